Source: an optimization exercise on an open RTL-to-GDS flow (aim: small area). Production flows keep margins and buffers that such runs may drop. At most, simulation tests tie the RTL to the original design; equivalence was not proved. Order is by start time. A run may have started before the one above it ended, and the first run may already hold edits. Not every run is shown, and edits may drop behaviour that the tests do not exercise. Only the layout flow was run in runs 6 and 7; the RTL was not checked for function there. Power is estimated from default activity; no workload was simulated.

### flow/design.v
module LedMatrix (
  output reg [34:0]   io_col,
  output     [5:0]    io_row,
  input               bus_write,
  input      [6:0]    bus_address,
  input      [31:0]   bus_writeData,
  input               clk,
  input               reset
);
  wire       [0:0]    _zz_112;
  wire       [7:0]    _zz_113;
  wire       [0:0]    _zz_114;
  wire       [2:0]    _zz_115;
  wire       [5:0]    _zz_116;
  wire                _zz_117;
  wire       [0:0]    _zz_118;
  wire       [64:0]   _zz_119;
  wire                _zz_120;
  wire       [0:0]    _zz_121;
  wire       [56:0]   _zz_122;
  wire                _zz_123;
  wire       [0:0]    _zz_124;
  wire       [48:0]   _zz_125;
  wire                _zz_126;
  wire       [0:0]    _zz_127;
  wire       [40:0]   _zz_128;
  wire                _zz_129;
  wire       [0:0]    _zz_130;
  wire       [32:0]   _zz_131;
  wire                _zz_132;
  wire       [0:0]    _zz_133;
  wire       [24:0]   _zz_134;
  wire                _zz_135;
  wire       [0:0]    _zz_136;
  wire       [16:0]   _zz_137;
  wire                _zz_138;
  wire       [0:0]    _zz_139;
  wire       [8:0]    _zz_140;
  wire                _zz_141;
  wire       [0:0]    _zz_142;
  wire       [0:0]    _zz_143;
  wire       [7:0]    regs_ice_0;
  wire       [7:0]    regs_ice_1;
  wire       [7:0]    regs_ice_2;
  wire       [7:0]    regs_ice_3;
  wire       [7:0]    regs_ice_4;
  wire       [7:0]    regs_ice_5;
  wire       [7:0]    regs_ice_6;
  wire       [7:0]    regs_ice_7;
  wire       [7:0]    regs_ice_8;
  wire       [7:0]    regs_ice_9;
  wire       [7:0]    regs_ice_10;
  wire       [7:0]    regs_ice_11;
  wire       [7:0]    regs_ice_12;
  wire       [7:0]    regs_ice_13;
  wire       [7:0]    regs_ice_14;
  wire       [7:0]    regs_ice_15;
  wire       [7:0]    regs_ice_16;
  wire       [7:0]    regs_ice_17;
  wire       [7:0]    regs_ice_18;
  wire       [7:0]    regs_ice_19;
  wire       [7:0]    regs_ice_20;
  wire       [7:0]    regs_ice_21;
  wire       [7:0]    regs_ice_22;
  wire       [7:0]    regs_ice_23;
  wire       [7:0]    regs_ice_24;
  wire       [7:0]    regs_ice_25;
  wire       [7:0]    regs_ice_26;
  wire       [7:0]    regs_ice_27;
  wire       [7:0]    regs_ice_28;
  wire       [7:0]    regs_ice_29;
  wire       [7:0]    regs_ice_30;
  wire       [7:0]    regs_ice_31;
  wire       [7:0]    regs_ice_32;
  wire       [7:0]    regs_ice_33;
  wire       [7:0]    regs_ice_34;
  wire       [7:0]    regs_ice_35;
  wire       [7:0]    regs_ice_36;
  wire       [7:0]    regs_ice_37;
  wire       [7:0]    regs_ice_38;
  wire       [7:0]    regs_ice_39;
  wire       [7:0]    regs_ice_40;
  wire       [7:0]    regs_ice_41;
  wire       [7:0]    regs_ice_42;
  wire       [7:0]    regs_ice_43;
  wire       [7:0]    regs_ice_44;
  wire       [7:0]    regs_ice_45;
  wire       [7:0]    regs_ice_46;
  wire       [7:0]    regs_ice_47;
  wire       [7:0]    regs_ice_48;
  wire       [7:0]    regs_ice_49;
  wire       [7:0]    regs_ice_50;
  wire       [7:0]    regs_ice_51;
  wire       [7:0]    regs_ice_52;
  wire       [7:0]    regs_ice_53;
  wire       [7:0]    regs_ice_54;
  wire       [7:0]    regs_ice_55;
  wire       [7:0]    regs_ice_56;
  wire       [7:0]    regs_ice_57;
  wire       [7:0]    regs_ice_58;
  wire       [7:0]    regs_ice_59;
  wire       [7:0]    regs_ice_60;
  wire       [7:0]    regs_ice_61;
  wire       [7:0]    regs_ice_62;
  wire       [7:0]    regs_ice_63;
  wire       [7:0]    regs_ice_64;
  wire       [7:0]    regs_ice_65;
  wire       [7:0]    regs_ice_66;
  wire       [7:0]    regs_ice_67;
  wire       [7:0]    regs_ice_68;
  wire       [7:0]    regs_ice_69;
  wire       [7:0]    regs_ice_70;
  wire       [7:0]    regs_ice_71;
  wire       [7:0]    regs_ice_72;
  wire       [15:0]   regs_fn;
  wire       [7:0]    regs_locks_0;
  wire       [7:0]    regs_locks_1;
  wire       [7:0]    regs_locks_2;
  wire       [23:0]   regs_rgb_0;
  wire       [23:0]   regs_rgb_1;
  wire       [23:0]   regs_rgb_2;
  wire       [23:0]   regs_rgb_3;
  wire       [23:0]   regs_rgb_4;
  wire       [23:0]   regs_rgb_5;
  wire       [23:0]   regs_rgb_6;
  wire       [23:0]   regs_rgb_7;
  wire       [23:0]   regs_rgb_8;
  wire       [23:0]   regs_rgb_9;
  wire       [23:0]   regs_rgb_10;
  wire       [23:0]   regs_rgb_11;
  wire       [23:0]   regs_rgb_12;
  wire       [23:0]   regs_rgb_13;
  wire       [23:0]   regs_rgb_14;
  wire       [23:0]   regs_rgb_15;
  wire       [23:0]   regs_rgb_16;
  wire       [23:0]   regs_rgb_17;
  wire       [23:0]   regs_rgb_18;
  wire       [23:0]   regs_rgb_19;
  wire       [23:0]   regs_rgb_20;
  wire       [23:0]   regs_rgb_21;
  wire       [23:0]   regs_rgb_22;
  wire       [23:0]   regs_rgb_23;
  wire       [23:0]   regs_rgb_24;
  wire       [23:0]   regs_rgb_25;
  wire       [23:0]   regs_rgb_26;
  wire       [23:0]   regs_rgb_27;
  wire       [23:0]   regs_rgb_28;
  wire       [23:0]   regs_rgb_29;
  reg        [7:0]    _zz_1;
  reg        [7:0]    _zz_2;
  reg        [7:0]    _zz_3;
  reg        [7:0]    _zz_4;
  reg        [7:0]    _zz_5;
  reg        [7:0]    _zz_6;
  reg        [7:0]    _zz_7;
  reg        [7:0]    _zz_8;
  reg        [7:0]    _zz_9;
  reg        [7:0]    _zz_10;
  reg        [7:0]    _zz_11;
  reg        [7:0]    _zz_12;
  reg        [7:0]    _zz_13;
  reg        [7:0]    _zz_14;
  reg        [7:0]    _zz_15;
  reg        [7:0]    _zz_16;
  reg        [7:0]    _zz_17;
  reg        [7:0]    _zz_18;
  reg        [7:0]    _zz_19;
  reg        [7:0]    _zz_20;
  reg        [7:0]    _zz_21;
  reg        [7:0]    _zz_22;
  reg        [7:0]    _zz_23;
  reg        [7:0]    _zz_24;
  reg        [7:0]    _zz_25;
  reg        [7:0]    _zz_26;
  reg        [7:0]    _zz_27;
  reg        [7:0]    _zz_28;
  reg        [7:0]    _zz_29;
  reg        [7:0]    _zz_30;
  reg        [7:0]    _zz_31;
  reg        [7:0]    _zz_32;
  reg        [7:0]    _zz_33;
  reg        [7:0]    _zz_34;
  reg        [7:0]    _zz_35;
  reg        [7:0]    _zz_36;
  reg        [7:0]    _zz_37;
  reg        [7:0]    _zz_38;
  reg        [7:0]    _zz_39;
  reg        [7:0]    _zz_40;
  reg        [7:0]    _zz_41;
  reg        [7:0]    _zz_42;
  reg        [7:0]    _zz_43;
  reg        [7:0]    _zz_44;
  reg        [7:0]    _zz_45;
  reg        [7:0]    _zz_46;
  reg        [7:0]    _zz_47;
  reg        [7:0]    _zz_48;
  reg        [7:0]    _zz_49;
  reg        [7:0]    _zz_50;
  reg        [7:0]    _zz_51;
  reg        [7:0]    _zz_52;
  reg        [7:0]    _zz_53;
  reg        [7:0]    _zz_54;
  reg        [7:0]    _zz_55;
  reg        [7:0]    _zz_56;
  reg        [7:0]    _zz_57;
  reg        [7:0]    _zz_58;
  reg        [7:0]    _zz_59;
  reg        [7:0]    _zz_60;
  reg        [7:0]    _zz_61;
  reg        [7:0]    _zz_62;
  reg        [7:0]    _zz_63;
  reg        [7:0]    _zz_64;
  reg        [7:0]    _zz_65;
  reg        [7:0]    _zz_66;
  reg        [7:0]    _zz_67;
  reg        [7:0]    _zz_68;
  reg        [7:0]    _zz_69;
  reg        [7:0]    _zz_70;
  reg        [7:0]    _zz_71;
  reg        [7:0]    _zz_72;
  reg        [7:0]    _zz_73;
  reg        [15:0]   _zz_74;
  reg        [23:0]   _zz_75;
  reg        [23:0]   _zz_76;
  reg        [23:0]   _zz_77;
  reg        [23:0]   _zz_78;
  reg        [23:0]   _zz_79;
  reg        [23:0]   _zz_80;
  reg        [23:0]   _zz_81;
  reg        [23:0]   _zz_82;
  reg        [23:0]   _zz_83;
  reg        [23:0]   _zz_84;
  reg        [23:0]   _zz_85;
  reg        [23:0]   _zz_86;
  reg        [23:0]   _zz_87;
  reg        [23:0]   _zz_88;
  reg        [23:0]   _zz_89;
  reg        [23:0]   _zz_90;
  reg        [23:0]   _zz_91;
  reg        [23:0]   _zz_92;
  reg        [23:0]   _zz_93;
  reg        [23:0]   _zz_94;
  reg        [23:0]   _zz_95;
  reg        [23:0]   _zz_96;
  reg        [23:0]   _zz_97;
  reg        [23:0]   _zz_98;
  reg        [23:0]   _zz_99;
  reg        [23:0]   _zz_100;
  reg        [23:0]   _zz_101;
  reg        [23:0]   _zz_102;
  reg        [23:0]   _zz_103;
  reg        [23:0]   _zz_104;
  reg        [7:0]    _zz_105;
  reg        [7:0]    _zz_106;
  reg        [7:0]    _zz_107;
  reg        [167:0]  ledSta;
  reg        [12:0]   _zz_108;
  wire                _zz_109;
  reg                 _zz_109_regNext;
  wire                pwm_pwmCnt_willIncrement;
  wire                pwm_pwmCnt_willClear;
  reg        [7:0]    pwm_pwmCnt_valueNext;
  reg        [7:0]    pwm_pwmCnt_value;
  wire                pwm_pwmCnt_willOverflowIfInc;
  wire                pwm_pwmCnt_willOverflow;
  reg        [9:0]    _zz_110;
  wire                _zz_111;
  reg                 _zz_111_regNext;
  wire                scanner_rowCnt_willIncrement;
  wire                scanner_rowCnt_willClear;
  reg        [2:0]    scanner_rowCnt_valueNext;
  reg        [2:0]    scanner_rowCnt_value;
  wire                scanner_rowCnt_willOverflowIfInc;
  wire                scanner_rowCnt_willOverflow;
  assign _zz_112 = pwm_pwmCnt_willIncrement;
  assign _zz_113 = {7'd0, _zz_112};
  assign _zz_114 = scanner_rowCnt_willIncrement;
  assign _zz_115 = {2'd0, _zz_114};
  assign _zz_116 = (6'h01 <<< scanner_rowCnt_value);
  assign _zz_117 = (regs_ice_66 < pwm_pwmCnt_value);
  assign _zz_118 = (regs_ice_65 < pwm_pwmCnt_value);
  assign _zz_119 = {(regs_ice_64 < pwm_pwmCnt_value),{(regs_ice_63 < pwm_pwmCnt_value),{(regs_ice_62 < pwm_pwmCnt_value),{(regs_ice_61 < pwm_pwmCnt_value),{(regs_ice_60 < pwm_pwmCnt_value),{(regs_ice_59 < pwm_pwmCnt_value),{_zz_120,{_zz_121,_zz_122}}}}}}}};
  assign _zz_120 = (regs_ice_58 < pwm_pwmCnt_value);
  assign _zz_121 = (regs_ice_57 < pwm_pwmCnt_value);
  assign _zz_122 = {(regs_ice_56 < pwm_pwmCnt_value),{(regs_ice_55 < pwm_pwmCnt_value),{(regs_ice_54 < pwm_pwmCnt_value),{(regs_ice_53 < pwm_pwmCnt_value),{(regs_ice_52 < pwm_pwmCnt_value),{(regs_ice_51 < pwm_pwmCnt_value),{_zz_123,{_zz_124,_zz_125}}}}}}}};
  assign _zz_123 = (regs_ice_50 < pwm_pwmCnt_value);
  assign _zz_124 = (regs_ice_49 < pwm_pwmCnt_value);
  assign _zz_125 = {(regs_ice_48 < pwm_pwmCnt_value),{(regs_ice_47 < pwm_pwmCnt_value),{(regs_ice_46 < pwm_pwmCnt_value),{(regs_ice_45 < pwm_pwmCnt_value),{(regs_ice_44 < pwm_pwmCnt_value),{(regs_ice_43 < pwm_pwmCnt_value),{_zz_126,{_zz_127,_zz_128}}}}}}}};
  assign _zz_126 = (regs_ice_42 < pwm_pwmCnt_value);
  assign _zz_127 = (regs_ice_41 < pwm_pwmCnt_value);
  assign _zz_128 = {(regs_ice_40 < pwm_pwmCnt_value),{(regs_ice_39 < pwm_pwmCnt_value),{(regs_ice_38 < pwm_pwmCnt_value),{(regs_ice_37 < pwm_pwmCnt_value),{(regs_ice_36 < pwm_pwmCnt_value),{(regs_ice_35 < pwm_pwmCnt_value),{_zz_129,{_zz_130,_zz_131}}}}}}}};
  assign _zz_129 = (regs_ice_34 < pwm_pwmCnt_value);
  assign _zz_130 = (regs_ice_33 < pwm_pwmCnt_value);
  assign _zz_131 = {(regs_ice_32 < pwm_pwmCnt_value),{(regs_ice_31 < pwm_pwmCnt_value),{(regs_ice_30 < pwm_pwmCnt_value),{(regs_ice_29 < pwm_pwmCnt_value),{(regs_ice_28 < pwm_pwmCnt_value),{(regs_ice_27 < pwm_pwmCnt_value),{_zz_132,{_zz_133,_zz_134}}}}}}}};
  assign _zz_132 = (regs_ice_26 < pwm_pwmCnt_value);
  assign _zz_133 = (regs_ice_25 < pwm_pwmCnt_value);
  assign _zz_134 = {(regs_ice_24 < pwm_pwmCnt_value),{(regs_ice_23 < pwm_pwmCnt_value),{(regs_ice_22 < pwm_pwmCnt_value),{(regs_ice_21 < pwm_pwmCnt_value),{(regs_ice_20 < pwm_pwmCnt_value),{(regs_ice_19 < pwm_pwmCnt_value),{_zz_135,{_zz_136,_zz_137}}}}}}}};
  assign _zz_135 = (regs_ice_18 < pwm_pwmCnt_value);
  assign _zz_136 = (regs_ice_17 < pwm_pwmCnt_value);
  assign _zz_137 = {(regs_ice_16 < pwm_pwmCnt_value),{(regs_ice_15 < pwm_pwmCnt_value),{(regs_ice_14 < pwm_pwmCnt_value),{(regs_ice_13 < pwm_pwmCnt_value),{(regs_ice_12 < pwm_pwmCnt_value),{(regs_ice_11 < pwm_pwmCnt_value),{_zz_138,{_zz_139,_zz_140}}}}}}}};
  assign _zz_138 = (regs_ice_10 < pwm_pwmCnt_value);
  assign _zz_139 = (regs_ice_9 < pwm_pwmCnt_value);
  assign _zz_140 = {(regs_ice_8 < pwm_pwmCnt_value),{(regs_ice_7 < pwm_pwmCnt_value),{(regs_ice_6 < pwm_pwmCnt_value),{(regs_ice_5 < pwm_pwmCnt_value),{(regs_ice_4 < pwm_pwmCnt_value),{(regs_ice_3 < pwm_pwmCnt_value),{_zz_141,{_zz_142,_zz_143}}}}}}}};
  assign _zz_141 = (regs_ice_2 < pwm_pwmCnt_value);
  assign _zz_142 = (regs_ice_1 < pwm_pwmCnt_value);
  assign _zz_143 = (regs_ice_0 < pwm_pwmCnt_value);
  assign regs_ice_0 = _zz_1;
  assign regs_ice_1 = _zz_2;
  assign regs_ice_2 = _zz_3;
  assign regs_ice_3 = _zz_4;
  assign regs_ice_4 = _zz_5;
  assign regs_ice_5 = _zz_6;
  assign regs_ice_6 = _zz_7;
  assign regs_ice_7 = _zz_8;
  assign regs_ice_8 = _zz_9;
  assign regs_ice_9 = _zz_10;
  assign regs_ice_10 = _zz_11;
  assign regs_ice_11 = _zz_12;
  assign regs_ice_12 = _zz_13;
  assign regs_ice_13 = _zz_14;
  assign regs_ice_14 = _zz_15;
  assign regs_ice_15 = _zz_16;
  assign regs_ice_16 = _zz_17;
  assign regs_ice_17 = _zz_18;
  assign regs_ice_18 = _zz_19;
  assign regs_ice_19 = _zz_20;
  assign regs_ice_20 = _zz_21;
  assign regs_ice_21 = _zz_22;
  assign regs_ice_22 = _zz_23;
  assign regs_ice_23 = _zz_24;
  assign regs_ice_24 = _zz_25;
  assign regs_ice_25 = _zz_26;
  assign regs_ice_26 = _zz_27;
  assign regs_ice_27 = _zz_28;
  assign regs_ice_28 = _zz_29;
  assign regs_ice_29 = _zz_30;
  assign regs_ice_30 = _zz_31;
  assign regs_ice_31 = _zz_32;
  assign regs_ice_32 = _zz_33;
  assign regs_ice_33 = _zz_34;
  assign regs_ice_34 = _zz_35;
  assign regs_ice_35 = _zz_36;
  assign regs_ice_36 = _zz_37;
  assign regs_ice_37 = _zz_38;
  assign regs_ice_38 = _zz_39;
  assign regs_ice_39 = _zz_40;
  assign regs_ice_40 = _zz_41;
  assign regs_ice_41 = _zz_42;
  assign regs_ice_42 = _zz_43;
  assign regs_ice_43 = _zz_44;
  assign regs_ice_44 = _zz_45;
  assign regs_ice_45 = _zz_46;
  assign regs_ice_46 = _zz_47;
  assign regs_ice_47 = _zz_48;
  assign regs_ice_48 = _zz_49;
  assign regs_ice_49 = _zz_50;
  assign regs_ice_50 = _zz_51;
  assign regs_ice_51 = _zz_52;
  assign regs_ice_52 = _zz_53;
  assign regs_ice_53 = _zz_54;
  assign regs_ice_54 = _zz_55;
  assign regs_ice_55 = _zz_56;
  assign regs_ice_56 = _zz_57;
  assign regs_ice_57 = _zz_58;
  assign regs_ice_58 = _zz_59;
  assign regs_ice_59 = _zz_60;
  assign regs_ice_60 = _zz_61;
  assign regs_ice_61 = _zz_62;
  assign regs_ice_62 = _zz_63;
  assign regs_ice_63 = _zz_64;
  assign regs_ice_64 = _zz_65;
  assign regs_ice_65 = _zz_66;
  assign regs_ice_66 = _zz_67;
  assign regs_ice_67 = _zz_68;
  assign regs_ice_68 = _zz_69;
  assign regs_ice_69 = _zz_70;
  assign regs_ice_70 = _zz_71;
  assign regs_ice_71 = _zz_72;
  assign regs_ice_72 = _zz_73;
  assign regs_fn = _zz_74;
  assign regs_rgb_0 = _zz_75;
  assign regs_rgb_1 = _zz_76;
  assign regs_rgb_2 = _zz_77;
  assign regs_rgb_3 = _zz_78;
  assign regs_rgb_4 = _zz_79;
  assign regs_rgb_5 = _zz_80;
  assign regs_rgb_6 = _zz_81;
  assign regs_rgb_7 = _zz_82;
  assign regs_rgb_8 = _zz_83;
  assign regs_rgb_9 = _zz_84;
  assign regs_rgb_10 = _zz_85;
  assign regs_rgb_11 = _zz_86;
  assign regs_rgb_12 = _zz_87;
  assign regs_rgb_13 = _zz_88;
  assign regs_rgb_14 = _zz_89;
  assign regs_rgb_15 = _zz_90;
  assign regs_rgb_16 = _zz_91;
  assign regs_rgb_17 = _zz_92;
  assign regs_rgb_18 = _zz_93;
  assign regs_rgb_19 = _zz_94;
  assign regs_rgb_20 = _zz_95;
  assign regs_rgb_21 = _zz_96;
  assign regs_rgb_22 = _zz_97;
  assign regs_rgb_23 = _zz_98;
  assign regs_rgb_24 = _zz_99;
  assign regs_rgb_25 = _zz_100;
  assign regs_rgb_26 = _zz_101;
  assign regs_rgb_27 = _zz_102;
  assign regs_rgb_28 = _zz_103;
  assign regs_rgb_29 = _zz_104;
  assign regs_locks_0 = _zz_105;
  assign regs_locks_1 = _zz_106;
  assign regs_locks_2 = _zz_107;
  assign _zz_109 = (_zz_108 == 13'h1387);
  assign pwm_pwmCnt_willClear = 1'b0;
  assign pwm_pwmCnt_willOverflowIfInc = (pwm_pwmCnt_value == 8'hff);
  assign pwm_pwmCnt_willOverflow = (pwm_pwmCnt_willOverflowIfInc && pwm_pwmCnt_willIncrement);
  always @ (*) begin
    pwm_pwmCnt_valueNext = (pwm_pwmCnt_value + _zz_113);
    if(pwm_pwmCnt_willClear)begin
      pwm_pwmCnt_valueNext = 8'h0;
    end
  end
  assign pwm_pwmCnt_willIncrement = 1'b1;
  always @ (*) begin
    ledSta[72 : 0] = {(regs_ice_72 < pwm_pwmCnt_value),{(regs_ice_71 < pwm_pwmCnt_value),{(regs_ice_70 < pwm_pwmCnt_value),{(regs_ice_69 < pwm_pwmCnt_value),{(regs_ice_68 < pwm_pwmCnt_value),{(regs_ice_67 < pwm_pwmCnt_value),{_zz_117,{_zz_118,_zz_119}}}}}}}};
    ledSta[74 : 73] = {(regs_fn[7 : 0] < pwm_pwmCnt_value),(regs_fn[15 : 8] < pwm_pwmCnt_value)};
    ledSta[77 : 75] = {(regs_rgb_0[7 : 0] < pwm_pwmCnt_value),{(regs_rgb_0[15 : 8] < pwm_pwmCnt_value),(regs_rgb_0[23 : 16] < pwm_pwmCnt_value)}};
    ledSta[80 : 78] = {(regs_rgb_1[7 : 0] < pwm_pwmCnt_value),{(regs_rgb_1[15 : 8] < pwm_pwmCnt_value),(regs_rgb_1[23 : 16] < pwm_pwmCnt_value)}};
    ledSta[83 : 81] = {(regs_rgb_2[7 : 0] < pwm_pwmCnt_value),{(regs_rgb_2[15 : 8] < pwm_pwmCnt_value),(regs_rgb_2[23 : 16] < pwm_pwmCnt_value)}};
    ledSta[86 : 84] = {(regs_rgb_3[7 : 0] < pwm_pwmCnt_value),{(regs_rgb_3[15 : 8] < pwm_pwmCnt_value),(regs_rgb_3[23 : 16] < pwm_pwmCnt_value)}};
    ledSta[89 : 87] = {(regs_rgb_4[7 : 0] < pwm_pwmCnt_value),{(regs_rgb_4[15 : 8] < pwm_pwmCnt_value),(regs_rgb_4[23 : 16] < pwm_pwmCnt_value)}};
    ledSta[92 : 90] = {(regs_rgb_5[7 : 0] < pwm_pwmCnt_value),{(regs_rgb_5[15 : 8] < pwm_pwmCnt_value),(regs_rgb_5[23 : 16] < pwm_pwmCnt_value)}};
    ledSta[95 : 93] = {(regs_rgb_6[7 : 0] < pwm_pwmCnt_value),{(regs_rgb_6[15 : 8] < pwm_pwmCnt_value),(regs_rgb_6[23 : 16] < pwm_pwmCnt_value)}};
    ledSta[98 : 96] = {(regs_rgb_7[7 : 0] < pwm_pwmCnt_value),{(regs_rgb_7[15 : 8] < pwm_pwmCnt_value),(regs_rgb_7[23 : 16] < pwm_pwmCnt_value)}};
    ledSta[101 : 99] = {(regs_rgb_8[7 : 0] < pwm_pwmCnt_value),{(regs_rgb_8[15 : 8] < pwm_pwmCnt_value),(regs_rgb_8[23 : 16] < pwm_pwmCnt_value)}};
    ledSta[104 : 102] = {(regs_rgb_9[7 : 0] < pwm_pwmCnt_value),{(regs_rgb_9[15 : 8] < pwm_pwmCnt_value),(regs_rgb_9[23 : 16] < pwm_pwmCnt_value)}};
    ledSta[107 : 105] = {(regs_rgb_10[7 : 0] < pwm_pwmCnt_value),{(regs_rgb_10[15 : 8] < pwm_pwmCnt_value),(regs_rgb_10[23 : 16] < pwm_pwmCnt_value)}};
    ledSta[110 : 108] = {(regs_rgb_11[7 : 0] < pwm_pwmCnt_value),{(regs_rgb_11[15 : 8] < pwm_pwmCnt_value),(regs_rgb_11[23 : 16] < pwm_pwmCnt_value)}};
    ledSta[113 : 111] = {(regs_rgb_12[7 : 0] < pwm_pwmCnt_value),{(regs_rgb_12[15 : 8] < pwm_pwmCnt_value),(regs_rgb_12[23 : 16] < pwm_pwmCnt_value)}};
    ledSta[116 : 114] = {(regs_rgb_13[7 : 0] < pwm_pwmCnt_value),{(regs_rgb_13[15 : 8] < pwm_pwmCnt_value),(regs_rgb_13[23 : 16] < pwm_pwmCnt_value)}};
    ledSta[119 : 117] = {(regs_rgb_14[7 : 0] < pwm_pwmCnt_value),{(regs_rgb_14[15 : 8] < pwm_pwmCnt_value),(regs_rgb_14[23 : 16] < pwm_pwmCnt_value)}};
    ledSta[122 : 120] = {(regs_rgb_15[7 : 0] < pwm_pwmCnt_value),{(regs_rgb_15[15 : 8] < pwm_pwmCnt_value),(regs_rgb_15[23 : 16] < pwm_pwmCnt_value)}};
    ledSta[125 : 123] = {(regs_rgb_16[7 : 0] < pwm_pwmCnt_value),{(regs_rgb_16[15 : 8] < pwm_pwmCnt_value),(regs_rgb_16[23 : 16] < pwm_pwmCnt_value)}};
    ledSta[128 : 126] = {(regs_rgb_17[7 : 0] < pwm_pwmCnt_value),{(regs_rgb_17[15 : 8] < pwm_pwmCnt_value),(regs_rgb_17[23 : 16] < pwm_pwmCnt_value)}};
    ledSta[131 : 129] = {(regs_rgb_18[7 : 0] < pwm_pwmCnt_value),{(regs_rgb_18[15 : 8] < pwm_pwmCnt_value),(regs_rgb_18[23 : 16] < pwm_pwmCnt_value)}};
    ledSta[134 : 132] = {(regs_rgb_19[7 : 0] < pwm_pwmCnt_value),{(regs_rgb_19[15 : 8] < pwm_pwmCnt_value),(regs_rgb_19[23 : 16] < pwm_pwmCnt_value)}};
    ledSta[137 : 135] = {(regs_rgb_20[7 : 0] < pwm_pwmCnt_value),{(regs_rgb_20[15 : 8] < pwm_pwmCnt_value),(regs_rgb_20[23 : 16] < pwm_pwmCnt_value)}};
    ledSta[140 : 138] = {(regs_rgb_21[7 : 0] < pwm_pwmCnt_value),{(regs_rgb_21[15 : 8] < pwm_pwmCnt_value),(regs_rgb_21[23 : 16] < pwm_pwmCnt_value)}};
    ledSta[143 : 141] = {(regs_rgb_22[7 : 0] < pwm_pwmCnt_value),{(regs_rgb_22[15 : 8] < pwm_pwmCnt_value),(regs_rgb_22[23 : 16] < pwm_pwmCnt_value)}};
    ledSta[146 : 144] = {(regs_rgb_23[7 : 0] < pwm_pwmCnt_value),{(regs_rgb_23[15 : 8] < pwm_pwmCnt_value),(regs_rgb_23[23 : 16] < pwm_pwmCnt_value)}};
    ledSta[149 : 147] = {(regs_rgb_24[7 : 0] < pwm_pwmCnt_value),{(regs_rgb_24[15 : 8] < pwm_pwmCnt_value),(regs_rgb_24[23 : 16] < pwm_pwmCnt_value)}};
    ledSta[152 : 150] = {(regs_rgb_25[7 : 0] < pwm_pwmCnt_value),{(regs_rgb_25[15 : 8] < pwm_pwmCnt_value),(regs_rgb_25[23 : 16] < pwm_pwmCnt_value)}};
    ledSta[155 : 153] = {(regs_rgb_26[7 : 0] < pwm_pwmCnt_value),{(regs_rgb_26[15 : 8] < pwm_pwmCnt_value),(regs_rgb_26[23 : 16] < pwm_pwmCnt_value)}};
    ledSta[158 : 156] = {(regs_rgb_27[7 : 0] < pwm_pwmCnt_value),{(regs_rgb_27[15 : 8] < pwm_pwmCnt_value),(regs_rgb_27[23 : 16] < pwm_pwmCnt_value)}};
    ledSta[161 : 159] = {(regs_rgb_28[7 : 0] < pwm_pwmCnt_value),{(regs_rgb_28[15 : 8] < pwm_pwmCnt_value),(regs_rgb_28[23 : 16] < pwm_pwmCnt_value)}};
    ledSta[164 : 162] = {(regs_rgb_29[7 : 0] < pwm_pwmCnt_value),{(regs_rgb_29[15 : 8] < pwm_pwmCnt_value),(regs_rgb_29[23 : 16] < pwm_pwmCnt_value)}};
    ledSta[167 : 165] = {(regs_locks_2 < pwm_pwmCnt_value),{(regs_locks_1 < pwm_pwmCnt_value),(regs_locks_0 < pwm_pwmCnt_value)}};
  end
  assign _zz_111 = (_zz_110 == 10'h340);
  assign scanner_rowCnt_willClear = 1'b0;
  assign scanner_rowCnt_willOverflowIfInc = (scanner_rowCnt_value == 3'b101);
  assign scanner_rowCnt_willOverflow = (scanner_rowCnt_willOverflowIfInc && scanner_rowCnt_willIncrement);
  always @ (*) begin
    if(scanner_rowCnt_willOverflow)begin
      scanner_rowCnt_valueNext = 3'b000;
    end else begin
      scanner_rowCnt_valueNext = (scanner_rowCnt_value + _zz_115);
    end
    if(scanner_rowCnt_willClear)begin
      scanner_rowCnt_valueNext = 3'b000;
    end
  end
  assign scanner_rowCnt_willIncrement = 1'b1;
  assign io_row = (~ _zz_116);
  always @ (*) begin
    io_col = (~ 35'h0);
    case(scanner_rowCnt_value)
      3'b000 : begin
        io_col[0] = ledSta[0];
        io_col[13 : 2] = ledSta[12 : 1];
        io_col[22 : 14] = ledSta[83 : 75];
        io_col[28] = ledSta[165];
        io_col[31] = ledSta[166];
        io_col[34] = ledSta[167];
      end
      3'b001 : begin
        io_col[13 : 0] = ledSta[26 : 13];
        io_col[34 : 14] = ledSta[104 : 84];
      end
      3'b010 : begin
        io_col[13 : 0] = ledSta[40 : 27];
        io_col[34 : 14] = ledSta[125 : 105];
      end
      3'b011 : begin
        io_col[11 : 0] = ledSta[52 : 41];
        io_col[13] = ledSta[53];
        io_col[31 : 23] = ledSta[134 : 126];
      end
      3'b100 : begin
        io_col[10 : 0] = ledSta[64 : 54];
        io_col[13] = ledSta[65];
        io_col[19 : 17] = ledSta[137 : 135];
        io_col[31 : 23] = ledSta[146 : 138];
      end
      3'b101 : begin
        io_col[2 : 0] = ledSta[68 : 66];
        io_col[5] = ledSta[69];
        io_col[10 : 9] = ledSta[71 : 70];
        io_col[12 : 11] = ledSta[74 : 73];
        io_col[25 : 13] = {ledSta[158 : 147],ledSta[72]};
        io_col[34 : 29] = ledSta[164 : 159];
      end
      default : begin
      end
    endcase
  end
  always @ (posedge clk or posedge reset) begin
    if (reset) begin
      _zz_1 <= 8'h0;
      _zz_2 <= 8'h0;
      _zz_3 <= 8'h0;
      _zz_4 <= 8'h0;
      _zz_5 <= 8'h0;
      _zz_6 <= 8'h0;
      _zz_7 <= 8'h0;
      _zz_8 <= 8'h0;
      _zz_9 <= 8'h0;
      _zz_10 <= 8'h0;
      _zz_11 <= 8'h0;
      _zz_12 <= 8'h0;
      _zz_13 <= 8'h0;
      _zz_14 <= 8'h0;
      _zz_15 <= 8'h0;
      _zz_16 <= 8'h0;
      _zz_17 <= 8'h0;
      _zz_18 <= 8'h0;
      _zz_19 <= 8'h0;
      _zz_20 <= 8'h0;
      _zz_21 <= 8'h0;
      _zz_22 <= 8'h0;
      _zz_23 <= 8'h0;
      _zz_24 <= 8'h0;
      _zz_25 <= 8'h0;
      _zz_26 <= 8'h0;
      _zz_27 <= 8'h0;
      _zz_28 <= 8'h0;
      _zz_29 <= 8'h0;
      _zz_30 <= 8'h0;
      _zz_31 <= 8'h0;
      _zz_32 <= 8'h0;
      _zz_33 <= 8'h0;
      _zz_34 <= 8'h0;
      _zz_35 <= 8'h0;
      _zz_36 <= 8'h0;
      _zz_37 <= 8'h0;
      _zz_38 <= 8'h0;
      _zz_39 <= 8'h0;
      _zz_40 <= 8'h0;
      _zz_41 <= 8'h0;
      _zz_42 <= 8'h0;
      _zz_43 <= 8'h0;
      _zz_44 <= 8'h0;
      _zz_45 <= 8'h0;
      _zz_46 <= 8'h0;
      _zz_47 <= 8'h0;
      _zz_48 <= 8'h0;
      _zz_49 <= 8'h0;
      _zz_50 <= 8'h0;
      _zz_51 <= 8'h0;
      _zz_52 <= 8'h0;
      _zz_53 <= 8'h0;
      _zz_54 <= 8'h0;
      _zz_55 <= 8'h0;
      _zz_56 <= 8'h0;
      _zz_57 <= 8'h0;
      _zz_58 <= 8'h0;
      _zz_59 <= 8'h0;
      _zz_60 <= 8'h0;
      _zz_61 <= 8'h0;
      _zz_62 <= 8'h0;
      _zz_63 <= 8'h0;
      _zz_64 <= 8'h0;
      _zz_65 <= 8'h0;
      _zz_66 <= 8'h0;
      _zz_67 <= 8'h0;
      _zz_68 <= 8'h0;
      _zz_69 <= 8'h0;
      _zz_70 <= 8'h0;
      _zz_71 <= 8'h0;
      _zz_72 <= 8'h0;
      _zz_73 <= 8'h0;
      _zz_74 <= 16'h0;
      _zz_75 <= 24'h0;
      _zz_76 <= 24'h0;
      _zz_77 <= 24'h0;
      _zz_78 <= 24'h0;
      _zz_79 <= 24'h0;
      _zz_80 <= 24'h0;
      _zz_81 <= 24'h0;
      _zz_82 <= 24'h0;
      _zz_83 <= 24'h0;
      _zz_84 <= 24'h0;
      _zz_85 <= 24'h0;
      _zz_86 <= 24'h0;
      _zz_87 <= 24'h0;
      _zz_88 <= 24'h0;
      _zz_89 <= 24'h0;
      _zz_90 <= 24'h0;
      _zz_91 <= 24'h0;
      _zz_92 <= 24'h0;
      _zz_93 <= 24'h0;
      _zz_94 <= 24'h0;
      _zz_95 <= 24'h0;
      _zz_96 <= 24'h0;
      _zz_97 <= 24'h0;
      _zz_98 <= 24'h0;
      _zz_99 <= 24'h0;
      _zz_100 <= 24'h0;
      _zz_101 <= 24'h0;
      _zz_102 <= 24'h0;
      _zz_103 <= 24'h0;
      _zz_104 <= 24'h0;
      _zz_105 <= 8'h0;
      _zz_106 <= 8'h0;
      _zz_107 <= 8'h0;
      _zz_108 <= 13'h0;
      _zz_109_regNext <= 1'b0;
      _zz_110 <= 10'h0;
      _zz_111_regNext <= 1'b0;
    end else begin
      if((bus_write && (bus_address == 7'h0)))begin
        _zz_1 <= bus_writeData[7:0];
      end
      if((bus_write && (bus_address == 7'h01)))begin
        _zz_2 <= bus_writeData[7:0];
      end
      if((bus_write && (bus_address == 7'h02)))begin
        _zz_3 <= bus_writeData[7:0];
      end
      if((bus_write && (bus_address == 7'h03)))begin
        _zz_4 <= bus_writeData[7:0];
      end
      if((bus_write && (bus_address == 7'h04)))begin
        _zz_5 <= bus_writeData[7:0];
      end
      if((bus_write && (bus_address == 7'h05)))begin
        _zz_6 <= bus_writeData[7:0];
      end
      if((bus_write && (bus_address == 7'h06)))begin
        _zz_7 <= bus_writeData[7:0];
      end
      if((bus_write && (bus_address == 7'h07)))begin
        _zz_8 <= bus_writeData[7:0];
      end
      if((bus_write && (bus_address == 7'h08)))begin
        _zz_9 <= bus_writeData[7:0];
      end
      if((bus_write && (bus_address == 7'h09)))begin
        _zz_10 <= bus_writeData[7:0];
      end
      if((bus_write && (bus_address == 7'h0a)))begin
        _zz_11 <= bus_writeData[7:0];
      end
      if((bus_write && (bus_address == 7'h0b)))begin
        _zz_12 <= bus_writeData[7:0];
      end
      if((bus_write && (bus_address == 7'h0c)))begin
        _zz_13 <= bus_writeData[7:0];
      end
      if((bus_write && (bus_address == 7'h0d)))begin
        _zz_14 <= bus_writeData[7:0];
      end
      if((bus_write && (bus_address == 7'h0e)))begin
        _zz_15 <= bus_writeData[7:0];
      end
      if((bus_write && (bus_address == 7'h0f)))begin
        _zz_16 <= bus_writeData[7:0];
      end
      if((bus_write && (bus_address == 7'h10)))begin
        _zz_17 <= bus_writeData[7:0];
      end
      if((bus_write && (bus_address == 7'h11)))begin
        _zz_18 <= bus_writeData[7:0];
      end
      if((bus_write && (bus_address == 7'h12)))begin
        _zz_19 <= bus_writeData[7:0];
      end
      if((bus_write && (bus_address == 7'h13)))begin
        _zz_20 <= bus_writeData[7:0];
      end
      if((bus_write && (bus_address == 7'h14)))begin
        _zz_21 <= bus_writeData[7:0];
      end
      if((bus_write && (bus_address == 7'h15)))begin
        _zz_22 <= bus_writeData[7:0];
      end
      if((bus_write && (bus_address == 7'h16)))begin
        _zz_23 <= bus_writeData[7:0];
      end
      if((bus_write && (bus_address == 7'h17)))begin
        _zz_24 <= bus_writeData[7:0];
      end
      if((bus_write && (bus_address == 7'h18)))begin
        _zz_25 <= bus_writeData[7:0];
      end
      if((bus_write && (bus_address == 7'h19)))begin
        _zz_26 <= bus_writeData[7:0];
      end
      if((bus_write && (bus_address == 7'h1a)))begin
        _zz_27 <= bus_writeData[7:0];
      end
      if((bus_write && (bus_address == 7'h1b)))begin
        _zz_28 <= bus_writeData[7:0];
      end
      if((bus_write && (bus_address == 7'h1c)))begin
        _zz_29 <= bus_writeData[7:0];
      end
      if((bus_write && (bus_address == 7'h1d)))begin
        _zz_30 <= bus_writeData[7:0];
      end
      if((bus_write && (bus_address == 7'h1e)))begin
        _zz_31 <= bus_writeData[7:0];
      end
      if((bus_write && (bus_address == 7'h1f)))begin
        _zz_32 <= bus_writeData[7:0];
      end
      if((bus_write && (bus_address == 7'h20)))begin
        _zz_33 <= bus_writeData[7:0];
      end
      if((bus_write && (bus_address == 7'h21)))begin
        _zz_34 <= bus_writeData[7:0];
      end
      if((bus_write && (bus_address == 7'h22)))begin
        _zz_35 <= bus_writeData[7:0];
      end
      if((bus_write && (bus_address == 7'h23)))begin
        _zz_36 <= bus_writeData[7:0];
      end
      if((bus_write && (bus_address == 7'h24)))begin
        _zz_37 <= bus_writeData[7:0];
      end
      if((bus_write && (bus_address == 7'h25)))begin
        _zz_38 <= bus_writeData[7:0];
      end
      if((bus_write && (bus_address == 7'h26)))begin
        _zz_39 <= bus_writeData[7:0];
      end
      if((bus_write && (bus_address == 7'h27)))begin
        _zz_40 <= bus_writeData[7:0];
      end
      if((bus_write && (bus_address == 7'h28)))begin
        _zz_41 <= bus_writeData[7:0];
      end
      if((bus_write && (bus_address == 7'h29)))begin
        _zz_42 <= bus_writeData[7:0];
      end
      if((bus_write && (bus_address == 7'h2a)))begin
        _zz_43 <= bus_writeData[7:0];
      end
      if((bus_write && (bus_address == 7'h2b)))begin
        _zz_44 <= bus_writeData[7:0];
      end
      if((bus_write && (bus_address == 7'h2c)))begin
        _zz_45 <= bus_writeData[7:0];
      end
      if((bus_write && (bus_address == 7'h2d)))begin
        _zz_46 <= bus_writeData[7:0];
      end
      if((bus_write && (bus_address == 7'h2e)))begin
        _zz_47 <= bus_writeData[7:0];
      end
      if((bus_write && (bus_address == 7'h2f)))begin
        _zz_48 <= bus_writeData[7:0];
      end
      if((bus_write && (bus_address == 7'h30)))begin
        _zz_49 <= bus_writeData[7:0];
      end
      if((bus_write && (bus_address == 7'h31)))begin
        _zz_50 <= bus_writeData[7:0];
      end
      if((bus_write && (bus_address == 7'h32)))begin
        _zz_51 <= bus_writeData[7:0];
      end
      if((bus_write && (bus_address == 7'h33)))begin
        _zz_52 <= bus_writeData[7:0];
      end
      if((bus_write && (bus_address == 7'h34)))begin
        _zz_53 <= bus_writeData[7:0];
      end
      if((bus_write && (bus_address == 7'h35)))begin
        _zz_54 <= bus_writeData[7:0];
      end
      if((bus_write && (bus_address == 7'h36)))begin
        _zz_55 <= bus_writeData[7:0];
      end
      if((bus_write && (bus_address == 7'h37)))begin
        _zz_56 <= bus_writeData[7:0];
      end
      if((bus_write && (bus_address == 7'h38)))begin
        _zz_57 <= bus_writeData[7:0];
      end
      if((bus_write && (bus_address == 7'h39)))begin
        _zz_58 <= bus_writeData[7:0];
      end
      if((bus_write && (bus_address == 7'h3a)))begin
        _zz_59 <= bus_writeData[7:0];
      end
      if((bus_write && (bus_address == 7'h3b)))begin
        _zz_60 <= bus_writeData[7:0];
      end
      if((bus_write && (bus_address == 7'h3c)))begin
        _zz_61 <= bus_writeData[7:0];
      end
      if((bus_write && (bus_address == 7'h3d)))begin
        _zz_62 <= bus_writeData[7:0];
      end
      if((bus_write && (bus_address == 7'h3e)))begin
        _zz_63 <= bus_writeData[7:0];
      end
      if((bus_write && (bus_address == 7'h3f)))begin
        _zz_64 <= bus_writeData[7:0];
      end
      if((bus_write && (bus_address == 7'h40)))begin
        _zz_65 <= bus_writeData[7:0];
      end
      if((bus_write && (bus_address == 7'h41)))begin
        _zz_66 <= bus_writeData[7:0];
      end
      if((bus_write && (bus_address == 7'h42)))begin
        _zz_67 <= bus_writeData[7:0];
      end
      if((bus_write && (bus_address == 7'h43)))begin
        _zz_68 <= bus_writeData[7:0];
      end
      if((bus_write && (bus_address == 7'h44)))begin
        _zz_69 <= bus_writeData[7:0];
      end
      if((bus_write && (bus_address == 7'h45)))begin
        _zz_70 <= bus_writeData[7:0];
      end
      if((bus_write && (bus_address == 7'h46)))begin
        _zz_71 <= bus_writeData[7:0];
      end
      if((bus_write && (bus_address == 7'h47)))begin
        _zz_72 <= bus_writeData[7:0];
      end
      if((bus_write && (bus_address == 7'h48)))begin
        _zz_73 <= bus_writeData[7:0];
      end
      if((bus_write && (bus_address == 7'h49)))begin
        _zz_74 <= bus_writeData[15:0];
      end
      if((bus_write && (bus_address == 7'h4a)))begin
        _zz_75 <= bus_writeData[23:0];
      end
      if((bus_write && (bus_address == 7'h4b)))begin
        _zz_76 <= bus_writeData[23:0];
      end
      if((bus_write && (bus_address == 7'h4c)))begin
        _zz_77 <= bus_writeData[23:0];
      end
      if((bus_write && (bus_address == 7'h4d)))begin
        _zz_78 <= bus_writeData[23:0];
      end
      if((bus_write && (bus_address == 7'h4e)))begin
        _zz_79 <= bus_writeData[23:0];
      end
      if((bus_write && (bus_address == 7'h4f)))begin
        _zz_80 <= bus_writeData[23:0];
      end
      if((bus_write && (bus_address == 7'h50)))begin
        _zz_81 <= bus_writeData[23:0];
      end
      if((bus_write && (bus_address == 7'h51)))begin
        _zz_82 <= bus_writeData[23:0];
      end
      if((bus_write && (bus_address == 7'h52)))begin
        _zz_83 <= bus_writeData[23:0];
      end
      if((bus_write && (bus_address == 7'h53)))begin
        _zz_84 <= bus_writeData[23:0];
      end
      if((bus_write && (bus_address == 7'h54)))begin
        _zz_85 <= bus_writeData[23:0];
      end
      if((bus_write && (bus_address == 7'h55)))begin
        _zz_86 <= bus_writeData[23:0];
      end
      if((bus_write && (bus_address == 7'h56)))begin
        _zz_87 <= bus_writeData[23:0];
      end
      if((bus_write && (bus_address == 7'h57)))begin
        _zz_88 <= bus_writeData[23:0];
      end
      if((bus_write && (bus_address == 7'h58)))begin
        _zz_89 <= bus_writeData[23:0];
      end
      if((bus_write && (bus_address == 7'h59)))begin
        _zz_90 <= bus_writeData[23:0];
      end
      if((bus_write && (bus_address == 7'h5a)))begin
        _zz_91 <= bus_writeData[23:0];
      end
      if((bus_write && (bus_address == 7'h5b)))begin
        _zz_92 <= bus_writeData[23:0];
      end
      if((bus_write && (bus_address == 7'h5c)))begin
        _zz_93 <= bus_writeData[23:0];
      end
      if((bus_write && (bus_address == 7'h5d)))begin
        _zz_94 <= bus_writeData[23:0];
      end
      if((bus_write && (bus_address == 7'h5e)))begin
        _zz_95 <= bus_writeData[23:0];
      end
      if((bus_write && (bus_address == 7'h5f)))begin
        _zz_96 <= bus_writeData[23:0];
      end
      if((bus_write && (bus_address == 7'h60)))begin
        _zz_97 <= bus_writeData[23:0];
      end
      if((bus_write && (bus_address == 7'h61)))begin
        _zz_98 <= bus_writeData[23:0];
      end
      if((bus_write && (bus_address == 7'h62)))begin
        _zz_99 <= bus_writeData[23:0];
      end
      if((bus_write && (bus_address == 7'h63)))begin
        _zz_100 <= bus_writeData[23:0];
      end
      if((bus_write && (bus_address == 7'h64)))begin
        _zz_101 <= bus_writeData[23:0];
      end
      if((bus_write && (bus_address == 7'h65)))begin
        _zz_102 <= bus_writeData[23:0];
      end
      if((bus_write && (bus_address == 7'h66)))begin
        _zz_103 <= bus_writeData[23:0];
      end
      if((bus_write && (bus_address == 7'h67)))begin
        _zz_104 <= bus_writeData[23:0];
      end
      if((bus_write && (bus_address == 7'h68)))begin
        _zz_105 <= bus_writeData[7:0];
      end
      if((bus_write && (bus_address == 7'h69)))begin
        _zz_106 <= bus_writeData[7:0];
      end
      if((bus_write && (bus_address == 7'h6a)))begin
        _zz_107 <= bus_writeData[7:0];
      end
      _zz_108 <= (_zz_108 + 13'h0001);
      if(_zz_109)begin
        _zz_108 <= 13'h0;
      end
      _zz_109_regNext <= _zz_109;
      _zz_110 <= (_zz_110 + 10'h001);
      if(_zz_111)begin
        _zz_110 <= 10'h0;
      end
      _zz_111_regNext <= _zz_111;
    end
  end
  always @ (posedge clk or posedge reset) begin
    if (reset) begin
      pwm_pwmCnt_value <= 8'h0;
    end else begin
      if(_zz_109_regNext) begin
        pwm_pwmCnt_value <= pwm_pwmCnt_valueNext;
      end
    end
  end
  always @ (posedge clk or posedge reset) begin
    if (reset) begin
      scanner_rowCnt_value <= 3'b000;
    end else begin
      if(_zz_111_regNext) begin
        scanner_rowCnt_value <= scanner_rowCnt_valueNext;
      end
    end
  end
endmodule
### flow/run.sh
#!/bin/bash
# synth_recipe.tcl (not shown) runs the flow's synth.tcl, then flattens the netlist and writes it again
# the make line also repeats each setting of config.mk as NAME=value (left out here)
make -C /OpenROAD-flow-scripts/flow DESIGN_CONFIG=/design/flow/config.mk WORK_HOME=/design/flow/orfs CLKGATE_MAP_FILE= SYNTH_SCRIPT=/design/flow/synth_recipe.tcl finish
### flow/config.mk
export PLATFORM = sky130hd
export DESIGN_NAME = LedMatrix
export DESIGN_NICKNAME = LedMatrix
export VERILOG_FILES = /design/flow/design.v
export SDC_FILE = /design/flow/constraint.sdc
export NUM_CORES = 4
export LEC_CHECK = 0
export CAP_MARGIN = 20
export CORE_MARGIN = 2
export CORE_UTILIZATION = 40
export SLEW_MARGIN = 20
### flow/constraint.sdc
create_clock -name core_clock -period 10.0 [get_ports {clk}]
set_input_delay 2.0000 -clock core_clock [delete_from_list [all_inputs] [get_ports {clk}]]
set_output_delay 2.0000 -clock core_clock [all_outputs]
set_load 0.01 [all_outputs]
==> summary.txt, run 1 <==
Clocking
  • CTS sink count: 1,380
  • CTS tree: built
  • Htree depth: 4
  • Worst-Skew Late Latency: 0.80 ns
  • Setup Fix Bufs, Post-CTS: 0
  • Post-CTS Resized: 0
  • CTS Buffer Depth: 3
  • Worst-path clk slew: 0.06 ns
  • CTS root buffer: clkbuf_16
  • Post-CTS Hold Buffers: 0
  • CTS Buf Count: 155

Pwr
  • Switching share of power: 0.2618
  • Int Pwr: 10.37 mW
  • Peak supply drop: 0.1316 mV
  • Part of the power in the clock network: 0.412
  • PwrDens: 162.6 nW/µm²
  • Net Sw Power: 3.679 mW
  • Combinational share of power: 0.142
  • Flop pwr share: 0.446
  • Lkg Pwr: 42.61 nW

STA
  • Final Max Tran Viols: 0
  • Final setup fails: 0
  • Final hold vios: 0
  • Final Critical Period: 7.124 ns
  • Worst slew margin: 0.2004
  • Worst Tran Pin Value: 1.190 ns
  • Setup TNS: 0 ns
  • Fmax: 140.4 MHz
  • RSZ-0062 raised after global routing: no
  • Layout Skew: 0.03100 ns
  • Fin crit share: 0.7124

Hold path
  • Worst hold path stage count: 1
  • Min-delay worst type: register to register
  • Hold Crit Endpoint: _zz_108[0]
  • Hold path start: _zz_108[0]

Yosys
  • EDFF count, synth: 0
  • Synth area leaders: dfrtp_1, mux2_2, ha_1
  • Mapped Cells: 6,118
  • Synth cell count leaders: dfrtp_1, mux2_2, ha_1
  • Area leader, netlist: dfrtp_1
  • Synthesis-stage register bit count: 1,380
  • Yosys warning count: 1
  • Post-synth top area share: 0.4434
  • Post-Syn Area: 77,880 µm²
  • Async SR Flop Fraction: 1.000
  • Synth unique cells: 83
  • Sequential-to-total area share from yosys stat: 0.4434
  • Primary FF master, synth: dfrtp_1
  • Net count after synthesis: 7,343
  • Syn Area/Cell: 12.73 µm²
  • Count leader, synth: dfrtp_1

Route
  • Post-DR vias/cell: 5.770
  • Initial drt markers: 2,931
  • Residual DRC count: 0
  • Metal1 wirelength: 99.87 mm
  • Post-route ant nets: 0
  • First-pass DRT Iterations: 5
  • Avg WL per Cell: 24.48 µm
  • Metal2 WL: 99.21 mm
  • Via count: 50,900
  • Top Layer Used: met5
  • Post-Route WL: 216.0 mm
  • Metal3 WL: 9.801 mm

Worst setup path
  • Crit path max-delay cell type: clkdlybuf4s50_1
  • Reg2Reg Capture Point: pwm_pwmCnt_value[6]
  • Worst reg2reg path depth: 4
  • Crit path top cell by count: buf_4
  • CP peak stage delay: 0.69 ns
  • Req. time, crit path: 8.00 ns
  • Worst-path maximum fanout: 67
  • Crit-path cells: inv_8 -> buf_4 -> ha_1 -> and3_1 -> a2111o_1 -> a31oi_1 -> a2111oi_1 -> buf_4 -> o311ai_0 -> clkdlybuf4s50_1
  • CP startpoint: pwm_pwmCnt_value[5]
  • CP Capture Type: output port
  • Worst reg2reg startpoint: pwm_pwmCnt_value[6]
  • Worst setup SP type: register
  • Crit path DAT: 5.12 ns
  • Critical setup path kind: register to output port
  • Flop2flop setup slack: 7.80 ns

Layout
  • Nets: 7,395
  • Multi-input logic area: 41,970 µm²
  • Layout area overhead: 10.99%
  • Number of fill cells: 17,540
  • Non-filler cells, final: 8,821
  • Layout cells sized above 1: 0.2797
  • Register Area: 34,540 µm²

Placed design
  • Placer congestion estimate: 0.7884
  • DP Cell Count: 8,538
  • Hpwl dp: 123.9 mm
  • Port Buffers: 74

Floorplanning
  • Starting Density: 0.4036
  • Site row count: 161
  • Die X: 445.2 µm
  • Die span in y: 445.2 µm
  • Io pins: 83
  • Die Area: 198,200 µm²
  • Placeable core region: 193,000 µm²

Status
  • Outcome: finished clean

Global route
  • Total grt overflow: 0
  • First-pass GRT wire length: 329.8 mm
  • Pin count of the biggest net entering global routing: 152
  • GRT Overall Usage: 0.2187
  • Vias in the first global route: 52,630
  • Initial antenna violation count: 18

Run
  • Max Cap Viol: 0
cells in the final DEF (no fill, tap or decap), types with 10 or more instances in the layout:
master           count
xor2_1              12
mux2_2            1315
nand2b_1            93
o21ai_1             15
o21ai_0            272
nand3_1             59
o211ai_1            54
a2111oi_0           55
a21o_1             143
a211oi_1           121
buf_2               16
clkdlybuf4s50_1     50
clkbuf_16          157
clkbuf_1            41
a211o_1             36
nor3_1              26
o21a_1              27
xnor2_1             13
and3_1              22
clkbuf_8            37
o2111ai_1           28
a31oi_1             18
nor2_4              14
ha_1              1183
and4_1              35
dfrtp_1           1379
nand2_1            187
nor2b_1             62
nand4_1             86
nand2_2             10
buf_12              11
a21oi_1            255
a21boi_0            14
buf_4               72
clkinv_2            20
nor2_1              98
inv_1               19
mux2_4              20
cell type report:
| cell class | count | share of cell area |
|---|---|---|
| inverters | 33 | 0.002099 |
| multi-input cells | 4441 | 0.4855 |
| clock buffers | 235 | 0.05312 |
| diodes | 5 | 0.0001448 |
| clock inverters | 42 | 0.005949 |
| repair buffers | 159 | 0.01705 |
| flip-flops and latches | 1380 | 0.3996 |
| well taps | 2526 | 0.03656 |
power by group through the flow:
stage,registers [mW],logic [mW],clock network (mW)
6_report,6.27,1.99,5.79
5_1_grt,6.32,2.28,6.16
4_1_cts,6.27,2.02,5.93
3_5_place_dp,6.37,2.01,0
3_3_place_gp,6.34,1.94,0
2_1_floorplan,6.33,1.45,0
worst max-delay path by stage:
stage | to | slack (ns) | cells past startpoint
2_1_floorplan | _zz_100[0] | -11.09 | 1
3_3_place_gp | io_col[11] | 3.69 | 10
3_5_place_dp | io_col[11] | 3.67 | 10
4_1_cts | io_col[11] | 2.78 | 10
5_1_grt | io_col[31] | 2.71 | 8
6_report | io_col[11] | 2.88 | 10
critical path, delay by kind of cell (launching register included):
kind	cells	cell delay [ns]
buffers and inverters	4	2.03
AOI/OAI and AO/OA	4	1.20
DFF	1	0.44
adders and majority gates	1	0.33
and+or+nand+nor	1	0.18
stage by stage:
| step | hold slack (ns) | setup WS (ns) | total power [mW] | area, µm² | util |
|---|---|---|---|---|---|
| 6_report | 0.4620 | 2.876 | 14.05 | 86440 | 0.4479 |
| 5_1_grt | 0.4832 | 2.710 | 14.77 | 86440 | 0.4479 |
| 4_1_cts | 0.4637 | 2.775 | 14.21 | 86400 | 0.4477 |
| 3_5_place_dp | 0.4570 | 3.669 | 8.371 | 81290 | 0.4212 |
| 3_3_place_gp | 0.4488 | 3.686 | 8.282 | 81270 | 0.4211 |
| 2_1_floorplan | 0.4329 | -11.09 | 7.786 | 77880 | - |
cells by family (layout without fill, tap and decap cells):
logic type	Yosys count	after routing	synth area share
buffers and inverters	297	469	0.01811
xor gates and xnor gates	25	25	0.002812
and+or+nand+nor	771	771	0.05646
AOI/OAI and AO/OA	1118	1118	0.09386
adders and majority gates	1183	1183	0.1901
muxes	1344	1344	0.1953
other	0	5	0
DFF	1380	1380	0.4434
routing by layer:
| metal | global-route usage | vias up |
|---|---|---|
| met2 | 0.3533 | 902 |
| met3 | 0.03516 | 348 |
| met4 | 0.07086 | 4 |
| met5 | 0 | - |
| met1 | 0.2993 | 26340 |
| li1 | - | 23300 |
==> run 2, diff against run 1 <==
==> flow/design.v (replaced) <==
module LedMatrix (
  output     [34:0]   io_col,
  output     [5:0]    io_row,
  input               bus_write,
  input      [6:0]    bus_address,
  input      [31:0]   bus_writeData,
  input               clk,
  input               reset
);
  reg [12:0] pwmPre;
  reg        pwmTick;
  reg [7:0]  pwm;
  reg [9:0]  rowPre;
  reg        rowTick;
  reg [2:0]  row;
  always @(posedge clk or posedge reset) begin
    if (reset) begin
      pwmPre <= 13'd0; pwmTick <= 1'b0; pwm <= 8'd0;
      rowPre <= 10'd0; rowTick <= 1'b0; row <= 3'd0;
    end else begin
      pwmPre  <= (pwmPre == 13'd4999) ? 13'd0 : pwmPre + 13'd1;
      pwmTick <= (pwmPre == 13'd4999);
      if (pwmTick) pwm <= pwm + 8'd1;
      rowPre  <= (rowPre == 10'd832) ? 10'd0 : rowPre + 10'd1;
      rowTick <= (rowPre == 10'd832);
      if (rowTick) row <= (row == 3'd5) ? 3'd0 : row + 3'd1;
    end
  end
  wire [5:0] rowHot = 6'b000001 << row;
  assign io_row = ~rowHot;
  reg [7:0] r0;
  reg       v0;
  reg [7:0] r1;
  reg       v1;
  reg [7:0] r2;
  reg       v2;
  reg [7:0] r3;
  reg       v3;
  reg [7:0] r4;
  reg       v4;
  reg [7:0] r5;
  reg       v5;
  reg [7:0] r6;
  reg       v6;
  reg [7:0] r7;
  reg       v7;
  reg [7:0] r8;
  reg       v8;
  reg [7:0] r9;
  reg       v9;
  reg [7:0] r10;
  reg       v10;
  reg [7:0] r11;
  reg       v11;
  reg [7:0] r12;
  reg       v12;
  reg [7:0] r13;
  reg       v13;
  reg [7:0] r14;
  reg       v14;
  reg [7:0] r15;
  reg       v15;
  reg [7:0] r16;
  reg       v16;
  reg [7:0] r17;
  reg       v17;
  reg [7:0] r18;
  reg       v18;
  reg [7:0] r19;
  reg       v19;
  reg [7:0] r20;
  reg       v20;
  reg [7:0] r21;
  reg       v21;
  reg [7:0] r22;
  reg       v22;
  reg [7:0] r23;
  reg       v23;
  reg [7:0] r24;
  reg       v24;
  reg [7:0] r25;
  reg       v25;
  reg [7:0] r26;
  reg       v26;
  reg [7:0] r27;
  reg       v27;
  reg [7:0] r28;
  reg       v28;
  reg [7:0] r29;
  reg       v29;
  reg [7:0] r30;
  reg       v30;
  reg [7:0] r31;
  reg       v31;
  reg [7:0] r32;
  reg       v32;
  reg [7:0] r33;
  reg       v33;
  reg [7:0] r34;
  reg       v34;
  reg [7:0] r35;
  reg       v35;
  reg [7:0] r36;
  reg       v36;
  reg [7:0] r37;
  reg       v37;
  reg [7:0] r38;
  reg       v38;
  reg [7:0] r39;
  reg       v39;
  reg [7:0] r40;
  reg       v40;
  reg [7:0] r41;
  reg       v41;
  reg [7:0] r42;
  reg       v42;
  reg [7:0] r43;
  reg       v43;
  reg [7:0] r44;
  reg       v44;
  reg [7:0] r45;
  reg       v45;
  reg [7:0] r46;
  reg       v46;
  reg [7:0] r47;
  reg       v47;
  reg [7:0] r48;
  reg       v48;
  reg [7:0] r49;
  reg       v49;
  reg [7:0] r50;
  reg       v50;
  reg [7:0] r51;
  reg       v51;
  reg [7:0] r52;
  reg       v52;
  reg [7:0] r53;
  reg       v53;
  reg [7:0] r54;
  reg       v54;
  reg [7:0] r55;
  reg       v55;
  reg [7:0] r56;
  reg       v56;
  reg [7:0] r57;
  reg       v57;
  reg [7:0] r58;
  reg       v58;
  reg [7:0] r59;
  reg       v59;
  reg [7:0] r60;
  reg       v60;
  reg [7:0] r61;
  reg       v61;
  reg [7:0] r62;
  reg       v62;
  reg [7:0] r63;
  reg       v63;
  reg [7:0] r64;
  reg       v64;
  reg [7:0] r65;
  reg       v65;
  reg [7:0] r66;
  reg       v66;
  reg [7:0] r67;
  reg       v67;
  reg [7:0] r68;
  reg       v68;
  reg [7:0] r69;
  reg       v69;
  reg [7:0] r70;
  reg       v70;
  reg [7:0] r71;
  reg       v71;
  reg [7:0] r72;
  reg       v72;
  reg [15:0] r73;
  reg       v73;
  reg [23:0] r74;
  reg       v74;
  reg [23:0] r75;
  reg       v75;
  reg [23:0] r76;
  reg       v76;
  reg [23:0] r77;
  reg       v77;
  reg [23:0] r78;
  reg       v78;
  reg [23:0] r79;
  reg       v79;
  reg [23:0] r80;
  reg       v80;
  reg [23:0] r81;
  reg       v81;
  reg [23:0] r82;
  reg       v82;
  reg [23:0] r83;
  reg       v83;
  reg [23:0] r84;
  reg       v84;
  reg [23:0] r85;
  reg       v85;
  reg [23:0] r86;
  reg       v86;
  reg [23:0] r87;
  reg       v87;
  reg [23:0] r88;
  reg       v88;
  reg [23:0] r89;
  reg       v89;
  reg [23:0] r90;
  reg       v90;
  reg [23:0] r91;
  reg       v91;
  reg [23:0] r92;
  reg       v92;
  reg [23:0] r93;
  reg       v93;
  reg [23:0] r94;
  reg       v94;
  reg [23:0] r95;
  reg       v95;
  reg [23:0] r96;
  reg       v96;
  reg [23:0] r97;
  reg       v97;
  reg [23:0] r98;
  reg       v98;
  reg [23:0] r99;
  reg       v99;
  reg [23:0] r100;
  reg       v100;
  reg [23:0] r101;
  reg       v101;
  reg [23:0] r102;
  reg       v102;
  reg [23:0] r103;
  reg       v103;
  reg [7:0] r104;
  reg       v104;
  reg [7:0] r105;
  reg       v105;
  reg [7:0] r106;
  reg       v106;
  always @(posedge clk) begin
    if (bus_write && bus_address == 7'd0) r0 <= bus_writeData[7:0];
    if (bus_write && bus_address == 7'd1) r1 <= bus_writeData[7:0];
    if (bus_write && bus_address == 7'd2) r2 <= bus_writeData[7:0];
    if (bus_write && bus_address == 7'd3) r3 <= bus_writeData[7:0];
    if (bus_write && bus_address == 7'd4) r4 <= bus_writeData[7:0];
    if (bus_write && bus_address == 7'd5) r5 <= bus_writeData[7:0];
    if (bus_write && bus_address == 7'd6) r6 <= bus_writeData[7:0];
    if (bus_write && bus_address == 7'd7) r7 <= bus_writeData[7:0];
    if (bus_write && bus_address == 7'd8) r8 <= bus_writeData[7:0];
    if (bus_write && bus_address == 7'd9) r9 <= bus_writeData[7:0];
    if (bus_write && bus_address == 7'd10) r10 <= bus_writeData[7:0];
    if (bus_write && bus_address == 7'd11) r11 <= bus_writeData[7:0];
    if (bus_write && bus_address == 7'd12) r12 <= bus_writeData[7:0];
    if (bus_write && bus_address == 7'd13) r13 <= bus_writeData[7:0];
    if (bus_write && bus_address == 7'd14) r14 <= bus_writeData[7:0];
    if (bus_write && bus_address == 7'd15) r15 <= bus_writeData[7:0];
    if (bus_write && bus_address == 7'd16) r16 <= bus_writeData[7:0];
    if (bus_write && bus_address == 7'd17) r17 <= bus_writeData[7:0];
    if (bus_write && bus_address == 7'd18) r18 <= bus_writeData[7:0];
    if (bus_write && bus_address == 7'd19) r19 <= bus_writeData[7:0];
    if (bus_write && bus_address == 7'd20) r20 <= bus_writeData[7:0];
    if (bus_write && bus_address == 7'd21) r21 <= bus_writeData[7:0];
    if (bus_write && bus_address == 7'd22) r22 <= bus_writeData[7:0];
    if (bus_write && bus_address == 7'd23) r23 <= bus_writeData[7:0];
    if (bus_write && bus_address == 7'd24) r24 <= bus_writeData[7:0];
    if (bus_write && bus_address == 7'd25) r25 <= bus_writeData[7:0];
    if (bus_write && bus_address == 7'd26) r26 <= bus_writeData[7:0];
    if (bus_write && bus_address == 7'd27) r27 <= bus_writeData[7:0];
    if (bus_write && bus_address == 7'd28) r28 <= bus_writeData[7:0];
    if (bus_write && bus_address == 7'd29) r29 <= bus_writeData[7:0];
    if (bus_write && bus_address == 7'd30) r30 <= bus_writeData[7:0];
    if (bus_write && bus_address == 7'd31) r31 <= bus_writeData[7:0];
    if (bus_write && bus_address == 7'd32) r32 <= bus_writeData[7:0];
    if (bus_write && bus_address == 7'd33) r33 <= bus_writeData[7:0];
    if (bus_write && bus_address == 7'd34) r34 <= bus_writeData[7:0];
    if (bus_write && bus_address == 7'd35) r35 <= bus_writeData[7:0];
    if (bus_write && bus_address == 7'd36) r36 <= bus_writeData[7:0];
    if (bus_write && bus_address == 7'd37) r37 <= bus_writeData[7:0];
    if (bus_write && bus_address == 7'd38) r38 <= bus_writeData[7:0];
    if (bus_write && bus_address == 7'd39) r39 <= bus_writeData[7:0];
    if (bus_write && bus_address == 7'd40) r40 <= bus_writeData[7:0];
    if (bus_write && bus_address == 7'd41) r41 <= bus_writeData[7:0];
    if (bus_write && bus_address == 7'd42) r42 <= bus_writeData[7:0];
    if (bus_write && bus_address == 7'd43) r43 <= bus_writeData[7:0];
    if (bus_write && bus_address == 7'd44) r44 <= bus_writeData[7:0];
    if (bus_write && bus_address == 7'd45) r45 <= bus_writeData[7:0];
    if (bus_write && bus_address == 7'd46) r46 <= bus_writeData[7:0];
    if (bus_write && bus_address == 7'd47) r47 <= bus_writeData[7:0];
    if (bus_write && bus_address == 7'd48) r48 <= bus_writeData[7:0];
    if (bus_write && bus_address == 7'd49) r49 <= bus_writeData[7:0];
    if (bus_write && bus_address == 7'd50) r50 <= bus_writeData[7:0];
    if (bus_write && bus_address == 7'd51) r51 <= bus_writeData[7:0];
    if (bus_write && bus_address == 7'd52) r52 <= bus_writeData[7:0];
    if (bus_write && bus_address == 7'd53) r53 <= bus_writeData[7:0];
    if (bus_write && bus_address == 7'd54) r54 <= bus_writeData[7:0];
    if (bus_write && bus_address == 7'd55) r55 <= bus_writeData[7:0];
    if (bus_write && bus_address == 7'd56) r56 <= bus_writeData[7:0];
    if (bus_write && bus_address == 7'd57) r57 <= bus_writeData[7:0];
    if (bus_write && bus_address == 7'd58) r58 <= bus_writeData[7:0];
    if (bus_write && bus_address == 7'd59) r59 <= bus_writeData[7:0];
    if (bus_write && bus_address == 7'd60) r60 <= bus_writeData[7:0];
    if (bus_write && bus_address == 7'd61) r61 <= bus_writeData[7:0];
    if (bus_write && bus_address == 7'd62) r62 <= bus_writeData[7:0];
    if (bus_write && bus_address == 7'd63) r63 <= bus_writeData[7:0];
    if (bus_write && bus_address == 7'd64) r64 <= bus_writeData[7:0];
    if (bus_write && bus_address == 7'd65) r65 <= bus_writeData[7:0];
    if (bus_write && bus_address == 7'd66) r66 <= bus_writeData[7:0];
    if (bus_write && bus_address == 7'd67) r67 <= bus_writeData[7:0];
    if (bus_write && bus_address == 7'd68) r68 <= bus_writeData[7:0];
    if (bus_write && bus_address == 7'd69) r69 <= bus_writeData[7:0];
    if (bus_write && bus_address == 7'd70) r70 <= bus_writeData[7:0];
    if (bus_write && bus_address == 7'd71) r71 <= bus_writeData[7:0];
    if (bus_write && bus_address == 7'd72) r72 <= bus_writeData[7:0];
    if (bus_write && bus_address == 7'd73) r73 <= bus_writeData[15:0];
    if (bus_write && bus_address == 7'd74) r74 <= bus_writeData[23:0];
    if (bus_write && bus_address == 7'd75) r75 <= bus_writeData[23:0];
    if (bus_write && bus_address == 7'd76) r76 <= bus_writeData[23:0];
    if (bus_write && bus_address == 7'd77) r77 <= bus_writeData[23:0];
    if (bus_write && bus_address == 7'd78) r78 <= bus_writeData[23:0];
    if (bus_write && bus_address == 7'd79) r79 <= bus_writeData[23:0];
    if (bus_write && bus_address == 7'd80) r80 <= bus_writeData[23:0];
    if (bus_write && bus_address == 7'd81) r81 <= bus_writeData[23:0];
    if (bus_write && bus_address == 7'd82) r82 <= bus_writeData[23:0];
    if (bus_write && bus_address == 7'd83) r83 <= bus_writeData[23:0];
    if (bus_write && bus_address == 7'd84) r84 <= bus_writeData[23:0];
    if (bus_write && bus_address == 7'd85) r85 <= bus_writeData[23:0];
    if (bus_write && bus_address == 7'd86) r86 <= bus_writeData[23:0];
    if (bus_write && bus_address == 7'd87) r87 <= bus_writeData[23:0];
    if (bus_write && bus_address == 7'd88) r88 <= bus_writeData[23:0];
    if (bus_write && bus_address == 7'd89) r89 <= bus_writeData[23:0];
    if (bus_write && bus_address == 7'd90) r90 <= bus_writeData[23:0];
    if (bus_write && bus_address == 7'd91) r91 <= bus_writeData[23:0];
    if (bus_write && bus_address == 7'd92) r92 <= bus_writeData[23:0];
    if (bus_write && bus_address == 7'd93) r93 <= bus_writeData[23:0];
    if (bus_write && bus_address == 7'd94) r94 <= bus_writeData[23:0];
    if (bus_write && bus_address == 7'd95) r95 <= bus_writeData[23:0];
    if (bus_write && bus_address == 7'd96) r96 <= bus_writeData[23:0];
    if (bus_write && bus_address == 7'd97) r97 <= bus_writeData[23:0];
    if (bus_write && bus_address == 7'd98) r98 <= bus_writeData[23:0];
    if (bus_write && bus_address == 7'd99) r99 <= bus_writeData[23:0];
    if (bus_write && bus_address == 7'd100) r100 <= bus_writeData[23:0];
    if (bus_write && bus_address == 7'd101) r101 <= bus_writeData[23:0];
    if (bus_write && bus_address == 7'd102) r102 <= bus_writeData[23:0];
    if (bus_write && bus_address == 7'd103) r103 <= bus_writeData[23:0];
    if (bus_write && bus_address == 7'd104) r104 <= bus_writeData[7:0];
    if (bus_write && bus_address == 7'd105) r105 <= bus_writeData[7:0];
    if (bus_write && bus_address == 7'd106) r106 <= bus_writeData[7:0];
  end
  always @(posedge clk or posedge reset) begin
    if (reset) begin
      v0 <= 1'b0;
      v1 <= 1'b0;
      v2 <= 1'b0;
      v3 <= 1'b0;
      v4 <= 1'b0;
      v5 <= 1'b0;
      v6 <= 1'b0;
      v7 <= 1'b0;
      v8 <= 1'b0;
      v9 <= 1'b0;
      v10 <= 1'b0;
      v11 <= 1'b0;
      v12 <= 1'b0;
      v13 <= 1'b0;
      v14 <= 1'b0;
      v15 <= 1'b0;
      v16 <= 1'b0;
      v17 <= 1'b0;
      v18 <= 1'b0;
      v19 <= 1'b0;
      v20 <= 1'b0;
      v21 <= 1'b0;
      v22 <= 1'b0;
      v23 <= 1'b0;
      v24 <= 1'b0;
      v25 <= 1'b0;
      v26 <= 1'b0;
      v27 <= 1'b0;
      v28 <= 1'b0;
      v29 <= 1'b0;
      v30 <= 1'b0;
      v31 <= 1'b0;
      v32 <= 1'b0;
      v33 <= 1'b0;
      v34 <= 1'b0;
      v35 <= 1'b0;
      v36 <= 1'b0;
      v37 <= 1'b0;
      v38 <= 1'b0;
      v39 <= 1'b0;
      v40 <= 1'b0;
      v41 <= 1'b0;
      v42 <= 1'b0;
      v43 <= 1'b0;
      v44 <= 1'b0;
      v45 <= 1'b0;
      v46 <= 1'b0;
      v47 <= 1'b0;
      v48 <= 1'b0;
      v49 <= 1'b0;
      v50 <= 1'b0;
      v51 <= 1'b0;
      v52 <= 1'b0;
      v53 <= 1'b0;
      v54 <= 1'b0;
      v55 <= 1'b0;
      v56 <= 1'b0;
      v57 <= 1'b0;
      v58 <= 1'b0;
      v59 <= 1'b0;
      v60 <= 1'b0;
      v61 <= 1'b0;
      v62 <= 1'b0;
      v63 <= 1'b0;
      v64 <= 1'b0;
      v65 <= 1'b0;
      v66 <= 1'b0;
      v67 <= 1'b0;
      v68 <= 1'b0;
      v69 <= 1'b0;
      v70 <= 1'b0;
      v71 <= 1'b0;
      v72 <= 1'b0;
      v73 <= 1'b0;
      v74 <= 1'b0;
      v75 <= 1'b0;
      v76 <= 1'b0;
      v77 <= 1'b0;
      v78 <= 1'b0;
      v79 <= 1'b0;
      v80 <= 1'b0;
      v81 <= 1'b0;
      v82 <= 1'b0;
      v83 <= 1'b0;
      v84 <= 1'b0;
      v85 <= 1'b0;
      v86 <= 1'b0;
      v87 <= 1'b0;
      v88 <= 1'b0;
      v89 <= 1'b0;
      v90 <= 1'b0;
      v91 <= 1'b0;
      v92 <= 1'b0;
      v93 <= 1'b0;
      v94 <= 1'b0;
      v95 <= 1'b0;
      v96 <= 1'b0;
      v97 <= 1'b0;
      v98 <= 1'b0;
      v99 <= 1'b0;
      v100 <= 1'b0;
      v101 <= 1'b0;
      v102 <= 1'b0;
      v103 <= 1'b0;
      v104 <= 1'b0;
      v105 <= 1'b0;
      v106 <= 1'b0;
    end else begin
      if (bus_write && bus_address == 7'd0) v0 <= 1'b1;
      if (bus_write && bus_address == 7'd1) v1 <= 1'b1;
      if (bus_write && bus_address == 7'd2) v2 <= 1'b1;
      if (bus_write && bus_address == 7'd3) v3 <= 1'b1;
      if (bus_write && bus_address == 7'd4) v4 <= 1'b1;
      if (bus_write && bus_address == 7'd5) v5 <= 1'b1;
      if (bus_write && bus_address == 7'd6) v6 <= 1'b1;
      if (bus_write && bus_address == 7'd7) v7 <= 1'b1;
      if (bus_write && bus_address == 7'd8) v8 <= 1'b1;
      if (bus_write && bus_address == 7'd9) v9 <= 1'b1;
      if (bus_write && bus_address == 7'd10) v10 <= 1'b1;
      if (bus_write && bus_address == 7'd11) v11 <= 1'b1;
      if (bus_write && bus_address == 7'd12) v12 <= 1'b1;
      if (bus_write && bus_address == 7'd13) v13 <= 1'b1;
      if (bus_write && bus_address == 7'd14) v14 <= 1'b1;
      if (bus_write && bus_address == 7'd15) v15 <= 1'b1;
      if (bus_write && bus_address == 7'd16) v16 <= 1'b1;
      if (bus_write && bus_address == 7'd17) v17 <= 1'b1;
      if (bus_write && bus_address == 7'd18) v18 <= 1'b1;
      if (bus_write && bus_address == 7'd19) v19 <= 1'b1;
      if (bus_write && bus_address == 7'd20) v20 <= 1'b1;
      if (bus_write && bus_address == 7'd21) v21 <= 1'b1;
      if (bus_write && bus_address == 7'd22) v22 <= 1'b1;
      if (bus_write && bus_address == 7'd23) v23 <= 1'b1;
      if (bus_write && bus_address == 7'd24) v24 <= 1'b1;
      if (bus_write && bus_address == 7'd25) v25 <= 1'b1;
      if (bus_write && bus_address == 7'd26) v26 <= 1'b1;
      if (bus_write && bus_address == 7'd27) v27 <= 1'b1;
      if (bus_write && bus_address == 7'd28) v28 <= 1'b1;
      if (bus_write && bus_address == 7'd29) v29 <= 1'b1;
      if (bus_write && bus_address == 7'd30) v30 <= 1'b1;
      if (bus_write && bus_address == 7'd31) v31 <= 1'b1;
      if (bus_write && bus_address == 7'd32) v32 <= 1'b1;
      if (bus_write && bus_address == 7'd33) v33 <= 1'b1;
      if (bus_write && bus_address == 7'd34) v34 <= 1'b1;
      if (bus_write && bus_address == 7'd35) v35 <= 1'b1;
      if (bus_write && bus_address == 7'd36) v36 <= 1'b1;
      if (bus_write && bus_address == 7'd37) v37 <= 1'b1;
      if (bus_write && bus_address == 7'd38) v38 <= 1'b1;
      if (bus_write && bus_address == 7'd39) v39 <= 1'b1;
      if (bus_write && bus_address == 7'd40) v40 <= 1'b1;
      if (bus_write && bus_address == 7'd41) v41 <= 1'b1;
      if (bus_write && bus_address == 7'd42) v42 <= 1'b1;
      if (bus_write && bus_address == 7'd43) v43 <= 1'b1;
      if (bus_write && bus_address == 7'd44) v44 <= 1'b1;
      if (bus_write && bus_address == 7'd45) v45 <= 1'b1;
      if (bus_write && bus_address == 7'd46) v46 <= 1'b1;
      if (bus_write && bus_address == 7'd47) v47 <= 1'b1;
      if (bus_write && bus_address == 7'd48) v48 <= 1'b1;
      if (bus_write && bus_address == 7'd49) v49 <= 1'b1;
      if (bus_write && bus_address == 7'd50) v50 <= 1'b1;
      if (bus_write && bus_address == 7'd51) v51 <= 1'b1;
      if (bus_write && bus_address == 7'd52) v52 <= 1'b1;
      if (bus_write && bus_address == 7'd53) v53 <= 1'b1;
      if (bus_write && bus_address == 7'd54) v54 <= 1'b1;
      if (bus_write && bus_address == 7'd55) v55 <= 1'b1;
      if (bus_write && bus_address == 7'd56) v56 <= 1'b1;
      if (bus_write && bus_address == 7'd57) v57 <= 1'b1;
      if (bus_write && bus_address == 7'd58) v58 <= 1'b1;
      if (bus_write && bus_address == 7'd59) v59 <= 1'b1;
      if (bus_write && bus_address == 7'd60) v60 <= 1'b1;
      if (bus_write && bus_address == 7'd61) v61 <= 1'b1;
      if (bus_write && bus_address == 7'd62) v62 <= 1'b1;
      if (bus_write && bus_address == 7'd63) v63 <= 1'b1;
      if (bus_write && bus_address == 7'd64) v64 <= 1'b1;
      if (bus_write && bus_address == 7'd65) v65 <= 1'b1;
      if (bus_write && bus_address == 7'd66) v66 <= 1'b1;
      if (bus_write && bus_address == 7'd67) v67 <= 1'b1;
      if (bus_write && bus_address == 7'd68) v68 <= 1'b1;
      if (bus_write && bus_address == 7'd69) v69 <= 1'b1;
      if (bus_write && bus_address == 7'd70) v70 <= 1'b1;
      if (bus_write && bus_address == 7'd71) v71 <= 1'b1;
      if (bus_write && bus_address == 7'd72) v72 <= 1'b1;
      if (bus_write && bus_address == 7'd73) v73 <= 1'b1;
      if (bus_write && bus_address == 7'd74) v74 <= 1'b1;
      if (bus_write && bus_address == 7'd75) v75 <= 1'b1;
      if (bus_write && bus_address == 7'd76) v76 <= 1'b1;
      if (bus_write && bus_address == 7'd77) v77 <= 1'b1;
      if (bus_write && bus_address == 7'd78) v78 <= 1'b1;
      if (bus_write && bus_address == 7'd79) v79 <= 1'b1;
      if (bus_write && bus_address == 7'd80) v80 <= 1'b1;
      if (bus_write && bus_address == 7'd81) v81 <= 1'b1;
      if (bus_write && bus_address == 7'd82) v82 <= 1'b1;
      if (bus_write && bus_address == 7'd83) v83 <= 1'b1;
      if (bus_write && bus_address == 7'd84) v84 <= 1'b1;
      if (bus_write && bus_address == 7'd85) v85 <= 1'b1;
      if (bus_write && bus_address == 7'd86) v86 <= 1'b1;
      if (bus_write && bus_address == 7'd87) v87 <= 1'b1;
      if (bus_write && bus_address == 7'd88) v88 <= 1'b1;
      if (bus_write && bus_address == 7'd89) v89 <= 1'b1;
      if (bus_write && bus_address == 7'd90) v90 <= 1'b1;
      if (bus_write && bus_address == 7'd91) v91 <= 1'b1;
      if (bus_write && bus_address == 7'd92) v92 <= 1'b1;
      if (bus_write && bus_address == 7'd93) v93 <= 1'b1;
      if (bus_write && bus_address == 7'd94) v94 <= 1'b1;
      if (bus_write && bus_address == 7'd95) v95 <= 1'b1;
      if (bus_write && bus_address == 7'd96) v96 <= 1'b1;
      if (bus_write && bus_address == 7'd97) v97 <= 1'b1;
      if (bus_write && bus_address == 7'd98) v98 <= 1'b1;
      if (bus_write && bus_address == 7'd99) v99 <= 1'b1;
      if (bus_write && bus_address == 7'd100) v100 <= 1'b1;
      if (bus_write && bus_address == 7'd101) v101 <= 1'b1;
      if (bus_write && bus_address == 7'd102) v102 <= 1'b1;
      if (bus_write && bus_address == 7'd103) v103 <= 1'b1;
      if (bus_write && bus_address == 7'd104) v104 <= 1'b1;
      if (bus_write && bus_address == 7'd105) v105 <= 1'b1;
      if (bus_write && bus_address == 7'd106) v106 <= 1'b1;
    end
  end
  wire s0_0 = rowHot[0] & v0;
  wire s0_1 = rowHot[0] & v1;
  wire s0_2 = rowHot[0] & v2;
  wire s0_3 = rowHot[0] & v3;
  wire s0_4 = rowHot[0] & v4;
  wire s0_5 = rowHot[0] & v5;
  wire s0_6 = rowHot[0] & v6;
  wire s0_7 = rowHot[0] & v7;
  wire s0_8 = rowHot[0] & v8;
  wire s0_9 = rowHot[0] & v9;
  wire s0_10 = rowHot[0] & v10;
  wire s0_11 = rowHot[0] & v11;
  wire s0_12 = rowHot[0] & v12;
  wire s0_74 = rowHot[0] & v74;
  wire s0_75 = rowHot[0] & v75;
  wire s0_76 = rowHot[0] & v76;
  wire s0_104 = rowHot[0] & v104;
  wire s0_105 = rowHot[0] & v105;
  wire s0_106 = rowHot[0] & v106;
  wire s1_13 = rowHot[1] & v13;
  wire s1_14 = rowHot[1] & v14;
  wire s1_15 = rowHot[1] & v15;
  wire s1_16 = rowHot[1] & v16;
  wire s1_17 = rowHot[1] & v17;
  wire s1_18 = rowHot[1] & v18;
  wire s1_19 = rowHot[1] & v19;
  wire s1_20 = rowHot[1] & v20;
  wire s1_21 = rowHot[1] & v21;
  wire s1_22 = rowHot[1] & v22;
  wire s1_23 = rowHot[1] & v23;
  wire s1_24 = rowHot[1] & v24;
  wire s1_25 = rowHot[1] & v25;
  wire s1_26 = rowHot[1] & v26;
  wire s1_77 = rowHot[1] & v77;
  wire s1_78 = rowHot[1] & v78;
  wire s1_79 = rowHot[1] & v79;
  wire s1_80 = rowHot[1] & v80;
  wire s1_81 = rowHot[1] & v81;
  wire s1_82 = rowHot[1] & v82;
  wire s1_83 = rowHot[1] & v83;
  wire s2_27 = rowHot[2] & v27;
  wire s2_28 = rowHot[2] & v28;
  wire s2_29 = rowHot[2] & v29;
  wire s2_30 = rowHot[2] & v30;
  wire s2_31 = rowHot[2] & v31;
  wire s2_32 = rowHot[2] & v32;
  wire s2_33 = rowHot[2] & v33;
  wire s2_34 = rowHot[2] & v34;
  wire s2_35 = rowHot[2] & v35;
  wire s2_36 = rowHot[2] & v36;
  wire s2_37 = rowHot[2] & v37;
  wire s2_38 = rowHot[2] & v38;
  wire s2_39 = rowHot[2] & v39;
  wire s2_40 = rowHot[2] & v40;
  wire s2_84 = rowHot[2] & v84;
  wire s2_85 = rowHot[2] & v85;
  wire s2_86 = rowHot[2] & v86;
  wire s2_87 = rowHot[2] & v87;
  wire s2_88 = rowHot[2] & v88;
  wire s2_89 = rowHot[2] & v89;
  wire s2_90 = rowHot[2] & v90;
  wire s3_41 = rowHot[3] & v41;
  wire s3_42 = rowHot[3] & v42;
  wire s3_43 = rowHot[3] & v43;
  wire s3_44 = rowHot[3] & v44;
  wire s3_45 = rowHot[3] & v45;
  wire s3_46 = rowHot[3] & v46;
  wire s3_47 = rowHot[3] & v47;
  wire s3_48 = rowHot[3] & v48;
  wire s3_49 = rowHot[3] & v49;
  wire s3_50 = rowHot[3] & v50;
  wire s3_51 = rowHot[3] & v51;
  wire s3_52 = rowHot[3] & v52;
  wire s3_53 = rowHot[3] & v53;
  wire s3_91 = rowHot[3] & v91;
  wire s3_92 = rowHot[3] & v92;
  wire s3_93 = rowHot[3] & v93;
  wire s4_54 = rowHot[4] & v54;
  wire s4_55 = rowHot[4] & v55;
  wire s4_56 = rowHot[4] & v56;
  wire s4_57 = rowHot[4] & v57;
  wire s4_58 = rowHot[4] & v58;
  wire s4_59 = rowHot[4] & v59;
  wire s4_60 = rowHot[4] & v60;
  wire s4_61 = rowHot[4] & v61;
  wire s4_62 = rowHot[4] & v62;
  wire s4_63 = rowHot[4] & v63;
  wire s4_64 = rowHot[4] & v64;
  wire s4_65 = rowHot[4] & v65;
  wire s4_94 = rowHot[4] & v94;
  wire s4_95 = rowHot[4] & v95;
  wire s4_96 = rowHot[4] & v96;
  wire s4_97 = rowHot[4] & v97;
  wire s5_66 = rowHot[5] & v66;
  wire s5_67 = rowHot[5] & v67;
  wire s5_68 = rowHot[5] & v68;
  wire s5_69 = rowHot[5] & v69;
  wire s5_70 = rowHot[5] & v70;
  wire s5_71 = rowHot[5] & v71;
  wire s5_72 = rowHot[5] & v72;
  wire s5_73 = rowHot[5] & v73;
  wire s5_98 = rowHot[5] & v98;
  wire s5_99 = rowHot[5] & v99;
  wire s5_100 = rowHot[5] & v100;
  wire s5_101 = rowHot[5] & v101;
  wire s5_102 = rowHot[5] & v102;
  wire s5_103 = rowHot[5] & v103;
  wire [34:0] lt;
  wire [7:0] val0 = ({8{s0_0}} & r0[7:0]) | ({8{s1_13}} & r13[7:0]) | ({8{s2_27}} & r27[7:0]) | ({8{s3_41}} & r41[7:0]) | ({8{s4_54}} & r54[7:0]) | ({8{s5_66}} & r66[7:0]);
  assign lt[0] = val0 < pwm;
  assign io_col[0] = lt[0] | ~(rowHot[0] | rowHot[1] | rowHot[2] | rowHot[3] | rowHot[4] | rowHot[5]);
  wire [7:0] val1 = ({8{s1_14}} & r14[7:0]) | ({8{s2_28}} & r28[7:0]) | ({8{s3_42}} & r42[7:0]) | ({8{s4_55}} & r55[7:0]) | ({8{s5_67}} & r67[7:0]);
  assign lt[1] = val1 < pwm;
  assign io_col[1] = lt[1] | ~(rowHot[1] | rowHot[2] | rowHot[3] | rowHot[4] | rowHot[5]);
  wire [7:0] val2 = ({8{s0_1}} & r1[7:0]) | ({8{s1_15}} & r15[7:0]) | ({8{s2_29}} & r29[7:0]) | ({8{s3_43}} & r43[7:0]) | ({8{s4_56}} & r56[7:0]) | ({8{s5_68}} & r68[7:0]);
  assign lt[2] = val2 < pwm;
  assign io_col[2] = lt[2] | ~(rowHot[0] | rowHot[1] | rowHot[2] | rowHot[3] | rowHot[4] | rowHot[5]);
  wire [7:0] val3 = ({8{s0_2}} & r2[7:0]) | ({8{s1_16}} & r16[7:0]) | ({8{s2_30}} & r30[7:0]) | ({8{s3_44}} & r44[7:0]) | ({8{s4_57}} & r57[7:0]);
  assign lt[3] = val3 < pwm;
  assign io_col[3] = lt[3] | ~(rowHot[0] | rowHot[1] | rowHot[2] | rowHot[3] | rowHot[4]);
  wire [7:0] val4 = ({8{s0_3}} & r3[7:0]) | ({8{s1_17}} & r17[7:0]) | ({8{s2_31}} & r31[7:0]) | ({8{s3_45}} & r45[7:0]) | ({8{s4_58}} & r58[7:0]);
  assign lt[4] = val4 < pwm;
  assign io_col[4] = lt[4] | ~(rowHot[0] | rowHot[1] | rowHot[2] | rowHot[3] | rowHot[4]);
  wire [7:0] val5 = ({8{s0_4}} & r4[7:0]) | ({8{s1_18}} & r18[7:0]) | ({8{s2_32}} & r32[7:0]) | ({8{s3_46}} & r46[7:0]) | ({8{s4_59}} & r59[7:0]) | ({8{s5_69}} & r69[7:0]);
  assign lt[5] = val5 < pwm;
  assign io_col[5] = lt[5] | ~(rowHot[0] | rowHot[1] | rowHot[2] | rowHot[3] | rowHot[4] | rowHot[5]);
  wire [7:0] val6 = ({8{s0_5}} & r5[7:0]) | ({8{s1_19}} & r19[7:0]) | ({8{s2_33}} & r33[7:0]) | ({8{s3_47}} & r47[7:0]) | ({8{s4_60}} & r60[7:0]);
  assign lt[6] = val6 < pwm;
  assign io_col[6] = lt[6] | ~(rowHot[0] | rowHot[1] | rowHot[2] | rowHot[3] | rowHot[4]);
  wire [7:0] val7 = ({8{s0_6}} & r6[7:0]) | ({8{s1_20}} & r20[7:0]) | ({8{s2_34}} & r34[7:0]) | ({8{s3_48}} & r48[7:0]) | ({8{s4_61}} & r61[7:0]);
  assign lt[7] = val7 < pwm;
  assign io_col[7] = lt[7] | ~(rowHot[0] | rowHot[1] | rowHot[2] | rowHot[3] | rowHot[4]);
  wire [7:0] val8 = ({8{s0_7}} & r7[7:0]) | ({8{s1_21}} & r21[7:0]) | ({8{s2_35}} & r35[7:0]) | ({8{s3_49}} & r49[7:0]) | ({8{s4_62}} & r62[7:0]);
  assign lt[8] = val8 < pwm;
  assign io_col[8] = lt[8] | ~(rowHot[0] | rowHot[1] | rowHot[2] | rowHot[3] | rowHot[4]);
  wire [7:0] val9 = ({8{s0_8}} & r8[7:0]) | ({8{s1_22}} & r22[7:0]) | ({8{s2_36}} & r36[7:0]) | ({8{s3_50}} & r50[7:0]) | ({8{s4_63}} & r63[7:0]) | ({8{s5_70}} & r70[7:0]);
  assign lt[9] = val9 < pwm;
  assign io_col[9] = lt[9] | ~(rowHot[0] | rowHot[1] | rowHot[2] | rowHot[3] | rowHot[4] | rowHot[5]);
  wire [7:0] val10 = ({8{s0_9}} & r9[7:0]) | ({8{s1_23}} & r23[7:0]) | ({8{s2_37}} & r37[7:0]) | ({8{s3_51}} & r51[7:0]) | ({8{s4_64}} & r64[7:0]) | ({8{s5_71}} & r71[7:0]);
  assign lt[10] = val10 < pwm;
  assign io_col[10] = lt[10] | ~(rowHot[0] | rowHot[1] | rowHot[2] | rowHot[3] | rowHot[4] | rowHot[5]);
  wire [7:0] val11 = ({8{s0_10}} & r10[7:0]) | ({8{s1_24}} & r24[7:0]) | ({8{s2_38}} & r38[7:0]) | ({8{s3_52}} & r52[7:0]) | ({8{s5_73}} & r73[15:8]);
  assign lt[11] = val11 < pwm;
  assign io_col[11] = lt[11] | ~(rowHot[0] | rowHot[1] | rowHot[2] | rowHot[3] | rowHot[5]);
  wire [7:0] val12 = ({8{s0_11}} & r11[7:0]) | ({8{s1_25}} & r25[7:0]) | ({8{s2_39}} & r39[7:0]) | ({8{s5_73}} & r73[7:0]);
  assign lt[12] = val12 < pwm;
  assign io_col[12] = lt[12] | ~(rowHot[0] | rowHot[1] | rowHot[2] | rowHot[5]);
  wire [7:0] val13 = ({8{s0_12}} & r12[7:0]) | ({8{s1_26}} & r26[7:0]) | ({8{s2_40}} & r40[7:0]) | ({8{s3_53}} & r53[7:0]) | ({8{s4_65}} & r65[7:0]) | ({8{s5_72}} & r72[7:0]);
  assign lt[13] = val13 < pwm;
  assign io_col[13] = lt[13] | ~(rowHot[0] | rowHot[1] | rowHot[2] | rowHot[3] | rowHot[4] | rowHot[5]);
  wire [7:0] val14 = ({8{s0_74}} & r74[23:16]) | ({8{s1_77}} & r77[23:16]) | ({8{s2_84}} & r84[23:16]) | ({8{s5_98}} & r98[23:16]);
  assign lt[14] = val14 < pwm;
  assign io_col[14] = lt[14] | ~(rowHot[0] | rowHot[1] | rowHot[2] | rowHot[5]);
  wire [7:0] val15 = ({8{s0_74}} & r74[15:8]) | ({8{s1_77}} & r77[15:8]) | ({8{s2_84}} & r84[15:8]) | ({8{s5_98}} & r98[15:8]);
  assign lt[15] = val15 < pwm;
  assign io_col[15] = lt[15] | ~(rowHot[0] | rowHot[1] | rowHot[2] | rowHot[5]);
  wire [7:0] val16 = ({8{s0_74}} & r74[7:0]) | ({8{s1_77}} & r77[7:0]) | ({8{s2_84}} & r84[7:0]) | ({8{s5_98}} & r98[7:0]);
  assign lt[16] = val16 < pwm;
  assign io_col[16] = lt[16] | ~(rowHot[0] | rowHot[1] | rowHot[2] | rowHot[5]);
  wire [7:0] val17 = ({8{s0_75}} & r75[23:16]) | ({8{s1_78}} & r78[23:16]) | ({8{s2_85}} & r85[23:16]) | ({8{s4_94}} & r94[23:16]) | ({8{s5_99}} & r99[23:16]);
  assign lt[17] = val17 < pwm;
  assign io_col[17] = lt[17] | ~(rowHot[0] | rowHot[1] | rowHot[2] | rowHot[4] | rowHot[5]);
  wire [7:0] val18 = ({8{s0_75}} & r75[15:8]) | ({8{s1_78}} & r78[15:8]) | ({8{s2_85}} & r85[15:8]) | ({8{s4_94}} & r94[15:8]) | ({8{s5_99}} & r99[15:8]);
  assign lt[18] = val18 < pwm;
  assign io_col[18] = lt[18] | ~(rowHot[0] | rowHot[1] | rowHot[2] | rowHot[4] | rowHot[5]);
  wire [7:0] val19 = ({8{s0_75}} & r75[7:0]) | ({8{s1_78}} & r78[7:0]) | ({8{s2_85}} & r85[7:0]) | ({8{s4_94}} & r94[7:0]) | ({8{s5_99}} & r99[7:0]);
  assign lt[19] = val19 < pwm;
  assign io_col[19] = lt[19] | ~(rowHot[0] | rowHot[1] | rowHot[2] | rowHot[4] | rowHot[5]);
  wire [7:0] val20 = ({8{s0_76}} & r76[23:16]) | ({8{s1_79}} & r79[23:16]) | ({8{s2_86}} & r86[23:16]) | ({8{s5_100}} & r100[23:16]);
  assign lt[20] = val20 < pwm;
  assign io_col[20] = lt[20] | ~(rowHot[0] | rowHot[1] | rowHot[2] | rowHot[5]);
  wire [7:0] val21 = ({8{s0_76}} & r76[15:8]) | ({8{s1_79}} & r79[15:8]) | ({8{s2_86}} & r86[15:8]) | ({8{s5_100}} & r100[15:8]);
  assign lt[21] = val21 < pwm;
  assign io_col[21] = lt[21] | ~(rowHot[0] | rowHot[1] | rowHot[2] | rowHot[5]);
  wire [7:0] val22 = ({8{s0_76}} & r76[7:0]) | ({8{s1_79}} & r79[7:0]) | ({8{s2_86}} & r86[7:0]) | ({8{s5_100}} & r100[7:0]);
  assign lt[22] = val22 < pwm;
  assign io_col[22] = lt[22] | ~(rowHot[0] | rowHot[1] | rowHot[2] | rowHot[5]);
  wire [7:0] val23 = ({8{s1_80}} & r80[23:16]) | ({8{s2_87}} & r87[23:16]) | ({8{s3_91}} & r91[23:16]) | ({8{s4_95}} & r95[23:16]) | ({8{s5_101}} & r101[23:16]);
  assign lt[23] = val23 < pwm;
  assign io_col[23] = lt[23] | ~(rowHot[1] | rowHot[2] | rowHot[3] | rowHot[4] | rowHot[5]);
  wire [7:0] val24 = ({8{s1_80}} & r80[15:8]) | ({8{s2_87}} & r87[15:8]) | ({8{s3_91}} & r91[15:8]) | ({8{s4_95}} & r95[15:8]) | ({8{s5_101}} & r101[15:8]);
  assign lt[24] = val24 < pwm;
  assign io_col[24] = lt[24] | ~(rowHot[1] | rowHot[2] | rowHot[3] | rowHot[4] | rowHot[5]);
  wire [7:0] val25 = ({8{s1_80}} & r80[7:0]) | ({8{s2_87}} & r87[7:0]) | ({8{s3_91}} & r91[7:0]) | ({8{s4_95}} & r95[7:0]) | ({8{s5_101}} & r101[7:0]);
  assign lt[25] = val25 < pwm;
  assign io_col[25] = lt[25] | ~(rowHot[1] | rowHot[2] | rowHot[3] | rowHot[4] | rowHot[5]);
  wire [7:0] val26 = ({8{s1_81}} & r81[23:16]) | ({8{s2_88}} & r88[23:16]) | ({8{s3_92}} & r92[23:16]) | ({8{s4_96}} & r96[23:16]);
  assign lt[26] = val26 < pwm;
  assign io_col[26] = lt[26] | ~(rowHot[1] | rowHot[2] | rowHot[3] | rowHot[4]);
  wire [7:0] val27 = ({8{s1_81}} & r81[15:8]) | ({8{s2_88}} & r88[15:8]) | ({8{s3_92}} & r92[15:8]) | ({8{s4_96}} & r96[15:8]);
  assign lt[27] = val27 < pwm;
  assign io_col[27] = lt[27] | ~(rowHot[1] | rowHot[2] | rowHot[3] | rowHot[4]);
  wire [7:0] val28 = ({8{s0_104}} & r104[7:0]) | ({8{s1_81}} & r81[7:0]) | ({8{s2_88}} & r88[7:0]) | ({8{s3_92}} & r92[7:0]) | ({8{s4_96}} & r96[7:0]);
  assign lt[28] = val28 < pwm;
  assign io_col[28] = lt[28] | ~(rowHot[0] | rowHot[1] | rowHot[2] | rowHot[3] | rowHot[4]);
  wire [7:0] val29 = ({8{s1_82}} & r82[23:16]) | ({8{s2_89}} & r89[23:16]) | ({8{s3_93}} & r93[23:16]) | ({8{s4_97}} & r97[23:16]) | ({8{s5_102}} & r102[23:16]);
  assign lt[29] = val29 < pwm;
  assign io_col[29] = lt[29] | ~(rowHot[1] | rowHot[2] | rowHot[3] | rowHot[4] | rowHot[5]);
  wire [7:0] val30 = ({8{s1_82}} & r82[15:8]) | ({8{s2_89}} & r89[15:8]) | ({8{s3_93}} & r93[15:8]) | ({8{s4_97}} & r97[15:8]) | ({8{s5_102}} & r102[15:8]);
  assign lt[30] = val30 < pwm;
  assign io_col[30] = lt[30] | ~(rowHot[1] | rowHot[2] | rowHot[3] | rowHot[4] | rowHot[5]);
  wire [7:0] val31 = ({8{s0_105}} & r105[7:0]) | ({8{s1_82}} & r82[7:0]) | ({8{s2_89}} & r89[7:0]) | ({8{s3_93}} & r93[7:0]) | ({8{s4_97}} & r97[7:0]) | ({8{s5_102}} & r102[7:0]);
  assign lt[31] = val31 < pwm;
  assign io_col[31] = lt[31] | ~(rowHot[0] | rowHot[1] | rowHot[2] | rowHot[3] | rowHot[4] | rowHot[5]);
  wire [7:0] val32 = ({8{s1_83}} & r83[23:16]) | ({8{s2_90}} & r90[23:16]) | ({8{s5_103}} & r103[23:16]);
  assign lt[32] = val32 < pwm;
  assign io_col[32] = lt[32] | ~(rowHot[1] | rowHot[2] | rowHot[5]);
  wire [7:0] val33 = ({8{s1_83}} & r83[15:8]) | ({8{s2_90}} & r90[15:8]) | ({8{s5_103}} & r103[15:8]);
  assign lt[33] = val33 < pwm;
  assign io_col[33] = lt[33] | ~(rowHot[1] | rowHot[2] | rowHot[5]);
  wire [7:0] val34 = ({8{s0_106}} & r106[7:0]) | ({8{s1_83}} & r83[7:0]) | ({8{s2_90}} & r90[7:0]) | ({8{s5_103}} & r103[7:0]);
  assign lt[34] = val34 < pwm;
  assign io_col[34] = lt[34] | ~(rowHot[0] | rowHot[1] | rowHot[2] | rowHot[5]);
endmodule
==> run 2 against run 1 <==
Compared with the run above:
- still clean on timing, DRC and antenna
- wire length decreased by 28%
- first-iteration DRC count rose by 40%
- die area fell by 24%
- synthesized area is 24% lower
- maximum frequency fell by 9.0%
- synthesized cell count down 40%
- clock power is 4.1% lower
- via count fell by 34%
- sequential power is about 10% higher
- critical path depth increased by 3
- final cell count is 34% lower
- sequential share of layout area increased by 26 points
- critical endpoint is now io_col[10]
==> summary.txt, run 2 <==
Yosys
  • Synth cell count leaders: edfxtp_1, nand2_1, ha_1 (was dfrtp_1, mux2_2, ha_1)
  • Sequential-to-total area share from yosys stat: 0.7453 (was 0.4434)
  • Synthesis-stage register bit count: 1,487 (was 1,380)
  • Compound-Gate Fraction of Synth Area: 0.1103 (was 0.09386)
  • Primary FF master, synth: edfxtp_1 (was dfrtp_1)
  • Synth area leaders: edfxtp_1, dfrtp_1, ha_1 (was dfrtp_1, mux2_2, ha_1)
  • Syn Area/Cell: 16.17 µm² (was 12.73 µm²)
  • Post-Syn Area: 58,960 µm² (was 77,880 µm²)
  • Synth Area in Simple Gates: 0.07080 (was 0.05646)
  • Area leader, netlist: edfxtp_1 (was dfrtp_1)
  • Post-Synth XOR/XNOR Area: 0.004160 (was 0.002812)
  • Async SR Flop Fraction: 0.09617 (was 1.000)
  • Mapped Cells: 3,646 (was 6,118)
  • Post-synth top area share: 0.6846 (was 0.4434)
  • Count leader, synth: edfxtp_1 (was dfrtp_1)
  • EDFF count, synth: 1,344 (was 0)
  • Yosys warning count: 1 (unchanged)
  • Net count after synthesis: 3,938 (was 7,343)
  • Post-synthesis adder-cell area fraction: 0.05306 (was 0.1901)
  • Largest family of logic cells by synthesized area: compound AO/OA/AOI/OAI gates (was multiplexers)
  • Mux cell area share after synthesis: 0.0001910 (was 0.1953)
  • Synth unique cells: 68 (was 83)

Worst setup path
  • CP Capture Type: output port (unchanged)
  • CP peak stage delay: 0.81 ns (was 0.69 ns)
  • Worst setup SP type: register (unchanged)
  • Crit-path cells: buf_4 -> nor3b_2 -> buf_4 -> and2_1 -> a222oi_1 -> nand2_1 -> ha_1 -> a211oi_1 -> nand2_1 -> a221oi_1 -> a31oi_1 -> o21ai_0 -> clkdlybuf4s50_1 (was inv_8 -> buf_4 -> ha_1 -> and3_1 -> a2111o_1 -> a31oi_1 -> a2111oi_1 -> buf_4 -> o311ai_0 -> clkdlybuf4s50_1)
  • Worst-path maximum fanout: 32 (was 67)
  • Crit path DAT: 5.83 ns (was 5.12 ns)
  • Crit path max-delay cell type: nor3b_2 (was clkdlybuf4s50_1)
  • Critical setup path kind: register to output port (unchanged)
  • Req. time, crit path: 8.00 ns (about the same)

STA
  • Final Max Tran Viols: 0 (unchanged)
  • Setup TNS: 0 ns (unchanged)
  • Final Critical Period: 7.826 ns (was 7.124 ns)
  • Final setup fails: 0 (unchanged)
  • Final hold vios: 0 (unchanged)
  • RSZ-0062 raised after global routing: no (unchanged)
  • Worst slew margin: 0.1846 (was 0.2004)
  • Fmax: 127.8 MHz (was 140.4 MHz)
  • Layout Skew: 0.01176 ns (was 0.03100 ns)
  • Worst hold margin: 0.4576 ns (was 0.4620 ns)
  • Worst Tran Pin Value: 1.223 ns (was 1.190 ns)
  • Fin crit share: 0.7826 (was 0.7124)

Placed design
  • DP Cell Count: 5,543 (was 8,538)
  • Port Buffers: 74 (unchanged)
  • Placer congestion estimate: 0.8143 (was 0.7884)
  • Hpwl dp: 84.96 mm (was 123.9 mm)

Pwr
  • PwrDens: 195.2 nW/µm² (was 162.6 nW/µm²)
  • Peak supply drop: 0.1714 mV (was 0.1316 mV)
  • Lkg Pwr: 23.84 nW (was 42.61 nW)

Layout
  • Number of fill cells: 12,430 (was 17,540)
  • Layout area overhead: 13.74% (was 10.99%)
  • Nets: 4,071 (was 7,395)
  • Commonest non-fill, non-tap cell in the layout: edfxtp_1 (was dfrtp_1)
  • Commonest non-fill, non-tap cells in the layout: edfxtp_1, nand2_1, ha_1 (was dfrtp_1, mux2_2, ha_1)
  • Layout cells sized above 1: 0.1276 (was 0.2797)
  • Non-filler cells, final: 5,821 (was 8,821)

Clocking
  • CTS tree: built (unchanged)
  • CTS Buffer Depth: 3 (unchanged)
  • Post-CTS Hold Buffers: 0 (unchanged)
  • CTS sink count: 1,487 (was 1,380)
  • CTS root buffer: clkbuf_16 (unchanged)
  • Setup Fix Bufs, Post-CTS: 0 (unchanged)
  • Post-CTS Resized: 0 (unchanged)
  • Worst-path clk slew: 0.06 ns (about the same)
  • Worst-Skew Late Latency: 0.77 ns (was 0.80 ns)
  • Htree depth: 4 (unchanged)
  • CTS Buf Count: 151 (was 155)

Route
  • Via count: 33,820 (was 50,900)
  • Metal1 wirelength: 65.85 mm (was 99.87 mm)
  • Top Layer Used: met5 (unchanged)
  • Metal2 WL: 74.72 mm (was 99.21 mm)
  • Avg WL per Cell: 26.55 µm (was 24.48 µm)
  • Metal3 WL: 9.697 mm (was 9.801 mm)
  • Post-Route WL: 154.6 mm (was 216.0 mm)
  • Residual DRC count: 0 (unchanged)
  • First-pass DRT Iterations: 9 (was 5)
  • Post-DR vias/cell: 5.811 (was 5.770)
  • Post-route ant nets: 0 (unchanged)
  • Initial drt markers: 4,108 (was 2,931)

Floorplanning
  • Die Area: 150,500 µm² (was 198,200 µm²)
  • Die X: 387.9 µm (was 445.2 µm)
  • Placeable core region: 145,900 µm² (was 193,000 µm²)
  • Site row count: 140 (was 161)
  • Io pins: 83 (unchanged)
  • Die span in y: 387.9 µm (was 445.2 µm)
  • Starting Density: 0.4040 (was 0.4036)

Global route
  • GRT Overall Usage: 0.2031 (was 0.2187)
  • Pin count of the biggest net entering global routing: 90 (was 152)
  • Initial antenna violation count: 9 (was 18)
  • Vias in the first global route: 33,660 (was 52,630)
  • First-pass GRT wire length: 225.5 mm (was 329.8 mm)
  • Total grt overflow: 0 (unchanged)

Hold path
  • Min-delay worst type: register to register (unchanged)

Status
  • Outcome: finished clean (unchanged)

Run
  • Max Cap Viol: 0 (unchanged)
-- run 2: changes by cell type after synthesis, sizes merged, moves of 104 or more --
| cell | delta |
|---|---|
| a22oi | +214 |
| nand2 | +122 |
| mux2 | -1343 |
| a222oi | +206 |
| edfxtp | +1344 |
| o21ai | -247 |
| or2 | +104 |
| ha | -933 |
| a21oi | -166 |
| dfrtp | -1237 |
-- run 2: cells by family (layout without fill, tap and decap cells) --
logic type               Yosys count  count (layout)
adder cells (fa/ha/maj)          250             250
other                              0               1
multiplexers                       1               1
AND/OR/NAND/NOR                  841             841
XOR/XNOR                          28              28
buffers and inverters            227             484
AO/OA/AOI/OAI                    812             812
flip-flops                      1487            1487
-- run 2: routing by layer --
| metal | GRT usage | up-vias |
|---|---|---|
| met4 | 0.06534 | 6 |
| met5 | 0 | - |
| met1 | 0.2752 | 17420 |
| met3 | 0.03047 | 212 |
| li1 | - | 15000 |
| met2 | 0.3364 | 1185 |
-- run 2: layout make-up --
type                            count  area, µm²  area share
Tap cell                         1917       2399     0.03577
Clock buffer                      220       4263     0.06357
Clock inverter                     57      574.3    0.008565
Timing Repair Buffer              183       1524     0.02273
Sequential cell                  1487      43940      0.6553
Multi-Input combinational cell   1932      14250      0.2125
Inverter                           24      106.4    0.001586
Antenna cell                        1      2.502  0.00003732
-- run 2: worst max-delay path: cells and delay by family, from the launching register on --
kind	cells	cell delay (ns)
buffers and inverters	3	1.57
adders and majority gates	1	0.23
AOI/OAI and AO/OA	5	1.19
DFF	1	0.60
and+or+nand+nor	4	1.43
-- run 2: per-stage QoR --
stage,power (mW),worst slack [ns],utilization,area [µm²]
after CTS,13.18,2.037,0.4595,67050
after detailed placement,7.673,2.901,0.4264,62220
after global routing,13.49,1.948,0.4595,67050
final,13.09,2.174,0.4596,67060
after floorplan,7.350,4.162,-,58960
after global placement,7.661,2.921,0.4264,62210
-- run 2: path summary, 6_finish.rpt --
check	startpoint	endpoint	slack (ns)	cells past startpoint
min	v19	v19	0.46	1
min in group asynchronous	reset	pwmPre[2]	1.80	2
max reg2reg	pwm[0]	pwm[7]	7.78	4
min reg2reg	v19	v19	0.46	1
max in group asynchronous	reset	row[2]	6.67	3
max	row[2]	io_col[10]	2.17	13
-- run 2: where the power goes --
group / switching [mW] / internal [mW]
sequential: 0.0401 / 6.86
combinational: 0.390 / 0.257
clock: 2.33 / 3.22
total: 2.76 / 10.3
==> run 3: too many edits to list; what changed since run 2 <==
flow/design.v: 786 -> 904 lines; modules unchanged: 0
  LedMatrix: edited, 786 -> 904 lines, shown in part
==> module LedMatrix, changes in run 3, first 69 of 1483 lines <==
@@ -8,779 +8,897 @@
   input               reset
 );
   reg [12:0] pwmPre;
-  reg        pwmTick;
   reg [7:0]  pwm;
   reg [9:0]  rowPre;
-  reg        rowTick;
-  reg [2:0]  row;
+  reg [5:0]  rowHot;  
+  wire pwmStep = (pwmPre == 13'd5000);
+  wire rowStep = (rowPre == 10'd833);
   always @(posedge clk or posedge reset) begin
     if (reset) begin
-      pwmPre <= 13'd0; pwmTick <= 1'b0; pwm <= 8'd0;
-      rowPre <= 10'd0; rowTick <= 1'b0; row <= 3'd0;
+      pwmPre <= 13'd0; pwm <= 8'd0;
+      rowPre <= 10'd0; rowHot <= 6'b000001;
     end else begin
-      pwmPre  <= (pwmPre == 13'd4999) ? 13'd0 : pwmPre + 13'd1;
-      pwmTick <= (pwmPre == 13'd4999);
-      if (pwmTick) pwm <= pwm + 8'd1;
-      rowPre  <= (rowPre == 10'd832) ? 10'd0 : rowPre + 10'd1;
-      rowTick <= (rowPre == 10'd832);
-      if (rowTick) row <= (row == 3'd5) ? 3'd0 : row + 3'd1;
+      pwmPre <= pwmStep ? 13'd1 : pwmPre + 13'd1;
+      if (pwmStep) pwm <= pwm + 8'd1;
+      rowPre <= rowStep ? 10'd1 : rowPre + 10'd1;
+      if (rowStep) rowHot <= {rowHot[4:0], rowHot[5]};
     end
   end
-  wire [5:0] rowHot = 6'b000001 << row;
   assign io_row = ~rowHot;
   reg [7:0] r0;
-  reg       v0;
   reg [7:0] r1;
-  reg       v1;
   reg [7:0] r2;
-  reg       v2;
   reg [7:0] r3;
-  reg       v3;
   reg [7:0] r4;
-  reg       v4;
   reg [7:0] r5;
-  reg       v5;
   reg [7:0] r6;
-  reg       v6;
   reg [7:0] r7;
-  reg       v7;
   reg [7:0] r8;
-  reg       v8;
   reg [7:0] r9;
-  reg       v9;
   reg [7:0] r10;
-  reg       v10;
   reg [7:0] r11;
-  reg       v11;
   reg [7:0] r12;
-  reg       v12;
   reg [7:0] r13;
-  reg       v13;
   reg [7:0] r14;
-  reg       v14;
   reg [7:0] r15;
-  reg       v15;
   reg [7:0] r16;
-  reg       v16;
   reg [7:0] r17;
-  reg       v17;
==> run 3 against run 2 <==
Compared with the run above:
- worst setup slack gained 0.57 ns
- sequential power grew 4.6%
- die area shrank 8.0%
- via count shrank 5.5%
- total power shrank 0.92%
- core utilization grew 0.36 points
- synthesized cell count shrank 7.0%
- clock skew grew 0.0075 ns
- critical path type unchanged
- largest cell class unchanged
==> summary.txt, run 3 <==
Status
  • Outcome: finished clean (unchanged)

Route
  • First-pass DRT Iterations: 8 (was 9)
  • Post-route ant nets: 0 (unchanged)
  • Initial drt markers: 3,595 (was 4,108)
  • Post-DR vias/cell: 5.868 (was 5.811)
  • Avg WL per Cell: 25.98 µm (was 26.55 µm)
  • Post-Route WL: 141.5 mm (was 154.6 mm)
  • Residual DRC count: 0 (unchanged)
  • Via count: 31,950 (was 33,820)

Yosys
  • Net count after synthesis: 3,437 (was 3,938)
  • Synth cell count leaders: edfxtp_1, nand2_1, a22oi_1 (was edfxtp_1, nand2_1, ha_1)
  • Synthesis-stage register bit count: 1,415 (was 1,487)
  • Synth area leaders: edfxtp_1, a22oi_1, nand2_1 (was edfxtp_1, dfrtp_1, ha_1)
  • Count leader, synth: edfxtp_1 (unchanged)
  • Syn Area/Cell: 15.98 µm² (was 16.17 µm²)
  • EDFF count, synth: 1,344 (unchanged)
  • Yosys warning count: 1 (unchanged)
  • Mapped Cells: 3,390 (was 3,646)
  • Post-Syn Area: 54,160 µm² (was 58,960 µm²)
  • Post-synth top area share: 0.7451 (was 0.6846)
  • Primary FF master, synth: edfxtp_1 (unchanged)
  • Area leader, netlist: edfxtp_1 (unchanged)
  • Synth unique cells: 67 (was 68)
  • Sequential-to-total area share from yosys stat: 0.7750 (was 0.7453)
  • Async SR Flop Fraction: 0.02756 (was 0.09617)

Clocking
  • CTS Buffer Depth: 3 (unchanged)
  • CTS tree: built (unchanged)
  • Post-CTS Hold Buffers: 0 (unchanged)
  • Post-CTS Resized: 0 (unchanged)
  • Worst-path clk slew: 0.06 ns (about the same)
  • CTS sink count: 1,415 (was 1,487)
  • Setup Fix Bufs, Post-CTS: 0 (unchanged)
  • Htree depth: 4 (unchanged)
  • Worst-Skew Late Latency: 0.76 ns (was 0.77 ns)
  • CTS root buffer: clkbuf_16 (unchanged)
  • CTS Buf Count: 146 (was 151)

Global route
  • Initial antenna violation count: 2 (was 9)
  • Grt peak-use layer: met2 (unchanged)
  • First-pass GRT wire length: 208.5 mm (was 225.5 mm)
  • Fraction of met2 tracks used by global routing: 0.3448 (was 0.3364)
  • Met1 Use GR: 0.2666 (was 0.2752)
  • Met3 usage: 0.03696 (was 0.03047)
  • Pin count of the biggest net entering global routing: 113 (was 90)
  • Vias in the first global route: 31,940 (was 33,660)
  • Total grt overflow: 0 (unchanged)
  • GRT Overall Usage: 0.2046 (was 0.2031)

STA
  • Final Critical Period: 7.261 ns (was 7.826 ns)
  • Worst slew margin: 0.2827 (was 0.1846)
  • Fin crit share: 0.7261 (was 0.7826)
  • Final Max Tran Viols: 0 (unchanged)
  • RSZ-0062 raised after global routing: no (unchanged)
  • Final WS setup: 2.739 ns (was 2.174 ns)
  • Worst Tran Pin Value: 1.068 ns (was 1.223 ns)
  • Worst hold margin: 0.4937 ns (was 0.4576 ns)
  • Fmax: 137.7 MHz (was 127.8 MHz)
  • Final hold vios: 0 (unchanged)
  • Final setup fails: 0 (unchanged)
  • Layout Skew: 0.01924 ns (was 0.01176 ns)
  • Setup TNS: 0 ns (unchanged)

Layout
  • Commonest non-fill, non-tap cells in the layout: edfxtp_1, nand2_1, a22oi_1 (was edfxtp_1, nand2_1, ha_1)
  • Nets: 3,600 (was 4,071)
  • Number of fill cells: 11,420 (was 12,430)
  • Layout area overhead: 15.41% (was 13.74%)
  • Post-Layout Inst Area: 62,510 µm² (was 67,060 µm²)
  • Commonest non-fill, non-tap cell in the layout: edfxtp_1 (unchanged)
  • Final core occ: 0.4632 (was 0.4596)
  • Layout cells sized above 1: 0.1308 (was 0.1276)

Worst setup path
  • Flop2flop setup slack: 5.09 ns (was 7.78 ns)
  • Worst setup SP type: register (unchanged)
  • Worst reg2reg startpoint: addrQ[1] (was pwm[0])
  • Reg2Reg Capture Point: r98[18] (was pwm[7])
  • Req. time, crit path: 8.00 ns (about the same)
  • Crit path DAT: 5.26 ns (was 5.83 ns)
  • Critical setup path kind: register to output port (unchanged)
  • Worst-path maximum fanout: 62 (was 32)
  • CP Capture Type: output port (unchanged)
  • Worst reg2reg path depth: 9 (was 4)

Placed design
  • Dpl cell area: 57,770 µm² (was 62,220 µm²)
  • Placer congestion estimate: 0.7762 (was 0.8143)
  • Post-place setup slack: 2.865 ns (was 2.901 ns)
  • Port Buffers: 74 (unchanged)
  • Hpwl dp: 75.92 mm (was 84.96 mm)

Floorplanning
  • Starting Density: 0.4013 (was 0.4040)
  • Die X: 372.0 µm (was 387.9 µm)
  • Placeable core region: 135,000 µm² (was 145,900 µm²)
  • Io pins: 83 (unchanged)
  • Site row count: 135 (was 140)
  • Die Area: 138,400 µm² (was 150,500 µm²)
  • Die span in y: 372.0 µm (was 387.9 µm)

Pwr
  • Lkg Pwr: 21.75 nW (was 23.84 nW)
  • PwrDens: 207.5 nW/µm² (was 195.2 nW/µm²)
  • Peak supply drop: 0.2014 mV (was 0.1714 mV)

Hold path
  • Worst hold path stage count: 1 (unchanged)
  • Min-delay worst type: register to register (unchanged)
  • Hold path start: pwmPre[10] (was v19)
  • Hold Crit Endpoint: pwmPre[10] (was v19)

Run
  • Max Cap Viol: 0 (unchanged)
## run 3: changes by cell type in the layout (fill, tap and decap cells not counted), sizes merged, moves of 70 or more
cell,before,now
o21ai,40,159
nor2,139,69
maj3,0,94
nand2,320,420
or2,109,1
ha,250,5
a22oi,216,344
dfrtp,143,37
## run 3: area by class of cell
class,instances,area (µm²),area share
clock inverters,71,641.9,0.01027
clock buffers,185,3970,0.06351
flip-flops and latches,1415,42010,0.6720
diodes,2,5.005,0.00008007
repair buffers,240,2113,0.03381
multi-input cells,1702,11360,0.1818
well taps,1781,2228,0.03565
inverters,48,181.4,0.002902
## run 3: kinds of logic (layout without fill, tap and decap cells)
family,Yosys count,after routing,share of synthesized area
flops,1415,1415,0.7750
compound gates,891,891,0.1244
simple gates,676,676,0.05362
buf+inv,273,544,0.02185
fa+ha+maj,99,99,0.01934
xor+xnor,33,33,0.005336
mux,2,2,0.0003927
other cells,1,3,0.00006924
## run 3: worst max path at each step
| stage | depth (start not counted) | slack [ns] | endpoint | from |
|---|---|---|---|---|
| global route | 11 | 2.47 | io_col[33] | rowHot[1] |
| global placement | 10 | 2.79 | r64[5] | bus_address[0] |
| finish | 11 | 2.74 | io_col[33] | rowHot[1] |
| floorplan | 8 | 2.83 | r0[4] | bus_address[0] |
| CTS | 10 | 2.64 | io_col[12] | rowHot[0] |
| detailed placement | 10 | 2.86 | r34[7] | bus_address[1] |
## run 3: stage by stage
step / total power [mW] / std cells
2_1_floorplan: 7.526 / 3390
3_3_place_gp: 7.780 / 5180
3_5_place_dp: 7.813 / 5182
4_1_cts: 13.05 / 5438
5_1_grt: 13.36 / 5442
6_report: 12.97 / 5444
## run 3: where the power goes
part	internal, mW	switching, mW	leakage (nW)
Sequential	7.09	0.129	15.0
Combinational	0.0870	0.389	4.48
Clock	3.08	2.19	2.26
Total	10.3	2.71	21.7
## run 3: worst max-delay path: stages, from the launching register on
cell and delay (ns):
dfrtp_4 0.84, buf_4 0.77, buf_4 0.60, a222oi_1 0.25, a41oi_1 0.27, a2bb2oi_1 0.19, o21ai_0 0.14, maj3_1 0.37
a21oi_1 0.13, a211o_1 0.11, nand4_1 0.11, clkdlybuf4s50_1 0.54
## run 3: layer usage
layer / part of all wire / vias up
li1: - / 14080
met1: 0.41 / 16520
met2: 0.49 / 1132
met3: 0.065 / 219
met4: 0.029 / 0
met5: 0 / -
==> run 4, diff against run 3 <==
--- a/flow/config.mk
+++ b/flow/config.mk
@@ -8,4 +8,7 @@
 export CAP_MARGIN = 20
 export CORE_MARGIN = 2
 export CORE_UTILIZATION = 40
+export CTS_BUF_LIST = sky130_fd_sc_hd__clkbuf_16
+export CTS_CLUSTER_DIAMETER = 100
+export CTS_CLUSTER_SIZE = 20
 export SLEW_MARGIN = 20
==> run 4 against run 3 <==
Compared with the run above:
- final area fell by 3.7%
- non-clock buffer count stayed put
- still clean
- sequential power about the same
- highest routed layer unchanged
- clock-buffer cell count fell by 101
- worst hold slack better by 0.0035 ns
- sequential cell count did not move
- final cell count is 2.5% lower
- total power shrank 15%
- via count fell by 1.5%
- clock skew rose by 0.015 ns
- core utilization shrank 1.7 points
==> summary.txt, run 4 <==
Status
  • Outcome: finished clean (unchanged)

Route
  • Initial drt markers: 3,770 (was 3,595)
  • First-pass DRT Iterations: 6 (was 8)
  • Post-DR vias/cell: 5.927 (was 5.868)
  • Post-route ant nets: 0 (unchanged)
  • Avg WL per Cell: 26.43 µm (was 25.98 µm)
  • Post-Route WL: 140.3 mm (was 141.5 mm)
  • Via count: 31,460 (was 31,950)
  • Residual DRC count: 0 (unchanged)

Pwr
  • Combinational share of power: 0.043 (was 0.037)
  • Flop pwr share: 0.651 (was 0.557)
  • Net Sw Power: 2.350 mW (was 2.710 mW)
  • Part of the power in the clock network: 0.305 (was 0.407)
  • Switching share of power: 0.2126 (was 0.2090)
  • Lkg Pwr: 20.73 nW (was 21.75 nW)
  • Int Pwr: 8.707 mW (was 10.26 mW)
  • Peak supply drop: 0.1185 mV (was 0.2014 mV)
  • PwrDens: 183.7 nW/µm² (was 207.5 nW/µm²)

Global route
  • Initial antenna violation count: 1 (was 2)
  • First-pass GRT wire length: 205.8 mm (was 208.5 mm)
  • GRT Overall Usage: 0.2009 (was 0.2046)
  • Vias in the first global route: 31,200 (was 31,940)
  • Total grt overflow: 0 (unchanged)
  • Pin count of the biggest net entering global routing: 113 (unchanged)

Yosys
  • Synthesis-stage register bit count: 1,415 (unchanged)
  • Primary FF master, synth: edfxtp_1 (unchanged)
  • Yosys warning count: 1 (unchanged)
  • Count leader, synth: edfxtp_1 (unchanged)
  • Area leader, netlist: edfxtp_1 (unchanged)
  • EDFF count, synth: 1,344 (unchanged)
  • Synth area leaders: edfxtp_1, a22oi_1, nand2_1 (unchanged)
  • Net count after synthesis: 3,437 (unchanged)
  • Mapped Cells: 3,390 (unchanged)
  • Async SR Flop Fraction: 0.02756 (unchanged)
  • Post-synth top area share: 0.7451 (unchanged)
  • Post-Syn Area: 54,160 µm² (unchanged)
  • Sequential-to-total area share from yosys stat: 0.7750 (unchanged)
  • Syn Area/Cell: 15.98 µm² (unchanged)
  • Synth unique cells: 67 (unchanged)
  • Synth cell count leaders: edfxtp_1, nand2_1, a22oi_1 (unchanged)

Layout
  • Commonest non-fill, non-tap cells in the layout: edfxtp_1, nand2_1, a22oi_1 (unchanged)
  • Layout area overhead: 11.14% (was 15.41%)
  • Non-filler cells, final: 5,308 (was 5,444)
  • Commonest non-fill, non-tap cell in the layout: edfxtp_1 (unchanged)
  • Nets: 3,535 (was 3,600)
  • Layout cells sized above 1: 0.1041 (was 0.1308)

Worst setup path
  • Req. time, crit path: 8.00 ns (about the same)
  • Flop2flop setup slack: 5.07 ns (was 5.09 ns)
  • CP peak stage delay: 0.85 ns (was 0.84 ns)
  • Worst reg2reg path depth: 9 (unchanged)
  • Worst setup SP type: register (unchanged)
  • Worst reg2reg startpoint: addrQ[1] (unchanged)
  • CP Capture Type: output port (unchanged)
  • Cell family with most CP delay: buffers and inverters (unchanged)
  • Crit path DAT: 5.17 ns (was 5.26 ns)
  • Crit-path cells: buf_4 -> buf_4 -> a222oi_1 -> a41oi_1 -> a2bb2oi_1 -> o21ai_0 -> maj3_1 -> a21oi_1 -> a211o_1 -> nand4_1 -> clkdlybuf4s50_1 (unchanged)
  • Worst-path maximum fanout: 62 (unchanged)
  • Crit path top cell by count: buf_4 (unchanged)
  • Reg2Reg Capture Point: r98[18] (unchanged)
  • CP bufs+invs: 3 (unchanged)
  • Crit path max-delay cell type: dfrtp_4 (unchanged)
  • Critical setup path kind: register to output port (unchanged)

Floorplanning
  • Io pins: 83 (unchanged)
  • Die span in y: 372.0 µm (unchanged)
  • Site row count: 135 (unchanged)
  • Starting Density: 0.4013 (unchanged)
  • Placeable core region: 135,000 µm² (unchanged)
  • Die X: 372.0 µm (unchanged)
  • Die Area: 138,400 µm² (unchanged)

STA
  • Final Critical Period: 7.170 ns (was 7.261 ns)
  • Worst Tran Pin Value: 1.083 ns (was 1.068 ns)
  • Fin crit share: 0.7170 (was 0.7261)
  • Worst slew margin: 0.2773 (was 0.2827)
  • Final hold vios: 0 (unchanged)
  • Layout Skew: 0.03415 ns (was 0.01924 ns)
  • Fmax: 139.5 MHz (was 137.7 MHz)
  • RSZ-0062 raised after global routing: no (unchanged)
  • Final Max Tran Viols: 0 (unchanged)
  • Setup TNS: 0 ns (unchanged)
  • Final setup fails: 0 (unchanged)

Run
  • Max Cap Viol: 0 (unchanged)

Clocking
  • Setup Fix Bufs, Post-CTS: 0 (unchanged)
  • CTS root buffer: clkbuf_16 (unchanged)
  • Worst-path clk slew: 0.08 ns (was 0.06 ns)
  • CTS Buf Count: 81 (was 146)
  • CTS tree: built (unchanged)
  • Post-CTS Resized: 0 (unchanged)
  • Worst-Skew Late Latency: 0.68 ns (was 0.76 ns)
  • CTS sink count: 1,415 (unchanged)
  • CTS Buffer Depth: 3 (unchanged)
  • Htree depth: 3 (was 4)
  • Post-CTS Hold Buffers: 0 (unchanged)

Placed design
  • Hpwl dp: 75.92 mm (unchanged)
  • Port Buffers: 74 (unchanged)
  • DP Cell Count: 5,182 (unchanged)
  • Placer congestion estimate: 0.7762 (unchanged)

Hold path
  • Min-delay worst type: register to register (unchanged)
  • Hold path start: pwmPre[10] (unchanged)
  • Hold Crit Endpoint: pwmPre[10] (unchanged)
  • Worst hold path stage count: 1 (unchanged)
## run 4: cell counts after synthesis
No cell type changed its count.
## run 4: logic make-up after synthesis
kind of cell | Yosys count | synth area share
simple gates | 676 | 0.05362
buf+inv | 273 | 0.02185
mux | 2 | 0.0003927
fa+ha+maj | 99 | 0.01934
flops | 1415 | 0.7750
compound gates | 891 | 0.1244
xor+xnor | 33 | 0.005336
other cells | 1 | 0.00006924
## run 4: worst max path at each step
stage                   startpoint    endpoint  slack, ns  cells past startpoint
global placement    bus_address[0]      r64[5]       2.79                     10
global route             rowHot[1]  io_col[33]       2.56                     11
CTS                      rowHot[0]  io_col[12]       2.72                     10
detailed placement  bus_address[1]      r34[7]       2.86                     10
floorplan           bus_address[0]       r0[4]       2.83                      8
finish                   rowHot[1]  io_col[33]       2.83                     11
## run 4: layout make-up
class / count / area [µm²]
inverter: 48 / 181.4
multi-input combinational: 1702 / 11360
sequential: 1415 / 42010
timing repair buffer: 240 / 2113
tap: 1781 / 2228
antenna: 1 / 2.502
fill: 11630 / 74770
clock buffer: 84 / 2102
clock inverter: 37 / 200.2
## run 4: power groups by stage
stage / clock [mW] / sequential, mW / combinational, mW
after floorplan: 0 / 7.32 / 0.202
after global placement: 0 / 7.32 / 0.465
after detailed placement: 0 / 7.34 / 0.475
after CTS: 3.45 / 7.20 / 0.475
after global routing: 3.66 / 7.25 / 0.511
final: 3.38 / 7.20 / 0.477
## run 4: per-layer routing
metal,vias to the layer above,share of wire,wire [µm],track usage
met5,-,0,0,0
met4,0,0.022,3155,0.05366
met3,152,0.066,9322,0.02632
met2,1107,0.50,69920,0.3469
met1,16330,0.41,57890,0.2674
li1,13870,-,-,-
## run 4: per-stage QoR
| stage | util | area, µm² | setup WS, ns | hold WS [ns] | total power [mW] |
|---|---|---|---|---|---|
| after detailed placement | 0.4280 | 57770 | 2.865 | 0.4903 | 7.813 |
| after global placement | 0.4279 | 57760 | 2.795 | 0.4836 | 7.780 |
| final | 0.4460 | 60200 | 2.830 | 0.4973 | 11.06 |
| after global routing | 0.4460 | 60190 | 2.559 | 0.5299 | 11.42 |
| after CTS | 0.4451 | 60070 | 2.719 | 0.5069 | 11.12 |
| after floorplan | - | 54160 | 2.832 | 0.4604 | 7.526 |
==> run 5, diff against run 4 <==
--- a/flow/config.mk
+++ b/flow/config.mk
@@ -10,5 +10,5 @@
 export CORE_UTILIZATION = 40
 export CTS_BUF_LIST = sky130_fd_sc_hd__clkbuf_16
 export CTS_CLUSTER_DIAMETER = 100
-export CTS_CLUSTER_SIZE = 20
+export CTS_CLUSTER_SIZE = 28
 export SLEW_MARGIN = 20
==> run 5 against run 4 <==
Compared with the run above:
- still clean on timing, DRC and antenna
- clock skew is 0.015 ns lower
- sequential share of layout area rose by 0.70 points
- synthesized cell count did not move
- final area fell by 1.0%
- die area did not move
- critical path type unchanged
- critical endpoint unchanged
- largest cell class unchanged
==> summary.txt, run 5 <==
STA
  • Fmax: 138.8 MHz (was 139.5 MHz)
  • Setup TNS: 0 ns (unchanged)
  • Final hold vios: 0 (unchanged)
  • Final Critical Period: 7.205 ns (was 7.170 ns)
  • Final setup fails: 0 (unchanged)
  • Worst Tran Pin Value: 1.089 ns (was 1.083 ns)
  • Final Max Tran Viols: 0 (unchanged)
  • Fin crit share: 0.7205 (was 0.7170)
  • Layout Skew: 0.01939 ns (was 0.03415 ns)
  • Final WS setup: 2.795 ns (was 2.830 ns)
  • RSZ-0062 raised after global routing: no (unchanged)
  • Worst slew margin: 0.2735 (was 0.2773)

Placed design
  • Hpwl dp: 75.92 mm (unchanged)
  • Placer congestion estimate: 0.7762 (unchanged)
  • Port Buffers: 74 (unchanged)
  • Post-place setup slack: 2.865 ns (unchanged)

Run
  • Max Cap Viol: 0 (unchanged)

Pwr
  • Flop pwr share: 0.685 (was 0.651)
  • Peak supply drop: 0.1817 mV (was 0.1185 mV)
  • Lkg Pwr: 20.48 nW (was 20.73 nW)
  • Net Sw Power: 2.265 mW (was 2.350 mW)
  • PwrDens: 176.5 nW/µm² (was 183.7 nW/µm²)
  • Part of the power in the clock network: 0.270 (was 0.305)
  • Combinational share of power: 0.045 (was 0.043)
  • Int Pwr: 8.254 mW (was 8.707 mW)
  • Switching share of power: 0.2153 (was 0.2126)

Layout
  • Nets: 3,511 (was 3,535)
  • Commonest non-fill, non-tap cells in the layout: edfxtp_1, nand2_1, a22oi_1 (unchanged)
  • Commonest non-fill, non-tap cell in the layout: edfxtp_1 (unchanged)
  • Layout area overhead: 10.03% (was 11.14%)
  • Final core occ: 0.4416 (was 0.4460)
  • Layout cells sized above 1: 0.09735 (was 0.1041)

Floorplanning
  • Die X: 372.0 µm (unchanged)
  • Placeable core region: 135,000 µm² (unchanged)
  • Starting Density: 0.4013 (unchanged)
  • Io pins: 83 (unchanged)
  • Die span in y: 372.0 µm (unchanged)
  • Site row count: 135 (unchanged)
  • Die Area: 138,400 µm² (unchanged)

Yosys
  • Area leader, netlist: edfxtp_1 (unchanged)
  • Mapped Cells: 3,390 (unchanged)
  • Yosys warning count: 1 (unchanged)
  • Net count after synthesis: 3,437 (unchanged)
  • Async SR Flop Fraction: 0.02756 (unchanged)
  • Synthesis-stage register bit count: 1,415 (unchanged)
  • Synth area leaders: edfxtp_1, a22oi_1, nand2_1 (unchanged)
  • EDFF count, synth: 1,344 (unchanged)
  • Post-synth top area share: 0.7451 (unchanged)
  • Synth cell count leaders: edfxtp_1, nand2_1, a22oi_1 (unchanged)
  • Primary FF master, synth: edfxtp_1 (unchanged)
  • Synth unique cells: 67 (unchanged)
  • Sequential-to-total area share from yosys stat: 0.7750 (unchanged)
  • Post-Syn Area: 54,160 µm² (unchanged)
  • Syn Area/Cell: 15.98 µm² (unchanged)
  • Count leader, synth: edfxtp_1 (unchanged)

Global route
  • First-pass GRT wire length: 204.5 mm (was 205.8 mm)
  • Initial antenna violation count: 1 (unchanged)
  • Pin count of the biggest net entering global routing: 113 (unchanged)
  • GRT Overall Usage: 0.1994 (was 0.2009)
  • Total grt overflow: 0 (unchanged)
  • Vias in the first global route: 30,930 (was 31,200)

Status
  • Outcome: finished clean (unchanged)

Clocking
  • CTS sink count: 1,415 (unchanged)
  • CTS tree: built (unchanged)
  • CTS Buffer Depth: 3 (unchanged)
  • Worst-path clk slew: 0.10 ns (was 0.08 ns)
  • CTS Buf Count: 57 (was 81)
  • Post-CTS Resized: 0 (unchanged)
  • CTS root buffer: clkbuf_16 (unchanged)
  • Worst-Skew Late Latency: 0.71 ns (was 0.68 ns)
  • Post-CTS Hold Buffers: 0 (unchanged)
  • Setup Fix Bufs, Post-CTS: 0 (unchanged)
  • Htree depth: 2 (was 3)

Hold path
  • Worst hold path stage count: 1 (unchanged)
  • Min-delay worst type: register to register (unchanged)

Route
  • Post-route ant nets: 0 (unchanged)
  • Avg WL per Cell: 26.28 µm (was 26.43 µm)
  • Post-Route WL: 139.2 mm (was 140.3 mm)
  • Via count: 31,160 (was 31,460)
  • Initial drt markers: 3,760 (was 3,770)
  • First-pass DRT Iterations: 6 (unchanged)
  • Residual DRC count: 0 (unchanged)
  • Post-DR vias/cell: 5.884 (was 5.927)

Worst setup path
  • Crit path DAT: 5.21 ns (was 5.17 ns)
  • Worst reg2reg path depth: 9 (unchanged)
  • Req. time, crit path: 8.00 ns (about the same)
  • Worst setup SP type: register (unchanged)
  • Critical setup path kind: register to output port (unchanged)
  • CP Capture Type: output port (unchanged)
  • Worst-path maximum fanout: 62 (unchanged)
  • Flop2flop setup slack: 5.04 ns (was 5.07 ns)
==> run 5: layout make-up <==
type                       count  area, µm²
fill                       11680      75370
sequential                  1415      42010
multi-input combinational   1702      11360
tap                         1781       2228
timing repair buffer         240       2113
clock buffer                  59       1476
clock inverter                49      222.7
inverter                      48      181.4
antenna                        2      5.005
==> run 5: routing by layer <==
layer | track usage | part of all wire | vias up | wire, µm
met3 | 0.02749 | 0.063 | 145 | 8804
met4 | 0.05009 | 0.024 | 0 | 3281
met5 | 0 | 0 | - | 0
li1 | - | - | 13820 | -
met1 | 0.2660 | 0.42 | 16130 | 58150
met2 | 0.3439 | 0.50 | 1064 | 68960
==> run 5: cell families (layout without fill, tap and decap cells) <==
| group | count (synthesis) | in the layout | synth area share |
|---|---|---|---|
| AND/OR/NAND/NOR | 676 | 676 | 0.05362 |
| buffers and inverters | 273 | 396 | 0.02185 |
| adder cells (fa/ha/maj) | 99 | 99 | 0.01934 |
| multiplexers | 2 | 2 | 0.0003927 |
| AO/OA/AOI/OAI | 891 | 891 | 0.1244 |
| other | 1 | 3 | 0.00006924 |
| flip-flops | 1415 | 1415 | 0.7750 |
| XOR/XNOR | 33 | 33 | 0.005336 |
==> run 5: worst max-delay path: stages (launching register included) <==
cell and delay (ns):
dfrtp_4 0.86, buf_4 0.78, buf_4 0.60, a222oi_1 0.24
a41oi_1 0.27, a2bb2oi_1 0.19, o21ai_0 0.14, maj3_1 0.37
a21oi_1 0.13, a211o_1 0.11, nand4_1 0.11, clkdlybuf4s50_1 0.54
==> run 5: stage by stage <==
| stage | std cells | cell area [µm²] | hold slack, ns | total power [mW] |
|---|---|---|---|---|
| floorplan | 3390 | 54160 | 0.4604 | 7.526 |
| global placement | 5180 | 57760 | 0.4836 | 7.780 |
| detailed placement | 5182 | 57770 | 0.4903 | 7.813 |
| CTS | 5290 | 59470 | 0.5095 | 10.59 |
| global route | 5294 | 59590 | 0.5336 | 10.86 |
| finish | 5296 | 59590 | 0.5032 | 10.52 |
==> run 5: power by group through the flow <==
stage / sequential (mW) / clock, mW / combinational (mW)
floorplan: 7.32 / 0 / 0.202
global placement: 7.32 / 0 / 0.465
detailed placement: 7.34 / 0 / 0.475
CTS: 7.20 / 2.91 / 0.475
global route: 7.24 / 3.10 / 0.511
finish: 7.20 / 2.84 / 0.476
==> run 5: final timing paths <==
kind | start | end
min in group asynchronous | reset | held
worst max register to register | addrQ[0] | r98[20]
worst min-delay path | pwmPre[6] | pwmPre[6]
max in group asynchronous | reset | rowHot[2]
worst min register to register | pwmPre[6] | pwmPre[6]
worst max-delay path | rowHot[1] | io_col[33]
==> run 6, diff against run 5 <==
--- a/flow/design.v
+++ b/flow/design.v
@@ -133,13 +133,11 @@
   reg [7:0] r105;
   reg [7:0] r106;
   reg resetSeen;    
-  reg resetAtEdge;  
   always @(posedge clk or posedge reset) begin
     if (reset) resetSeen <= 1'b1;
     else resetSeen <= 1'b0;
   end
-  always @(posedge clk) resetAtEdge <= reset;
-  wire clr = reset | (resetSeen & ~resetAtEdge);
+  wire clr = reset | resetSeen;
   wire addrValid = (bus_address < 7'd107);
   reg        held;
   reg [6:0]  addrQ;
==> flow/flow/run.sh (new file) <==
#!/bin/bash
# The standard layout (standard.sh), with one change to synthesis: Yosys's abc call maps the
# combinational logic with flow/area.abc, an area-oriented script, in place of ORFS's speed
# script. Everything else in synth_recipe.tcl (and so every register) is as the standard
# synthesis makes it.
# Port buffers are buf_1 cells.
set -euo pipefail
W=$(pwd)
cat > "$W/own_synth.tcl" <<TCL
# synth_recipe.tcl, with the -script of every abc call pointing at flow/area.abc
proc abc {args} {
  set i [lsearch -exact \$args -script]
  if {\$i >= 0} { lset args [expr {\$i + 1}] $W/flow/area.abc }
  yosys abc {*}\$args
}
source $W/synth_recipe.tcl
TCL
sed "s|SYNTH_SCRIPT=[^ ]*|SYNTH_SCRIPT=$W/own_synth.tcl|" standard.sh > own_standard.sh
grep -q "SYNTH_SCRIPT=$W/own_synth.tcl" own_standard.sh
# port buffers: the smallest buffer (ORFS otherwise picks clkdlybuf4s50_1)
bash own_standard.sh "BUFFER_PORTS_ARGS=-buffer_cell sky130_fd_sc_hd__buf_1" finish > "$W/flow_make.log" 2>&1
==> flow/flow/area.abc (new file) <==
strash
&get -n
&dch
&nf -R 1000
&put
strash
&get -n
&dch
&nf -R 1000
&put
==> flow/standard.sh (new file) <==
#!/bin/bash
# synth_recipe.tcl (not shown) runs the flow's synth.tcl, then flattens the netlist and writes it again
# the make line also repeats each setting of config.mk as NAME=value (left out here)
make -C /OpenROAD-flow-scripts/flow DESIGN_CONFIG=/design/flow/config.mk WORK_HOME=/design/flow/orfs CLKGATE_MAP_FILE= SYNTH_SCRIPT=/design/flow/synth_recipe.tcl "${@:-finish}"
removed: flow/run.sh
==> run 6 against run 5 <==
Compared with the run above:
- still clean on timing, DRC and antenna
- synthesized area fell by 3.1%
- core utilization up 0.66 points
- maximum frequency increased by 1.1%
- sequential power down 1%
- combinational power shrank 19%
- critical endpoint is now io_col[22]
==> summary.txt, run 6 <==
Status
  • Outcome: finished clean (unchanged)

Floorplanning
  • Starting Density: 0.4042 (was 0.4013)
  • Die span in y: 366.2 µm (was 372.0 µm)
  • Die Area: 134,100 µm² (was 138,400 µm²)
  • Site row count: 132 (was 135)
  • Die X: 366.2 µm (was 372.0 µm)
  • Placeable core region: 129,800 µm² (was 135,000 µm²)
  • Io pins: 83 (unchanged)

Worst setup path
  • Crit path top cell by count: maj3_1 (was buf_4)
  • Crit path DAT: 5.13 ns (was 5.21 ns)
  • Req. time, crit path: 8.00 ns (about the same)
  • Critical setup path kind: register to output port (unchanged)
  • Worst-path maximum fanout: 72 (was 62)
  • Crit path max-delay cell type: dfstp_4 (was dfrtp_4)
  • Worst reg2reg path depth: 9 (unchanged)
  • Worst setup SP type: register (unchanged)
  • CP peak stage delay: 1.07 ns (was 0.86 ns)
  • Crit-path cells: buf_12 -> a222oi_1 -> a21oi_1 -> o21ai_0 -> maj3_1 -> maj3_1 -> maj3_1 -> maj3_1 -> maj3_1 -> o21ai_0 -> nand3_1 -> buf_1 (was buf_4 -> buf_4 -> a222oi_1 -> a41oi_1 -> a2bb2oi_1 -> o21ai_0 -> maj3_1 -> a21oi_1 -> a211o_1 -> nand4_1 -> clkdlybuf4s50_1)
  • CP Capture Type: output port (unchanged)

STA
  • Layout Skew: 0.02418 ns (was 0.01939 ns)
  • Final Critical Period: 7.126 ns (was 7.205 ns)
  • Worst hold margin: 0.5214 ns (was 0.5032 ns)
  • Final Max Tran Viols: 0 (unchanged)
  • Final setup fails: 0 (unchanged)
  • RSZ-0062 raised after global routing: no (unchanged)
  • Worst slew margin: 0.2567 (was 0.2735)
  • Final hold vios: 0 (unchanged)
  • Setup TNS: 0 ns (unchanged)
  • Fmax: 140.3 MHz (was 138.8 MHz)
  • Fin crit share: 0.7126 (was 0.7205)
  • Worst Tran Pin Value: 1.115 ns (was 1.089 ns)

Layout
  • Layout cells sized above 1: 0.08914 (was 0.09735)
  • Nets: 3,389 (was 3,511)
  • Commonest non-fill, non-tap cell in the layout: edfxtp_1 (unchanged)
  • Layout area overhead: 10.89% (was 10.03%)
  • Commonest non-fill, non-tap cells in the layout: edfxtp_1, a222oi_1, nand2_1 (was edfxtp_1, nand2_1, a22oi_1)
  • Post-Layout Inst Area: 58,180 µm² (was 59,590 µm²)

Pwr
  • Lkg Pwr: 19.84 nW (was 20.48 nW)
  • PwrDens: 177.0 nW/µm² (was 176.5 nW/µm²)
  • Peak supply drop: 0.1371 mV (was 0.1817 mV)

Yosys
  • Synth cell count leaders: edfxtp_1, a222oi_1, nand2_1 (was edfxtp_1, nand2_1, a22oi_1)
  • Post-synth top area share: 0.7692 (was 0.7451)
  • Synth area leaders: edfxtp_1, a222oi_1, o21ai_0 (was edfxtp_1, a22oi_1, nand2_1)
  • Mapped Cells: 3,040 (was 3,390)
  • Count leader, synth: edfxtp_1 (unchanged)
  • EDFF count, synth: 1,344 (unchanged)
  • Synth unique cells: 47 (was 67)
  • Net count after synthesis: 3,087 (was 3,437)
  • Post-Syn Area: 52,470 µm² (was 54,160 µm²)
  • Yosys warning count: 1 (unchanged)
  • Async SR Flop Fraction: 0.02758 (was 0.02756)
  • Syn Area/Cell: 17.26 µm² (was 15.98 µm²)
  • Area leader, netlist: edfxtp_1 (unchanged)
  • Primary FF master, synth: edfxtp_1 (unchanged)
  • Synthesis-stage register bit count: 1,414 (was 1,415)
  • Sequential-to-total area share from yosys stat: 0.7997 (was 0.7750)

Global route
  • Met1 Use GR: 0.2884 (was 0.2660)
  • First-pass GRT wire length: 204.8 mm (was 204.5 mm)
  • Fraction of met2 tracks used by global routing: 0.3302 (was 0.3439)
  • Grt peak-use layer: met2 (unchanged)
  • Vias in the first global route: 30,830 (was 30,930)
  • Met3 usage: 0.02974 (was 0.02749)
  • GRT Overall Usage: 0.2030 (was 0.1994)
  • Pin count of the biggest net entering global routing: 108 (was 113)
  • Total grt overflow: 0 (unchanged)
  • Initial antenna violation count: 6 (was 1)

Run
  • Max Cap Viol: 0 (unchanged)

Clocking
  • CTS sink count: 1,414 (was 1,415)
  • Setup Fix Bufs, Post-CTS: 0 (unchanged)
  • Htree depth: 2 (unchanged)
  • Worst-Skew Late Latency: 0.69 ns (was 0.71 ns)
  • Post-CTS Hold Buffers: 0 (unchanged)
  • CTS Buf Count: 56 (was 57)
  • CTS root buffer: clkbuf_16 (unchanged)
  • CTS tree: built (unchanged)
  • Post-CTS Resized: 0 (unchanged)
  • Worst-path clk slew: 0.10 ns (about the same)
  • CTS Buffer Depth: 3 (unchanged)

Placed design
  • Hpwl dp: 73.72 mm (was 75.92 mm)
  • Port Buffers: 74 (unchanged)
  • Placer congestion estimate: 0.7673 (was 0.7762)
  • Dpl cell area: 56,510 µm² (was 57,770 µm²)

Hold path
  • Worst hold path stage count: 1 (unchanged)
  • Min-delay worst type: register to register (unchanged)

Route
  • First-pass DRT Iterations: 10 (was 6)
  • Initial drt markers: 5,046 (was 3,760)
  • Avg WL per Cell: 27.41 µm (was 26.28 µm)
  • Post-DR vias/cell: 6.123 (was 5.884)
  • Via count: 31,420 (was 31,160)
  • Post-Route WL: 140.6 mm (was 139.2 mm)
  • Residual DRC count: 0 (unchanged)
  • Post-route ant nets: 0 (unchanged)
run 6: cell count changes after synthesis, sizes merged, moves of 44 or more:
cell    change
a21boi     +57
buf       -139
a21oi     +102
clkbuf     -86
nand2     -155
a222oi    +185
o21ai      +49
inv        -46
a22oi     -287
clkinv     +44
run 6: cell families after synthesis:
family                   synth area share
flip-flops                         0.7997
AO/OA/AOI/OAI                      0.1309
AND/OR/NAND/NOR                   0.04820
adder cells (fa/ha/maj)           0.01283
buffers and inverters            0.003291
XOR/XNOR                         0.003672
multiplexers                     0.001359
other                          0.00007147
run 6: path summary, 6_finish.rpt:
kind / endpoint / startpoint / slack, ns
max in group asynchronous: pwm[3] / reset / 7.88
setup reg to reg: r73[6] / addrQ[3] / 5.76
setup / recovery: io_col[22] / rowHot[0] / 2.87
hold / removal: pwmPre[2] / pwmPre[2] / 0.52
min in group asynchronous: rowHot[4] / reset / 1.63
hold reg to reg: pwmPre[2] / pwmPre[2] / 0.52
run 6: area by class of cell:
type	count	area [µm²]
fillers	11380	71640
flip-flops and latches	1414	42010
multi-input cells	1580	10580
well taps	1742	2180
repair buffers	244	1624
clock buffers	57	1426
clock inverters	47	188.9
inverters	46	172.7
diodes	2	5.005
run 6: where the power goes:
part	internal, mW	leakage (nW)	switching [mW]	total (mW)
clock	1.05	0.955	1.74	2.80
combinational	0.0593	3.42	0.325	0.384
sequential	7.00	15.5	0.121	7.12
total	8.11	19.8	2.19	10.3
run 6: critical path: cells and delay by family (launching register included):
family | cells | cell delay, ns
adders and majority gates | 5 | 1.92
DFF | 1 | 1.07
AOI/OAI and AO/OA | 4 | 0.64
buffers and inverters | 2 | 0.60
and+or+nand+nor | 1 | 0.16
run 6: per-layer routing:
layer  vias up  wire length [µm]
met2      1428             65400
met4         4              3237
li1      13560                 -
met3       165             12360
met1     16270             59620
met5         -                25
run 6: per-stage QoR:
step,cells,setup WS (ns),power [mW],utilization
2_1_floorplan,3040,0.5354,7.398,-
3_3_place_gp,5024,3.567,7.609,0.4353
3_5_place_dp,5024,3.569,7.638,0.4353
4_1_cts,5128,2.808,10.34,0.4477
5_1_grt,5130,2.658,10.60,0.4481
6_report,5132,2.874,10.30,0.4482
==> run 7, diff against run 6 <==
--- a/flow/config.mk
+++ b/flow/config.mk
@@ -7,8 +7,9 @@
 export LEC_CHECK = 0
 export CAP_MARGIN = 20
 export CORE_MARGIN = 2
-export CORE_UTILIZATION = 40
+export CORE_UTILIZATION = 55
 export CTS_BUF_LIST = sky130_fd_sc_hd__clkbuf_16
-export CTS_CLUSTER_DIAMETER = 100
-export CTS_CLUSTER_SIZE = 28
+export CTS_CLUSTER_DIAMETER = 60
+export CTS_CLUSTER_SIZE = 30
+export PLACE_DENSITY = 0.7
 export SLEW_MARGIN = 20
==> run 7 against run 6 <==
Compared with the run above:
- sequential cell count is the same
- clock power grew 47%
- worst hold slack lost 0.018 ns
==> summary.txt, run 7 <==
Status
  • Outcome: finished clean (unchanged)

STA
  • Final Max Tran Viols: 0 (unchanged)
  • Fin crit share: 0.7355 (was 0.7126)
  • Worst slew margin: 0.2304 (was 0.2567)
  • Worst Tran Pin Value: 1.152 ns (was 1.115 ns)
  • Setup TNS: 0 ns (unchanged)
  • RSZ-0062 raised after global routing: no (unchanged)
  • Final Critical Period: 7.355 ns (was 7.126 ns)
  • Layout Skew: 0.03744 ns (was 0.02418 ns)
  • Final hold vios: 0 (unchanged)
  • Worst hold margin: 0.5033 ns (was 0.5214 ns)
  • Final setup fails: 0 (unchanged)
  • Fmax: 136.0 MHz (was 140.3 MHz)

Clocking
  • CTS sink count: 1,414 (unchanged)
  • Worst-Skew Late Latency: 0.70 ns (was 0.69 ns)
  • CTS tree: built (unchanged)
  • Htree depth: 3 (was 2)
  • Post-CTS Resized: 0 (unchanged)
  • Setup Fix Bufs, Post-CTS: 0 (unchanged)
  • CTS Buffer Depth: 3 (unchanged)
  • Worst-path clk slew: 0.09 ns (was 0.10 ns)
  • CTS Buf Count: 85 (was 56)
  • Post-CTS Hold Buffers: 0 (unchanged)
  • CTS root buffer: clkbuf_16 (unchanged)

Worst setup path
  • CP peak stage delay: 0.98 ns (was 1.07 ns)
  • Cell family with most CP delay: adder cells (unchanged)
  • Req. time, crit path: 8.00 ns (about the same)
  • Crit path max-delay cell type: dfrtp_4 (was dfstp_4)
  • Crit path top cell by count: maj3_1 (unchanged)
  • Critical setup path kind: register to output port (unchanged)
  • Crit-path cells: buf_4 -> a222oi_1 -> a21oi_1 -> o21ai_0 -> maj3_1 -> maj3_1 -> maj3_1 -> maj3_1 -> maj3_1 -> o21ai_0 -> nand3_1 -> buf_1 (was buf_12 -> a222oi_1 -> a21oi_1 -> o21ai_0 -> maj3_1 -> maj3_1 -> maj3_1 -> maj3_1 -> maj3_1 -> o21ai_0 -> nand3_1 -> buf_1)
  • Worst setup SP type: register (unchanged)
  • CP bufs+invs: 2 (unchanged)
  • CP Capture Type: output port (unchanged)
  • CP startpoint: rowHot[2] (was rowHot[0])
  • Crit path DAT: 5.36 ns (was 5.13 ns)
  • Worst-path maximum fanout: 67 (was 72)
  • Worst reg2reg startpoint: addrQ[3] (unchanged)

Route
  • Avg WL per Cell: 28.64 µm (was 27.41 µm)
  • Via count: 31,830 (was 31,420)
  • Post-route ant nets: 0 (unchanged)
  • Post-Route WL: 133.6 mm (was 140.6 mm)
  • First-pass DRT Iterations: 11 (was 10)
  • Post-DR vias/cell: 6.822 (was 6.123)
  • Residual DRC count: 0 (unchanged)
  • Initial drt markers: 5,079 (was 5,046)

Placed design
  • Dpl cell area: 55,570 µm² (was 56,510 µm²)
  • Hpwl dp: 69.70 mm (was 73.72 mm)
  • DP Cell Count: 4,502 (was 5,024)
  • Placer congestion estimate: 0.7970 (was 0.7673)
  • Port Buffers: 74 (unchanged)

Yosys
  • Syn Area/Cell: 17.26 µm² (unchanged)
  • Area leader, netlist: edfxtp_1 (unchanged)
  • Post-Syn Area: 52,470 µm² (unchanged)
  • Mapped Cells: 3,040 (unchanged)
  • Compound-Gate Fraction of Synth Area: 0.1309 (unchanged)
  • Synthesis-stage register bit count: 1,414 (unchanged)
  • Post-synth top area share: 0.7692 (unchanged)
  • Mux cell area share after synthesis: 0.001359 (unchanged)
  • Sequential-to-total area share from yosys stat: 0.7997 (unchanged)
  • Synth Area in Simple Gates: 0.04820 (unchanged)
  • EDFF count, synth: 1,344 (unchanged)
  • Yosys warning count: 1 (unchanged)
  • Async SR Flop Fraction: 0.02758 (unchanged)
  • Primary FF master, synth: edfxtp_1 (unchanged)
  • Net count after synthesis: 3,087 (unchanged)
  • Largest family of logic cells by synthesized area: compound AO/OA/AOI/OAI gates (unchanged)
  • Post-Synth XOR/XNOR Area: 0.003673 (unchanged)
  • Synth area leaders: edfxtp_1, a222oi_1, o21ai_0 (unchanged)
  • Synth cell count leaders: edfxtp_1, a222oi_1, nand2_1 (unchanged)
  • Synth unique cells: 47 (unchanged)
  • Post-synthesis adder-cell area fraction: 0.01283 (unchanged)
  • Count leader, synth: edfxtp_1 (unchanged)

Pwr
  • Lkg Pwr: 20.23 nW (was 19.84 nW)
  • PwrDens: 197.3 nW/µm² (was 177.0 nW/µm²)
  • Peak supply drop: 0.1611 mV (was 0.1371 mV)

Floorplanning
  • Io pins: 83 (unchanged)
  • Die Area: 97,880 µm² (was 134,100 µm²)
  • Site row count: 113 (was 132)
  • Die X: 312.9 µm (was 366.2 µm)
  • Placeable core region: 94,730 µm² (was 129,800 µm²)
  • Die span in y: 312.9 µm (was 366.2 µm)
  • Starting Density: 0.5539 (was 0.4042)

Layout
  • Commonest non-fill, non-tap cell in the layout: edfxtp_1 (unchanged)
  • Non-filler cells, final: 4,665 (was 5,132)
  • Post-Layout Inst Area: 58,860 µm² (was 58,180 µm²)
  • Number of fill cells: 6,571 (was 11,380)
  • Commonest non-fill, non-tap cells in the layout: edfxtp_1, a222oi_1, nand2_1 (unchanged)
  • Layout cells sized above 1: 0.1047 (was 0.08914)
  • Layout area overhead: 12.18% (was 10.89%)
  • Antenna Cells: 0 (was 2)
  • Nets: 3,374 (was 3,389)

Global route
  • Total grt overflow: 0 (unchanged)
  • GRT Overall Usage: 0.2694 (was 0.2030)
  • Vias in the first global route: 31,520 (was 30,830)
  • Initial antenna violation count: 3 (was 6)
  • First-pass GRT wire length: 196.4 mm (was 204.8 mm)
  • Pin count of the biggest net entering global routing: 170 (was 108)

Hold path
  • Min-delay worst type: register to register (unchanged)
  • Hold path start: pwmPre[11] (was pwmPre[2])

Run
  • Max Cap Viol: 0 (unchanged)
==> run 7: final timing paths <==
check                             end  cells past startpoint  slack (ns)
setup / recovery           io_col[14]                     12        2.64
hold / removal             pwmPre[11]                      1        0.50
setup reg to reg               r70[0]                      9        5.50
hold reg to reg            pwmPre[11]                      1        0.50
max in group asynchronous      pwm[6]                      3        7.87
min in group asynchronous   rowPre[6]                      3        1.66
==> run 7: cell families after synthesis <==
family                     count (synthesis)
AOI/OAI and AO/OA                        923
xor gates and xnor gates                  22
adders and majority gates                 66
buffers and inverters                     46
DFF                                     1414
muxes                                      7
other                                      1
and+or+nand+nor                          561
==> run 7: power by group <==
group | internal, mW | switching, mW | total, mW | leakage, nW
Clock | 1.92 | 2.19 | 4.11 | 1.56
Sequential | 7.00 | 0.134 | 7.14 | 15.5
Combinational | 0.0505 | 0.313 | 0.364 | 3.20
Total | 8.98 | 2.64 | 11.6 | 20.2
==> run 7: layer usage <==
layer | part of all wire | track usage | wire (µm)
met3 | 0.094 | 0.03374 | 12490
met5 | 0 | 0 | 0
met1 | 0.37 | 0.3553 | 49380
met2 | 0.50 | 0.4661 | 67080
met4 | 0.035 | 0.09374 | 4629
==> run 7: per-stage QoR <==
step / total power [mW] / setup slack [ns] / utilization
after floorplan: 7.398 / 0.5354 / -
after global placement: 7.575 / 3.495 / 0.5864
after detailed placement: 7.628 / 3.484 / 0.5867
after CTS: 11.64 / 2.734 / 0.6208
after global routing: 11.92 / 2.472 / 0.6213
final: 11.61 / 2.645 / 0.6213
==> run 7: final cells by class <==
type	count	area (µm²)	area share
Timing Repair Buffer	200	1295	0.02200
Multi-Input combinational cell	1580	10570	0.1796
Inverter	46	172.7	0.002934
Sequential cell	1414	42000	0.7137
Tap cell	1265	1583	0.02689
Clock inverter	71	1006	0.01709
Clock buffer	89	2227	0.03784
==> run 7: worst reg2reg max path, stage by stage, from the launching register on <==
cell and delay, ns:
dfxtp_1 0.33, xor2_1 0.16, nor4_1 0.34, nand3_1 0.14, nand2_1 0.32, mux2i_1 0.47, nor2b_1 0.36, nand2_1 0.74
o21ai_0 1.08, buf_4 0.28
==> run 8, diff against run 7 <==
--- a/flow/design.v
+++ b/flow/design.v
@@ -11,16 +11,16 @@
   reg [7:0]  pwm;
   reg [9:0]  rowPre;
   reg [5:0]  rowHot;  
-  wire pwmStep = (pwmPre == 13'd5000);
-  wire rowStep = (rowPre == 10'd833);
+  wire pwmStep = (pwmPre == 13'd622);
+  wire rowStep = (rowPre == 10'd247);
   always @(posedge clk or posedge reset) begin
     if (reset) begin
       pwmPre <= 13'd0; pwm <= 8'd0;
       rowPre <= 10'd0; rowHot <= 6'b000001;
     end else begin
-      pwmPre <= pwmStep ? 13'd1 : pwmPre + 13'd1;
+      pwmPre <= pwmStep ? 13'd1 : {pwmPre[11:0], ~(pwmPre[12] ^ pwmPre[0])};
       if (pwmStep) pwm <= pwm + 8'd1;
-      rowPre <= rowStep ? 10'd1 : rowPre + 10'd1;
+      rowPre <= rowStep ? 10'd1 : {rowPre[8:0], ~(rowPre[9] ^ rowPre[0])};
       if (rowStep) rowHot <= {rowHot[4:0], rowHot[5]};
     end
   end
@@ -490,7 +490,7 @@
   assign cc0[6] = (pwm[6] & ~val0[6]) | (cc0[5] & (pwm[6] | ~val0[6]));
   assign cc0[7] = (pwm[7] & ~val0[7]) | (cc0[6] & (pwm[7] | ~val0[7]));
   assign lt[0] = cc0[7];
-  assign io_col[0] = lt[0] | ~(rowHot[0] | rowHot[1] | rowHot[2] | rowHot[3] | rowHot[4] | rowHot[5]);
+  assign io_col[0] = lt[0];
   wire [7:0] val1 = ({8{s1_14}} & r14[7:0]) | ({8{s2_28}} & r28[7:0]) | ({8{s3_42}} & r42[7:0]) | ({8{s4_55}} & r55[7:0]) | ({8{s5_67}} & r67[7:0]);
   wire [7:0] cc1;
   assign cc1[0] = pwm[0] & ~val1[0];
@@ -502,7 +502,7 @@
   assign cc1[6] = (pwm[6] & ~val1[6]) | (cc1[5] & (pwm[6] | ~val1[6]));
   assign cc1[7] = (pwm[7] & ~val1[7]) | (cc1[6] & (pwm[7] | ~val1[7]));
   assign lt[1] = cc1[7];
-  assign io_col[1] = lt[1] | ~(rowHot[1] | rowHot[2] | rowHot[3] | rowHot[4] | rowHot[5]);
+  assign io_col[1] = lt[1] | rowHot[0];
   wire [7:0] val2 = ({8{s0_1}} & r1[7:0]) | ({8{s1_15}} & r15[7:0]) | ({8{s2_29}} & r29[7:0]) | ({8{s3_43}} & r43[7:0]) | ({8{s4_56}} & r56[7:0]) | ({8{s5_68}} & r68[7:0]);
   wire [7:0] cc2;
   assign cc2[0] = pwm[0] & ~val2[0];
@@ -514,7 +514,7 @@
   assign cc2[6] = (pwm[6] & ~val2[6]) | (cc2[5] & (pwm[6] | ~val2[6]));
   assign cc2[7] = (pwm[7] & ~val2[7]) | (cc2[6] & (pwm[7] | ~val2[7]));
   assign lt[2] = cc2[7];
-  assign io_col[2] = lt[2] | ~(rowHot[0] | rowHot[1] | rowHot[2] | rowHot[3] | rowHot[4] | rowHot[5]);
+  assign io_col[2] = lt[2];
   wire [7:0] val3 = ({8{s0_2}} & r2[7:0]) | ({8{s1_16}} & r16[7:0]) | ({8{s2_30}} & r30[7:0]) | ({8{s3_44}} & r44[7:0]) | ({8{s4_57}} & r57[7:0]);
   wire [7:0] cc3;
   assign cc3[0] = pwm[0] & ~val3[0];
@@ -526,7 +526,7 @@
   assign cc3[6] = (pwm[6] & ~val3[6]) | (cc3[5] & (pwm[6] | ~val3[6]));
   assign cc3[7] = (pwm[7] & ~val3[7]) | (cc3[6] & (pwm[7] | ~val3[7]));
   assign lt[3] = cc3[7];
-  assign io_col[3] = lt[3] | ~(rowHot[0] | rowHot[1] | rowHot[2] | rowHot[3] | rowHot[4]);
+  assign io_col[3] = lt[3] | rowHot[5];
   wire [7:0] val4 = ({8{s0_3}} & r3[7:0]) | ({8{s1_17}} & r17[7:0]) | ({8{s2_31}} & r31[7:0]) | ({8{s3_45}} & r45[7:0]) | ({8{s4_58}} & r58[7:0]);
   wire [7:0] cc4;
   assign cc4[0] = pwm[0] & ~val4[0];
@@ -538,7 +538,7 @@
   assign cc4[6] = (pwm[6] & ~val4[6]) | (cc4[5] & (pwm[6] | ~val4[6]));
   assign cc4[7] = (pwm[7] & ~val4[7]) | (cc4[6] & (pwm[7] | ~val4[7]));
   assign lt[4] = cc4[7];
-  assign io_col[4] = lt[4] | ~(rowHot[0] | rowHot[1] | rowHot[2] | rowHot[3] | rowHot[4]);
+  assign io_col[4] = lt[4] | rowHot[5];
   wire [7:0] val5 = ({8{s0_4}} & r4[7:0]) | ({8{s1_18}} & r18[7:0]) | ({8{s2_32}} & r32[7:0]) | ({8{s3_46}} & r46[7:0]) | ({8{s4_59}} & r59[7:0]) | ({8{s5_69}} & r69[7:0]);
   wire [7:0] cc5;
   assign cc5[0] = pwm[0] & ~val5[0];
@@ -550,7 +550,7 @@
   assign cc5[6] = (pwm[6] & ~val5[6]) | (cc5[5] & (pwm[6] | ~val5[6]));
   assign cc5[7] = (pwm[7] & ~val5[7]) | (cc5[6] & (pwm[7] | ~val5[7]));
   assign lt[5] = cc5[7];
-  assign io_col[5] = lt[5] | ~(rowHot[0] | rowHot[1] | rowHot[2] | rowHot[3] | rowHot[4] | rowHot[5]);
+  assign io_col[5] = lt[5];
   wire [7:0] val6 = ({8{s0_5}} & r5[7:0]) | ({8{s1_19}} & r19[7:0]) | ({8{s2_33}} & r33[7:0]) | ({8{s3_47}} & r47[7:0]) | ({8{s4_60}} & r60[7:0]);
   wire [7:0] cc6;
   assign cc6[0] = pwm[0] & ~val6[0];
@@ -562,7 +562,7 @@
   assign cc6[6] = (pwm[6] & ~val6[6]) | (cc6[5] & (pwm[6] | ~val6[6]));
   assign cc6[7] = (pwm[7] & ~val6[7]) | (cc6[6] & (pwm[7] | ~val6[7]));
   assign lt[6] = cc6[7];
-  assign io_col[6] = lt[6] | ~(rowHot[0] | rowHot[1] | rowHot[2] | rowHot[3] | rowHot[4]);
+  assign io_col[6] = lt[6] | rowHot[5];
   wire [7:0] val7 = ({8{s0_6}} & r6[7:0]) | ({8{s1_20}} & r20[7:0]) | ({8{s2_34}} & r34[7:0]) | ({8{s3_48}} & r48[7:0]) | ({8{s4_61}} & r61[7:0]);
   wire [7:0] cc7;
   assign cc7[0] = pwm[0] & ~val7[0];
@@ -574,7 +574,7 @@
   assign cc7[6] = (pwm[6] & ~val7[6]) | (cc7[5] & (pwm[6] | ~val7[6]));
   assign cc7[7] = (pwm[7] & ~val7[7]) | (cc7[6] & (pwm[7] | ~val7[7]));
   assign lt[7] = cc7[7];
-  assign io_col[7] = lt[7] | ~(rowHot[0] | rowHot[1] | rowHot[2] | rowHot[3] | rowHot[4]);
+  assign io_col[7] = lt[7] | rowHot[5];
   wire [7:0] val8 = ({8{s0_7}} & r7[7:0]) | ({8{s1_21}} & r21[7:0]) | ({8{s2_35}} & r35[7:0]) | ({8{s3_49}} & r49[7:0]) | ({8{s4_62}} & r62[7:0]);
   wire [7:0] cc8;
   assign cc8[0] = pwm[0] & ~val8[0];
@@ -586,7 +586,7 @@
   assign cc8[6] = (pwm[6] & ~val8[6]) | (cc8[5] & (pwm[6] | ~val8[6]));
   assign cc8[7] = (pwm[7] & ~val8[7]) | (cc8[6] & (pwm[7] | ~val8[7]));
   assign lt[8] = cc8[7];
-  assign io_col[8] = lt[8] | ~(rowHot[0] | rowHot[1] | rowHot[2] | rowHot[3] | rowHot[4]);
+  assign io_col[8] = lt[8] | rowHot[5];
   wire [7:0] val9 = ({8{s0_8}} & r8[7:0]) | ({8{s1_22}} & r22[7:0]) | ({8{s2_36}} & r36[7:0]) | ({8{s3_50}} & r50[7:0]) | ({8{s4_63}} & r63[7:0]) | ({8{s5_70}} & r70[7:0]);
   wire [7:0] cc9;
   assign cc9[0] = pwm[0] & ~val9[0];
@@ -598,7 +598,7 @@
   assign cc9[6] = (pwm[6] & ~val9[6]) | (cc9[5] & (pwm[6] | ~val9[6]));
   assign cc9[7] = (pwm[7] & ~val9[7]) | (cc9[6] & (pwm[7] | ~val9[7]));
   assign lt[9] = cc9[7];
-  assign io_col[9] = lt[9] | ~(rowHot[0] | rowHot[1] | rowHot[2] | rowHot[3] | rowHot[4] | rowHot[5]);
+  assign io_col[9] = lt[9];
   wire [7:0] val10 = ({8{s0_9}} & r9[7:0]) | ({8{s1_23}} & r23[7:0]) | ({8{s2_37}} & r37[7:0]) | ({8{s3_51}} & r51[7:0]) | ({8{s4_64}} & r64[7:0]) | ({8{s5_71}} & r71[7:0]);
   wire [7:0] cc10;
   assign cc10[0] = pwm[0] & ~val10[0];
@@ -610,7 +610,7 @@
   assign cc10[6] = (pwm[6] & ~val10[6]) | (cc10[5] & (pwm[6] | ~val10[6]));
   assign cc10[7] = (pwm[7] & ~val10[7]) | (cc10[6] & (pwm[7] | ~val10[7]));
   assign lt[10] = cc10[7];
-  assign io_col[10] = lt[10] | ~(rowHot[0] | rowHot[1] | rowHot[2] | rowHot[3] | rowHot[4] | rowHot[5]);
+  assign io_col[10] = lt[10];
   wire [7:0] val11 = ({8{s0_10}} & r10[7:0]) | ({8{s1_24}} & r24[7:0]) | ({8{s2_38}} & r38[7:0]) | ({8{s3_52}} & r52[7:0]) | ({8{s5_73}} & r73[15:8]);
   wire [7:0] cc11;
   assign cc11[0] = pwm[0] & ~val11[0];
@@ -622,7 +622,7 @@
   assign cc11[6] = (pwm[6] & ~val11[6]) | (cc11[5] & (pwm[6] | ~val11[6]));
   assign cc11[7] = (pwm[7] & ~val11[7]) | (cc11[6] & (pwm[7] | ~val11[7]));
   assign lt[11] = cc11[7];
-  assign io_col[11] = lt[11] | ~(rowHot[0] | rowHot[1] | rowHot[2] | rowHot[3] | rowHot[5]);
+  assign io_col[11] = lt[11] | rowHot[4];
   wire [7:0] val12 = ({8{s0_11}} & r11[7:0]) | ({8{s1_25}} & r25[7:0]) | ({8{s2_39}} & r39[7:0]) | ({8{s5_73}} & r73[7:0]);
   wire [7:0] cc12;
   assign cc12[0] = pwm[0] & ~val12[0];
@@ -634,7 +634,7 @@
   assign cc12[6] = (pwm[6] & ~val12[6]) | (cc12[5] & (pwm[6] | ~val12[6]));
   assign cc12[7] = (pwm[7] & ~val12[7]) | (cc12[6] & (pwm[7] | ~val12[7]));
   assign lt[12] = cc12[7];
-  assign io_col[12] = lt[12] | ~(rowHot[0] | rowHot[1] | rowHot[2] | rowHot[5]);
+  assign io_col[12] = lt[12] | rowHot[3] | rowHot[4];
   wire [7:0] val13 = ({8{s0_12}} & r12[7:0]) | ({8{s1_26}} & r26[7:0]) | ({8{s2_40}} & r40[7:0]) | ({8{s3_53}} & r53[7:0]) | ({8{s4_65}} & r65[7:0]) | ({8{s5_72}} & r72[7:0]);
   wire [7:0] cc13;
   assign cc13[0] = pwm[0] & ~val13[0];
@@ -646,7 +646,7 @@
   assign cc13[6] = (pwm[6] & ~val13[6]) | (cc13[5] & (pwm[6] | ~val13[6]));
   assign cc13[7] = (pwm[7] & ~val13[7]) | (cc13[6] & (pwm[7] | ~val13[7]));
   assign lt[13] = cc13[7];
-  assign io_col[13] = lt[13] | ~(rowHot[0] | rowHot[1] | rowHot[2] | rowHot[3] | rowHot[4] | rowHot[5]);
+  assign io_col[13] = lt[13];
   wire [7:0] val14 = ({8{s0_74}} & r74[23:16]) | ({8{s1_77}} & r77[23:16]) | ({8{s2_84}} & r84[23:16]) | ({8{s5_98}} & r98[23:16]);
   wire [7:0] cc14;
   assign cc14[0] = pwm[0] & ~val14[0];
@@ -658,7 +658,7 @@
   assign cc14[6] = (pwm[6] & ~val14[6]) | (cc14[5] & (pwm[6] | ~val14[6]));
   assign cc14[7] = (pwm[7] & ~val14[7]) | (cc14[6] & (pwm[7] | ~val14[7]));
   assign lt[14] = cc14[7];
-  assign io_col[14] = lt[14] | ~(rowHot[0] | rowHot[1] | rowHot[2] | rowHot[5]);
+  assign io_col[14] = lt[14] | rowHot[3] | rowHot[4];
   wire [7:0] val15 = ({8{s0_74}} & r74[15:8]) | ({8{s1_77}} & r77[15:8]) | ({8{s2_84}} & r84[15:8]) | ({8{s5_98}} & r98[15:8]);
   wire [7:0] cc15;
   assign cc15[0] = pwm[0] & ~val15[0];
@@ -670,7 +670,7 @@
   assign cc15[6] = (pwm[6] & ~val15[6]) | (cc15[5] & (pwm[6] | ~val15[6]));
   assign cc15[7] = (pwm[7] & ~val15[7]) | (cc15[6] & (pwm[7] | ~val15[7]));
   assign lt[15] = cc15[7];
-  assign io_col[15] = lt[15] | ~(rowHot[0] | rowHot[1] | rowHot[2] | rowHot[5]);
+  assign io_col[15] = lt[15] | rowHot[3] | rowHot[4];
   wire [7:0] val16 = ({8{s0_74}} & r74[7:0]) | ({8{s1_77}} & r77[7:0]) | ({8{s2_84}} & r84[7:0]) | ({8{s5_98}} & r98[7:0]);
   wire [7:0] cc16;
   assign cc16[0] = pwm[0] & ~val16[0];
@@ -682,7 +682,7 @@
   assign cc16[6] = (pwm[6] & ~val16[6]) | (cc16[5] & (pwm[6] | ~val16[6]));
   assign cc16[7] = (pwm[7] & ~val16[7]) | (cc16[6] & (pwm[7] | ~val16[7]));
   assign lt[16] = cc16[7];
-  assign io_col[16] = lt[16] | ~(rowHot[0] | rowHot[1] | rowHot[2] | rowHot[5]);
+  assign io_col[16] = lt[16] | rowHot[3] | rowHot[4];
   wire [7:0] val17 = ({8{s0_75}} & r75[23:16]) | ({8{s1_78}} & r78[23:16]) | ({8{s2_85}} & r85[23:16]) | ({8{s4_94}} & r94[23:16]) | ({8{s5_99}} & r99[23:16]);
   wire [7:0] cc17;
   assign cc17[0] = pwm[0] & ~val17[0];
@@ -694,7 +694,7 @@
   assign cc17[6] = (pwm[6] & ~val17[6]) | (cc17[5] & (pwm[6] | ~val17[6]));
   assign cc17[7] = (pwm[7] & ~val17[7]) | (cc17[6] & (pwm[7] | ~val17[7]));
   assign lt[17] = cc17[7];
-  assign io_col[17] = lt[17] | ~(rowHot[0] | rowHot[1] | rowHot[2] | rowHot[4] | rowHot[5]);
+  assign io_col[17] = lt[17] | rowHot[3];
   wire [7:0] val18 = ({8{s0_75}} & r75[15:8]) | ({8{s1_78}} & r78[15:8]) | ({8{s2_85}} & r85[15:8]) | ({8{s4_94}} & r94[15:8]) | ({8{s5_99}} & r99[15:8]);
   wire [7:0] cc18;
   assign cc18[0] = pwm[0] & ~val18[0];
@@ -706,7 +706,7 @@
   assign cc18[6] = (pwm[6] & ~val18[6]) | (cc18[5] & (pwm[6] | ~val18[6]));
   assign cc18[7] = (pwm[7] & ~val18[7]) | (cc18[6] & (pwm[7] | ~val18[7]));
   assign lt[18] = cc18[7];
-  assign io_col[18] = lt[18] | ~(rowHot[0] | rowHot[1] | rowHot[2] | rowHot[4] | rowHot[5]);
+  assign io_col[18] = lt[18] | rowHot[3];
   wire [7:0] val19 = ({8{s0_75}} & r75[7:0]) | ({8{s1_78}} & r78[7:0]) | ({8{s2_85}} & r85[7:0]) | ({8{s4_94}} & r94[7:0]) | ({8{s5_99}} & r99[7:0]);
   wire [7:0] cc19;
   assign cc19[0] = pwm[0] & ~val19[0];
@@ -718,7 +718,7 @@
   assign cc19[6] = (pwm[6] & ~val19[6]) | (cc19[5] & (pwm[6] | ~val19[6]));
   assign cc19[7] = (pwm[7] & ~val19[7]) | (cc19[6] & (pwm[7] | ~val19[7]));
   assign lt[19] = cc19[7];
-  assign io_col[19] = lt[19] | ~(rowHot[0] | rowHot[1] | rowHot[2] | rowHot[4] | rowHot[5]);
+  assign io_col[19] = lt[19] | rowHot[3];
   wire [7:0] val20 = ({8{s0_76}} & r76[23:16]) | ({8{s1_79}} & r79[23:16]) | ({8{s2_86}} & r86[23:16]) | ({8{s5_100}} & r100[23:16]);
   wire [7:0] cc20;
   assign cc20[0] = pwm[0] & ~val20[0];
@@ -730,7 +730,7 @@
   assign cc20[6] = (pwm[6] & ~val20[6]) | (cc20[5] & (pwm[6] | ~val20[6]));
   assign cc20[7] = (pwm[7] & ~val20[7]) | (cc20[6] & (pwm[7] | ~val20[7]));
   assign lt[20] = cc20[7];
-  assign io_col[20] = lt[20] | ~(rowHot[0] | rowHot[1] | rowHot[2] | rowHot[5]);
+  assign io_col[20] = lt[20] | rowHot[3] | rowHot[4];
   wire [7:0] val21 = ({8{s0_76}} & r76[15:8]) | ({8{s1_79}} & r79[15:8]) | ({8{s2_86}} & r86[15:8]) | ({8{s5_100}} & r100[15:8]);
   wire [7:0] cc21;
   assign cc21[0] = pwm[0] & ~val21[0];
@@ -742,7 +742,7 @@
   assign cc21[6] = (pwm[6] & ~val21[6]) | (cc21[5] & (pwm[6] | ~val21[6]));
   assign cc21[7] = (pwm[7] & ~val21[7]) | (cc21[6] & (pwm[7] | ~val21[7]));
   assign lt[21] = cc21[7];
-  assign io_col[21] = lt[21] | ~(rowHot[0] | rowHot[1] | rowHot[2] | rowHot[5]);
+  assign io_col[21] = lt[21] | rowHot[3] | rowHot[4];
   wire [7:0] val22 = ({8{s0_76}} & r76[7:0]) | ({8{s1_79}} & r79[7:0]) | ({8{s2_86}} & r86[7:0]) | ({8{s5_100}} & r100[7:0]);
   wire [7:0] cc22;
   assign cc22[0] = pwm[0] & ~val22[0];
@@ -754,7 +754,7 @@
   assign cc22[6] = (pwm[6] & ~val22[6]) | (cc22[5] & (pwm[6] | ~val22[6]));
   assign cc22[7] = (pwm[7] & ~val22[7]) | (cc22[6] & (pwm[7] | ~val22[7]));
   assign lt[22] = cc22[7];
-  assign io_col[22] = lt[22] | ~(rowHot[0] | rowHot[1] | rowHot[2] | rowHot[5]);
+  assign io_col[22] = lt[22] | rowHot[3] | rowHot[4];
   wire [7:0] val23 = ({8{s1_80}} & r80[23:16]) | ({8{s2_87}} & r87[23:16]) | ({8{s3_91}} & r91[23:16]) | ({8{s4_95}} & r95[23:16]) | ({8{s5_101}} & r101[23:16]);
   wire [7:0] cc23;
   assign cc23[0] = pwm[0] & ~val23[0];
@@ -766,7 +766,7 @@
   assign cc23[6] = (pwm[6] & ~val23[6]) | (cc23[5] & (pwm[6] | ~val23[6]));
   assign cc23[7] = (pwm[7] & ~val23[7]) | (cc23[6] & (pwm[7] | ~val23[7]));
   assign lt[23] = cc23[7];
-  assign io_col[23] = lt[23] | ~(rowHot[1] | rowHot[2] | rowHot[3] | rowHot[4] | rowHot[5]);
+  assign io_col[23] = lt[23] | rowHot[0];
   wire [7:0] val24 = ({8{s1_80}} & r80[15:8]) | ({8{s2_87}} & r87[15:8]) | ({8{s3_91}} & r91[15:8]) | ({8{s4_95}} & r95[15:8]) | ({8{s5_101}} & r101[15:8]);
   wire [7:0] cc24;
   assign cc24[0] = pwm[0] & ~val24[0];
@@ -778,7 +778,7 @@
   assign cc24[6] = (pwm[6] & ~val24[6]) | (cc24[5] & (pwm[6] | ~val24[6]));
   assign cc24[7] = (pwm[7] & ~val24[7]) | (cc24[6] & (pwm[7] | ~val24[7]));
   assign lt[24] = cc24[7];
-  assign io_col[24] = lt[24] | ~(rowHot[1] | rowHot[2] | rowHot[3] | rowHot[4] | rowHot[5]);
+  assign io_col[24] = lt[24] | rowHot[0];
   wire [7:0] val25 = ({8{s1_80}} & r80[7:0]) | ({8{s2_87}} & r87[7:0]) | ({8{s3_91}} & r91[7:0]) | ({8{s4_95}} & r95[7:0]) | ({8{s5_101}} & r101[7:0]);
   wire [7:0] cc25;
   assign cc25[0] = pwm[0] & ~val25[0];
@@ -790,7 +790,7 @@
   assign cc25[6] = (pwm[6] & ~val25[6]) | (cc25[5] & (pwm[6] | ~val25[6]));
   assign cc25[7] = (pwm[7] & ~val25[7]) | (cc25[6] & (pwm[7] | ~val25[7]));
   assign lt[25] = cc25[7];
-  assign io_col[25] = lt[25] | ~(rowHot[1] | rowHot[2] | rowHot[3] | rowHot[4] | rowHot[5]);
+  assign io_col[25] = lt[25] | rowHot[0];
   wire [7:0] val26 = ({8{s1_81}} & r81[23:16]) | ({8{s2_88}} & r88[23:16]) | ({8{s3_92}} & r92[23:16]) | ({8{s4_96}} & r96[23:16]);
   wire [7:0] cc26;
   assign cc26[0] = pwm[0] & ~val26[0];
@@ -802,7 +802,7 @@
   assign cc26[6] = (pwm[6] & ~val26[6]) | (cc26[5] & (pwm[6] | ~val26[6]));
   assign cc26[7] = (pwm[7] & ~val26[7]) | (cc26[6] & (pwm[7] | ~val26[7]));
   assign lt[26] = cc26[7];
-  assign io_col[26] = lt[26] | ~(rowHot[1] | rowHot[2] | rowHot[3] | rowHot[4]);
+  assign io_col[26] = lt[26] | rowHot[0] | rowHot[5];
   wire [7:0] val27 = ({8{s1_81}} & r81[15:8]) | ({8{s2_88}} & r88[15:8]) | ({8{s3_92}} & r92[15:8]) | ({8{s4_96}} & r96[15:8]);
   wire [7:0] cc27;
   assign cc27[0] = pwm[0] & ~val27[0];
@@ -814,7 +814,7 @@
   assign cc27[6] = (pwm[6] & ~val27[6]) | (cc27[5] & (pwm[6] | ~val27[6]));
   assign cc27[7] = (pwm[7] & ~val27[7]) | (cc27[6] & (pwm[7] | ~val27[7]));
   assign lt[27] = cc27[7];
-  assign io_col[27] = lt[27] | ~(rowHot[1] | rowHot[2] | rowHot[3] | rowHot[4]);
+  assign io_col[27] = lt[27] | rowHot[0] | rowHot[5];
   wire [7:0] val28 = ({8{s0_104}} & r104[7:0]) | ({8{s1_81}} & r81[7:0]) | ({8{s2_88}} & r88[7:0]) | ({8{s3_92}} & r92[7:0]) | ({8{s4_96}} & r96[7:0]);
   wire [7:0] cc28;
   assign cc28[0] = pwm[0] & ~val28[0];
@@ -826,7 +826,7 @@
   assign cc28[6] = (pwm[6] & ~val28[6]) | (cc28[5] & (pwm[6] | ~val28[6]));
   assign cc28[7] = (pwm[7] & ~val28[7]) | (cc28[6] & (pwm[7] | ~val28[7]));
   assign lt[28] = cc28[7];
-  assign io_col[28] = lt[28] | ~(rowHot[0] | rowHot[1] | rowHot[2] | rowHot[3] | rowHot[4]);
+  assign io_col[28] = lt[28] | rowHot[5];
   wire [7:0] val29 = ({8{s1_82}} & r82[23:16]) | ({8{s2_89}} & r89[23:16]) | ({8{s3_93}} & r93[23:16]) | ({8{s4_97}} & r97[23:16]) | ({8{s5_102}} & r102[23:16]);
   wire [7:0] cc29;
   assign cc29[0] = pwm[0] & ~val29[0];
@@ -838,7 +838,7 @@
   assign cc29[6] = (pwm[6] & ~val29[6]) | (cc29[5] & (pwm[6] | ~val29[6]));
   assign cc29[7] = (pwm[7] & ~val29[7]) | (cc29[6] & (pwm[7] | ~val29[7]));
   assign lt[29] = cc29[7];
-  assign io_col[29] = lt[29] | ~(rowHot[1] | rowHot[2] | rowHot[3] | rowHot[4] | rowHot[5]);
+  assign io_col[29] = lt[29] | rowHot[0];
   wire [7:0] val30 = ({8{s1_82}} & r82[15:8]) | ({8{s2_89}} & r89[15:8]) | ({8{s3_93}} & r93[15:8]) | ({8{s4_97}} & r97[15:8]) | ({8{s5_102}} & r102[15:8]);
   wire [7:0] cc30;
   assign cc30[0] = pwm[0] & ~val30[0];
@@ -850,7 +850,7 @@
   assign cc30[6] = (pwm[6] & ~val30[6]) | (cc30[5] & (pwm[6] | ~val30[6]));
   assign cc30[7] = (pwm[7] & ~val30[7]) | (cc30[6] & (pwm[7] | ~val30[7]));
   assign lt[30] = cc30[7];
-  assign io_col[30] = lt[30] | ~(rowHot[1] | rowHot[2] | rowHot[3] | rowHot[4] | rowHot[5]);
+  assign io_col[30] = lt[30] | rowHot[0];
   wire [7:0] val31 = ({8{s0_105}} & r105[7:0]) | ({8{s1_82}} & r82[7:0]) | ({8{s2_89}} & r89[7:0]) | ({8{s3_93}} & r93[7:0]) | ({8{s4_97}} & r97[7:0]) | ({8{s5_102}} & r102[7:0]);
   wire [7:0] cc31;
   assign cc31[0] = pwm[0] & ~val31[0];
@@ -862,7 +862,7 @@
   assign cc31[6] = (pwm[6] & ~val31[6]) | (cc31[5] & (pwm[6] | ~val31[6]));
   assign cc31[7] = (pwm[7] & ~val31[7]) | (cc31[6] & (pwm[7] | ~val31[7]));
   assign lt[31] = cc31[7];
-  assign io_col[31] = lt[31] | ~(rowHot[0] | rowHot[1] | rowHot[2] | rowHot[3] | rowHot[4] | rowHot[5]);
+  assign io_col[31] = lt[31];
   wire [7:0] val32 = ({8{s1_83}} & r83[23:16]) | ({8{s2_90}} & r90[23:16]) | ({8{s5_103}} & r103[23:16]);
   wire [7:0] cc32;
   assign cc32[0] = pwm[0] & ~val32[0];
@@ -874,7 +874,7 @@
   assign cc32[6] = (pwm[6] & ~val32[6]) | (cc32[5] & (pwm[6] | ~val32[6]));
   assign cc32[7] = (pwm[7] & ~val32[7]) | (cc32[6] & (pwm[7] | ~val32[7]));
   assign lt[32] = cc32[7];
-  assign io_col[32] = lt[32] | ~(rowHot[1] | rowHot[2] | rowHot[5]);
+  assign io_col[32] = lt[32] | rowHot[0] | rowHot[3] | rowHot[4];
   wire [7:0] val33 = ({8{s1_83}} & r83[15:8]) | ({8{s2_90}} & r90[15:8]) | ({8{s5_103}} & r103[15:8]);
   wire [7:0] cc33;
   assign cc33[0] = pwm[0] & ~val33[0];
@@ -886,7 +886,7 @@
   assign cc33[6] = (pwm[6] & ~val33[6]) | (cc33[5] & (pwm[6] | ~val33[6]));
   assign cc33[7] = (pwm[7] & ~val33[7]) | (cc33[6] & (pwm[7] | ~val33[7]));
   assign lt[33] = cc33[7];
-  assign io_col[33] = lt[33] | ~(rowHot[1] | rowHot[2] | rowHot[5]);
+  assign io_col[33] = lt[33] | rowHot[0] | rowHot[3] | rowHot[4];
   wire [7:0] val34 = ({8{s0_106}} & r106[7:0]) | ({8{s1_83}} & r83[7:0]) | ({8{s2_90}} & r90[7:0]) | ({8{s5_103}} & r103[7:0]);
   wire [7:0] cc34;
   assign cc34[0] = pwm[0] & ~val34[0];
@@ -898,5 +898,5 @@
   assign cc34[6] = (pwm[6] & ~val34[6]) | (cc34[5] & (pwm[6] | ~val34[6]));
   assign cc34[7] = (pwm[7] & ~val34[7]) | (cc34[6] & (pwm[7] | ~val34[7]));
   assign lt[34] = cc34[7];
-  assign io_col[34] = lt[34] | ~(rowHot[0] | rowHot[1] | rowHot[2] | rowHot[5]);
+  assign io_col[34] = lt[34] | rowHot[3] | rowHot[4];
 endmodule
--- a/flow/config.mk
+++ b/flow/config.mk
@@ -7,9 +7,8 @@
 export LEC_CHECK = 0
 export CAP_MARGIN = 20
 export CORE_MARGIN = 2
-export CORE_UTILIZATION = 55
+export CORE_UTILIZATION = 40
 export CTS_BUF_LIST = sky130_fd_sc_hd__clkbuf_16
-export CTS_CLUSTER_DIAMETER = 60
-export CTS_CLUSTER_SIZE = 30
-export PLACE_DENSITY = 0.7
+export CTS_CLUSTER_DIAMETER = 100
+export CTS_CLUSTER_SIZE = 28
 export SLEW_MARGIN = 20
==> run 8 against run 7 <==
Compared with the run above:
- critical path type unchanged
- core utilization down 18 points
- largest cell class unchanged
- final area decreased by 2.0%
- clock-buffer cell count fell by 32
- largest power group unchanged
- global-route usage decreased by 7.2 points
- maximum frequency is 3.9% higher
- worst setup slack improved by 0.27 ns
==> summary.txt, run 8 <==
Status
  • Outcome: finished clean (unchanged)

Route
  • Post-route ant nets: 0 (unchanged)
  • Post-Route WL: 134.3 mm (was 133.6 mm)
  • Initial drt markers: 5,087 (was 5,079)
  • Via count: 30,540 (was 31,830)
  • Avg WL per Cell: 26.71 µm (was 28.64 µm)
  • Residual DRC count: 0 (unchanged)
  • Post-DR vias/cell: 6.075 (was 6.822)
  • First-pass DRT Iterations: 7 (was 11)

Floorplanning
  • Io pins: 83 (unchanged)
  • Starting Density: 0.4027 (was 0.5539)
  • Site row count: 132 (was 113)
  • Die Area: 133,100 µm² (was 97,880 µm²)
  • Die X: 364.8 µm (was 312.9 µm)
  • Placeable core region: 129,300 µm² (was 94,730 µm²)
  • Die span in y: 364.8 µm (was 312.9 µm)

Worst setup path
  • Worst setup SP type: register (unchanged)
  • Req. time, crit path: 8.00 ns (about the same)
  • Worst-path maximum fanout: 123 (was 67)
  • Crit path DAT: 5.08 ns (was 5.36 ns)
  • Critical setup path kind: register to output port (unchanged)
  • CP Capture Type: output port (unchanged)

STA
  • Final Critical Period: 7.081 ns (was 7.355 ns)
  • Worst Tran Pin Value: 1.120 ns (was 1.152 ns)
  • Final setup fails: 0 (unchanged)
  • Fmax: 141.2 MHz (was 136.0 MHz)
  • Setup TNS: 0 ns (unchanged)
  • Final hold vios: 0 (unchanged)
  • Layout Skew: 0.02709 ns (was 0.03744 ns)
  • Final Max Tran Viols: 0 (unchanged)
  • Final WS setup: 2.919 ns (was 2.645 ns)
  • RSZ-0062 raised after global routing: no (unchanged)
  • Fin crit share: 0.7081 (was 0.7355)
  • Worst hold margin: 0.3759 ns (was 0.5033 ns)
  • Worst slew margin: 0.2466 (was 0.2304)

Global route
  • First-pass GRT wire length: 195.4 mm (was 196.4 mm)
  • Vias in the first global route: 29,340 (was 31,520)
  • Pin count of the biggest net entering global routing: 124 (was 170)
  • Initial antenna violation count: 2 (was 3)
  • GRT Overall Usage: 0.1970 (was 0.2694)
  • Total grt overflow: 0 (unchanged)

Clocking
  • CTS root buffer: clkbuf_16 (unchanged)
  • Post-CTS Hold Buffers: 0 (unchanged)
  • Post-CTS Resized: 0 (unchanged)
  • Htree depth: 2 (was 3)
  • CTS Buffer Depth: 3 (unchanged)
  • CTS Buf Count: 56 (was 85)
  • Worst-Skew Late Latency: 0.69 ns (was 0.70 ns)
  • CTS tree: built (unchanged)
  • Setup Fix Bufs, Post-CTS: 0 (unchanged)
  • Worst-path clk slew: 0.11 ns (was 0.09 ns)
  • CTS sink count: 1,414 (unchanged)

Layout
  • Layout area overhead: 10.76% (was 12.18%)
  • Nets: 3,282 (was 3,374)
  • Layout cells sized above 1: 0.08858 (was 0.1047)
  • Commonest non-fill, non-tap cells in the layout: edfxtp_1, a222oi_1, nand2_1 (unchanged)
  • Post-Layout Inst Area: 57,670 µm² (was 58,860 µm²)
  • Commonest non-fill, non-tap cell in the layout: edfxtp_1 (unchanged)
  • Antenna Cells: 0 (unchanged)
  • Non-filler cells, final: 5,027 (was 4,665)

Yosys
  • Post-Syn Area: 52,070 µm² (was 52,470 µm²)
  • Synth cell count leaders: edfxtp_1, a222oi_1, nand2_1 (unchanged)
  • Post-synth top area share: 0.7751 (was 0.7692)
  • Net count after synthesis: 2,996 (was 3,087)
  • EDFF count, synth: 1,344 (unchanged)
  • Async SR Flop Fraction: 0.02758 (unchanged)
  • Count leader, synth: edfxtp_1 (unchanged)
  • Area leader, netlist: edfxtp_1 (unchanged)
  • Syn Area/Cell: 17.63 µm² (was 17.26 µm²)
  • Primary FF master, synth: edfxtp_1 (unchanged)
  • Synth area leaders: edfxtp_1, a222oi_1, o21ai_0 (unchanged)
  • Sequential-to-total area share from yosys stat: 0.8058 (was 0.7997)
  • Yosys warning count: 1 (unchanged)
  • Synthesis-stage register bit count: 1,414 (unchanged)
  • Mapped Cells: 2,953 (was 3,040)
  • Synth unique cells: 45 (was 47)

Run
  • Max Cap Viol: 0 (unchanged)

Pwr
  • PwrDens: 178.1 nW/µm² (was 197.3 nW/µm²)
  • Peak supply drop: 0.1418 mV (was 0.1611 mV)
  • Lkg Pwr: 19.50 nW (was 20.23 nW)

Placed design
  • Post-place setup slack: 3.665 ns (was 3.484 ns)
  • Placer congestion estimate: 0.7477 (was 0.7970)
  • Port Buffers: 74 (unchanged)
  • Dpl cell area: 56,050 µm² (was 55,570 µm²)
  • Hpwl dp: 69.65 mm (was 69.70 mm)
  • DP Cell Count: 4,923 (was 4,502)

Hold path
  • Min-delay worst type: register to register (unchanged)
-- run 8: path summary, 6_finish.rpt --
path                            from    endpoint  slack [ns]  cells past startpoint
setup / recovery           rowHot[0]  io_col[12]        2.92                     12
hold / removal             pwmPre[4]   pwmPre[5]        0.38                      0
setup reg to reg            addrQ[0]      r32[0]        5.96                      9
hold reg to reg            pwmPre[4]   pwmPre[5]        0.38                      0
max in group asynchronous      reset      pwm[4]        7.83                      3
min in group asynchronous      reset   rowPre[3]        1.37                      2
-- run 8: cells by family after synthesis --
family / Yosys count / share of synthesized area
xor+xnor: 16 / 0.002691
fa+ha+maj: 61 / 0.01177
buf+inv: 30 / 0.002163
simple gates: 496 / 0.04347
other cells: 1 / 0.00007202
compound gates: 929 / 0.1329
flops: 1414 / 0.8058
mux: 6 / 0.001153
-- run 8: stage by stage --
stage | utilization | total power [mW]
after floorplan | - | 7.399
after global placement | 0.4334 | 7.608
after detailed placement | 0.4334 | 7.634
after CTS | 0.4459 | 10.33
after global routing | 0.4460 | 10.58
final | 0.4460 | 10.27
-- run 8: cell type report --
cell class                 instances  area (µm²)
clock buffer                      57        1426
clock inverter                    47       188.9
fill                           11280       71650
inverter                          22       82.58
multi-input combinational       1509       10240
sequential                      1414       42010
tap                             1742        2180
timing repair buffer             236        1549
-- run 8: layer usage --
| layer | track usage | up-vias | share of wire |
|---|---|---|---|
| li1 | - | 13280 | - |
| met1 | 0.2820 | 15780 | 0.43 |
| met2 | 0.3269 | 1360 | 0.47 |
| met3 | 0.02553 | 121 | 0.086 |
| met4 | 0.03273 | 0 | 0.013 |
| met5 | 0 | - | 0 |
-- run 8: critical path: stages, from the launching register on --
cell	delay, ns
dfstp_4	1.07
buf_12	0.56
a222oi_1	0.23
nand3_1	0.14
maj3_1	0.18
a21oi_1	0.07
maj3_1	0.37
maj3_1	0.36
maj3_1	0.37
maj3_1	0.35
o21ai_0	0.07
nand3_1	0.27
buf_1	0.22
-- run 8: power breakdown --
part / total, mW / switching, mW / leakage [nW] / internal [mW]
Combinational: 0.378 / 0.320 / 3.10 / 0.0585
Clock: 2.78 / 1.73 / 0.954 / 1.05
Sequential: 7.12 / 0.119 / 15.4 / 7.00
Total: 10.3 / 2.16 / 19.5 / 8.11
==> run 9, diff against run 8 <==
==> flow/config.mk (replaced) <==
export PLATFORM = sky130hd
export DESIGN_NAME = LedMatrix
export DESIGN_NICKNAME = LedMatrix
export VERILOG_FILES = /design/flow/design.v
export SDC_FILE = /design/flow/constraint.sdc
export NUM_CORES = 4
export LEC_CHECK = 0
export CAP_MARGIN = 5
export CORE_MARGIN = 2
export CORE_UTILIZATION = 55
export CTS_BUF_LIST = sky130_fd_sc_hd__clkbuf_16
export CTS_CLUSTER_DIAMETER = 100
export CTS_CLUSTER_SIZE = 28
export PLACE_DENSITY = 0.7
export SLEW_MARGIN = 5
==> run 9 against run 8 <==
Compared with the run above:
- worst hold slack gained 0.0055 ns
- final cell count is 10% lower
- total power is 0.54% lower
- largest power group unchanged
==> summary.txt, run 9 <==
Yosys
  • Post-Syn Area: 52,070 µm² (unchanged)
  • Synth cell count leaders: edfxtp_1, a222oi_1, nand2_1 (unchanged)
  • Net count after synthesis: 2,996 (unchanged)
  • Mapped Cells: 2,953 (unchanged)
  • Area leader, netlist: edfxtp_1 (unchanged)
  • Count leader, synth: edfxtp_1 (unchanged)
  • Syn Area/Cell: 17.63 µm² (unchanged)
  • Synth area leaders: edfxtp_1, a222oi_1, o21ai_0 (unchanged)
  • EDFF count, synth: 1,344 (unchanged)
  • Synthesis-stage register bit count: 1,414 (unchanged)
  • Sequential-to-total area share from yosys stat: 0.8058 (unchanged)
  • Primary FF master, synth: edfxtp_1 (unchanged)
  • Synth unique cells: 45 (unchanged)
  • Post-synth top area share: 0.7751 (unchanged)
  • Async SR Flop Fraction: 0.02758 (unchanged)
  • Yosys warning count: 1 (unchanged)

Layout
  • Commonest non-fill, non-tap cell in the layout: edfxtp_1 (unchanged)
  • Layout cells sized above 1: 0.07882 (was 0.08858)
  • Layout area overhead: 9.025% (was 10.76%)
  • Nets: 3,245 (was 3,282)
  • Commonest non-fill, non-tap cells in the layout: edfxtp_1, a222oi_1, nand2_1 (unchanged)

Floorplanning
  • Die Area: 97,150 µm² (was 133,100 µm²)
  • Die X: 311.7 µm (was 364.8 µm)
  • Io pins: 83 (unchanged)
  • Placeable core region: 93,610 µm² (was 129,300 µm²)
  • Starting Density: 0.5563 (was 0.4027)
  • Die span in y: 311.7 µm (was 364.8 µm)
  • Site row count: 112 (was 132)

Route
  • Post-route ant nets: 0 (unchanged)
  • Initial drt markers: 5,085 (was 5,087)
  • Via count: 30,920 (was 30,540)
  • Avg WL per Cell: 28.96 µm (was 26.71 µm)
  • First-pass DRT Iterations: 12 (was 7)
  • Residual DRC count: 0 (unchanged)
  • Post-Route WL: 130.4 mm (was 134.3 mm)
  • Post-DR vias/cell: 6.867 (was 6.075)

Worst setup path
  • Req. time, crit path: 8.00 ns (about the same)
  • CP Capture Type: output port (unchanged)
  • Crit-path cells: buf_4 -> a222oi_1 -> nand3_1 -> maj3_1 -> a21oi_1 -> maj3_1 -> maj3_1 -> maj3_1 -> maj3_1 -> o21ai_0 -> nand3_1 -> buf_1 (was buf_12 -> a222oi_1 -> nand3_1 -> maj3_1 -> a21oi_1 -> maj3_1 -> maj3_1 -> maj3_1 -> maj3_1 -> o21ai_0 -> nand3_1 -> buf_1)
  • Cell family with most CP delay: adder cells (unchanged)
  • Flop2flop setup slack: 5.32 ns (was 5.96 ns)
  • Worst setup SP type: register (unchanged)
  • Reg2Reg Capture Point: r18[7] (was r32[0])
  • Worst-path maximum fanout: 65 (was 123)
  • CP peak stage delay: 0.97 ns (was 1.07 ns)
  • Crit path DAT: 5.04 ns (was 5.08 ns)
  • CP bufs+invs: 2 (unchanged)
  • Crit path max-delay cell type: dfrtp_4 (was dfstp_4)
  • Worst reg2reg path depth: 9 (unchanged)
  • Critical setup path kind: register to output port (unchanged)
  • Worst reg2reg startpoint: addrQ[0] (unchanged)
  • Crit path top cell by count: maj3_1 (unchanged)

STA
  • Setup TNS: 0 ns (unchanged)
  • Final Critical Period: 7.039 ns (was 7.081 ns)
  • Fin crit share: 0.7039 (was 0.7081)
  • RSZ-0062 raised after global routing: no (unchanged)
  • Final Max Tran Viols: 0 (unchanged)
  • Worst slew margin: 0.1067 (was 0.2466)
  • Final setup fails: 0 (unchanged)
  • Worst Tran Pin Value: 1.326 ns (was 1.120 ns)
  • Fmax: 142.1 MHz (was 141.2 MHz)
  • Final hold vios: 0 (unchanged)
  • Worst hold margin: 0.3815 ns (was 0.3759 ns)
  • Layout Skew: 0.02930 ns (was 0.02709 ns)

Placed design
  • Hpwl dp: 68.15 mm (was 69.65 mm)
  • Placer congestion estimate: 0.8451 (was 0.7477)
  • Port Buffers: 74 (unchanged)

Clocking
  • Post-CTS Resized: 0 (unchanged)
  • CTS tree: built (unchanged)
  • Worst-Skew Late Latency: 0.67 ns (was 0.69 ns)
  • Post-CTS Hold Buffers: 0 (unchanged)
  • CTS root buffer: clkbuf_16 (unchanged)
  • CTS Buf Count: 56 (unchanged)
  • Worst-path clk slew: 0.10 ns (was 0.11 ns)
  • Htree depth: 2 (unchanged)
  • CTS sink count: 1,414 (unchanged)
  • CTS Buffer Depth: 3 (unchanged)
  • Setup Fix Bufs, Post-CTS: 0 (unchanged)

Hold path
  • Hold Crit Endpoint: rowPre[4] (was pwmPre[5])
  • Hold path start: rowPre[3] (was pwmPre[4])
  • Worst hold path stage count: 0 (unchanged)
  • Min-delay worst type: register to register (unchanged)

Global route
  • Total grt overflow: 0 (unchanged)
  • Pin count of the biggest net entering global routing: 121 (was 124)
  • First-pass GRT wire length: 190.8 mm (was 195.4 mm)
  • GRT Overall Usage: 0.2618 (was 0.1970)
  • Initial antenna violation count: 7 (was 2)
  • Vias in the first global route: 30,220 (was 29,340)

Pwr
  • Peak supply drop: 0.1365 mV (was 0.1418 mV)
  • Lkg Pwr: 19.33 nW (was 19.50 nW)
  • PwrDens: 180.0 nW/µm² (was 178.1 nW/µm²)

Status
  • Outcome: finished clean (unchanged)

Run
  • Max Cap Viol: 0 (unchanged)
[run 9: logic make-up after synthesis]
logic type      synth area share
compound gates            0.1329
buf+inv                 0.002163
simple gates             0.04347
other cells           0.00007202
fa+ha+maj                0.01177
mux                     0.001153
xor+xnor                0.002691
flops                     0.8058
[run 9: through the flow]
step	total power, mW	instances	cell area, µm²	utilization	setup slack, ns
2_1_floorplan	7.399	2953	52070	-	0.8199
3_3_place_gp	7.572	4393	55100	0.5886	3.714
3_5_place_dp	7.625	4393	55100	0.5886	3.729
4_1_cts	10.23	4497	56710	0.6058	3.005
5_1_grt	10.50	4502	56770	0.6064	2.826
6_report	10.22	4503	56770	0.6065	2.961
[run 9: power by group]
group          total [mW]  switching [mW]  internal [mW]
combinational       0.365           0.316         0.0489
sequential           7.14           0.132           7.00
clock                2.72            1.67           1.05
[run 9: routing by layer]
layer | track usage | wire length (µm) | vias to the layer above
li1 | - | - | 13200
met1 | 0.3553 | 49080 | 15740
met2 | 0.4446 | 64020 | 1801
met3 | 0.04732 | 14270 | 183
met4 | 0.06086 | 2998 | 4
met5 | 0 | 21 | -
[run 9: area by class of cell]
type,count,area [µm²]
diodes,1,2.502
clock buffers,57,1426
clock inverters,47,183.9
fillers,6760,36840
inverters,22,82.58
multi-input cells,1509,10240
flip-flops and latches,1414,42010
well taps,1254,1569
repair buffers,199,1259
[run 9: how the worst max path moves through the flow]
stage,start,cells past startpoint,end
after floorplan,rowHot[1],9,io_col[21]
after global placement,rowHot[1],12,io_col[12]
after detailed placement,rowHot[0],12,io_col[21]
after CTS,rowHot[0],12,io_col[21]
after global routing,rowHot[1],12,io_col[12]
final,rowHot[1],12,io_col[12]
==> run 10, diff against run 9 <==
==> flow/config.mk (replaced) <==
export PLATFORM = sky130hd
export DESIGN_NAME = LedMatrix
export DESIGN_NICKNAME = LedMatrix
export VERILOG_FILES = /design/flow/design.v
export SDC_FILE = /design/flow/constraint.sdc
export NUM_CORES = 4
export LEC_CHECK = 0
export CAP_MARGIN = 0
export CORE_MARGIN = 2
export CORE_UTILIZATION = 70
export CTS_BUF_LIST = sky130_fd_sc_hd__clkbuf_16
export CTS_CLUSTER_DIAMETER = 100
export CTS_CLUSTER_SIZE = 30
export PLACE_DENSITY = 0.8
export SLEW_MARGIN = 0
==> run 10 against run 9 <==
Compared with the run above:
- the layout now fails its checks (max-capacitance violations, max-slew violations)
- final cell count shrank 6.8%
- sequential share of layout area grew 0.67 points
- final area shrank 0.91%
- first-iteration DRC count grew 6.7%
- highest routed layer unchanged
- critical path depth shrank 1
==> summary.txt, run 10 <==
Floorplanning
  • Die X: 276.7 µm (was 311.7 µm)
  • Io pins: 83 (unchanged)
  • Placeable core region: 74,070 µm² (was 93,610 µm²)
  • Die Area: 76,590 µm² (was 97,150 µm²)
  • Starting Density: 0.7030 (was 0.5563)
  • Die span in y: 276.7 µm (was 311.7 µm)
  • Site row count: 100 (was 112)

Layout
  • Layout area overhead: 8.028% (was 9.025%)
  • Commonest non-fill, non-tap cell in the layout: edfxtp_1 (unchanged)
  • Number of fill cells: 4,070 (was 6,760)
  • Layout cells sized above 1: 0.07289 (was 0.07882)
  • Final core occ: 0.7594 (was 0.6065)
  • Nets: 3,222 (was 3,245)
  • Commonest non-fill, non-tap cells in the layout: edfxtp_1, a222oi_1, nand2_1 (unchanged)
  • Post-Layout Inst Area: 56,250 µm² (was 56,770 µm²)
  • Non-filler cells, final: 4,195 (was 4,503)

Yosys
  • Area leader, netlist: edfxtp_1 (unchanged)
  • EDFF count, synth: 1,344 (unchanged)
  • Primary FF master, synth: edfxtp_1 (unchanged)
  • Yosys warning count: 1 (unchanged)
  • Post-synth top area share: 0.7751 (unchanged)
  • Mapped Cells: 2,953 (unchanged)
  • Syn Area/Cell: 17.63 µm² (unchanged)
  • Synth area leaders: edfxtp_1, a222oi_1, o21ai_0 (unchanged)
  • Count leader, synth: edfxtp_1 (unchanged)
  • Sequential-to-total area share from yosys stat: 0.8058 (unchanged)
  • Async SR Flop Fraction: 0.02758 (unchanged)
  • Synth unique cells: 45 (unchanged)
  • Net count after synthesis: 2,996 (unchanged)
  • Post-Syn Area: 52,070 µm² (unchanged)
  • Synthesis-stage register bit count: 1,414 (unchanged)
  • Synth cell count leaders: edfxtp_1, a222oi_1, nand2_1 (unchanged)

Route
  • Post-DR vias/cell: 7.455 (was 6.867)
  • Post-Route WL: 125.5 mm (was 130.4 mm)
  • Initial drt markers: 5,424 (was 5,085)
  • Avg WL per Cell: 29.91 µm (was 28.96 µm)
  • Via count: 31,270 (was 30,920)
  • First-pass DRT Iterations: 10 (was 12)
  • Residual DRC count: 0 (unchanged)
  • Post-route ant nets: 0 (unchanged)

STA
  • Final setup fails: 0 (unchanged)
  • Final Critical Period: 7.090 ns (was 7.039 ns)
  • Final hold vios: 0 (unchanged)
  • Final WS setup: 2.910 ns (was 2.961 ns)
  • Worst Tran Pin Value: 1.497 ns (was 1.326 ns)
  • Layout Skew: 0.02486 ns (was 0.02930 ns)
  • Final Max Tran Viols: 1 (was 0)
  • Setup TNS: 0 ns (unchanged)
  • Fmax: 141.0 MHz (was 142.1 MHz)
  • Worst hold margin: 0.3859 ns (was 0.3815 ns)
  • Fin crit share: 0.7090 (was 0.7039)
  • RSZ-0062 raised after global routing: no (unchanged)
  • Worst slew margin: -0.008398 (was 0.1067)

Placed design
  • Dpl cell area: 54,670 µm² (was 55,100 µm²)
  • Hpwl dp: 64.47 mm (was 68.15 mm)
  • DP Cell Count: 4,092 (was 4,393)
  • Post-place setup slack: 3.700 ns (was 3.729 ns)
  • Port Buffers: 74 (unchanged)
  • Placer congestion estimate: 0.8436 (was 0.8451)

Pwr
  • Combinational share of power: 0.034 (was 0.036)
  • PwrDens: 180.4 nW/µm² (was 180.0 nW/µm²)
  • Total power: 10.15 mW (was 10.22 mW)
  • Flop pwr share: 0.704 (was 0.698)
  • Lkg Pwr: 19.20 nW (was 19.33 nW)
  • Net Sw Power: 2.079 mW (was 2.116 mW)
  • Part of the power in the clock network: 0.262 (was 0.266)
  • Switching share of power: 0.2049 (was 0.2071)
  • Peak supply drop: 0.1927 mV (was 0.1365 mV)
  • Int Pwr: 8.070 mW (was 8.100 mW)

Clocking
  • CTS tree: built (unchanged)
  • Worst-path clk slew: 0.10 ns (about the same)
  • Worst-Skew Late Latency: 0.68 ns (was 0.67 ns)
  • Setup Fix Bufs, Post-CTS: 0 (unchanged)
  • Htree depth: 2 (unchanged)
  • Post-CTS Resized: 0 (unchanged)
  • CTS root buffer: clkbuf_16 (unchanged)
  • Post-CTS Hold Buffers: 0 (unchanged)
  • CTS sink count: 1,414 (unchanged)
  • CTS Buf Count: 53 (was 56)
  • CTS Buffer Depth: 3 (unchanged)

Hold path
  • Min-delay worst type: register to register (unchanged)
  • Worst hold path stage count: 0 (unchanged)

Worst setup path
  • Crit path DAT: 5.09 ns (was 5.04 ns)
  • CP Capture Type: output port (unchanged)
  • Critical setup path kind: register to output port (unchanged)
  • Worst setup SP type: register (unchanged)
  • Worst-path maximum fanout: 114 (was 65)
  • Flop2flop setup slack: 5.60 ns (was 5.32 ns)
  • Worst reg2reg path depth: 9 (unchanged)
  • Req. time, crit path: 8.00 ns (about the same)

Global route
  • Pin count of the biggest net entering global routing: 136 (was 121)
  • First-pass GRT wire length: 186.0 mm (was 190.8 mm)
  • Total grt overflow: 0 (unchanged)
  • Initial antenna violation count: 1 (was 7)
  • Vias in the first global route: 31,210 (was 30,220)
  • GRT Overall Usage: 0.3245 (was 0.2618)

Status
  • Layout Check Fails: max-capacitance violations, max-slew violations
  • Outcome: finished with violations (was finished clean)

Run
  • Max Cap Viol: 1 (was 0)
-- run 10: power groups by stage --
stage | clock network (mW) | logic (mW) | registers, mW
4_1_cts | 2.67 | 0.343 | 7.14
3_3_place_gp | 0 | 0.326 | 7.23
3_5_place_dp | 0 | 0.343 | 7.27
5_1_grt | 2.87 | 0.368 | 7.18
2_1_floorplan | 0 | 0.162 | 7.24
6_report | 2.66 | 0.346 | 7.15
-- run 10: kinds of logic after synthesis --
family,synth area share
AND/OR/NAND/NOR,0.04347
XOR/XNOR,0.002691
flip-flops,0.8058
other,0.00007202
buffers and inverters,0.002163
multiplexers,0.001153
adder cells (fa/ha/maj),0.01177
AO/OA/AOI/OAI,0.1329
-- run 10: layout make-up --
type | count | area, µm² | share of cell area
diodes | 2 | 5.005 | 0.00008897
clock buffers | 55 | 1376 | 0.02447
well taps | 969 | 1212 | 0.02155
multi-input cells | 1509 | 10240 | 0.1821
inverters | 22 | 82.58 | 0.001468
clock inverters | 45 | 193.9 | 0.003448
flip-flops and latches | 1414 | 42000 | 0.7467
repair buffers | 179 | 1139 | 0.02024
-- run 10: worst max-delay path, cell delays in order (launching register included) --
cell	delay, ns
dfstp_4	1.07
buf_12	0.45
a222oi_1	0.23
a21boi_0	0.18
maj3_1	0.37
maj3_1	0.36
maj3_1	0.36
maj3_1	0.34
maj3_1	0.36
a21oi_1	0.15
o211ai_1	0.12
buf_1	0.15
-- run 10: final timing paths --
path,end,from
setup reg to reg,r12[5],addrQ[0]
hold / removal,rowPre[4],rowPre[3]
max in group asynchronous,rowHot[4],reset
setup / recovery,io_col[21],rowHot[0]
min in group asynchronous,held,reset
hold reg to reg,rowPre[4],rowPre[3]
-- run 10: routing by layer --
layer,share of wire,up-vias,GRT usage
met1,0.35,15430,0.4413
met5,0.00013,-,0
li1,-,13150,-
met4,0.038,2,0.1162
met3,0.12,318,0.05307
met2,0.49,2373,0.5429
==> run 11, diff against run 10 <==
==> flow/config.mk (replaced) <==
export PLATFORM = sky130hd
export DESIGN_NAME = LedMatrix
export DESIGN_NICKNAME = LedMatrix
export VERILOG_FILES = /design/flow/design.v
export SDC_FILE = /design/flow/constraint.sdc
export NUM_CORES = 4
export LEC_CHECK = 0
export CAP_MARGIN = 5
export CORE_MARGIN = 2
export CORE_UTILIZATION = 55
export CTS_BUF_LIST = sky130_fd_sc_hd__clkbuf_8
export CTS_CLUSTER_DIAMETER = 100
export CTS_CLUSTER_SIZE = 18
export PLACE_DENSITY = 0.7
export SLEW_MARGIN = 5
==> run 11 against run 10 <==
Compared with the run above:
- now clean on timing, DRC and antenna
- global-route usage is 6.0 points lower
- worst setup slack lost 0.025 ns
- register-to-register slack lost 0.17 ns
- critical path depth grew 1
- sequential power is essentially flat
- combinational power grew 5%
- final area rose by 0.61%
- critical path type unchanged
- largest cell class unchanged
- largest power group unchanged
- highest routed layer unchanged
==> summary.txt, run 11 <==
Clocking
  • Setup Fix Bufs, Post-CTS: 0 (unchanged)
  • CTS tree: built (unchanged)
  • Worst-path clk slew: 0.11 ns (was 0.10 ns)
  • CTS root buffer: clkbuf_8 (was clkbuf_16)
  • Post-CTS Hold Buffers: 0 (unchanged)
  • Worst-Skew Late Latency: 0.78 ns (was 0.68 ns)
  • Htree depth: 3 (was 2)
  • CTS sink count: 1,414 (unchanged)
  • Post-CTS Resized: 0 (unchanged)
  • CTS Buffer Depth: 3 (unchanged)
  • CTS Buf Count: 88 (was 53)

Worst setup path
  • Crit-path cells: buf_4 -> a222oi_1 -> nand3_1 -> maj3_1 -> a21oi_1 -> maj3_1 -> maj3_1 -> maj3_1 -> maj3_1 -> o21ai_0 -> nand3_1 -> buf_1 (was buf_12 -> a222oi_1 -> a21boi_0 -> maj3_1 -> maj3_1 -> maj3_1 -> maj3_1 -> maj3_1 -> a21oi_1 -> o211ai_1 -> buf_1)
  • Crit path top cell by count: maj3_1 (unchanged)
  • Req. time, crit path: 8.00 ns (about the same)
  • Crit path max-delay cell type: dfrtp_4 (was dfstp_4)
  • CP Capture Type: output port (unchanged)
  • Worst setup SP type: register (unchanged)
  • Crit path DAT: 5.11 ns (was 5.09 ns)
  • Critical setup path kind: register to output port (unchanged)
  • CP peak stage delay: 0.98 ns (was 1.07 ns)
  • Worst-path maximum fanout: 65 (was 114)
  • Worst reg2reg path depth: 9 (unchanged)

Yosys
  • Yosys warning count: 1 (unchanged)
  • Synth area leaders: edfxtp_1, a222oi_1, o21ai_0 (unchanged)
  • Synth unique cells: 45 (unchanged)
  • Mapped Cells: 2,953 (unchanged)
  • Synth cell count leaders: edfxtp_1, a222oi_1, nand2_1 (unchanged)
  • Syn Area/Cell: 17.63 µm² (unchanged)
  • Sequential-to-total area share from yosys stat: 0.8058 (unchanged)
  • Primary FF master, synth: edfxtp_1 (unchanged)
  • Synthesis-stage register bit count: 1,414 (unchanged)
  • Async SR Flop Fraction: 0.02758 (unchanged)
  • Net count after synthesis: 2,996 (unchanged)
  • Post-synth top area share: 0.7751 (unchanged)
  • Post-Syn Area: 52,070 µm² (unchanged)
  • Area leader, netlist: edfxtp_1 (unchanged)
  • Count leader, synth: edfxtp_1 (unchanged)
  • EDFF count, synth: 1,344 (unchanged)

Route
  • Initial drt markers: 5,204 (was 5,424)
  • Post-DR vias/cell: 6.859 (was 7.455)
  • Avg WL per Cell: 28.87 µm (was 29.91 µm)
  • Post-route ant nets: 0 (unchanged)
  • First-pass DRT Iterations: 9 (was 10)
  • Post-Route WL: 131.0 mm (was 125.5 mm)
  • Via count: 31,120 (was 31,270)
  • Residual DRC count: 0 (unchanged)

Layout
  • Commonest non-fill, non-tap cell in the layout: edfxtp_1 (unchanged)
  • Layout cells sized above 1: 0.08927 (was 0.07289)
  • Commonest non-fill, non-tap cells in the layout: edfxtp_1, a222oi_1, nand2_1 (unchanged)
  • Layout area overhead: 8.691% (was 8.028%)
  • Post-Layout Inst Area: 56,600 µm² (was 56,250 µm²)
  • Nets: 3,278 (was 3,222)

STA
  • Final Max Tran Viols: 0 (was 1)
  • Final Critical Period: 7.115 ns (was 7.090 ns)
  • Layout Skew: 0.05015 ns (was 0.02486 ns)
  • Worst Tran Pin Value: 1.328 ns (was 1.497 ns)
  • Worst slew margin: 0.1055 (was -0.008398)
  • Setup TNS: 0 ns (unchanged)
  • Fin crit share: 0.7115 (was 0.7090)
  • Final hold vios: 0 (unchanged)
  • Final setup fails: 0 (unchanged)
  • RSZ-0062 raised after global routing: no (unchanged)
  • Fmax: 140.6 MHz (was 141.0 MHz)

Pwr
  • PwrDens: 177.2 nW/µm² (was 180.4 nW/µm²)
  • Peak supply drop: 0.1710 mV (was 0.1927 mV)
  • Lkg Pwr: 19.26 nW (was 19.20 nW)

Global route
  • GRT Overall Usage: 0.2646 (was 0.3245)
  • Pin count of the biggest net entering global routing: 121 (was 136)
  • Initial antenna violation count: 9 (was 1)
  • Total grt overflow: 0 (unchanged)
  • Vias in the first global route: 30,590 (was 31,210)
  • First-pass GRT wire length: 192.1 mm (was 186.0 mm)

Floorplanning
  • Die Area: 97,150 µm² (was 76,590 µm²)
  • Starting Density: 0.5563 (was 0.7030)
  • Placeable core region: 93,610 µm² (was 74,070 µm²)
  • Die span in y: 311.7 µm (was 276.7 µm)
  • Site row count: 112 (was 100)
  • Io pins: 83 (unchanged)
  • Die X: 311.7 µm (was 276.7 µm)

Placed design
  • Dpl cell area: 55,100 µm² (was 54,670 µm²)
  • Placer congestion estimate: 0.8451 (was 0.8436)
  • Hpwl dp: 68.15 mm (was 64.47 mm)
  • Port Buffers: 74 (unchanged)

Run
  • Max Cap Viol: 0 (was 1)

Status
  • Outcome: finished clean (was finished with violations)

Hold path
  • Min-delay worst type: register to register (unchanged)
  • Worst hold path stage count: 0 (unchanged)
-- run 11: cell type report --
cell class              count  area [µm²]
multi-input cells        1509       10240
inverters                  22       82.58
well taps                1254        1569
fillers                  6759       37010
repair buffers            200        1254
flip-flops and latches   1414       42010
clock inverters            46       188.9
diodes                      1       2.502
clock buffers              91        1252
-- run 11: through the flow --
| stage | power (mW) | utilization | worst slack [ns] | hold slack (ns) | std cells |
|---|---|---|---|---|---|
| floorplan | 7.399 | - | 0.8199 | 0.4206 | 2953 |
| global placement | 7.572 | 0.5886 | 3.714 | 0.3521 | 4393 |
| detailed placement | 7.625 | 0.5886 | 3.729 | 0.3594 | 4393 |
| CTS | 10.07 | 0.6040 | 2.869 | 0.3896 | 4530 |
| global route | 10.34 | 0.6046 | 2.699 | 0.4003 | 4537 |
| finish | 10.03 | 0.6046 | 2.885 | 0.3895 | 4537 |
-- run 11: final timing paths --
kind                       startpoint         end  slack, ns
max in group asynchronous       reset   rowHot[2]       7.60
min                        pwmPre[10]  pwmPre[11]       0.39
max reg2reg                  addrQ[0]      r18[2]       5.43
max                         rowHot[1]  io_col[12]       2.89
min reg2reg                pwmPre[10]  pwmPre[11]       0.39
min in group asynchronous       reset      pwm[0]       1.64
-- run 11: kinds of logic after synthesis --
group | Yosys count | synth area share
buffers and inverters | 30 | 0.002163
adders and majority gates | 61 | 0.01177
xor gates and xnor gates | 16 | 0.002691
AOI/OAI and AO/OA | 929 | 0.1329
muxes | 6 | 0.001153
DFF | 1414 | 0.8058
and+or+nand+nor | 496 | 0.04347
other | 1 | 0.00007202
-- run 11: worst max-delay path, delay by kind of cell, from the launching register on --
family          cells  cell delay, ns
flops               1            0.98
simple gates        2            0.40
fa+ha+maj           5            1.61
buf+inv             2            0.98
compound gates      3            0.35
-- run 11: where the power goes --
group | switching (mW) | internal [mW] | total, mW
registers | 0.131 | 7.00 | 7.13
clock network | 1.69 | 0.845 | 2.53
logic | 0.315 | 0.0487 | 0.364
total | 2.13 | 7.90 | 10.0
-- run 11: layer usage --
layer	GRT usage	vias up	part of all wire
met5	0	-	0.00016
met3	0.05104	225	0.11
met1	0.3576	15730	0.37
met2	0.4429	1915	0.49
li1	-	13250	-
met4	0.07397	4	0.027
==> run 12, diff against run 11 <==
--- a/flow/design.v
+++ b/flow/design.v
@@ -132,352 +132,548 @@
   reg [7:0] r104;
   reg [7:0] r105;
   reg [7:0] r106;
-  reg resetSeen;    
-  always @(posedge clk or posedge reset) begin
-    if (reset) resetSeen <= 1'b1;
-    else resetSeen <= 1'b0;
-  end
-  wire clr = reset | resetSeen;
-  wire addrValid = (bus_address < 7'd107);
-  reg        held;
-  reg [6:0]  addrQ;
-  reg [23:0] dataQ;
+  reg       v0;
+  reg       v1;
+  reg       v2;
+  reg       v3;
+  reg       v4;
+  reg       v5;
+  reg       v6;
+  reg       v7;
+  reg       v8;
+  reg       v9;
+  reg       v10;
+  reg       v11;
+  reg       v12;
+  reg       v13;
+  reg       v14;
+  reg       v15;
+  reg       v16;
+  reg       v17;
+  reg       v18;
+  reg       v19;
+  reg       v20;
+  reg       v21;
+  reg       v22;
+  reg       v23;
+  reg       v24;
+  reg       v25;
+  reg       v26;
+  reg       v27;
+  reg       v28;
+  reg       v29;
+  reg       v30;
+  reg       v31;
+  reg       v32;
+  reg       v33;
+  reg       v34;
+  reg       v35;
+  reg       v36;
+  reg       v37;
+  reg       v38;
+  reg       v39;
+  reg       v40;
+  reg       v41;
+  reg       v42;
+  reg       v43;
+  reg       v44;
+  reg       v45;
+  reg       v46;
+  reg       v47;
+  reg       v48;
+  reg       v49;
+  reg       v50;
+  reg       v51;
+  reg       v52;
+  reg       v53;
+  reg       v54;
+  reg       v55;
+  reg       v56;
+  reg       v57;
+  reg       v58;
+  reg       v59;
+  reg       v60;
+  reg       v61;
+  reg       v62;
+  reg       v63;
+  reg       v64;
+  reg       v65;
+  reg       v66;
+  reg       v67;
+  reg       v68;
+  reg       v69;
+  reg       v70;
+  reg       v71;
+  reg       v72;
+  reg       v73;
+  reg       v74;
+  reg       v75;
+  reg       v76;
+  reg       v77;
+  reg       v78;
+  reg       v79;
+  reg       v80;
+  reg       v81;
+  reg       v82;
+  reg       v83;
+  reg       v84;
+  reg       v85;
+  reg       v86;
+  reg       v87;
+  reg       v88;
+  reg       v89;
+  reg       v90;
+  reg       v91;
+  reg       v92;
+  reg       v93;
+  reg       v94;
+  reg       v95;
+  reg       v96;
+  reg       v97;
+  reg       v98;
+  reg       v99;
+  reg       v100;
+  reg       v101;
+  reg       v102;
+  reg       v103;
+  reg       v104;
+  reg       v105;
+  reg       v106;
   always @(posedge clk) begin
-    addrQ <= bus_address;
-    dataQ <= bus_writeData[23:0];
+    if (bus_write && bus_address == 7'd0) r0 <= bus_writeData[7:0];
+    if (bus_write && bus_address == 7'd1) r1 <= bus_writeData[7:0];
+    if (bus_write && bus_address == 7'd2) r2 <= bus_writeData[7:0];
+    if (bus_write && bus_address == 7'd3) r3 <= bus_writeData[7:0];
+    if (bus_write && bus_address == 7'd4) r4 <= bus_writeData[7:0];
+    if (bus_write && bus_address == 7'd5) r5 <= bus_writeData[7:0];
+    if (bus_write && bus_address == 7'd6) r6 <= bus_writeData[7:0];
+    if (bus_write && bus_address == 7'd7) r7 <= bus_writeData[7:0];
+    if (bus_write && bus_address == 7'd8) r8 <= bus_writeData[7:0];
+    if (bus_write && bus_address == 7'd9) r9 <= bus_writeData[7:0];
+    if (bus_write && bus_address == 7'd10) r10 <= bus_writeData[7:0];
+    if (bus_write && bus_address == 7'd11) r11 <= bus_writeData[7:0];
+    if (bus_write && bus_address == 7'd12) r12 <= bus_writeData[7:0];
+    if (bus_write && bus_address == 7'd13) r13 <= bus_writeData[7:0];
+    if (bus_write && bus_address == 7'd14) r14 <= bus_writeData[7:0];
+    if (bus_write && bus_address == 7'd15) r15 <= bus_writeData[7:0];
+    if (bus_write && bus_address == 7'd16) r16 <= bus_writeData[7:0];
+    if (bus_write && bus_address == 7'd17) r17 <= bus_writeData[7:0];
+    if (bus_write && bus_address == 7'd18) r18 <= bus_writeData[7:0];
+    if (bus_write && bus_address == 7'd19) r19 <= bus_writeData[7:0];
+    if (bus_write && bus_address == 7'd20) r20 <= bus_writeData[7:0];
+    if (bus_write && bus_address == 7'd21) r21 <= bus_writeData[7:0];
+    if (bus_write && bus_address == 7'd22) r22 <= bus_writeData[7:0];
+    if (bus_write && bus_address == 7'd23) r23 <= bus_writeData[7:0];
+    if (bus_write && bus_address == 7'd24) r24 <= bus_writeData[7:0];
+    if (bus_write && bus_address == 7'd25) r25 <= bus_writeData[7:0];
+    if (bus_write && bus_address == 7'd26) r26 <= bus_writeData[7:0];
+    if (bus_write && bus_address == 7'd27) r27 <= bus_writeData[7:0];
+    if (bus_write && bus_address == 7'd28) r28 <= bus_writeData[7:0];
+    if (bus_write && bus_address == 7'd29) r29 <= bus_writeData[7:0];
+    if (bus_write && bus_address == 7'd30) r30 <= bus_writeData[7:0];
+    if (bus_write && bus_address == 7'd31) r31 <= bus_writeData[7:0];
+    if (bus_write && bus_address == 7'd32) r32 <= bus_writeData[7:0];
+    if (bus_write && bus_address == 7'd33) r33 <= bus_writeData[7:0];
+    if (bus_write && bus_address == 7'd34) r34 <= bus_writeData[7:0];
+    if (bus_write && bus_address == 7'd35) r35 <= bus_writeData[7:0];
+    if (bus_write && bus_address == 7'd36) r36 <= bus_writeData[7:0];
+    if (bus_write && bus_address == 7'd37) r37 <= bus_writeData[7:0];
+    if (bus_write && bus_address == 7'd38) r38 <= bus_writeData[7:0];
+    if (bus_write && bus_address == 7'd39) r39 <= bus_writeData[7:0];
+    if (bus_write && bus_address == 7'd40) r40 <= bus_writeData[7:0];
+    if (bus_write && bus_address == 7'd41) r41 <= bus_writeData[7:0];
+    if (bus_write && bus_address == 7'd42) r42 <= bus_writeData[7:0];
+    if (bus_write && bus_address == 7'd43) r43 <= bus_writeData[7:0];
+    if (bus_write && bus_address == 7'd44) r44 <= bus_writeData[7:0];
+    if (bus_write && bus_address == 7'd45) r45 <= bus_writeData[7:0];
+    if (bus_write && bus_address == 7'd46) r46 <= bus_writeData[7:0];
+    if (bus_write && bus_address == 7'd47) r47 <= bus_writeData[7:0];
+    if (bus_write && bus_address == 7'd48) r48 <= bus_writeData[7:0];
+    if (bus_write && bus_address == 7'd49) r49 <= bus_writeData[7:0];
+    if (bus_write && bus_address == 7'd50) r50 <= bus_writeData[7:0];
+    if (bus_write && bus_address == 7'd51) r51 <= bus_writeData[7:0];
+    if (bus_write && bus_address == 7'd52) r52 <= bus_writeData[7:0];
+    if (bus_write && bus_address == 7'd53) r53 <= bus_writeData[7:0];
+    if (bus_write && bus_address == 7'd54) r54 <= bus_writeData[7:0];
+    if (bus_write && bus_address == 7'd55) r55 <= bus_writeData[7:0];
+    if (bus_write && bus_address == 7'd56) r56 <= bus_writeData[7:0];
+    if (bus_write && bus_address == 7'd57) r57 <= bus_writeData[7:0];
+    if (bus_write && bus_address == 7'd58) r58 <= bus_writeData[7:0];
+    if (bus_write && bus_address == 7'd59) r59 <= bus_writeData[7:0];
+    if (bus_write && bus_address == 7'd60) r60 <= bus_writeData[7:0];
+    if (bus_write && bus_address == 7'd61) r61 <= bus_writeData[7:0];
+    if (bus_write && bus_address == 7'd62) r62 <= bus_writeData[7:0];
+    if (bus_write && bus_address == 7'd63) r63 <= bus_writeData[7:0];
+    if (bus_write && bus_address == 7'd64) r64 <= bus_writeData[7:0];
+    if (bus_write && bus_address == 7'd65) r65 <= bus_writeData[7:0];
+    if (bus_write && bus_address == 7'd66) r66 <= bus_writeData[7:0];
+    if (bus_write && bus_address == 7'd67) r67 <= bus_writeData[7:0];
+    if (bus_write && bus_address == 7'd68) r68 <= bus_writeData[7:0];
+    if (bus_write && bus_address == 7'd69) r69 <= bus_writeData[7:0];
+    if (bus_write && bus_address == 7'd70) r70 <= bus_writeData[7:0];
+    if (bus_write && bus_address == 7'd71) r71 <= bus_writeData[7:0];
+    if (bus_write && bus_address == 7'd72) r72 <= bus_writeData[7:0];
+    if (bus_write && bus_address == 7'd73) r73 <= bus_writeData[15:0];
+    if (bus_write && bus_address == 7'd74) r74 <= bus_writeData[23:0];
+    if (bus_write && bus_address == 7'd75) r75 <= bus_writeData[23:0];
+    if (bus_write && bus_address == 7'd76) r76 <= bus_writeData[23:0];
+    if (bus_write && bus_address == 7'd77) r77 <= bus_writeData[23:0];
+    if (bus_write && bus_address == 7'd78) r78 <= bus_writeData[23:0];
+    if (bus_write && bus_address == 7'd79) r79 <= bus_writeData[23:0];
+    if (bus_write && bus_address == 7'd80) r80 <= bus_writeData[23:0];
+    if (bus_write && bus_address == 7'd81) r81 <= bus_writeData[23:0];
+    if (bus_write && bus_address == 7'd82) r82 <= bus_writeData[23:0];
+    if (bus_write && bus_address == 7'd83) r83 <= bus_writeData[23:0];
+    if (bus_write && bus_address == 7'd84) r84 <= bus_writeData[23:0];
+    if (bus_write && bus_address == 7'd85) r85 <= bus_writeData[23:0];
+    if (bus_write && bus_address == 7'd86) r86 <= bus_writeData[23:0];
+    if (bus_write && bus_address == 7'd87) r87 <= bus_writeData[23:0];
+    if (bus_write && bus_address == 7'd88) r88 <= bus_writeData[23:0];
+    if (bus_write && bus_address == 7'd89) r89 <= bus_writeData[23:0];
+    if (bus_write && bus_address == 7'd90) r90 <= bus_writeData[23:0];
+    if (bus_write && bus_address == 7'd91) r91 <= bus_writeData[23:0];
+    if (bus_write && bus_address == 7'd92) r92 <= bus_writeData[23:0];
+    if (bus_write && bus_address == 7'd93) r93 <= bus_writeData[23:0];
+    if (bus_write && bus_address == 7'd94) r94 <= bus_writeData[23:0];
+    if (bus_write && bus_address == 7'd95) r95 <= bus_writeData[23:0];
+    if (bus_write && bus_address == 7'd96) r96 <= bus_writeData[23:0];
+    if (bus_write && bus_address == 7'd97) r97 <= bus_writeData[23:0];
+    if (bus_write && bus_address == 7'd98) r98 <= bus_writeData[23:0];
+    if (bus_write && bus_address == 7'd99) r99 <= bus_writeData[23:0];
+    if (bus_write && bus_address == 7'd100) r100 <= bus_writeData[23:0];
+    if (bus_write && bus_address == 7'd101) r101 <= bus_writeData[23:0];
+    if (bus_write && bus_address == 7'd102) r102 <= bus_writeData[23:0];
+    if (bus_write && bus_address == 7'd103) r103 <= bus_writeData[23:0];
+    if (bus_write && bus_address == 7'd104) r104 <= bus_writeData[7:0];
+    if (bus_write && bus_address == 7'd105) r105 <= bus_writeData[7:0];
+    if (bus_write && bus_address == 7'd106) r106 <= bus_writeData[7:0];
   end
-  wire sameAddr = (bus_address == addrQ);
-  wire useHeld = held & ~(bus_write & sameAddr);
   always @(posedge clk or posedge reset) begin
-    if (reset) held <= 1'b0;
-    else held <= bus_write & addrValid & (clr | useHeld);
-  end
-  wire [6:0]  wa  = useHeld ? addrQ : bus_address;
-  wire        wen = useHeld | bus_write;
-  wire [23:0] wd  = clr ? 24'd0 : (useHeld ? dataQ : bus_writeData[23:0]);
-  always @(posedge clk) begin
-    if (clr || (wen && wa == 7'd0)) r0 <= wd[7:0];
-    if (clr || (wen && wa == 7'd1)) r1 <= wd[7:0];
-    if (clr || (wen && wa == 7'd2)) r2 <= wd[7:0];
-    if (clr || (wen && wa == 7'd3)) r3 <= wd[7:0];
-    if (clr || (wen && wa == 7'd4)) r4 <= wd[7:0];
-    if (clr || (wen && wa == 7'd5)) r5 <= wd[7:0];
-    if (clr || (wen && wa == 7'd6)) r6 <= wd[7:0];
-    if (clr || (wen && wa == 7'd7)) r7 <= wd[7:0];
-    if (clr || (wen && wa == 7'd8)) r8 <= wd[7:0];
-    if (clr || (wen && wa == 7'd9)) r9 <= wd[7:0];
-    if (clr || (wen && wa == 7'd10)) r10 <= wd[7:0];
-    if (clr || (wen && wa == 7'd11)) r11 <= wd[7:0];
-    if (clr || (wen && wa == 7'd12)) r12 <= wd[7:0];
-    if (clr || (wen && wa == 7'd13)) r13 <= wd[7:0];
-    if (clr || (wen && wa == 7'd14)) r14 <= wd[7:0];
-    if (clr || (wen && wa == 7'd15)) r15 <= wd[7:0];
-    if (clr || (wen && wa == 7'd16)) r16 <= wd[7:0];
-    if (clr || (wen && wa == 7'd17)) r17 <= wd[7:0];
-    if (clr || (wen && wa == 7'd18)) r18 <= wd[7:0];
-    if (clr || (wen && wa == 7'd19)) r19 <= wd[7:0];
-    if (clr || (wen && wa == 7'd20)) r20 <= wd[7:0];
-    if (clr || (wen && wa == 7'd21)) r21 <= wd[7:0];
-    if (clr || (wen && wa == 7'd22)) r22 <= wd[7:0];
-    if (clr || (wen && wa == 7'd23)) r23 <= wd[7:0];
-    if (clr || (wen && wa == 7'd24)) r24 <= wd[7:0];
-    if (clr || (wen && wa == 7'd25)) r25 <= wd[7:0];
-    if (clr || (wen && wa == 7'd26)) r26 <= wd[7:0];
-    if (clr || (wen && wa == 7'd27)) r27 <= wd[7:0];
-    if (clr || (wen && wa == 7'd28)) r28 <= wd[7:0];
-    if (clr || (wen && wa == 7'd29)) r29 <= wd[7:0];
-    if (clr || (wen && wa == 7'd30)) r30 <= wd[7:0];
-    if (clr || (wen && wa == 7'd31)) r31 <= wd[7:0];
-    if (clr || (wen && wa == 7'd32)) r32 <= wd[7:0];
-    if (clr || (wen && wa == 7'd33)) r33 <= wd[7:0];
-    if (clr || (wen && wa == 7'd34)) r34 <= wd[7:0];
-    if (clr || (wen && wa == 7'd35)) r35 <= wd[7:0];
-    if (clr || (wen && wa == 7'd36)) r36 <= wd[7:0];
-    if (clr || (wen && wa == 7'd37)) r37 <= wd[7:0];
-    if (clr || (wen && wa == 7'd38)) r38 <= wd[7:0];
-    if (clr || (wen && wa == 7'd39)) r39 <= wd[7:0];
-    if (clr || (wen && wa == 7'd40)) r40 <= wd[7:0];
-    if (clr || (wen && wa == 7'd41)) r41 <= wd[7:0];
-    if (clr || (wen && wa == 7'd42)) r42 <= wd[7:0];
-    if (clr || (wen && wa == 7'd43)) r43 <= wd[7:0];
-    if (clr || (wen && wa == 7'd44)) r44 <= wd[7:0];
-    if (clr || (wen && wa == 7'd45)) r45 <= wd[7:0];
-    if (clr || (wen && wa == 7'd46)) r46 <= wd[7:0];
-    if (clr || (wen && wa == 7'd47)) r47 <= wd[7:0];
-    if (clr || (wen && wa == 7'd48)) r48 <= wd[7:0];
-    if (clr || (wen && wa == 7'd49)) r49 <= wd[7:0];
-    if (clr || (wen && wa == 7'd50)) r50 <= wd[7:0];
-    if (clr || (wen && wa == 7'd51)) r51 <= wd[7:0];
-    if (clr || (wen && wa == 7'd52)) r52 <= wd[7:0];
-    if (clr || (wen && wa == 7'd53)) r53 <= wd[7:0];
-    if (clr || (wen && wa == 7'd54)) r54 <= wd[7:0];
-    if (clr || (wen && wa == 7'd55)) r55 <= wd[7:0];
-    if (clr || (wen && wa == 7'd56)) r56 <= wd[7:0];
-    if (clr || (wen && wa == 7'd57)) r57 <= wd[7:0];
-    if (clr || (wen && wa == 7'd58)) r58 <= wd[7:0];
-    if (clr || (wen && wa == 7'd59)) r59 <= wd[7:0];
-    if (clr || (wen && wa == 7'd60)) r60 <= wd[7:0];
-    if (clr || (wen && wa == 7'd61)) r61 <= wd[7:0];
-    if (clr || (wen && wa == 7'd62)) r62 <= wd[7:0];
-    if (clr || (wen && wa == 7'd63)) r63 <= wd[7:0];
-    if (clr || (wen && wa == 7'd64)) r64 <= wd[7:0];
-    if (clr || (wen && wa == 7'd65)) r65 <= wd[7:0];
-    if (clr || (wen && wa == 7'd66)) r66 <= wd[7:0];
-    if (clr || (wen && wa == 7'd67)) r67 <= wd[7:0];
-    if (clr || (wen && wa == 7'd68)) r68 <= wd[7:0];
-    if (clr || (wen && wa == 7'd69)) r69 <= wd[7:0];
-    if (clr || (wen && wa == 7'd70)) r70 <= wd[7:0];
-    if (clr || (wen && wa == 7'd71)) r71 <= wd[7:0];
-    if (clr || (wen && wa == 7'd72)) r72 <= wd[7:0];
-    if (clr || (wen && wa == 7'd73)) r73 <= wd[15:0];
-    if (clr || (wen && wa == 7'd74)) r74 <= wd[23:0];
-    if (clr || (wen && wa == 7'd75)) r75 <= wd[23:0];
-    if (clr || (wen && wa == 7'd76)) r76 <= wd[23:0];
-    if (clr || (wen && wa == 7'd77)) r77 <= wd[23:0];
-    if (clr || (wen && wa == 7'd78)) r78 <= wd[23:0];
-    if (clr || (wen && wa == 7'd79)) r79 <= wd[23:0];
-    if (clr || (wen && wa == 7'd80)) r80 <= wd[23:0];
-    if (clr || (wen && wa == 7'd81)) r81 <= wd[23:0];
-    if (clr || (wen && wa == 7'd82)) r82 <= wd[23:0];
-    if (clr || (wen && wa == 7'd83)) r83 <= wd[23:0];
-    if (clr || (wen && wa == 7'd84)) r84 <= wd[23:0];
-    if (clr || (wen && wa == 7'd85)) r85 <= wd[23:0];
-    if (clr || (wen && wa == 7'd86)) r86 <= wd[23:0];
-    if (clr || (wen && wa == 7'd87)) r87 <= wd[23:0];
-    if (clr || (wen && wa == 7'd88)) r88 <= wd[23:0];
-    if (clr || (wen && wa == 7'd89)) r89 <= wd[23:0];
-    if (clr || (wen && wa == 7'd90)) r90 <= wd[23:0];
-    if (clr || (wen && wa == 7'd91)) r91 <= wd[23:0];
-    if (clr || (wen && wa == 7'd92)) r92 <= wd[23:0];
-    if (clr || (wen && wa == 7'd93)) r93 <= wd[23:0];
-    if (clr || (wen && wa == 7'd94)) r94 <= wd[23:0];
-    if (clr || (wen && wa == 7'd95)) r95 <= wd[23:0];
-    if (clr || (wen && wa == 7'd96)) r96 <= wd[23:0];
-    if (clr || (wen && wa == 7'd97)) r97 <= wd[23:0];
-    if (clr || (wen && wa == 7'd98)) r98 <= wd[23:0];
-    if (clr || (wen && wa == 7'd99)) r99 <= wd[23:0];
-    if (clr || (wen && wa == 7'd100)) r100 <= wd[23:0];
-    if (clr || (wen && wa == 7'd101)) r101 <= wd[23:0];
-    if (clr || (wen && wa == 7'd102)) r102 <= wd[23:0];
-    if (clr || (wen && wa == 7'd103)) r103 <= wd[23:0];
-    if (clr || (wen && wa == 7'd104)) r104 <= wd[7:0];
-    if (clr || (wen && wa == 7'd105)) r105 <= wd[7:0];
-    if (clr || (wen && wa == 7'd106)) r106 <= wd[7:0];
+    if (reset) begin
+      v0 <= 1'b0;
+      v1 <= 1'b0;
+      v2 <= 1'b0;
+      v3 <= 1'b0;
+      v4 <= 1'b0;
+      v5 <= 1'b0;
+      v6 <= 1'b0;
+      v7 <= 1'b0;
+      v8 <= 1'b0;
+      v9 <= 1'b0;
+      v10 <= 1'b0;
+      v11 <= 1'b0;
+      v12 <= 1'b0;
+      v13 <= 1'b0;
+      v14 <= 1'b0;
+      v15 <= 1'b0;
+      v16 <= 1'b0;
+      v17 <= 1'b0;
+      v18 <= 1'b0;
+      v19 <= 1'b0;
+      v20 <= 1'b0;
+      v21 <= 1'b0;
+      v22 <= 1'b0;
+      v23 <= 1'b0;
+      v24 <= 1'b0;
+      v25 <= 1'b0;
+      v26 <= 1'b0;
+      v27 <= 1'b0;
+      v28 <= 1'b0;
+      v29 <= 1'b0;
+      v30 <= 1'b0;
+      v31 <= 1'b0;
+      v32 <= 1'b0;
+      v33 <= 1'b0;
+      v34 <= 1'b0;
+      v35 <= 1'b0;
+      v36 <= 1'b0;
+      v37 <= 1'b0;
+      v38 <= 1'b0;
+      v39 <= 1'b0;
+      v40 <= 1'b0;
+      v41 <= 1'b0;
+      v42 <= 1'b0;
+      v43 <= 1'b0;
+      v44 <= 1'b0;
+      v45 <= 1'b0;
+      v46 <= 1'b0;
+      v47 <= 1'b0;
+      v48 <= 1'b0;
+      v49 <= 1'b0;
+      v50 <= 1'b0;
+      v51 <= 1'b0;
+      v52 <= 1'b0;
+      v53 <= 1'b0;
+      v54 <= 1'b0;
+      v55 <= 1'b0;
+      v56 <= 1'b0;
+      v57 <= 1'b0;
+      v58 <= 1'b0;
+      v59 <= 1'b0;
+      v60 <= 1'b0;
+      v61 <= 1'b0;
+      v62 <= 1'b0;
+      v63 <= 1'b0;
+      v64 <= 1'b0;
+      v65 <= 1'b0;
+      v66 <= 1'b0;
+      v67 <= 1'b0;
+      v68 <= 1'b0;
+      v69 <= 1'b0;
+      v70 <= 1'b0;
+      v71 <= 1'b0;
+      v72 <= 1'b0;
+      v73 <= 1'b0;
+      v74 <= 1'b0;
+      v75 <= 1'b0;
+      v76 <= 1'b0;
+      v77 <= 1'b0;
+      v78 <= 1'b0;
+      v79 <= 1'b0;
+      v80 <= 1'b0;
+      v81 <= 1'b0;
+      v82 <= 1'b0;
+      v83 <= 1'b0;
+      v84 <= 1'b0;
+      v85 <= 1'b0;
+      v86 <= 1'b0;
+      v87 <= 1'b0;
+      v88 <= 1'b0;
+      v89 <= 1'b0;
+      v90 <= 1'b0;
+      v91 <= 1'b0;
+      v92 <= 1'b0;
+      v93 <= 1'b0;
+      v94 <= 1'b0;
+      v95 <= 1'b0;
+      v96 <= 1'b0;
+      v97 <= 1'b0;
+      v98 <= 1'b0;
+      v99 <= 1'b0;
+      v100 <= 1'b0;
+      v101 <= 1'b0;
+      v102 <= 1'b0;
+      v103 <= 1'b0;
+      v104 <= 1'b0;
+      v105 <= 1'b0;
+      v106 <= 1'b0;
+    end else begin
+      if (bus_write && bus_address == 7'd0) v0 <= 1'b1;
+      if (bus_write && bus_address == 7'd1) v1 <= 1'b1;
+      if (bus_write && bus_address == 7'd2) v2 <= 1'b1;
+      if (bus_write && bus_address == 7'd3) v3 <= 1'b1;
+      if (bus_write && bus_address == 7'd4) v4 <= 1'b1;
+      if (bus_write && bus_address == 7'd5) v5 <= 1'b1;
+      if (bus_write && bus_address == 7'd6) v6 <= 1'b1;
+      if (bus_write && bus_address == 7'd7) v7 <= 1'b1;
+      if (bus_write && bus_address == 7'd8) v8 <= 1'b1;
+      if (bus_write && bus_address == 7'd9) v9 <= 1'b1;
+      if (bus_write && bus_address == 7'd10) v10 <= 1'b1;
+      if (bus_write && bus_address == 7'd11) v11 <= 1'b1;
+      if (bus_write && bus_address == 7'd12) v12 <= 1'b1;
+      if (bus_write && bus_address == 7'd13) v13 <= 1'b1;
+      if (bus_write && bus_address == 7'd14) v14 <= 1'b1;
+      if (bus_write && bus_address == 7'd15) v15 <= 1'b1;
+      if (bus_write && bus_address == 7'd16) v16 <= 1'b1;
+      if (bus_write && bus_address == 7'd17) v17 <= 1'b1;
+      if (bus_write && bus_address == 7'd18) v18 <= 1'b1;
+      if (bus_write && bus_address == 7'd19) v19 <= 1'b1;
+      if (bus_write && bus_address == 7'd20) v20 <= 1'b1;
+      if (bus_write && bus_address == 7'd21) v21 <= 1'b1;
+      if (bus_write && bus_address == 7'd22) v22 <= 1'b1;
+      if (bus_write && bus_address == 7'd23) v23 <= 1'b1;
+      if (bus_write && bus_address == 7'd24) v24 <= 1'b1;
+      if (bus_write && bus_address == 7'd25) v25 <= 1'b1;
+      if (bus_write && bus_address == 7'd26) v26 <= 1'b1;
+      if (bus_write && bus_address == 7'd27) v27 <= 1'b1;
+      if (bus_write && bus_address == 7'd28) v28 <= 1'b1;
+      if (bus_write && bus_address == 7'd29) v29 <= 1'b1;
+      if (bus_write && bus_address == 7'd30) v30 <= 1'b1;
+      if (bus_write && bus_address == 7'd31) v31 <= 1'b1;
+      if (bus_write && bus_address == 7'd32) v32 <= 1'b1;
+      if (bus_write && bus_address == 7'd33) v33 <= 1'b1;
+      if (bus_write && bus_address == 7'd34) v34 <= 1'b1;
+      if (bus_write && bus_address == 7'd35) v35 <= 1'b1;
+      if (bus_write && bus_address == 7'd36) v36 <= 1'b1;
+      if (bus_write && bus_address == 7'd37) v37 <= 1'b1;
+      if (bus_write && bus_address == 7'd38) v38 <= 1'b1;
+      if (bus_write && bus_address == 7'd39) v39 <= 1'b1;
+      if (bus_write && bus_address == 7'd40) v40 <= 1'b1;
+      if (bus_write && bus_address == 7'd41) v41 <= 1'b1;
+      if (bus_write && bus_address == 7'd42) v42 <= 1'b1;
+      if (bus_write && bus_address == 7'd43) v43 <= 1'b1;
+      if (bus_write && bus_address == 7'd44) v44 <= 1'b1;
+      if (bus_write && bus_address == 7'd45) v45 <= 1'b1;
+      if (bus_write && bus_address == 7'd46) v46 <= 1'b1;
+      if (bus_write && bus_address == 7'd47) v47 <= 1'b1;
+      if (bus_write && bus_address == 7'd48) v48 <= 1'b1;
+      if (bus_write && bus_address == 7'd49) v49 <= 1'b1;
+      if (bus_write && bus_address == 7'd50) v50 <= 1'b1;
+      if (bus_write && bus_address == 7'd51) v51 <= 1'b1;
+      if (bus_write && bus_address == 7'd52) v52 <= 1'b1;
+      if (bus_write && bus_address == 7'd53) v53 <= 1'b1;
+      if (bus_write && bus_address == 7'd54) v54 <= 1'b1;
+      if (bus_write && bus_address == 7'd55) v55 <= 1'b1;
+      if (bus_write && bus_address == 7'd56) v56 <= 1'b1;
+      if (bus_write && bus_address == 7'd57) v57 <= 1'b1;
+      if (bus_write && bus_address == 7'd58) v58 <= 1'b1;
+      if (bus_write && bus_address == 7'd59) v59 <= 1'b1;
+      if (bus_write && bus_address == 7'd60) v60 <= 1'b1;
+      if (bus_write && bus_address == 7'd61) v61 <= 1'b1;
+      if (bus_write && bus_address == 7'd62) v62 <= 1'b1;
+      if (bus_write && bus_address == 7'd63) v63 <= 1'b1;
+      if (bus_write && bus_address == 7'd64) v64 <= 1'b1;
+      if (bus_write && bus_address == 7'd65) v65 <= 1'b1;
+      if (bus_write && bus_address == 7'd66) v66 <= 1'b1;
+      if (bus_write && bus_address == 7'd67) v67 <= 1'b1;
+      if (bus_write && bus_address == 7'd68) v68 <= 1'b1;
+      if (bus_write && bus_address == 7'd69) v69 <= 1'b1;
+      if (bus_write && bus_address == 7'd70) v70 <= 1'b1;
+      if (bus_write && bus_address == 7'd71) v71 <= 1'b1;
+      if (bus_write && bus_address == 7'd72) v72 <= 1'b1;
+      if (bus_write && bus_address == 7'd73) v73 <= 1'b1;
+      if (bus_write && bus_address == 7'd74) v74 <= 1'b1;
+      if (bus_write && bus_address == 7'd75) v75 <= 1'b1;
+      if (bus_write && bus_address == 7'd76) v76 <= 1'b1;
+      if (bus_write && bus_address == 7'd77) v77 <= 1'b1;
+      if (bus_write && bus_address == 7'd78) v78 <= 1'b1;
+      if (bus_write && bus_address == 7'd79) v79 <= 1'b1;
+      if (bus_write && bus_address == 7'd80) v80 <= 1'b1;
+      if (bus_write && bus_address == 7'd81) v81 <= 1'b1;
+      if (bus_write && bus_address == 7'd82) v82 <= 1'b1;
+      if (bus_write && bus_address == 7'd83) v83 <= 1'b1;
+      if (bus_write && bus_address == 7'd84) v84 <= 1'b1;
+      if (bus_write && bus_address == 7'd85) v85 <= 1'b1;
+      if (bus_write && bus_address == 7'd86) v86 <= 1'b1;
+      if (bus_write && bus_address == 7'd87) v87 <= 1'b1;
+      if (bus_write && bus_address == 7'd88) v88 <= 1'b1;
+      if (bus_write && bus_address == 7'd89) v89 <= 1'b1;
+      if (bus_write && bus_address == 7'd90) v90 <= 1'b1;
+      if (bus_write && bus_address == 7'd91) v91 <= 1'b1;
+      if (bus_write && bus_address == 7'd92) v92 <= 1'b1;
+      if (bus_write && bus_address == 7'd93) v93 <= 1'b1;
+      if (bus_write && bus_address == 7'd94) v94 <= 1'b1;
+      if (bus_write && bus_address == 7'd95) v95 <= 1'b1;
+      if (bus_write && bus_address == 7'd96) v96 <= 1'b1;
+      if (bus_write && bus_address == 7'd97) v97 <= 1'b1;
+      if (bus_write && bus_address == 7'd98) v98 <= 1'b1;
+      if (bus_write && bus_address == 7'd99) v99 <= 1'b1;
+      if (bus_write && bus_address == 7'd100) v100 <= 1'b1;
+      if (bus_write && bus_address == 7'd101) v101 <= 1'b1;
+      if (bus_write && bus_address == 7'd102) v102 <= 1'b1;
+      if (bus_write && bus_address == 7'd103) v103 <= 1'b1;
+      if (bus_write && bus_address == 7'd104) v104 <= 1'b1;
+      if (bus_write && bus_address == 7'd105) v105 <= 1'b1;
+      if (bus_write && bus_address == 7'd106) v106 <= 1'b1;
+    end
   end
-  wire v0 = 1'b1;
-  wire v1 = 1'b1;
-  wire v2 = 1'b1;
-  wire v3 = 1'b1;
-  wire v4 = 1'b1;
-  wire v5 = 1'b1;
-  wire v6 = 1'b1;
-  wire v7 = 1'b1;
-  wire v8 = 1'b1;
-  wire v9 = 1'b1;
-  wire v10 = 1'b1;
-  wire v11 = 1'b1;
-  wire v12 = 1'b1;
-  wire v13 = 1'b1;
-  wire v14 = 1'b1;
-  wire v15 = 1'b1;
-  wire v16 = 1'b1;
-  wire v17 = 1'b1;
-  wire v18 = 1'b1;
-  wire v19 = 1'b1;
-  wire v20 = 1'b1;
-  wire v21 = 1'b1;
-  wire v22 = 1'b1;
-  wire v23 = 1'b1;
-  wire v24 = 1'b1;
-  wire v25 = 1'b1;
-  wire v26 = 1'b1;
-  wire v27 = 1'b1;
-  wire v28 = 1'b1;
-  wire v29 = 1'b1;
-  wire v30 = 1'b1;
-  wire v31 = 1'b1;
-  wire v32 = 1'b1;
-  wire v33 = 1'b1;
-  wire v34 = 1'b1;
-  wire v35 = 1'b1;
-  wire v36 = 1'b1;
-  wire v37 = 1'b1;
-  wire v38 = 1'b1;
-  wire v39 = 1'b1;
-  wire v40 = 1'b1;
-  wire v41 = 1'b1;
-  wire v42 = 1'b1;
-  wire v43 = 1'b1;
-  wire v44 = 1'b1;
-  wire v45 = 1'b1;
-  wire v46 = 1'b1;
-  wire v47 = 1'b1;
-  wire v48 = 1'b1;
-  wire v49 = 1'b1;
-  wire v50 = 1'b1;
-  wire v51 = 1'b1;
-  wire v52 = 1'b1;
-  wire v53 = 1'b1;
-  wire v54 = 1'b1;
-  wire v55 = 1'b1;
-  wire v56 = 1'b1;
-  wire v57 = 1'b1;
-  wire v58 = 1'b1;
-  wire v59 = 1'b1;
-  wire v60 = 1'b1;
-  wire v61 = 1'b1;
-  wire v62 = 1'b1;
-  wire v63 = 1'b1;
-  wire v64 = 1'b1;
-  wire v65 = 1'b1;
-  wire v66 = 1'b1;
-  wire v67 = 1'b1;
-  wire v68 = 1'b1;
-  wire v69 = 1'b1;
-  wire v70 = 1'b1;
-  wire v71 = 1'b1;
-  wire v72 = 1'b1;
-  wire v73 = 1'b1;
-  wire v74 = 1'b1;
-  wire v75 = 1'b1;
-  wire v76 = 1'b1;
-  wire v77 = 1'b1;
-  wire v78 = 1'b1;
-  wire v79 = 1'b1;
-  wire v80 = 1'b1;
-  wire v81 = 1'b1;
-  wire v82 = 1'b1;
-  wire v83 = 1'b1;
-  wire v84 = 1'b1;
-  wire v85 = 1'b1;
-  wire v86 = 1'b1;
-  wire v87 = 1'b1;
-  wire v88 = 1'b1;
-  wire v89 = 1'b1;
-  wire v90 = 1'b1;
-  wire v91 = 1'b1;
-  wire v92 = 1'b1;
-  wire v93 = 1'b1;
-  wire v94 = 1'b1;
-  wire v95 = 1'b1;
-  wire v96 = 1'b1;
-  wire v97 = 1'b1;
-  wire v98 = 1'b1;
-  wire v99 = 1'b1;
-  wire v100 = 1'b1;
-  wire v101 = 1'b1;
-  wire v102 = 1'b1;
-  wire v103 = 1'b1;
-  wire v104 = 1'b1;
-  wire v105 = 1'b1;
-  wire v106 = 1'b1;
-  wire s0_0 = rowHot[0];
-  wire s0_1 = rowHot[0];
-  wire s0_2 = rowHot[0];
-  wire s0_3 = rowHot[0];
-  wire s0_4 = rowHot[0];
-  wire s0_5 = rowHot[0];
-  wire s0_6 = rowHot[0];
-  wire s0_7 = rowHot[0];
-  wire s0_8 = rowHot[0];
-  wire s0_9 = rowHot[0];
-  wire s0_10 = rowHot[0];
-  wire s0_11 = rowHot[0];
-  wire s0_12 = rowHot[0];
-  wire s0_74 = rowHot[0];
-  wire s0_75 = rowHot[0];
-  wire s0_76 = rowHot[0];
-  wire s0_104 = rowHot[0];
-  wire s0_105 = rowHot[0];
-  wire s0_106 = rowHot[0];
-  wire s1_13 = rowHot[1];
-  wire s1_14 = rowHot[1];
-  wire s1_15 = rowHot[1];
-  wire s1_16 = rowHot[1];
-  wire s1_17 = rowHot[1];
-  wire s1_18 = rowHot[1];
-  wire s1_19 = rowHot[1];
-  wire s1_20 = rowHot[1];
-  wire s1_21 = rowHot[1];
-  wire s1_22 = rowHot[1];
-  wire s1_23 = rowHot[1];
-  wire s1_24 = rowHot[1];
-  wire s1_25 = rowHot[1];
-  wire s1_26 = rowHot[1];
-  wire s1_77 = rowHot[1];
-  wire s1_78 = rowHot[1];
-  wire s1_79 = rowHot[1];
-  wire s1_80 = rowHot[1];
-  wire s1_81 = rowHot[1];
-  wire s1_82 = rowHot[1];
-  wire s1_83 = rowHot[1];
-  wire s2_27 = rowHot[2];
-  wire s2_28 = rowHot[2];
-  wire s2_29 = rowHot[2];
-  wire s2_30 = rowHot[2];
-  wire s2_31 = rowHot[2];
-  wire s2_32 = rowHot[2];
-  wire s2_33 = rowHot[2];
-  wire s2_34 = rowHot[2];
-  wire s2_35 = rowHot[2];
-  wire s2_36 = rowHot[2];
-  wire s2_37 = rowHot[2];
-  wire s2_38 = rowHot[2];
-  wire s2_39 = rowHot[2];
-  wire s2_40 = rowHot[2];
-  wire s2_84 = rowHot[2];
-  wire s2_85 = rowHot[2];
-  wire s2_86 = rowHot[2];
-  wire s2_87 = rowHot[2];
-  wire s2_88 = rowHot[2];
-  wire s2_89 = rowHot[2];
-  wire s2_90 = rowHot[2];
-  wire s3_41 = rowHot[3];
-  wire s3_42 = rowHot[3];
-  wire s3_43 = rowHot[3];
-  wire s3_44 = rowHot[3];
-  wire s3_45 = rowHot[3];
-  wire s3_46 = rowHot[3];
-  wire s3_47 = rowHot[3];
-  wire s3_48 = rowHot[3];
-  wire s3_49 = rowHot[3];
-  wire s3_50 = rowHot[3];
-  wire s3_51 = rowHot[3];
-  wire s3_52 = rowHot[3];
-  wire s3_53 = rowHot[3];
-  wire s3_91 = rowHot[3];
-  wire s3_92 = rowHot[3];
-  wire s3_93 = rowHot[3];
-  wire s4_54 = rowHot[4];
-  wire s4_55 = rowHot[4];
-  wire s4_56 = rowHot[4];
-  wire s4_57 = rowHot[4];
-  wire s4_58 = rowHot[4];
-  wire s4_59 = rowHot[4];
-  wire s4_60 = rowHot[4];
-  wire s4_61 = rowHot[4];
-  wire s4_62 = rowHot[4];
-  wire s4_63 = rowHot[4];
-  wire s4_64 = rowHot[4];
-  wire s4_65 = rowHot[4];
-  wire s4_94 = rowHot[4];
-  wire s4_95 = rowHot[4];
-  wire s4_96 = rowHot[4];
-  wire s4_97 = rowHot[4];
-  wire s5_66 = rowHot[5];
-  wire s5_67 = rowHot[5];
-  wire s5_68 = rowHot[5];
-  wire s5_69 = rowHot[5];
-  wire s5_70 = rowHot[5];
-  wire s5_71 = rowHot[5];
-  wire s5_72 = rowHot[5];
-  wire s5_73 = rowHot[5];
-  wire s5_98 = rowHot[5];
-  wire s5_99 = rowHot[5];
-  wire s5_100 = rowHot[5];
-  wire s5_101 = rowHot[5];
-  wire s5_102 = rowHot[5];
-  wire s5_103 = rowHot[5];
+  wire s0_0 = rowHot[0] & v0;
+  wire s0_1 = rowHot[0] & v1;
+  wire s0_2 = rowHot[0] & v2;
+  wire s0_3 = rowHot[0] & v3;
+  wire s0_4 = rowHot[0] & v4;
+  wire s0_5 = rowHot[0] & v5;
+  wire s0_6 = rowHot[0] & v6;
+  wire s0_7 = rowHot[0] & v7;
+  wire s0_8 = rowHot[0] & v8;
+  wire s0_9 = rowHot[0] & v9;
+  wire s0_10 = rowHot[0] & v10;
+  wire s0_11 = rowHot[0] & v11;
+  wire s0_12 = rowHot[0] & v12;
+  wire s0_74 = rowHot[0] & v74;
+  wire s0_75 = rowHot[0] & v75;
+  wire s0_76 = rowHot[0] & v76;
+  wire s0_104 = rowHot[0] & v104;
+  wire s0_105 = rowHot[0] & v105;
+  wire s0_106 = rowHot[0] & v106;
+  wire s1_13 = rowHot[1] & v13;
+  wire s1_14 = rowHot[1] & v14;
+  wire s1_15 = rowHot[1] & v15;
+  wire s1_16 = rowHot[1] & v16;
+  wire s1_17 = rowHot[1] & v17;
+  wire s1_18 = rowHot[1] & v18;
+  wire s1_19 = rowHot[1] & v19;
+  wire s1_20 = rowHot[1] & v20;
+  wire s1_21 = rowHot[1] & v21;
+  wire s1_22 = rowHot[1] & v22;
+  wire s1_23 = rowHot[1] & v23;
+  wire s1_24 = rowHot[1] & v24;
+  wire s1_25 = rowHot[1] & v25;
+  wire s1_26 = rowHot[1] & v26;
+  wire s1_77 = rowHot[1] & v77;
+  wire s1_78 = rowHot[1] & v78;
+  wire s1_79 = rowHot[1] & v79;
+  wire s1_80 = rowHot[1] & v80;
+  wire s1_81 = rowHot[1] & v81;
+  wire s1_82 = rowHot[1] & v82;
+  wire s1_83 = rowHot[1] & v83;
+  wire s2_27 = rowHot[2] & v27;
+  wire s2_28 = rowHot[2] & v28;
+  wire s2_29 = rowHot[2] & v29;
+  wire s2_30 = rowHot[2] & v30;
+  wire s2_31 = rowHot[2] & v31;
+  wire s2_32 = rowHot[2] & v32;
+  wire s2_33 = rowHot[2] & v33;
+  wire s2_34 = rowHot[2] & v34;
+  wire s2_35 = rowHot[2] & v35;
+  wire s2_36 = rowHot[2] & v36;
+  wire s2_37 = rowHot[2] & v37;
+  wire s2_38 = rowHot[2] & v38;
+  wire s2_39 = rowHot[2] & v39;
+  wire s2_40 = rowHot[2] & v40;
+  wire s2_84 = rowHot[2] & v84;
+  wire s2_85 = rowHot[2] & v85;
+  wire s2_86 = rowHot[2] & v86;
+  wire s2_87 = rowHot[2] & v87;
+  wire s2_88 = rowHot[2] & v88;
+  wire s2_89 = rowHot[2] & v89;
+  wire s2_90 = rowHot[2] & v90;
+  wire s3_41 = rowHot[3] & v41;
+  wire s3_42 = rowHot[3] & v42;
+  wire s3_43 = rowHot[3] & v43;
+  wire s3_44 = rowHot[3] & v44;
+  wire s3_45 = rowHot[3] & v45;
+  wire s3_46 = rowHot[3] & v46;
+  wire s3_47 = rowHot[3] & v47;
+  wire s3_48 = rowHot[3] & v48;
+  wire s3_49 = rowHot[3] & v49;
+  wire s3_50 = rowHot[3] & v50;
+  wire s3_51 = rowHot[3] & v51;
+  wire s3_52 = rowHot[3] & v52;
+  wire s3_53 = rowHot[3] & v53;
+  wire s3_91 = rowHot[3] & v91;
+  wire s3_92 = rowHot[3] & v92;
+  wire s3_93 = rowHot[3] & v93;
+  wire s4_54 = rowHot[4] & v54;
+  wire s4_55 = rowHot[4] & v55;
+  wire s4_56 = rowHot[4] & v56;
+  wire s4_57 = rowHot[4] & v57;
+  wire s4_58 = rowHot[4] & v58;
+  wire s4_59 = rowHot[4] & v59;
+  wire s4_60 = rowHot[4] & v60;
+  wire s4_61 = rowHot[4] & v61;
+  wire s4_62 = rowHot[4] & v62;
+  wire s4_63 = rowHot[4] & v63;
+  wire s4_64 = rowHot[4] & v64;
+  wire s4_65 = rowHot[4] & v65;
+  wire s4_94 = rowHot[4] & v94;
+  wire s4_95 = rowHot[4] & v95;
+  wire s4_96 = rowHot[4] & v96;
+  wire s4_97 = rowHot[4] & v97;
+  wire s5_66 = rowHot[5] & v66;
+  wire s5_67 = rowHot[5] & v67;
+  wire s5_68 = rowHot[5] & v68;
+  wire s5_69 = rowHot[5] & v69;
+  wire s5_70 = rowHot[5] & v70;
+  wire s5_71 = rowHot[5] & v71;
+  wire s5_72 = rowHot[5] & v72;
+  wire s5_73 = rowHot[5] & v73;
+  wire s5_98 = rowHot[5] & v98;
+  wire s5_99 = rowHot[5] & v99;
+  wire s5_100 = rowHot[5] & v100;
+  wire s5_101 = rowHot[5] & v101;
+  wire s5_102 = rowHot[5] & v102;
+  wire s5_103 = rowHot[5] & v103;
   wire [34:0] lt;
   wire [7:0] val0 = ({8{s0_0}} & r0[7:0]) | ({8{s1_13}} & r13[7:0]) | ({8{s2_27}} & r27[7:0]) | ({8{s3_41}} & r41[7:0]) | ({8{s4_54}} & r54[7:0]) | ({8{s5_66}} & r66[7:0]);
   wire [7:0] cc0;
--- a/flow/config.mk
+++ b/flow/config.mk
@@ -8,8 +8,8 @@
 export CAP_MARGIN = 5
 export CORE_MARGIN = 2
 export CORE_UTILIZATION = 55
-export CTS_BUF_LIST = sky130_fd_sc_hd__clkbuf_8
+export CTS_BUF_LIST = sky130_fd_sc_hd__clkbuf_16
 export CTS_CLUSTER_DIAMETER = 100
-export CTS_CLUSTER_SIZE = 18
+export CTS_CLUSTER_SIZE = 28
 export PLACE_DENSITY = 0.7
 export SLEW_MARGIN = 5
==> run 12 against run 11 <==
Compared with the run above:
- worst setup slack worse by 0.24 ns
- largest cell class unchanged
- critical endpoint unchanged
- wire length grew 2.6%
- synthesized cell count up 7.1%
- clock skew is 0.043 ns lower
- final area is 5.0% higher
- still clean on timing, DRC and antenna
- maximum frequency is 3.2% lower
- synthesized area grew 5.5%
- largest power group unchanged
- non-clock buffer count decreased by 30
- critical path type unchanged
==> summary.txt, run 12 <==
STA
  • Worst Tran Pin Value: 1.236 ns (was 1.328 ns)
  • Worst slew margin: 0.1760 (was 0.1055)
  • Fin crit share: 0.7350 (was 0.7115)
  • Final setup fails: 0 (unchanged)
  • Final Max Tran Viols: 0 (unchanged)
  • Final hold vios: 0 (unchanged)
  • RSZ-0062 raised after global routing: no (unchanged)
  • Layout Skew: 0.006720 ns (was 0.05015 ns)
  • Fmax: 136.1 MHz (was 140.6 MHz)
  • Setup TNS: 0 ns (unchanged)
  • Final Critical Period: 7.350 ns (was 7.115 ns)

Clocking
  • CTS sink count: 1,488 (was 1,414)
  • CTS Buf Count: 59 (was 88)
  • Worst-path clk slew: 0.10 ns (was 0.11 ns)
  • CTS root buffer: clkbuf_16 (was clkbuf_8)
  • CTS tree: built (unchanged)
  • Worst-Skew Late Latency: 0.69 ns (was 0.78 ns)
  • Post-CTS Hold Buffers: 0 (unchanged)
  • CTS Buffer Depth: 3 (unchanged)
  • Post-CTS Resized: 0 (unchanged)
  • Setup Fix Bufs, Post-CTS: 0 (unchanged)
  • Htree depth: 2 (was 3)

Route
  • Initial drt markers: 5,329 (was 5,204)
  • Avg WL per Cell: 28.43 µm (was 28.87 µm)
  • First-pass DRT Iterations: 10 (was 9)
  • Via count: 31,530 (was 31,120)
  • Post-route ant nets: 0 (unchanged)
  • Post-Route WL: 134.4 mm (was 131.0 mm)
  • Post-DR vias/cell: 6.672 (was 6.859)
  • Residual DRC count: 0 (unchanged)

Yosys
  • Area leader, netlist: edfxtp_1 (unchanged)
  • Primary FF master, synth: edfxtp_1 (unchanged)
  • Sequential-to-total area share from yosys stat: 0.8004 (was 0.8058)
  • Net count after synthesis: 3,205 (was 2,996)
  • Mapped Cells: 3,162 (was 2,953)
  • Async SR Flop Fraction: 0.09677 (was 0.02758)
  • EDFF count, synth: 1,344 (unchanged)
  • Count leader, synth: edfxtp_1 (unchanged)
  • Post-synth top area share: 0.7348 (was 0.7751)
  • Post-Syn Area: 54,930 µm² (was 52,070 µm²)
  • Syn Area/Cell: 17.37 µm² (was 17.63 µm²)
  • Synth area leaders: edfxtp_1, dfrtp_1, a222oi_1 (was edfxtp_1, a222oi_1, o21ai_0)
  • Synth cell count leaders: edfxtp_1, a222oi_1, nand2_1 (unchanged)
  • Yosys warning count: 1 (unchanged)
  • Synthesis-stage register bit count: 1,488 (was 1,414)
  • Synth unique cells: 46 (was 45)

Layout
  • Commonest non-fill, non-tap cells in the layout: edfxtp_1, a222oi_1, nand2_1 (unchanged)
  • Number of fill cells: 7,118 (was 6,759)
  • Layout area overhead: 8.194% (was 8.691%)
  • Final core occ: 0.6021 (was 0.6046)
  • Multi-input logic area: 10,970 µm² (was 10,240 µm²)
  • Register Area: 43,990 µm² (was 42,010 µm²)
  • Commonest non-fill, non-tap cell in the layout: edfxtp_1 (unchanged)
  • Layout cells sized above 1: 0.06405 (was 0.08927)
  • Nets: 3,428 (was 3,278)

Worst setup path
  • Req. time, crit path: 8.00 ns (about the same)
  • Flop2flop setup slack: 7.64 ns (was 5.43 ns)
  • CP Capture Type: output port (unchanged)
  • End point of the critical path: io_col[12] (unchanged)
  • Reg2Reg Capture Point: pwm[7] (was r18[2])
  • Worst-path maximum fanout: 16 (was 65)
  • Worst setup SP type: register (unchanged)
  • Worst reg2reg path depth: 7 (was 9)
  • Crit path DAT: 5.35 ns (was 5.11 ns)
  • Worst reg2reg startpoint: pwmPre[7] (was addrQ[0])
  • Critical setup path kind: register to output port (unchanged)
  • CP startpoint: rowHot[5] (was rowHot[1])

Run
  • Max Cap Viol: 0 (unchanged)

Global route
  • Pin count of the biggest net entering global routing: 108 (was 121)
  • Vias in the first global route: 30,670 (was 30,590)
  • GRT Overall Usage: 0.2575 (was 0.2646)
  • Initial antenna violation count: 9 (unchanged)
  • First-pass GRT wire length: 196.0 mm (was 192.1 mm)
  • Total grt overflow: 0 (unchanged)

Placed design
  • Hpwl dp: 72.57 mm (was 68.15 mm)
  • Placer congestion estimate: 0.8479 (was 0.8451)
  • Port Buffers: 74 (unchanged)

Pwr
  • Lkg Pwr: 18.54 nW (was 19.26 nW)
  • Peak supply drop: 0.1441 mV (was 0.1710 mV)
  • PwrDens: 167.8 nW/µm² (was 177.2 nW/µm²)
  • Total power: 9.974 mW (was 10.03 mW)

Floorplanning
  • Die X: 320.0 µm (was 311.7 µm)
  • Placeable core region: 98,710 µm² (was 93,610 µm²)
  • Io pins: 83 (unchanged)
  • Die span in y: 320.0 µm (was 311.7 µm)
  • Starting Density: 0.5565 (was 0.5563)
  • Site row count: 115 (was 112)
  • Die Area: 102,400 µm² (was 97,150 µm²)

Status
  • Outcome: finished clean (unchanged)

Hold path
  • Min-delay worst type: register to register (unchanged)
run 12: metal layers:
| layer | vias to the layer above | wire (µm) | track usage |
|---|---|---|---|
| met3 | 213 | 12670 | 0.03875 |
| met5 | - | 85 | 0 |
| met4 | 12 | 3516 | 0.07032 |
| li1 | 13570 | - | - |
| met1 | 16120 | 53650 | 0.3656 |
| met2 | 1619 | 64440 | 0.4211 |
run 12: worst min path at each step:
stage,from,end,cells past startpoint
global placement,rowPre[3],rowPre[4],0
CTS,rowPre[3],rowPre[4],0
detailed placement,rowPre[3],rowPre[4],0
finish,pwmPre[11],pwmPre[12],0
global route,pwmPre[11],pwmPre[12],0
floorplan,pwmPre[4],pwmPre[5],1
run 12: layout make-up:
class                   count  area share
diodes                      4   0.0001684
clock buffers              61     0.02569
clock inverters            50    0.003600
inverters                  17    0.001158
multi-input cells        1649      0.1846
flip-flops and latches   1488      0.7402
well taps                1287     0.02710
repair buffers            170     0.01748
run 12: kinds of logic after synthesis:
family	count (synthesis)	synth area share
compound gates	769	0.1089
xor+xnor	9	0.001435
fa+ha+maj	89	0.01626
buf+inv	25	0.001708
flops	1488	0.8004
mux	1	0.0002050
simple gates	781	0.07105
run 12: power by group:
part / internal, mW / total [mW] / switching, mW
Sequential: 6.85 / 6.88 / 0.0330
Clock: 1.12 / 2.89 / 1.77
Combinational: 0.0357 / 0.199 / 0.163
run 12: critical path: stages (launching register included):
cell and delay [ns]:
dfrtp_1 0.92, and2_0 0.79, nand2_1 0.16, a21oi_1 0.15, o21ai_0 0.10, maj3_1 0.39, maj3_1 0.37, maj3_1 0.36
maj3_1 0.35, maj3_1 0.36, o21ai_0 0.11, nand3_1 0.32, buf_1 0.25
run 12: through the flow:
step | hold slack [ns] | setup WS (ns) | cell area [µm²] | cells
after global placement | 0.3510 | 3.509 | 57670 | 4611
after global routing | 0.3853 | 2.555 | 59420 | 4723
after CTS | 0.3816 | 2.690 | 59410 | 4722
after floorplan | 0.4206 | 3.833 | 54930 | 3162
after detailed placement | 0.3571 | 3.473 | 57670 | 4611
final | 0.3798 | 2.650 | 59430 | 4726
==> run 13, diff against run 12 <==
==> flow/design.v (replaced) <==
module LedMatrix (
  output     [34:0]   io_col,
  output     [5:0]    io_row,
  input               bus_write,
  input      [6:0]    bus_address,
  input      [31:0]   bus_writeData,
  input               clk,
  input               reset
);
  reg [12:0] pwmPre;
  reg [7:0]  npwm;  
  wire [7:0] pwm = ~npwm;
  reg [9:0]  rowPre;
  reg [5:0]  rowHot;  
  wire pwmStep = (pwmPre == 13'd622);
  wire rowStep = (rowPre == 10'd247);
  always @(posedge clk or posedge reset) begin
    if (reset) begin
      pwmPre <= 13'd0; npwm <= 8'hff;
      rowPre <= 10'd0; rowHot <= 6'b000001;
    end else begin
      pwmPre <= pwmStep ? 13'd1 : {pwmPre[11:0], ~(pwmPre[12] ^ pwmPre[0])};
      if (pwmStep) npwm <= npwm - 8'd1;
      rowPre <= rowStep ? 10'd1 : {rowPre[8:0], ~(rowPre[9] ^ rowPre[0])};
      if (rowStep) rowHot <= {rowHot[4:0], rowHot[5]};
    end
  end
  assign io_row = ~rowHot;
  reg [7:0] r0;
  reg [7:0] r1;
  reg [7:0] r2;
  reg [7:0] r3;
  reg [7:0] r4;
  reg [7:0] r5;
  reg [7:0] r6;
  reg [7:0] r7;
  reg [7:0] r8;
  reg [7:0] r9;
  reg [7:0] r10;
  reg [7:0] r11;
  reg [7:0] r12;
  reg [7:0] r13;
  reg [7:0] r14;
  reg [7:0] r15;
  reg [7:0] r16;
  reg [7:0] r17;
  reg [7:0] r18;
  reg [7:0] r19;
  reg [7:0] r20;
  reg [7:0] r21;
  reg [7:0] r22;
  reg [7:0] r23;
  reg [7:0] r24;
  reg [7:0] r25;
  reg [7:0] r26;
  reg [7:0] r27;
  reg [7:0] r28;
  reg [7:0] r29;
  reg [7:0] r30;
  reg [7:0] r31;
  reg [7:0] r32;
  reg [7:0] r33;
  reg [7:0] r34;
  reg [7:0] r35;
  reg [7:0] r36;
  reg [7:0] r37;
  reg [7:0] r38;
  reg [7:0] r39;
  reg [7:0] r40;
  reg [7:0] r41;
  reg [7:0] r42;
  reg [7:0] r43;
  reg [7:0] r44;
  reg [7:0] r45;
  reg [7:0] r46;
  reg [7:0] r47;
  reg [7:0] r48;
  reg [7:0] r49;
  reg [7:0] r50;
  reg [7:0] r51;
  reg [7:0] r52;
  reg [7:0] r53;
  reg [7:0] r54;
  reg [7:0] r55;
  reg [7:0] r56;
  reg [7:0] r57;
  reg [7:0] r58;
  reg [7:0] r59;
  reg [7:0] r60;
  reg [7:0] r61;
  reg [7:0] r62;
  reg [7:0] r63;
  reg [7:0] r64;
  reg [7:0] r65;
  reg [7:0] r66;
  reg [7:0] r67;
  reg [7:0] r68;
  reg [7:0] r69;
  reg [7:0] r70;
  reg [7:0] r71;
  reg [7:0] r72;
  reg [15:0] r73;
  reg [23:0] r74;
  reg [23:0] r75;
  reg [23:0] r76;
  reg [23:0] r77;
  reg [23:0] r78;
  reg [23:0] r79;
  reg [23:0] r80;
  reg [23:0] r81;
  reg [23:0] r82;
  reg [23:0] r83;
  reg [23:0] r84;
  reg [23:0] r85;
  reg [23:0] r86;
  reg [23:0] r87;
  reg [23:0] r88;
  reg [23:0] r89;
  reg [23:0] r90;
  reg [23:0] r91;
  reg [23:0] r92;
  reg [23:0] r93;
  reg [23:0] r94;
  reg [23:0] r95;
  reg [23:0] r96;
  reg [23:0] r97;
  reg [23:0] r98;
  reg [23:0] r99;
  reg [23:0] r100;
  reg [23:0] r101;
  reg [23:0] r102;
  reg [23:0] r103;
  reg [7:0] r104;
  reg [7:0] r105;
  reg [7:0] r106;
  reg resetSeen;    
  always @(posedge clk or posedge reset) begin
    if (reset) resetSeen <= 1'b1;
    else resetSeen <= 1'b0;
  end
  wire clr = reset | resetSeen;
  wire addrValid = (bus_address < 7'd107);
  reg        held;
  reg [6:0]  addrQ;
  reg [23:0] dataQ;
  always @(posedge clk) begin
    addrQ <= bus_address;
    dataQ <= bus_writeData[23:0];
  end
  wire sameAddr = (bus_address == addrQ);
  wire useHeld = held & ~(bus_write & sameAddr);
  always @(posedge clk or posedge reset) begin
    if (reset) held <= 1'b0;
    else held <= bus_write & addrValid & (clr | useHeld);
  end
  wire [6:0]  wa  = useHeld ? addrQ : bus_address;
  wire        wen = useHeld | bus_write;
  wire [23:0] wd  = clr ? 24'd0 : (useHeld ? dataQ : bus_writeData[23:0]);
  always @(posedge clk) begin
    if (clr || (wen && wa == 7'd0)) r0 <= wd[7:0];
    if (clr || (wen && wa == 7'd1)) r1 <= wd[7:0];
    if (clr || (wen && wa == 7'd2)) r2 <= wd[7:0];
    if (clr || (wen && wa == 7'd3)) r3 <= wd[7:0];
    if (clr || (wen && wa == 7'd4)) r4 <= wd[7:0];
    if (clr || (wen && wa == 7'd5)) r5 <= wd[7:0];
    if (clr || (wen && wa == 7'd6)) r6 <= wd[7:0];
    if (clr || (wen && wa == 7'd7)) r7 <= wd[7:0];
    if (clr || (wen && wa == 7'd8)) r8 <= wd[7:0];
    if (clr || (wen && wa == 7'd9)) r9 <= wd[7:0];
    if (clr || (wen && wa == 7'd10)) r10 <= wd[7:0];
    if (clr || (wen && wa == 7'd11)) r11 <= wd[7:0];
    if (clr || (wen && wa == 7'd12)) r12 <= wd[7:0];
    if (clr || (wen && wa == 7'd13)) r13 <= wd[7:0];
    if (clr || (wen && wa == 7'd14)) r14 <= wd[7:0];
    if (clr || (wen && wa == 7'd15)) r15 <= wd[7:0];
    if (clr || (wen && wa == 7'd16)) r16 <= wd[7:0];
    if (clr || (wen && wa == 7'd17)) r17 <= wd[7:0];
    if (clr || (wen && wa == 7'd18)) r18 <= wd[7:0];
    if (clr || (wen && wa == 7'd19)) r19 <= wd[7:0];
    if (clr || (wen && wa == 7'd20)) r20 <= wd[7:0];
    if (clr || (wen && wa == 7'd21)) r21 <= wd[7:0];
    if (clr || (wen && wa == 7'd22)) r22 <= wd[7:0];
    if (clr || (wen && wa == 7'd23)) r23 <= wd[7:0];
    if (clr || (wen && wa == 7'd24)) r24 <= wd[7:0];
    if (clr || (wen && wa == 7'd25)) r25 <= wd[7:0];
    if (clr || (wen && wa == 7'd26)) r26 <= wd[7:0];
    if (clr || (wen && wa == 7'd27)) r27 <= wd[7:0];
    if (clr || (wen && wa == 7'd28)) r28 <= wd[7:0];
    if (clr || (wen && wa == 7'd29)) r29 <= wd[7:0];
    if (clr || (wen && wa == 7'd30)) r30 <= wd[7:0];
    if (clr || (wen && wa == 7'd31)) r31 <= wd[7:0];
    if (clr || (wen && wa == 7'd32)) r32 <= wd[7:0];
    if (clr || (wen && wa == 7'd33)) r33 <= wd[7:0];
    if (clr || (wen && wa == 7'd34)) r34 <= wd[7:0];
    if (clr || (wen && wa == 7'd35)) r35 <= wd[7:0];
    if (clr || (wen && wa == 7'd36)) r36 <= wd[7:0];
    if (clr || (wen && wa == 7'd37)) r37 <= wd[7:0];
    if (clr || (wen && wa == 7'd38)) r38 <= wd[7:0];
    if (clr || (wen && wa == 7'd39)) r39 <= wd[7:0];
    if (clr || (wen && wa == 7'd40)) r40 <= wd[7:0];
    if (clr || (wen && wa == 7'd41)) r41 <= wd[7:0];
    if (clr || (wen && wa == 7'd42)) r42 <= wd[7:0];
    if (clr || (wen && wa == 7'd43)) r43 <= wd[7:0];
    if (clr || (wen && wa == 7'd44)) r44 <= wd[7:0];
    if (clr || (wen && wa == 7'd45)) r45 <= wd[7:0];
    if (clr || (wen && wa == 7'd46)) r46 <= wd[7:0];
    if (clr || (wen && wa == 7'd47)) r47 <= wd[7:0];
    if (clr || (wen && wa == 7'd48)) r48 <= wd[7:0];
    if (clr || (wen && wa == 7'd49)) r49 <= wd[7:0];
    if (clr || (wen && wa == 7'd50)) r50 <= wd[7:0];
    if (clr || (wen && wa == 7'd51)) r51 <= wd[7:0];
    if (clr || (wen && wa == 7'd52)) r52 <= wd[7:0];
    if (clr || (wen && wa == 7'd53)) r53 <= wd[7:0];
    if (clr || (wen && wa == 7'd54)) r54 <= wd[7:0];
    if (clr || (wen && wa == 7'd55)) r55 <= wd[7:0];
    if (clr || (wen && wa == 7'd56)) r56 <= wd[7:0];
    if (clr || (wen && wa == 7'd57)) r57 <= wd[7:0];
    if (clr || (wen && wa == 7'd58)) r58 <= wd[7:0];
    if (clr || (wen && wa == 7'd59)) r59 <= wd[7:0];
    if (clr || (wen && wa == 7'd60)) r60 <= wd[7:0];
    if (clr || (wen && wa == 7'd61)) r61 <= wd[7:0];
    if (clr || (wen && wa == 7'd62)) r62 <= wd[7:0];
    if (clr || (wen && wa == 7'd63)) r63 <= wd[7:0];
    if (clr || (wen && wa == 7'd64)) r64 <= wd[7:0];
    if (clr || (wen && wa == 7'd65)) r65 <= wd[7:0];
    if (clr || (wen && wa == 7'd66)) r66 <= wd[7:0];
    if (clr || (wen && wa == 7'd67)) r67 <= wd[7:0];
    if (clr || (wen && wa == 7'd68)) r68 <= wd[7:0];
    if (clr || (wen && wa == 7'd69)) r69 <= wd[7:0];
    if (clr || (wen && wa == 7'd70)) r70 <= wd[7:0];
    if (clr || (wen && wa == 7'd71)) r71 <= wd[7:0];
    if (clr || (wen && wa == 7'd72)) r72 <= wd[7:0];
    if (clr || (wen && wa == 7'd73)) r73 <= wd[15:0];
    if (clr || (wen && wa == 7'd74)) r74 <= wd[23:0];
    if (clr || (wen && wa == 7'd75)) r75 <= wd[23:0];
    if (clr || (wen && wa == 7'd76)) r76 <= wd[23:0];
    if (clr || (wen && wa == 7'd77)) r77 <= wd[23:0];
    if (clr || (wen && wa == 7'd78)) r78 <= wd[23:0];
    if (clr || (wen && wa == 7'd79)) r79 <= wd[23:0];
    if (clr || (wen && wa == 7'd80)) r80 <= wd[23:0];
    if (clr || (wen && wa == 7'd81)) r81 <= wd[23:0];
    if (clr || (wen && wa == 7'd82)) r82 <= wd[23:0];
    if (clr || (wen && wa == 7'd83)) r83 <= wd[23:0];
    if (clr || (wen && wa == 7'd84)) r84 <= wd[23:0];
    if (clr || (wen && wa == 7'd85)) r85 <= wd[23:0];
    if (clr || (wen && wa == 7'd86)) r86 <= wd[23:0];
    if (clr || (wen && wa == 7'd87)) r87 <= wd[23:0];
    if (clr || (wen && wa == 7'd88)) r88 <= wd[23:0];
    if (clr || (wen && wa == 7'd89)) r89 <= wd[23:0];
    if (clr || (wen && wa == 7'd90)) r90 <= wd[23:0];
    if (clr || (wen && wa == 7'd91)) r91 <= wd[23:0];
    if (clr || (wen && wa == 7'd92)) r92 <= wd[23:0];
    if (clr || (wen && wa == 7'd93)) r93 <= wd[23:0];
    if (clr || (wen && wa == 7'd94)) r94 <= wd[23:0];
    if (clr || (wen && wa == 7'd95)) r95 <= wd[23:0];
    if (clr || (wen && wa == 7'd96)) r96 <= wd[23:0];
    if (clr || (wen && wa == 7'd97)) r97 <= wd[23:0];
    if (clr || (wen && wa == 7'd98)) r98 <= wd[23:0];
    if (clr || (wen && wa == 7'd99)) r99 <= wd[23:0];
    if (clr || (wen && wa == 7'd100)) r100 <= wd[23:0];
    if (clr || (wen && wa == 7'd101)) r101 <= wd[23:0];
    if (clr || (wen && wa == 7'd102)) r102 <= wd[23:0];
    if (clr || (wen && wa == 7'd103)) r103 <= wd[23:0];
    if (clr || (wen && wa == 7'd104)) r104 <= wd[7:0];
    if (clr || (wen && wa == 7'd105)) r105 <= wd[7:0];
    if (clr || (wen && wa == 7'd106)) r106 <= wd[7:0];
  end
  wire v0 = 1'b1;
  wire v1 = 1'b1;
  wire v2 = 1'b1;
  wire v3 = 1'b1;
  wire v4 = 1'b1;
  wire v5 = 1'b1;
  wire v6 = 1'b1;
  wire v7 = 1'b1;
  wire v8 = 1'b1;
  wire v9 = 1'b1;
  wire v10 = 1'b1;
  wire v11 = 1'b1;
  wire v12 = 1'b1;
  wire v13 = 1'b1;
  wire v14 = 1'b1;
  wire v15 = 1'b1;
  wire v16 = 1'b1;
  wire v17 = 1'b1;
  wire v18 = 1'b1;
  wire v19 = 1'b1;
  wire v20 = 1'b1;
  wire v21 = 1'b1;
  wire v22 = 1'b1;
  wire v23 = 1'b1;
  wire v24 = 1'b1;
  wire v25 = 1'b1;
  wire v26 = 1'b1;
  wire v27 = 1'b1;
  wire v28 = 1'b1;
  wire v29 = 1'b1;
  wire v30 = 1'b1;
  wire v31 = 1'b1;
  wire v32 = 1'b1;
  wire v33 = 1'b1;
  wire v34 = 1'b1;
  wire v35 = 1'b1;
  wire v36 = 1'b1;
  wire v37 = 1'b1;
  wire v38 = 1'b1;
  wire v39 = 1'b1;
  wire v40 = 1'b1;
  wire v41 = 1'b1;
  wire v42 = 1'b1;
  wire v43 = 1'b1;
  wire v44 = 1'b1;
  wire v45 = 1'b1;
  wire v46 = 1'b1;
  wire v47 = 1'b1;
  wire v48 = 1'b1;
  wire v49 = 1'b1;
  wire v50 = 1'b1;
  wire v51 = 1'b1;
  wire v52 = 1'b1;
  wire v53 = 1'b1;
  wire v54 = 1'b1;
  wire v55 = 1'b1;
  wire v56 = 1'b1;
  wire v57 = 1'b1;
  wire v58 = 1'b1;
  wire v59 = 1'b1;
  wire v60 = 1'b1;
  wire v61 = 1'b1;
  wire v62 = 1'b1;
  wire v63 = 1'b1;
  wire v64 = 1'b1;
  wire v65 = 1'b1;
  wire v66 = 1'b1;
  wire v67 = 1'b1;
  wire v68 = 1'b1;
  wire v69 = 1'b1;
  wire v70 = 1'b1;
  wire v71 = 1'b1;
  wire v72 = 1'b1;
  wire v73 = 1'b1;
  wire v74 = 1'b1;
  wire v75 = 1'b1;
  wire v76 = 1'b1;
  wire v77 = 1'b1;
  wire v78 = 1'b1;
  wire v79 = 1'b1;
  wire v80 = 1'b1;
  wire v81 = 1'b1;
  wire v82 = 1'b1;
  wire v83 = 1'b1;
  wire v84 = 1'b1;
  wire v85 = 1'b1;
  wire v86 = 1'b1;
  wire v87 = 1'b1;
  wire v88 = 1'b1;
  wire v89 = 1'b1;
  wire v90 = 1'b1;
  wire v91 = 1'b1;
  wire v92 = 1'b1;
  wire v93 = 1'b1;
  wire v94 = 1'b1;
  wire v95 = 1'b1;
  wire v96 = 1'b1;
  wire v97 = 1'b1;
  wire v98 = 1'b1;
  wire v99 = 1'b1;
  wire v100 = 1'b1;
  wire v101 = 1'b1;
  wire v102 = 1'b1;
  wire v103 = 1'b1;
  wire v104 = 1'b1;
  wire v105 = 1'b1;
  wire v106 = 1'b1;
  wire s0_0 = rowHot[0];
  wire s0_1 = rowHot[0];
  wire s0_2 = rowHot[0];
  wire s0_3 = rowHot[0];
  wire s0_4 = rowHot[0];
  wire s0_5 = rowHot[0];
  wire s0_6 = rowHot[0];
  wire s0_7 = rowHot[0];
  wire s0_8 = rowHot[0];
  wire s0_9 = rowHot[0];
  wire s0_10 = rowHot[0];
  wire s0_11 = rowHot[0];
  wire s0_12 = rowHot[0];
  wire s0_74 = rowHot[0];
  wire s0_75 = rowHot[0];
  wire s0_76 = rowHot[0];
  wire s0_104 = rowHot[0];
  wire s0_105 = rowHot[0];
  wire s0_106 = rowHot[0];
  wire s1_13 = rowHot[1];
  wire s1_14 = rowHot[1];
  wire s1_15 = rowHot[1];
  wire s1_16 = rowHot[1];
  wire s1_17 = rowHot[1];
  wire s1_18 = rowHot[1];
  wire s1_19 = rowHot[1];
  wire s1_20 = rowHot[1];
  wire s1_21 = rowHot[1];
  wire s1_22 = rowHot[1];
  wire s1_23 = rowHot[1];
  wire s1_24 = rowHot[1];
  wire s1_25 = rowHot[1];
  wire s1_26 = rowHot[1];
  wire s1_77 = rowHot[1];
  wire s1_78 = rowHot[1];
  wire s1_79 = rowHot[1];
  wire s1_80 = rowHot[1];
  wire s1_81 = rowHot[1];
  wire s1_82 = rowHot[1];
  wire s1_83 = rowHot[1];
  wire s2_27 = rowHot[2];
  wire s2_28 = rowHot[2];
  wire s2_29 = rowHot[2];
  wire s2_30 = rowHot[2];
  wire s2_31 = rowHot[2];
  wire s2_32 = rowHot[2];
  wire s2_33 = rowHot[2];
  wire s2_34 = rowHot[2];
  wire s2_35 = rowHot[2];
  wire s2_36 = rowHot[2];
  wire s2_37 = rowHot[2];
  wire s2_38 = rowHot[2];
  wire s2_39 = rowHot[2];
  wire s2_40 = rowHot[2];
  wire s2_84 = rowHot[2];
  wire s2_85 = rowHot[2];
  wire s2_86 = rowHot[2];
  wire s2_87 = rowHot[2];
  wire s2_88 = rowHot[2];
  wire s2_89 = rowHot[2];
  wire s2_90 = rowHot[2];
  wire s3_41 = rowHot[3];
  wire s3_42 = rowHot[3];
  wire s3_43 = rowHot[3];
  wire s3_44 = rowHot[3];
  wire s3_45 = rowHot[3];
  wire s3_46 = rowHot[3];
  wire s3_47 = rowHot[3];
  wire s3_48 = rowHot[3];
  wire s3_49 = rowHot[3];
  wire s3_50 = rowHot[3];
  wire s3_51 = rowHot[3];
  wire s3_52 = rowHot[3];
  wire s3_53 = rowHot[3];
  wire s3_91 = rowHot[3];
  wire s3_92 = rowHot[3];
  wire s3_93 = rowHot[3];
  wire s4_54 = rowHot[4];
  wire s4_55 = rowHot[4];
  wire s4_56 = rowHot[4];
  wire s4_57 = rowHot[4];
  wire s4_58 = rowHot[4];
  wire s4_59 = rowHot[4];
  wire s4_60 = rowHot[4];
  wire s4_61 = rowHot[4];
  wire s4_62 = rowHot[4];
  wire s4_63 = rowHot[4];
  wire s4_64 = rowHot[4];
  wire s4_65 = rowHot[4];
  wire s4_94 = rowHot[4];
  wire s4_95 = rowHot[4];
  wire s4_96 = rowHot[4];
  wire s4_97 = rowHot[4];
  wire s5_66 = rowHot[5];
  wire s5_67 = rowHot[5];
  wire s5_68 = rowHot[5];
  wire s5_69 = rowHot[5];
  wire s5_70 = rowHot[5];
  wire s5_71 = rowHot[5];
  wire s5_72 = rowHot[5];
  wire s5_73 = rowHot[5];
  wire s5_98 = rowHot[5];
  wire s5_99 = rowHot[5];
  wire s5_100 = rowHot[5];
  wire s5_101 = rowHot[5];
  wire s5_102 = rowHot[5];
  wire s5_103 = rowHot[5];
  wire [34:0] lt;
  wire [7:0] val0 = ({8{s0_0}} & r0[7:0]) | ({8{s1_13}} & r13[7:0]) | ({8{s2_27}} & r27[7:0]) | ({8{s3_41}} & r41[7:0]) | ({8{s4_54}} & r54[7:0]) | ({8{s5_66}} & r66[7:0]);
  wire [7:0] nc0;
  assign nc0[0] = npwm[0] | val0[0];
  assign nc0[1] = (npwm[1] & val0[1]) | (nc0[0] & (npwm[1] | val0[1]));
  assign nc0[2] = (npwm[2] & val0[2]) | (nc0[1] & (npwm[2] | val0[2]));
  assign nc0[3] = (npwm[3] & val0[3]) | (nc0[2] & (npwm[3] | val0[3]));
  assign nc0[4] = (npwm[4] & val0[4]) | (nc0[3] & (npwm[4] | val0[4]));
  assign nc0[5] = (npwm[5] & val0[5]) | (nc0[4] & (npwm[5] | val0[5]));
  assign nc0[6] = (npwm[6] & val0[6]) | (nc0[5] & (npwm[6] | val0[6]));
  assign nc0[7] = (npwm[7] & val0[7]) | (nc0[6] & (npwm[7] | val0[7]));
  assign lt[0] = ~nc0[7];
  assign io_col[0] = lt[0];
  wire [7:0] val1 = ({8{s1_14}} & r14[7:0]) | ({8{s2_28}} & r28[7:0]) | ({8{s3_42}} & r42[7:0]) | ({8{s4_55}} & r55[7:0]) | ({8{s5_67}} & r67[7:0]);
  wire [7:0] nc1;
  assign nc1[0] = npwm[0] | val1[0];
  assign nc1[1] = (npwm[1] & val1[1]) | (nc1[0] & (npwm[1] | val1[1]));
  assign nc1[2] = (npwm[2] & val1[2]) | (nc1[1] & (npwm[2] | val1[2]));
  assign nc1[3] = (npwm[3] & val1[3]) | (nc1[2] & (npwm[3] | val1[3]));
  assign nc1[4] = (npwm[4] & val1[4]) | (nc1[3] & (npwm[4] | val1[4]));
  assign nc1[5] = (npwm[5] & val1[5]) | (nc1[4] & (npwm[5] | val1[5]));
  assign nc1[6] = (npwm[6] & val1[6]) | (nc1[5] & (npwm[6] | val1[6]));
  assign nc1[7] = (npwm[7] & val1[7]) | (nc1[6] & (npwm[7] | val1[7]));
  assign lt[1] = ~nc1[7];
  assign io_col[1] = lt[1] | rowHot[0];
  wire [7:0] val2 = ({8{s0_1}} & r1[7:0]) | ({8{s1_15}} & r15[7:0]) | ({8{s2_29}} & r29[7:0]) | ({8{s3_43}} & r43[7:0]) | ({8{s4_56}} & r56[7:0]) | ({8{s5_68}} & r68[7:0]);
  wire [7:0] nc2;
  assign nc2[0] = npwm[0] | val2[0];
  assign nc2[1] = (npwm[1] & val2[1]) | (nc2[0] & (npwm[1] | val2[1]));
  assign nc2[2] = (npwm[2] & val2[2]) | (nc2[1] & (npwm[2] | val2[2]));
  assign nc2[3] = (npwm[3] & val2[3]) | (nc2[2] & (npwm[3] | val2[3]));
  assign nc2[4] = (npwm[4] & val2[4]) | (nc2[3] & (npwm[4] | val2[4]));
  assign nc2[5] = (npwm[5] & val2[5]) | (nc2[4] & (npwm[5] | val2[5]));
  assign nc2[6] = (npwm[6] & val2[6]) | (nc2[5] & (npwm[6] | val2[6]));
  assign nc2[7] = (npwm[7] & val2[7]) | (nc2[6] & (npwm[7] | val2[7]));
  assign lt[2] = ~nc2[7];
  assign io_col[2] = lt[2];
  wire [7:0] val3 = ({8{s0_2}} & r2[7:0]) | ({8{s1_16}} & r16[7:0]) | ({8{s2_30}} & r30[7:0]) | ({8{s3_44}} & r44[7:0]) | ({8{s4_57}} & r57[7:0]);
  wire [7:0] nc3;
  assign nc3[0] = npwm[0] | val3[0];
  assign nc3[1] = (npwm[1] & val3[1]) | (nc3[0] & (npwm[1] | val3[1]));
  assign nc3[2] = (npwm[2] & val3[2]) | (nc3[1] & (npwm[2] | val3[2]));
  assign nc3[3] = (npwm[3] & val3[3]) | (nc3[2] & (npwm[3] | val3[3]));
  assign nc3[4] = (npwm[4] & val3[4]) | (nc3[3] & (npwm[4] | val3[4]));
  assign nc3[5] = (npwm[5] & val3[5]) | (nc3[4] & (npwm[5] | val3[5]));
  assign nc3[6] = (npwm[6] & val3[6]) | (nc3[5] & (npwm[6] | val3[6]));
  assign nc3[7] = (npwm[7] & val3[7]) | (nc3[6] & (npwm[7] | val3[7]));
  assign lt[3] = ~nc3[7];
  assign io_col[3] = lt[3] | rowHot[5];
  wire [7:0] val4 = ({8{s0_3}} & r3[7:0]) | ({8{s1_17}} & r17[7:0]) | ({8{s2_31}} & r31[7:0]) | ({8{s3_45}} & r45[7:0]) | ({8{s4_58}} & r58[7:0]);
  wire [7:0] nc4;
  assign nc4[0] = npwm[0] | val4[0];
  assign nc4[1] = (npwm[1] & val4[1]) | (nc4[0] & (npwm[1] | val4[1]));
  assign nc4[2] = (npwm[2] & val4[2]) | (nc4[1] & (npwm[2] | val4[2]));
  assign nc4[3] = (npwm[3] & val4[3]) | (nc4[2] & (npwm[3] | val4[3]));
  assign nc4[4] = (npwm[4] & val4[4]) | (nc4[3] & (npwm[4] | val4[4]));
  assign nc4[5] = (npwm[5] & val4[5]) | (nc4[4] & (npwm[5] | val4[5]));
  assign nc4[6] = (npwm[6] & val4[6]) | (nc4[5] & (npwm[6] | val4[6]));
  assign nc4[7] = (npwm[7] & val4[7]) | (nc4[6] & (npwm[7] | val4[7]));
  assign lt[4] = ~nc4[7];
  assign io_col[4] = lt[4] | rowHot[5];
  wire [7:0] val5 = ({8{s0_4}} & r4[7:0]) | ({8{s1_18}} & r18[7:0]) | ({8{s2_32}} & r32[7:0]) | ({8{s3_46}} & r46[7:0]) | ({8{s4_59}} & r59[7:0]) | ({8{s5_69}} & r69[7:0]);
  wire [7:0] nc5;
  assign nc5[0] = npwm[0] | val5[0];
  assign nc5[1] = (npwm[1] & val5[1]) | (nc5[0] & (npwm[1] | val5[1]));
  assign nc5[2] = (npwm[2] & val5[2]) | (nc5[1] & (npwm[2] | val5[2]));
  assign nc5[3] = (npwm[3] & val5[3]) | (nc5[2] & (npwm[3] | val5[3]));
  assign nc5[4] = (npwm[4] & val5[4]) | (nc5[3] & (npwm[4] | val5[4]));
  assign nc5[5] = (npwm[5] & val5[5]) | (nc5[4] & (npwm[5] | val5[5]));
  assign nc5[6] = (npwm[6] & val5[6]) | (nc5[5] & (npwm[6] | val5[6]));
  assign nc5[7] = (npwm[7] & val5[7]) | (nc5[6] & (npwm[7] | val5[7]));
  assign lt[5] = ~nc5[7];
  assign io_col[5] = lt[5];
  wire [7:0] val6 = ({8{s0_5}} & r5[7:0]) | ({8{s1_19}} & r19[7:0]) | ({8{s2_33}} & r33[7:0]) | ({8{s3_47}} & r47[7:0]) | ({8{s4_60}} & r60[7:0]);
  wire [7:0] nc6;
  assign nc6[0] = npwm[0] | val6[0];
  assign nc6[1] = (npwm[1] & val6[1]) | (nc6[0] & (npwm[1] | val6[1]));
  assign nc6[2] = (npwm[2] & val6[2]) | (nc6[1] & (npwm[2] | val6[2]));
  assign nc6[3] = (npwm[3] & val6[3]) | (nc6[2] & (npwm[3] | val6[3]));
  assign nc6[4] = (npwm[4] & val6[4]) | (nc6[3] & (npwm[4] | val6[4]));
  assign nc6[5] = (npwm[5] & val6[5]) | (nc6[4] & (npwm[5] | val6[5]));
  assign nc6[6] = (npwm[6] & val6[6]) | (nc6[5] & (npwm[6] | val6[6]));
  assign nc6[7] = (npwm[7] & val6[7]) | (nc6[6] & (npwm[7] | val6[7]));
  assign lt[6] = ~nc6[7];
  assign io_col[6] = lt[6] | rowHot[5];
  wire [7:0] val7 = ({8{s0_6}} & r6[7:0]) | ({8{s1_20}} & r20[7:0]) | ({8{s2_34}} & r34[7:0]) | ({8{s3_48}} & r48[7:0]) | ({8{s4_61}} & r61[7:0]);
  wire [7:0] nc7;
  assign nc7[0] = npwm[0] | val7[0];
  assign nc7[1] = (npwm[1] & val7[1]) | (nc7[0] & (npwm[1] | val7[1]));
  assign nc7[2] = (npwm[2] & val7[2]) | (nc7[1] & (npwm[2] | val7[2]));
  assign nc7[3] = (npwm[3] & val7[3]) | (nc7[2] & (npwm[3] | val7[3]));
  assign nc7[4] = (npwm[4] & val7[4]) | (nc7[3] & (npwm[4] | val7[4]));
  assign nc7[5] = (npwm[5] & val7[5]) | (nc7[4] & (npwm[5] | val7[5]));
  assign nc7[6] = (npwm[6] & val7[6]) | (nc7[5] & (npwm[6] | val7[6]));
  assign nc7[7] = (npwm[7] & val7[7]) | (nc7[6] & (npwm[7] | val7[7]));
  assign lt[7] = ~nc7[7];
  assign io_col[7] = lt[7] | rowHot[5];
  wire [7:0] val8 = ({8{s0_7}} & r7[7:0]) | ({8{s1_21}} & r21[7:0]) | ({8{s2_35}} & r35[7:0]) | ({8{s3_49}} & r49[7:0]) | ({8{s4_62}} & r62[7:0]);
  wire [7:0] nc8;
  assign nc8[0] = npwm[0] | val8[0];
  assign nc8[1] = (npwm[1] & val8[1]) | (nc8[0] & (npwm[1] | val8[1]));
  assign nc8[2] = (npwm[2] & val8[2]) | (nc8[1] & (npwm[2] | val8[2]));
  assign nc8[3] = (npwm[3] & val8[3]) | (nc8[2] & (npwm[3] | val8[3]));
  assign nc8[4] = (npwm[4] & val8[4]) | (nc8[3] & (npwm[4] | val8[4]));
  assign nc8[5] = (npwm[5] & val8[5]) | (nc8[4] & (npwm[5] | val8[5]));
  assign nc8[6] = (npwm[6] & val8[6]) | (nc8[5] & (npwm[6] | val8[6]));
  assign nc8[7] = (npwm[7] & val8[7]) | (nc8[6] & (npwm[7] | val8[7]));
  assign lt[8] = ~nc8[7];
  assign io_col[8] = lt[8] | rowHot[5];
  wire [7:0] val9 = ({8{s0_8}} & r8[7:0]) | ({8{s1_22}} & r22[7:0]) | ({8{s2_36}} & r36[7:0]) | ({8{s3_50}} & r50[7:0]) | ({8{s4_63}} & r63[7:0]) | ({8{s5_70}} & r70[7:0]);
  wire [7:0] nc9;
  assign nc9[0] = npwm[0] | val9[0];
  assign nc9[1] = (npwm[1] & val9[1]) | (nc9[0] & (npwm[1] | val9[1]));
  assign nc9[2] = (npwm[2] & val9[2]) | (nc9[1] & (npwm[2] | val9[2]));
  assign nc9[3] = (npwm[3] & val9[3]) | (nc9[2] & (npwm[3] | val9[3]));
  assign nc9[4] = (npwm[4] & val9[4]) | (nc9[3] & (npwm[4] | val9[4]));
  assign nc9[5] = (npwm[5] & val9[5]) | (nc9[4] & (npwm[5] | val9[5]));
  assign nc9[6] = (npwm[6] & val9[6]) | (nc9[5] & (npwm[6] | val9[6]));
  assign nc9[7] = (npwm[7] & val9[7]) | (nc9[6] & (npwm[7] | val9[7]));
  assign lt[9] = ~nc9[7];
  assign io_col[9] = lt[9];
  wire [7:0] val10 = ({8{s0_9}} & r9[7:0]) | ({8{s1_23}} & r23[7:0]) | ({8{s2_37}} & r37[7:0]) | ({8{s3_51}} & r51[7:0]) | ({8{s4_64}} & r64[7:0]) | ({8{s5_71}} & r71[7:0]);
  wire [7:0] nc10;
  assign nc10[0] = npwm[0] | val10[0];
  assign nc10[1] = (npwm[1] & val10[1]) | (nc10[0] & (npwm[1] | val10[1]));
  assign nc10[2] = (npwm[2] & val10[2]) | (nc10[1] & (npwm[2] | val10[2]));
  assign nc10[3] = (npwm[3] & val10[3]) | (nc10[2] & (npwm[3] | val10[3]));
  assign nc10[4] = (npwm[4] & val10[4]) | (nc10[3] & (npwm[4] | val10[4]));
  assign nc10[5] = (npwm[5] & val10[5]) | (nc10[4] & (npwm[5] | val10[5]));
  assign nc10[6] = (npwm[6] & val10[6]) | (nc10[5] & (npwm[6] | val10[6]));
  assign nc10[7] = (npwm[7] & val10[7]) | (nc10[6] & (npwm[7] | val10[7]));
  assign lt[10] = ~nc10[7];
  assign io_col[10] = lt[10];
  wire [7:0] val11 = ({8{s0_10}} & r10[7:0]) | ({8{s1_24}} & r24[7:0]) | ({8{s2_38}} & r38[7:0]) | ({8{s3_52}} & r52[7:0]) | ({8{s5_73}} & r73[15:8]);
  wire [7:0] nc11;
  assign nc11[0] = npwm[0] | val11[0];
  assign nc11[1] = (npwm[1] & val11[1]) | (nc11[0] & (npwm[1] | val11[1]));
  assign nc11[2] = (npwm[2] & val11[2]) | (nc11[1] & (npwm[2] | val11[2]));
  assign nc11[3] = (npwm[3] & val11[3]) | (nc11[2] & (npwm[3] | val11[3]));
  assign nc11[4] = (npwm[4] & val11[4]) | (nc11[3] & (npwm[4] | val11[4]));
  assign nc11[5] = (npwm[5] & val11[5]) | (nc11[4] & (npwm[5] | val11[5]));
  assign nc11[6] = (npwm[6] & val11[6]) | (nc11[5] & (npwm[6] | val11[6]));
  assign nc11[7] = (npwm[7] & val11[7]) | (nc11[6] & (npwm[7] | val11[7]));
  assign lt[11] = ~nc11[7];
  assign io_col[11] = lt[11] | rowHot[4];
  wire [7:0] val12 = ({8{s0_11}} & r11[7:0]) | ({8{s1_25}} & r25[7:0]) | ({8{s2_39}} & r39[7:0]) | ({8{s5_73}} & r73[7:0]);
  wire [7:0] nc12;
  assign nc12[0] = npwm[0] | val12[0];
  assign nc12[1] = (npwm[1] & val12[1]) | (nc12[0] & (npwm[1] | val12[1]));
  assign nc12[2] = (npwm[2] & val12[2]) | (nc12[1] & (npwm[2] | val12[2]));
  assign nc12[3] = (npwm[3] & val12[3]) | (nc12[2] & (npwm[3] | val12[3]));
  assign nc12[4] = (npwm[4] & val12[4]) | (nc12[3] & (npwm[4] | val12[4]));
  assign nc12[5] = (npwm[5] & val12[5]) | (nc12[4] & (npwm[5] | val12[5]));
  assign nc12[6] = (npwm[6] & val12[6]) | (nc12[5] & (npwm[6] | val12[6]));
  assign nc12[7] = (npwm[7] & val12[7]) | (nc12[6] & (npwm[7] | val12[7]));
  assign lt[12] = ~nc12[7];
  assign io_col[12] = lt[12] | rowHot[3] | rowHot[4];
  wire [7:0] val13 = ({8{s0_12}} & r12[7:0]) | ({8{s1_26}} & r26[7:0]) | ({8{s2_40}} & r40[7:0]) | ({8{s3_53}} & r53[7:0]) | ({8{s4_65}} & r65[7:0]) | ({8{s5_72}} & r72[7:0]);
  wire [7:0] nc13;
  assign nc13[0] = npwm[0] | val13[0];
  assign nc13[1] = (npwm[1] & val13[1]) | (nc13[0] & (npwm[1] | val13[1]));
  assign nc13[2] = (npwm[2] & val13[2]) | (nc13[1] & (npwm[2] | val13[2]));
  assign nc13[3] = (npwm[3] & val13[3]) | (nc13[2] & (npwm[3] | val13[3]));
  assign nc13[4] = (npwm[4] & val13[4]) | (nc13[3] & (npwm[4] | val13[4]));
  assign nc13[5] = (npwm[5] & val13[5]) | (nc13[4] & (npwm[5] | val13[5]));
  assign nc13[6] = (npwm[6] & val13[6]) | (nc13[5] & (npwm[6] | val13[6]));
  assign nc13[7] = (npwm[7] & val13[7]) | (nc13[6] & (npwm[7] | val13[7]));
  assign lt[13] = ~nc13[7];
  assign io_col[13] = lt[13];
  wire [7:0] val14 = ({8{s0_74}} & r74[23:16]) | ({8{s1_77}} & r77[23:16]) | ({8{s2_84}} & r84[23:16]) | ({8{s5_98}} & r98[23:16]);
  wire [7:0] nc14;
  assign nc14[0] = npwm[0] | val14[0];
  assign nc14[1] = (npwm[1] & val14[1]) | (nc14[0] & (npwm[1] | val14[1]));
  assign nc14[2] = (npwm[2] & val14[2]) | (nc14[1] & (npwm[2] | val14[2]));
  assign nc14[3] = (npwm[3] & val14[3]) | (nc14[2] & (npwm[3] | val14[3]));
  assign nc14[4] = (npwm[4] & val14[4]) | (nc14[3] & (npwm[4] | val14[4]));
  assign nc14[5] = (npwm[5] & val14[5]) | (nc14[4] & (npwm[5] | val14[5]));
  assign nc14[6] = (npwm[6] & val14[6]) | (nc14[5] & (npwm[6] | val14[6]));
  assign nc14[7] = (npwm[7] & val14[7]) | (nc14[6] & (npwm[7] | val14[7]));
  assign lt[14] = ~nc14[7];
  assign io_col[14] = lt[14] | rowHot[3] | rowHot[4];
  wire [7:0] val15 = ({8{s0_74}} & r74[15:8]) | ({8{s1_77}} & r77[15:8]) | ({8{s2_84}} & r84[15:8]) | ({8{s5_98}} & r98[15:8]);
  wire [7:0] nc15;
  assign nc15[0] = npwm[0] | val15[0];
  assign nc15[1] = (npwm[1] & val15[1]) | (nc15[0] & (npwm[1] | val15[1]));
  assign nc15[2] = (npwm[2] & val15[2]) | (nc15[1] & (npwm[2] | val15[2]));
  assign nc15[3] = (npwm[3] & val15[3]) | (nc15[2] & (npwm[3] | val15[3]));
  assign nc15[4] = (npwm[4] & val15[4]) | (nc15[3] & (npwm[4] | val15[4]));
  assign nc15[5] = (npwm[5] & val15[5]) | (nc15[4] & (npwm[5] | val15[5]));
  assign nc15[6] = (npwm[6] & val15[6]) | (nc15[5] & (npwm[6] | val15[6]));
  assign nc15[7] = (npwm[7] & val15[7]) | (nc15[6] & (npwm[7] | val15[7]));
  assign lt[15] = ~nc15[7];
  assign io_col[15] = lt[15] | rowHot[3] | rowHot[4];
  wire [7:0] val16 = ({8{s0_74}} & r74[7:0]) | ({8{s1_77}} & r77[7:0]) | ({8{s2_84}} & r84[7:0]) | ({8{s5_98}} & r98[7:0]);
  wire [7:0] nc16;
  assign nc16[0] = npwm[0] | val16[0];
  assign nc16[1] = (npwm[1] & val16[1]) | (nc16[0] & (npwm[1] | val16[1]));
  assign nc16[2] = (npwm[2] & val16[2]) | (nc16[1] & (npwm[2] | val16[2]));
  assign nc16[3] = (npwm[3] & val16[3]) | (nc16[2] & (npwm[3] | val16[3]));
  assign nc16[4] = (npwm[4] & val16[4]) | (nc16[3] & (npwm[4] | val16[4]));
  assign nc16[5] = (npwm[5] & val16[5]) | (nc16[4] & (npwm[5] | val16[5]));
  assign nc16[6] = (npwm[6] & val16[6]) | (nc16[5] & (npwm[6] | val16[6]));
  assign nc16[7] = (npwm[7] & val16[7]) | (nc16[6] & (npwm[7] | val16[7]));
  assign lt[16] = ~nc16[7];
  assign io_col[16] = lt[16] | rowHot[3] | rowHot[4];
  wire [7:0] val17 = ({8{s0_75}} & r75[23:16]) | ({8{s1_78}} & r78[23:16]) | ({8{s2_85}} & r85[23:16]) | ({8{s4_94}} & r94[23:16]) | ({8{s5_99}} & r99[23:16]);
  wire [7:0] nc17;
  assign nc17[0] = npwm[0] | val17[0];
  assign nc17[1] = (npwm[1] & val17[1]) | (nc17[0] & (npwm[1] | val17[1]));
  assign nc17[2] = (npwm[2] & val17[2]) | (nc17[1] & (npwm[2] | val17[2]));
  assign nc17[3] = (npwm[3] & val17[3]) | (nc17[2] & (npwm[3] | val17[3]));
  assign nc17[4] = (npwm[4] & val17[4]) | (nc17[3] & (npwm[4] | val17[4]));
  assign nc17[5] = (npwm[5] & val17[5]) | (nc17[4] & (npwm[5] | val17[5]));
  assign nc17[6] = (npwm[6] & val17[6]) | (nc17[5] & (npwm[6] | val17[6]));
  assign nc17[7] = (npwm[7] & val17[7]) | (nc17[6] & (npwm[7] | val17[7]));
  assign lt[17] = ~nc17[7];
  assign io_col[17] = lt[17] | rowHot[3];
  wire [7:0] val18 = ({8{s0_75}} & r75[15:8]) | ({8{s1_78}} & r78[15:8]) | ({8{s2_85}} & r85[15:8]) | ({8{s4_94}} & r94[15:8]) | ({8{s5_99}} & r99[15:8]);
  wire [7:0] nc18;
  assign nc18[0] = npwm[0] | val18[0];
  assign nc18[1] = (npwm[1] & val18[1]) | (nc18[0] & (npwm[1] | val18[1]));
  assign nc18[2] = (npwm[2] & val18[2]) | (nc18[1] & (npwm[2] | val18[2]));
  assign nc18[3] = (npwm[3] & val18[3]) | (nc18[2] & (npwm[3] | val18[3]));
  assign nc18[4] = (npwm[4] & val18[4]) | (nc18[3] & (npwm[4] | val18[4]));
  assign nc18[5] = (npwm[5] & val18[5]) | (nc18[4] & (npwm[5] | val18[5]));
  assign nc18[6] = (npwm[6] & val18[6]) | (nc18[5] & (npwm[6] | val18[6]));
  assign nc18[7] = (npwm[7] & val18[7]) | (nc18[6] & (npwm[7] | val18[7]));
  assign lt[18] = ~nc18[7];
  assign io_col[18] = lt[18] | rowHot[3];
  wire [7:0] val19 = ({8{s0_75}} & r75[7:0]) | ({8{s1_78}} & r78[7:0]) | ({8{s2_85}} & r85[7:0]) | ({8{s4_94}} & r94[7:0]) | ({8{s5_99}} & r99[7:0]);
  wire [7:0] nc19;
  assign nc19[0] = npwm[0] | val19[0];
  assign nc19[1] = (npwm[1] & val19[1]) | (nc19[0] & (npwm[1] | val19[1]));
  assign nc19[2] = (npwm[2] & val19[2]) | (nc19[1] & (npwm[2] | val19[2]));
  assign nc19[3] = (npwm[3] & val19[3]) | (nc19[2] & (npwm[3] | val19[3]));
  assign nc19[4] = (npwm[4] & val19[4]) | (nc19[3] & (npwm[4] | val19[4]));
  assign nc19[5] = (npwm[5] & val19[5]) | (nc19[4] & (npwm[5] | val19[5]));
  assign nc19[6] = (npwm[6] & val19[6]) | (nc19[5] & (npwm[6] | val19[6]));
  assign nc19[7] = (npwm[7] & val19[7]) | (nc19[6] & (npwm[7] | val19[7]));
  assign lt[19] = ~nc19[7];
  assign io_col[19] = lt[19] | rowHot[3];
  wire [7:0] val20 = ({8{s0_76}} & r76[23:16]) | ({8{s1_79}} & r79[23:16]) | ({8{s2_86}} & r86[23:16]) | ({8{s5_100}} & r100[23:16]);
  wire [7:0] nc20;
  assign nc20[0] = npwm[0] | val20[0];
  assign nc20[1] = (npwm[1] & val20[1]) | (nc20[0] & (npwm[1] | val20[1]));
  assign nc20[2] = (npwm[2] & val20[2]) | (nc20[1] & (npwm[2] | val20[2]));
  assign nc20[3] = (npwm[3] & val20[3]) | (nc20[2] & (npwm[3] | val20[3]));
  assign nc20[4] = (npwm[4] & val20[4]) | (nc20[3] & (npwm[4] | val20[4]));
  assign nc20[5] = (npwm[5] & val20[5]) | (nc20[4] & (npwm[5] | val20[5]));
  assign nc20[6] = (npwm[6] & val20[6]) | (nc20[5] & (npwm[6] | val20[6]));
  assign nc20[7] = (npwm[7] & val20[7]) | (nc20[6] & (npwm[7] | val20[7]));
  assign lt[20] = ~nc20[7];
  assign io_col[20] = lt[20] | rowHot[3] | rowHot[4];
  wire [7:0] val21 = ({8{s0_76}} & r76[15:8]) | ({8{s1_79}} & r79[15:8]) | ({8{s2_86}} & r86[15:8]) | ({8{s5_100}} & r100[15:8]);
  wire [7:0] nc21;
  assign nc21[0] = npwm[0] | val21[0];
  assign nc21[1] = (npwm[1] & val21[1]) | (nc21[0] & (npwm[1] | val21[1]));
  assign nc21[2] = (npwm[2] & val21[2]) | (nc21[1] & (npwm[2] | val21[2]));
  assign nc21[3] = (npwm[3] & val21[3]) | (nc21[2] & (npwm[3] | val21[3]));
  assign nc21[4] = (npwm[4] & val21[4]) | (nc21[3] & (npwm[4] | val21[4]));
  assign nc21[5] = (npwm[5] & val21[5]) | (nc21[4] & (npwm[5] | val21[5]));
  assign nc21[6] = (npwm[6] & val21[6]) | (nc21[5] & (npwm[6] | val21[6]));
  assign nc21[7] = (npwm[7] & val21[7]) | (nc21[6] & (npwm[7] | val21[7]));
  assign lt[21] = ~nc21[7];
  assign io_col[21] = lt[21] | rowHot[3] | rowHot[4];
  wire [7:0] val22 = ({8{s0_76}} & r76[7:0]) | ({8{s1_79}} & r79[7:0]) | ({8{s2_86}} & r86[7:0]) | ({8{s5_100}} & r100[7:0]);
  wire [7:0] nc22;
  assign nc22[0] = npwm[0] | val22[0];
  assign nc22[1] = (npwm[1] & val22[1]) | (nc22[0] & (npwm[1] | val22[1]));
  assign nc22[2] = (npwm[2] & val22[2]) | (nc22[1] & (npwm[2] | val22[2]));
  assign nc22[3] = (npwm[3] & val22[3]) | (nc22[2] & (npwm[3] | val22[3]));
  assign nc22[4] = (npwm[4] & val22[4]) | (nc22[3] & (npwm[4] | val22[4]));
  assign nc22[5] = (npwm[5] & val22[5]) | (nc22[4] & (npwm[5] | val22[5]));
  assign nc22[6] = (npwm[6] & val22[6]) | (nc22[5] & (npwm[6] | val22[6]));
  assign nc22[7] = (npwm[7] & val22[7]) | (nc22[6] & (npwm[7] | val22[7]));
  assign lt[22] = ~nc22[7];
  assign io_col[22] = lt[22] | rowHot[3] | rowHot[4];
  wire [7:0] val23 = ({8{s1_80}} & r80[23:16]) | ({8{s2_87}} & r87[23:16]) | ({8{s3_91}} & r91[23:16]) | ({8{s4_95}} & r95[23:16]) | ({8{s5_101}} & r101[23:16]);
  wire [7:0] nc23;
  assign nc23[0] = npwm[0] | val23[0];
  assign nc23[1] = (npwm[1] & val23[1]) | (nc23[0] & (npwm[1] | val23[1]));
  assign nc23[2] = (npwm[2] & val23[2]) | (nc23[1] & (npwm[2] | val23[2]));
  assign nc23[3] = (npwm[3] & val23[3]) | (nc23[2] & (npwm[3] | val23[3]));
  assign nc23[4] = (npwm[4] & val23[4]) | (nc23[3] & (npwm[4] | val23[4]));
  assign nc23[5] = (npwm[5] & val23[5]) | (nc23[4] & (npwm[5] | val23[5]));
  assign nc23[6] = (npwm[6] & val23[6]) | (nc23[5] & (npwm[6] | val23[6]));
  assign nc23[7] = (npwm[7] & val23[7]) | (nc23[6] & (npwm[7] | val23[7]));
  assign lt[23] = ~nc23[7];
  assign io_col[23] = lt[23] | rowHot[0];
  wire [7:0] val24 = ({8{s1_80}} & r80[15:8]) | ({8{s2_87}} & r87[15:8]) | ({8{s3_91}} & r91[15:8]) | ({8{s4_95}} & r95[15:8]) | ({8{s5_101}} & r101[15:8]);
  wire [7:0] nc24;
  assign nc24[0] = npwm[0] | val24[0];
  assign nc24[1] = (npwm[1] & val24[1]) | (nc24[0] & (npwm[1] | val24[1]));
  assign nc24[2] = (npwm[2] & val24[2]) | (nc24[1] & (npwm[2] | val24[2]));
  assign nc24[3] = (npwm[3] & val24[3]) | (nc24[2] & (npwm[3] | val24[3]));
  assign nc24[4] = (npwm[4] & val24[4]) | (nc24[3] & (npwm[4] | val24[4]));
  assign nc24[5] = (npwm[5] & val24[5]) | (nc24[4] & (npwm[5] | val24[5]));
  assign nc24[6] = (npwm[6] & val24[6]) | (nc24[5] & (npwm[6] | val24[6]));
  assign nc24[7] = (npwm[7] & val24[7]) | (nc24[6] & (npwm[7] | val24[7]));
  assign lt[24] = ~nc24[7];
  assign io_col[24] = lt[24] | rowHot[0];
  wire [7:0] val25 = ({8{s1_80}} & r80[7:0]) | ({8{s2_87}} & r87[7:0]) | ({8{s3_91}} & r91[7:0]) | ({8{s4_95}} & r95[7:0]) | ({8{s5_101}} & r101[7:0]);
  wire [7:0] nc25;
  assign nc25[0] = npwm[0] | val25[0];
  assign nc25[1] = (npwm[1] & val25[1]) | (nc25[0] & (npwm[1] | val25[1]));
  assign nc25[2] = (npwm[2] & val25[2]) | (nc25[1] & (npwm[2] | val25[2]));
  assign nc25[3] = (npwm[3] & val25[3]) | (nc25[2] & (npwm[3] | val25[3]));
  assign nc25[4] = (npwm[4] & val25[4]) | (nc25[3] & (npwm[4] | val25[4]));
  assign nc25[5] = (npwm[5] & val25[5]) | (nc25[4] & (npwm[5] | val25[5]));
  assign nc25[6] = (npwm[6] & val25[6]) | (nc25[5] & (npwm[6] | val25[6]));
  assign nc25[7] = (npwm[7] & val25[7]) | (nc25[6] & (npwm[7] | val25[7]));
  assign lt[25] = ~nc25[7];
  assign io_col[25] = lt[25] | rowHot[0];
  wire [7:0] val26 = ({8{s1_81}} & r81[23:16]) | ({8{s2_88}} & r88[23:16]) | ({8{s3_92}} & r92[23:16]) | ({8{s4_96}} & r96[23:16]);
  wire [7:0] nc26;
  assign nc26[0] = npwm[0] | val26[0];
  assign nc26[1] = (npwm[1] & val26[1]) | (nc26[0] & (npwm[1] | val26[1]));
  assign nc26[2] = (npwm[2] & val26[2]) | (nc26[1] & (npwm[2] | val26[2]));
  assign nc26[3] = (npwm[3] & val26[3]) | (nc26[2] & (npwm[3] | val26[3]));
  assign nc26[4] = (npwm[4] & val26[4]) | (nc26[3] & (npwm[4] | val26[4]));
  assign nc26[5] = (npwm[5] & val26[5]) | (nc26[4] & (npwm[5] | val26[5]));
  assign nc26[6] = (npwm[6] & val26[6]) | (nc26[5] & (npwm[6] | val26[6]));
  assign nc26[7] = (npwm[7] & val26[7]) | (nc26[6] & (npwm[7] | val26[7]));
  assign lt[26] = ~nc26[7];
  assign io_col[26] = lt[26] | rowHot[0] | rowHot[5];
  wire [7:0] val27 = ({8{s1_81}} & r81[15:8]) | ({8{s2_88}} & r88[15:8]) | ({8{s3_92}} & r92[15:8]) | ({8{s4_96}} & r96[15:8]);
  wire [7:0] nc27;
  assign nc27[0] = npwm[0] | val27[0];
  assign nc27[1] = (npwm[1] & val27[1]) | (nc27[0] & (npwm[1] | val27[1]));
  assign nc27[2] = (npwm[2] & val27[2]) | (nc27[1] & (npwm[2] | val27[2]));
  assign nc27[3] = (npwm[3] & val27[3]) | (nc27[2] & (npwm[3] | val27[3]));
  assign nc27[4] = (npwm[4] & val27[4]) | (nc27[3] & (npwm[4] | val27[4]));
  assign nc27[5] = (npwm[5] & val27[5]) | (nc27[4] & (npwm[5] | val27[5]));
  assign nc27[6] = (npwm[6] & val27[6]) | (nc27[5] & (npwm[6] | val27[6]));
  assign nc27[7] = (npwm[7] & val27[7]) | (nc27[6] & (npwm[7] | val27[7]));
  assign lt[27] = ~nc27[7];
  assign io_col[27] = lt[27] | rowHot[0] | rowHot[5];
  wire [7:0] val28 = ({8{s0_104}} & r104[7:0]) | ({8{s1_81}} & r81[7:0]) | ({8{s2_88}} & r88[7:0]) | ({8{s3_92}} & r92[7:0]) | ({8{s4_96}} & r96[7:0]);
  wire [7:0] nc28;
  assign nc28[0] = npwm[0] | val28[0];
  assign nc28[1] = (npwm[1] & val28[1]) | (nc28[0] & (npwm[1] | val28[1]));
  assign nc28[2] = (npwm[2] & val28[2]) | (nc28[1] & (npwm[2] | val28[2]));
  assign nc28[3] = (npwm[3] & val28[3]) | (nc28[2] & (npwm[3] | val28[3]));
  assign nc28[4] = (npwm[4] & val28[4]) | (nc28[3] & (npwm[4] | val28[4]));
  assign nc28[5] = (npwm[5] & val28[5]) | (nc28[4] & (npwm[5] | val28[5]));
  assign nc28[6] = (npwm[6] & val28[6]) | (nc28[5] & (npwm[6] | val28[6]));
  assign nc28[7] = (npwm[7] & val28[7]) | (nc28[6] & (npwm[7] | val28[7]));
  assign lt[28] = ~nc28[7];
  assign io_col[28] = lt[28] | rowHot[5];
  wire [7:0] val29 = ({8{s1_82}} & r82[23:16]) | ({8{s2_89}} & r89[23:16]) | ({8{s3_93}} & r93[23:16]) | ({8{s4_97}} & r97[23:16]) | ({8{s5_102}} & r102[23:16]);
  wire [7:0] nc29;
  assign nc29[0] = npwm[0] | val29[0];
  assign nc29[1] = (npwm[1] & val29[1]) | (nc29[0] & (npwm[1] | val29[1]));
  assign nc29[2] = (npwm[2] & val29[2]) | (nc29[1] & (npwm[2] | val29[2]));
  assign nc29[3] = (npwm[3] & val29[3]) | (nc29[2] & (npwm[3] | val29[3]));
  assign nc29[4] = (npwm[4] & val29[4]) | (nc29[3] & (npwm[4] | val29[4]));
  assign nc29[5] = (npwm[5] & val29[5]) | (nc29[4] & (npwm[5] | val29[5]));
  assign nc29[6] = (npwm[6] & val29[6]) | (nc29[5] & (npwm[6] | val29[6]));
  assign nc29[7] = (npwm[7] & val29[7]) | (nc29[6] & (npwm[7] | val29[7]));
  assign lt[29] = ~nc29[7];
  assign io_col[29] = lt[29] | rowHot[0];
  wire [7:0] val30 = ({8{s1_82}} & r82[15:8]) | ({8{s2_89}} & r89[15:8]) | ({8{s3_93}} & r93[15:8]) | ({8{s4_97}} & r97[15:8]) | ({8{s5_102}} & r102[15:8]);
  wire [7:0] nc30;
  assign nc30[0] = npwm[0] | val30[0];
  assign nc30[1] = (npwm[1] & val30[1]) | (nc30[0] & (npwm[1] | val30[1]));
  assign nc30[2] = (npwm[2] & val30[2]) | (nc30[1] & (npwm[2] | val30[2]));
  assign nc30[3] = (npwm[3] & val30[3]) | (nc30[2] & (npwm[3] | val30[3]));
  assign nc30[4] = (npwm[4] & val30[4]) | (nc30[3] & (npwm[4] | val30[4]));
  assign nc30[5] = (npwm[5] & val30[5]) | (nc30[4] & (npwm[5] | val30[5]));
  assign nc30[6] = (npwm[6] & val30[6]) | (nc30[5] & (npwm[6] | val30[6]));
  assign nc30[7] = (npwm[7] & val30[7]) | (nc30[6] & (npwm[7] | val30[7]));
  assign lt[30] = ~nc30[7];
  assign io_col[30] = lt[30] | rowHot[0];
  wire [7:0] val31 = ({8{s0_105}} & r105[7:0]) | ({8{s1_82}} & r82[7:0]) | ({8{s2_89}} & r89[7:0]) | ({8{s3_93}} & r93[7:0]) | ({8{s4_97}} & r97[7:0]) | ({8{s5_102}} & r102[7:0]);
  wire [7:0] nc31;
  assign nc31[0] = npwm[0] | val31[0];
  assign nc31[1] = (npwm[1] & val31[1]) | (nc31[0] & (npwm[1] | val31[1]));
  assign nc31[2] = (npwm[2] & val31[2]) | (nc31[1] & (npwm[2] | val31[2]));
  assign nc31[3] = (npwm[3] & val31[3]) | (nc31[2] & (npwm[3] | val31[3]));
  assign nc31[4] = (npwm[4] & val31[4]) | (nc31[3] & (npwm[4] | val31[4]));
  assign nc31[5] = (npwm[5] & val31[5]) | (nc31[4] & (npwm[5] | val31[5]));
  assign nc31[6] = (npwm[6] & val31[6]) | (nc31[5] & (npwm[6] | val31[6]));
  assign nc31[7] = (npwm[7] & val31[7]) | (nc31[6] & (npwm[7] | val31[7]));
  assign lt[31] = ~nc31[7];
  assign io_col[31] = lt[31];
  wire [7:0] val32 = ({8{s1_83}} & r83[23:16]) | ({8{s2_90}} & r90[23:16]) | ({8{s5_103}} & r103[23:16]);
  wire [7:0] nc32;
  assign nc32[0] = npwm[0] | val32[0];
  assign nc32[1] = (npwm[1] & val32[1]) | (nc32[0] & (npwm[1] | val32[1]));
  assign nc32[2] = (npwm[2] & val32[2]) | (nc32[1] & (npwm[2] | val32[2]));
  assign nc32[3] = (npwm[3] & val32[3]) | (nc32[2] & (npwm[3] | val32[3]));
  assign nc32[4] = (npwm[4] & val32[4]) | (nc32[3] & (npwm[4] | val32[4]));
  assign nc32[5] = (npwm[5] & val32[5]) | (nc32[4] & (npwm[5] | val32[5]));
  assign nc32[6] = (npwm[6] & val32[6]) | (nc32[5] & (npwm[6] | val32[6]));
  assign nc32[7] = (npwm[7] & val32[7]) | (nc32[6] & (npwm[7] | val32[7]));
  assign lt[32] = ~nc32[7];
  assign io_col[32] = lt[32] | rowHot[0] | rowHot[3] | rowHot[4];
  wire [7:0] val33 = ({8{s1_83}} & r83[15:8]) | ({8{s2_90}} & r90[15:8]) | ({8{s5_103}} & r103[15:8]);
  wire [7:0] nc33;
  assign nc33[0] = npwm[0] | val33[0];
  assign nc33[1] = (npwm[1] & val33[1]) | (nc33[0] & (npwm[1] | val33[1]));
  assign nc33[2] = (npwm[2] & val33[2]) | (nc33[1] & (npwm[2] | val33[2]));
  assign nc33[3] = (npwm[3] & val33[3]) | (nc33[2] & (npwm[3] | val33[3]));
  assign nc33[4] = (npwm[4] & val33[4]) | (nc33[3] & (npwm[4] | val33[4]));
  assign nc33[5] = (npwm[5] & val33[5]) | (nc33[4] & (npwm[5] | val33[5]));
  assign nc33[6] = (npwm[6] & val33[6]) | (nc33[5] & (npwm[6] | val33[6]));
  assign nc33[7] = (npwm[7] & val33[7]) | (nc33[6] & (npwm[7] | val33[7]));
  assign lt[33] = ~nc33[7];
  assign io_col[33] = lt[33] | rowHot[0] | rowHot[3] | rowHot[4];
  wire [7:0] val34 = ({8{s0_106}} & r106[7:0]) | ({8{s1_83}} & r83[7:0]) | ({8{s2_90}} & r90[7:0]) | ({8{s5_103}} & r103[7:0]);
  wire [7:0] nc34;
  assign nc34[0] = npwm[0] | val34[0];
  assign nc34[1] = (npwm[1] & val34[1]) | (nc34[0] & (npwm[1] | val34[1]));
  assign nc34[2] = (npwm[2] & val34[2]) | (nc34[1] & (npwm[2] | val34[2]));
  assign nc34[3] = (npwm[3] & val34[3]) | (nc34[2] & (npwm[3] | val34[3]));
  assign nc34[4] = (npwm[4] & val34[4]) | (nc34[3] & (npwm[4] | val34[4]));
  assign nc34[5] = (npwm[5] & val34[5]) | (nc34[4] & (npwm[5] | val34[5]));
  assign nc34[6] = (npwm[6] & val34[6]) | (nc34[5] & (npwm[6] | val34[6]));
  assign nc34[7] = (npwm[7] & val34[7]) | (nc34[6] & (npwm[7] | val34[7]));
  assign lt[34] = ~nc34[7];
  assign io_col[34] = lt[34] | rowHot[3] | rowHot[4];
endmodule
--- a/flow/config.mk
+++ b/flow/config.mk
@@ -8,8 +8,8 @@
 export CAP_MARGIN = 5
 export CORE_MARGIN = 2
 export CORE_UTILIZATION = 55
-export CTS_BUF_LIST = sky130_fd_sc_hd__clkbuf_16
+export CTS_BUF_LIST = sky130_fd_sc_hd__clkbuf_8
 export CTS_CLUSTER_DIAMETER = 100
-export CTS_CLUSTER_SIZE = 28
+export CTS_CLUSTER_SIZE = 18
 export PLACE_DENSITY = 0.7
 export SLEW_MARGIN = 5
==> run 13 against run 12 <==
Compared with the run above:
- synthesized cell count is 7.7% lower
- via count is 1.9% lower
- sequential power is 3.8% higher
- clock-buffer cell count is 32 higher
- global-route usage is 1.4 points higher
- final cell count is 3.9% lower
- maximum frequency is 0.19% lower
==> summary.txt, run 13 <==
Status
  • Outcome: finished clean (unchanged)

Yosys
  • Post-synth top area share: 0.7784 (was 0.7348)
  • Syn Area/Cell: 17.76 µm² (was 17.37 µm²)
  • Yosys warning count: 1 (unchanged)
  • Sequential-to-total area share from yosys stat: 0.8095 (was 0.8004)
  • Async SR Flop Fraction: 0.02758 (was 0.09677)
  • Count leader, synth: edfxtp_1 (unchanged)
  • Net count after synthesis: 2,962 (was 3,205)
  • Area leader, netlist: edfxtp_1 (unchanged)
  • EDFF count, synth: 1,344 (unchanged)
  • Primary FF master, synth: edfxtp_1 (unchanged)
  • Synth area leaders: edfxtp_1, a222oi_1, nand2_1 (was edfxtp_1, dfrtp_1, a222oi_1)
  • Post-Syn Area: 51,850 µm² (was 54,930 µm²)
  • Synth cell count leaders: edfxtp_1, nand2_1, a222oi_1 (was edfxtp_1, a222oi_1, nand2_1)
  • Mapped Cells: 2,919 (was 3,162)
  • Synth unique cells: 41 (was 46)
  • Synthesis-stage register bit count: 1,414 (was 1,488)

Layout
  • Nets: 3,264 (was 3,428)
  • Commonest non-fill, non-tap cell in the layout: edfxtp_1 (unchanged)
  • Post-Layout Inst Area: 56,600 µm² (was 59,430 µm²)
  • Layout area overhead: 9.175% (was 8.194%)
  • Commonest non-fill, non-tap cells in the layout: edfxtp_1, nand2_1, a222oi_1 (was edfxtp_1, a222oi_1, nand2_1)
  • Layout cells sized above 1: 0.09610 (was 0.06405)
  • Number of fill cells: 6,756 (was 7,118)

Worst setup path
  • Worst-path maximum fanout: 44 (was 16)
  • CP Capture Type: output port (unchanged)
  • Req. time, crit path: 8.00 ns (about the same)
  • Critical setup path kind: register to output port (unchanged)
  • Crit path DAT: 5.36 ns (was 5.35 ns)
  • Worst setup SP type: register (unchanged)

Clocking
  • Worst-Skew Late Latency: 0.78 ns (was 0.69 ns)
  • CTS sink count: 1,414 (was 1,488)
  • Post-CTS Resized: 0 (unchanged)
  • CTS Buffer Depth: 3 (unchanged)
  • CTS root buffer: clkbuf_8 (was clkbuf_16)
  • Post-CTS Hold Buffers: 0 (unchanged)
  • Worst-path clk slew: 0.12 ns (was 0.10 ns)
  • CTS tree: built (unchanged)
  • Setup Fix Bufs, Post-CTS: 0 (unchanged)
  • CTS Buf Count: 88 (was 59)
  • Htree depth: 3 (was 2)

Floorplanning
  • Die Area: 96,740 µm² (was 102,400 µm²)
  • Site row count: 112 (was 115)
  • Io pins: 83 (unchanged)
  • Placeable core region: 93,330 µm² (was 98,710 µm²)
  • Starting Density: 0.5555 (was 0.5565)
  • Die span in y: 311.0 µm (was 320.0 µm)
  • Die X: 311.0 µm (was 320.0 µm)

Placed design
  • Placer congestion estimate: 0.8123 (was 0.8479)
  • Post-place setup slack: 3.476 ns (was 3.473 ns)
  • Port Buffers: 74 (unchanged)
  • Hpwl dp: 71.00 mm (was 72.57 mm)
  • Dpl cell area: 55,050 µm² (was 57,670 µm²)

Hold path
  • Min-delay worst type: register to register (unchanged)

Global route
  • Pin count of the biggest net entering global routing: 120 (was 108)
  • Vias in the first global route: 30,550 (was 30,670)
  • Fraction of met2 tracks used by global routing: 0.4450 (was 0.4211)
  • Met3 usage: 0.04619 (was 0.03875)
  • Grt peak-use layer: met2 (unchanged)
  • Total grt overflow: 0 (unchanged)
  • Met1 Use GR: 0.3744 (was 0.3656)
  • Initial antenna violation count: 8 (was 9)
  • First-pass GRT wire length: 194.9 mm (was 196.0 mm)
  • GRT Overall Usage: 0.2711 (was 0.2575)

STA
  • Worst slew margin: 0.1189 (was 0.1760)
  • Final setup fails: 0 (unchanged)
  • Fin crit share: 0.7364 (was 0.7350)
  • Worst Tran Pin Value: 1.322 ns (was 1.236 ns)
  • Fmax: 135.8 MHz (was 136.1 MHz)
  • Final Max Tran Viols: 0 (unchanged)
  • Final WS setup: 2.636 ns (was 2.650 ns)
  • Setup TNS: 0 ns (unchanged)
  • Layout Skew: 0.02973 ns (was 0.006720 ns)
  • Final hold vios: 0 (unchanged)
  • Final Critical Period: 7.364 ns (was 7.350 ns)
  • Worst hold margin: 0.3819 ns (was 0.3798 ns)
  • RSZ-0062 raised after global routing: no (unchanged)

Pwr
  • Peak supply drop: 0.1017 mV (was 0.1441 mV)
  • Lkg Pwr: 20.38 nW (was 18.54 nW)
  • PwrDens: 178.4 nW/µm² (was 167.8 nW/µm²)

Route
  • Residual DRC count: 0 (unchanged)
  • Initial drt markers: 5,863 (was 5,329)
  • Post-route ant nets: 0 (unchanged)
  • Post-DR vias/cell: 6.814 (was 6.672)
  • Via count: 30,930 (was 31,530)
  • First-pass DRT Iterations: 9 (was 10)
  • Post-Route WL: 133.9 mm (was 134.4 mm)
  • Avg WL per Cell: 29.50 µm (was 28.43 µm)

Run
  • Max Cap Viol: 0 (unchanged)
run 13: cell count changes after synthesis, moves of 52 or more:
cell / delta
and2_0: -115
nand3_1: -54
nor2_1: -52
a22oi_1: +78
a21oi_1: -85
or2_0: -106
nand2_1: +127
o21ai_0: +132
dfrtp_1: -114
run 13: path summary, 6_finish.rpt:
path,start,endpoint,slack [ns],depth (start not counted)
max in group asynchronous,reset,rowHot[3],7.78,2
worst max-delay path,rowHot[1],io_col[10],2.64,12
worst max register to register,addrQ[3],r3[1],5.42,9
min in group asynchronous,reset,pwmPre[8],1.49,2
worst min-delay path,pwmPre[7],pwmPre[8],0.38,0
worst min register to register,pwmPre[7],pwmPre[8],0.38,0
run 13: logic make-up (layout without fill, tap and decap cells):
| group | count (synthesis) | after routing | synth area share |
|---|---|---|---|
| XOR/XNOR | 16 | 16 | 0.002703 |
| buffers and inverters | 32 | 391 | 0.002317 |
| adder cells (fa/ha/maj) | 108 | 108 | 0.02090 |
| AND/OR/NAND/NOR | 499 | 499 | 0.03885 |
| other | 1 | 9 | 0.00007233 |
| multiplexers | 6 | 6 | 0.001158 |
| AO/OA/AOI/OAI | 843 | 843 | 0.1245 |
| flip-flops | 1414 | 1414 | 0.8095 |
run 13: area by class of cell:
type	instances	area, µm²	area share
multi-input cells	1473	9993	0.1765
repair buffers	220	1416	0.02502
well taps	1254	1569	0.02772
diodes	8	20.02	0.0003537
flip-flops and latches	1414	42000	0.7420
inverters	24	90.09	0.001592
clock buffers	93	1280	0.02261
clock inverters	54	237.7	0.004200
run 13: through the flow:
step | total power [mW] | utilization | cells
2_1_floorplan | 7.401 | - | 2919
3_3_place_gp | 7.582 | 0.5898 | 4381
3_5_place_dp | 7.639 | 0.5899 | 4382
4_1_cts | 10.13 | 0.6061 | 4529
5_1_grt | 10.39 | 0.6064 | 4538
6_report | 10.10 | 0.6065 | 4540
run 13: where the power goes:
group          switching (mW)  internal, mW
Sequential              0.133          7.00
Combinational           0.319        0.0533
Clock                    1.70         0.889
run 13: critical path, cell delays in order (launching register included):
cell and delay, ns:
dfrtp_4 0.74, buf_4 0.44, a222oi_1 0.40, nand3_1 0.12
maj3_1 0.38, maj3_1 0.37, maj3_1 0.37, maj3_1 0.36
maj3_1 0.36, maj3_1 0.36, maj3_1 0.38, clkinv_1 0.07
buf_1 0.17
run 13: metal layers:
layer,routed length [µm],up-vias
li1,-,13070
met1,51130,15640
met2,64350,1991
met3,14600,233
met4,3837,4
met5,26,-
==> run 14, diff against run 13 <==
--- a/flow/design.v
+++ b/flow/design.v
@@ -156,114 +156,123 @@
   wire [6:0]  wa  = useHeld ? addrQ : bus_address;
   wire        wen = useHeld | bus_write;
   wire [23:0] wd  = clr ? 24'd0 : (useHeld ? dataQ : bus_writeData[23:0]);
+  wire [7:0]  preHi;
+  wire [15:0] preLo;
+  genvar gi;
+  generate for (gi = 0; gi < 8; gi = gi + 1) begin : gPreHi
+    assign preHi[gi] = clr | (wen & (wa[6:4] == gi));
+  end endgenerate
+  generate for (gi = 0; gi < 16; gi = gi + 1) begin : gPreLo
+    assign preLo[gi] = clr | (wa[3:0] == gi);
+  end endgenerate
   always @(posedge clk) begin
-    if (clr || (wen && wa == 7'd0)) r0 <= wd[7:0];
-    if (clr || (wen && wa == 7'd1)) r1 <= wd[7:0];
-    if (clr || (wen && wa == 7'd2)) r2 <= wd[7:0];
-    if (clr || (wen && wa == 7'd3)) r3 <= wd[7:0];
-    if (clr || (wen && wa == 7'd4)) r4 <= wd[7:0];
-    if (clr || (wen && wa == 7'd5)) r5 <= wd[7:0];
-    if (clr || (wen && wa == 7'd6)) r6 <= wd[7:0];
-    if (clr || (wen && wa == 7'd7)) r7 <= wd[7:0];
-    if (clr || (wen && wa == 7'd8)) r8 <= wd[7:0];
-    if (clr || (wen && wa == 7'd9)) r9 <= wd[7:0];
-    if (clr || (wen && wa == 7'd10)) r10 <= wd[7:0];
-    if (clr || (wen && wa == 7'd11)) r11 <= wd[7:0];
-    if (clr || (wen && wa == 7'd12)) r12 <= wd[7:0];
-    if (clr || (wen && wa == 7'd13)) r13 <= wd[7:0];
-    if (clr || (wen && wa == 7'd14)) r14 <= wd[7:0];
-    if (clr || (wen && wa == 7'd15)) r15 <= wd[7:0];
-    if (clr || (wen && wa == 7'd16)) r16 <= wd[7:0];
-    if (clr || (wen && wa == 7'd17)) r17 <= wd[7:0];
-    if (clr || (wen && wa == 7'd18)) r18 <= wd[7:0];
-    if (clr || (wen && wa == 7'd19)) r19 <= wd[7:0];
-    if (clr || (wen && wa == 7'd20)) r20 <= wd[7:0];
-    if (clr || (wen && wa == 7'd21)) r21 <= wd[7:0];
-    if (clr || (wen && wa == 7'd22)) r22 <= wd[7:0];
-    if (clr || (wen && wa == 7'd23)) r23 <= wd[7:0];
-    if (clr || (wen && wa == 7'd24)) r24 <= wd[7:0];
-    if (clr || (wen && wa == 7'd25)) r25 <= wd[7:0];
-    if (clr || (wen && wa == 7'd26)) r26 <= wd[7:0];
-    if (clr || (wen && wa == 7'd27)) r27 <= wd[7:0];
-    if (clr || (wen && wa == 7'd28)) r28 <= wd[7:0];
-    if (clr || (wen && wa == 7'd29)) r29 <= wd[7:0];
-    if (clr || (wen && wa == 7'd30)) r30 <= wd[7:0];
-    if (clr || (wen && wa == 7'd31)) r31 <= wd[7:0];
-    if (clr || (wen && wa == 7'd32)) r32 <= wd[7:0];
-    if (clr || (wen && wa == 7'd33)) r33 <= wd[7:0];
-    if (clr || (wen && wa == 7'd34)) r34 <= wd[7:0];
-    if (clr || (wen && wa == 7'd35)) r35 <= wd[7:0];
-    if (clr || (wen && wa == 7'd36)) r36 <= wd[7:0];
-    if (clr || (wen && wa == 7'd37)) r37 <= wd[7:0];
-    if (clr || (wen && wa == 7'd38)) r38 <= wd[7:0];
-    if (clr || (wen && wa == 7'd39)) r39 <= wd[7:0];
-    if (clr || (wen && wa == 7'd40)) r40 <= wd[7:0];
-    if (clr || (wen && wa == 7'd41)) r41 <= wd[7:0];
-    if (clr || (wen && wa == 7'd42)) r42 <= wd[7:0];
-    if (clr || (wen && wa == 7'd43)) r43 <= wd[7:0];
-    if (clr || (wen && wa == 7'd44)) r44 <= wd[7:0];
-    if (clr || (wen && wa == 7'd45)) r45 <= wd[7:0];
-    if (clr || (wen && wa == 7'd46)) r46 <= wd[7:0];
-    if (clr || (wen && wa == 7'd47)) r47 <= wd[7:0];
-    if (clr || (wen && wa == 7'd48)) r48 <= wd[7:0];
-    if (clr || (wen && wa == 7'd49)) r49 <= wd[7:0];
-    if (clr || (wen && wa == 7'd50)) r50 <= wd[7:0];
-    if (clr || (wen && wa == 7'd51)) r51 <= wd[7:0];
-    if (clr || (wen && wa == 7'd52)) r52 <= wd[7:0];
-    if (clr || (wen && wa == 7'd53)) r53 <= wd[7:0];
-    if (clr || (wen && wa == 7'd54)) r54 <= wd[7:0];
-    if (clr || (wen && wa == 7'd55)) r55 <= wd[7:0];
-    if (clr || (wen && wa == 7'd56)) r56 <= wd[7:0];
-    if (clr || (wen && wa == 7'd57)) r57 <= wd[7:0];
-    if (clr || (wen && wa == 7'd58)) r58 <= wd[7:0];
-    if (clr || (wen && wa == 7'd59)) r59 <= wd[7:0];
-    if (clr || (wen && wa == 7'd60)) r60 <= wd[7:0];
-    if (clr || (wen && wa == 7'd61)) r61 <= wd[7:0];
-    if (clr || (wen && wa == 7'd62)) r62 <= wd[7:0];
-    if (clr || (wen && wa == 7'd63)) r63 <= wd[7:0];
-    if (clr || (wen && wa == 7'd64)) r64 <= wd[7:0];
-    if (clr || (wen && wa == 7'd65)) r65 <= wd[7:0];
-    if (clr || (wen && wa == 7'd66)) r66 <= wd[7:0];
-    if (clr || (wen && wa == 7'd67)) r67 <= wd[7:0];
-    if (clr || (wen && wa == 7'd68)) r68 <= wd[7:0];
-    if (clr || (wen && wa == 7'd69)) r69 <= wd[7:0];
-    if (clr || (wen && wa == 7'd70)) r70 <= wd[7:0];
-    if (clr || (wen && wa == 7'd71)) r71 <= wd[7:0];
-    if (clr || (wen && wa == 7'd72)) r72 <= wd[7:0];
-    if (clr || (wen && wa == 7'd73)) r73 <= wd[15:0];
-    if (clr || (wen && wa == 7'd74)) r74 <= wd[23:0];
-    if (clr || (wen && wa == 7'd75)) r75 <= wd[23:0];
-    if (clr || (wen && wa == 7'd76)) r76 <= wd[23:0];
-    if (clr || (wen && wa == 7'd77)) r77 <= wd[23:0];
-    if (clr || (wen && wa == 7'd78)) r78 <= wd[23:0];
-    if (clr || (wen && wa == 7'd79)) r79 <= wd[23:0];
-    if (clr || (wen && wa == 7'd80)) r80 <= wd[23:0];
-    if (clr || (wen && wa == 7'd81)) r81 <= wd[23:0];
-    if (clr || (wen && wa == 7'd82)) r82 <= wd[23:0];
-    if (clr || (wen && wa == 7'd83)) r83 <= wd[23:0];
-    if (clr || (wen && wa == 7'd84)) r84 <= wd[23:0];
-    if (clr || (wen && wa == 7'd85)) r85 <= wd[23:0];
-    if (clr || (wen && wa == 7'd86)) r86 <= wd[23:0];
-    if (clr || (wen && wa == 7'd87)) r87 <= wd[23:0];
-    if (clr || (wen && wa == 7'd88)) r88 <= wd[23:0];
-    if (clr || (wen && wa == 7'd89)) r89 <= wd[23:0];
-    if (clr || (wen && wa == 7'd90)) r90 <= wd[23:0];
-    if (clr || (wen && wa == 7'd91)) r91 <= wd[23:0];
-    if (clr || (wen && wa == 7'd92)) r92 <= wd[23:0];
-    if (clr || (wen && wa == 7'd93)) r93 <= wd[23:0];
-    if (clr || (wen && wa == 7'd94)) r94 <= wd[23:0];
-    if (clr || (wen && wa == 7'd95)) r95 <= wd[23:0];
-    if (clr || (wen && wa == 7'd96)) r96 <= wd[23:0];
-    if (clr || (wen && wa == 7'd97)) r97 <= wd[23:0];
-    if (clr || (wen && wa == 7'd98)) r98 <= wd[23:0];
-    if (clr || (wen && wa == 7'd99)) r99 <= wd[23:0];
-    if (clr || (wen && wa == 7'd100)) r100 <= wd[23:0];
-    if (clr || (wen && wa == 7'd101)) r101 <= wd[23:0];
-    if (clr || (wen && wa == 7'd102)) r102 <= wd[23:0];
-    if (clr || (wen && wa == 7'd103)) r103 <= wd[23:0];
-    if (clr || (wen && wa == 7'd104)) r104 <= wd[7:0];
-    if (clr || (wen && wa == 7'd105)) r105 <= wd[7:0];
-    if (clr || (wen && wa == 7'd106)) r106 <= wd[7:0];
+    if (preHi[0] & preLo[0]) r0 <= wd[7:0];
+    if (preHi[0] & preLo[1]) r1 <= wd[7:0];
+    if (preHi[0] & preLo[2]) r2 <= wd[7:0];
+    if (preHi[0] & preLo[3]) r3 <= wd[7:0];
+    if (preHi[0] & preLo[4]) r4 <= wd[7:0];
+    if (preHi[0] & preLo[5]) r5 <= wd[7:0];
+    if (preHi[0] & preLo[6]) r6 <= wd[7:0];
+    if (preHi[0] & preLo[7]) r7 <= wd[7:0];
+    if (preHi[0] & preLo[8]) r8 <= wd[7:0];
+    if (preHi[0] & preLo[9]) r9 <= wd[7:0];
+    if (preHi[0] & preLo[10]) r10 <= wd[7:0];
+    if (preHi[0] & preLo[11]) r11 <= wd[7:0];
+    if (preHi[0] & preLo[12]) r12 <= wd[7:0];
+    if (preHi[0] & preLo[13]) r13 <= wd[7:0];
+    if (preHi[0] & preLo[14]) r14 <= wd[7:0];
+    if (preHi[0] & preLo[15]) r15 <= wd[7:0];
+    if (preHi[1] & preLo[0]) r16 <= wd[7:0];
+    if (preHi[1] & preLo[1]) r17 <= wd[7:0];
+    if (preHi[1] & preLo[2]) r18 <= wd[7:0];
+    if (preHi[1] & preLo[3]) r19 <= wd[7:0];
+    if (preHi[1] & preLo[4]) r20 <= wd[7:0];
+    if (preHi[1] & preLo[5]) r21 <= wd[7:0];
+    if (preHi[1] & preLo[6]) r22 <= wd[7:0];
+    if (preHi[1] & preLo[7]) r23 <= wd[7:0];
+    if (preHi[1] & preLo[8]) r24 <= wd[7:0];
+    if (preHi[1] & preLo[9]) r25 <= wd[7:0];
+    if (preHi[1] & preLo[10]) r26 <= wd[7:0];
+    if (preHi[1] & preLo[11]) r27 <= wd[7:0];
+    if (preHi[1] & preLo[12]) r28 <= wd[7:0];
+    if (preHi[1] & preLo[13]) r29 <= wd[7:0];
+    if (preHi[1] & preLo[14]) r30 <= wd[7:0];
+    if (preHi[1] & preLo[15]) r31 <= wd[7:0];
+    if (preHi[2] & preLo[0]) r32 <= wd[7:0];
+    if (preHi[2] & preLo[1]) r33 <= wd[7:0];
+    if (preHi[2] & preLo[2]) r34 <= wd[7:0];
+    if (preHi[2] & preLo[3]) r35 <= wd[7:0];
+    if (preHi[2] & preLo[4]) r36 <= wd[7:0];
+    if (preHi[2] & preLo[5]) r37 <= wd[7:0];
+    if (preHi[2] & preLo[6]) r38 <= wd[7:0];
+    if (preHi[2] & preLo[7]) r39 <= wd[7:0];
+    if (preHi[2] & preLo[8]) r40 <= wd[7:0];
+    if (preHi[2] & preLo[9]) r41 <= wd[7:0];
+    if (preHi[2] & preLo[10]) r42 <= wd[7:0];
+    if (preHi[2] & preLo[11]) r43 <= wd[7:0];
+    if (preHi[2] & preLo[12]) r44 <= wd[7:0];
+    if (preHi[2] & preLo[13]) r45 <= wd[7:0];
+    if (preHi[2] & preLo[14]) r46 <= wd[7:0];
+    if (preHi[2] & preLo[15]) r47 <= wd[7:0];
+    if (preHi[3] & preLo[0]) r48 <= wd[7:0];
+    if (preHi[3] & preLo[1]) r49 <= wd[7:0];
+    if (preHi[3] & preLo[2]) r50 <= wd[7:0];
+    if (preHi[3] & preLo[3]) r51 <= wd[7:0];
+    if (preHi[3] & preLo[4]) r52 <= wd[7:0];
+    if (preHi[3] & preLo[5]) r53 <= wd[7:0];
+    if (preHi[3] & preLo[6]) r54 <= wd[7:0];
+    if (preHi[3] & preLo[7]) r55 <= wd[7:0];
+    if (preHi[3] & preLo[8]) r56 <= wd[7:0];
+    if (preHi[3] & preLo[9]) r57 <= wd[7:0];
+    if (preHi[3] & preLo[10]) r58 <= wd[7:0];
+    if (preHi[3] & preLo[11]) r59 <= wd[7:0];
+    if (preHi[3] & preLo[12]) r60 <= wd[7:0];
+    if (preHi[3] & preLo[13]) r61 <= wd[7:0];
+    if (preHi[3] & preLo[14]) r62 <= wd[7:0];
+    if (preHi[3] & preLo[15]) r63 <= wd[7:0];
+    if (preHi[4] & preLo[0]) r64 <= wd[7:0];
+    if (preHi[4] & preLo[1]) r65 <= wd[7:0];
+    if (preHi[4] & preLo[2]) r66 <= wd[7:0];
+    if (preHi[4] & preLo[3]) r67 <= wd[7:0];
+    if (preHi[4] & preLo[4]) r68 <= wd[7:0];
+    if (preHi[4] & preLo[5]) r69 <= wd[7:0];
+    if (preHi[4] & preLo[6]) r70 <= wd[7:0];
+    if (preHi[4] & preLo[7]) r71 <= wd[7:0];
+    if (preHi[4] & preLo[8]) r72 <= wd[7:0];
+    if (preHi[4] & preLo[9]) r73 <= wd[15:0];
+    if (preHi[4] & preLo[10]) r74 <= wd[23:0];
+    if (preHi[4] & preLo[11]) r75 <= wd[23:0];
+    if (preHi[4] & preLo[12]) r76 <= wd[23:0];
+    if (preHi[4] & preLo[13]) r77 <= wd[23:0];
+    if (preHi[4] & preLo[14]) r78 <= wd[23:0];
+    if (preHi[4] & preLo[15]) r79 <= wd[23:0];
+    if (preHi[5] & preLo[0]) r80 <= wd[23:0];
+    if (preHi[5] & preLo[1]) r81 <= wd[23:0];
+    if (preHi[5] & preLo[2]) r82 <= wd[23:0];
+    if (preHi[5] & preLo[3]) r83 <= wd[23:0];
+    if (preHi[5] & preLo[4]) r84 <= wd[23:0];
+    if (preHi[5] & preLo[5]) r85 <= wd[23:0];
+    if (preHi[5] & preLo[6]) r86 <= wd[23:0];
+    if (preHi[5] & preLo[7]) r87 <= wd[23:0];
+    if (preHi[5] & preLo[8]) r88 <= wd[23:0];
+    if (preHi[5] & preLo[9]) r89 <= wd[23:0];
+    if (preHi[5] & preLo[10]) r90 <= wd[23:0];
+    if (preHi[5] & preLo[11]) r91 <= wd[23:0];
+    if (preHi[5] & preLo[12]) r92 <= wd[23:0];
+    if (preHi[5] & preLo[13]) r93 <= wd[23:0];
+    if (preHi[5] & preLo[14]) r94 <= wd[23:0];
+    if (preHi[5] & preLo[15]) r95 <= wd[23:0];
+    if (preHi[6] & preLo[0]) r96 <= wd[23:0];
+    if (preHi[6] & preLo[1]) r97 <= wd[23:0];
+    if (preHi[6] & preLo[2]) r98 <= wd[23:0];
+    if (preHi[6] & preLo[3]) r99 <= wd[23:0];
+    if (preHi[6] & preLo[4]) r100 <= wd[23:0];
+    if (preHi[6] & preLo[5]) r101 <= wd[23:0];
+    if (preHi[6] & preLo[6]) r102 <= wd[23:0];
+    if (preHi[6] & preLo[7]) r103 <= wd[23:0];
+    if (preHi[6] & preLo[8]) r104 <= wd[7:0];
+    if (preHi[6] & preLo[9]) r105 <= wd[7:0];
+    if (preHi[6] & preLo[10]) r106 <= wd[7:0];
   end
   wire v0 = 1'b1;
   wire v1 = 1'b1;
==> run 14 against run 13 <==
Compared with the run above:
- combinational power rose by 25%
- critical path depth did not move
- core utilization fell by 0.46 points
- first-iteration DRC count fell by 13%
- synthesized cell count fell by 1.5%
- wire length fell by 2.7%
- clock power barely moved
==> summary.txt, run 14 <==
Placed design
  • Post-place setup slack: 3.461 ns (was 3.476 ns)
  • Port Buffers: 74 (unchanged)
  • Dpl cell area: 54,700 µm² (was 55,050 µm²)
  • Hpwl dp: 68.63 mm (was 71.00 mm)
  • Placer congestion estimate: 0.7943 (was 0.8123)

Clocking
  • CTS Buffer Depth: 3 (unchanged)
  • Setup Fix Bufs, Post-CTS: 0 (unchanged)
  • CTS Buf Count: 88 (unchanged)
  • Post-CTS Resized: 0 (unchanged)
  • Worst-Skew Late Latency: 0.77 ns (was 0.78 ns)
  • Htree depth: 3 (unchanged)
  • CTS sink count: 1,414 (unchanged)
  • CTS root buffer: clkbuf_8 (unchanged)
  • Post-CTS Hold Buffers: 0 (unchanged)
  • Worst-path clk slew: 0.11 ns (was 0.12 ns)
  • CTS tree: built (unchanged)

Yosys
  • Async SR Flop Fraction: 0.02758 (unchanged)
  • Sequential-to-total area share from yosys stat: 0.8110 (was 0.8095)
  • Syn Area/Cell: 17.99 µm² (was 17.76 µm²)
  • Synthesis-stage register bit count: 1,414 (unchanged)
  • Yosys warning count: 1 (unchanged)
  • Post-synth top area share: 0.7799 (was 0.7784)
  • Post-Syn Area: 51,750 µm² (was 51,850 µm²)
  • Net count after synthesis: 2,919 (was 2,962)
  • Synth area leaders: edfxtp_1, a222oi_1, maj3_1 (was edfxtp_1, a222oi_1, nand2_1)
  • Synth cell count leaders: edfxtp_1, nand2_1, a222oi_1 (unchanged)
  • Area leader, netlist: edfxtp_1 (unchanged)
  • Synth unique cells: 38 (was 41)
  • EDFF count, synth: 1,344 (unchanged)
  • Mapped Cells: 2,876 (was 2,919)
  • Primary FF master, synth: edfxtp_1 (unchanged)
  • Count leader, synth: edfxtp_1 (unchanged)

Global route
  • Initial antenna violation count: 2 (was 8)
  • GRT Overall Usage: 0.2649 (was 0.2711)
  • Pin count of the biggest net entering global routing: 117 (was 120)
  • Total grt overflow: 0 (unchanged)
  • Vias in the first global route: 29,900 (was 30,550)
  • First-pass GRT wire length: 191.1 mm (was 194.9 mm)

Floorplanning
  • Die span in y: 310.7 µm (was 311.0 µm)
  • Die X: 310.7 µm (was 311.0 µm)
  • Placeable core region: 93,330 µm² (unchanged)
  • Die Area: 96,560 µm² (was 96,740 µm²)
  • Starting Density: 0.5545 (was 0.5555)
  • Io pins: 83 (unchanged)
  • Site row count: 112 (unchanged)

Worst setup path
  • Crit path DAT: 5.37 ns (was 5.36 ns)
  • CP peak stage delay: 0.78 ns (was 0.74 ns)
  • Req. time, crit path: 8.00 ns (about the same)
  • Crit-path cells: buf_12 -> a222oi_1 -> nand2_1 -> maj3_1 -> maj3_1 -> maj3_1 -> maj3_1 -> maj3_1 -> maj3_1 -> maj3_1 -> clkinv_1 -> buf_1 (was buf_4 -> a222oi_1 -> nand3_1 -> maj3_1 -> maj3_1 -> maj3_1 -> maj3_1 -> maj3_1 -> maj3_1 -> maj3_1 -> clkinv_1 -> buf_1)
  • CP Capture Type: output port (unchanged)
  • Critical setup path kind: register to output port (unchanged)
  • Worst-path maximum fanout: 92 (was 44)
  • Worst setup SP type: register (unchanged)
  • Crit path max-delay cell type: dfrtp_4 (unchanged)
  • Cell family with most CP delay: adder cells (unchanged)
  • Crit path top cell by count: maj3_1 (unchanged)
  • CP bufs+invs: 3 (unchanged)

Hold path
  • Min-delay worst type: register to register (unchanged)

STA
  • Setup TNS: 0 ns (unchanged)
  • RSZ-0062 raised after global routing: no (unchanged)
  • Final WS setup: 2.630 ns (was 2.636 ns)
  • Final hold vios: 0 (unchanged)
  • Final Max Tran Viols: 0 (unchanged)
  • Fmax: 135.7 MHz (was 135.8 MHz)
  • Final Critical Period: 7.370 ns (was 7.364 ns)
  • Layout Skew: 0.03745 ns (was 0.02973 ns)
  • Final setup fails: 0 (unchanged)
  • Fin crit share: 0.7370 (was 0.7364)
  • Worst Tran Pin Value: 1.244 ns (was 1.322 ns)
  • Worst slew margin: 0.1706 (was 0.1189)
  • Worst hold margin: 0.3881 ns (was 0.3819 ns)

Pwr
  • PwrDens: 184.3 nW/µm² (was 178.4 nW/µm²)
  • Peak supply drop: 0.1198 mV (was 0.1017 mV)
  • Total power: 10.35 mW (was 10.10 mW)
  • Lkg Pwr: 19.61 nW (was 20.38 nW)

Layout
  • Layout area overhead: 8.555% (was 9.175%)
  • Post-Layout Inst Area: 56,170 µm² (was 56,600 µm²)
  • Nets: 3,185 (was 3,264)
  • Commonest non-fill, non-tap cells in the layout: edfxtp_1, nand2_1, a222oi_1 (unchanged)
  • Commonest non-fill, non-tap cell in the layout: edfxtp_1 (unchanged)
  • Layout cells sized above 1: 0.09000 (was 0.09610)

Route
  • Post-route ant nets: 0 (unchanged)
  • Avg WL per Cell: 29.33 µm (was 29.50 µm)
  • First-pass DRT Iterations: 10 (was 9)
  • Via count: 30,170 (was 30,930)
  • Post-Route WL: 130.3 mm (was 133.9 mm)
  • Post-DR vias/cell: 6.788 (was 6.814)
  • Initial drt markers: 5,087 (was 5,863)
  • Residual DRC count: 0 (unchanged)

Run
  • Max Cap Viol: 0 (unchanged)

Status
  • Outcome: finished clean (unchanged)
[run 14: cells by family after synthesis]
group	count (synthesis)	share of synthesized area
flip-flops	1414	0.8110
adder cells (fa/ha/maj)	127	0.02461
other	1	0.00007247
buffers and inverters	31	0.002249
XOR/XNOR	16	0.002708
multiplexers	34	0.006625
AND/OR/NAND/NOR	538	0.04142
AO/OA/AOI/OAI	715	0.1113
[run 14: path summary, 6_finish.rpt]
kind | from | endpoint | slack [ns] | cells after the start
worst max-delay path | rowHot[1] | io_col[31] | 2.63 | 12
worst min-delay path | pwmPre[10] | pwmPre[11] | 0.39 | 0
worst max register to register | addrQ[2] | r36[6] | 5.90 | 10
worst min register to register | pwmPre[10] | pwmPre[11] | 0.39 | 0
max in group asynchronous | reset | rowHot[3] | 7.93 | 3
min in group asynchronous | reset | held | 1.11 | 2
[run 14: through the flow]
stage | util | std cells
floorplan | - | 2876
global placement | 0.5860 | 4306
detailed placement | 0.5860 | 4306
CTS | 0.6018 | 4443
global route | 0.6019 | 4444
finish | 0.6019 | 4444
[run 14: worst register-to-register path: stages, from the launching register on]
cell and delay (ns):
dfxtp_1 0.35, xnor2_1 0.19, nand4_1 0.12, nor4_1 0.49
a21boi_4 0.10, buf_4 0.30, mux2i_1 0.45, nor2b_1 0.25
a21oi_1 0.36, buf_4 0.35, nor2_1 0.74
[run 14: power by group]
part	total, mW	switching [mW]	internal [mW]
Combinational	0.466	0.405	0.0605
Sequential	7.31	0.162	7.15
Clock	2.58	1.70	0.877
Total	10.4	2.27	8.09
[run 14: layer usage]
layer,up-vias,wire (µm),track usage
met3,208,14020,0.04525
met5,-,0,0
met2,1854,62290,0.4291
met4,0,3774,0.07697
li1,12720,-,-
met1,15390,50260,0.3740
[run 14: area by class of cell]
| type | count | area (µm²) |
|---|---|---|
| repair buffers | 184 | 1154 |
| well taps | 1254 | 1569 |
| diodes | 1 | 2.502 |
| flip-flops and latches | 1414 | 41990 |
| clock inverters | 45 | 205.2 |
| fillers | 6748 | 37160 |
| clock buffers | 92 | 1266 |
| multi-input cells | 1431 | 9897 |
| inverters | 23 | 86.33 |
==> run 15, diff against run 14 <==
--- a/flow/config.mk
+++ b/flow/config.mk
@@ -7,9 +7,9 @@
 export LEC_CHECK = 0
 export CAP_MARGIN = 5
 export CORE_MARGIN = 2
-export CORE_UTILIZATION = 55
+export CORE_UTILIZATION = 48
 export CTS_BUF_LIST = sky130_fd_sc_hd__clkbuf_8
 export CTS_CLUSTER_DIAMETER = 100
 export CTS_CLUSTER_SIZE = 18
-export PLACE_DENSITY = 0.7
+export PLACE_DENSITY = 0.65
 export SLEW_MARGIN = 5
==> run 15 against run 14 <==
Compared with the run above:
- final area up 0.35%
- clock-buffer cell count up 1
- synthesized area unchanged
- via count down 1.5%
- wire length up 0.88%
- clock skew down 0.0089 ns
- combinational power about the same
- first-iteration DRC count down 2.1%
- critical path type unchanged
- largest cell class unchanged
- highest routed layer is now met5
==> summary.txt, run 15 <==
Status
  • Outcome: finished clean (unchanged)

Pwr
  • Peak supply drop: 0.08488 mV (was 0.1198 mV)
  • Total power: 10.35 mW (about the same)
  • Part of the power in the clock network: 0.249 (about the same)
  • Flop pwr share: 0.706 (about the same)
  • Lkg Pwr: 19.63 nW (was 19.61 nW)
  • Combinational share of power: 0.045 (about the same)
  • PwrDens: 183.6 nW/µm² (was 184.3 nW/µm²)
  • Int Pwr: 8.073 mW (was 8.087 mW)
  • Switching share of power: 0.2201 (was 0.2190)
  • Net Sw Power: 2.278 mW (was 2.267 mW)

Placed design
  • Hpwl dp: 68.68 mm (was 68.63 mm)
  • Post-place setup slack: 3.439 ns (was 3.461 ns)
  • Port Buffers: 74 (unchanged)
  • Dpl cell area: 54,850 µm² (was 54,700 µm²)
  • Placer congestion estimate: 0.8187 (was 0.7943)
  • DP Cell Count: 4,448 (was 4,306)

Worst setup path
  • Crit-path cells: buf_4 -> a222oi_1 -> nand3_1 -> maj3_1 -> maj3_1 -> maj3_1 -> maj3_1 -> maj3_1 -> maj3_1 -> maj3_1 -> clkinv_1 -> buf_1 (was buf_12 -> a222oi_1 -> nand2_1 -> maj3_1 -> maj3_1 -> maj3_1 -> maj3_1 -> maj3_1 -> maj3_1 -> maj3_1 -> clkinv_1 -> buf_1)
  • Critical setup path kind: register to output port (unchanged)
  • Worst-path maximum fanout: 58 (was 92)
  • Worst setup SP type: register (unchanged)
  • Reg2Reg Capture Point: r37[3] (was r36[6])
  • CP peak stage delay: 0.69 ns (was 0.78 ns)
  • CP bufs+invs: 3 (unchanged)
  • Crit path max-delay cell type: dfstp_4 (was dfrtp_4)
  • Worst reg2reg startpoint: addrQ[3] (was addrQ[2])
  • Req. time, crit path: 8.00 ns (about the same)
  • Crit path DAT: 5.41 ns (was 5.37 ns)
  • Worst reg2reg path depth: 10 (unchanged)
  • Flop2flop setup slack: 5.99 ns (was 5.90 ns)
  • Crit path top cell by count: maj3_1 (unchanged)
  • Cell family with most CP delay: adder cells (unchanged)
  • CP Capture Type: output port (unchanged)

Layout
  • Layout area overhead: 8.939% (was 8.555%)
  • Non-filler cells, final: 4,600 (was 4,444)
  • Number of fill cells: 8,402 (was 6,748)
  • Commonest non-fill, non-tap cells in the layout: edfxtp_1, nand2_1, a222oi_1 (unchanged)
  • Layout cells sized above 1: 0.08923 (was 0.09000)
  • Nets: 3,179 (was 3,185)
  • Post-Layout Inst Area: 56,370 µm² (was 56,170 µm²)
  • Final core occ: 0.5266 (was 0.6019)
  • Commonest non-fill, non-tap cell in the layout: edfxtp_1 (unchanged)

Global route
  • Grt peak-use layer: met2 (unchanged)
  • Met3 usage: 0.04979 (was 0.04525)
  • Met1 Use GR: 0.3229 (was 0.3740)
  • First-pass GRT wire length: 192.5 mm (was 191.1 mm)
  • Total grt overflow: 0 (unchanged)
  • Fraction of met2 tracks used by global routing: 0.3820 (was 0.4291)
  • Pin count of the biggest net entering global routing: 119 (was 117)
  • Vias in the first global route: 29,650 (was 29,900)
  • Initial antenna violation count: 4 (was 2)
  • GRT Overall Usage: 0.2343 (was 0.2649)

Hold path
  • Worst hold path stage count: 0 (unchanged)
  • Hold Crit Endpoint: rowPre[4] (was pwmPre[11])
  • Hold path start: rowPre[3] (was pwmPre[10])
  • Min-delay worst type: register to register (unchanged)

Floorplanning
  • Placeable core region: 107,100 µm² (was 93,330 µm²)
  • Die span in y: 332.3 µm (was 310.7 µm)
  • Starting Density: 0.4834 (was 0.5545)
  • Site row count: 120 (was 112)
  • Die Area: 110,500 µm² (was 96,560 µm²)
  • Die X: 332.3 µm (was 310.7 µm)
  • Io pins: 83 (unchanged)

Yosys
  • Yosys warning count: 1 (unchanged)
  • Sequential-to-total area share from yosys stat: 0.8110 (unchanged)
  • Synthesis-stage register bit count: 1,414 (unchanged)
  • Primary FF master, synth: edfxtp_1 (unchanged)
  • Synth cell count leaders: edfxtp_1, nand2_1, a222oi_1 (unchanged)
  • Count leader, synth: edfxtp_1 (unchanged)
  • EDFF count, synth: 1,344 (unchanged)
  • Net count after synthesis: 2,919 (unchanged)
  • Syn Area/Cell: 17.99 µm² (unchanged)
  • Post-Syn Area: 51,750 µm² (unchanged)
  • Synth unique cells: 38 (unchanged)
  • Area leader, netlist: edfxtp_1 (unchanged)
  • Async SR Flop Fraction: 0.02758 (unchanged)
  • Post-synth top area share: 0.7799 (unchanged)
  • Synth area leaders: edfxtp_1, a222oi_1, maj3_1 (unchanged)
  • Mapped Cells: 2,876 (unchanged)

STA
  • RSZ-0062 raised after global routing: no (unchanged)
  • Worst Tran Pin Value: 1.330 ns (was 1.244 ns)
  • Fin crit share: 0.7410 (was 0.7370)
  • Final hold vios: 0 (unchanged)
  • Layout Skew: 0.02857 ns (was 0.03745 ns)
  • Final setup fails: 0 (unchanged)
  • Final WS setup: 2.590 ns (was 2.630 ns)
  • Worst hold margin: 0.3927 ns (was 0.3881 ns)
  • Setup TNS: 0 ns (unchanged)
  • Final Max Tran Viols: 0 (unchanged)
  • Fmax: 134.9 MHz (was 135.7 MHz)
  • Final Critical Period: 7.410 ns (was 7.370 ns)
  • Worst slew margin: 0.1114 (was 0.1706)

Clocking
  • Worst-Skew Late Latency: 0.77 ns (about the same)
  • Post-CTS Hold Buffers: 0 (unchanged)
  • CTS sink count: 1,414 (unchanged)
  • CTS Buf Count: 88 (unchanged)
  • CTS root buffer: clkbuf_8 (unchanged)
  • CTS tree: built (unchanged)
  • Post-CTS Resized: 0 (unchanged)
  • Worst-path clk slew: 0.11 ns (about the same)
  • CTS Buffer Depth: 3 (unchanged)
  • Setup Fix Bufs, Post-CTS: 0 (unchanged)
  • Htree depth: 3 (unchanged)

Route
  • Post-Route WL: 131.5 mm (was 130.3 mm)
  • Via count: 29,700 (was 30,170)
  • Post-route ant nets: 0 (unchanged)
  • Residual DRC count: 0 (unchanged)
  • Avg WL per Cell: 28.59 µm (was 29.33 µm)
  • First-pass DRT Iterations: 11 (was 10)
  • Post-DR vias/cell: 6.456 (was 6.788)
  • Initial drt markers: 4,980 (was 5,087)

Run
  • Max Cap Viol: 0 (unchanged)
[run 15: cell count changes in the layout (fill, tap and decap cells not counted), moves of 2 or more]
cell	before	now
diode_2	1	3
a21oi_2	5	10
inv_1	41	52
a21oi_1	95	90
buf_4	106	100
[run 15: cell families (layout without fill, tap and decap cells)]
group | Yosys count | after routing | share of synthesized area
compound gates | 715 | 715 | 0.1113
xor+xnor | 16 | 16 | 0.002708
fa+ha+maj | 127 | 127 | 0.02461
buf+inv | 31 | 349 | 0.002249
flops | 1414 | 1414 | 0.8110
mux | 34 | 34 | 0.006625
other cells | 1 | 4 | 0.00007247
simple gates | 538 | 538 | 0.04142
[run 15: worst max-delay path by stage]
stage                   start          to  cells past startpoint
5_1_grt             rowHot[1]  io_col[11]                     12
4_1_cts             rowHot[1]   io_col[2]                     12
2_1_floorplan  bus_address[1]       r0[0]                      6
6_report            rowHot[0]  io_col[31]                     12
3_5_place_dp        rowHot[1]   io_col[2]                     12
3_3_place_gp        rowHot[0]  io_col[31]                     12
[run 15: per-layer routing]
layer / wire [µm] / up-vias
li1: - / 12740
met1: 51840 / 15080
met2: 62160 / 1700
met3: 14770 / 171
met4: 2701 / 4
met5: 21 / -
[run 15: area by class of cell]
type	count	area (µm²)	area share
antenna	3	7.507	0.0001332
tap	1403	1755	0.03114
multi-input combinational	1431	9922	0.1760
timing repair buffer	178	1109	0.01966
clock inverter	55	219.0	0.003884
inverter	23	86.33	0.001531
sequential	1414	41990	0.7449
clock buffer	93	1280	0.02271
[run 15: power groups by stage]
| stage | clock [mW] | sequential [mW] | combinational, mW |
|---|---|---|---|
| 2_1_floorplan | 0 | 7.40 | 0.228 |
| 3_3_place_gp | 0 | 7.40 | 0.450 |
| 3_5_place_dp | 0 | 7.44 | 0.468 |
| 4_1_cts | 2.63 | 7.30 | 0.468 |
| 5_1_grt | 2.84 | 7.35 | 0.499 |
| 6_report | 2.58 | 7.31 | 0.465 |
==> run 16, diff against run 15 <==
--- a/flow/config.mk
+++ b/flow/config.mk
@@ -7,9 +7,9 @@
 export LEC_CHECK = 0
 export CAP_MARGIN = 5
 export CORE_MARGIN = 2
-export CORE_UTILIZATION = 48
+export CORE_UTILIZATION = 65
 export CTS_BUF_LIST = sky130_fd_sc_hd__clkbuf_8
 export CTS_CLUSTER_DIAMETER = 100
 export CTS_CLUSTER_SIZE = 18
-export PLACE_DENSITY = 0.65
+export PLACE_DENSITY = 0.75
 export SLEW_MARGIN = 5
==> run 16 against run 15 <==
Compared with the run above:
- worst hold slack worse by 0.0090 ns
- wire length fell by 4.7%
- final area decreased by 0.80%
- sequential power about the same
- clock skew decreased by 0.0071 ns
- critical path type unchanged
- combinational power decreased by 2%
- critical path depth stayed put
==> summary.txt, run 16 <==
Floorplanning
  • Starting Density: 0.6561 (was 0.4834)
  • Die span in y: 286.2 µm (was 332.3 µm)
  • Die Area: 81,880 µm² (was 110,500 µm²)
  • Placeable core region: 78,870 µm² (was 107,100 µm²)
  • Io pins: 83 (unchanged)
  • Die X: 286.2 µm (was 332.3 µm)
  • Site row count: 103 (was 120)

STA
  • Worst slew margin: 0.1527 (was 0.1114)
  • Fin crit share: 0.7389 (was 0.7410)
  • Fmax: 135.3 MHz (was 134.9 MHz)
  • Final Critical Period: 7.389 ns (was 7.410 ns)
  • Final setup fails: 0 (unchanged)
  • Worst hold margin: 0.3836 ns (was 0.3927 ns)
  • Final Max Tran Viols: 0 (unchanged)
  • Final WS setup: 2.611 ns (was 2.590 ns)
  • Worst Tran Pin Value: 1.271 ns (was 1.330 ns)
  • Setup TNS: 0 ns (unchanged)
  • Final hold vios: 0 (unchanged)
  • Layout Skew: 0.02149 ns (was 0.02857 ns)
  • RSZ-0062 raised after global routing: no (unchanged)

Yosys
  • Synth cell count leaders: edfxtp_1, nand2_1, a222oi_1 (unchanged)
  • Count leader, synth: edfxtp_1 (unchanged)
  • Mapped Cells: 2,876 (unchanged)
  • Synthesis-stage register bit count: 1,414 (unchanged)
  • Synth unique cells: 38 (unchanged)
  • Post-Syn Area: 51,750 µm² (unchanged)
  • Sequential-to-total area share from yosys stat: 0.8110 (unchanged)
  • Yosys warning count: 1 (unchanged)
  • Syn Area/Cell: 17.99 µm² (unchanged)
  • Post-synth top area share: 0.7799 (unchanged)
  • Primary FF master, synth: edfxtp_1 (unchanged)
  • Async SR Flop Fraction: 0.02758 (unchanged)
  • Net count after synthesis: 2,919 (unchanged)
  • EDFF count, synth: 1,344 (unchanged)
  • Area leader, netlist: edfxtp_1 (unchanged)
  • Synth area leaders: edfxtp_1, a222oi_1, maj3_1 (unchanged)

Status
  • Outcome: finished clean (unchanged)

Clocking
  • CTS Buf Count: 88 (unchanged)
  • CTS sink count: 1,414 (unchanged)
  • Worst-path clk slew: 0.10 ns (was 0.11 ns)
  • CTS tree: built (unchanged)
  • Worst-Skew Late Latency: 0.75 ns (was 0.77 ns)
  • Htree depth: 3 (unchanged)
  • Post-CTS Hold Buffers: 0 (unchanged)
  • Setup Fix Bufs, Post-CTS: 0 (unchanged)
  • Post-CTS Resized: 0 (unchanged)
  • CTS root buffer: clkbuf_8 (unchanged)
  • CTS Buffer Depth: 3 (unchanged)

Worst setup path
  • Crit path DAT: 5.39 ns (was 5.41 ns)
  • Worst setup SP type: register (unchanged)
  • Cell family with most CP delay: adder cells (unchanged)
  • Worst-path maximum fanout: 40 (was 58)
  • Crit path max-delay cell type: dfrtp_4 (was dfstp_4)
  • Flop2flop setup slack: 5.95 ns (was 5.99 ns)
  • Critical setup path kind: register to output port (unchanged)
  • Crit path top cell by count: maj3_1 (unchanged)
  • CP Capture Type: output port (unchanged)
  • CP bufs+invs: 3 (unchanged)
  • CP peak stage delay: 0.77 ns (was 0.69 ns)
  • Crit-path cells: buf_4 -> a222oi_1 -> nand2_1 -> maj3_1 -> maj3_1 -> maj3_1 -> maj3_1 -> maj3_1 -> maj3_1 -> maj3_1 -> clkinv_1 -> buf_1 (was buf_4 -> a222oi_1 -> nand3_1 -> maj3_1 -> maj3_1 -> maj3_1 -> maj3_1 -> maj3_1 -> maj3_1 -> maj3_1 -> clkinv_1 -> buf_1)
  • Req. time, crit path: 8.00 ns (about the same)

Placed design
  • Placer congestion estimate: 0.7900 (was 0.8187)
  • Hpwl dp: 66.06 mm (was 68.68 mm)
  • Port Buffers: 74 (unchanged)
  • Post-place setup slack: 3.483 ns (was 3.439 ns)
  • Dpl cell area: 54,390 µm² (was 54,850 µm²)
  • DP Cell Count: 4,098 (was 4,448)

Run
  • Max Cap Viol: 0 (unchanged)

Layout
  • Commonest non-fill, non-tap cell in the layout: edfxtp_1 (unchanged)
  • Non-filler cells, final: 4,253 (was 4,600)
  • Post-Layout Inst Area: 55,920 µm² (was 56,370 µm²)
  • Layout cells sized above 1: 0.08824 (was 0.08923)
  • Layout area overhead: 8.069% (was 8.939%)
  • Nets: 3,182 (was 3,179)
  • Final core occ: 0.7090 (was 0.5266)
  • Commonest non-fill, non-tap cells in the layout: edfxtp_1, nand2_1, a222oi_1 (unchanged)
  • Number of fill cells: 4,764 (was 8,402)
  • Register Area: 41,990 µm² (unchanged)
  • Multi-input logic area: 9889 µm² (was 9922 µm²)

Global route
  • Total grt overflow: 0 (unchanged)
  • Initial antenna violation count: 7 (was 4)
  • GRT Overall Usage: 0.3065 (was 0.2343)
  • Pin count of the biggest net entering global routing: 109 (was 119)
  • First-pass GRT wire length: 186.2 mm (was 192.5 mm)
  • Vias in the first global route: 29,870 (was 29,650)

Pwr
  • Peak supply drop: 0.1306 mV (was 0.08488 mV)
  • Lkg Pwr: 19.64 nW (was 19.63 nW)
  • PwrDens: 184.5 nW/µm² (was 183.6 nW/µm²)
  • Total power: 10.32 mW (was 10.35 mW)

Route
  • Post-DR vias/cell: 7.094 (was 6.456)
  • Post-route ant nets: 0 (unchanged)
  • Avg WL per Cell: 29.45 µm (was 28.59 µm)
  • Initial drt markers: 5,589 (was 4,980)
  • Post-Route WL: 125.3 mm (was 131.5 mm)
  • First-pass DRT Iterations: 8 (was 11)
  • Residual DRC count: 0 (unchanged)
  • Via count: 30,170 (was 29,700)

Hold path
  • Min-delay worst type: register to register (unchanged)
run 16: final cells by class:
class / count / share of cell area
inverters: 23 / 0.001544
clock inverters: 54 / 0.003848
repair buffers: 181 / 0.02014
diodes: 7 / 0.0003132
clock buffers: 93 / 0.02289
well taps: 1050 / 0.02349
flip-flops and latches: 1414 / 0.7509
multi-input cells: 1431 / 0.1768
run 16: final timing paths:
check	startpoint	end	depth (start not counted)
worst max-delay path	rowHot[4]	io_col[31]	12
worst min-delay path	rowPre[3]	rowPre[4]	0
worst max register to register	addrQ[3]	r23[5]	10
worst min register to register	rowPre[3]	rowPre[4]	0
max in group asynchronous	reset	rowHot[3]	2
min in group asynchronous	reset	rowHot[4]	2
run 16: cells by family after synthesis:
family          synth area share
flops                     0.8110
compound gates            0.1113
simple gates             0.04142
other cells           0.00007247
mux                     0.006625
xor+xnor                0.002708
fa+ha+maj                0.02461
buf+inv                 0.002249
run 16: report_power, final:
part / internal (mW) / switching, mW / total (mW)
logic: 0.0596 / 0.394 / 0.454
clock network: 0.865 / 1.68 / 2.55
registers: 7.15 / 0.165 / 7.32
total: 8.08 / 2.24 / 10.3
run 16: metal layers:
| layer | vias up | wire, µm | part of all wire | GRT usage |
|---|---|---|---|---|
| li1 | 12740 | - | - | - |
| met1 | 15100 | 46290 | 0.37 | 0.4354 |
| met2 | 2126 | 61100 | 0.49 | 0.5031 |
| met3 | 209 | 14760 | 0.12 | 0.05040 |
| met4 | 0 | 3097 | 0.025 | 0.08351 |
| met5 | - | 0 | 0 | 0 |
==> run 17, diff against run 16 <==
--- a/flow/design.v
+++ b/flow/design.v
@@ -133,361 +133,548 @@
   reg [7:0] r104;
   reg [7:0] r105;
   reg [7:0] r106;
-  reg resetSeen;    
-  always @(posedge clk or posedge reset) begin
-    if (reset) resetSeen <= 1'b1;
-    else resetSeen <= 1'b0;
-  end
-  wire clr = reset | resetSeen;
-  wire addrValid = (bus_address < 7'd107);
-  reg        held;
-  reg [6:0]  addrQ;
-  reg [23:0] dataQ;
+  reg       v0;
+  reg       v1;
+  reg       v2;
+  reg       v3;
+  reg       v4;
+  reg       v5;
+  reg       v6;
+  reg       v7;
+  reg       v8;
+  reg       v9;
+  reg       v10;
+  reg       v11;
+  reg       v12;
+  reg       v13;
+  reg       v14;
+  reg       v15;
+  reg       v16;
+  reg       v17;
+  reg       v18;
+  reg       v19;
+  reg       v20;
+  reg       v21;
+  reg       v22;
+  reg       v23;
+  reg       v24;
+  reg       v25;
+  reg       v26;
+  reg       v27;
+  reg       v28;
+  reg       v29;
+  reg       v30;
+  reg       v31;
+  reg       v32;
+  reg       v33;
+  reg       v34;
+  reg       v35;
+  reg       v36;
+  reg       v37;
+  reg       v38;
+  reg       v39;
+  reg       v40;
+  reg       v41;
+  reg       v42;
+  reg       v43;
+  reg       v44;
+  reg       v45;
+  reg       v46;
+  reg       v47;
+  reg       v48;
+  reg       v49;
+  reg       v50;
+  reg       v51;
+  reg       v52;
+  reg       v53;
+  reg       v54;
+  reg       v55;
+  reg       v56;
+  reg       v57;
+  reg       v58;
+  reg       v59;
+  reg       v60;
+  reg       v61;
+  reg       v62;
+  reg       v63;
+  reg       v64;
+  reg       v65;
+  reg       v66;
+  reg       v67;
+  reg       v68;
+  reg       v69;
+  reg       v70;
+  reg       v71;
+  reg       v72;
+  reg       v73;
+  reg       v74;
+  reg       v75;
+  reg       v76;
+  reg       v77;
+  reg       v78;
+  reg       v79;
+  reg       v80;
+  reg       v81;
+  reg       v82;
+  reg       v83;
+  reg       v84;
+  reg       v85;
+  reg       v86;
+  reg       v87;
+  reg       v88;
+  reg       v89;
+  reg       v90;
+  reg       v91;
+  reg       v92;
+  reg       v93;
+  reg       v94;
+  reg       v95;
+  reg       v96;
+  reg       v97;
+  reg       v98;
+  reg       v99;
+  reg       v100;
+  reg       v101;
+  reg       v102;
+  reg       v103;
+  reg       v104;
+  reg       v105;
+  reg       v106;
   always @(posedge clk) begin
-    addrQ <= bus_address;
-    dataQ <= bus_writeData[23:0];
+    if (bus_write && bus_address == 7'd0) r0 <= bus_writeData[7:0];
+    if (bus_write && bus_address == 7'd1) r1 <= bus_writeData[7:0];
+    if (bus_write && bus_address == 7'd2) r2 <= bus_writeData[7:0];
+    if (bus_write && bus_address == 7'd3) r3 <= bus_writeData[7:0];
+    if (bus_write && bus_address == 7'd4) r4 <= bus_writeData[7:0];
+    if (bus_write && bus_address == 7'd5) r5 <= bus_writeData[7:0];
+    if (bus_write && bus_address == 7'd6) r6 <= bus_writeData[7:0];
+    if (bus_write && bus_address == 7'd7) r7 <= bus_writeData[7:0];
+    if (bus_write && bus_address == 7'd8) r8 <= bus_writeData[7:0];
+    if (bus_write && bus_address == 7'd9) r9 <= bus_writeData[7:0];
+    if (bus_write && bus_address == 7'd10) r10 <= bus_writeData[7:0];
+    if (bus_write && bus_address == 7'd11) r11 <= bus_writeData[7:0];
+    if (bus_write && bus_address == 7'd12) r12 <= bus_writeData[7:0];
+    if (bus_write && bus_address == 7'd13) r13 <= bus_writeData[7:0];
+    if (bus_write && bus_address == 7'd14) r14 <= bus_writeData[7:0];
+    if (bus_write && bus_address == 7'd15) r15 <= bus_writeData[7:0];
+    if (bus_write && bus_address == 7'd16) r16 <= bus_writeData[7:0];
+    if (bus_write && bus_address == 7'd17) r17 <= bus_writeData[7:0];
+    if (bus_write && bus_address == 7'd18) r18 <= bus_writeData[7:0];
+    if (bus_write && bus_address == 7'd19) r19 <= bus_writeData[7:0];
+    if (bus_write && bus_address == 7'd20) r20 <= bus_writeData[7:0];
+    if (bus_write && bus_address == 7'd21) r21 <= bus_writeData[7:0];
+    if (bus_write && bus_address == 7'd22) r22 <= bus_writeData[7:0];
+    if (bus_write && bus_address == 7'd23) r23 <= bus_writeData[7:0];
+    if (bus_write && bus_address == 7'd24) r24 <= bus_writeData[7:0];
+    if (bus_write && bus_address == 7'd25) r25 <= bus_writeData[7:0];
+    if (bus_write && bus_address == 7'd26) r26 <= bus_writeData[7:0];
+    if (bus_write && bus_address == 7'd27) r27 <= bus_writeData[7:0];
+    if (bus_write && bus_address == 7'd28) r28 <= bus_writeData[7:0];
+    if (bus_write && bus_address == 7'd29) r29 <= bus_writeData[7:0];
+    if (bus_write && bus_address == 7'd30) r30 <= bus_writeData[7:0];
+    if (bus_write && bus_address == 7'd31) r31 <= bus_writeData[7:0];
+    if (bus_write && bus_address == 7'd32) r32 <= bus_writeData[7:0];
+    if (bus_write && bus_address == 7'd33) r33 <= bus_writeData[7:0];
+    if (bus_write && bus_address == 7'd34) r34 <= bus_writeData[7:0];
+    if (bus_write && bus_address == 7'd35) r35 <= bus_writeData[7:0];
+    if (bus_write && bus_address == 7'd36) r36 <= bus_writeData[7:0];
+    if (bus_write && bus_address == 7'd37) r37 <= bus_writeData[7:0];
+    if (bus_write && bus_address == 7'd38) r38 <= bus_writeData[7:0];
+    if (bus_write && bus_address == 7'd39) r39 <= bus_writeData[7:0];
+    if (bus_write && bus_address == 7'd40) r40 <= bus_writeData[7:0];
+    if (bus_write && bus_address == 7'd41) r41 <= bus_writeData[7:0];
+    if (bus_write && bus_address == 7'd42) r42 <= bus_writeData[7:0];
+    if (bus_write && bus_address == 7'd43) r43 <= bus_writeData[7:0];
+    if (bus_write && bus_address == 7'd44) r44 <= bus_writeData[7:0];
+    if (bus_write && bus_address == 7'd45) r45 <= bus_writeData[7:0];
+    if (bus_write && bus_address == 7'd46) r46 <= bus_writeData[7:0];
+    if (bus_write && bus_address == 7'd47) r47 <= bus_writeData[7:0];
+    if (bus_write && bus_address == 7'd48) r48 <= bus_writeData[7:0];
+    if (bus_write && bus_address == 7'd49) r49 <= bus_writeData[7:0];
+    if (bus_write && bus_address == 7'd50) r50 <= bus_writeData[7:0];
+    if (bus_write && bus_address == 7'd51) r51 <= bus_writeData[7:0];
+    if (bus_write && bus_address == 7'd52) r52 <= bus_writeData[7:0];
+    if (bus_write && bus_address == 7'd53) r53 <= bus_writeData[7:0];
+    if (bus_write && bus_address == 7'd54) r54 <= bus_writeData[7:0];
+    if (bus_write && bus_address == 7'd55) r55 <= bus_writeData[7:0];
+    if (bus_write && bus_address == 7'd56) r56 <= bus_writeData[7:0];
+    if (bus_write && bus_address == 7'd57) r57 <= bus_writeData[7:0];
+    if (bus_write && bus_address == 7'd58) r58 <= bus_writeData[7:0];
+    if (bus_write && bus_address == 7'd59) r59 <= bus_writeData[7:0];
+    if (bus_write && bus_address == 7'd60) r60 <= bus_writeData[7:0];
+    if (bus_write && bus_address == 7'd61) r61 <= bus_writeData[7:0];
+    if (bus_write && bus_address == 7'd62) r62 <= bus_writeData[7:0];
+    if (bus_write && bus_address == 7'd63) r63 <= bus_writeData[7:0];
+    if (bus_write && bus_address == 7'd64) r64 <= bus_writeData[7:0];
+    if (bus_write && bus_address == 7'd65) r65 <= bus_writeData[7:0];
+    if (bus_write && bus_address == 7'd66) r66 <= bus_writeData[7:0];
+    if (bus_write && bus_address == 7'd67) r67 <= bus_writeData[7:0];
+    if (bus_write && bus_address == 7'd68) r68 <= bus_writeData[7:0];
+    if (bus_write && bus_address == 7'd69) r69 <= bus_writeData[7:0];
+    if (bus_write && bus_address == 7'd70) r70 <= bus_writeData[7:0];
+    if (bus_write && bus_address == 7'd71) r71 <= bus_writeData[7:0];
+    if (bus_write && bus_address == 7'd72) r72 <= bus_writeData[7:0];
+    if (bus_write && bus_address == 7'd73) r73 <= bus_writeData[15:0];
+    if (bus_write && bus_address == 7'd74) r74 <= bus_writeData[23:0];
+    if (bus_write && bus_address == 7'd75) r75 <= bus_writeData[23:0];
+    if (bus_write && bus_address == 7'd76) r76 <= bus_writeData[23:0];
+    if (bus_write && bus_address == 7'd77) r77 <= bus_writeData[23:0];
+    if (bus_write && bus_address == 7'd78) r78 <= bus_writeData[23:0];
+    if (bus_write && bus_address == 7'd79) r79 <= bus_writeData[23:0];
+    if (bus_write && bus_address == 7'd80) r80 <= bus_writeData[23:0];
+    if (bus_write && bus_address == 7'd81) r81 <= bus_writeData[23:0];
+    if (bus_write && bus_address == 7'd82) r82 <= bus_writeData[23:0];
+    if (bus_write && bus_address == 7'd83) r83 <= bus_writeData[23:0];
+    if (bus_write && bus_address == 7'd84) r84 <= bus_writeData[23:0];
+    if (bus_write && bus_address == 7'd85) r85 <= bus_writeData[23:0];
+    if (bus_write && bus_address == 7'd86) r86 <= bus_writeData[23:0];
+    if (bus_write && bus_address == 7'd87) r87 <= bus_writeData[23:0];
+    if (bus_write && bus_address == 7'd88) r88 <= bus_writeData[23:0];
+    if (bus_write && bus_address == 7'd89) r89 <= bus_writeData[23:0];
+    if (bus_write && bus_address == 7'd90) r90 <= bus_writeData[23:0];
+    if (bus_write && bus_address == 7'd91) r91 <= bus_writeData[23:0];
+    if (bus_write && bus_address == 7'd92) r92 <= bus_writeData[23:0];
+    if (bus_write && bus_address == 7'd93) r93 <= bus_writeData[23:0];
+    if (bus_write && bus_address == 7'd94) r94 <= bus_writeData[23:0];
+    if (bus_write && bus_address == 7'd95) r95 <= bus_writeData[23:0];
+    if (bus_write && bus_address == 7'd96) r96 <= bus_writeData[23:0];
+    if (bus_write && bus_address == 7'd97) r97 <= bus_writeData[23:0];
+    if (bus_write && bus_address == 7'd98) r98 <= bus_writeData[23:0];
+    if (bus_write && bus_address == 7'd99) r99 <= bus_writeData[23:0];
+    if (bus_write && bus_address == 7'd100) r100 <= bus_writeData[23:0];
+    if (bus_write && bus_address == 7'd101) r101 <= bus_writeData[23:0];
+    if (bus_write && bus_address == 7'd102) r102 <= bus_writeData[23:0];
+    if (bus_write && bus_address == 7'd103) r103 <= bus_writeData[23:0];
+    if (bus_write && bus_address == 7'd104) r104 <= bus_writeData[7:0];
+    if (bus_write && bus_address == 7'd105) r105 <= bus_writeData[7:0];
+    if (bus_write && bus_address == 7'd106) r106 <= bus_writeData[7:0];
   end
-  wire sameAddr = (bus_address == addrQ);
-  wire useHeld = held & ~(bus_write & sameAddr);
   always @(posedge clk or posedge reset) begin
-    if (reset) held <= 1'b0;
-    else held <= bus_write & addrValid & (clr | useHeld);
-  end
-  wire [6:0]  wa  = useHeld ? addrQ : bus_address;
-  wire        wen = useHeld | bus_write;
-  wire [23:0] wd  = clr ? 24'd0 : (useHeld ? dataQ : bus_writeData[23:0]);
-  wire [7:0]  preHi;
-  wire [15:0] preLo;
-  genvar gi;
-  generate for (gi = 0; gi < 8; gi = gi + 1) begin : gPreHi
-    assign preHi[gi] = clr | (wen & (wa[6:4] == gi));
-  end endgenerate
-  generate for (gi = 0; gi < 16; gi = gi + 1) begin : gPreLo
-    assign preLo[gi] = clr | (wa[3:0] == gi);
-  end endgenerate
-  always @(posedge clk) begin
-    if (preHi[0] & preLo[0]) r0 <= wd[7:0];
-    if (preHi[0] & preLo[1]) r1 <= wd[7:0];
-    if (preHi[0] & preLo[2]) r2 <= wd[7:0];
-    if (preHi[0] & preLo[3]) r3 <= wd[7:0];
-    if (preHi[0] & preLo[4]) r4 <= wd[7:0];
-    if (preHi[0] & preLo[5]) r5 <= wd[7:0];
-    if (preHi[0] & preLo[6]) r6 <= wd[7:0];
-    if (preHi[0] & preLo[7]) r7 <= wd[7:0];
-    if (preHi[0] & preLo[8]) r8 <= wd[7:0];
-    if (preHi[0] & preLo[9]) r9 <= wd[7:0];
-    if (preHi[0] & preLo[10]) r10 <= wd[7:0];
-    if (preHi[0] & preLo[11]) r11 <= wd[7:0];
-    if (preHi[0] & preLo[12]) r12 <= wd[7:0];
-    if (preHi[0] & preLo[13]) r13 <= wd[7:0];
-    if (preHi[0] & preLo[14]) r14 <= wd[7:0];
-    if (preHi[0] & preLo[15]) r15 <= wd[7:0];
-    if (preHi[1] & preLo[0]) r16 <= wd[7:0];
-    if (preHi[1] & preLo[1]) r17 <= wd[7:0];
-    if (preHi[1] & preLo[2]) r18 <= wd[7:0];
-    if (preHi[1] & preLo[3]) r19 <= wd[7:0];
-    if (preHi[1] & preLo[4]) r20 <= wd[7:0];
-    if (preHi[1] & preLo[5]) r21 <= wd[7:0];
-    if (preHi[1] & preLo[6]) r22 <= wd[7:0];
-    if (preHi[1] & preLo[7]) r23 <= wd[7:0];
-    if (preHi[1] & preLo[8]) r24 <= wd[7:0];
-    if (preHi[1] & preLo[9]) r25 <= wd[7:0];
-    if (preHi[1] & preLo[10]) r26 <= wd[7:0];
-    if (preHi[1] & preLo[11]) r27 <= wd[7:0];
-    if (preHi[1] & preLo[12]) r28 <= wd[7:0];
-    if (preHi[1] & preLo[13]) r29 <= wd[7:0];
-    if (preHi[1] & preLo[14]) r30 <= wd[7:0];
-    if (preHi[1] & preLo[15]) r31 <= wd[7:0];
-    if (preHi[2] & preLo[0]) r32 <= wd[7:0];
-    if (preHi[2] & preLo[1]) r33 <= wd[7:0];
-    if (preHi[2] & preLo[2]) r34 <= wd[7:0];
-    if (preHi[2] & preLo[3]) r35 <= wd[7:0];
-    if (preHi[2] & preLo[4]) r36 <= wd[7:0];
-    if (preHi[2] & preLo[5]) r37 <= wd[7:0];
-    if (preHi[2] & preLo[6]) r38 <= wd[7:0];
-    if (preHi[2] & preLo[7]) r39 <= wd[7:0];
-    if (preHi[2] & preLo[8]) r40 <= wd[7:0];
-    if (preHi[2] & preLo[9]) r41 <= wd[7:0];
-    if (preHi[2] & preLo[10]) r42 <= wd[7:0];
-    if (preHi[2] & preLo[11]) r43 <= wd[7:0];
-    if (preHi[2] & preLo[12]) r44 <= wd[7:0];
-    if (preHi[2] & preLo[13]) r45 <= wd[7:0];
-    if (preHi[2] & preLo[14]) r46 <= wd[7:0];
-    if (preHi[2] & preLo[15]) r47 <= wd[7:0];
-    if (preHi[3] & preLo[0]) r48 <= wd[7:0];
-    if (preHi[3] & preLo[1]) r49 <= wd[7:0];
-    if (preHi[3] & preLo[2]) r50 <= wd[7:0];
-    if (preHi[3] & preLo[3]) r51 <= wd[7:0];
-    if (preHi[3] & preLo[4]) r52 <= wd[7:0];
-    if (preHi[3] & preLo[5]) r53 <= wd[7:0];
-    if (preHi[3] & preLo[6]) r54 <= wd[7:0];
-    if (preHi[3] & preLo[7]) r55 <= wd[7:0];
-    if (preHi[3] & preLo[8]) r56 <= wd[7:0];
-    if (preHi[3] & preLo[9]) r57 <= wd[7:0];
-    if (preHi[3] & preLo[10]) r58 <= wd[7:0];
-    if (preHi[3] & preLo[11]) r59 <= wd[7:0];
-    if (preHi[3] & preLo[12]) r60 <= wd[7:0];
-    if (preHi[3] & preLo[13]) r61 <= wd[7:0];
-    if (preHi[3] & preLo[14]) r62 <= wd[7:0];
-    if (preHi[3] & preLo[15]) r63 <= wd[7:0];
-    if (preHi[4] & preLo[0]) r64 <= wd[7:0];
-    if (preHi[4] & preLo[1]) r65 <= wd[7:0];
-    if (preHi[4] & preLo[2]) r66 <= wd[7:0];
-    if (preHi[4] & preLo[3]) r67 <= wd[7:0];
-    if (preHi[4] & preLo[4]) r68 <= wd[7:0];
-    if (preHi[4] & preLo[5]) r69 <= wd[7:0];
-    if (preHi[4] & preLo[6]) r70 <= wd[7:0];
-    if (preHi[4] & preLo[7]) r71 <= wd[7:0];
-    if (preHi[4] & preLo[8]) r72 <= wd[7:0];
-    if (preHi[4] & preLo[9]) r73 <= wd[15:0];
-    if (preHi[4] & preLo[10]) r74 <= wd[23:0];
-    if (preHi[4] & preLo[11]) r75 <= wd[23:0];
-    if (preHi[4] & preLo[12]) r76 <= wd[23:0];
-    if (preHi[4] & preLo[13]) r77 <= wd[23:0];
-    if (preHi[4] & preLo[14]) r78 <= wd[23:0];
-    if (preHi[4] & preLo[15]) r79 <= wd[23:0];
-    if (preHi[5] & preLo[0]) r80 <= wd[23:0];
-    if (preHi[5] & preLo[1]) r81 <= wd[23:0];
-    if (preHi[5] & preLo[2]) r82 <= wd[23:0];
-    if (preHi[5] & preLo[3]) r83 <= wd[23:0];
-    if (preHi[5] & preLo[4]) r84 <= wd[23:0];
-    if (preHi[5] & preLo[5]) r85 <= wd[23:0];
-    if (preHi[5] & preLo[6]) r86 <= wd[23:0];
-    if (preHi[5] & preLo[7]) r87 <= wd[23:0];
-    if (preHi[5] & preLo[8]) r88 <= wd[23:0];
-    if (preHi[5] & preLo[9]) r89 <= wd[23:0];
-    if (preHi[5] & preLo[10]) r90 <= wd[23:0];
-    if (preHi[5] & preLo[11]) r91 <= wd[23:0];
-    if (preHi[5] & preLo[12]) r92 <= wd[23:0];
-    if (preHi[5] & preLo[13]) r93 <= wd[23:0];
-    if (preHi[5] & preLo[14]) r94 <= wd[23:0];
-    if (preHi[5] & preLo[15]) r95 <= wd[23:0];
-    if (preHi[6] & preLo[0]) r96 <= wd[23:0];
-    if (preHi[6] & preLo[1]) r97 <= wd[23:0];
-    if (preHi[6] & preLo[2]) r98 <= wd[23:0];
-    if (preHi[6] & preLo[3]) r99 <= wd[23:0];
-    if (preHi[6] & preLo[4]) r100 <= wd[23:0];
-    if (preHi[6] & preLo[5]) r101 <= wd[23:0];
-    if (preHi[6] & preLo[6]) r102 <= wd[23:0];
-    if (preHi[6] & preLo[7]) r103 <= wd[23:0];
-    if (preHi[6] & preLo[8]) r104 <= wd[7:0];
-    if (preHi[6] & preLo[9]) r105 <= wd[7:0];
-    if (preHi[6] & preLo[10]) r106 <= wd[7:0];
+    if (reset) begin
+      v0 <= 1'b0;
+      v1 <= 1'b0;
+      v2 <= 1'b0;
+      v3 <= 1'b0;
+      v4 <= 1'b0;
+      v5 <= 1'b0;
+      v6 <= 1'b0;
+      v7 <= 1'b0;
+      v8 <= 1'b0;
+      v9 <= 1'b0;
+      v10 <= 1'b0;
+      v11 <= 1'b0;
+      v12 <= 1'b0;
+      v13 <= 1'b0;
+      v14 <= 1'b0;
+      v15 <= 1'b0;
+      v16 <= 1'b0;
+      v17 <= 1'b0;
+      v18 <= 1'b0;
+      v19 <= 1'b0;
+      v20 <= 1'b0;
+      v21 <= 1'b0;
+      v22 <= 1'b0;
+      v23 <= 1'b0;
+      v24 <= 1'b0;
+      v25 <= 1'b0;
+      v26 <= 1'b0;
+      v27 <= 1'b0;
+      v28 <= 1'b0;
+      v29 <= 1'b0;
+      v30 <= 1'b0;
+      v31 <= 1'b0;
+      v32 <= 1'b0;
+      v33 <= 1'b0;
+      v34 <= 1'b0;
+      v35 <= 1'b0;
+      v36 <= 1'b0;
+      v37 <= 1'b0;
+      v38 <= 1'b0;
+      v39 <= 1'b0;
+      v40 <= 1'b0;
+      v41 <= 1'b0;
+      v42 <= 1'b0;
+      v43 <= 1'b0;
+      v44 <= 1'b0;
+      v45 <= 1'b0;
+      v46 <= 1'b0;
+      v47 <= 1'b0;
+      v48 <= 1'b0;
+      v49 <= 1'b0;
+      v50 <= 1'b0;
+      v51 <= 1'b0;
+      v52 <= 1'b0;
+      v53 <= 1'b0;
+      v54 <= 1'b0;
+      v55 <= 1'b0;
+      v56 <= 1'b0;
+      v57 <= 1'b0;
+      v58 <= 1'b0;
+      v59 <= 1'b0;
+      v60 <= 1'b0;
+      v61 <= 1'b0;
+      v62 <= 1'b0;
+      v63 <= 1'b0;
+      v64 <= 1'b0;
+      v65 <= 1'b0;
+      v66 <= 1'b0;
+      v67 <= 1'b0;
+      v68 <= 1'b0;
+      v69 <= 1'b0;
+      v70 <= 1'b0;
+      v71 <= 1'b0;
+      v72 <= 1'b0;
+      v73 <= 1'b0;
+      v74 <= 1'b0;
+      v75 <= 1'b0;
+      v76 <= 1'b0;
+      v77 <= 1'b0;
+      v78 <= 1'b0;
+      v79 <= 1'b0;
+      v80 <= 1'b0;
+      v81 <= 1'b0;
+      v82 <= 1'b0;
+      v83 <= 1'b0;
+      v84 <= 1'b0;
+      v85 <= 1'b0;
+      v86 <= 1'b0;
+      v87 <= 1'b0;
+      v88 <= 1'b0;
+      v89 <= 1'b0;
+      v90 <= 1'b0;
+      v91 <= 1'b0;
+      v92 <= 1'b0;
+      v93 <= 1'b0;
+      v94 <= 1'b0;
+      v95 <= 1'b0;
+      v96 <= 1'b0;
+      v97 <= 1'b0;
+      v98 <= 1'b0;
+      v99 <= 1'b0;
+      v100 <= 1'b0;
+      v101 <= 1'b0;
+      v102 <= 1'b0;
+      v103 <= 1'b0;
+      v104 <= 1'b0;
+      v105 <= 1'b0;
+      v106 <= 1'b0;
+    end else begin
+      if (bus_write && bus_address == 7'd0) v0 <= 1'b1;
+      if (bus_write && bus_address == 7'd1) v1 <= 1'b1;
+      if (bus_write && bus_address == 7'd2) v2 <= 1'b1;
+      if (bus_write && bus_address == 7'd3) v3 <= 1'b1;
+      if (bus_write && bus_address == 7'd4) v4 <= 1'b1;
+      if (bus_write && bus_address == 7'd5) v5 <= 1'b1;
+      if (bus_write && bus_address == 7'd6) v6 <= 1'b1;
+      if (bus_write && bus_address == 7'd7) v7 <= 1'b1;
+      if (bus_write && bus_address == 7'd8) v8 <= 1'b1;
+      if (bus_write && bus_address == 7'd9) v9 <= 1'b1;
+      if (bus_write && bus_address == 7'd10) v10 <= 1'b1;
+      if (bus_write && bus_address == 7'd11) v11 <= 1'b1;
+      if (bus_write && bus_address == 7'd12) v12 <= 1'b1;
+      if (bus_write && bus_address == 7'd13) v13 <= 1'b1;
+      if (bus_write && bus_address == 7'd14) v14 <= 1'b1;
+      if (bus_write && bus_address == 7'd15) v15 <= 1'b1;
+      if (bus_write && bus_address == 7'd16) v16 <= 1'b1;
+      if (bus_write && bus_address == 7'd17) v17 <= 1'b1;
+      if (bus_write && bus_address == 7'd18) v18 <= 1'b1;
+      if (bus_write && bus_address == 7'd19) v19 <= 1'b1;
+      if (bus_write && bus_address == 7'd20) v20 <= 1'b1;
+      if (bus_write && bus_address == 7'd21) v21 <= 1'b1;
+      if (bus_write && bus_address == 7'd22) v22 <= 1'b1;
+      if (bus_write && bus_address == 7'd23) v23 <= 1'b1;
+      if (bus_write && bus_address == 7'd24) v24 <= 1'b1;
+      if (bus_write && bus_address == 7'd25) v25 <= 1'b1;
+      if (bus_write && bus_address == 7'd26) v26 <= 1'b1;
+      if (bus_write && bus_address == 7'd27) v27 <= 1'b1;
+      if (bus_write && bus_address == 7'd28) v28 <= 1'b1;
+      if (bus_write && bus_address == 7'd29) v29 <= 1'b1;
+      if (bus_write && bus_address == 7'd30) v30 <= 1'b1;
+      if (bus_write && bus_address == 7'd31) v31 <= 1'b1;
+      if (bus_write && bus_address == 7'd32) v32 <= 1'b1;
+      if (bus_write && bus_address == 7'd33) v33 <= 1'b1;
+      if (bus_write && bus_address == 7'd34) v34 <= 1'b1;
+      if (bus_write && bus_address == 7'd35) v35 <= 1'b1;
+      if (bus_write && bus_address == 7'd36) v36 <= 1'b1;
+      if (bus_write && bus_address == 7'd37) v37 <= 1'b1;
+      if (bus_write && bus_address == 7'd38) v38 <= 1'b1;
+      if (bus_write && bus_address == 7'd39) v39 <= 1'b1;
+      if (bus_write && bus_address == 7'd40) v40 <= 1'b1;
+      if (bus_write && bus_address == 7'd41) v41 <= 1'b1;
+      if (bus_write && bus_address == 7'd42) v42 <= 1'b1;
+      if (bus_write && bus_address == 7'd43) v43 <= 1'b1;
+      if (bus_write && bus_address == 7'd44) v44 <= 1'b1;
+      if (bus_write && bus_address == 7'd45) v45 <= 1'b1;
+      if (bus_write && bus_address == 7'd46) v46 <= 1'b1;
+      if (bus_write && bus_address == 7'd47) v47 <= 1'b1;
+      if (bus_write && bus_address == 7'd48) v48 <= 1'b1;
+      if (bus_write && bus_address == 7'd49) v49 <= 1'b1;
+      if (bus_write && bus_address == 7'd50) v50 <= 1'b1;
+      if (bus_write && bus_address == 7'd51) v51 <= 1'b1;
+      if (bus_write && bus_address == 7'd52) v52 <= 1'b1;
+      if (bus_write && bus_address == 7'd53) v53 <= 1'b1;
+      if (bus_write && bus_address == 7'd54) v54 <= 1'b1;
+      if (bus_write && bus_address == 7'd55) v55 <= 1'b1;
+      if (bus_write && bus_address == 7'd56) v56 <= 1'b1;
+      if (bus_write && bus_address == 7'd57) v57 <= 1'b1;
+      if (bus_write && bus_address == 7'd58) v58 <= 1'b1;
+      if (bus_write && bus_address == 7'd59) v59 <= 1'b1;
+      if (bus_write && bus_address == 7'd60) v60 <= 1'b1;
+      if (bus_write && bus_address == 7'd61) v61 <= 1'b1;
+      if (bus_write && bus_address == 7'd62) v62 <= 1'b1;
+      if (bus_write && bus_address == 7'd63) v63 <= 1'b1;
+      if (bus_write && bus_address == 7'd64) v64 <= 1'b1;
+      if (bus_write && bus_address == 7'd65) v65 <= 1'b1;
+      if (bus_write && bus_address == 7'd66) v66 <= 1'b1;
+      if (bus_write && bus_address == 7'd67) v67 <= 1'b1;
+      if (bus_write && bus_address == 7'd68) v68 <= 1'b1;
+      if (bus_write && bus_address == 7'd69) v69 <= 1'b1;
+      if (bus_write && bus_address == 7'd70) v70 <= 1'b1;
+      if (bus_write && bus_address == 7'd71) v71 <= 1'b1;
+      if (bus_write && bus_address == 7'd72) v72 <= 1'b1;
+      if (bus_write && bus_address == 7'd73) v73 <= 1'b1;
+      if (bus_write && bus_address == 7'd74) v74 <= 1'b1;
+      if (bus_write && bus_address == 7'd75) v75 <= 1'b1;
+      if (bus_write && bus_address == 7'd76) v76 <= 1'b1;
+      if (bus_write && bus_address == 7'd77) v77 <= 1'b1;
+      if (bus_write && bus_address == 7'd78) v78 <= 1'b1;
+      if (bus_write && bus_address == 7'd79) v79 <= 1'b1;
+      if (bus_write && bus_address == 7'd80) v80 <= 1'b1;
+      if (bus_write && bus_address == 7'd81) v81 <= 1'b1;
+      if (bus_write && bus_address == 7'd82) v82 <= 1'b1;
+      if (bus_write && bus_address == 7'd83) v83 <= 1'b1;
+      if (bus_write && bus_address == 7'd84) v84 <= 1'b1;
+      if (bus_write && bus_address == 7'd85) v85 <= 1'b1;
+      if (bus_write && bus_address == 7'd86) v86 <= 1'b1;
+      if (bus_write && bus_address == 7'd87) v87 <= 1'b1;
+      if (bus_write && bus_address == 7'd88) v88 <= 1'b1;
+      if (bus_write && bus_address == 7'd89) v89 <= 1'b1;
+      if (bus_write && bus_address == 7'd90) v90 <= 1'b1;
+      if (bus_write && bus_address == 7'd91) v91 <= 1'b1;
+      if (bus_write && bus_address == 7'd92) v92 <= 1'b1;
+      if (bus_write && bus_address == 7'd93) v93 <= 1'b1;
+      if (bus_write && bus_address == 7'd94) v94 <= 1'b1;
+      if (bus_write && bus_address == 7'd95) v95 <= 1'b1;
+      if (bus_write && bus_address == 7'd96) v96 <= 1'b1;
+      if (bus_write && bus_address == 7'd97) v97 <= 1'b1;
+      if (bus_write && bus_address == 7'd98) v98 <= 1'b1;
+      if (bus_write && bus_address == 7'd99) v99 <= 1'b1;
+      if (bus_write && bus_address == 7'd100) v100 <= 1'b1;
+      if (bus_write && bus_address == 7'd101) v101 <= 1'b1;
+      if (bus_write && bus_address == 7'd102) v102 <= 1'b1;
+      if (bus_write && bus_address == 7'd103) v103 <= 1'b1;
+      if (bus_write && bus_address == 7'd104) v104 <= 1'b1;
+      if (bus_write && bus_address == 7'd105) v105 <= 1'b1;
+      if (bus_write && bus_address == 7'd106) v106 <= 1'b1;
+    end
   end
-  wire v0 = 1'b1;
-  wire v1 = 1'b1;
-  wire v2 = 1'b1;
-  wire v3 = 1'b1;
-  wire v4 = 1'b1;
-  wire v5 = 1'b1;
-  wire v6 = 1'b1;
-  wire v7 = 1'b1;
-  wire v8 = 1'b1;
-  wire v9 = 1'b1;
-  wire v10 = 1'b1;
-  wire v11 = 1'b1;
-  wire v12 = 1'b1;
-  wire v13 = 1'b1;
-  wire v14 = 1'b1;
-  wire v15 = 1'b1;
-  wire v16 = 1'b1;
-  wire v17 = 1'b1;
-  wire v18 = 1'b1;
-  wire v19 = 1'b1;
-  wire v20 = 1'b1;
-  wire v21 = 1'b1;
-  wire v22 = 1'b1;
-  wire v23 = 1'b1;
-  wire v24 = 1'b1;
-  wire v25 = 1'b1;
-  wire v26 = 1'b1;
-  wire v27 = 1'b1;
-  wire v28 = 1'b1;
-  wire v29 = 1'b1;
-  wire v30 = 1'b1;
-  wire v31 = 1'b1;
-  wire v32 = 1'b1;
-  wire v33 = 1'b1;
-  wire v34 = 1'b1;
-  wire v35 = 1'b1;
-  wire v36 = 1'b1;
-  wire v37 = 1'b1;
-  wire v38 = 1'b1;
-  wire v39 = 1'b1;
-  wire v40 = 1'b1;
-  wire v41 = 1'b1;
-  wire v42 = 1'b1;
-  wire v43 = 1'b1;
-  wire v44 = 1'b1;
-  wire v45 = 1'b1;
-  wire v46 = 1'b1;
-  wire v47 = 1'b1;
-  wire v48 = 1'b1;
-  wire v49 = 1'b1;
-  wire v50 = 1'b1;
-  wire v51 = 1'b1;
-  wire v52 = 1'b1;
-  wire v53 = 1'b1;
-  wire v54 = 1'b1;
-  wire v55 = 1'b1;
-  wire v56 = 1'b1;
-  wire v57 = 1'b1;
-  wire v58 = 1'b1;
-  wire v59 = 1'b1;
-  wire v60 = 1'b1;
-  wire v61 = 1'b1;
-  wire v62 = 1'b1;
-  wire v63 = 1'b1;
-  wire v64 = 1'b1;
-  wire v65 = 1'b1;
-  wire v66 = 1'b1;
-  wire v67 = 1'b1;
-  wire v68 = 1'b1;
-  wire v69 = 1'b1;
-  wire v70 = 1'b1;
-  wire v71 = 1'b1;
-  wire v72 = 1'b1;
-  wire v73 = 1'b1;
-  wire v74 = 1'b1;
-  wire v75 = 1'b1;
-  wire v76 = 1'b1;
-  wire v77 = 1'b1;
-  wire v78 = 1'b1;
-  wire v79 = 1'b1;
-  wire v80 = 1'b1;
-  wire v81 = 1'b1;
-  wire v82 = 1'b1;
-  wire v83 = 1'b1;
-  wire v84 = 1'b1;
-  wire v85 = 1'b1;
-  wire v86 = 1'b1;
-  wire v87 = 1'b1;
-  wire v88 = 1'b1;
-  wire v89 = 1'b1;
-  wire v90 = 1'b1;
-  wire v91 = 1'b1;
-  wire v92 = 1'b1;
-  wire v93 = 1'b1;
-  wire v94 = 1'b1;
-  wire v95 = 1'b1;
-  wire v96 = 1'b1;
-  wire v97 = 1'b1;
-  wire v98 = 1'b1;
-  wire v99 = 1'b1;
-  wire v100 = 1'b1;
-  wire v101 = 1'b1;
-  wire v102 = 1'b1;
-  wire v103 = 1'b1;
-  wire v104 = 1'b1;
-  wire v105 = 1'b1;
-  wire v106 = 1'b1;
-  wire s0_0 = rowHot[0];
-  wire s0_1 = rowHot[0];
-  wire s0_2 = rowHot[0];
-  wire s0_3 = rowHot[0];
-  wire s0_4 = rowHot[0];
-  wire s0_5 = rowHot[0];
-  wire s0_6 = rowHot[0];
-  wire s0_7 = rowHot[0];
-  wire s0_8 = rowHot[0];
-  wire s0_9 = rowHot[0];
-  wire s0_10 = rowHot[0];
-  wire s0_11 = rowHot[0];
-  wire s0_12 = rowHot[0];
-  wire s0_74 = rowHot[0];
-  wire s0_75 = rowHot[0];
-  wire s0_76 = rowHot[0];
-  wire s0_104 = rowHot[0];
-  wire s0_105 = rowHot[0];
-  wire s0_106 = rowHot[0];
-  wire s1_13 = rowHot[1];
-  wire s1_14 = rowHot[1];
-  wire s1_15 = rowHot[1];
-  wire s1_16 = rowHot[1];
-  wire s1_17 = rowHot[1];
-  wire s1_18 = rowHot[1];
-  wire s1_19 = rowHot[1];
-  wire s1_20 = rowHot[1];
-  wire s1_21 = rowHot[1];
-  wire s1_22 = rowHot[1];
-  wire s1_23 = rowHot[1];
-  wire s1_24 = rowHot[1];
-  wire s1_25 = rowHot[1];
-  wire s1_26 = rowHot[1];
-  wire s1_77 = rowHot[1];
-  wire s1_78 = rowHot[1];
-  wire s1_79 = rowHot[1];
-  wire s1_80 = rowHot[1];
-  wire s1_81 = rowHot[1];
-  wire s1_82 = rowHot[1];
-  wire s1_83 = rowHot[1];
-  wire s2_27 = rowHot[2];
-  wire s2_28 = rowHot[2];
-  wire s2_29 = rowHot[2];
-  wire s2_30 = rowHot[2];
-  wire s2_31 = rowHot[2];
-  wire s2_32 = rowHot[2];
-  wire s2_33 = rowHot[2];
-  wire s2_34 = rowHot[2];
-  wire s2_35 = rowHot[2];
-  wire s2_36 = rowHot[2];
-  wire s2_37 = rowHot[2];
-  wire s2_38 = rowHot[2];
-  wire s2_39 = rowHot[2];
-  wire s2_40 = rowHot[2];
-  wire s2_84 = rowHot[2];
-  wire s2_85 = rowHot[2];
-  wire s2_86 = rowHot[2];
-  wire s2_87 = rowHot[2];
-  wire s2_88 = rowHot[2];
-  wire s2_89 = rowHot[2];
-  wire s2_90 = rowHot[2];
-  wire s3_41 = rowHot[3];
-  wire s3_42 = rowHot[3];
-  wire s3_43 = rowHot[3];
-  wire s3_44 = rowHot[3];
-  wire s3_45 = rowHot[3];
-  wire s3_46 = rowHot[3];
-  wire s3_47 = rowHot[3];
-  wire s3_48 = rowHot[3];
-  wire s3_49 = rowHot[3];
-  wire s3_50 = rowHot[3];
-  wire s3_51 = rowHot[3];
-  wire s3_52 = rowHot[3];
-  wire s3_53 = rowHot[3];
-  wire s3_91 = rowHot[3];
-  wire s3_92 = rowHot[3];
-  wire s3_93 = rowHot[3];
-  wire s4_54 = rowHot[4];
-  wire s4_55 = rowHot[4];
-  wire s4_56 = rowHot[4];
-  wire s4_57 = rowHot[4];
-  wire s4_58 = rowHot[4];
-  wire s4_59 = rowHot[4];
-  wire s4_60 = rowHot[4];
-  wire s4_61 = rowHot[4];
-  wire s4_62 = rowHot[4];
-  wire s4_63 = rowHot[4];
-  wire s4_64 = rowHot[4];
-  wire s4_65 = rowHot[4];
-  wire s4_94 = rowHot[4];
-  wire s4_95 = rowHot[4];
-  wire s4_96 = rowHot[4];
-  wire s4_97 = rowHot[4];
-  wire s5_66 = rowHot[5];
-  wire s5_67 = rowHot[5];
-  wire s5_68 = rowHot[5];
-  wire s5_69 = rowHot[5];
-  wire s5_70 = rowHot[5];
-  wire s5_71 = rowHot[5];
-  wire s5_72 = rowHot[5];
-  wire s5_73 = rowHot[5];
-  wire s5_98 = rowHot[5];
-  wire s5_99 = rowHot[5];
-  wire s5_100 = rowHot[5];
-  wire s5_101 = rowHot[5];
-  wire s5_102 = rowHot[5];
-  wire s5_103 = rowHot[5];
+  wire s0_0 = rowHot[0] & v0;
+  wire s0_1 = rowHot[0] & v1;
+  wire s0_2 = rowHot[0] & v2;
+  wire s0_3 = rowHot[0] & v3;
+  wire s0_4 = rowHot[0] & v4;
+  wire s0_5 = rowHot[0] & v5;
+  wire s0_6 = rowHot[0] & v6;
+  wire s0_7 = rowHot[0] & v7;
+  wire s0_8 = rowHot[0] & v8;
+  wire s0_9 = rowHot[0] & v9;
+  wire s0_10 = rowHot[0] & v10;
+  wire s0_11 = rowHot[0] & v11;
+  wire s0_12 = rowHot[0] & v12;
+  wire s0_74 = rowHot[0] & v74;
+  wire s0_75 = rowHot[0] & v75;
+  wire s0_76 = rowHot[0] & v76;
+  wire s0_104 = rowHot[0] & v104;
+  wire s0_105 = rowHot[0] & v105;
+  wire s0_106 = rowHot[0] & v106;
+  wire s1_13 = rowHot[1] & v13;
+  wire s1_14 = rowHot[1] & v14;
+  wire s1_15 = rowHot[1] & v15;
+  wire s1_16 = rowHot[1] & v16;
+  wire s1_17 = rowHot[1] & v17;
+  wire s1_18 = rowHot[1] & v18;
+  wire s1_19 = rowHot[1] & v19;
+  wire s1_20 = rowHot[1] & v20;
+  wire s1_21 = rowHot[1] & v21;
+  wire s1_22 = rowHot[1] & v22;
+  wire s1_23 = rowHot[1] & v23;
+  wire s1_24 = rowHot[1] & v24;
+  wire s1_25 = rowHot[1] & v25;
+  wire s1_26 = rowHot[1] & v26;
+  wire s1_77 = rowHot[1] & v77;
+  wire s1_78 = rowHot[1] & v78;
+  wire s1_79 = rowHot[1] & v79;
+  wire s1_80 = rowHot[1] & v80;
+  wire s1_81 = rowHot[1] & v81;
+  wire s1_82 = rowHot[1] & v82;
+  wire s1_83 = rowHot[1] & v83;
+  wire s2_27 = rowHot[2] & v27;
+  wire s2_28 = rowHot[2] & v28;
+  wire s2_29 = rowHot[2] & v29;
+  wire s2_30 = rowHot[2] & v30;
+  wire s2_31 = rowHot[2] & v31;
+  wire s2_32 = rowHot[2] & v32;
+  wire s2_33 = rowHot[2] & v33;
+  wire s2_34 = rowHot[2] & v34;
+  wire s2_35 = rowHot[2] & v35;
+  wire s2_36 = rowHot[2] & v36;
+  wire s2_37 = rowHot[2] & v37;
+  wire s2_38 = rowHot[2] & v38;
+  wire s2_39 = rowHot[2] & v39;
+  wire s2_40 = rowHot[2] & v40;
+  wire s2_84 = rowHot[2] & v84;
+  wire s2_85 = rowHot[2] & v85;
+  wire s2_86 = rowHot[2] & v86;
+  wire s2_87 = rowHot[2] & v87;
+  wire s2_88 = rowHot[2] & v88;
+  wire s2_89 = rowHot[2] & v89;
+  wire s2_90 = rowHot[2] & v90;
+  wire s3_41 = rowHot[3] & v41;
+  wire s3_42 = rowHot[3] & v42;
+  wire s3_43 = rowHot[3] & v43;
+  wire s3_44 = rowHot[3] & v44;
+  wire s3_45 = rowHot[3] & v45;
+  wire s3_46 = rowHot[3] & v46;
+  wire s3_47 = rowHot[3] & v47;
+  wire s3_48 = rowHot[3] & v48;
+  wire s3_49 = rowHot[3] & v49;
+  wire s3_50 = rowHot[3] & v50;
+  wire s3_51 = rowHot[3] & v51;
+  wire s3_52 = rowHot[3] & v52;
+  wire s3_53 = rowHot[3] & v53;
+  wire s3_91 = rowHot[3] & v91;
+  wire s3_92 = rowHot[3] & v92;
+  wire s3_93 = rowHot[3] & v93;
+  wire s4_54 = rowHot[4] & v54;
+  wire s4_55 = rowHot[4] & v55;
+  wire s4_56 = rowHot[4] & v56;
+  wire s4_57 = rowHot[4] & v57;
+  wire s4_58 = rowHot[4] & v58;
+  wire s4_59 = rowHot[4] & v59;
+  wire s4_60 = rowHot[4] & v60;
+  wire s4_61 = rowHot[4] & v61;
+  wire s4_62 = rowHot[4] & v62;
+  wire s4_63 = rowHot[4] & v63;
+  wire s4_64 = rowHot[4] & v64;
+  wire s4_65 = rowHot[4] & v65;
+  wire s4_94 = rowHot[4] & v94;
+  wire s4_95 = rowHot[4] & v95;
+  wire s4_96 = rowHot[4] & v96;
+  wire s4_97 = rowHot[4] & v97;
+  wire s5_66 = rowHot[5] & v66;
+  wire s5_67 = rowHot[5] & v67;
+  wire s5_68 = rowHot[5] & v68;
+  wire s5_69 = rowHot[5] & v69;
+  wire s5_70 = rowHot[5] & v70;
+  wire s5_71 = rowHot[5] & v71;
+  wire s5_72 = rowHot[5] & v72;
+  wire s5_73 = rowHot[5] & v73;
+  wire s5_98 = rowHot[5] & v98;
+  wire s5_99 = rowHot[5] & v99;
+  wire s5_100 = rowHot[5] & v100;
+  wire s5_101 = rowHot[5] & v101;
+  wire s5_102 = rowHot[5] & v102;
+  wire s5_103 = rowHot[5] & v103;
   wire [34:0] lt;
   wire [7:0] val0 = ({8{s0_0}} & r0[7:0]) | ({8{s1_13}} & r13[7:0]) | ({8{s2_27}} & r27[7:0]) | ({8{s3_41}} & r41[7:0]) | ({8{s4_54}} & r54[7:0]) | ({8{s5_66}} & r66[7:0]);
   wire [7:0] nc0;
--- a/flow/config.mk
+++ b/flow/config.mk
@@ -7,9 +7,9 @@
 export LEC_CHECK = 0
 export CAP_MARGIN = 5
 export CORE_MARGIN = 2
-export CORE_UTILIZATION = 65
+export CORE_UTILIZATION = 55
 export CTS_BUF_LIST = sky130_fd_sc_hd__clkbuf_8
 export CTS_CLUSTER_DIAMETER = 100
 export CTS_CLUSTER_SIZE = 18
-export PLACE_DENSITY = 0.75
+export PLACE_DENSITY = 0.7
 export SLEW_MARGIN = 5
==> run 17 against run 16 <==
Compared with the run above:
- critical endpoint is now io_col[0]
- clock power is 5% higher
- final cell count is 11% higher
- the layout now fails its checks (antenna violations)
- clock skew is 0.0014 ns lower
- synthesized area is 5.6% higher
- critical path type unchanged
- highest routed layer is now met5
- combinational power is 56% lower
==> summary.txt, run 17 <==
Global route
  • Vias in the first global route: 31,400 (was 29,870)
  • GRT Overall Usage: 0.2621 (was 0.3065)
  • Total grt overflow: 0 (unchanged)
  • Initial antenna violation count: 10 (was 7)
  • First-pass GRT wire length: 198.1 mm (was 186.2 mm)
  • Pin count of the biggest net entering global routing: 89 (was 109)

Placed design
  • DP Cell Count: 4,552 (was 4,098)
  • Placer congestion estimate: 0.8333 (was 0.7900)
  • Port Buffers: 74 (unchanged)
  • Hpwl dp: 74.15 mm (was 66.06 mm)

Worst setup path
  • Crit path max-delay cell type: dfrtp_1 (was dfrtp_4)
  • Crit path top cell by count: maj3_1 (unchanged)
  • Worst-path maximum fanout: 11 (was 40)
  • CP Capture Type: output port (unchanged)
  • Critical setup path kind: register to output port (unchanged)
  • Cell family with most CP delay: adder cells (unchanged)
  • Req. time, crit path: 8.00 ns (about the same)
  • Crit-path cells: buf_4 -> and2_0 -> a222oi_1 -> nand2_1 -> nand2_1 -> a41oi_1 -> maj3_1 -> maj3_1 -> maj3_1 -> maj3_1 -> maj3_1 -> maj3_1 -> clkinv_1 -> buf_1 (was buf_4 -> a222oi_1 -> nand2_1 -> maj3_1 -> maj3_1 -> maj3_1 -> maj3_1 -> maj3_1 -> maj3_1 -> maj3_1 -> clkinv_1 -> buf_1)
  • Crit path DAT: 5.45 ns (was 5.39 ns)
  • CP bufs+invs: 3 (unchanged)
  • Flop2flop setup slack: 7.32 ns (was 5.95 ns)
  • Worst setup SP type: register (unchanged)
  • CP peak stage delay: 0.70 ns (was 0.77 ns)

Layout
  • Layout cells sized above 1: 0.07368 (was 0.08824)
  • Number of fill cells: 7,139 (was 4,764)
  • Final core occ: 0.5991 (was 0.7090)
  • Layout area overhead: 7.958% (was 8.069%)
  • Nets: 3,402 (was 3,182)
  • Non-filler cells, final: 4,731 (was 4,253)
  • Commonest non-fill, non-tap cell in the layout: edfxtp_1 (unchanged)
  • Multi-input logic area: 10,640 µm² (was 9889 µm²)
  • Register Area: 43,990 µm² (was 41,990 µm²)
  • Commonest non-fill, non-tap cells in the layout: edfxtp_1, nand2_1, a222oi_1 (unchanged)

Route
  • Via count: 31,340 (was 30,170)
  • Residual DRC count: 0 (unchanged)
  • Post-DR vias/cell: 6.624 (was 7.094)
  • Post-route ant nets: 1 (was 0)
  • First-pass DRT Iterations: 9 (was 8)
  • Avg WL per Cell: 28.45 µm (was 29.45 µm)
  • Initial drt markers: 5,130 (was 5,589)
  • Post-Route WL: 134.6 mm (was 125.3 mm)

STA
  • Final Critical Period: 7.447 ns (was 7.389 ns)
  • Final hold vios: 0 (unchanged)
  • Fin crit share: 0.7447 (was 0.7389)
  • Fmax: 134.3 MHz (was 135.3 MHz)
  • Worst slew margin: 0.2204 (was 0.1527)
  • RSZ-0062 raised after global routing: no (unchanged)
  • Worst hold margin: 0.3855 ns (was 0.3836 ns)
  • Worst Tran Pin Value: 1.166 ns (was 1.271 ns)
  • Setup TNS: 0 ns (unchanged)
  • Final Max Tran Viols: 0 (unchanged)
  • Layout Skew: 0.02010 ns (was 0.02149 ns)
  • Final setup fails: 0 (unchanged)

Clocking
  • Htree depth: 3 (unchanged)
  • CTS root buffer: clkbuf_8 (unchanged)
  • Setup Fix Bufs, Post-CTS: 0 (unchanged)
  • Worst-Skew Late Latency: 0.78 ns (was 0.75 ns)
  • CTS sink count: 1,488 (was 1,414)
  • CTS tree: built (unchanged)
  • CTS Buf Count: 92 (was 88)
  • CTS Buffer Depth: 3 (unchanged)
  • Post-CTS Resized: 0 (unchanged)
  • Worst-path clk slew: 0.10 ns (about the same)
  • Post-CTS Hold Buffers: 0 (unchanged)

Yosys
  • Post-synth top area share: 0.7389 (was 0.7799)
  • Mapped Cells: 3,102 (was 2,876)
  • Count leader, synth: edfxtp_1 (unchanged)
  • Synth unique cells: 41 (was 38)
  • Synth cell count leaders: edfxtp_1, nand2_1, a222oi_1 (unchanged)
  • Synthesis-stage register bit count: 1,488 (was 1,414)
  • Post-Syn Area: 54,620 µm² (was 51,750 µm²)
  • Primary FF master, synth: edfxtp_1 (unchanged)
  • Synth area leaders: edfxtp_1, dfrtp_1, a222oi_1 (was edfxtp_1, a222oi_1, maj3_1)
  • Async SR Flop Fraction: 0.09677 (was 0.02758)
  • Yosys warning count: 1 (unchanged)
  • Net count after synthesis: 3,145 (was 2,919)
  • Area leader, netlist: edfxtp_1 (unchanged)
  • EDFF count, synth: 1,344 (unchanged)
  • Syn Area/Cell: 17.61 µm² (was 17.99 µm²)
  • Sequential-to-total area share from yosys stat: 0.8051 (was 0.8110)

Floorplanning
  • Die X: 319.1 µm (was 286.2 µm)
  • Site row count: 115 (was 103)
  • Starting Density: 0.5550 (was 0.6561)
  • Die span in y: 319.1 µm (was 286.2 µm)
  • Io pins: 83 (unchanged)
  • Placeable core region: 98,420 µm² (was 78,870 µm²)
  • Die Area: 101,800 µm² (was 81,880 µm²)

Pwr
  • Switching share of power: 0.2038 (was 0.2173)
  • Net Sw Power: 1.989 mW (was 2.242 mW)
  • Lkg Pwr: 19.41 nW (was 19.64 nW)
  • Flop pwr share: 0.705 (was 0.709)
  • PwrDens: 165.5 nW/µm² (was 184.5 nW/µm²)
  • Part of the power in the clock network: 0.275 (was 0.247)
  • Combinational share of power: 0.020 (was 0.044)
  • Peak supply drop: 0.1615 mV (was 0.1306 mV)
  • Int Pwr: 7.771 mW (was 8.075 mW)

Run
  • Max Cap Viol: 0 (unchanged)

Status
  • Layout Check Fails: antenna violations
  • Outcome: finished with violations (was finished clean)

Hold path
  • Min-delay worst type: register to register (unchanged)
-- run 17: cell count changes after synthesis, sizes merged, moves of 9 or more --
cell / delta
or2: +107
mux2i: -31
and2: +101
nand2: +57
o211ai: +9
a222oi: -12
dfrtp: +106
a21oi: -47
o221ai: +9
dfxtp: -31
nor2: -26
a22oi: +21
a31oi: -15
o21ai: -14
-- run 17: kinds of logic after synthesis --
kind of cell               Yosys count  share of synthesized area
DFF                               1488                     0.8051
and+or+nand+nor                    782                    0.06600
AOI/OAI and AO/OA                  670                     0.1023
adders and majority gates          127                    0.02332
buffers and inverters               25                   0.001718
xor gates and xnor gates             9                   0.001443
muxes                                1                  0.0001833
-- run 17: area by class of cell --
class,instances,area share
tap,1287,0.02731
timing repair buffer,171,0.01776
antenna,10,0.0004244
clock buffer,94,0.02194
clock inverter,75,0.004944
multi-input combinational,1589,0.1804
sequential,1488,0.7460
inverter,17,0.001167
-- run 17: worst reg2reg max path, cell delays in order, from the launching register on --
cell     delay (ns)
dfrtp_1        0.40
nor3_1         0.24
nand4_1        0.14
nor4_2         0.84
nand3_1        0.26
nor3_1         0.30
nor3b_1        0.28
xor2_1         0.17
-- run 17: layer usage --
layer	up-vias	global-route usage	part of all wire
met5	-	0	0.00016
met4	4	0.09088	0.035
met3	267	0.04668	0.10
met2	1875	0.4224	0.47
met1	15820	0.3644	0.39
li1	13380	-	-
-- run 17: power by group through the flow --
stage | registers [mW] | clock network (mW) | logic (mW)
5_1_grt | 6.89 | 2.93 | 0.216
3_5_place_dp | 7.02 | 0 | 0.199
4_1_cts | 6.88 | 2.73 | 0.199
3_3_place_gp | 7.01 | 0 | 0.186
6_report | 6.88 | 2.68 | 0.200
2_1_floorplan | 7.01 | 0 | 0.0543
-- run 17: through the flow --
stage	setup slack, ns	area (µm²)	total power [mW]
2_1_floorplan	4.135	54620	7.064
3_3_place_gp	3.510	57360	7.201
3_5_place_dp	3.452	57360	7.219
4_1_cts	2.571	58940	9.804
5_1_grt	2.414	58950	10.04
6_report	2.553	58970	9.760
-- run 17: worst paths after layout --
check / start / endpoint / cells past startpoint
min reg2reg: pwmPre[10] / pwmPre[11] / 0
min: pwmPre[10] / pwmPre[11] / 0
max in group asynchronous: reset / pwmPre[0] / 3
max reg2reg: pwmPre[4] / npwm[7] / 7
max: rowHot[3] / io_col[0] / 14
min in group asynchronous: reset / v74 / 2
==> run 18, diff against run 17 <==
==> flow/design.v: back to that of run 14 <==
--- a/flow/config.mk
+++ b/flow/config.mk
@@ -8,7 +8,7 @@
 export CAP_MARGIN = 5
 export CORE_MARGIN = 2
 export CORE_UTILIZATION = 55
-export CTS_BUF_LIST = sky130_fd_sc_hd__clkbuf_8
+export CTS_BUF_LIST = sky130_fd_sc_hd__clkbuf_8 sky130_fd_sc_hd__clkbuf_16
 export CTS_CLUSTER_DIAMETER = 100
 export CTS_CLUSTER_SIZE = 18
 export PLACE_DENSITY = 0.7
==> run 18 against run 17 <==
Compared with the run above:
- the run now finishes clean
- final area fell by 3.0%
- critical path depth decreased by 2
- sequential power is 6.2% higher
- wire length down 2.8%
- non-clock buffer count increased by 13
- critical path type unchanged
- largest power group unchanged
==> summary.txt, run 18 <==
Clocking
  • Post-CTS Hold Buffers: 0 (unchanged)
  • Setup Fix Bufs, Post-CTS: 0 (unchanged)
  • CTS Buf Count: 88 (was 92)
  • CTS tree: built (unchanged)
  • Worst-path clk slew: 0.08 ns (was 0.10 ns)
  • Post-CTS Resized: 0 (unchanged)
  • CTS root buffer: clkbuf_16 (was clkbuf_8)
  • CTS sink count: 1,414 (was 1,488)
  • Htree depth: 3 (unchanged)
  • Worst-Skew Late Latency: 0.67 ns (was 0.78 ns)
  • CTS Buffer Depth: 3 (unchanged)

Yosys
  • Count leader, synth: edfxtp_1 (unchanged)
  • Async SR Flop Fraction: 0.02758 (was 0.09677)
  • Primary FF master, synth: edfxtp_1 (unchanged)
  • Compound-Gate Fraction of Synth Area: 0.1113 (was 0.1023)
  • Post-synth top area share: 0.7799 (was 0.7389)
  • Syn Area/Cell: 17.99 µm² (was 17.61 µm²)
  • Post-Syn Area: 51,750 µm² (was 54,620 µm²)
  • Sequential-to-total area share from yosys stat: 0.8110 (was 0.8051)
  • Synth Area in Simple Gates: 0.04142 (was 0.06600)
  • Yosys warning count: 1 (unchanged)
  • Synthesis-stage register bit count: 1,414 (was 1,488)
  • Mux cell area share after synthesis: 0.006625 (was 0.0001833)
  • Area leader, netlist: edfxtp_1 (unchanged)
  • Synth cell count leaders: edfxtp_1, nand2_1, a222oi_1 (unchanged)
  • Synth unique cells: 38 (was 41)
  • EDFF count, synth: 1,344 (unchanged)
  • Net count after synthesis: 2,919 (was 3,145)
  • Post-Synth XOR/XNOR Area: 0.002708 (was 0.001443)
  • Largest family of logic cells by synthesized area: compound AO/OA/AOI/OAI gates (unchanged)
  • Synth area leaders: edfxtp_1, a222oi_1, maj3_1 (was edfxtp_1, dfrtp_1, a222oi_1)
  • Post-synthesis adder-cell area fraction: 0.02461 (was 0.02332)
  • Mapped Cells: 2,876 (was 3,102)

STA
  • Final setup fails: 0 (unchanged)
  • Fmax: 137.9 MHz (was 134.3 MHz)
  • Layout Skew: 0.02121 ns (was 0.02010 ns)
  • Worst slew margin: 0.1413 (was 0.2204)
  • Fin crit share: 0.7250 (was 0.7447)
  • Final hold vios: 0 (unchanged)
  • Final Critical Period: 7.250 ns (was 7.447 ns)
  • Setup TNS: 0 ns (unchanged)
  • Final Max Tran Viols: 0 (unchanged)
  • RSZ-0062 raised after global routing: no (unchanged)
  • Worst Tran Pin Value: 1.288 ns (was 1.166 ns)

Floorplanning
  • Io pins: 83 (unchanged)
  • Die Area: 96,560 µm² (was 101,800 µm²)
  • Die X: 310.7 µm (was 319.1 µm)
  • Starting Density: 0.5545 (was 0.5550)
  • Die span in y: 310.7 µm (was 319.1 µm)
  • Site row count: 112 (was 115)
  • Placeable core region: 93,330 µm² (was 98,420 µm²)

Route
  • Residual DRC count: 0 (unchanged)
  • Via count: 30,110 (was 31,340)
  • Initial drt markers: 5,322 (was 5,130)
  • Post-route ant nets: 0 (was 1)
  • First-pass DRT Iterations: 8 (was 9)
  • Post-Route WL: 130.8 mm (was 134.6 mm)
  • Avg WL per Cell: 29.43 µm (was 28.45 µm)
  • Post-DR vias/cell: 6.776 (was 6.624)

Layout
  • Layout cells sized above 1: 0.09000 (was 0.07368)
  • Commonest non-fill, non-tap cells in the layout: edfxtp_1, nand2_1, a222oi_1 (unchanged)
  • Commonest non-fill, non-tap cell in the layout: edfxtp_1 (unchanged)
  • Final core occ: 0.6131 (was 0.5991)
  • Nets: 3,185 (was 3,402)
  • Layout area overhead: 10.57% (was 7.958%)
  • Post-Layout Inst Area: 57,220 µm² (was 58,970 µm²)

Placed design
  • Placer congestion estimate: 0.7943 (was 0.8333)
  • Port Buffers: 74 (unchanged)
  • Dpl cell area: 54,700 µm² (was 57,360 µm²)
  • Hpwl dp: 68.63 mm (was 74.15 mm)

Global route
  • GRT Overall Usage: 0.2661 (was 0.2621)
  • Initial antenna violation count: 3 (was 10)
  • Vias in the first global route: 30,050 (was 31,400)
  • First-pass GRT wire length: 191.8 mm (was 198.1 mm)
  • Pin count of the biggest net entering global routing: 117 (was 89)
  • Total grt overflow: 0 (unchanged)

Worst setup path
  • Worst reg2reg startpoint: addrQ[2] (was pwmPre[4])
  • CP Capture Type: output port (unchanged)
  • Worst setup SP type: register (unchanged)
  • Worst-path maximum fanout: 116 (was 11)
  • Req. time, crit path: 8.00 ns (about the same)
  • Crit path DAT: 5.25 ns (was 5.45 ns)
  • CP startpoint: rowHot[0] (was rowHot[3])
  • Critical setup path kind: register to output port (unchanged)

Hold path
  • Hold path start: pwmPre[10] (unchanged)
  • Min-delay worst type: register to register (unchanged)

Pwr
  • PwrDens: 197.1 nW/µm² (was 165.5 nW/µm²)
  • Peak supply drop: 0.1540 mV (was 0.1615 mV)
  • Lkg Pwr: 20.09 nW (was 19.41 nW)

Run
  • Max Cap Viol: 0 (unchanged)

Status
  • Outcome: finished clean (was finished with violations)
## run 18: metrics by stage
step                hold slack [ns]  cells  power (mW)  worst slack (ns)
global placement             0.3605   4306       7.845             3.452
global route                 0.4001   4444       11.60             2.579
floorplan                    0.4206   2876       7.624             1.098
finish                       0.3822   4444       11.28             2.750
CTS                          0.3902   4443       11.31             2.740
detailed placement           0.3682   4306       7.909             3.461
## run 18: final cells by class
class / count / area [µm²]
Multi-Input combinational cell: 1431 / 9897
Clock inverter: 45 / 214.0
Antenna cell: 1 / 2.502
Fill cell: 6624 / 36110
Clock buffer: 92 / 2302
Sequential cell: 1414 / 41990
Timing Repair Buffer: 184 / 1154
Tap cell: 1254 / 1569
Inverter: 23 / 86.33
## run 18: power breakdown
group          switching [mW]  internal, mW  leakage, nW
Combinational           0.405        0.0605         4.05
Sequential              0.162          7.15         14.7
Clock                    1.82          1.68         1.38
Total                    2.39          8.89         20.1
## run 18: critical path, stage by stage, from the launching register on
cell and delay (ns):
dfstp_4 0.62, buf_12 0.37, a222oi_1 0.45, nand3_1 0.14, maj3_1 0.37, maj3_1 0.37, maj3_1 0.38, maj3_1 0.38
maj3_1 0.36, maj3_1 0.37, maj3_1 0.44, clkinv_1 0.08, buf_1 0.15
## run 18: logic make-up after synthesis
kind of cell | Yosys count
XOR/XNOR | 16
other | 1
flip-flops | 1414
AO/OA/AOI/OAI | 715
buffers and inverters | 31
AND/OR/NAND/NOR | 538
multiplexers | 34
adder cells (fa/ha/maj) | 127
## run 18: worst paths after layout
| check | cells after the start | endpoint | slack, ns |
|---|---|---|---|
| worst max-delay path | 12 | io_col[31] | 2.75 |
| worst min-delay path | 0 | pwmPre[11] | 0.38 |
| worst max register to register | 10 | r36[7] | 5.94 |
| worst min register to register | 0 | pwmPre[11] | 0.38 |
| max in group asynchronous | 3 | rowHot[3] | 7.84 |
| min in group asynchronous | 2 | held | 1.22 |
## run 18: metal layers
layer | wire [µm] | track usage
met5 | 0 | 0
met4 | 4298 | 0.08849
met3 | 14420 | 0.04979
met2 | 61950 | 0.4258
met1 | 50110 | 0.3729

## static timing again, ports no longer ideal
How much do the figures lean on ideal ports? The routed layouts below were timed once more, with nothing changed but the port constraints.
Step 1 sets driving cells, clkbuf_16 on the clock port and buf_2 on the other inputs (assumed; they add their load-dependent delay and slew).
Step 2 adds t to the input delays and takes it off the output delays; t is the mean of the earliest and latest rising clock arrival at the registers after step 1. Input paths then give back, and output paths get back, about the clock's delay inside the block.
a / b / c = ideal ports / drivers / drivers and shift; a / b = the first two.
run	t, ns	setup slack, ns	worst setup path at the end	slew at the worst register clock pin (ns)
run 1	0.873	2.876 / 2.793 / 3.667	register to output	0.06 / 0.06
run 2	0.845	2.174 / 2.095 / 2.939	register to output	0.06 / 0.06
run 3	0.823	2.739 / 2.668 / 2.894	input to register	0.06 / 0.06
run 4	0.735	2.830 / 2.760 / 2.881	input to register	0.09 / 0.09
run 5	0.773	2.795 / 2.724 / 2.850	input to register	0.11 / 0.11
run 6	0.742	2.874 / 2.810 / 3.552	register to output	0.11 / 0.11
run 7	0.742	2.645 / 2.577 / 3.319	register to output	0.11 / 0.11
run 8	0.748	2.919 / 2.850 / 3.597	register to output	0.11 / 0.11
run 9	0.724	2.961 / 2.895 / 3.482	input to register	0.11 / 0.11
run 10	0.731	2.910 / 2.843 / 3.574	register to output	0.11 / 0.11
run 11	0.810	2.885 / 2.823 / 3.565	input to register	0.12 / 0.12
run 12	0.746	2.650 / 2.582 / 3.328	register to output	0.11 / 0.11
run 13	0.826	2.636 / 2.568 / 3.394	register to output	0.12 / 0.12
run 14	0.826	2.630 / 2.559 / 3.385	register to output	0.12 / 0.12
run 15	0.809	2.590 / 2.528 / 3.337	register to output	0.12 / 0.12
run 16	0.801	2.611 / 2.543 / 3.344	register to output	0.12 / 0.12
run 17	0.828	2.553 / 2.488 / 3.315	register to output	0.12 / 0.12
run 18	0.730	2.750 / 2.682 / 3.412	register to output	0.08 / 0.08
